Source: an optimization exercise on an open RTL-to-GDS flow (aim: small area and a short achievable clock period). Production flows keep margins and buffers that such runs may drop. RTL that was checked went through simulation tests only; none was proved equivalent to the original. Runs are listed by start time; runs that overlapped did not see each other's results, and the first one shown may already differ from the original design. The series may have gaps, and a smaller design here may also do less where the tests do not look. The RTL of runs 12 and 13 was laid out without a check of its function.

<file path="design/flow/design.v">
module intt4point(
    input clk, rst,
    input [15:0] in0, in1, in2, in3,
    output reg [15:0] out0, out1, out2, out3
);
    wire [15:0] q_val = 16'd7681;
    wire [15:0] phim1 = 16'd1213;
    wire [15:0] phim2 = 16'd4298;
    wire [15:0] phim3 = 16'd5756;
    wire [15:0] temp0, temp1, temp2, temp3;
    wire [15:0] y0, y1, y2, y3;
    wire [15:0] n_inv = 16'd5761;  
    wire [15:0] z0, z1, z2, z3;
    gsbf u0(.in_up(in0), .in_down(in2), .twf(phim1), .q(q_val), .out_up(temp0), .out_down(temp1)); 
    gsbf u1(.in_up(in1), .in_down(in3), .twf(phim3), .q(q_val), .out_up(temp2), .out_down(temp3)); 
    gsbf u2(.in_up(temp0), .in_down(temp2), .twf(phim2), .q(q_val), .out_up(y0), .out_down(y2));
    gsbf u3(.in_up(temp1), .in_down(temp3), .twf(phim2), .q(q_val), .out_up(y1), .out_down(y3));
    modmul s0(.a(y0), .b(n_inv), .q(q_val), .y(z0));
    modmul s1(.a(y1), .b(n_inv), .q(q_val), .y(z1));
    modmul s2(.a(y2), .b(n_inv), .q(q_val), .y(z2));
    modmul s3(.a(y3), .b(n_inv), .q(q_val), .y(z3));
    always @(posedge clk) begin
      if (rst) begin
        out0 <= 0;
        out1 <= 0;
        out2 <= 0;
        out3 <= 0;
      end else begin
        out0 <= z0;  
        out1 <= z1;
        out2 <= z2;
        out3 <= z3;
      end
    end
endmodule
module gsbf(
  input [15:0] in_up, in_down, twf, q,
  output [15:0] out_up, out_down
);
  wire [15:0] temp;
  modadd ma(.a(in_up), .b(in_down), .q(q), .y(out_up));
  modsub ms(.a(in_up), .b(in_down), .q(q), .y(temp));
  modmul mm(.a(temp), .b(twf), .q(q), .y(out_down));
endmodule
module modadd(
    input [15:0] a, b, q,
    output [15:0] y
);
    wire [16:0] sum;
    assign sum = a + b;
    assign y = (sum >= q) ? sum - q : sum;
endmodule
module modsub(
    input [15:0] a, b, q,
    output [15:0] y
);
    wire [16:0] qplusa;
    assign qplusa = q + a;
    assign y = (a >= b) ? (a - b) : (qplusa - b);
endmodule
module modmul(
    input [15:0] a, b, q,
    output [15:0] y
);
    wire [31:0] result;
    assign result = a * b;
    assign y = result % q;
endmodule
</file>
<file path="design/flow/run.sh">
#!/bin/bash
# synth_recipe.tcl (not shown) runs the flow's synth.tcl, then flattens the netlist and writes it again
# the make line also repeats each setting of config.mk as NAME=value (left out here)
make -C /OpenROAD-flow-scripts/flow DESIGN_CONFIG=/design/flow/config.mk WORK_HOME=/design/flow/orfs CLKGATE_MAP_FILE= SYNTH_SCRIPT=/design/flow/synth_recipe.tcl finish
</file>
<file path="design/flow/config.mk">
export PLATFORM = sky130hd
export DESIGN_NAME = intt4point
export DESIGN_NICKNAME = intt4point
export VERILOG_FILES = /design/flow/design.v
export SDC_FILE = /design/flow/constraint.sdc
export NUM_CORES = 4
export LEC_CHECK = 0
export CAP_MARGIN = 20
export CORE_MARGIN = 2
export CORE_UTILIZATION = 40
export SLEW_MARGIN = 20
</file>
<file path="design/flow/constraint.sdc">
create_clock -name core_clock -period 110.0 [get_ports {clk}]
set_input_delay 22.0000 -clock core_clock [delete_from_list [all_inputs] [get_ports {clk}]]
set_output_delay 22.0000 -clock core_clock [all_outputs]
set_load 0.01 [all_outputs]
</file>
==> results of run 1 <==
==> worst max-delay path: cells and delay by family <==
family | cells | cell delay [ns]
compound gates | 151 | 35.47
simple gates | 100 | 24.94
fa+ha+maj | 29 | 10.33
xor+xnor | 26 | 5.72
buf+inv | 32 | 4.41
mux | 8 | 2.26
==> sequential cells by signal (all words and copies together), names as in the netlist <==
register,cells
out1,16
out2,16
out3,16
out0,16
==> cells by family after synthesis <==
group | synth area share, %
adder cells (fa/ha/maj) | 18.88
flip-flops | 1.246
multiplexers | 2.550
AND/OR/NAND/NOR | 27.41
AO/OA/AOI/OAI | 27.46
XOR/XNOR | 14.79
buffers and inverters | 7.665
==> final cells by class <==
| cell class | instances | share of cell area [%] |
|---|---|---|
| clock buffers | 10 | 0.2156 |
| well taps | 3384 | 3.820 |
| clock inverters | 6 | 0.03950 |
| inverters | 1242 | 4.232 |
| repair buffers | 629 | 4.592 |
| flip-flops and latches | 64 | 1.156 |
| multi-input cells | 11960 | 85.95 |
==> path summary, 6_finish.rpt <==
kind / start / end / slack [ns] / depth (start not counted)
max: in3[2] / out3[15] / 4.89 / 346
min: rst / out2[7] / 22.26 / 3
==> through the flow <==
| step | TNS, ns | cells |
|---|---|---|
| final | 0 | 17290 |
| after global routing | -4.105 | 17290 |
| after CTS | 0 | 17200 |
| after detailed placement | -39.01 | 17190 |
| after global placement | -27.42 | 17190 |
| after floorplan | 0 | 13620 |
==> placed cells by master (no fill, tap or decap), types with 127 or more instances in the layout <==
| cell | instances |
|---|---|
| sky130_fd_sc_hd__a21oi_1 | 632 |
| sky130_fd_sc_hd__a31oi_1 | 152 |
| sky130_fd_sc_hd__and2_1 | 130 |
| sky130_fd_sc_hd__buf_4 | 496 |
| sky130_fd_sc_hd__clkdlybuf4s50_1 | 128 |
| sky130_fd_sc_hd__fa_1 | 369 |
| sky130_fd_sc_hd__ha_1 | 927 |
| sky130_fd_sc_hd__inv_1 | 1228 |
| sky130_fd_sc_hd__mux2i_1 | 131 |
| sky130_fd_sc_hd__nand2_1 | 971 |
| sky130_fd_sc_hd__nand2b_1 | 157 |
| sky130_fd_sc_hd__nand3_1 | 410 |
| sky130_fd_sc_hd__nand4_1 | 160 |
| sky130_fd_sc_hd__nor2_1 | 1288 |
| sky130_fd_sc_hd__nor3_1 | 444 |
| sky130_fd_sc_hd__nor4_1 | 127 |
| sky130_fd_sc_hd__o211ai_1 | 136 |
| sky130_fd_sc_hd__o21ai_0 | 496 |
| sky130_fd_sc_hd__o21bai_1 | 128 |
| sky130_fd_sc_hd__or2_2 | 134 |
| sky130_fd_sc_hd__or3_1 | 127 |
| sky130_fd_sc_hd__xnor2_1 | 1070 |
| sky130_fd_sc_hd__xor2_1 | 435 |
==> per-layer routing <==
metal	global-route usage, %	up-vias	part of all wire [%]
met5	0	-	0
met4	3.464	0	1.6
met3	1.106	286	4.1
met2	37.60	2477	46
met1	31.29	47480	48
li1	-	49950	-
==> synth_stat cells, types with 127 or more instances <==
cell type and n:
sky130_fd_sc_hd__nor2_1 1295, sky130_fd_sc_hd__inv_1 1228, sky130_fd_sc_hd__xnor2_1 1103, sky130_fd_sc_hd__nand2_1 973, sky130_fd_sc_hd__ha_1 928, sky130_fd_sc_hd__a21oi_1 653
sky130_fd_sc_hd__o21ai_0 508, sky130_fd_sc_hd__xor2_1 456, sky130_fd_sc_hd__nor3_1 450, sky130_fd_sc_hd__nand3_1 411, sky130_fd_sc_hd__fa_1 369, sky130_fd_sc_hd__nand4_1 160
sky130_fd_sc_hd__a31oi_1 158, sky130_fd_sc_hd__nand2b_1 158, sky130_fd_sc_hd__mux2i_1 142, sky130_fd_sc_hd__nor4_1 139, sky130_fd_sc_hd__o211ai_1 136, sky130_fd_sc_hd__or2_2 134
sky130_fd_sc_hd__and2_1 132, sky130_fd_sc_hd__o21bai_1 128, sky130_fd_sc_hd__or3_1 127
==> what timing repair did <==
action | 4_1_cts | 5_1_grt
gates cloned | 1 | 3
buffers inserted | 2 | 84
resized for setup | 20 | 255
setup endpoints to repair | 16 | 16
pin swaps | 2 | 50
==> flow_results.org, run 1 <==
** Drt
- Pre-Repair DR Iteration Count :: 6
- Mean routed wirelength per cell :: between 15 and 20 µm
- Via count normalized by instance count :: ~5.8
- Total DRC errors in the routed layout :: 0
- Remaining antenna violation count :: 0
- Total wirelength of the detailed-routed design :: about 300000 µm
- Via count of the routed design :: ~100k
- Starting DRC count in detailed routing :: 6924

** Synthesis
- For this run, the number of Yosys warnings is 1.
- For this run, asynchronously set or reset flops after synthesis account for 0%.
- Post-synthesis area per instance :: approximately 7.6 µm²
- Synthesis produced a netlist whose cell count is around 14000.
- Sequential area share after synthesis :: approximately 1.2%
- Yosys mapped a number of flops with a built-in enable equal to 0.
- The cell area that synthesis handed to floorplanning was slightly above 100000 µm².
- Unique cell type count in the Yosys netlist :: 237
- The synthesized design spends more area on one cell type than any other, namely sky130_fd_sc_hd__ha_1.
- Most frequently used flop master after synthesis :: sky130_fd_sc_hd__dfxtp_1
- Counting flops and latches in the post-synthesis netlist gives 64.
- After synthesis, the cell types taking the most area are sky130_fd_sc_hd__ha_1 11%, sky130_fd_sc_hd__xnor2_1 9.4%, sky130_fd_sc_hd__fa_1 7.2%.
- Share of the synthesized area in the top cell type :: between 10% and 20%

** Clock network
- CTS tree :: built
- Root Buffer Master :: sky130_fd_sc_hd__clkbuf_16
- The clock drives between 60 and 70 sinks.
- Clock-pin slew was measured on the worst setup and hold paths at 0.09 ns.
- The clock passes through at most 2 buffers.
- In this run, post-CTS hold repair placed 0 buffers.
- The clock tree synthesis step divided the H-tree into 3 levels.
- TritonCTS buffer count :: 9

** GRT
- The initial antenna violation count is 1.
- Wire length of the first global-routing pass :: slightly below 500000 µm
- Pin count of the biggest net entering global routing :: between 60 and 70
- Vias in the first global route :: around 94000
- All-Layer GR Usage :: approximately 22%
- The total overflow left after global routing is 0.

** Cells and area
- Count of fill cells added during filler insertion :: approximately 26000
- The multi-input combinational cells in the finished layout cover a total of between 90000 and 100000 µm².
- Registers take 1281 µm².
- Layout-stage area growth over the synthesis result :: 7.772%
- Ratio of cells with drive above 1 in the final layout :: between 15 and 20%
- For this run, the share of the core covered by cells in the final layout is a little over two fifths.
- The repair_antennas step left the layout with diodes totalling 0.
- Final std cell area, no fill :: approximately 110000 µm²
- Final layout net count :: approximately 15000

** Timing
- Final-report setup violation count :: 0
- Number of max-slew violations in the final report :: 0
- Final hold slack :: 22.26 ns
- Crit path time final :: between 100 and 150 ns
- Hold Violations, Final :: 0
- For the pin with the worst max-slew slack, the measured transition is 1.101 ns.
- Max transition margin :: between 20% and 30%
- Dividing the final minimum period by the clock period gives a little over nine tenths.
- Max Freq :: 9.514 MHz
- Across all setup checks in the final design, the least slack found is just under 5 ns.

** Setup path
- Worst Path Required :: 110.27 ns
- Crit path max-delay cell type :: sky130_fd_sc_hd__or4b_2
- Crit start category :: input pin
- Crit path kind :: input pin to flip-flop
- Worst path max stage delay :: approximately 0.75 ns
- Maximum fanout count along the critical path :: 13
- Data arrives at the worst endpoint at 105.38 ns.
- The cell that appears most often on the critical path is sky130_fd_sc_hd__a21oi_1.
- STA classifies the critical path endpoint as a flip-flop.

** Die
- Die footprint :: 261200 µm²
- Number of I/O pins :: 130
- DIE HEIGHT :: between 500 and 600 µm
- After floorplanning, the core was sized to cover ~260000 µm².
- Core Rows :: between 150 and 200
- From left edge to right edge, the die measures around 500 µm.
- Initial Util :: 40.14%

** Place
- After legalization and detailed placement, the total HPWL measured about 260000 µm.
- At the end of routability-driven placement, the weighted congestion stood at slightly below 1.
- Placed standard-cell area :: between 100000 and 150000 µm²
- In this run the tool buffered the top-level ports with around 130 buffer cells.
- Worst slack, placed :: -2.599 ns

** Hold path
- Worst min-delay path category :: input pin to flip-flop

** Run status
- Run status :: no timing/DRC/antenna violations

** Flow run
- Max-capacitance violation count :: 0
Power of run 1 is left out: the tool's default activity adds up to more than one toggle a clock period on the data nets, which glitch-free logic cannot reach.
==> inputs of run 2 (changes only) <==
==> design/flow/design.v (replaced) <==
module intt4point(
    input clk, rst,
    input [15:0] in0, in1, in2, in3,
    output [15:0] out0, out1, out2, out3
);
  wire [12:0] z0, z1, z2, z3;
  wire s1, c2;
  ha_m us1 (.a(in0[0]), .b(in2[0]), .s(s1), .co(c2));
  wire s3, c4;
  fa_m us3 (.a(in0[1]), .b(in2[1]), .c(c2), .s(s3), .co(c4));
  wire s5, c6;
  fa_m us5 (.a(in0[2]), .b(in2[2]), .c(c4), .s(s5), .co(c6));
  wire s7, c8;
  fa_m us7 (.a(in0[3]), .b(in2[3]), .c(c6), .s(s7), .co(c8));
  wire s9, c10;
  fa_m us9 (.a(in0[4]), .b(in2[4]), .c(c8), .s(s9), .co(c10));
  wire s11, c12;
  fa_m us11 (.a(in0[5]), .b(in2[5]), .c(c10), .s(s11), .co(c12));
  wire s13, c14;
  fa_m us13 (.a(in0[6]), .b(in2[6]), .c(c12), .s(s13), .co(c14));
  wire s15, c16;
  fa_m us15 (.a(in0[7]), .b(in2[7]), .c(c14), .s(s15), .co(c16));
  wire s17, c18;
  fa_m us17 (.a(in0[8]), .b(in2[8]), .c(c16), .s(s17), .co(c18));
  wire s19, c20;
  fa_m us19 (.a(in0[9]), .b(in2[9]), .c(c18), .s(s19), .co(c20));
  wire s21, c22;
  fa_m us21 (.a(in0[10]), .b(in2[10]), .c(c20), .s(s21), .co(c22));
  wire s23, c24;
  fa_m us23 (.a(in0[11]), .b(in2[11]), .c(c22), .s(s23), .co(c24));
  wire s25, c26;
  fa_m us25 (.a(in0[12]), .b(in2[12]), .c(c24), .s(s25), .co(c26));
  wire s27, c28;
  ha_m us27 (.a(in1[0]), .b(in3[0]), .s(s27), .co(c28));
  wire s29, c30;
  fa_m us29 (.a(in1[1]), .b(in3[1]), .c(c28), .s(s29), .co(c30));
  wire s31, c32;
  fa_m us31 (.a(in1[2]), .b(in3[2]), .c(c30), .s(s31), .co(c32));
  wire s33, c34;
  fa_m us33 (.a(in1[3]), .b(in3[3]), .c(c32), .s(s33), .co(c34));
  wire s35, c36;
  fa_m us35 (.a(in1[4]), .b(in3[4]), .c(c34), .s(s35), .co(c36));
  wire s37, c38;
  fa_m us37 (.a(in1[5]), .b(in3[5]), .c(c36), .s(s37), .co(c38));
  wire s39, c40;
  fa_m us39 (.a(in1[6]), .b(in3[6]), .c(c38), .s(s39), .co(c40));
  wire s41, c42;
  fa_m us41 (.a(in1[7]), .b(in3[7]), .c(c40), .s(s41), .co(c42));
  wire s43, c44;
  fa_m us43 (.a(in1[8]), .b(in3[8]), .c(c42), .s(s43), .co(c44));
  wire s45, c46;
  fa_m us45 (.a(in1[9]), .b(in3[9]), .c(c44), .s(s45), .co(c46));
  wire s47, c48;
  fa_m us47 (.a(in1[10]), .b(in3[10]), .c(c46), .s(s47), .co(c48));
  wire s49, c50;
  fa_m us49 (.a(in1[11]), .b(in3[11]), .c(c48), .s(s49), .co(c50));
  wire s51, c52;
  fa_m us51 (.a(in1[12]), .b(in3[12]), .c(c50), .s(s51), .co(c52));
  wire i53 = ~in2[1];
  wire s54, c55;
  ha_m us54 (.a(in0[1]), .b(i53), .s(s54), .co(c55));
  wire i56 = ~in2[2];
  wire s57, c58;
  ha_m us57 (.a(in0[2]), .b(i56), .s(s57), .co(c58));
  wire i59 = ~in2[3];
  wire s60, c61;
  ha_m us60 (.a(in0[3]), .b(i59), .s(s60), .co(c61));
  wire i62 = ~in2[4];
  wire s63, c64;
  ha_m us63 (.a(in0[4]), .b(i62), .s(s63), .co(c64));
  wire i65 = ~in2[5];
  wire s66, c67;
  ha_m us66 (.a(in0[5]), .b(i65), .s(s66), .co(c67));
  wire i68 = ~in2[6];
  wire s69, c70;
  ha_m us69 (.a(in0[6]), .b(i68), .s(s69), .co(c70));
  wire i71 = ~in2[7];
  wire s72, c73;
  ha_m us72 (.a(in0[7]), .b(i71), .s(s72), .co(c73));
  wire i74 = ~in2[8];
  wire s75, c76;
  ha_m us75 (.a(in0[8]), .b(i74), .s(s75), .co(c76));
  wire i77 = ~in2[9];
  wire s78, c79;
  ha_m us78 (.a(in0[9]), .b(i77), .s(s78), .co(c79));
  wire i80 = ~in2[10];
  wire s81, c82;
  ha_m us81 (.a(in0[10]), .b(i80), .s(s81), .co(c82));
  wire i83 = ~in2[11];
  wire s84, c85;
  ha_m us84 (.a(in0[11]), .b(i83), .s(s84), .co(c85));
  wire i86 = ~in2[12];
  wire s87, c88;
  ha_m us87 (.a(in0[12]), .b(i86), .s(s87), .co(c88));
  wire s89, c90;
  xn_m us89 (.a(in2[0]), .b(in0[0]), .y(s89));
  or_m uc90 (.a(in2[0]), .b(in0[0]), .y(c90));
  wire i91 = ~c90;
  wire s92, c93;
  fa_m us92 (.a(in0[0]), .b(s54), .c(i91), .s(s92), .co(c93));
  wire s94, c95;
  fa_m us94 (.a(c55), .b(s57), .c(c93), .s(s94), .co(c95));
  wire s96, c97;
  fa_m us96 (.a(c58), .b(s60), .c(c95), .s(s96), .co(c97));
  wire s98, c99;
  fa_m us98 (.a(c61), .b(s63), .c(c97), .s(s98), .co(c99));
  wire s100, c101;
  fa_m us100 (.a(c64), .b(s66), .c(c99), .s(s100), .co(c101));
  wire s102, c103;
  fa_m us102 (.a(c67), .b(s69), .c(c101), .s(s102), .co(c103));
  wire s104, c105;
  fa_m us104 (.a(c70), .b(s72), .c(c103), .s(s104), .co(c105));
  wire s106, c107;
  fa_m us106 (.a(c73), .b(s75), .c(c105), .s(s106), .co(c107));
  wire s108, c109;
  fa_m us108 (.a(c76), .b(s78), .c(c107), .s(s108), .co(c109));
  wire s110, c111;
  fa_m us110 (.a(c79), .b(s81), .c(c109), .s(s110), .co(c111));
  wire s112, c113;
  fa_m us112 (.a(c82), .b(s84), .c(c111), .s(s112), .co(c113));
  wire s114, c115;
  fa_m us114 (.a(c85), .b(s87), .c(c113), .s(s114), .co(c115));
  wire s116, c117;
  xn_m us116 (.a(c88), .b(c115), .y(s116));
  or_m uc117 (.a(c88), .b(c115), .y(c117));
  wire i118 = ~in3[1];
  wire s119, c120;
  ha_m us119 (.a(in1[1]), .b(i118), .s(s119), .co(c120));
  wire i121 = ~in3[2];
  wire s122, c123;
  ha_m us122 (.a(in1[2]), .b(i121), .s(s122), .co(c123));
  wire i124 = ~in3[3];
  wire s125, c126;
  ha_m us125 (.a(in1[3]), .b(i124), .s(s125), .co(c126));
  wire i127 = ~in3[4];
  wire s128, c129;
  ha_m us128 (.a(in1[4]), .b(i127), .s(s128), .co(c129));
  wire i130 = ~in3[5];
  wire s131, c132;
  ha_m us131 (.a(in1[5]), .b(i130), .s(s131), .co(c132));
  wire i133 = ~in3[6];
  wire s134, c135;
  ha_m us134 (.a(in1[6]), .b(i133), .s(s134), .co(c135));
  wire i136 = ~in3[7];
  wire s137, c138;
  ha_m us137 (.a(in1[7]), .b(i136), .s(s137), .co(c138));
  wire i139 = ~in3[8];
  wire s140, c141;
  ha_m us140 (.a(in1[8]), .b(i139), .s(s140), .co(c141));
  wire i142 = ~in3[9];
  wire s143, c144;
  ha_m us143 (.a(in1[9]), .b(i142), .s(s143), .co(c144));
  wire i145 = ~in3[10];
  wire s146, c147;
  ha_m us146 (.a(in1[10]), .b(i145), .s(s146), .co(c147));
  wire i148 = ~in3[11];
  wire s149, c150;
  ha_m us149 (.a(in1[11]), .b(i148), .s(s149), .co(c150));
  wire i151 = ~in3[12];
  wire s152, c153;
  ha_m us152 (.a(in1[12]), .b(i151), .s(s152), .co(c153));
  wire s154, c155;
  xn_m us154 (.a(in3[0]), .b(in1[0]), .y(s154));
  or_m uc155 (.a(in3[0]), .b(in1[0]), .y(c155));
  wire i156 = ~c155;
  wire s157, c158;
  fa_m us157 (.a(in1[0]), .b(s119), .c(i156), .s(s157), .co(c158));
  wire s159, c160;
  fa_m us159 (.a(c120), .b(s122), .c(c158), .s(s159), .co(c160));
  wire s161, c162;
  fa_m us161 (.a(c123), .b(s125), .c(c160), .s(s161), .co(c162));
  wire s163, c164;
  fa_m us163 (.a(c126), .b(s128), .c(c162), .s(s163), .co(c164));
  wire s165, c166;
  fa_m us165 (.a(c129), .b(s131), .c(c164), .s(s165), .co(c166));
  wire s167, c168;
  fa_m us167 (.a(c132), .b(s134), .c(c166), .s(s167), .co(c168));
  wire s169, c170;
  fa_m us169 (.a(c135), .b(s137), .c(c168), .s(s169), .co(c170));
  wire s171, c172;
  fa_m us171 (.a(c138), .b(s140), .c(c170), .s(s171), .co(c172));
  wire s173, c174;
  fa_m us173 (.a(c141), .b(s143), .c(c172), .s(s173), .co(c174));
  wire s175, c176;
  fa_m us175 (.a(c144), .b(s146), .c(c174), .s(s175), .co(c176));
  wire s177, c178;
  fa_m us177 (.a(c147), .b(s149), .c(c176), .s(s177), .co(c178));
  wire s179, c180;
  fa_m us179 (.a(c150), .b(s152), .c(c178), .s(s179), .co(c180));
  wire s181, c182;
  xn_m us181 (.a(c153), .b(c180), .y(s181));
  or_m uc182 (.a(c153), .b(c180), .y(c182));
  wire s183, c184;
  ha_m us183 (.a(s1), .b(s27), .s(s183), .co(c184));
  wire s185, c186;
  fa_m us185 (.a(s3), .b(s29), .c(c184), .s(s185), .co(c186));
  wire s187, c188;
  fa_m us187 (.a(s5), .b(s31), .c(c186), .s(s187), .co(c188));
  wire s189, c190;
  fa_m us189 (.a(s7), .b(s33), .c(c188), .s(s189), .co(c190));
  wire s191, c192;
  fa_m us191 (.a(s9), .b(s35), .c(c190), .s(s191), .co(c192));
  wire s193, c194;
  fa_m us193 (.a(s11), .b(s37), .c(c192), .s(s193), .co(c194));
  wire s195, c196;
  fa_m us195 (.a(s13), .b(s39), .c(c194), .s(s195), .co(c196));
  wire s197, c198;
  fa_m us197 (.a(s15), .b(s41), .c(c196), .s(s197), .co(c198));
  wire s199, c200;
  fa_m us199 (.a(s17), .b(s43), .c(c198), .s(s199), .co(c200));
  wire s201, c202;
  fa_m us201 (.a(s19), .b(s45), .c(c200), .s(s201), .co(c202));
  wire s203, c204;
  fa_m us203 (.a(s21), .b(s47), .c(c202), .s(s203), .co(c204));
  wire s205, c206;
  fa_m us205 (.a(s23), .b(s49), .c(c204), .s(s205), .co(c206));
  wire s207, c208;
  fa_m us207 (.a(s25), .b(s51), .c(c206), .s(s207), .co(c208));
  wire s209, c210;
  fa_m us209 (.a(c26), .b(c52), .c(c208), .s(s209), .co(c210));
  wire s211, c212;
  xn_m us211 (.a(s183), .b(s185), .y(s211));
  or_m uc212 (.a(s183), .b(s185), .y(c212));
  wire s213, c214;
  ha_m us213 (.a(s183), .b(s201), .s(s213), .co(c214));
  wire s215, c216;
  fa_m us215 (.a(s185), .b(s203), .c(c214), .s(s215), .co(c216));
  wire s217, c218;
  ha_m us217 (.a(s205), .b(c216), .s(s217), .co(c218));
  wire s219, c220;
  ha_m us219 (.a(s207), .b(c218), .s(s219), .co(c220));
  wire s221, c222;
  fa_m us221 (.a(s209), .b(s183), .c(c220), .s(s221), .co(c222));
  wire i223 = ~s211;
  wire s224, c225;
  fa_m us224 (.a(c210), .b(i223), .c(c222), .s(s224), .co(c225));
  wire i226 = ~c212;
  wire s227, c228;
  xn_m us227 (.a(i226), .b(c225), .y(s227));
  or_m uc228 (.a(i226), .b(c225), .y(c228));
  wire [12:0] w229 = {s224, s221, s219, s217, s215, s213, s199, s197, s195, s193, s191, s189, s187};
  assign z0 = s227 ? w229 + 13'd7681 : w229;
  wire s230, c231;
  ha_m us230 (.a(s1), .b(s3), .s(s230), .co(c231));
  wire s232, c233;
  ha_m us232 (.a(c231), .b(s5), .s(s232), .co(c233));
  wire s234, c235;
  ha_m us234 (.a(c233), .b(s7), .s(s234), .co(c235));
  wire s236, c237;
  ha_m us236 (.a(c235), .b(s9), .s(s236), .co(c237));
  wire s238, c239;
  ha_m us238 (.a(c237), .b(s11), .s(s238), .co(c239));
  wire s240, c241;
  ha_m us240 (.a(c239), .b(s13), .s(s240), .co(c241));
  wire i242 = ~s1;
  wire s243, c244;
  xn_m us243 (.a(i242), .b(s27), .y(s243));
  or_m uc244 (.a(i242), .b(s27), .y(c244));
  wire s245, c246;
  fa_m us245 (.a(s243), .b(c241), .c(s15), .s(s245), .co(c246));
  wire i247 = ~s3;
  wire s248, c249;
  fa_m us248 (.a(i247), .b(s29), .c(c244), .s(s248), .co(c249));
  wire s250, c251;
  fa_m us250 (.a(s248), .b(s17), .c(c246), .s(s250), .co(c251));
  wire i252 = ~s5;
  wire s253, c254;
  fa_m us253 (.a(i252), .b(s31), .c(c249), .s(s253), .co(c254));
  wire s255, c256;
  fa_m us255 (.a(s253), .b(s19), .c(c251), .s(s255), .co(c256));
  wire i257 = ~s7;
  wire s258, c259;
  fa_m us258 (.a(i257), .b(s33), .c(c254), .s(s258), .co(c259));
  wire s260, c261;
  fa_m us260 (.a(s258), .b(s21), .c(c256), .s(s260), .co(c261));
  wire i262 = ~s9;
  wire s263, c264;
  fa_m us263 (.a(c259), .b(i262), .c(s35), .s(s263), .co(c264));
  wire s265, c266;
  fa_m us265 (.a(s263), .b(s23), .c(c261), .s(s265), .co(c266));
  wire i267 = ~s11;
  wire s268, c269;
  fa_m us268 (.a(i267), .b(s37), .c(c264), .s(s268), .co(c269));
  wire s270, c271;
  fa_m us270 (.a(s268), .b(s25), .c(c266), .s(s270), .co(c271));
  wire i272 = ~s13;
  wire s273, c274;
  fa_m us273 (.a(i272), .b(s39), .c(c269), .s(s273), .co(c274));
  wire i275 = ~c52;
  wire s276, c277;
  fa_m us276 (.a(s273), .b(c26), .c(i275), .s(s276), .co(c277));
  wire i278 = ~s15;
  wire s279, c280;
  xn_m us279 (.a(i278), .b(s41), .y(s279));
  or_m uc280 (.a(i278), .b(s41), .y(c280));
  wire s281, c282;
  ha_m us281 (.a(c274), .b(s279), .s(s281), .co(c282));
  wire i283 = ~s17;
  wire s284, c285;
  xn_m us284 (.a(i283), .b(s43), .y(s284));
  or_m uc285 (.a(i283), .b(s43), .y(c285));
  wire s286, c287;
  ha_m us286 (.a(c280), .b(c282), .s(s286), .co(c287));
  wire i288 = ~s19;
  wire s289, c290;
  xn_m us289 (.a(i288), .b(s45), .y(s289));
  or_m uc290 (.a(i288), .b(s45), .y(c290));
  wire s291, c292;
  ha_m us291 (.a(c285), .b(c287), .s(s291), .co(c292));
  wire i293 = ~s21;
  wire s294, c295;
  xn_m us294 (.a(i293), .b(s47), .y(s294));
  or_m uc295 (.a(i293), .b(s47), .y(c295));
  wire s296, c297;
  ha_m us296 (.a(c290), .b(c292), .s(s296), .co(c297));
  wire i298 = ~s23;
  wire s299, c300;
  xn_m us299 (.a(c297), .b(i298), .y(s299));
  or_m uc300 (.a(c297), .b(i298), .y(c300));
  wire s301, c302;
  ha_m us301 (.a(s49), .b(c295), .s(s301), .co(c302));
  wire i303 = ~s25;
  wire s304, c305;
  xn_m us304 (.a(c302), .b(i303), .y(s304));
  or_m uc305 (.a(c302), .b(i303), .y(c305));
  wire s306, c307;
  ha_m us306 (.a(s51), .b(c300), .s(s306), .co(c307));
  wire i308 = ~c26;
  wire s309, c310;
  xn_m us309 (.a(i308), .b(c52), .y(s309));
  or_m uc310 (.a(i308), .b(c52), .y(c310));
  wire s311, c312;
  ha_m us311 (.a(c307), .b(c305), .s(s311), .co(c312));
  wire s313, c314;
  xn_m us313 (.a(s27), .b(s1), .y(s313));
  or_m uc314 (.a(s27), .b(s1), .y(c314));
  wire i315 = ~s230;
  wire s316, c317;
  fa_m us316 (.a(s29), .b(i315), .c(c314), .s(s316), .co(c317));
  wire i318 = ~s232;
  wire s319, c320;
  fa_m us319 (.a(s31), .b(i318), .c(c317), .s(s319), .co(c320));
  wire i321 = ~s234;
  wire s322, c323;
  fa_m us322 (.a(s33), .b(i321), .c(c320), .s(s322), .co(c323));
  wire i324 = ~s236;
  wire s325, c326;
  fa_m us325 (.a(s35), .b(i324), .c(c323), .s(s325), .co(c326));
  wire i327 = ~s238;
  wire s328, c329;
  fa_m us328 (.a(s37), .b(i327), .c(c326), .s(s328), .co(c329));
  wire i330 = ~s240;
  wire s331, c332;
  fa_m us331 (.a(s39), .b(i330), .c(c329), .s(s331), .co(c332));
  wire i333 = ~s245;
  wire s334, c335;
  fa_m us334 (.a(s41), .b(i333), .c(c332), .s(s334), .co(c335));
  wire i336 = ~s250;
  wire s337, c338;
  fa_m us337 (.a(s43), .b(i336), .c(c335), .s(s337), .co(c338));
  wire s339, c340;
  fa_m us339 (.a(s313), .b(s45), .c(c338), .s(s339), .co(c340));
  wire s341, c342;
  fa_m us341 (.a(s316), .b(s47), .c(c340), .s(s341), .co(c342));
  wire s343, c344;
  fa_m us343 (.a(s319), .b(s49), .c(c342), .s(s343), .co(c344));
  wire s345, c346;
  fa_m us345 (.a(s322), .b(s51), .c(c344), .s(s345), .co(c346));
  wire i347 = ~s325;
  wire s348, c349;
  xn_m us348 (.a(s313), .b(i347), .y(s348));
  or_m uc349 (.a(s313), .b(i347), .y(c349));
  wire s350, c351;
  fa_m us350 (.a(s348), .b(c271), .c(s276), .s(s350), .co(c351));
  wire i352 = ~s328;
  wire s353, c354;
  fa_m us353 (.a(s316), .b(i352), .c(c349), .s(s353), .co(c354));
  wire s355, c356;
  fa_m us355 (.a(s353), .b(s281), .c(c277), .s(s355), .co(c356));
  wire i357 = ~s331;
  wire s358, c359;
  fa_m us358 (.a(s319), .b(i357), .c(c354), .s(s358), .co(c359));
  wire s360, c361;
  fa_m us360 (.a(s358), .b(s284), .c(s286), .s(s360), .co(c361));
  wire i362 = ~s334;
  wire s363, c364;
  fa_m us363 (.a(s322), .b(c359), .c(i362), .s(s363), .co(c364));
  wire s365, c366;
  fa_m us365 (.a(s289), .b(s291), .c(s363), .s(s365), .co(c366));
  wire i367 = ~s337;
  wire s368, c369;
  fa_m us368 (.a(s325), .b(i367), .c(c364), .s(s368), .co(c369));
  wire s370, c371;
  fa_m us370 (.a(s296), .b(s294), .c(c366), .s(s370), .co(c371));
  wire s372, c373;
  fa_m us372 (.a(s328), .b(c369), .c(s301), .s(s372), .co(c373));
  wire s374, c375;
  ha_m us374 (.a(s299), .b(c371), .s(s374), .co(c375));
  wire s376, c377;
  fa_m us376 (.a(s331), .b(s306), .c(c373), .s(s376), .co(c377));
  wire s378, c379;
  ha_m us378 (.a(c375), .b(s304), .s(s378), .co(c379));
  wire s380, c381;
  fa_m us380 (.a(s334), .b(s309), .c(s311), .s(s380), .co(c381));
  wire s382, c383;
  ha_m us382 (.a(c377), .b(c379), .s(s382), .co(c383));
  wire s384, c385;
  fa_m us384 (.a(s337), .b(c310), .c(c312), .s(s384), .co(c385));
  wire s386, c387;
  ha_m us386 (.a(c383), .b(c381), .s(s386), .co(c387));
  wire i388 = ~s339;
  wire s389, c390;
  ha_m us389 (.a(s255), .b(i388), .s(s389), .co(c390));
  wire i391 = ~s341;
  wire s392, c393;
  fa_m us392 (.a(s260), .b(i391), .c(c390), .s(s392), .co(c393));
  wire i394 = ~s343;
  wire s395, c396;
  fa_m us395 (.a(s265), .b(i394), .c(c393), .s(s395), .co(c396));
  wire i397 = ~s345;
  wire s398, c399;
  fa_m us398 (.a(s270), .b(i397), .c(c396), .s(s398), .co(c399));
  wire i400 = ~c346;
  wire s401, c402;
  fa_m us401 (.a(i400), .b(s350), .c(c399), .s(s401), .co(c402));
  wire s403, c404;
  fa_m us403 (.a(c351), .b(s355), .c(c402), .s(s403), .co(c404));
  wire s405, c406;
  fa_m us405 (.a(c356), .b(s360), .c(c404), .s(s405), .co(c406));
  wire s407, c408;
  fa_m us407 (.a(c361), .b(s365), .c(c406), .s(s407), .co(c408));
  wire s409, c410;
  fa_m us409 (.a(s368), .b(s370), .c(c408), .s(s409), .co(c410));
  wire s411, c412;
  fa_m us411 (.a(s389), .b(s372), .c(s374), .s(s411), .co(c412));
  wire s413, c414;
  fa_m us413 (.a(s392), .b(s376), .c(s378), .s(s413), .co(c414));
  wire s415, c416;
  fa_m us415 (.a(s395), .b(s382), .c(s380), .s(s415), .co(c416));
  wire s417, c418;
  fa_m us417 (.a(s384), .b(s398), .c(s386), .s(s417), .co(c418));
  wire i419 = ~s389;
  wire s420, c421;
  xn_m us420 (.a(i419), .b(c385), .y(s420));
  or_m uc421 (.a(i419), .b(c385), .y(c421));
  wire s422, c423;
  fa_m us422 (.a(c387), .b(s420), .c(s401), .s(s422), .co(c423));
  wire i424 = ~s392;
  wire s425, c426;
  xn_m us425 (.a(i424), .b(c421), .y(s425));
  or_m uc426 (.a(i424), .b(c421), .y(c426));
  wire s427, c428;
  ha_m us427 (.a(s425), .b(s403), .s(s427), .co(c428));
  wire i429 = ~s395;
  wire s430, c431;
  xn_m us430 (.a(i429), .b(c426), .y(s430));
  or_m uc431 (.a(i429), .b(c426), .y(c431));
  wire s432, c433;
  ha_m us432 (.a(s430), .b(c428), .s(s432), .co(c433));
  wire i434 = ~s398;
  wire s435, c436;
  xn_m us435 (.a(i434), .b(c431), .y(s435));
  or_m uc436 (.a(i434), .b(c431), .y(c436));
  wire s437, c438;
  ha_m us437 (.a(c433), .b(s435), .s(s437), .co(c438));
  wire i439 = ~s401;
  wire s440, c441;
  xn_m us440 (.a(i439), .b(c436), .y(s440));
  or_m uc441 (.a(i439), .b(c436), .y(c441));
  wire s442, c443;
  ha_m us442 (.a(c438), .b(s440), .s(s442), .co(c443));
  wire i444 = ~s403;
  wire s445, c446;
  xn_m us445 (.a(i444), .b(c441), .y(s445));
  or_m uc446 (.a(i444), .b(c441), .y(c446));
  wire s447, c448;
  ha_m us447 (.a(c410), .b(s411), .s(s447), .co(c448));
  wire s449, c450;
  xn_m us449 (.a(c412), .b(s413), .y(s449));
  or_m uc450 (.a(c412), .b(s413), .y(c450));
  wire s451, c452;
  ha_m us451 (.a(c414), .b(s415), .s(s451), .co(c452));
  wire s453, c454;
  ha_m us453 (.a(c416), .b(s417), .s(s453), .co(c454));
  wire s455, c456;
  ha_m us455 (.a(c418), .b(c454), .s(s455), .co(c456));
  wire s457, c458;
  ha_m us457 (.a(c423), .b(c456), .s(s457), .co(c458));
  wire s459, c460;
  ha_m us459 (.a(s405), .b(c458), .s(s459), .co(c460));
  wire s461, c462;
  ha_m us461 (.a(c460), .b(s407), .s(s461), .co(c462));
  wire s463, c464;
  ha_m us463 (.a(c462), .b(s409), .s(s463), .co(c464));
  wire s465, c466;
  fa_m us465 (.a(c443), .b(s445), .c(c464), .s(s465), .co(c466));
  wire s467, c468;
  xn_m us467 (.a(s405), .b(c446), .y(s467));
  or_m uc468 (.a(s405), .b(c446), .y(c468));
  wire i469 = ~s405;
  wire s470, c471;
  xn_m us470 (.a(i469), .b(s407), .y(s470));
  or_m uc471 (.a(i469), .b(s407), .y(c471));
  wire i472 = ~s407;
  wire s473, c474;
  xn_m us473 (.a(i472), .b(s409), .y(s473));
  or_m uc474 (.a(i472), .b(s409), .y(c474));
  wire s475, c476;
  xn_m us475 (.a(s409), .b(s447), .y(s475));
  or_m uc476 (.a(s409), .b(s447), .y(c476));
  wire s477, c478;
  ha_m us477 (.a(c448), .b(s449), .s(s477), .co(c478));
  wire s479, c480;
  fa_m us479 (.a(c450), .b(s451), .c(c478), .s(s479), .co(c480));
  wire s481, c482;
  fa_m us481 (.a(c452), .b(s453), .c(c480), .s(s481), .co(c482));
  wire s483, c484;
  fa_m us483 (.a(s422), .b(s455), .c(c482), .s(s483), .co(c484));
  wire s485, c486;
  fa_m us485 (.a(s427), .b(s457), .c(c484), .s(s485), .co(c486));
  wire s487, c488;
  fa_m us487 (.a(s432), .b(s459), .c(c486), .s(s487), .co(c488));
  wire s489, c490;
  fa_m us489 (.a(s437), .b(s461), .c(c488), .s(s489), .co(c490));
  wire s491, c492;
  fa_m us491 (.a(s442), .b(s463), .c(c490), .s(s491), .co(c492));
  wire s493, c494;
  fa_m us493 (.a(s447), .b(s465), .c(c492), .s(s493), .co(c494));
  wire s495, c496;
  fa_m us495 (.a(c466), .b(s467), .c(c494), .s(s495), .co(c496));
  wire s497, c498;
  fa_m us497 (.a(c468), .b(s470), .c(c496), .s(s497), .co(c498));
  wire s499, c500;
  fa_m us499 (.a(c471), .b(s473), .c(c498), .s(s499), .co(c500));
  wire i501 = ~s475;
  wire s502, c503;
  fa_m us502 (.a(c474), .b(i501), .c(c500), .s(s502), .co(c503));
  wire i504 = ~c476;
  wire s505, c506;
  xn_m us505 (.a(i504), .b(c503), .y(s505));
  or_m uc506 (.a(i504), .b(c503), .y(c506));
  wire [13:0] w507 = {s505, s502, s499, s497, s495, s493, s491, s489, s487, s485, s483, s481, s479, s477};
  wire i508 = ~s505;
  wire n509 = i508 & (w507[12:0] >= 13'd7681);
  wire n510 = s505 | n509;
  wire [12:0] w511 = {s502, s499, s497, s495, s493, s491, s489, s487, s485, s483, s481, s479, s477};
  assign z2 = s505 ? w511 + 13'd7681 : (n509 ? w511 + 13'd511 : w511);
  wire i512 = ~s92;
  wire s513, c514;
  ha_m us513 (.a(s89), .b(i512), .s(s513), .co(c514));
  wire i515 = ~s94;
  wire s516, c517;
  ha_m us516 (.a(c514), .b(i515), .s(s516), .co(c517));
  wire i518 = ~s96;
  wire s519, c520;
  ha_m us519 (.a(c517), .b(i518), .s(s519), .co(c520));
  wire s521, c522;
  xn_m us521 (.a(s89), .b(c520), .y(s521));
  or_m uc522 (.a(s89), .b(c520), .y(c522));
  wire i523 = ~s98;
  wire s524, c525;
  ha_m us524 (.a(i523), .b(s521), .s(s524), .co(c525));
  wire i526 = ~c522;
  wire s527, c528;
  fa_m us527 (.a(s92), .b(i526), .c(s100), .s(s527), .co(c528));
  wire i529 = ~s527;
  wire s530, c531;
  ha_m us530 (.a(c525), .b(i529), .s(s530), .co(c531));
  wire s532, c533;
  xn_m us532 (.a(s89), .b(i515), .y(s532));
  or_m uc533 (.a(s89), .b(i515), .y(c533));
  wire i534 = ~s532;
  wire s535, c536;
  fa_m us535 (.a(i534), .b(s102), .c(c528), .s(s535), .co(c536));
  wire i537 = ~s535;
  wire s538, c539;
  ha_m us538 (.a(c531), .b(i537), .s(s538), .co(c539));
  wire i540 = ~c533;
  wire s541, c542;
  fa_m us541 (.a(s92), .b(i540), .c(s96), .s(s541), .co(c542));
  wire s543, c544;
  fa_m us543 (.a(s541), .b(s104), .c(c536), .s(s543), .co(c544));
  wire i545 = ~s543;
  wire s546, c547;
  ha_m us546 (.a(c539), .b(i545), .s(s546), .co(c547));
  wire s548, c549;
  fa_m us548 (.a(s94), .b(s98), .c(c542), .s(s548), .co(c549));
  wire s550, c551;
  fa_m us550 (.a(s548), .b(s106), .c(c544), .s(s550), .co(c551));
  wire i552 = ~s550;
  wire s553, c554;
  ha_m us553 (.a(c547), .b(i552), .s(s553), .co(c554));
  wire s555, c556;
  xn_m us555 (.a(s154), .b(i518), .y(s555));
  or_m uc556 (.a(s154), .b(i518), .y(c556));
  wire i557 = ~s555;
  wire s558, c559;
  fa_m us558 (.a(i557), .b(s100), .c(c549), .s(s558), .co(c559));
  wire s560, c561;
  fa_m us560 (.a(s558), .b(s108), .c(c551), .s(s560), .co(c561));
  wire i562 = ~s560;
  wire s563, c564;
  ha_m us563 (.a(c554), .b(i562), .s(s563), .co(c564));
  wire i565 = ~s157;
  wire s566, c567;
  xn_m us566 (.a(s89), .b(i565), .y(s566));
  or_m uc567 (.a(s89), .b(i565), .y(c567));
  wire s568, c569;
  fa_m us568 (.a(s566), .b(i523), .c(c556), .s(s568), .co(c569));
  wire i570 = ~s568;
  wire s571, c572;
  fa_m us571 (.a(i570), .b(s102), .c(c559), .s(s571), .co(c572));
  wire s573, c574;
  fa_m us573 (.a(s571), .b(s110), .c(c561), .s(s573), .co(c574));
  wire i575 = ~s573;
  wire s576, c577;
  ha_m us576 (.a(c564), .b(i575), .s(s576), .co(c577));
  wire s578, c579;
  ha_m us578 (.a(s92), .b(s159), .s(s578), .co(c579));
  wire i580 = ~c567;
  wire s581, c582;
  fa_m us581 (.a(i580), .b(s578), .c(s100), .s(s581), .co(c582));
  wire s583, c584;
  fa_m us583 (.a(s581), .b(s104), .c(c572), .s(s583), .co(c584));
  wire s585, c586;
  fa_m us585 (.a(s583), .b(s112), .c(c574), .s(s585), .co(c586));
  wire i587 = ~s585;
  wire s588, c589;
  fa_m us588 (.a(c569), .b(c577), .c(i587), .s(s588), .co(c589));
  wire s590, c591;
  ha_m us590 (.a(s94), .b(c579), .s(s590), .co(c591));
  wire s592, c593;
  fa_m us592 (.a(s161), .b(s590), .c(s102), .s(s592), .co(c593));
  wire s594, c595;
  fa_m us594 (.a(c582), .b(s592), .c(s106), .s(s594), .co(c595));
  wire s596, c597;
  fa_m us596 (.a(c584), .b(s594), .c(s114), .s(s596), .co(c597));
  wire i598 = ~c586;
  wire s599, c600;
  ha_m us599 (.a(i598), .b(c589), .s(s599), .co(c600));
  wire s601, c602;
  fa_m us601 (.a(s96), .b(c591), .c(s163), .s(s601), .co(c602));
  wire s603, c604;
  fa_m us603 (.a(s601), .b(s104), .c(c593), .s(s603), .co(c604));
  wire s605, c606;
  fa_m us605 (.a(s603), .b(s108), .c(c595), .s(s605), .co(c606));
  wire i607 = ~s116;
  wire s608, c609;
  fa_m us608 (.a(s605), .b(i607), .c(c597), .s(s608), .co(c609));
  wire s610, c611;
  ha_m us610 (.a(s98), .b(s165), .s(s610), .co(c611));
  wire s612, c613;
  fa_m us612 (.a(c602), .b(s610), .c(s106), .s(s612), .co(c613));
  wire s614, c615;
  fa_m us614 (.a(c604), .b(s612), .c(s110), .s(s614), .co(c615));
  wire s616, c617;
  xn_m us616 (.a(c606), .b(s614), .y(s616));
  or_m uc617 (.a(c606), .b(s614), .y(c617));
  wire s618, c619;
  ha_m us618 (.a(s100), .b(s167), .s(s618), .co(c619));
  wire s620, c621;
  fa_m us620 (.a(c611), .b(s618), .c(s108), .s(s620), .co(c621));
  wire s622, c623;
  fa_m us622 (.a(c613), .b(s620), .c(s112), .s(s622), .co(c623));
  wire s624, c625;
  xn_m us624 (.a(c615), .b(c617), .y(s624));
  or_m uc625 (.a(c615), .b(c617), .y(c625));
  wire s626, c627;
  ha_m us626 (.a(s102), .b(s169), .s(s626), .co(c627));
  wire s628, c629;
  fa_m us628 (.a(c619), .b(s626), .c(s110), .s(s628), .co(c629));
  wire s630, c631;
  fa_m us630 (.a(c621), .b(s628), .c(s114), .s(s630), .co(c631));
  wire s632, c633;
  xn_m us632 (.a(c623), .b(c625), .y(s632));
  or_m uc633 (.a(c623), .b(c625), .y(c633));
  wire s634, c635;
  fa_m us634 (.a(s104), .b(s171), .c(c627), .s(s634), .co(c635));
  wire s636, c637;
  fa_m us636 (.a(s634), .b(s112), .c(c629), .s(s636), .co(c637));
  wire s638, c639;
  fa_m us638 (.a(s636), .b(c633), .c(c631), .s(s638), .co(c639));
  wire s640, c641;
  ha_m us640 (.a(s106), .b(s173), .s(s640), .co(c641));
  wire s642, c643;
  fa_m us642 (.a(c635), .b(s640), .c(s114), .s(s642), .co(c643));
  wire s644, c645;
  xn_m us644 (.a(c637), .b(s642), .y(s644));
  or_m uc645 (.a(c637), .b(s642), .y(c645));
  wire s646, c647;
  fa_m us646 (.a(s108), .b(s175), .c(c641), .s(s646), .co(c647));
  wire s648, c649;
  fa_m us648 (.a(s646), .b(i607), .c(c643), .s(s648), .co(c649));
  wire s650, c651;
  ha_m us650 (.a(s110), .b(s177), .s(s650), .co(c651));
  wire s652, c653;
  xn_m us652 (.a(c647), .b(s650), .y(s652));
  or_m uc653 (.a(c647), .b(s650), .y(c653));
  wire s654, c655;
  ha_m us654 (.a(s112), .b(s179), .s(s654), .co(c655));
  wire s656, c657;
  xn_m us656 (.a(c651), .b(c653), .y(s656));
  or_m uc657 (.a(c651), .b(c653), .y(c657));
  wire i658 = ~s181;
  wire s659, c660;
  fa_m us659 (.a(s114), .b(i658), .c(c655), .s(s659), .co(c660));
  wire i661 = ~s89;
  wire s662, c663;
  ha_m us662 (.a(s159), .b(i661), .s(s662), .co(c663));
  wire s664, c665;
  fa_m us664 (.a(s161), .b(s513), .c(c663), .s(s664), .co(c665));
  wire s666, c667;
  fa_m us666 (.a(s163), .b(s516), .c(c665), .s(s666), .co(c667));
  wire s668, c669;
  fa_m us668 (.a(s165), .b(s519), .c(c667), .s(s668), .co(c669));
  wire s670, c671;
  fa_m us670 (.a(s167), .b(s524), .c(c669), .s(s670), .co(c671));
  wire s672, c673;
  fa_m us672 (.a(s169), .b(s530), .c(c671), .s(s672), .co(c673));
  wire s674, c675;
  fa_m us674 (.a(s171), .b(s538), .c(c673), .s(s674), .co(c675));
  wire s676, c677;
  fa_m us676 (.a(s546), .b(s173), .c(c675), .s(s676), .co(c677));
  wire s678, c679;
  fa_m us678 (.a(s157), .b(s553), .c(s175), .s(s678), .co(c679));
  wire s680, c681;
  fa_m us680 (.a(s662), .b(s563), .c(s177), .s(s680), .co(c681));
  wire s682, c683;
  fa_m us682 (.a(s664), .b(s576), .c(s179), .s(s682), .co(c683));
  wire s684, c685;
  xn_m us684 (.a(s154), .b(s666), .y(s684));
  or_m uc685 (.a(s154), .b(s666), .y(c685));
  wire s686, c687;
  fa_m us686 (.a(s684), .b(c683), .c(s588), .s(s686), .co(c687));
  wire s688, c689;
  fa_m us688 (.a(i565), .b(s668), .c(c685), .s(s688), .co(c689));
  wire i690 = ~s596;
  wire s691, c692;
  fa_m us691 (.a(s688), .b(i690), .c(s599), .s(s691), .co(c692));
  wire i693 = ~s662;
  wire s694, c695;
  fa_m us694 (.a(i693), .b(s670), .c(c689), .s(s694), .co(c695));
  wire i696 = ~s608;
  wire s697, c698;
  fa_m us697 (.a(s694), .b(c600), .c(i696), .s(s697), .co(c698));
  wire i699 = ~s664;
  wire s700, c701;
  fa_m us700 (.a(i699), .b(s672), .c(c695), .s(s700), .co(c701));
  wire i702 = ~s700;
  wire s703, c704;
  fa_m us703 (.a(i702), .b(s616), .c(c609), .s(s703), .co(c704));
  wire i705 = ~s666;
  wire s706, c707;
  fa_m us706 (.a(i705), .b(s674), .c(c701), .s(s706), .co(c707));
  wire i708 = ~s706;
  wire s709, c710;
  fa_m us709 (.a(i708), .b(s622), .c(s624), .s(s709), .co(c710));
  wire s711, c712;
  fa_m us711 (.a(s668), .b(s632), .c(s630), .s(s711), .co(c712));
  wire i713 = ~c710;
  wire s714, c715;
  ha_m us714 (.a(c707), .b(i713), .s(s714), .co(c715));
  wire s716, c717;
  fa_m us716 (.a(s670), .b(s638), .c(c712), .s(s716), .co(c717));
  wire s718, c719;
  ha_m us718 (.a(s116), .b(c715), .s(s718), .co(c719));
  wire s720, c721;
  fa_m us720 (.a(s672), .b(s644), .c(c639), .s(s720), .co(c721));
  wire i722 = ~c717;
  wire s723, c724;
  ha_m us723 (.a(c719), .b(i722), .s(s723), .co(c724));
  wire s725, c726;
  fa_m us725 (.a(s674), .b(c645), .c(s648), .s(s725), .co(c726));
  wire s727, c728;
  xn_m us727 (.a(c721), .b(s725), .y(s727));
  or_m uc728 (.a(c721), .b(s725), .y(c728));
  wire s729, c730;
  ha_m us729 (.a(s652), .b(c649), .s(s729), .co(c730));
  wire s731, c732;
  xn_m us731 (.a(c726), .b(s729), .y(s731));
  or_m uc732 (.a(c726), .b(s729), .y(c732));
  wire s733, c734;
  ha_m us733 (.a(s654), .b(s656), .s(s733), .co(c734));
  wire s735, c736;
  xn_m us735 (.a(s733), .b(c730), .y(s735));
  or_m uc736 (.a(s733), .b(c730), .y(c736));
  wire s737, c738;
  ha_m us737 (.a(c657), .b(s659), .s(s737), .co(c738));
  wire s739, c740;
  xn_m us739 (.a(c734), .b(s737), .y(s739));
  or_m uc740 (.a(c734), .b(s737), .y(c740));
  wire i741 = ~c660;
  wire s742, c743;
  xn_m us742 (.a(s116), .b(i741), .y(s742));
  or_m uc743 (.a(s116), .b(i741), .y(c743));
  wire i744 = ~c738;
  wire s745, c746;
  ha_m us745 (.a(i744), .b(s742), .s(s745), .co(c746));
  wire i747 = ~s154;
  wire s748, c749;
  ha_m us748 (.a(i747), .b(s676), .s(s748), .co(c749));
  wire s750, c751;
  fa_m us750 (.a(c677), .b(s678), .c(c749), .s(s750), .co(c751));
  wire s752, c753;
  fa_m us752 (.a(c679), .b(s680), .c(c751), .s(s752), .co(c753));
  wire s754, c755;
  fa_m us754 (.a(c681), .b(s682), .c(c753), .s(s754), .co(c755));
  wire s756, c757;
  xn_m us756 (.a(i658), .b(c755), .y(s756));
  or_m uc757 (.a(i658), .b(c755), .y(c757));
  wire s758, c759;
  ha_m us758 (.a(c687), .b(s691), .s(s758), .co(c759));
  wire s760, c761;
  ha_m us760 (.a(c692), .b(s697), .s(s760), .co(c761));
  wire i762 = ~s703;
  wire s763, c764;
  ha_m us763 (.a(c698), .b(i762), .s(s763), .co(c764));
  wire s765, c766;
  xn_m us765 (.a(s709), .b(c704), .y(s765));
  or_m uc766 (.a(s709), .b(c704), .y(c766));
  wire i767 = ~s711;
  wire s768, c769;
  fa_m us768 (.a(s748), .b(s714), .c(i767), .s(s768), .co(c769));
  wire s770, c771;
  fa_m us770 (.a(s750), .b(s718), .c(c769), .s(s770), .co(c771));
  wire i772 = ~s720;
  wire s773, c774;
  fa_m us773 (.a(s752), .b(i772), .c(s723), .s(s773), .co(c774));
  wire i775 = ~s727;
  wire s776, c777;
  fa_m us776 (.a(s754), .b(c724), .c(i775), .s(s776), .co(c777));
  wire s778, c779;
  fa_m us778 (.a(s748), .b(c728), .c(s731), .s(s778), .co(c779));
  wire s780, c781;
  fa_m us780 (.a(s750), .b(c732), .c(s735), .s(s780), .co(c781));
  wire s782, c783;
  fa_m us782 (.a(s752), .b(c736), .c(s739), .s(s782), .co(c783));
  wire i784 = ~s745;
  wire s785, c786;
  fa_m us785 (.a(s754), .b(c740), .c(i784), .s(s785), .co(c786));
  wire s787, c788;
  ha_m us787 (.a(c743), .b(c746), .s(s787), .co(c788));
  wire s789, c790;
  ha_m us789 (.a(s686), .b(s756), .s(s789), .co(c790));
  wire s791, c792;
  fa_m us791 (.a(c757), .b(s758), .c(c790), .s(s791), .co(c792));
  wire s793, c794;
  fa_m us793 (.a(c759), .b(s760), .c(c792), .s(s793), .co(c794));
  wire s795, c796;
  fa_m us795 (.a(c761), .b(s763), .c(c794), .s(s795), .co(c796));
  wire i797 = ~s765;
  wire s798, c799;
  fa_m us798 (.a(c764), .b(i797), .c(c796), .s(s798), .co(c799));
  wire i800 = ~c766;
  wire s801, c802;
  fa_m us801 (.a(i800), .b(s768), .c(c799), .s(s801), .co(c802));
  wire i803 = ~s716;
  wire s804, c805;
  fa_m us804 (.a(i803), .b(s770), .c(c802), .s(s804), .co(c805));
  wire s806, c807;
  fa_m us806 (.a(c771), .b(s773), .c(c805), .s(s806), .co(c807));
  wire s808, c809;
  fa_m us808 (.a(c774), .b(s776), .c(c807), .s(s808), .co(c809));
  wire i810 = ~s778;
  wire s811, c812;
  fa_m us811 (.a(c777), .b(i810), .c(c809), .s(s811), .co(c812));
  wire i813 = ~c812;
  wire s814, c815;
  fa_m us814 (.a(c779), .b(s780), .c(i813), .s(s814), .co(c815));
  wire s816, c817;
  fa_m us816 (.a(c781), .b(s782), .c(c815), .s(s816), .co(c817));
  wire s818, c819;
  fa_m us818 (.a(c783), .b(s785), .c(c817), .s(s818), .co(c819));
  wire i820 = ~s787;
  wire s821, c822;
  fa_m us821 (.a(c786), .b(i820), .c(c819), .s(s821), .co(c822));
  wire i823 = ~c822;
  wire s824, c825;
  xn_m us824 (.a(c788), .b(i823), .y(s824));
  or_m uc825 (.a(c788), .b(i823), .y(c825));
  wire [14:0] w826 = {s824, ~s821, ~s818, ~s816, ~s814, s811, s808, s806, s804, s801, s798, s795, s793, s791, s789};
  wire i827 = ~s824;
  wire n828 = i827 & (w826[13:0] >= 14'd7681);
  wire n829 = s824 | n828;
  wire i830 = ~s814;
  wire i831 = ~s816;
  wire i832 = ~s818;
  wire [12:0] w833 = {i832, i831, i830, s811, s808, s806, s804, s801, s798, s795, s793, s791, s789};
  assign z1 = s824 ? w833 + 13'd7681 : (n828 ? w833 + 13'd511 : w833);
  wire s834, c835;
  ha_m us834 (.a(i565), .b(s94), .s(s834), .co(c835));
  wire i836 = ~s159;
  wire s837, c838;
  ha_m us837 (.a(i836), .b(c835), .s(s837), .co(c838));
  wire i839 = ~s161;
  wire s840, c841;
  ha_m us840 (.a(i839), .b(c838), .s(s840), .co(c841));
  wire s842, c843;
  xn_m us842 (.a(s154), .b(c841), .y(s842));
  or_m uc843 (.a(s154), .b(c841), .y(c843));
  wire i844 = ~s163;
  wire s845, c846;
  ha_m us845 (.a(i844), .b(s842), .s(s845), .co(c846));
  wire i847 = ~c843;
  wire s848, c849;
  fa_m us848 (.a(s157), .b(i847), .c(s165), .s(s848), .co(c849));
  wire i850 = ~s848;
  wire s851, c852;
  ha_m us851 (.a(c846), .b(i850), .s(s851), .co(c852));
  wire s853, c854;
  xn_m us853 (.a(s154), .b(i836), .y(s853));
  or_m uc854 (.a(s154), .b(i836), .y(c854));
  wire i855 = ~s853;
  wire s856, c857;
  fa_m us856 (.a(i855), .b(s167), .c(c849), .s(s856), .co(c857));
  wire i858 = ~s856;
  wire s859, c860;
  ha_m us859 (.a(c852), .b(i858), .s(s859), .co(c860));
  wire i861 = ~c854;
  wire s862, c863;
  fa_m us862 (.a(s157), .b(i861), .c(s161), .s(s862), .co(c863));
  wire s864, c865;
  fa_m us864 (.a(s862), .b(s169), .c(c857), .s(s864), .co(c865));
  wire i866 = ~s864;
  wire s867, c868;
  ha_m us867 (.a(c860), .b(i866), .s(s867), .co(c868));
  wire s869, c870;
  fa_m us869 (.a(s159), .b(s163), .c(c863), .s(s869), .co(c870));
  wire s871, c872;
  fa_m us871 (.a(s869), .b(s171), .c(c865), .s(s871), .co(c872));
  wire i873 = ~s871;
  wire s874, c875;
  ha_m us874 (.a(c868), .b(i873), .s(s874), .co(c875));
  wire s876, c877;
  xn_m us876 (.a(s89), .b(i839), .y(s876));
  or_m uc877 (.a(s89), .b(i839), .y(c877));
  wire i878 = ~s876;
  wire s879, c880;
  fa_m us879 (.a(i878), .b(s165), .c(c870), .s(s879), .co(c880));
  wire s881, c882;
  fa_m us881 (.a(s879), .b(s173), .c(c872), .s(s881), .co(c882));
  wire i883 = ~s881;
  wire s884, c885;
  ha_m us884 (.a(c875), .b(i883), .s(s884), .co(c885));
  wire s886, c887;
  xn_m us886 (.a(s154), .b(i512), .y(s886));
  or_m uc887 (.a(s154), .b(i512), .y(c887));
  wire s888, c889;
  fa_m us888 (.a(s886), .b(i844), .c(c877), .s(s888), .co(c889));
  wire i890 = ~s888;
  wire s891, c892;
  fa_m us891 (.a(i890), .b(s167), .c(c880), .s(s891), .co(c892));
  wire s893, c894;
  fa_m us893 (.a(s891), .b(s175), .c(c882), .s(s893), .co(c894));
  wire i895 = ~s893;
  wire s896, c897;
  ha_m us896 (.a(c885), .b(i895), .s(s896), .co(c897));
  wire s898, c899;
  ha_m us898 (.a(s157), .b(s94), .s(s898), .co(c899));
  wire i900 = ~c887;
  wire s901, c902;
  fa_m us901 (.a(i900), .b(s898), .c(s165), .s(s901), .co(c902));
  wire s903, c904;
  fa_m us903 (.a(s901), .b(s169), .c(c892), .s(s903), .co(c904));
  wire s905, c906;
  fa_m us905 (.a(s903), .b(s177), .c(c894), .s(s905), .co(c906));
  wire i907 = ~s905;
  wire s908, c909;
  fa_m us908 (.a(c889), .b(c897), .c(i907), .s(s908), .co(c909));
  wire s910, c911;
  ha_m us910 (.a(s159), .b(c899), .s(s910), .co(c911));
  wire s912, c913;
  fa_m us912 (.a(s96), .b(s910), .c(s167), .s(s912), .co(c913));
  wire s914, c915;
  fa_m us914 (.a(c902), .b(s912), .c(s171), .s(s914), .co(c915));
  wire s916, c917;
  fa_m us916 (.a(c904), .b(s914), .c(s179), .s(s916), .co(c917));
  wire i918 = ~c906;
  wire s919, c920;
  ha_m us919 (.a(i918), .b(c909), .s(s919), .co(c920));
  wire s921, c922;
  fa_m us921 (.a(s161), .b(c911), .c(s98), .s(s921), .co(c922));
  wire s923, c924;
  fa_m us923 (.a(s921), .b(s169), .c(c913), .s(s923), .co(c924));
  wire s925, c926;
  fa_m us925 (.a(s923), .b(s173), .c(c915), .s(s925), .co(c926));
  wire s927, c928;
  fa_m us927 (.a(s925), .b(i658), .c(c917), .s(s927), .co(c928));
  wire s929, c930;
  ha_m us929 (.a(s163), .b(s100), .s(s929), .co(c930));
  wire s931, c932;
  fa_m us931 (.a(c922), .b(s929), .c(s171), .s(s931), .co(c932));
  wire s933, c934;
  fa_m us933 (.a(c924), .b(s931), .c(s175), .s(s933), .co(c934));
  wire s935, c936;
  xn_m us935 (.a(c926), .b(s933), .y(s935));
  or_m uc936 (.a(c926), .b(s933), .y(c936));
  wire s937, c938;
  ha_m us937 (.a(s165), .b(s102), .s(s937), .co(c938));
  wire s939, c940;
  fa_m us939 (.a(c930), .b(s937), .c(s173), .s(s939), .co(c940));
  wire s941, c942;
  fa_m us941 (.a(c932), .b(s939), .c(s177), .s(s941), .co(c942));
  wire s943, c944;
  xn_m us943 (.a(c934), .b(c936), .y(s943));
  or_m uc944 (.a(c934), .b(c936), .y(c944));
  wire s945, c946;
  ha_m us945 (.a(s167), .b(s104), .s(s945), .co(c946));
  wire s947, c948;
  fa_m us947 (.a(c938), .b(s945), .c(s175), .s(s947), .co(c948));
  wire s949, c950;
  fa_m us949 (.a(c940), .b(s947), .c(s179), .s(s949), .co(c950));
  wire s951, c952;
  xn_m us951 (.a(c942), .b(c944), .y(s951));
  or_m uc952 (.a(c942), .b(c944), .y(c952));
  wire s953, c954;
  fa_m us953 (.a(s169), .b(s106), .c(c946), .s(s953), .co(c954));
  wire s955, c956;
  fa_m us955 (.a(s953), .b(s177), .c(c948), .s(s955), .co(c956));
  wire s957, c958;
  fa_m us957 (.a(s955), .b(c952), .c(c950), .s(s957), .co(c958));
  wire s959, c960;
  ha_m us959 (.a(s171), .b(s108), .s(s959), .co(c960));
  wire s961, c962;
  fa_m us961 (.a(c954), .b(s959), .c(s179), .s(s961), .co(c962));
  wire s963, c964;
  xn_m us963 (.a(c956), .b(s961), .y(s963));
  or_m uc964 (.a(c956), .b(s961), .y(c964));
  wire s965, c966;
  fa_m us965 (.a(s173), .b(s110), .c(c960), .s(s965), .co(c966));
  wire s967, c968;
  fa_m us967 (.a(s965), .b(i658), .c(c962), .s(s967), .co(c968));
  wire s969, c970;
  ha_m us969 (.a(s175), .b(s112), .s(s969), .co(c970));
  wire s971, c972;
  xn_m us971 (.a(c966), .b(s969), .y(s971));
  or_m uc972 (.a(c966), .b(s969), .y(c972));
  wire s973, c974;
  ha_m us973 (.a(s177), .b(s114), .s(s973), .co(c974));
  wire s975, c976;
  xn_m us975 (.a(c970), .b(c972), .y(s975));
  or_m uc976 (.a(c970), .b(c972), .y(c976));
  wire s977, c978;
  fa_m us977 (.a(s179), .b(i607), .c(c974), .s(s977), .co(c978));
  wire s979, c980;
  ha_m us979 (.a(s154), .b(i515), .s(s979), .co(c980));
  wire s981, c982;
  fa_m us981 (.a(s96), .b(s834), .c(c980), .s(s981), .co(c982));
  wire s983, c984;
  fa_m us983 (.a(s98), .b(s837), .c(c982), .s(s983), .co(c984));
  wire s985, c986;
  fa_m us985 (.a(s100), .b(s840), .c(c984), .s(s985), .co(c986));
  wire s987, c988;
  fa_m us987 (.a(s102), .b(s845), .c(c986), .s(s987), .co(c988));
  wire s989, c990;
  fa_m us989 (.a(s104), .b(s851), .c(c988), .s(s989), .co(c990));
  wire s991, c992;
  fa_m us991 (.a(s106), .b(s859), .c(c990), .s(s991), .co(c992));
  wire s993, c994;
  fa_m us993 (.a(s867), .b(s108), .c(c992), .s(s993), .co(c994));
  wire s995, c996;
  fa_m us995 (.a(s92), .b(s874), .c(s110), .s(s995), .co(c996));
  wire s997, c998;
  fa_m us997 (.a(s979), .b(s884), .c(s112), .s(s997), .co(c998));
  wire s999, c1000;
  fa_m us999 (.a(s981), .b(s896), .c(s114), .s(s999), .co(c1000));
  wire s1001, c1002;
  xn_m us1001 (.a(s89), .b(s983), .y(s1001));
  or_m uc1002 (.a(s89), .b(s983), .y(c1002));
  wire s1003, c1004;
  fa_m us1003 (.a(s1001), .b(c1000), .c(s908), .s(s1003), .co(c1004));
  wire s1005, c1006;
  fa_m us1005 (.a(i512), .b(s985), .c(c1002), .s(s1005), .co(c1006));
  wire i1007 = ~s916;
  wire s1008, c1009;
  fa_m us1008 (.a(s1005), .b(i1007), .c(s919), .s(s1008), .co(c1009));
  wire i1010 = ~s979;
  wire s1011, c1012;
  fa_m us1011 (.a(i1010), .b(s987), .c(c1006), .s(s1011), .co(c1012));
  wire i1013 = ~s927;
  wire s1014, c1015;
  fa_m us1014 (.a(s1011), .b(c920), .c(i1013), .s(s1014), .co(c1015));
  wire i1016 = ~s981;
  wire s1017, c1018;
  fa_m us1017 (.a(i1016), .b(s989), .c(c1012), .s(s1017), .co(c1018));
  wire i1019 = ~s1017;
  wire s1020, c1021;
  fa_m us1020 (.a(i1019), .b(s935), .c(c928), .s(s1020), .co(c1021));
  wire i1022 = ~s983;
  wire s1023, c1024;
  fa_m us1023 (.a(i1022), .b(s991), .c(c1018), .s(s1023), .co(c1024));
  wire i1025 = ~s1023;
  wire s1026, c1027;
  fa_m us1026 (.a(i1025), .b(s941), .c(s943), .s(s1026), .co(c1027));
  wire s1028, c1029;
  fa_m us1028 (.a(s985), .b(s951), .c(s949), .s(s1028), .co(c1029));
  wire i1030 = ~c1027;
  wire s1031, c1032;
  ha_m us1031 (.a(c1024), .b(i1030), .s(s1031), .co(c1032));
  wire s1033, c1034;
  fa_m us1033 (.a(s987), .b(s957), .c(c1029), .s(s1033), .co(c1034));
  wire s1035, c1036;
  ha_m us1035 (.a(s181), .b(c1032), .s(s1035), .co(c1036));
  wire s1037, c1038;
  fa_m us1037 (.a(s989), .b(s963), .c(c958), .s(s1037), .co(c1038));
  wire i1039 = ~c1034;
  wire s1040, c1041;
  ha_m us1040 (.a(c1036), .b(i1039), .s(s1040), .co(c1041));
  wire s1042, c1043;
  fa_m us1042 (.a(s991), .b(c964), .c(s967), .s(s1042), .co(c1043));
  wire s1044, c1045;
  xn_m us1044 (.a(c1038), .b(s1042), .y(s1044));
  or_m uc1045 (.a(c1038), .b(s1042), .y(c1045));
  wire s1046, c1047;
  ha_m us1046 (.a(s971), .b(c968), .s(s1046), .co(c1047));
  wire s1048, c1049;
  xn_m us1048 (.a(c1043), .b(s1046), .y(s1048));
  or_m uc1049 (.a(c1043), .b(s1046), .y(c1049));
  wire s1050, c1051;
  ha_m us1050 (.a(s973), .b(s975), .s(s1050), .co(c1051));
  wire s1052, c1053;
  xn_m us1052 (.a(s1050), .b(c1047), .y(s1052));
  or_m uc1053 (.a(s1050), .b(c1047), .y(c1053));
  wire s1054, c1055;
  ha_m us1054 (.a(c976), .b(s977), .s(s1054), .co(c1055));
  wire s1056, c1057;
  xn_m us1056 (.a(c1051), .b(s1054), .y(s1056));
  or_m uc1057 (.a(c1051), .b(s1054), .y(c1057));
  wire i1058 = ~c978;
  wire s1059, c1060;
  xn_m us1059 (.a(s181), .b(i1058), .y(s1059));
  or_m uc1060 (.a(s181), .b(i1058), .y(c1060));
  wire i1061 = ~c1055;
  wire s1062, c1063;
  ha_m us1062 (.a(i1061), .b(s1059), .s(s1062), .co(c1063));
  wire s1064, c1065;
  ha_m us1064 (.a(i661), .b(s993), .s(s1064), .co(c1065));
  wire s1066, c1067;
  fa_m us1066 (.a(c994), .b(s995), .c(c1065), .s(s1066), .co(c1067));
  wire s1068, c1069;
  fa_m us1068 (.a(c996), .b(s997), .c(c1067), .s(s1068), .co(c1069));
  wire s1070, c1071;
  fa_m us1070 (.a(c998), .b(s999), .c(c1069), .s(s1070), .co(c1071));
  wire s1072, c1073;
  xn_m us1072 (.a(i607), .b(c1071), .y(s1072));
  or_m uc1073 (.a(i607), .b(c1071), .y(c1073));
  wire s1074, c1075;
  ha_m us1074 (.a(c1004), .b(s1008), .s(s1074), .co(c1075));
  wire s1076, c1077;
  ha_m us1076 (.a(c1009), .b(s1014), .s(s1076), .co(c1077));
  wire i1078 = ~s1020;
  wire s1079, c1080;
  ha_m us1079 (.a(c1015), .b(i1078), .s(s1079), .co(c1080));
  wire s1081, c1082;
  xn_m us1081 (.a(s1026), .b(c1021), .y(s1081));
  or_m uc1082 (.a(s1026), .b(c1021), .y(c1082));
  wire i1083 = ~s1028;
  wire s1084, c1085;
  fa_m us1084 (.a(s1064), .b(s1031), .c(i1083), .s(s1084), .co(c1085));
  wire s1086, c1087;
  fa_m us1086 (.a(s1066), .b(s1035), .c(c1085), .s(s1086), .co(c1087));
  wire i1088 = ~s1037;
  wire s1089, c1090;
  fa_m us1089 (.a(s1068), .b(i1088), .c(s1040), .s(s1089), .co(c1090));
  wire i1091 = ~s1044;
  wire s1092, c1093;
  fa_m us1092 (.a(s1070), .b(c1041), .c(i1091), .s(s1092), .co(c1093));
  wire s1094, c1095;
  fa_m us1094 (.a(s1064), .b(c1045), .c(s1048), .s(s1094), .co(c1095));
  wire s1096, c1097;
  fa_m us1096 (.a(s1066), .b(c1049), .c(s1052), .s(s1096), .co(c1097));
  wire s1098, c1099;
  fa_m us1098 (.a(s1068), .b(c1053), .c(s1056), .s(s1098), .co(c1099));
  wire i1100 = ~s1062;
  wire s1101, c1102;
  fa_m us1101 (.a(s1070), .b(c1057), .c(i1100), .s(s1101), .co(c1102));
  wire s1103, c1104;
  ha_m us1103 (.a(c1060), .b(c1063), .s(s1103), .co(c1104));
  wire s1105, c1106;
  ha_m us1105 (.a(s1003), .b(s1072), .s(s1105), .co(c1106));
  wire s1107, c1108;
  fa_m us1107 (.a(c1073), .b(s1074), .c(c1106), .s(s1107), .co(c1108));
  wire s1109, c1110;
  fa_m us1109 (.a(c1075), .b(s1076), .c(c1108), .s(s1109), .co(c1110));
  wire s1111, c1112;
  fa_m us1111 (.a(c1077), .b(s1079), .c(c1110), .s(s1111), .co(c1112));
  wire i1113 = ~s1081;
  wire s1114, c1115;
  fa_m us1114 (.a(c1080), .b(i1113), .c(c1112), .s(s1114), .co(c1115));
  wire i1116 = ~c1082;
  wire s1117, c1118;
  fa_m us1117 (.a(i1116), .b(s1084), .c(c1115), .s(s1117), .co(c1118));
  wire i1119 = ~s1033;
  wire s1120, c1121;
  fa_m us1120 (.a(i1119), .b(s1086), .c(c1118), .s(s1120), .co(c1121));
  wire s1122, c1123;
  fa_m us1122 (.a(c1087), .b(s1089), .c(c1121), .s(s1122), .co(c1123));
  wire s1124, c1125;
  fa_m us1124 (.a(c1090), .b(s1092), .c(c1123), .s(s1124), .co(c1125));
  wire i1126 = ~s1094;
  wire s1127, c1128;
  fa_m us1127 (.a(c1093), .b(i1126), .c(c1125), .s(s1127), .co(c1128));
  wire i1129 = ~c1128;
  wire s1130, c1131;
  fa_m us1130 (.a(c1095), .b(s1096), .c(i1129), .s(s1130), .co(c1131));
  wire s1132, c1133;
  fa_m us1132 (.a(c1097), .b(s1098), .c(c1131), .s(s1132), .co(c1133));
  wire s1134, c1135;
  fa_m us1134 (.a(c1099), .b(s1101), .c(c1133), .s(s1134), .co(c1135));
  wire i1136 = ~s1103;
  wire s1137, c1138;
  fa_m us1137 (.a(c1102), .b(i1136), .c(c1135), .s(s1137), .co(c1138));
  wire i1139 = ~c1138;
  wire s1140, c1141;
  xn_m us1140 (.a(c1104), .b(i1139), .y(s1140));
  or_m uc1141 (.a(c1104), .b(i1139), .y(c1141));
  wire [14:0] w1142 = {s1140, ~s1137, ~s1134, ~s1132, ~s1130, s1127, s1124, s1122, s1120, s1117, s1114, s1111, s1109, s1107, s1105};
  wire i1143 = ~s1140;
  wire n1144 = i1143 & (w1142[13:0] >= 14'd7681);
  wire n1145 = s1140 | n1144;
  wire i1146 = ~s1130;
  wire i1147 = ~s1132;
  wire i1148 = ~s1134;
  wire [12:0] w1149 = {i1148, i1147, i1146, s1127, s1124, s1122, s1120, s1117, s1114, s1111, s1109, s1107, s1105};
  assign z3 = s1140 ? w1149 + 13'd7681 : (n1144 ? w1149 + 13'd511 : w1149);
  reg [12:0] r0, r1, r2, r3;
  always @(posedge clk) begin
    if (rst) begin
      r0 <= 13'd0; r1 <= 13'd0; r2 <= 13'd0; r3 <= 13'd0;
    end else begin
      r0 <= z0; r1 <= z1; r2 <= z2; r3 <= z3;
    end
  end
  assign out0 = {3'b000, r0};
  assign out1 = {3'b000, r1};
  assign out2 = {3'b000, r2};
  assign out3 = {3'b000, r3};
endmodule
module fa_m(input a, b, c, output s, co);
  assign s = a ^ b ^ c;
  assign co = (a & b) | (a & c) | (b & c);
endmodule
module xn_m(input a, b, output y);
  assign y = ~(a ^ b);
endmodule
module or_m(input a, b, output y);
  assign y = a | b;
endmodule
module ha_m(input a, b, output s, co);
  assign s = a ^ b;
  assign co = a & b;
endmodule
--- a/design/flow/config.mk
+++ b/design/flow/config.mk
@@ -11 +11,3 @@
 export SLEW_MARGIN = 20
+export SYNTH_HIERARCHICAL = 1
+export SYNTH_MINIMUM_KEEP_SIZE = 0
==> run 2 against run 1 <==
Effect of this change:
- final cell count shrank 90%
- synthesized cell count shrank 92%
- sequential cell count down 12
- synthesized area fell by 88%
- fmax grew to 2.8 times the previous value
- critical path type unchanged
- still clean
- die area shrank 87%
- first-iteration DRC count decreased by 92%
- hold slack gained 0.11 ns
- non-clock buffer count is 518 lower
- routed wire length decreased by 91%
- core utilization up 2.1 points
==> flow_results.org, run 2 <==
** Run status
- The run finished with no timing, DRC or antenna violations.

** Drt
- Starting DRC count in detailed routing :: 553
- Mean routed wirelength per cell :: 17.26 µm
- Via count of the routed design :: just over 8000
- Remaining antenna violation count :: 0
- Summed over all layers, the routed wires come to 28360 µm.
- In the routed design, unresolved DRC markers number 0.
- In the routed layout, each cell is associated on average with a via count of between 5 and 6.
- The first detailed-routing pass ran for 5 iterations.

** Clock network
- Clock tree synthesis inserted a total of 5 buffers.
- Count of hold-fix buffers inserted at cts :: 0
- The clock passes through at most 2 buffers.
- After clock tree synthesis, the clock-pin slew on the worst setup and hold paths is 0.08 ns.
- TritonCTS built the clock tree.
- After clock tree synthesis, the setup repair step added 0 buffers.
- After clock tree synthesis, the repair step resized 0 gates.
- Number of sinks handled by clock tree synthesis :: 52
- Level count of the clock H-tree :: 2
- The cell sitting at the root of the clock tree is a sky130_fd_sc_hd__clkbuf_16.

** Synthesis
- In this run, synthesis inferred 0 flip-flops with an integrated enable.
- Syn Std Cell Area :: approximately 13000 µm²
- Most frequently used flop master after synthesis :: sky130_fd_sc_hd__dfxtp_1
- Most used standard cell by instance count after synthesis :: sky130_fd_sc_hd__fa_1
- By count the netlist is led by 292 x sky130_fd_sc_hd__fa_1, 171 x sky130_fd_sc_hd__inv_1, 137 x sky130_fd_sc_hd__ha_1.
- Share of the synthesized area in the top cell type :: 46.28%
- Mapped Cells :: between 1000 and 1500
- Sequential elements use between 8 and 9% of the synthesized area.
- For this run, the number of Yosys warnings is 7.
- sky130_fd_sc_hd__fa_1 takes more of the synthesized area than any other cell.
- Yosys attributes the largest share of cell area to sky130_fd_sc_hd__fa_1 46%, sky130_fd_sc_hd__ha_1 14%, sky130_fd_sc_hd__dfxtp_1 8.2%.
- Post-synthesis area per instance :: ~11 µm²
- Share of async-settable or async-resettable flops after synthesis :: 0%
- In this run, distinct cell masters in the synthesized netlist total 59.
- Synthesis inferred 52 register bits.

** Setup path
- Of all nets on the critical path, the largest fanout is 10.
- Worst Path Required :: about 110 ns
- STA classifies the critical path endpoint as a flip-flop.
- The largest single stage delay on the critical path is roughly 0.61 ns.
- For this design, the slowest cell found on the critical path is sky130_fd_sc_hd__or4b_2.
- STA classifies the critical path startpoint as an input pin.
- Crit path kind :: input pin to flip-flop
- Counting stages on the worst path, the most repeated cell is sky130_fd_sc_hd__fa_1.
- Data arrival time of the critical path :: around 38 ns

** Timing
- The worst pin sits at a relative slew slack of 26.42%.
- The final-report max-slew violation count came to 0.
- Actual slew at the worst max-slew pin :: around 1.1 ns
- Final-report setup violation count :: 0
- Max Freq :: about 26 MHz
- Setup total negative slack :: 0 ns
- The final critical path takes up ~35% of the cycle.
- RSZ-0062 raised after global routing :: false
- Hold Violations, Final :: 0
- Crit path time final :: roughly 38 ns

** Flow run
- Across the run, the number of max-cap violations was 0.

** Hold path
- The path with the worst hold slack has its endpoint at r0[0].
- Worst hold start :: rst
- Counting instances, the worst hold path has a depth of 3.
- In this run the worst hold path is classified as input pin to flip-flop.

** GRT
- The initial antenna violation count was 0.
- The number of global-route vias before repair is just under 9000.
- In the global route stage, overall resource usage came out at 17.91%.
- Global-route congestion overflow total :: 0
- Pin count of the biggest net entering global routing :: 83
- Wire length of the first global-routing pass :: about 47000 µm

** Die
- For this design the top-level I/O count stands at between 100 and 150.
- Initial Util :: between 40% and 50%
- Die Width :: roughly 180 µm
- The die covers ~33000 µm².
- Core Region :: 31310 µm²
- The die is approximately 180 µm tall.
- Core Rows :: 65

** Place
- At the end of routability-driven placement, the weighted congestion stood at 0.9032.
- Detailed placement finished with a half-perimeter wire length of about 25000 µm.
- Port buffering added roughly 110 buffers.

** Cells and area
- In the final layout, the share of cells above drive strength 1 is under 10%.
- The library cell used most frequently in the layout, excluding fill and tap cells, is sky130_fd_sc_hd__fa_1.
- The library cells used most frequently in the layout, excluding fill and tap cells, are 292 x sky130_fd_sc_hd__fa_1, 171 x sky130_fd_sc_hd__inv_1, 137 x sky130_fd_sc_hd__ha_1, 104 x sky130_fd_sc_hd__clkdlybuf4s50_1, 69 x sky130_fd_sc_hd__xnor2_1.
- Final layout net count :: 1735
- Measured on the finished design, the core utilization comes to around 45%.
- 0 antenna diodes ended up in the layout.
- Layout-stage area growth over the synthesis result :: 12.50%
-- run 2: cell count changes after synthesis, sizes merged, moves of 474 or more --
cell and delta:
ha -791, xnor2 -1092, xor2 -474, nand2 -985
nor2 -1290, o21ai -640, a21oi -710, inv -1063
-- run 2: worst max path at each step --
stage	startpoint	to	depth (start not counted)
5_1_grt	in0[0]	r2[12]	44
2_1_floorplan	in0[0]	r2[5]	42
3_3_place_gp	in0[0]	r2[12]	43
4_1_cts	in0[0]	r2[12]	43
3_5_place_dp	in0[0]	r2[12]	43
6_report	in0[0]	r2[12]	44
-- run 2: Yosys stat by module (local to each module, per instance) --
module	cells	copies in the design	cell area, µm²	flops+latches
ha_m	1	127	12.51	0
intt4point	609	1	4244	52
xn_m	1	66	8.758	0
or_m	1	60	6.256	0
fa_m	1	292	20.02	0
-- run 2: area by class of cell --
class,count,area [µm²]
inverter,171,641.9
sequential,52,1041
clock inverter,2,38.79
clock buffer,6,128.9
fill,2891,17100
timing repair buffer,111,1089
tap,402,503.0
multi-input combinational,899,10770
-- run 2: metrics by stage --
step                instance area, µm²  setup WS, ns  instances  hold slack (ns)
finish                           14210         71.94       1643            22.38
global route                     14210         71.30       1643            22.43
CTS                              14200         71.79       1642            22.37
detailed placement               14040         71.49       1634            22.69
global placement                 14040         71.62       1634            22.69
floorplan                        12670         73.34       1165            22.30
-- run 2: critical path: cells and delay by family --
kind                       cells  cell delay (ns)
xor gates and xnor gates       1             0.40
buffers and inverters          4             0.90
adders and majority gates     35            13.89
AOI/OAI and AO/OA              1             0.20
and+or+nand+nor                3             0.88
-- run 2: cells by family after synthesis --
| group | Yosys count | share of synthesized area, % |
|---|---|---|
| buffers and inverters | 214 | 6.844 |
| AO/OA/AOI/OAI | 86 | 4.834 |
| adder cells (fa/ha/maj) | 429 | 59.85 |
| other | 1 | 0.02969 |
| flip-flops | 52 | 8.241 |
| multiplexers | 24 | 2.130 |
| XOR/XNOR | 77 | 5.339 |
| AND/OR/NAND/NOR | 271 | 12.74 |
-- run 2: routing by layer --
layer	vias to the layer above	wire length, µm	GRT usage [%]
met1	4175	14120	27.09
met3	21	1065	1.424
met2	202	12580	27.54
li1	3897	-	-
met4	0	594	5.268
met5	-	0	0
Power of run 2 is left out for the same reason.
## Run 3: large edit since run 2, in outline
design/flow/design.v: 1252 -> 1283 lines; modules unchanged: 4
  intt4point: edited, 1238 -> 1269 lines, shown in part
==> module intt4point, changes in run 3, first 39 of 1926 lines <==
@@ -6,2 +6,6 @@
   wire [12:0] z0, z1, z2, z3;
+  reg [13:0] ra;
+  reg [13:0] rc;
+  reg [13:0] rb;
+  reg [13:0] rd;
   wire s1, c2;
@@ -192,39 +196,43 @@
   or_m uc182 (.a(c153), .b(c180), .y(c182));
-  wire s183, c184;
-  ha_m us183 (.a(s1), .b(s27), .s(s183), .co(c184));
+  wire [13:0] ra_d = {c26, s25, s23, s21, s19, s17, s15, s13, s11, s9, s7, s5, s3, s1};
+  wire [13:0] rc_d = {c52, s51, s49, s47, s45, s43, s41, s39, s37, s35, s33, s31, s29, s27};
+  wire i183 = ~s89;
+  wire [13:0] rb_d = {s116, s114, s112, s110, s108, s106, s104, s102, s100, s98, s96, s94, s92, i183};
+  wire i184 = ~s154;
+  wire [13:0] rd_d = {s181, s179, s177, s175, s173, s171, s169, s167, s165, s163, s161, s159, s157, i184};
   wire s185, c186;
-  fa_m us185 (.a(s3), .b(s29), .c(c184), .s(s185), .co(c186));
+  ha_m us185 (.a(ra[0]), .b(rc[0]), .s(s185), .co(c186));
   wire s187, c188;
-  fa_m us187 (.a(s5), .b(s31), .c(c186), .s(s187), .co(c188));
+  fa_m us187 (.a(ra[1]), .b(rc[1]), .c(c186), .s(s187), .co(c188));
   wire s189, c190;
-  fa_m us189 (.a(s7), .b(s33), .c(c188), .s(s189), .co(c190));
+  fa_m us189 (.a(ra[2]), .b(rc[2]), .c(c188), .s(s189), .co(c190));
   wire s191, c192;
-  fa_m us191 (.a(s9), .b(s35), .c(c190), .s(s191), .co(c192));
+  fa_m us191 (.a(ra[3]), .b(rc[3]), .c(c190), .s(s191), .co(c192));
   wire s193, c194;
-  fa_m us193 (.a(s11), .b(s37), .c(c192), .s(s193), .co(c194));
+  fa_m us193 (.a(ra[4]), .b(rc[4]), .c(c192), .s(s193), .co(c194));
   wire s195, c196;
-  fa_m us195 (.a(s13), .b(s39), .c(c194), .s(s195), .co(c196));
+  fa_m us195 (.a(ra[5]), .b(rc[5]), .c(c194), .s(s195), .co(c196));
   wire s197, c198;
-  fa_m us197 (.a(s15), .b(s41), .c(c196), .s(s197), .co(c198));
+  fa_m us197 (.a(ra[6]), .b(rc[6]), .c(c196), .s(s197), .co(c198));
   wire s199, c200;
==> run 3 against run 2 <==
Effect of this change:
- cell area down 2.1%
- sequential share of layout area up 0.73 points
- via count down 8.0%
- first-iteration DRC count down 33%
- count of clock-buffer cells in the layout down 1
- fmax up 7.6%
- sequential cell count up 4
- synthesized cell count down 4.7%
- core utilization up 0.33 points
- critical path type is now flip-flop to output port
==> flow_results.org, run 3 <==
** Run status
- The run finished with no timing, DRC or antenna violations.

** Hold path
- In this run the most critical hold path is launched from rst.
- Worst min-delay path category :: input pin to flip-flop

** Drt
- Dividing the detail-routed via count by the number of cells gives roughly 4.8.
- The count of nets left with antenna violations once routing finished came out at 0.
- Via count of the routed design :: roughly 7600
- Summed over all layers, the routed wires come to 26990 µm.
- After detailed routing, the average wire length per cell comes to roughly 17 µm.
- Starting DRC count in detailed routing :: around 370
- Pre-Repair DR Iteration Count :: 4
- For this run, design rule violations remaining after detail routing come to 0.

** GRT
- Vias in the first global route :: about 8400
- For this run, the total global-route usage over all layers was measured as 17.80%.
- Entering global routing, the biggest net connects 57 pins.
- Global-route congestion overflow total :: 0
- Antenna violations before repair :: 1
- Wire length of the first global-routing pass :: between 40000 and 50000 µm

** Clock network
- After clock tree synthesis, the setup repair step added 0 buffers.
- CTS tree :: built
- Number of buffers between clock root and the deepest sink :: 2
- The H-tree was split into 2 levels.
- CTS saw 56 sinks.
- Clock slew at the register clock pins of the worst setup and hold paths :: roughly 0.07 ns
- The number of gates resized after CTS was 0.
- TritonCTS buffer count :: 5
- For this design, the CTS-stage hold fixing added 0 buffers.
- In this run the clock root is driven by a sky130_fd_sc_hd__clkbuf_16.

** Cells and area
- Final cell count without fillers :: between 1500 and 2000
- Ratio of cells with drive above 1 in the final layout :: roughly 1.8%
- Number of antenna cells inserted :: 0
- The final layout contains ~1700 nets.
- Leaving out fill and tap cells, the most frequent cells in the layout are 292 x sky130_fd_sc_hd__fa_1, 169 x sky130_fd_sc_hd__inv_1, 128 x sky130_fd_sc_hd__ha_1, 105 x sky130_fd_sc_hd__xnor2_1, 104 x sky130_fd_sc_hd__clkdlybuf4s50_1.
- Count of fill cells added during filler insertion :: around 2900
- Compared with the post-synthesis result, the final layout area differs by 13.15%.
- Cells fill roughly 46% of the core in the end.
- Most common cell after layout, fill and taps aside :: sky130_fd_sc_hd__fa_1

** Synthesis
- Post-synthesis register bit count :: 56
- The synthesized design contains 0 enable-type register cells.
- After Yosys synthesis, and, or, nand and nor cells account for 11.91% of the synthesized area.
- Top post-synthesis cells by area :: sky130_fd_sc_hd__fa_1 48%, sky130_fd_sc_hd__ha_1 13%, sky130_fd_sc_hd__dfxtp_1 9.1%
- Most frequently used flop master after synthesis :: sky130_fd_sc_hd__dfxtp_1
- Each instance of the synthesized netlist takes up on average 11.18 µm².
- Mapped Cells :: between 1000 and 1500
- The commonest cells after synthesis are 292 x sky130_fd_sc_hd__fa_1, 169 x sky130_fd_sc_hd__inv_1, 128 x sky130_fd_sc_hd__ha_1.
- In the post-synthesis netlist, the cell with the most instances is sky130_fd_sc_hd__fa_1.
- In this run the cell area of the synthesized design comes to 12290 µm².
- Post-Synth XOR/XNOR Area :: 8.549%
- Sequential area share after synthesis :: a little under a tenth
- Summing the areas of all fa, ha and maj instances in the mapped netlist gives between 60% and 70% of the synthesized area.
- For this run, the number of Yosys warnings is 7.
- Largest area contributor in the synthesized netlist :: sky130_fd_sc_hd__fa_1
- Compound-cell area share of the yosys netlist :: about 3.2%
- Share of the synthesized area in the top cell type :: between 40% and 50%
- After synthesis, the netlist uses 59 different library cells.
- Share of async-settable or async-resettable flops after synthesis :: 0%
- Largest family of logic cells by synthesized area :: adder cells
- Of the post-synthesis cell area, the part taken by muxes is 0.3460%.

** Place
- At the placement stage, the worst setup path has a slack of 75.02 ns.
- Including well taps, the total number of placed cells is 1588.
- During placement, the flow inserted port buffers numbering ~110.
- Detailed placement ended at an HPWL of between 20000 and 25000 µm.
- Last weighted congestion value of the routability-driven placer :: 0.8496

** Timing
- Crit path time final :: roughly 35 ns
- Post-route clock period utilization :: 32.16%
- Setup violations remaining at the end of the flow were counted as 0.
- Number of max-slew violations in the final report :: 0
- Once routing completed, OpenROAD measured the worst setup slack at around 75 ns.
- RSZ-0062 raised after global routing :: false
- For this run, the top clock speed supported by timing is about 28 MHz.
- The worst pin sits at a relative slew slack of 34.43%.
- For the pin with the worst max-slew slack, the measured transition is 0.9765 ns.
- Hold Violations, Final :: 0
- For the final routed database, the setup TNS stands at 0 ns.

** Setup path
- The largest single stage delay on the critical path is between 0.7 and 0.8 ns.
- Maximum fanout count along the critical path :: 10
- The slowest stage of the critical path is the sky130_fd_sc_hd__xnor2_1 cell.
- Data arrival time of the critical path :: approximately 13 ns
- The most critical setup path has its startpoint at rc[1].
- Worst path bufs/invs :: 4
- Counting stages on the worst path, the most repeated cell is sky130_fd_sc_hd__fa_1.
- The worst setup path is launched from a flip-flop.
- Worst Path Required :: 88.00 ns
- By startpoint and endpoint, the worst setup path is classified as flip-flop to output port.
- Among cell families on the critical path, the largest total delay comes from adder cells.
- STA classifies the critical path endpoint as an output port.

** Die
- Initial Util :: between 40 and 50%
- Die footprint :: around 32000 µm²
- In this run the count of I/O pins placed on the die edge is 130.
- The floorplan has 64 rows.
- Core Region :: about 30000 µm²
- DIE HEIGHT :: around 180 µm
- Die Width :: approximately 180 µm

** Flow run
- Max-capacitance violation count :: 0
[run 3: cell count changes after synthesis, sizes merged, moves of 10 or more]
cell and delta:
xnor2 +36, nor2b +26, nor2 -23, mux2 -21, a31oi -16, clkbuf -15
or2 +12, and4 -10
[run 3: cells by family (layout without fill, tap and decap cells)]
kind of cell | count (synthesis) | after routing
adders and majority gates | 420 | 420
muxes | 4 | 4
buffers and inverters | 193 | 282
other | 1 | 12
and+or+nand+nor | 248 | 248
DFF | 56 | 56
xor gates and xnor gates | 120 | 120
AOI/OAI and AO/OA | 58 | 58
[run 3: per-stage QoR]
stage	instance area, µm²	hold WS (ns)
global placement	13740	22.66
CTS	13910	22.36
global route	13910	22.41
detailed placement	13740	22.67
floorplan	12340	22.15
finish	13910	22.36
[run 3: final cells by class]
class | count | area [µm²] | area share [%]
Multi-Input combinational cell | 862 | 10440 | 75.07
Sequential cell | 56 | 1121 | 8.059
Timing Repair Buffer | 105 | 1046 | 7.519
Inverter | 169 | 634.4 | 4.560
Tap cell | 396 | 495.5 | 3.562
Clock buffer | 5 | 125.1 | 0.8994
Clock inverter | 3 | 46.29 | 0.3328
[run 3: Yosys stat by module (local to each module, per instance)]
| module | flops+latches | area [µm²] |
|---|---|---|
| intt4point | 56 | 3884 |
| fa_m | 0 | 20.02 |
| ha_m | 0 | 12.51 |
| xn_m | 0 | 8.758 |
| or_m | 0 | 6.256 |
[run 3: per-layer routing]
layer,vias to the layer above,share of wire [%],track usage [%]
met2,169,46,28.82
met1,3815,49,26.42
li1,3627,-,-
met5,-,0,0
met3,23,4.4,1.908
met4,0,1.2,2.587
[run 3: final timing paths]
| path | slack [ns] | cells past startpoint | to |
|---|---|---|---|
| worst max-delay path | 74.63 | 41 | out2[5] |
| worst min-delay path | 22.36 | 2 | ra[0] |
Power of run 3 is left out for the same reason.
## Run 4: large edit since run 3, in outline
design/flow/design.v: 1283 -> 1154 lines; modules unchanged: 4
  intt4point: edited, 1269 -> 1140 lines, shown in part
==> module intt4point, changes in run 4, first 38 of 1828 lines <==
@@ -6,4 +6,4 @@
   wire [12:0] z0, z1, z2, z3;
-  reg [13:0] ra;
-  reg [13:0] rc;
+  reg [14:0] rs0;
+  reg [14:0] rs2;
   reg [13:0] rb;
@@ -196,1061 +196,932 @@
   or_m uc182 (.a(c153), .b(c180), .y(c182));
-  wire [13:0] ra_d = {c26, s25, s23, s21, s19, s17, s15, s13, s11, s9, s7, s5, s3, s1};
-  wire [13:0] rc_d = {c52, s51, s49, s47, s45, s43, s41, s39, s37, s35, s33, s31, s29, s27};
-  wire i183 = ~s89;
-  wire [13:0] rb_d = {s116, s114, s112, s110, s108, s106, s104, s102, s100, s98, s96, s94, s92, i183};
-  wire i184 = ~s154;
-  wire [13:0] rd_d = {s181, s179, s177, s175, s173, s171, s169, s167, s165, s163, s161, s159, s157, i184};
+  wire s183, c184;
+  ha_m us183 (.a(s1), .b(s27), .s(s183), .co(c184));
   wire s185, c186;
-  ha_m us185 (.a(ra[0]), .b(rc[0]), .s(s185), .co(c186));
+  fa_m us185 (.a(s3), .b(s29), .c(c184), .s(s185), .co(c186));
   wire s187, c188;
-  fa_m us187 (.a(ra[1]), .b(rc[1]), .c(c186), .s(s187), .co(c188));
+  fa_m us187 (.a(s5), .b(s31), .c(c186), .s(s187), .co(c188));
   wire s189, c190;
-  fa_m us189 (.a(ra[2]), .b(rc[2]), .c(c188), .s(s189), .co(c190));
+  fa_m us189 (.a(s7), .b(s33), .c(c188), .s(s189), .co(c190));
   wire s191, c192;
-  fa_m us191 (.a(ra[3]), .b(rc[3]), .c(c190), .s(s191), .co(c192));
+  fa_m us191 (.a(s9), .b(s35), .c(c190), .s(s191), .co(c192));
   wire s193, c194;
-  fa_m us193 (.a(ra[4]), .b(rc[4]), .c(c192), .s(s193), .co(c194));
+  fa_m us193 (.a(s11), .b(s37), .c(c192), .s(s193), .co(c194));
   wire s195, c196;
-  fa_m us195 (.a(ra[5]), .b(rc[5]), .c(c194), .s(s195), .co(c196));
+  fa_m us195 (.a(s13), .b(s39), .c(c194), .s(s195), .co(c196));
   wire s197, c198;
-  fa_m us197 (.a(ra[6]), .b(rc[6]), .c(c196), .s(s197), .co(c198));
+  fa_m us197 (.a(s15), .b(s41), .c(c196), .s(s197), .co(c198));
==> run 4 against run 3 <==
Effect of this change:
- critical path type unchanged
- routed wire length decreased by 6.6%
- cell area is 3.6% lower
- still clean on timing, DRC and antenna
- final cell count down 4.8%
- critical path depth decreased by 12
- synthesized area decreased by 5.1%
- count of clock-buffer cells in the layout up 4
- die area is 4.9% lower
- core utilization grew 1.0 points
==> flow_results.org, run 4 <==
** Run status
- Run status :: no timing/DRC/antenna violations

** Cells and area
- Leading cell types in the layout, fill and taps excluded :: 300 x sky130_fd_sc_hd__fa_1, 184 x sky130_fd_sc_hd__inv_1, 104 x sky130_fd_sc_hd__clkdlybuf4s50_1, 94 x sky130_fd_sc_hd__ha_1, 64 x sky130_fd_sc_hd__xnor2_1
- The area growth from synthesis to layout is 14.89%.
- Regs by FF count :: rs0: 15 flops, rs2: 15 flops
- Of the cells placed in the final design, the portion with a size suffix greater than 1 is under 10%.
- Final layout net count :: ~1600
- Most common cell after layout, fill and taps aside :: sky130_fd_sc_hd__fa_1
- 0 antenna diodes ended up in the layout.

** Drt
- For this block, the routed nets add up to 25200 µm of wire.
- Pre-Repair DR Iteration Count :: 5
- Via count normalized by instance count :: just under 5
- In this run the remaining antenna-violating nets after routing total 0.
- Via count of the routed design :: between 7000 and 8000
- For this block, the initial DRC count from the detailed router was around 290.
- Dividing the detail-routed wire length by the instance count gives between 15 and 20 µm.
- Total DRC errors in the routed layout :: 0

** GRT
- Entering global routing, the biggest net connects 59 pins.
- After global routing the overflow that remains totals 0.
- Across every metal layer, demand over resource in global routing totals roughly 18%.
- Antenna violations before repair :: 0
- The number of global-route vias before repair was between 8000 and 9000.
- Wire length of the first global-routing pass :: around 42000 µm

** Setup path
- Setup crit end kind :: output port
- Crit start category :: flip-flop
- On the worst path, the slowest cell contributes a delay of roughly 0.7 ns.
- Crit path kind :: flip-flop to output port
- The number of buffers and inverters on the critical path is 3.
- For this design, the slowest cell found on the critical path is sky130_fd_sc_hd__dfxtp_1.
- Data arrival time of the critical path :: ~10 ns
- Crit path max-delay family :: adder cells
- Worst Path Required :: 88.00 ns
- The critical path crosses 29 cells after its start point.
- In this run the worst path has a maximum fanout of 7.
- In this design, the critical path's most frequently occurring cell is sky130_fd_sc_hd__fa_1.

** Timing
- Setup repair after global routing left no endpoint under its margin.
- In this run the tightest slew margin relative to its limit is a little under a third.
- Hold Violations, Final :: 0
- Number of max-slew violations in the final report :: 0
- Final-report setup violation count :: 0
- Post-route clock period utilization :: 29.47%
- Max Freq :: 30.85 MHz
- Crit path time final :: around 32 ns
- For the final routed database, the setup TNS stands at 0 ns.
- For the pin with the worst max-slew slack, the measured transition is 1.022 ns.

** Place
- Routability-driven placement finished with a final weighted congestion of approximately 0.84.
- IO Port Bufs :: ~110
- HPWL reported at the end of detailed placement :: roughly 23000 µm

** Synthesis
- For this run, the number of Yosys warnings is 7.
- Most used standard cell by instance count after synthesis :: sky130_fd_sc_hd__fa_1
- Of all cell types, the one taking the most synthesized area is sky130_fd_sc_hd__fa_1.
- Top post-synthesis cells by area :: sky130_fd_sc_hd__fa_1 51%, sky130_fd_sc_hd__ha_1 10%, sky130_fd_sc_hd__dfxtp_1 9.9%
- Summing the sequential cell areas from Yosys gives 9.947% of the chip area.
- Yosys mapped a number of flops with a built-in enable equal to 0.
- Mapped Cells :: between 1000 and 1500
- Post-synthesis area per instance :: 11.26 µm²
- Share of async-settable or async-resettable flops after synthesis :: 0%
- The synthesized netlist occupies a cell area of approximately 12000 µm².
- Unique cell type count in the Yosys netlist :: ~60
- Top cells by instance count after synthesis :: 300 x sky130_fd_sc_hd__fa_1, 184 x sky130_fd_sc_hd__inv_1, 94 x sky130_fd_sc_hd__ha_1
- In this run, synthesis produced a sequential element count of 58.
- Share of the synthesized area in the top cell type :: between 50 and 60%
- Most frequently used flop master after synthesis :: sky130_fd_sc_hd__dfxtp_1

** Die
- Core Region :: ~29000 µm²
- In this run the core area contains between 60 and 70 standard-cell rows.
- Die Width :: 174.8 µm
- Die footprint :: approximately 31000 µm²
- Measured along the y axis, the die boundary spans ~170 µm.
- The initial utilization of the core area, before any placement, comes to 40.67%.
- Number of I/O pins :: 130

** Clock network
- Count of hold-fix buffers inserted at cts :: 0
- Clock slew at the register clock pins of the worst setup and hold paths :: 0.06 ns
- Setup Fix Bufs, Post-CTS :: 0
- TritonCTS buffer count :: 9
- Number of sinks handled by clock tree synthesis :: 58
- Number of cells upsized or downsized after cts :: 0
- CTS tree :: built
- The H-tree generated during clock tree synthesis spans 3 levels.
- In this run the clock root is driven by a sky130_fd_sc_hd__clkbuf_16.
- Number of buffers between clock root and the deepest sink :: 2

** Flow run
- Max-capacitance violation count :: 0

** Hold path
- Worst hold start :: rst
- Worst min-delay path category :: input pin to flip-flop
- Capture endpoint of the worst hold path :: rs2[11]
- Along the worst hold path, the cell count comes to 2.
-- run 4: logic make-up after synthesis --
family,Yosys count,synth area share (%)
AO/OA/AOI/OAI,55,3.441
XOR/XNOR,88,6.603
adder cells (fa/ha/maj),394,61.53
buffers and inverters,217,7.461
flip-flops,58,9.947
multiplexers,5,0.4609
other,1,0.03213
AND/OR/NAND/NOR,219,10.53
-- run 4: how the worst max path moves through the flow --
stage,start,to
after floorplan,rd[4],out3[4]
after global placement,rd[3],out3[4]
after detailed placement,rd[3],out3[11]
after CTS,rd[3],out3[11]
after global routing,rd[3],out3[3]
final,rd[3],out3[11]
-- run 4: layer usage --
metal	GRT usage [%]	up-vias	share of wire, %
li1	-	3364	-
met1	22.32	3806	40
met2	32.23	155	54
met3	3.068	19	4.8
met4	2.361	0	0.92
met5	0	-	0
-- run 4: cell type report --
class,count,area (µm²)
Clock buffer,9,225.2
Clock inverter,7,125.1
Fill cell,2700,15290
Inverter,184,690.7
Multi-Input combinational cell,773,9682
Sequential cell,58,1161
Tap cell,384,480.5
Timing Repair Buffer,105,1046
-- run 4: through the flow --
stage          cell area, µm²  hold slack [ns]  setup WS, ns  util, %  instances
3_5_place_dp            13060            22.67         77.88    45.50       1504
4_1_cts                 13410            22.33         77.52    46.72       1520
5_1_grt                 13410            22.39         77.10    46.72       1520
2_1_floorplan           11710            22.15         79.00        -       1048
3_3_place_gp            13060            22.67         77.95    45.50       1504
6_report                13410            22.31         77.59    46.72       1520
-- run 4: Yosys stat by module (local to each module, per instance) --
module / flops+latches / cells / copies in the design
xn_m: 0 / 1 / 40
or_m: 0 / 1 / 36
intt4point: 58 / 577 / 1
fa_m: 0 / 1 / 300
ha_m: 0 / 1 / 84
Power of run 4 is left out for the same reason.
==> run 5: too many edits to list; what changed since run 4 <==
design/flow/design.v: 1154 -> 1175 lines; modules unchanged: 4
  intt4point: edited, 1140 -> 1161 lines, shown in part
==> module intt4point, changes in run 5, first 45 of 1107 lines <==
@@ -531,593 +531,614 @@
   wire s501, c502;
-  ha_m us501 (.a(rb[4]), .b(rb[0]), .s(s501), .co(c502));
-  wire i503 = ~rd[7];
-  wire s504, c505;
-  fa_m us504 (.a(rb[5]), .b(rb[1]), .c(i503), .s(s504), .co(c505));
-  wire s506, c507;
-  ha_m us506 (.a(rb[6]), .b(rb[2]), .s(s506), .co(c507));
-  wire s508, c509;
-  fa_m us508 (.a(rb[0]), .b(c505), .c(s506), .s(s508), .co(c509));
-  wire s510, c511;
-  fa_m us510 (.a(rb[7]), .b(rb[3]), .c(rb[1]), .s(s510), .co(c511));
-  wire i512 = ~c507;
-  wire s513, c514;
-  fa_m us513 (.a(rd[9]), .b(rd[0]), .c(i512), .s(s513), .co(c514));
-  wire s515, c516;
-  xn_m us515 (.a(s510), .b(c509), .y(s515));
-  or_m uc516 (.a(s510), .b(c509), .y(c516));
-  wire s517, c518;
-  fa_m us517 (.a(rb[8]), .b(rb[4]), .c(rb[2]), .s(s517), .co(c518));
-  wire i519 = ~c511;
-  wire s520, c521;
-  fa_m us520 (.a(rd[10]), .b(rd[1]), .c(i519), .s(s520), .co(c521));
-  wire i522 = ~s517;
+  fa_m us501 (.a(rb[7]), .b(rb[3]), .c(rb[1]), .s(s501), .co(c502));
+  wire s503, c504;
+  ha_m us503 (.a(rd[9]), .b(rd[0]), .s(s503), .co(c504));
+  wire s505, c506;
+  fa_m us505 (.a(rb[8]), .b(rb[4]), .c(rb[2]), .s(s505), .co(c506));
+  wire s507, c508;
+  fa_m us507 (.a(rd[10]), .b(rd[1]), .c(c504), .s(s507), .co(c508));
+  wire s509, c510;
+  xn_m us509 (.a(c502), .b(s505), .y(s509));
+  or_m uc510 (.a(c502), .b(s505), .y(c510));
+  wire s511, c512;
+  fa_m us511 (.a(rb[0]), .b(rb[9]), .c(rb[5]), .s(s511), .co(c512));
+  wire i513 = ~rb[3];
+  wire s514, c515;
+  fa_m us514 (.a(rd[2]), .b(i513), .c(rd[11]), .s(s514), .co(c515));
+  wire s516, c517;
+  fa_m us516 (.a(rd[0]), .b(c506), .c(s511), .s(s516), .co(c517));
+  wire i518 = ~c510;
+  wire s519, c520;
+  fa_m us519 (.a(s514), .b(c508), .c(i518), .s(s519), .co(c520));
+  wire s521, c522;
==> run 5 against run 4 <==
Effect of this change:
- synthesized cell count grew 0.29%
- first-iteration DRC count shrank 0.34%
- fmax increased by 1.1%
- highest routed layer unchanged
- worst setup slack improved by 0.36 ns
- cell area increased by 1.8%
- non-clock buffer count increased by 1
- critical path type unchanged
==> flow_results.org, run 5 <==
** Run status
- Run status :: no timing/DRC/antenna violations

** Drt
- Via count of the routed design :: approximately 7400
- Routed wire length on met2 :: between 10000 and 15000 µm
- Once detail routing completed, the nets flagged for antenna violations numbered 0.
- Mean routed wirelength per cell :: ~16 µm
- After the first detailed-routing iteration, the DRC count stood at slightly below 300.
- Via count normalized by instance count :: between 4 and 5
- In this run the top signal layer used is met4.
- Total wirelength of the detailed-routed design :: between 20000 and 25000 µm
- Total DRC errors in the routed layout :: 0
- The routed design uses between 800 and 900 µm of met3 wire.
- Pre-Repair DR Iteration Count :: 4
- Total routed wire length on the met1 layer :: ~11000 µm

** Cells and area
- Regs by FF count :: rs0: 15 flops, rs2: 15 flops
- Fill cells in the final layout number 2748.
- In the final layout, the share of cells above drive strength 1 is 2.717%.
- Leading cell types in the layout, fill and taps excluded :: 316 x sky130_fd_sc_hd__fa_1, 177 x sky130_fd_sc_hd__inv_1, 104 x sky130_fd_sc_hd__clkdlybuf4s50_1, 94 x sky130_fd_sc_hd__ha_1, 70 x sky130_fd_sc_hd__xnor2_1
- For this run, the post-layout net count is 1612.
- Leaving out fill and tap cells, the most frequent cell in the layout is sky130_fd_sc_hd__fa_1.
- Compared with the post-synthesis result, the final layout area differs by 14.12%.
- 0 antenna diodes ended up in the layout.

** Timing
- For the final routed database, the setup TNS stands at 0 ns.
- Crit path time final :: about 32 ns
- For the pin with the worst max-slew slack, the measured transition is around 1.0 ns.
- The final-report max-slew violation count is 0.
- The number of hold violations in the final report is 0.
- RSZ-0062 raised after global routing :: false
- Max transition margin :: 31.05%
- Setup violations remaining at the end of the flow were counted as 0.
- Post-route clock period utilization :: around 29%
- For this run, the top clock speed supported by timing is ~31 MHz.
- Worst setup slack after layout :: 77.95 ns

** Synthesis
- Yosys mapped a number of flops with a built-in enable equal to 0.
- Top cells by instance count after synthesis :: 316 x sky130_fd_sc_hd__fa_1, 177 x sky130_fd_sc_hd__inv_1, 94 x sky130_fd_sc_hd__ha_1
- Unique cell type count in the Yosys netlist :: 60
- Most frequently used flop master after synthesis :: sky130_fd_sc_hd__dfxtp_1
- Most used standard cell by instance count after synthesis :: sky130_fd_sc_hd__fa_1
- In this run the mean area of a mapped cell was 11.50 µm².
- The synthesized design contains 58 register bits.
- By area the synthesized netlist is led by sky130_fd_sc_hd__fa_1 53%, sky130_fd_sc_hd__ha_1 9.8%, sky130_fd_sc_hd__dfxtp_1 9.7%.
- Largest area contributor in the synthesized netlist :: sky130_fd_sc_hd__fa_1
- Share of async-settable or async-resettable flops after synthesis :: 0%
- Count of yosys warnings during synthesis :: 7
- Syn Std Cell Area :: ~12000 µm²
- The synthesized design devotes to its leading area cell type between 50% and 60% of total area.
- Sequential area share after synthesis :: 9.705%
- Mapped Cells :: 1040

** GRT
- The initial antenna violation count came to 0.
- The number of global-route vias before repair came to roughly 8000.
- The first global-routing pass estimated around 42000 µm of wire.
- Entering global routing, the biggest net connects between 50 and 60 pins.
- Global-route congestion overflow total :: 0
- All-Layer GR Usage :: between 10% and 20%

** Setup path
- Crit start category :: flip-flop
- Maximum fanout count along the critical path :: 10
- Data arrival time of the critical path :: ~10 ns
- Worst Path Required :: about 88 ns
- Setup crit end kind :: output port
- Crit path kind :: flip-flop to output port

** Die
- In this run the vertical extent of the chip is ~180 µm.
- The initialized floorplan defines 63 standard-cell rows.
- The die is 176.9 µm wide.
- The core region is roughly 30000 µm².
- Die footprint :: between 30000 and 40000 µm²
- Number of I/O pins :: between 100 and 150
- For this configuration, the core starts out at a cell density of 40.47%.

** Clock network
- TritonCTS buffer count :: 9
- Buffers inserted to repair hold after CTS numbered 0.
- Root Buffer Master :: sky130_fd_sc_hd__clkbuf_16
- Level count of the clock H-tree :: 3
- CTS tree :: built
- Number of sinks handled by clock tree synthesis :: 58
- Gates resized during post-CTS repair numbered 0.
- Clock-pin slew was measured on the worst setup and hold paths at 0.05 ns.
- Number of buffers between clock root and the deepest sink :: 2
- Setup Fix Bufs, Post-CTS :: 0

** Place
- Worst slack, placed :: 78.26 ns
- IO Port Bufs :: around 110
- HPWL reported at the end of detailed placement :: 22060 µm
- Last weighted congestion value of the routability-driven placer :: 0.8189

** Flow run
- Across the run, the number of max-cap violations was 0.

** Hold path
- Along the worst hold path, the cell count comes to 2.
- Worst min-delay path category :: input pin to flip-flop
## run 5: per-layer routing
| layer | track usage (%) | up-vias |
|---|---|---|
| met5 | 0 | - |
| met2 | 30.50 | 143 |
| li1 | - | 3386 |
| met3 | 1.740 | 21 |
| met1 | 23.37 | 3842 |
| met4 | 3.065 | 0 |
## run 5: critical path: stages (launching register included)
cell	delay, ns
sky130_fd_sc_hd__dfxtp_1	0.88
sky130_fd_sc_hd__fa_1	0.56
sky130_fd_sc_hd__fa_1	0.50
sky130_fd_sc_hd__fa_1	0.40
sky130_fd_sc_hd__fa_1	0.51
sky130_fd_sc_hd__inv_1	0.04
sky130_fd_sc_hd__ha_1	0.30
sky130_fd_sc_hd__fa_1	0.42
sky130_fd_sc_hd__fa_1	0.40
sky130_fd_sc_hd__fa_1	0.39
sky130_fd_sc_hd__fa_1	0.39
sky130_fd_sc_hd__fa_1	0.38
sky130_fd_sc_hd__fa_1	0.38
sky130_fd_sc_hd__fa_1	0.38
sky130_fd_sc_hd__fa_1	0.39
sky130_fd_sc_hd__fa_1	0.39
sky130_fd_sc_hd__fa_1	0.36
sky130_fd_sc_hd__inv_1	0.07
sky130_fd_sc_hd__fa_1	0.17
sky130_fd_sc_hd__fa_1	0.18
sky130_fd_sc_hd__fa_1	0.47
sky130_fd_sc_hd__and3b_1	0.23
sky130_fd_sc_hd__and2_1	0.17
sky130_fd_sc_hd__nor4bb_1	0.43
sky130_fd_sc_hd__a21boi_0	0.19
sky130_fd_sc_hd__xnor2_1	0.16
sky130_fd_sc_hd__clkdlybuf4s50_1	0.56
## run 5: cell families after synthesis
logic type | Yosys count | synth area share (%)
compound gates | 52 | 3.106
xor+xnor | 87 | 6.369
fa+ha+maj | 410 | 62.71
buf+inv | 209 | 7.059
flops | 58 | 9.705
mux | 5 | 0.4497
other cells | 1 | 0.03134
simple gates | 218 | 10.57
## run 5: through the flow
step | instance area, µm² | cells | hold WS, ns | utilization [%]
floorplan | 12010 | 1051 | 22.15 | -
global placement | 13370 | 1515 | 22.68 | 45.22
detailed placement | 13370 | 1515 | 22.69 | 45.22
CTS | 13650 | 1531 | 22.36 | 46.19
global route | 13650 | 1531 | 22.40 | 46.19
finish | 13650 | 1531 | 22.35 | 46.19
## run 5: final cells by class
type | count | area (µm²) | area share (%)
Sequential cell | 58 | 1161 | 8.504
Inverter | 177 | 664.4 | 4.866
Tap cell | 390 | 488.0 | 3.574
Multi-Input combinational cell | 784 | 10000 | 73.24
Clock buffer | 10 | 229.0 | 1.677
Timing Repair Buffer | 106 | 1054 | 7.716
Clock inverter | 6 | 57.56 | 0.4216
## run 5: final timing paths
| kind | from | end | slack [ns] |
|---|---|---|---|
| worst min-delay path | rst | rs2[8] | 22.35 |
| worst max-delay path | rb[0] | out3[8] | 77.95 |
## run 5: modules after synthesis (local to each module, per instance)
module | flops+latches | cells | times used
xn_m | 0 | 1 | 40
or_m | 0 | 1 | 36
ha_m | 0 | 1 | 84
fa_m | 0 | 1 | 316
intt4point | 58 | 564 | 1
Power of run 5 is left out for the same reason.
## Run 6: large edit since run 5, in outline
design/flow/design.v: 1175 -> 1035 lines; modules unchanged: 4
  intt4point: edited, 1161 -> 1021 lines, shown in part
==> module intt4point, changes in run 6, first 49 of 1863 lines <==
@@ -62,1083 +62,943 @@
   fa_m us51 (.a(in1[12]), .b(in3[12]), .c(c50), .s(s51), .co(c52));
-  wire i53 = ~in2[1];
+  wire i53 = ~in2[0];
   wire s54, c55;
-  ha_m us54 (.a(in0[1]), .b(i53), .s(s54), .co(c55));
-  wire i56 = ~in2[2];
+  xn_m us54 (.a(in0[0]), .b(i53), .y(s54));
+  or_m uc55 (.a(in0[0]), .b(i53), .y(c55));
+  wire i56 = ~in2[1];
   wire s57, c58;
-  ha_m us57 (.a(in0[2]), .b(i56), .s(s57), .co(c58));
-  wire i59 = ~in2[3];
+  fa_m us57 (.a(in0[1]), .b(i56), .c(c55), .s(s57), .co(c58));
+  wire i59 = ~in2[2];
   wire s60, c61;
-  ha_m us60 (.a(in0[3]), .b(i59), .s(s60), .co(c61));
-  wire i62 = ~in2[4];
+  fa_m us60 (.a(in0[2]), .b(i59), .c(c58), .s(s60), .co(c61));
+  wire i62 = ~in2[3];
   wire s63, c64;
-  ha_m us63 (.a(in0[4]), .b(i62), .s(s63), .co(c64));
-  wire i65 = ~in2[5];
+  fa_m us63 (.a(in0[3]), .b(i62), .c(c61), .s(s63), .co(c64));
+  wire i65 = ~in2[4];
   wire s66, c67;
-  ha_m us66 (.a(in0[5]), .b(i65), .s(s66), .co(c67));
-  wire i68 = ~in2[6];
+  fa_m us66 (.a(in0[4]), .b(i65), .c(c64), .s(s66), .co(c67));
+  wire i68 = ~in2[5];
   wire s69, c70;
-  ha_m us69 (.a(in0[6]), .b(i68), .s(s69), .co(c70));
-  wire i71 = ~in2[7];
+  fa_m us69 (.a(in0[5]), .b(i68), .c(c67), .s(s69), .co(c70));
+  wire i71 = ~in2[6];
   wire s72, c73;
-  ha_m us72 (.a(in0[7]), .b(i71), .s(s72), .co(c73));
-  wire i74 = ~in2[8];
+  fa_m us72 (.a(in0[6]), .b(i71), .c(c70), .s(s72), .co(c73));
+  wire i74 = ~in2[7];
   wire s75, c76;
-  ha_m us75 (.a(in0[8]), .b(i74), .s(s75), .co(c76));
-  wire i77 = ~in2[9];
+  fa_m us75 (.a(in0[7]), .b(i74), .c(c73), .s(s75), .co(c76));
+  wire i77 = ~in2[8];
   wire s78, c79;
-  ha_m us78 (.a(in0[9]), .b(i77), .s(s78), .co(c79));
-  wire i80 = ~in2[10];
+  fa_m us78 (.a(in0[8]), .b(i77), .c(c76), .s(s78), .co(c79));
--- a/design/flow/config.mk
+++ b/design/flow/config.mk
@@ -10,2 +10,3 @@
 export CORE_UTILIZATION = 40
+export CTS_BUF_LIST = sky130_fd_sc_hd__clkbuf_4 sky130_fd_sc_hd__clkbuf_8
 export SLEW_MARGIN = 20
==> run 6 against run 5 <==
Effect of this change:
- worst setup slack worse by 0.80 ns
- hold slack worse by 0.34 ns
- via count is 6.9% lower
- final cell count is 4.6% lower
- core utilization is 0.19 points higher
- fmax is 2.4% lower
- non-clock buffer count is 1 higher
- die area is 6.8% lower
- routed wire length is 2.8% lower
- critical path type unchanged
- still clean on timing, DRC and antenna
- sequential cell count stayed put
- sequential share of layout area is 0.58 points higher
- cell area is 6.4% lower
==> flow_results.org, run 6 <==
** Synthesis
- After Yosys synthesis, XOR and XNOR cells account for around 6.9% of the synthesized area.
- In the synthesized netlist, mux cells make up 0.4273% of the area.
- The synthesized netlist devotes about an eighth of its cell area to simple gates.
- After Yosys synthesis, full adders, half adders and majority gates account for between 50% and 60% of the synthesized area.
- Largest area contributor in the synthesized netlist :: sky130_fd_sc_hd__fa_1
- Unique cell type count in the Yosys netlist :: a little under 60
- Sorting the synthesized cells by how often they occur yields 300 x sky130_fd_sc_hd__fa_1, 164 x sky130_fd_sc_hd__inv_1, 62 x sky130_fd_sc_hd__xnor2_1.
- In this run the mean area of a mapped cell was approximately 11 µm².
- Sequential area share after synthesis :: a little over a tenth
- Syn Std Cell Area :: between 10000 and 15000 µm²
- By instance count, the leading cell after synthesis is sky130_fd_sc_hd__fa_1.
- For this run, the leading register cell type out of synthesis is sky130_fd_sc_hd__dfxtp_1.
- After synthesis, the largest area contributor takes up between 50 and 60% of total cell area.
- In the post-synthesis netlist, the biggest area contributors are sky130_fd_sc_hd__fa_1 54%, sky130_fd_sc_hd__dfxtp_1 10%, sky130_fd_sc_hd__ha_1 6.0%.
- Mapped Cells :: slightly below 1000
- Largest family of logic cells by synthesized area :: adder cells
- Count of yosys warnings during synthesis :: 7
- Compound-cell area share of the yosys netlist :: under 10%
- Post-synth EDFFs :: 0
- After synthesis, the share of flip-flops with an asynchronous set or reset is 0%.
- Post-synthesis register bit count :: 58

** Drt
- The pre-antenna-repair detailed-routing pass consisted of 4 iterations.
- For this run, design rule violations remaining after detail routing come to 0.
- Mean routed wirelength per cell :: approximately 17 µm
- Via count normalized by instance count :: ~4.7
- Via count of the routed design :: between 6000 and 7000
- The count of nets left with antenna violations once routing finished came out at 0.
- For this block, the initial DRC count from the detailed router was between 200 and 300.
- Total wirelength of the detailed-routed design :: approximately 24000 µm

** Cells and area
- Final layout net count :: roughly 1500
- Most common cell after layout, fill and taps aside :: sky130_fd_sc_hd__fa_1
- The repair_antennas step left the layout with diodes totalling 0.
- Regs by FF count :: rs0: 15 flops, rs2: 15 flops
- Of the cells placed in the final design, the portion with a size suffix greater than 1 is a little under 3%.
- Registers take about 1200 µm².
- Leaving out fill and tap cells, the most frequent cells in the layout are 300 x sky130_fd_sc_hd__fa_1, 164 x sky130_fd_sc_hd__inv_1, 104 x sky130_fd_sc_hd__clkdlybuf4s50_1, 62 x sky130_fd_sc_hd__xnor2_1, 60 x sky130_fd_sc_hd__nor2b_1.
- Cells fill a little under half of the core in the end.
- Total area of multi-input combinational cells :: 9230 µm²
- Relative to the synthesized area, the layout overhead comes to 14.83%.
- Counting the fill cells in the layout gives 2538.

** Clock network
- The number of gates resized after CTS was 0.
- The clock passes through at most 2 buffers.
- Root Buffer Master :: sky130_fd_sc_hd__clkbuf_8
- TritonCTS buffer count :: 9
- Hold repair after CTS inserted 0 buffers.
- For this design, the sink count on the clock tree is just under 60.
- Clock slew at the register clock pins of the worst setup and hold paths :: 0.08 ns
- In this run the number of H-tree levels came out at 3.
- Once the clock tree was built, the setup fixing pass inserted 0 buffers.
- TritonCTS built the clock tree.

** GRT
- Entering global routing, the biggest net connects 59 pins.
- The first global-routing pass estimated between 30000 and 40000 µm of wire.
- Across every metal layer, demand over resource in global routing totals roughly 18%.
- Vias in the first global route :: between 7000 and 8000
- Antenna violations before repair :: 0
- Global-route congestion overflow total :: 0

** Run status
- The run finished with no timing, DRC or antenna violations.

** Die
- During I/O placement, the number of pins put on the boundary was 130.
- The die is between 150 and 200 µm tall.
- Core Region :: between 20000 and 30000 µm²
- Die footprint :: ~29000 µm²
- Initial Util :: 40.39%
- The die is ~170 µm wide.
- The floorplan has a little over 60 rows.

** Setup path
- Crit path kind :: flip-flop to output port
- The worst setup path is captured at an output port.
- The worst setup path is launched from a flip-flop.
- Maximum fanout count along the critical path :: 7
- Data arrival time of the critical path :: around 11 ns
- Worst Path Required :: about 90 ns
- On the critical path, the stage with the largest delay is an instance of sky130_fd_sc_hd__dfxtp_1.
- Library cell appearing most often on the critical path :: sky130_fd_sc_hd__fa_1
- Worst path max stage delay :: 0.63 ns

** Timing
- The final-report max-slew violation count was 0.
- Based on the critical path, the design can be clocked at up to ~30 MHz.
- After routing, the total negative slack on setup checks comes to 0 ns.
- Setup violations remaining at the end of the flow were counted as 0.
- Crit path time final :: between 30 and 40 ns
- Max transition margin :: between 50% and 60%
- For the pin with the worst max-slew slack, the measured transition is just under 0.7 ns.
- Setup repair after global routing left no endpoint under its margin.
- Dividing the final minimum period by the clock period gives 29.86%.
- The number of hold violations in the final report came to 0.

** Place
- Last weighted congestion value of the routability-driven placer :: between 0.8 and 0.9
- Input and output buffers added on the ports amount to 105.
- HPWL reported at the end of detailed placement :: 21600 µm

** Flow run
- Across the run, the number of max-cap violations was 0.

** Hold path
- Worst min-delay path category :: input pin to flip-flop
==> run 6: path summary, 6_finish.rpt <==
path | startpoint | end | slack (ns) | cells past startpoint
min | rst | rd[13] | 22.00 | 2
max | rd[4] | out3[7] | 77.15 | 29
==> run 6: through the flow <==
step	instance area, µm²	hold slack [ns]	cells	worst slack, ns
6_report	12780	22.00	1460	77.15
5_1_grt	12780	22.03	1460	76.49
4_1_cts	12760	22.32	1459	77.08
3_5_place_dp	12530	22.71	1443	77.51
3_3_place_gp	12530	22.70	1443	77.61
2_1_floorplan	11170	22.20	988	78.78
==> run 6: critical path: cells and delay by family (launching register included) <==
| kind | cells | cell delay, ns |
|---|---|---|
| buffers and inverters | 3 | 0.86 |
| and+or+nand+nor | 2 | 0.84 |
| AOI/OAI and AO/OA | 2 | 0.38 |
| xor gates and xnor gates | 2 | 0.37 |
| DFF | 1 | 0.63 |
| adders and majority gates | 20 | 7.40 |
==> run 6: logic make-up after synthesis <==
| group | Yosys count |
|---|---|
| buffers and inverters | 193 |
| other | 1 |
| and+or+nand+nor | 225 |
| DFF | 58 |
| AOI/OAI and AO/OA | 55 |
| adders and majority gates | 353 |
| muxes | 4 |
| xor gates and xnor gates | 88 |
==> run 6: Yosys stat by module, one instance, submodules excluded <==
module / flops+latches / cell area (µm²)
or_m: 0 / 6.256
fa_m: 0 / 20.02
intt4point: 58 / 3975
xn_m: 0 / 8.758
ha_m: 0 / 12.51
==> run 6: metal layers <==
layer | wire length (µm) | global-route usage, %
met5 | 0 | 0
met4 | 487 | 3.828
met3 | 1483 | 3.516
met2 | 10640 | 27.37
met1 | 11640 | 26.75
==> run 6: cell type report <==
class	instances	share of cell area, %
Clock buffer	9	0.9694
Tap cell	378	3.701
Multi-Input combinational cell	737	72.23
Sequential cell	58	9.086
Inverter	164	4.817
Timing Repair Buffer	107	8.401
Clock inverter	7	0.7931
Power of run 6 is left out for the same reason.
==> inputs of run 7 (changes only) <==
--- a/design/flow/config.mk
+++ b/design/flow/config.mk
@@ -10,3 +10,2 @@
 export CORE_UTILIZATION = 40
-export CTS_BUF_LIST = sky130_fd_sc_hd__clkbuf_4 sky130_fd_sc_hd__clkbuf_8
 export SLEW_MARGIN = 20
==> run 7 against run 6 <==
Effect of this change:
- hold slack improved by 0.33 ns
- still clean
- global-route usage is essentially flat
- final cell count about the same
- worst setup slack better by 0.016 ns
- fmax about the same
- count of clock-buffer cells in the layout did not move
- critical endpoint unchanged
- sequential cell count stayed put
- cell area is 0.64% higher
==> flow_results.org, run 7 <==
** Die
- Die footprint :: around 30000 µm²
- Number of I/O pins :: between 100 and 150
- DIE HEIGHT :: roughly 170 µm
- Core Rows :: 61
- Core Region :: ~28000 µm²
- Die Width :: ~170 µm
- For this configuration, the core starts out at a cell density of approximately two fifths.

** Cells and area
- Ratio of cells with drive above 1 in the final layout :: 2.868%
- Seq. cell area :: 1161 µm²
- The library cell used most frequently in the layout, excluding fill and tap cells, is sky130_fd_sc_hd__fa_1.
- Total area of multi-input combinational cells :: ~9200 µm²
- From synthesis to final layout, the design area changed by 15.56%.
- After the last flow step, the layout net total stands at between 1000 and 1500.
- Count of fill cells added during filler insertion :: 2526
- The largest registers in the layout are rs0: 15 flops, rs2: 15 flops.
- Measured on the finished design, the core utilization comes to 46.67%.
- The number of antenna diodes in the final layout is 0.
- In the layout the commonest cells are 300 x sky130_fd_sc_hd__fa_1, 164 x sky130_fd_sc_hd__inv_1, 104 x sky130_fd_sc_hd__clkdlybuf4s50_1, 62 x sky130_fd_sc_hd__xnor2_1, 60 x sky130_fd_sc_hd__nor2b_1.
- Summing all non-filler instances in the final layout gives an area of 12860 µm².

** Clock network
- Clock slew at the register clock pins of the worst setup and hold paths :: about 0.060 ns
- Number of buffers between clock root and the deepest sink :: 2
- Number of cells upsized or downsized after cts :: 0
- Clock tree synthesis found a total of 58 sinks.
- Setup Fix Bufs, Post-CTS :: 0
- Root Buffer Master :: sky130_fd_sc_hd__clkbuf_16
- CTS tree :: built
- In this run the number of H-tree levels came out at 3.
- Buffers inserted during clock tree synthesis total 9.
- For this design, the CTS-stage hold fixing added 0 buffers.

** Place
- The wire-length estimate of the detail-placed layout is approximately 22000 µm.
- Buffers placed on the I/O ports in this run total roughly 110.
- In this run the cell area measured after placement is between 10000 and 15000 µm².
- Last weighted congestion value of the routability-driven placer :: 0.8763

** Setup path
- Data arrival time of the critical path :: approximately 11 ns
- For this design, the slowest cell found on the critical path is sky130_fd_sc_hd__dfxtp_1.
- Library cell appearing most often on the critical path :: sky130_fd_sc_hd__fa_1
- The critical path is of the flip-flop to output port type.
- STA classifies the critical path startpoint as a flip-flop.
- In this run the worst path has a maximum fanout of 7.
- Setup crit end kind :: output port
- Worst Path Required :: a little under 90 ns
- In this design, the stage delay of the slowest critical-path cell is between 0.6 and 0.7 ns.

** Drt
- The first TritonRoute pass finished after 5 iterations.
- For this block, the routed nets add up to approximately 24000 µm of wire.
- The routed layout has 6885 vias.
- After detailed routing, the number of remaining DRC violations is 0.
- The detail route stage leaves a number of antenna-violating nets equal to 0.
- Dividing the detail-routed wire length by the instance count gives approximately 17 µm.
- In the routed layout, each cell is associated on average with a via count of ~4.7.
- Starting DRC count in detailed routing :: between 300 and 400

** GRT
- Vias in the first global route :: roughly 7500
- For this run, global-route usage on met3 was measured as about 3.5%.
- Pin count of the biggest net entering global routing :: ~60
- In this run the most used layer during global routing was met2.
- The first global-routing pass estimated about 40000 µm of wire.
- For met1 alone, demand over resource in global routing was a little over a quarter.
- Global routing consumed, over all layers together, between 10% and 20% of the routing resources.
- Antenna violations before repair :: 0
- Global routing used between 20% and 30% of the available met2 tracks.
- For this run the aggregate overflow at the end of global routing stands at 0.

** Run status
- The run finished with no timing, DRC or antenna violations.

** Synthesis
- Counting every instance in the synthesized netlist gives 977.
- Post-synth EDFFs :: 0
- In the synthesized netlist, the cells that appear most often are 300 x sky130_fd_sc_hd__fa_1, 164 x sky130_fd_sc_hd__inv_1, 62 x sky130_fd_sc_hd__xnor2_1.
- The Yosys step of the flow raised 7 warnings.
- Share of async-settable or async-resettable flops after synthesis :: 0%
- Syn Std Cell Area :: ~11000 µm²
- Summed over all instances, the cell type with the most area after synthesis is sky130_fd_sc_hd__fa_1.
- In the post-synthesis netlist, the biggest area contributors are sky130_fd_sc_hd__fa_1 54%, sky130_fd_sc_hd__dfxtp_1 10%, sky130_fd_sc_hd__ha_1 6.0%.
- Post-synthesis area per instance :: 11.39 µm²
- The synthesized design devotes to its leading area cell type between 50% and 60% of total area.
- Unique cell type count in the Yosys netlist :: roughly 60
- By instance count, the leading cell after synthesis is sky130_fd_sc_hd__fa_1.
- Among all flip-flop cells after synthesis, the most frequent one is sky130_fd_sc_hd__dfxtp_1.
- Sequential area share after synthesis :: between 10% and 20%
- Counting flops and latches in the post-synthesis netlist gives 58.

** Timing
- Number of max-slew violations in the final report :: 0
- Final-report setup violation count :: 0
- RSZ-0062 raised after global routing :: false
- Static timing analysis puts the maximum clock frequency at 30.46 MHz.
- The number of hold violations in the final report is 0.
- Max transition margin :: between 20% and 30%
- Across all hold checks on the routed design, the worst slack comes to approximately 22 ns.
- Actual slew at the worst max-slew pin :: about 1.1 ns
- Crit path time final :: 32.83 ns
- Setup total negative slack :: 0 ns
- Post-route clock period utilization :: a little under 30%

** Hold path
- The worst hold path begins at rst.
- Along the worst hold path, the cell count comes to 2.
- Capture endpoint of the worst hold path :: rd[13]
- Worst min-delay path category :: input pin to flip-flop

** Flow run
- Max-capacitance violation count :: 0
run 7: cell counts after synthesis:
No cell type changed its count.
run 7: per-module statistics from Yosys, one instance, submodules excluded:
module      flops+latches  cell area, µm²
intt4point             58            3975
xn_m                    0           8.758
ha_m                    0           12.51
or_m                    0           6.256
fa_m                    0           20.02
run 7: cell type report:
cell class / count / area share (%)
well taps: 378 / 3.678
inverters: 164 / 4.787
clock buffers: 9 / 1.751
clock inverters: 7 / 0.7881
multi-input cells: 737 / 71.77
repair buffers: 106 / 8.192
flip-flops and latches: 58 / 9.029
run 7: logic make-up after synthesis:
group,after synthesis,share of synthesized area (%)
other,1,0.03370
AND/OR/NAND/NOR,225,11.78
buffers and inverters,193,6.993
XOR/XNOR,88,6.926
flip-flops,58,10.43
multiplexers,4,0.4272
AO/OA/AOI/OAI,55,3.475
adder cells (fa/ha/maj),353,59.93
run 7: critical path, delay by kind of cell (launching register included):
kind            cells  cell delay, ns
compound gates      2            0.38
simple gates        2            0.84
flops               1            0.63
fa+ha+maj          20            7.40
buf+inv             3            0.85
xor+xnor            2            0.37
run 7: through the flow:
stage               std cells  worst slack, ns
global route             1459            76.53
floorplan                 988            78.78
finish                   1459            77.17
global placement         1443            77.61
detailed placement       1443            77.51
CTS                      1459            77.12
run 7: worst max path at each step:
stage	startpoint	end	slack, ns
2_1_floorplan	rb[0]	out1[3]	78.78
3_3_place_gp	rd[4]	out3[7]	77.61
3_5_place_dp	rd[4]	out3[7]	77.51
4_1_cts	rd[4]	out3[7]	77.12
5_1_grt	rd[4]	out3[7]	76.53
6_report	rd[4]	out3[7]	77.17
run 7: metal layers:
metal,vias to the layer above,wire length (µm)
li1,3182,-
met1,3503,11850
met2,187,10790
met3,13,1280
met4,0,314
met5,-,0
Power of run 7 is left out for the same reason.
==> inputs of run 8 (changes only) <==
==> design/flow/flow/run.sh (new file) <==
#!/bin/bash
set -e
export BUFFER_PORTS_ARGS="-buffer_cell sky130_fd_sc_hd__buf_1"
bash standard.sh > standard.log 2>&1
==> design/flow/standard.sh (new file) <==
#!/bin/bash
# synth_recipe.tcl (not shown) runs the flow's synth.tcl, then flattens the netlist and writes it again
# the make line also repeats each setting of config.mk as NAME=value (left out here)
make -C /OpenROAD-flow-scripts/flow DESIGN_CONFIG=/design/flow/config.mk WORK_HOME=/design/flow/orfs CLKGATE_MAP_FILE= SYNTH_SCRIPT=/design/flow/synth_recipe.tcl "${@:-finish}"
removed: design/flow/run.sh
==> run 8 against run 7 <==
Effect of this change:
- cell area shrank 5.0%
- sequential share of layout area grew 0.47 points
- routed wire length up 1.3%
- core utilization decreased by 2.3 points
- critical path depth unchanged
- first-iteration DRC count shrank 22%
- via count increased by 1.1%
- synthesized cell count unchanged
- die area unchanged
- fmax up 1.3%
- non-clock buffer count grew 1
- synthesized area stayed put
- largest cell class unchanged
- highest routed layer unchanged
==> flow_results.org, run 8 <==
** Drt
- Pre-Repair DR Iteration Count :: 5
- For this block, the routed nets add up to between 20000 and 25000 µm of wire.
- The final route contains a little under 7000 vias.
- Total DRC errors in the routed layout :: 0
- Remaining antenna violation count :: 0
- Via count normalized by instance count :: between 4 and 5
- Starting DRC count in detailed routing :: around 260
- Dividing the detail-routed wire length by the instance count gives 16.78 µm.

** Timing
- Crit path time final :: roughly 32 ns
- Number of max-slew violations in the final report :: 0
- Derived from the worst setup path, the maximum achievable clock frequency is 30.85 MHz.
- RSZ-0062 raised after global routing :: false
- At the pin with the least slew margin, the transition time is just over 0.7 ns.
- Max transition margin :: around half
- Summed over all failing endpoints, the final setup total negative slack is 0 ns.
- Setup violations remaining at the end of the flow were counted as 0.
- Post-route clock period utilization :: roughly 29%
- The number of hold violations in the final report was 0.

** Synthesis
- Post-synthesis register bit count :: slightly below 60
- Largest family of logic cells by synthesized area :: adder cells
- Top cells by instance count after synthesis :: 300 x sky130_fd_sc_hd__fa_1, 164 x sky130_fd_sc_hd__inv_1, 62 x sky130_fd_sc_hd__xnor2_1
- Syn Std Cell Area :: about 11000 µm²
- Multiplexer cells account for less than 1% of the synthesized area.
- Most frequently used flop master after synthesis :: sky130_fd_sc_hd__dfxtp_1
- In the synthesized netlist, the number of instances is between 900 and 1000.
- After synthesis, the largest area contributor takes up 53.97% of total cell area.
- Yosys instantiated no cell more often than sky130_fd_sc_hd__fa_1.
- Summing the areas of all compound-gate instances in the mapped netlist gives about 3.5% of the synthesized area.
- Largest area contributor in the synthesized netlist :: sky130_fd_sc_hd__fa_1
- Post-synthesis area per instance :: roughly 11 µm²
- Counting flops with a built-in enable in the synthesized netlist gives 0.
- Sequential area share after synthesis :: 10.43%
- Share of async-settable or async-resettable flops after synthesis :: 0%
- Unique cell type count in the Yosys netlist :: 59
- Top post-synthesis cells by area :: sky130_fd_sc_hd__fa_1 54%, sky130_fd_sc_hd__dfxtp_1 10%, sky130_fd_sc_hd__ha_1 6.0%
- Adder-cell share of the synthesized area :: around three fifths
- Summing the areas of all xor and xnor instances in the mapped netlist gives a little under 7% of the synthesized area.
- Count of yosys warnings during synthesis :: 7
- Fraction of the mapped netlist area in simple logic gates :: a little under an eighth

** GRT
- Vias in the first global route :: 7458
- Antenna violations before repair :: 1
- Global routing used a little under a fifth of the available tracks.
- The first global-routing pass estimated 39860 µm of wire.
- Global-route congestion overflow total :: 0
- Pin count of the biggest net entering global routing :: slightly below 60

** Setup path
- The worst setup path is of the flip-flop to output port kind.
- Crit start category :: flip-flop
- Following the worst setup path forward leads to its endpoint at out3[7].
- At the worst endpoint, the arrival time is roughly 10 ns.
- For this run, the slowest stage of the critical path takes about 0.64 ns.
- Setup crit end kind :: output port
- For the worst setup path, the data required time is 88.00 ns.
- Library cell appearing most often on the critical path :: sky130_fd_sc_hd__fa_1
- The slowest stage of the critical path is the sky130_fd_sc_hd__dfxtp_1 cell.
- Tracing the worst setup path back leads to its startpoint at rd[4].
- Maximum fanout count along the critical path :: 7

** Clock network
- TritonCTS built the clock tree.
- Clock tree synthesis found a total of 58 sinks.
- Post-CTS repair changed the size of 0 cells.
- Clock tree synthesis selected as its root buffer the cell sky130_fd_sc_hd__clkbuf_16.
- TritonCTS buffer count :: 9
- After clock tree synthesis, the setup repair step added 0 buffers.
- After clock tree synthesis, the clock-pin slew on the worst setup and hold paths is approximately 0.06 ns.
- The number of hold buffers added after CTS was 0.
- The clock passes through at most 2 buffers.
- Level count of the clock H-tree :: 3

** Die
- After floorplanning, the core was sized to cover 27550 µm².
- Initial Util :: between 40% and 50%
- The floorplan has between 60 and 70 rows.
- 130 I/O pins were placed.
- DIE HEIGHT :: between 150 and 200 µm
- Die Width :: roughly 170 µm
- Die footprint :: a little under 30000 µm²

** Cells and area
- Counting the fill cells in the layout gives approximately 2600.
- Final cell count without fillers :: ~1500
- In the final layout, the share of cells above drive strength 1 is approximately 3%.
- Layout-stage area growth over the synthesis result :: 9.816%
- Most common cell after layout, fill and taps aside :: sky130_fd_sc_hd__fa_1
- At the end of the flow, the number of nets in the layout was about 1500.
- Regs by FF count :: rs0: 15 flops, rs2: 15 flops
- Summing all multi-input logic gate instances after layout gives ~9000 µm².
- The library cells used most frequently in the layout, excluding fill and tap cells, are 300 x sky130_fd_sc_hd__fa_1, 164 x sky130_fd_sc_hd__inv_1, 104 x sky130_fd_sc_hd__buf_1, 62 x sky130_fd_sc_hd__xnor2_1, 60 x sky130_fd_sc_hd__nor2b_1.
- Seq. cell area :: roughly 1200 µm²

** Place
- The congestion estimate from routability-driven global placement came to between 0.8 and 0.9.
- Post-Place Cells :: roughly 1400
- IO Port Bufs :: ~110
- After legalization and detailed placement, the total HPWL measured about 22000 µm.

** Hold path
- The worst hold path belongs to the class input pin to flip-flop.
- Worst hold start :: in0[0]

** Run status
- Run status :: no timing/DRC/antenna violations

** Flow run
- Max-cap violations in this run came to 0.
-- run 8: cell counts after synthesis --
No cell type changed its count.
-- run 8: worst max-delay path: cells and delay by family (launching register included) --
kind | cells | cell delay, ns
fa+ha+maj | 20 | 7.38
simple gates | 2 | 0.79
flops | 1 | 0.64
buf+inv | 3 | 0.48
xor+xnor | 2 | 0.38
compound gates | 2 | 0.38
-- run 8: cell type report --
cell class / count / area share, %
multi-input cells: 737 / 75.53
flip-flops and latches: 58 / 9.501
inverters: 164 / 5.037
well taps: 378 / 3.870
repair buffers: 107 / 3.358
clock buffers: 9 / 1.843
clock inverters: 7 / 0.8191
diodes: 2 / 0.04095
-- run 8: through the flow --
step                area, µm²  hold slack (ns)  setup WS [ns]  utilization (%)
detailed placement      11890            22.39          77.86            43.15
CTS                     12220            22.02          77.49            44.34
finish                  12220            22.02          77.58            44.35
floorplan               11170            22.20          78.78                -
global route            12220            22.06          77.01            44.34
global placement        11890            22.39          77.96            43.15
-- run 8: worst min-delay path by stage --
stage	cells after the start	slack, ns	to
floorplan	2	22.20	rb[0]
global placement	3	22.39	rb[0]
detailed placement	3	22.39	rb[0]
CTS	3	22.02	rb[0]
global route	3	22.06	rb[0]
finish	3	22.02	rb[0]
-- run 8: cell families (layout without fill, tap and decap cells) --
kind of cell / count (synthesis) / count (layout)
buffers and inverters: 193 / 287
adder cells (fa/ha/maj): 353 / 353
AND/OR/NAND/NOR: 225 / 225
flip-flops: 58 / 58
multiplexers: 4 / 4
AO/OA/AOI/OAI: 55 / 55
XOR/XNOR: 88 / 88
other: 1 / 14
-- run 8: Yosys stat by module (local to each module, per instance) --
module | area [µm²] | times used | cells
intt4point | 3975 | 1 | 553
or_m | 6.256 | 40 | 1
ha_m | 12.51 | 43 | 1
fa_m | 20.02 | 300 | 1
xn_m | 8.758 | 41 | 1
-- run 8: per-layer routing --
| metal | GRT usage [%] | share of wire [%] | vias up |
|---|---|---|---|
| li1 | - | - | 3181 |
| met2 | 27.35 | 44 | 178 |
| met3 | 3.539 | 5.6 | 26 |
| met5 | 0 | 0 | - |
| met1 | 26.85 | 49 | 3574 |
| met4 | 4.274 | 1.7 | 0 |
Power of run 8 is left out for the same reason.
==> inputs of run 9 (changes only) <==
==> design/flow/design.v (replaced) <==
module intt4point(
    input clk, rst,
    input [15:0] in0, in1, in2, in3,
    output [15:0] out0, out1, out2, out3
);
  wire [12:0] z0, z1, z2, z3;
  reg [14:0] rs0;
  reg [14:0] rs2;
  reg [13:0] rb;
  reg [13:0] rd;
  wire [12:0] g0 = in0[12:0] & {13{~rst}};
  wire [12:0] g1 = in1[12:0] & {13{~rst}};
  wire [12:0] g2 = in2[12:0] & {13{~rst}};
  wire [12:0] g3 = in3[12:0] & {13{~rst}};
  wire s1, c2;
  ha_m us1 (.a(g0[0]), .b(g2[0]), .s(s1), .co(c2));
  wire s3, c4;
  fa_m us3 (.a(g0[1]), .b(g2[1]), .c(c2), .s(s3), .co(c4));
  wire s5, c6;
  fa_m us5 (.a(g0[2]), .b(g2[2]), .c(c4), .s(s5), .co(c6));
  wire s7, c8;
  fa_m us7 (.a(g0[3]), .b(g2[3]), .c(c6), .s(s7), .co(c8));
  wire s9, c10;
  fa_m us9 (.a(g0[4]), .b(g2[4]), .c(c8), .s(s9), .co(c10));
  wire s11, c12;
  fa_m us11 (.a(g0[5]), .b(g2[5]), .c(c10), .s(s11), .co(c12));
  wire s13, c14;
  fa_m us13 (.a(g0[6]), .b(g2[6]), .c(c12), .s(s13), .co(c14));
  wire s15, c16;
  fa_m us15 (.a(g0[7]), .b(g2[7]), .c(c14), .s(s15), .co(c16));
  wire s17, c18;
  fa_m us17 (.a(g0[8]), .b(g2[8]), .c(c16), .s(s17), .co(c18));
  wire s19, c20;
  fa_m us19 (.a(g0[9]), .b(g2[9]), .c(c18), .s(s19), .co(c20));
  wire s21, c22;
  fa_m us21 (.a(g0[10]), .b(g2[10]), .c(c20), .s(s21), .co(c22));
  wire s23, c24;
  fa_m us23 (.a(g0[11]), .b(g2[11]), .c(c22), .s(s23), .co(c24));
  wire s25, c26;
  fa_m us25 (.a(g0[12]), .b(g2[12]), .c(c24), .s(s25), .co(c26));
  wire s27, c28;
  ha_m us27 (.a(g1[0]), .b(g3[0]), .s(s27), .co(c28));
  wire s29, c30;
  fa_m us29 (.a(g1[1]), .b(g3[1]), .c(c28), .s(s29), .co(c30));
  wire s31, c32;
  fa_m us31 (.a(g1[2]), .b(g3[2]), .c(c30), .s(s31), .co(c32));
  wire s33, c34;
  fa_m us33 (.a(g1[3]), .b(g3[3]), .c(c32), .s(s33), .co(c34));
  wire s35, c36;
  fa_m us35 (.a(g1[4]), .b(g3[4]), .c(c34), .s(s35), .co(c36));
  wire s37, c38;
  fa_m us37 (.a(g1[5]), .b(g3[5]), .c(c36), .s(s37), .co(c38));
  wire s39, c40;
  fa_m us39 (.a(g1[6]), .b(g3[6]), .c(c38), .s(s39), .co(c40));
  wire s41, c42;
  fa_m us41 (.a(g1[7]), .b(g3[7]), .c(c40), .s(s41), .co(c42));
  wire s43, c44;
  fa_m us43 (.a(g1[8]), .b(g3[8]), .c(c42), .s(s43), .co(c44));
  wire s45, c46;
  fa_m us45 (.a(g1[9]), .b(g3[9]), .c(c44), .s(s45), .co(c46));
  wire s47, c48;
  fa_m us47 (.a(g1[10]), .b(g3[10]), .c(c46), .s(s47), .co(c48));
  wire s49, c50;
  fa_m us49 (.a(g1[11]), .b(g3[11]), .c(c48), .s(s49), .co(c50));
  wire s51, c52;
  fa_m us51 (.a(g1[12]), .b(g3[12]), .c(c50), .s(s51), .co(c52));
  wire i53 = ~g2[0];
  wire s54, c55;
  xn_m us54 (.a(g0[0]), .b(i53), .y(s54));
  or_m uc55 (.a(g0[0]), .b(i53), .y(c55));
  wire i56 = ~g2[1];
  wire s57, c58;
  fa_m us57 (.a(g0[1]), .b(i56), .c(c55), .s(s57), .co(c58));
  wire i59 = ~g2[2];
  wire s60, c61;
  fa_m us60 (.a(g0[2]), .b(i59), .c(c58), .s(s60), .co(c61));
  wire i62 = ~g2[3];
  wire s63, c64;
  fa_m us63 (.a(g0[3]), .b(i62), .c(c61), .s(s63), .co(c64));
  wire i65 = ~g2[4];
  wire s66, c67;
  fa_m us66 (.a(g0[4]), .b(i65), .c(c64), .s(s66), .co(c67));
  wire i68 = ~g2[5];
  wire s69, c70;
  fa_m us69 (.a(g0[5]), .b(i68), .c(c67), .s(s69), .co(c70));
  wire i71 = ~g2[6];
  wire s72, c73;
  fa_m us72 (.a(g0[6]), .b(i71), .c(c70), .s(s72), .co(c73));
  wire i74 = ~g2[7];
  wire s75, c76;
  fa_m us75 (.a(g0[7]), .b(i74), .c(c73), .s(s75), .co(c76));
  wire i77 = ~g2[8];
  wire s78, c79;
  fa_m us78 (.a(g0[8]), .b(i77), .c(c76), .s(s78), .co(c79));
  wire i80 = ~g2[9];
  wire s81, c82;
  fa_m us81 (.a(g0[9]), .b(i80), .c(c79), .s(s81), .co(c82));
  wire i83 = ~g2[10];
  wire s84, c85;
  fa_m us84 (.a(g0[10]), .b(i83), .c(c82), .s(s84), .co(c85));
  wire i86 = ~g2[11];
  wire s87, c88;
  fa_m us87 (.a(g0[11]), .b(i86), .c(c85), .s(s87), .co(c88));
  wire i89 = ~g2[12];
  wire s90, c91;
  fa_m us90 (.a(g0[12]), .b(i89), .c(c88), .s(s90), .co(c91));
  wire i92 = ~g3[0];
  wire s93, c94;
  xn_m us93 (.a(g1[0]), .b(i92), .y(s93));
  or_m uc94 (.a(g1[0]), .b(i92), .y(c94));
  wire i95 = ~g3[1];
  wire s96, c97;
  fa_m us96 (.a(g1[1]), .b(i95), .c(c94), .s(s96), .co(c97));
  wire i98 = ~g3[2];
  wire s99, c100;
  fa_m us99 (.a(g1[2]), .b(i98), .c(c97), .s(s99), .co(c100));
  wire i101 = ~g3[3];
  wire s102, c103;
  fa_m us102 (.a(g1[3]), .b(i101), .c(c100), .s(s102), .co(c103));
  wire i104 = ~g3[4];
  wire s105, c106;
  fa_m us105 (.a(g1[4]), .b(i104), .c(c103), .s(s105), .co(c106));
  wire i107 = ~g3[5];
  wire s108, c109;
  fa_m us108 (.a(g1[5]), .b(i107), .c(c106), .s(s108), .co(c109));
  wire i110 = ~g3[6];
  wire s111, c112;
  fa_m us111 (.a(g1[6]), .b(i110), .c(c109), .s(s111), .co(c112));
  wire i113 = ~g3[7];
  wire s114, c115;
  fa_m us114 (.a(g1[7]), .b(i113), .c(c112), .s(s114), .co(c115));
  wire i116 = ~g3[8];
  wire s117, c118;
  fa_m us117 (.a(g1[8]), .b(i116), .c(c115), .s(s117), .co(c118));
  wire i119 = ~g3[9];
  wire s120, c121;
  fa_m us120 (.a(g1[9]), .b(i119), .c(c118), .s(s120), .co(c121));
  wire i122 = ~g3[10];
  wire s123, c124;
  fa_m us123 (.a(g1[10]), .b(i122), .c(c121), .s(s123), .co(c124));
  wire i125 = ~g3[11];
  wire s126, c127;
  fa_m us126 (.a(g1[11]), .b(i125), .c(c124), .s(s126), .co(c127));
  wire i128 = ~g3[12];
  wire s129, c130;
  fa_m us129 (.a(g1[12]), .b(i128), .c(c127), .s(s129), .co(c130));
  wire s131, c132;
  ha_m us131 (.a(s1), .b(s27), .s(s131), .co(c132));
  wire s133, c134;
  fa_m us133 (.a(s3), .b(s29), .c(c132), .s(s133), .co(c134));
  wire s135, c136;
  fa_m us135 (.a(s5), .b(s31), .c(c134), .s(s135), .co(c136));
  wire s137, c138;
  fa_m us137 (.a(s7), .b(s33), .c(c136), .s(s137), .co(c138));
  wire s139, c140;
  fa_m us139 (.a(s9), .b(s35), .c(c138), .s(s139), .co(c140));
  wire s141, c142;
  fa_m us141 (.a(s11), .b(s37), .c(c140), .s(s141), .co(c142));
  wire s143, c144;
  fa_m us143 (.a(s13), .b(s39), .c(c142), .s(s143), .co(c144));
  wire s145, c146;
  fa_m us145 (.a(s15), .b(s41), .c(c144), .s(s145), .co(c146));
  wire s147, c148;
  fa_m us147 (.a(s17), .b(s43), .c(c146), .s(s147), .co(c148));
  wire s149, c150;
  fa_m us149 (.a(s19), .b(s45), .c(c148), .s(s149), .co(c150));
  wire s151, c152;
  fa_m us151 (.a(s21), .b(s47), .c(c150), .s(s151), .co(c152));
  wire s153, c154;
  fa_m us153 (.a(s23), .b(s49), .c(c152), .s(s153), .co(c154));
  wire s155, c156;
  fa_m us155 (.a(s25), .b(s51), .c(c154), .s(s155), .co(c156));
  wire s157, c158;
  fa_m us157 (.a(c26), .b(c52), .c(c156), .s(s157), .co(c158));
  wire i159 = ~s27;
  wire s160, c161;
  xn_m us160 (.a(s1), .b(i159), .y(s160));
  or_m uc161 (.a(s1), .b(i159), .y(c161));
  wire i162 = ~s29;
  wire s163, c164;
  fa_m us163 (.a(s3), .b(i162), .c(c161), .s(s163), .co(c164));
  wire i165 = ~s31;
  wire s166, c167;
  fa_m us166 (.a(s5), .b(i165), .c(c164), .s(s166), .co(c167));
  wire i168 = ~s33;
  wire s169, c170;
  fa_m us169 (.a(s7), .b(i168), .c(c167), .s(s169), .co(c170));
  wire i171 = ~s35;
  wire s172, c173;
  fa_m us172 (.a(s9), .b(i171), .c(c170), .s(s172), .co(c173));
  wire i174 = ~s37;
  wire s175, c176;
  fa_m us175 (.a(s11), .b(i174), .c(c173), .s(s175), .co(c176));
  wire i177 = ~s39;
  wire s178, c179;
  fa_m us178 (.a(s13), .b(i177), .c(c176), .s(s178), .co(c179));
  wire i180 = ~s41;
  wire s181, c182;
  fa_m us181 (.a(s15), .b(i180), .c(c179), .s(s181), .co(c182));
  wire i183 = ~s43;
  wire s184, c185;
  fa_m us184 (.a(s17), .b(i183), .c(c182), .s(s184), .co(c185));
  wire i186 = ~s45;
  wire s187, c188;
  fa_m us187 (.a(s19), .b(i186), .c(c185), .s(s187), .co(c188));
  wire i189 = ~s47;
  wire s190, c191;
  fa_m us190 (.a(s21), .b(i189), .c(c188), .s(s190), .co(c191));
  wire i192 = ~s49;
  wire s193, c194;
  fa_m us193 (.a(s23), .b(i192), .c(c191), .s(s193), .co(c194));
  wire i195 = ~s51;
  wire s196, c197;
  fa_m us196 (.a(s25), .b(i195), .c(c194), .s(s196), .co(c197));
  wire i198 = ~c52;
  wire s199, c200;
  fa_m us199 (.a(c26), .b(i198), .c(c197), .s(s199), .co(c200));
  wire [14:0] rs0_d = {c158, s157, s155, s153, s151, s149, s147, s145, s143, s141, s139, s137, s135, s133, s131};
  wire [14:0] rs2_d = {c200, s199, s196, s193, s190, s187, s184, s181, s178, s175, s172, s169, s166, s163, s160};
  wire [13:0] rb_d = {c91, s90, s87, s84, s81, s78, s75, s72, s69, s66, s63, s60, s57, s54};
  wire [13:0] rd_d = {c130, s129, s126, s123, s120, s117, s114, s111, s108, s105, s102, s99, s96, s93};
  wire i201 = ~rs0[1];
  wire s202, c203;
  ha_m us202 (.a(i201), .b(rs0[14]), .s(s202), .co(c203));
  wire s204, c205;
  ha_m us204 (.a(rs0[0]), .b(rs0[9]), .s(s204), .co(c205));
  wire s206, c207;
  fa_m us206 (.a(rs0[1]), .b(rs0[10]), .c(c205), .s(s206), .co(c207));
  wire s208, c209;
  ha_m us208 (.a(rs0[11]), .b(c207), .s(s208), .co(c209));
  wire s210, c211;
  ha_m us210 (.a(rs0[12]), .b(c209), .s(s210), .co(c211));
  wire s212, c213;
  fa_m us212 (.a(rs0[13]), .b(rs0[0]), .c(c211), .s(s212), .co(c213));
  wire i214 = ~rs0[0];
  wire s215, c216;
  fa_m us215 (.a(i214), .b(s202), .c(c213), .s(s215), .co(c216));
  wire s217, c218;
  xn_m us217 (.a(c203), .b(c216), .y(s217));
  or_m uc218 (.a(c203), .b(c216), .y(c218));
  wire [12:0] w219 = {s215, s212, s210, s208, s206, s204, rs0[8], rs0[7], rs0[6], rs0[5], rs0[4], rs0[3], rs0[2]};
  assign z0 = s217 ? w219 + 13'd7681 : w219;
  wire i220 = ~rs2[1];
  wire s221, c222;
  xn_m us221 (.a(i220), .b(rs2[14]), .y(s221));
  or_m uc222 (.a(i220), .b(rs2[14]), .y(c222));
  wire i223 = ~rs2[7];
  wire s224, c225;
  ha_m us224 (.a(i223), .b(rs2[5]), .s(s224), .co(c225));
  wire s226, c227;
  ha_m us226 (.a(rs2[2]), .b(rs2[8]), .s(s226), .co(c227));
  wire s228, c229;
  fa_m us228 (.a(rs2[6]), .b(c225), .c(c222), .s(s228), .co(c229));
  wire s230, c231;
  fa_m us230 (.a(rs2[3]), .b(rs2[9]), .c(rs2[0]), .s(s230), .co(c231));
  wire s232, c233;
  fa_m us232 (.a(i223), .b(c227), .c(s230), .s(s232), .co(c233));
  wire s234, c235;
  fa_m us234 (.a(rs2[4]), .b(rs2[10]), .c(rs2[1]), .s(s234), .co(c235));
  wire s236, c237;
  fa_m us236 (.a(c231), .b(s234), .c(c233), .s(s236), .co(c237));
  wire s238, c239;
  fa_m us238 (.a(rs2[2]), .b(rs2[5]), .c(rs2[11]), .s(s238), .co(c239));
  wire i240 = ~c235;
  wire s241, c242;
  fa_m us241 (.a(rs2[0]), .b(rs2[9]), .c(i240), .s(s241), .co(c242));
  wire i243 = ~s238;
  wire s244, c245;
  ha_m us244 (.a(i243), .b(s241), .s(s244), .co(c245));
  wire s246, c247;
  fa_m us246 (.a(rs2[3]), .b(rs2[6]), .c(rs2[12]), .s(s246), .co(c247));
  wire s248, c249;
  fa_m us248 (.a(rs2[1]), .b(rs2[10]), .c(c242), .s(s248), .co(c249));
  wire i250 = ~c245;
  wire s251, c252;
  fa_m us251 (.a(c239), .b(s246), .c(i250), .s(s251), .co(c252));
  wire s253, c254;
  fa_m us253 (.a(rs2[2]), .b(rs2[11]), .c(rs2[0]), .s(s253), .co(c254));
  wire s255, c256;
  fa_m us255 (.a(rs2[4]), .b(rs2[7]), .c(rs2[13]), .s(s255), .co(c256));
  wire i257 = ~s253;
  wire s258, c259;
  fa_m us258 (.a(c247), .b(i257), .c(s255), .s(s258), .co(c259));
  wire i260 = ~s258;
  wire s261, c262;
  ha_m us261 (.a(i260), .b(c249), .s(s261), .co(c262));
  wire s263, c264;
  xn_m us263 (.a(rs2[3]), .b(rs2[12]), .y(s263));
  or_m uc264 (.a(rs2[3]), .b(rs2[12]), .y(c264));
  wire s265, c266;
  fa_m us265 (.a(rs2[5]), .b(rs2[8]), .c(rs2[14]), .s(s265), .co(c266));
  wire s267, c268;
  fa_m us267 (.a(rs2[1]), .b(c254), .c(s263), .s(s267), .co(c268));
  wire s269, c270;
  fa_m us269 (.a(c256), .b(s265), .c(c259), .s(s269), .co(c270));
  wire i271 = ~s269;
  wire s272, c273;
  ha_m us272 (.a(s267), .b(i271), .s(s272), .co(c273));
  wire s274, c275;
  ha_m us274 (.a(rs2[0]), .b(rs2[9]), .s(s274), .co(c275));
  wire s276, c277;
  fa_m us276 (.a(rs2[2]), .b(rs2[4]), .c(rs2[13]), .s(s276), .co(c277));
  wire s278, c279;
  fa_m us278 (.a(rs2[0]), .b(rs2[6]), .c(c266), .s(s278), .co(c279));
  wire s280, c281;
  fa_m us280 (.a(c264), .b(s276), .c(c268), .s(s280), .co(c281));
  wire s282, c283;
  fa_m us282 (.a(s274), .b(s278), .c(c270), .s(s282), .co(c283));
  wire s284, c285;
  ha_m us284 (.a(s280), .b(c273), .s(s284), .co(c285));
  wire s286, c287;
  fa_m us286 (.a(rs2[1]), .b(rs2[10]), .c(c275), .s(s286), .co(c287));
  wire s288, c289;
  fa_m us288 (.a(rs2[3]), .b(c277), .c(c281), .s(s288), .co(c289));
  wire s290, c291;
  fa_m us290 (.a(c279), .b(s286), .c(c283), .s(s290), .co(c291));
  wire s292, c293;
  ha_m us292 (.a(s288), .b(c285), .s(s292), .co(c293));
  wire i294 = ~rs2[4];
  wire s295, c296;
  fa_m us295 (.a(rs2[2]), .b(rs2[11]), .c(i294), .s(s295), .co(c296));
  wire s297, c298;
  fa_m us297 (.a(s295), .b(c287), .c(c291), .s(s297), .co(c298));
  wire s299, c300;
  ha_m us299 (.a(c289), .b(c293), .s(s299), .co(c300));
  wire s301, c302;
  fa_m us301 (.a(rs2[3]), .b(rs2[12]), .c(c296), .s(s301), .co(c302));
  wire i303 = ~s301;
  wire s304, c305;
  fa_m us304 (.a(rs2[5]), .b(i303), .c(c300), .s(s304), .co(c305));
  wire i306 = ~rs2[0];
  wire s307, c308;
  fa_m us307 (.a(i306), .b(rs2[4]), .c(rs2[13]), .s(s307), .co(c308));
  wire i309 = ~rs2[6];
  wire s310, c311;
  fa_m us310 (.a(i309), .b(s307), .c(c302), .s(s310), .co(c311));
  wire s312, c313;
  ha_m us312 (.a(s221), .b(s224), .s(s312), .co(c313));
  wire i314 = ~s226;
  wire s315, c316;
  fa_m us315 (.a(i314), .b(s228), .c(c313), .s(s315), .co(c316));
  wire i317 = ~s232;
  wire s318, c319;
  fa_m us318 (.a(c229), .b(i317), .c(c316), .s(s318), .co(c319));
  wire i320 = ~s236;
  wire s321, c322;
  fa_m us321 (.a(rs2[8]), .b(i320), .c(c319), .s(s321), .co(c322));
  wire i323 = ~c237;
  wire s324, c325;
  fa_m us324 (.a(i323), .b(s244), .c(c322), .s(s324), .co(c325));
  wire i326 = ~s251;
  wire s327, c328;
  xn_m us327 (.a(s248), .b(i326), .y(s327));
  or_m uc328 (.a(s248), .b(i326), .y(c328));
  wire i329 = ~c252;
  wire s330, c331;
  ha_m us330 (.a(i329), .b(s261), .s(s330), .co(c331));
  wire s332, c333;
  ha_m us332 (.a(c262), .b(s272), .s(s332), .co(c333));
  wire i334 = ~s282;
  wire s335, c336;
  ha_m us335 (.a(i334), .b(s284), .s(s335), .co(c336));
  wire s337, c338;
  fa_m us337 (.a(s312), .b(s292), .c(c336), .s(s337), .co(c338));
  wire s339, c340;
  fa_m us339 (.a(s315), .b(s299), .c(c338), .s(s339), .co(c340));
  wire s341, c342;
  fa_m us341 (.a(s318), .b(s304), .c(c340), .s(s341), .co(c342));
  wire s343, c344;
  fa_m us343 (.a(s321), .b(c305), .c(c342), .s(s343), .co(c344));
  wire s345, c346;
  ha_m us345 (.a(c308), .b(s312), .s(s345), .co(c346));
  wire i347 = ~s324;
  wire s348, c349;
  fa_m us348 (.a(s345), .b(c311), .c(i347), .s(s348), .co(c349));
  wire s350, c351;
  ha_m us350 (.a(c346), .b(s315), .s(s350), .co(c351));
  wire s352, c353;
  ha_m us352 (.a(c325), .b(s327), .s(s352), .co(c353));
  wire s354, c355;
  fa_m us354 (.a(c328), .b(s330), .c(c353), .s(s354), .co(c355));
  wire s356, c357;
  fa_m us356 (.a(c331), .b(s332), .c(c355), .s(s356), .co(c357));
  wire s358, c359;
  fa_m us358 (.a(c333), .b(s335), .c(c357), .s(s358), .co(c359));
  wire i360 = ~s290;
  wire s361, c362;
  fa_m us361 (.a(i360), .b(s337), .c(c359), .s(s361), .co(c362));
  wire i363 = ~s297;
  wire s364, c365;
  fa_m us364 (.a(i363), .b(s339), .c(c362), .s(s364), .co(c365));
  wire i366 = ~c298;
  wire s367, c368;
  fa_m us367 (.a(i366), .b(s341), .c(c365), .s(s367), .co(c368));
  wire i369 = ~s310;
  wire s370, c371;
  fa_m us370 (.a(i369), .b(s343), .c(c368), .s(s370), .co(c371));
  wire i372 = ~s348;
  wire s373, c374;
  fa_m us373 (.a(c344), .b(i372), .c(c371), .s(s373), .co(c374));
  wire i375 = ~c374;
  wire s376, c377;
  fa_m us376 (.a(c349), .b(s350), .c(i375), .s(s376), .co(c377));
  wire s378, c379;
  fa_m us378 (.a(s318), .b(c351), .c(c377), .s(s378), .co(c379));
  wire s380, c381;
  ha_m us380 (.a(s321), .b(c379), .s(s380), .co(c381));
  wire s382, c383;
  ha_m us382 (.a(s324), .b(c381), .s(s382), .co(c383));
  wire i384 = ~s376;
  wire i385 = ~s378;
  wire i386 = ~s380;
  wire i387 = ~s382;
  wire [12:0] w388 = {i387, i386, i385, i384, s373, s370, s367, s364, s361, s358, s356, s354, s352};
  assign z2 = c383 ? w388 + 13'd7681 : w388;
  wire s389, c390;
  ha_m us389 (.a(rb[4]), .b(rb[0]), .s(s389), .co(c390));
  wire s391, c392;
  fa_m us391 (.a(rb[5]), .b(rb[1]), .c(c390), .s(s391), .co(c392));
  wire s393, c394;
  ha_m us393 (.a(rb[6]), .b(rb[2]), .s(s393), .co(c394));
  wire s395, c396;
  fa_m us395 (.a(rb[0]), .b(s393), .c(c392), .s(s395), .co(c396));
  wire s397, c398;
  fa_m us397 (.a(rb[7]), .b(rb[3]), .c(rb[1]), .s(s397), .co(c398));
  wire i399 = ~c394;
  wire s400, c401;
  fa_m us400 (.a(rd[9]), .b(rd[0]), .c(i399), .s(s400), .co(c401));
  wire i402 = ~s397;
  wire s403, c404;
  ha_m us403 (.a(i402), .b(s400), .s(s403), .co(c404));
  wire s405, c406;
  fa_m us405 (.a(rb[8]), .b(rb[4]), .c(rb[2]), .s(s405), .co(c406));
  wire s407, c408;
  fa_m us407 (.a(rd[10]), .b(rd[1]), .c(c401), .s(s407), .co(c408));
  wire i409 = ~c404;
  wire s410, c411;
  fa_m us410 (.a(c398), .b(s405), .c(i409), .s(s410), .co(c411));
  wire s412, c413;
  fa_m us412 (.a(rb[0]), .b(rb[9]), .c(rb[5]), .s(s412), .co(c413));
  wire s414, c415;
  fa_m us414 (.a(rb[3]), .b(rd[0]), .c(c406), .s(s414), .co(c415));
  wire s416, c417;
  fa_m us416 (.a(rd[2]), .b(rd[11]), .c(c408), .s(s416), .co(c417));
  wire s418, c419;
  fa_m us418 (.a(s412), .b(s414), .c(c411), .s(s418), .co(c419));
  wire s420, c421;
  fa_m us420 (.a(rb[1]), .b(rb[10]), .c(rb[6]), .s(s420), .co(c421));
  wire s422, c423;
  fa_m us422 (.a(rb[4]), .b(rb[0]), .c(rd[1]), .s(s422), .co(c423));
  wire s424, c425;
  fa_m us424 (.a(c413), .b(s420), .c(s422), .s(s424), .co(c425));
  wire i426 = ~c415;
  wire s427, c428;
  fa_m us427 (.a(rd[3]), .b(rd[12]), .c(i426), .s(s427), .co(c428));
  wire i429 = ~s424;
  wire s430, c431;
  fa_m us430 (.a(i429), .b(s427), .c(c417), .s(s430), .co(c431));
  wire i432 = ~rb[2];
  wire s433, c434;
  xn_m us433 (.a(i432), .b(rd[4]), .y(s433));
  or_m uc434 (.a(i432), .b(rd[4]), .y(c434));
  wire s435, c436;
  fa_m us435 (.a(rb[11]), .b(rb[7]), .c(rb[5]), .s(s435), .co(c436));
  wire s437, c438;
  fa_m us437 (.a(rb[1]), .b(rd[2]), .c(rd[0]), .s(s437), .co(c438));
  wire s439, c440;
  fa_m us439 (.a(c421), .b(c423), .c(s435), .s(s439), .co(c440));
  wire s441, c442;
  fa_m us441 (.a(s437), .b(c425), .c(s439), .s(s441), .co(c442));
  wire s443, c444;
  fa_m us443 (.a(rd[13]), .b(s433), .c(c428), .s(s443), .co(c444));
  wire i445 = ~s441;
  wire s446, c447;
  ha_m us446 (.a(i445), .b(s443), .s(s446), .co(c447));
  wire s448, c449;
  fa_m us448 (.a(rb[12]), .b(rb[8]), .c(rb[6]), .s(s448), .co(c449));
  wire s450, c451;
  fa_m us450 (.a(rb[2]), .b(rd[3]), .c(rd[1]), .s(s450), .co(c451));
  wire s452, c453;
  fa_m us452 (.a(c436), .b(c438), .c(s448), .s(s452), .co(c453));
  wire s454, c455;
  fa_m us454 (.a(s450), .b(c440), .c(s452), .s(s454), .co(c455));
  wire s456, c457;
  fa_m us456 (.a(c434), .b(c444), .c(c447), .s(s456), .co(c457));
  wire s458, c459;
  xn_m us458 (.a(c442), .b(s454), .y(s458));
  or_m uc459 (.a(c442), .b(s454), .y(c459));
  wire i460 = ~rd[2];
  wire s461, c462;
  xn_m us461 (.a(rb[0]), .b(i460), .y(s461));
  or_m uc462 (.a(rb[0]), .b(i460), .y(c462));
  wire s463, c464;
  fa_m us463 (.a(rb[13]), .b(rb[9]), .c(rb[7]), .s(s463), .co(c464));
  wire s465, c466;
  fa_m us465 (.a(rb[3]), .b(rd[4]), .c(c449), .s(s465), .co(c466));
  wire s467, c468;
  fa_m us467 (.a(c451), .b(s463), .c(c453), .s(s467), .co(c468));
  wire s469, c470;
  fa_m us469 (.a(s465), .b(c455), .c(s467), .s(s469), .co(c470));
  wire i471 = ~s461;
  wire s472, c473;
  fa_m us472 (.a(i471), .b(c459), .c(s469), .s(s472), .co(c473));
  wire i474 = ~rd[3];
  wire s475, c476;
  xn_m us475 (.a(rb[1]), .b(i474), .y(s475));
  or_m uc476 (.a(rb[1]), .b(i474), .y(c476));
  wire s477, c478;
  fa_m us477 (.a(rb[10]), .b(rb[8]), .c(rb[4]), .s(s477), .co(c478));
  wire s479, c480;
  fa_m us479 (.a(rd[5]), .b(c464), .c(s477), .s(s479), .co(c480));
  wire s481, c482;
  fa_m us481 (.a(c466), .b(s479), .c(c468), .s(s481), .co(c482));
  wire s483, c484;
  fa_m us483 (.a(s481), .b(c470), .c(c473), .s(s483), .co(c484));
  wire s485, c486;
  ha_m us485 (.a(c462), .b(s475), .s(s485), .co(c486));
  wire i487 = ~rd[4];
  wire s488, c489;
  xn_m us488 (.a(rb[2]), .b(i487), .y(s488));
  or_m uc489 (.a(rb[2]), .b(i487), .y(c489));
  wire s490, c491;
  fa_m us490 (.a(rb[11]), .b(rb[9]), .c(rb[5]), .s(s490), .co(c491));
  wire s492, c493;
  fa_m us492 (.a(rd[6]), .b(c478), .c(s490), .s(s492), .co(c493));
  wire s494, c495;
  fa_m us494 (.a(c476), .b(s488), .c(c486), .s(s494), .co(c495));
  wire s496, c497;
  fa_m us496 (.a(c480), .b(s492), .c(c482), .s(s496), .co(c497));
  wire i498 = ~s496;
  wire s499, c500;
  ha_m us499 (.a(s494), .b(i498), .s(s499), .co(c500));
  wire s501, c502;
  ha_m us501 (.a(rb[12]), .b(rb[10]), .s(s501), .co(c502));
  wire s503, c504;
  fa_m us503 (.a(rb[6]), .b(rd[7]), .c(c491), .s(s503), .co(c504));
  wire s505, c506;
  fa_m us505 (.a(s501), .b(c493), .c(s503), .s(s505), .co(c506));
  wire i507 = ~s505;
  wire s508, c509;
  fa_m us508 (.a(c489), .b(c495), .c(i507), .s(s508), .co(c509));
  wire i510 = ~c497;
  wire s511, c512;
  ha_m us511 (.a(s508), .b(i510), .s(s511), .co(c512));
  wire s513, c514;
  ha_m us513 (.a(rb[13]), .b(rb[11]), .s(s513), .co(c514));
  wire s515, c516;
  fa_m us515 (.a(rb[7]), .b(rd[8]), .c(c502), .s(s515), .co(c516));
  wire s517, c518;
  fa_m us517 (.a(s513), .b(c504), .c(s515), .s(s517), .co(c518));
  wire i519 = ~c509;
  wire s520, c521;
  fa_m us520 (.a(c506), .b(s517), .c(i519), .s(s520), .co(c521));
  wire s522, c523;
  fa_m us522 (.a(rb[12]), .b(rb[8]), .c(rd[9]), .s(s522), .co(c523));
  wire s524, c525;
  fa_m us524 (.a(c514), .b(s522), .c(c516), .s(s524), .co(c525));
  wire s526, c527;
  xn_m us526 (.a(c518), .b(s524), .y(s526));
  or_m uc527 (.a(c518), .b(s524), .y(c527));
  wire s528, c529;
  fa_m us528 (.a(rb[13]), .b(rb[9]), .c(rd[10]), .s(s528), .co(c529));
  wire s530, c531;
  fa_m us530 (.a(c523), .b(s528), .c(c525), .s(s530), .co(c531));
  wire s532, c533;
  ha_m us532 (.a(rb[10]), .b(rd[11]), .s(s532), .co(c533));
  wire s534, c535;
  xn_m us534 (.a(c529), .b(s532), .y(s534));
  or_m uc535 (.a(c529), .b(s532), .y(c535));
  wire s536, c537;
  ha_m us536 (.a(rb[11]), .b(rd[12]), .s(s536), .co(c537));
  wire s538, c539;
  xn_m us538 (.a(c533), .b(s536), .y(s538));
  or_m uc539 (.a(c533), .b(s536), .y(c539));
  wire s540, c541;
  fa_m us540 (.a(rb[12]), .b(rd[13]), .c(c537), .s(s540), .co(c541));
  wire i542 = ~rb[3];
  wire s543, c544;
  ha_m us543 (.a(i542), .b(rd[5]), .s(s543), .co(c544));
  wire i545 = ~s389;
  wire s546, c547;
  fa_m us546 (.a(rd[6]), .b(i545), .c(c544), .s(s546), .co(c547));
  wire i548 = ~s391;
  wire s549, c550;
  fa_m us549 (.a(rd[7]), .b(i548), .c(c547), .s(s549), .co(c550));
  wire i551 = ~s395;
  wire s552, c553;
  fa_m us552 (.a(rd[8]), .b(i551), .c(c550), .s(s552), .co(c553));
  wire i554 = ~c396;
  wire s555, c556;
  fa_m us555 (.a(i554), .b(s403), .c(c553), .s(s555), .co(c556));
  wire i557 = ~s410;
  wire s558, c559;
  fa_m us558 (.a(s407), .b(i557), .c(c556), .s(s558), .co(c559));
  wire i560 = ~s418;
  wire s561, c562;
  fa_m us561 (.a(s416), .b(i560), .c(c559), .s(s561), .co(c562));
  wire i563 = ~c419;
  wire s564, c565;
  fa_m us564 (.a(i563), .b(s430), .c(c562), .s(s564), .co(c565));
  wire s566, c567;
  xn_m us566 (.a(s446), .b(c431), .y(s566));
  or_m uc567 (.a(s446), .b(c431), .y(c567));
  wire s568, c569;
  fa_m us568 (.a(s543), .b(s456), .c(c567), .s(s568), .co(c569));
  wire s570, c571;
  fa_m us570 (.a(s546), .b(c457), .c(c569), .s(s570), .co(c571));
  wire s572, c573;
  fa_m us572 (.a(s485), .b(s549), .c(c571), .s(s572), .co(c573));
  wire i574 = ~c484;
  wire s575, c576;
  fa_m us575 (.a(s552), .b(s499), .c(i574), .s(s575), .co(c576));
  wire i577 = ~s543;
  wire s578, c579;
  xn_m us578 (.a(i577), .b(s555), .y(s578));
  or_m uc579 (.a(i577), .b(s555), .y(c579));
  wire s580, c581;
  fa_m us580 (.a(s511), .b(c500), .c(s578), .s(s580), .co(c581));
  wire s582, c583;
  fa_m us582 (.a(c512), .b(s558), .c(c579), .s(s582), .co(c583));
  wire i584 = ~c581;
  wire s585, c586;
  fa_m us585 (.a(s546), .b(s520), .c(i584), .s(s585), .co(c586));
  wire s587, c588;
  fa_m us587 (.a(s549), .b(s526), .c(c521), .s(s587), .co(c588));
  wire i589 = ~s587;
  wire s590, c591;
  fa_m us590 (.a(i589), .b(s561), .c(c583), .s(s590), .co(c591));
  wire s592, c593;
  fa_m us592 (.a(c527), .b(s530), .c(s552), .s(s592), .co(c593));
  wire i594 = ~s564;
  wire s595, c596;
  fa_m us595 (.a(s592), .b(c588), .c(i594), .s(s595), .co(c596));
  wire s597, c598;
  ha_m us597 (.a(s534), .b(c531), .s(s597), .co(c598));
  wire s599, c600;
  fa_m us599 (.a(s597), .b(s555), .c(c593), .s(s599), .co(c600));
  wire s601, c602;
  ha_m us601 (.a(c535), .b(s538), .s(s601), .co(c602));
  wire s603, c604;
  fa_m us603 (.a(s601), .b(c598), .c(s558), .s(s603), .co(c604));
  wire s605, c606;
  ha_m us605 (.a(c539), .b(s540), .s(s605), .co(c606));
  wire s607, c608;
  fa_m us607 (.a(c602), .b(s605), .c(s561), .s(s607), .co(c608));
  wire s609, c610;
  ha_m us609 (.a(rb[13]), .b(c541), .s(s609), .co(c610));
  wire s611, c612;
  fa_m us611 (.a(c606), .b(s609), .c(s564), .s(s611), .co(c612));
  wire s613, c614;
  ha_m us613 (.a(c565), .b(s566), .s(s613), .co(c614));
  wire i615 = ~s458;
  wire s616, c617;
  fa_m us616 (.a(i615), .b(s568), .c(c614), .s(s616), .co(c617));
  wire i618 = ~s472;
  wire s619, c620;
  fa_m us619 (.a(i618), .b(s570), .c(c617), .s(s619), .co(c620));
  wire i621 = ~s483;
  wire s622, c623;
  fa_m us622 (.a(i621), .b(s572), .c(c620), .s(s622), .co(c623));
  wire s624, c625;
  fa_m us624 (.a(c573), .b(s575), .c(c623), .s(s624), .co(c625));
  wire s626, c627;
  fa_m us626 (.a(c576), .b(s580), .c(c625), .s(s626), .co(c627));
  wire i628 = ~s585;
  wire s629, c630;
  fa_m us629 (.a(s582), .b(i628), .c(c627), .s(s629), .co(c630));
  wire i631 = ~c586;
  wire s632, c633;
  fa_m us632 (.a(i631), .b(s590), .c(c630), .s(s632), .co(c633));
  wire i634 = ~s595;
  wire s635, c636;
  fa_m us635 (.a(c591), .b(i634), .c(c633), .s(s635), .co(c636));
  wire i637 = ~c636;
  wire s638, c639;
  fa_m us638 (.a(c596), .b(s599), .c(i637), .s(s638), .co(c639));
  wire s640, c641;
  fa_m us640 (.a(c600), .b(s603), .c(c639), .s(s640), .co(c641));
  wire s642, c643;
  fa_m us642 (.a(c604), .b(s607), .c(c641), .s(s642), .co(c643));
  wire s644, c645;
  fa_m us644 (.a(c608), .b(s611), .c(c643), .s(s644), .co(c645));
  wire s646, c647;
  fa_m us646 (.a(c610), .b(c612), .c(c645), .s(s646), .co(c647));
  wire [14:0] w648 = {c647, ~s646, ~s644, ~s642, ~s640, ~s638, s635, s632, s629, s626, s624, s622, s619, s616, s613};
  wire i649 = ~c647;
  wire n650 = i649 & (w648[13:0] >= 14'd7681);
  wire n651 = c647 | n650;
  wire i652 = ~s638;
  wire i653 = ~s640;
  wire i654 = ~s642;
  wire i655 = ~s644;
  wire [12:0] w656 = {i655, i654, i653, i652, s635, s632, s629, s626, s624, s622, s619, s616, s613};
  assign z1 = c647 ? w656 + 13'd7681 : (n650 ? w656 + 13'd511 : w656);
  wire s657, c658;
  xn_m us657 (.a(rb[6]), .b(i487), .y(s657));
  or_m uc658 (.a(rb[6]), .b(i487), .y(c658));
  wire i659 = ~rb[7];
  wire s660, c661;
  fa_m us660 (.a(i659), .b(rd[5]), .c(rd[1]), .s(s660), .co(c661));
  wire i662 = ~rd[6];
  wire s663, c664;
  xn_m us663 (.a(rb[8]), .b(i662), .y(s663));
  or_m uc664 (.a(rb[8]), .b(i662), .y(c664));
  wire s665, c666;
  fa_m us665 (.a(rd[2]), .b(rd[0]), .c(c661), .s(s665), .co(c666));
  wire s667, c668;
  fa_m us667 (.a(rd[7]), .b(rd[3]), .c(rd[1]), .s(s667), .co(c668));
  wire s669, c670;
  fa_m us669 (.a(rb[0]), .b(rb[9]), .c(c664), .s(s669), .co(c670));
  wire s671, c672;
  xn_m us671 (.a(s667), .b(c666), .y(s671));
  or_m uc672 (.a(s667), .b(c666), .y(c672));
  wire s673, c674;
  fa_m us673 (.a(rd[8]), .b(rd[4]), .c(rd[2]), .s(s673), .co(c674));
  wire s675, c676;
  fa_m us675 (.a(rb[1]), .b(rb[10]), .c(c670), .s(s675), .co(c676));
  wire s677, c678;
  fa_m us677 (.a(c668), .b(s673), .c(c672), .s(s677), .co(c678));
  wire s679, c680;
  fa_m us679 (.a(rd[0]), .b(rb[0]), .c(rd[9]), .s(s679), .co(c680));
  wire s681, c682;
  fa_m us681 (.a(rd[5]), .b(rd[3]), .c(c674), .s(s681), .co(c682));
  wire s683, c684;
  fa_m us683 (.a(rb[2]), .b(rb[11]), .c(c676), .s(s683), .co(c684));
  wire s685, c686;
  fa_m us685 (.a(s679), .b(s681), .c(c678), .s(s685), .co(c686));
  wire s687, c688;
  fa_m us687 (.a(rd[1]), .b(rb[1]), .c(rd[10]), .s(s687), .co(c688));
  wire s689, c690;
  fa_m us689 (.a(rd[6]), .b(rd[4]), .c(rd[0]), .s(s689), .co(c690));
  wire s691, c692;
  fa_m us691 (.a(c680), .b(s687), .c(s689), .s(s691), .co(c692));
  wire i693 = ~c682;
  wire s694, c695;
  fa_m us694 (.a(rb[3]), .b(rb[12]), .c(i693), .s(s694), .co(c695));
  wire i696 = ~s691;
  wire s697, c698;
  fa_m us697 (.a(i696), .b(s694), .c(c684), .s(s697), .co(c698));
  wire i699 = ~rb[0];
  wire s700, c701;
  xn_m us700 (.a(i699), .b(rb[13]), .y(s700));
  or_m uc701 (.a(i699), .b(rb[13]), .y(c701));
  wire s702, c703;
  fa_m us702 (.a(rb[2]), .b(rd[11]), .c(rd[7]), .s(s702), .co(c703));
  wire s704, c705;
  fa_m us704 (.a(rd[5]), .b(rd[1]), .c(rd[2]), .s(s704), .co(c705));
  wire s706, c707;
  fa_m us706 (.a(c688), .b(c690), .c(s702), .s(s706), .co(c707));
  wire s708, c709;
  fa_m us708 (.a(s704), .b(c692), .c(s706), .s(s708), .co(c709));
  wire s710, c711;
  fa_m us710 (.a(rb[4]), .b(s700), .c(c695), .s(s710), .co(c711));
  wire i712 = ~s708;
  wire s713, c714;
  ha_m us713 (.a(i712), .b(s710), .s(s713), .co(c714));
  wire s715, c716;
  fa_m us715 (.a(rb[1]), .b(rb[3]), .c(rd[12]), .s(s715), .co(c716));
  wire s717, c718;
  fa_m us717 (.a(rd[8]), .b(rd[6]), .c(rd[2]), .s(s717), .co(c718));
  wire s719, c720;
  fa_m us719 (.a(c703), .b(c705), .c(s715), .s(s719), .co(c720));
  wire s721, c722;
  fa_m us721 (.a(s717), .b(c707), .c(s719), .s(s721), .co(c722));
  wire s723, c724;
  fa_m us723 (.a(c701), .b(c711), .c(c714), .s(s723), .co(c724));
  wire s725, c726;
  xn_m us725 (.a(c709), .b(s721), .y(s725));
  or_m uc726 (.a(c709), .b(s721), .y(c726));
  wire s727, c728;
  xn_m us727 (.a(i432), .b(rd[0]), .y(s727));
  or_m uc728 (.a(i432), .b(rd[0]), .y(c728));
  wire s729, c730;
  fa_m us729 (.a(rb[4]), .b(rd[13]), .c(rd[9]), .s(s729), .co(c730));
  wire s731, c732;
  fa_m us731 (.a(rd[7]), .b(rd[3]), .c(c716), .s(s731), .co(c732));
  wire s733, c734;
  fa_m us733 (.a(c718), .b(s729), .c(c720), .s(s733), .co(c734));
  wire s735, c736;
  fa_m us735 (.a(s731), .b(c722), .c(s733), .s(s735), .co(c736));
  wire i737 = ~s727;
  wire s738, c739;
  fa_m us738 (.a(i737), .b(c726), .c(s735), .s(s738), .co(c739));
  wire s740, c741;
  xn_m us740 (.a(i542), .b(rd[1]), .y(s740));
  or_m uc741 (.a(i542), .b(rd[1]), .y(c741));
  wire s742, c743;
  fa_m us742 (.a(rb[5]), .b(rd[10]), .c(rd[8]), .s(s742), .co(c743));
  wire s744, c745;
  fa_m us744 (.a(rd[4]), .b(c730), .c(s742), .s(s744), .co(c745));
  wire s746, c747;
  fa_m us746 (.a(c732), .b(s744), .c(c734), .s(s746), .co(c747));
  wire s748, c749;
  fa_m us748 (.a(s746), .b(c736), .c(c739), .s(s748), .co(c749));
  wire s750, c751;
  ha_m us750 (.a(c728), .b(s740), .s(s750), .co(c751));
  wire i752 = ~rb[4];
  wire s753, c754;
  xn_m us753 (.a(i752), .b(rd[2]), .y(s753));
  or_m uc754 (.a(i752), .b(rd[2]), .y(c754));
  wire s755, c756;
  fa_m us755 (.a(rb[6]), .b(rd[11]), .c(rd[9]), .s(s755), .co(c756));
  wire s757, c758;
  fa_m us757 (.a(rd[5]), .b(c743), .c(s755), .s(s757), .co(c758));
  wire s759, c760;
  fa_m us759 (.a(c741), .b(s753), .c(c751), .s(s759), .co(c760));
  wire s761, c762;
  fa_m us761 (.a(c745), .b(s757), .c(c747), .s(s761), .co(c762));
  wire i763 = ~s761;
  wire s764, c765;
  ha_m us764 (.a(s759), .b(i763), .s(s764), .co(c765));
  wire s766, c767;
  ha_m us766 (.a(rb[7]), .b(rd[12]), .s(s766), .co(c767));
  wire s768, c769;
  fa_m us768 (.a(rd[10]), .b(rd[6]), .c(c756), .s(s768), .co(c769));
  wire s770, c771;
  fa_m us770 (.a(s766), .b(c758), .c(s768), .s(s770), .co(c771));
  wire i772 = ~s770;
  wire s773, c774;
  fa_m us773 (.a(c754), .b(c760), .c(i772), .s(s773), .co(c774));
  wire i775 = ~c762;
  wire s776, c777;
  ha_m us776 (.a(s773), .b(i775), .s(s776), .co(c777));
  wire s778, c779;
  ha_m us778 (.a(rb[8]), .b(rd[13]), .s(s778), .co(c779));
  wire s780, c781;
  fa_m us780 (.a(rd[11]), .b(rd[7]), .c(c767), .s(s780), .co(c781));
  wire s782, c783;
  fa_m us782 (.a(s778), .b(c769), .c(s780), .s(s782), .co(c783));
  wire i784 = ~c774;
  wire s785, c786;
  fa_m us785 (.a(c771), .b(s782), .c(i784), .s(s785), .co(c786));
  wire s787, c788;
  fa_m us787 (.a(rb[9]), .b(rd[12]), .c(rd[8]), .s(s787), .co(c788));
  wire s789, c790;
  fa_m us789 (.a(c779), .b(s787), .c(c781), .s(s789), .co(c790));
  wire s791, c792;
  xn_m us791 (.a(c783), .b(s789), .y(s791));
  or_m uc792 (.a(c783), .b(s789), .y(c792));
  wire s793, c794;
  fa_m us793 (.a(rb[10]), .b(rd[13]), .c(rd[9]), .s(s793), .co(c794));
  wire s795, c796;
  fa_m us795 (.a(c788), .b(s793), .c(c790), .s(s795), .co(c796));
  wire s797, c798;
  ha_m us797 (.a(rb[11]), .b(rd[10]), .s(s797), .co(c798));
  wire s799, c800;
  xn_m us799 (.a(c794), .b(s797), .y(s799));
  or_m uc800 (.a(c794), .b(s797), .y(c800));
  wire s801, c802;
  ha_m us801 (.a(rb[12]), .b(rd[11]), .s(s801), .co(c802));
  wire s803, c804;
  xn_m us803 (.a(c798), .b(s801), .y(s803));
  or_m uc804 (.a(c798), .b(s801), .y(c804));
  wire s805, c806;
  fa_m us805 (.a(rb[13]), .b(rd[12]), .c(c802), .s(s805), .co(c806));
  wire s807, c808;
  ha_m us807 (.a(rb[5]), .b(i474), .s(s807), .co(c808));
  wire i809 = ~rd[0];
  wire s810, c811;
  fa_m us810 (.a(i809), .b(s657), .c(c808), .s(s810), .co(c811));
  wire i812 = ~s660;
  wire s813, c814;
  fa_m us813 (.a(c658), .b(i812), .c(c811), .s(s813), .co(c814));
  wire i815 = ~s665;
  wire s816, c817;
  fa_m us816 (.a(s663), .b(i815), .c(c814), .s(s816), .co(c817));
  wire i818 = ~s671;
  wire s819, c820;
  fa_m us819 (.a(s669), .b(i818), .c(c817), .s(s819), .co(c820));
  wire i821 = ~s677;
  wire s822, c823;
  fa_m us822 (.a(s675), .b(i821), .c(c820), .s(s822), .co(c823));
  wire i824 = ~s685;
  wire s825, c826;
  fa_m us825 (.a(s683), .b(i824), .c(c823), .s(s825), .co(c826));
  wire i827 = ~c686;
  wire s828, c829;
  fa_m us828 (.a(i827), .b(s697), .c(c826), .s(s828), .co(c829));
  wire s830, c831;
  xn_m us830 (.a(s713), .b(c698), .y(s830));
  or_m uc831 (.a(s713), .b(c698), .y(c831));
  wire s832, c833;
  fa_m us832 (.a(s807), .b(s723), .c(c831), .s(s832), .co(c833));
  wire s834, c835;
  fa_m us834 (.a(s810), .b(c724), .c(c833), .s(s834), .co(c835));
  wire s836, c837;
  fa_m us836 (.a(s750), .b(s813), .c(c835), .s(s836), .co(c837));
  wire i838 = ~c749;
  wire s839, c840;
  fa_m us839 (.a(s816), .b(s764), .c(i838), .s(s839), .co(c840));
  wire i841 = ~s807;
  wire s842, c843;
  xn_m us842 (.a(i841), .b(s819), .y(s842));
  or_m uc843 (.a(i841), .b(s819), .y(c843));
  wire s844, c845;
  fa_m us844 (.a(s776), .b(c765), .c(s842), .s(s844), .co(c845));
  wire s846, c847;
  fa_m us846 (.a(c777), .b(s822), .c(c843), .s(s846), .co(c847));
  wire i848 = ~c845;
  wire s849, c850;
  fa_m us849 (.a(s810), .b(s785), .c(i848), .s(s849), .co(c850));
  wire s851, c852;
  fa_m us851 (.a(s813), .b(s791), .c(c786), .s(s851), .co(c852));
  wire i853 = ~s851;
  wire s854, c855;
  fa_m us854 (.a(i853), .b(s825), .c(c847), .s(s854), .co(c855));
  wire s856, c857;
  fa_m us856 (.a(c792), .b(s795), .c(s816), .s(s856), .co(c857));
  wire i858 = ~s828;
  wire s859, c860;
  fa_m us859 (.a(s856), .b(c852), .c(i858), .s(s859), .co(c860));
  wire s861, c862;
  ha_m us861 (.a(s799), .b(c796), .s(s861), .co(c862));
  wire s863, c864;
  fa_m us863 (.a(s861), .b(s819), .c(c857), .s(s863), .co(c864));
  wire s865, c866;
  ha_m us865 (.a(c800), .b(s803), .s(s865), .co(c866));
  wire s867, c868;
  fa_m us867 (.a(s865), .b(c862), .c(s822), .s(s867), .co(c868));
  wire s869, c870;
  ha_m us869 (.a(c804), .b(s805), .s(s869), .co(c870));
  wire s871, c872;
  fa_m us871 (.a(c866), .b(s869), .c(s825), .s(s871), .co(c872));
  wire s873, c874;
  ha_m us873 (.a(rd[13]), .b(c806), .s(s873), .co(c874));
  wire s875, c876;
  fa_m us875 (.a(c870), .b(s873), .c(s828), .s(s875), .co(c876));
  wire s877, c878;
  ha_m us877 (.a(c829), .b(s830), .s(s877), .co(c878));
  wire i879 = ~s725;
  wire s880, c881;
  fa_m us880 (.a(i879), .b(s832), .c(c878), .s(s880), .co(c881));
  wire i882 = ~s738;
  wire s883, c884;
  fa_m us883 (.a(i882), .b(s834), .c(c881), .s(s883), .co(c884));
  wire i885 = ~s748;
  wire s886, c887;
  fa_m us886 (.a(i885), .b(s836), .c(c884), .s(s886), .co(c887));
  wire s888, c889;
  fa_m us888 (.a(c837), .b(s839), .c(c887), .s(s888), .co(c889));
  wire s890, c891;
  fa_m us890 (.a(c840), .b(s844), .c(c889), .s(s890), .co(c891));
  wire i892 = ~s849;
  wire s893, c894;
  fa_m us893 (.a(s846), .b(i892), .c(c891), .s(s893), .co(c894));
  wire i895 = ~c850;
  wire s896, c897;
  fa_m us896 (.a(i895), .b(s854), .c(c894), .s(s896), .co(c897));
  wire i898 = ~s859;
  wire s899, c900;
  fa_m us899 (.a(c855), .b(i898), .c(c897), .s(s899), .co(c900));
  wire i901 = ~c900;
  wire s902, c903;
  fa_m us902 (.a(c860), .b(s863), .c(i901), .s(s902), .co(c903));
  wire s904, c905;
  fa_m us904 (.a(c864), .b(s867), .c(c903), .s(s904), .co(c905));
  wire s906, c907;
  fa_m us906 (.a(c868), .b(s871), .c(c905), .s(s906), .co(c907));
  wire s908, c909;
  fa_m us908 (.a(c872), .b(s875), .c(c907), .s(s908), .co(c909));
  wire s910, c911;
  fa_m us910 (.a(c874), .b(c876), .c(c909), .s(s910), .co(c911));
  wire [14:0] w912 = {c911, ~s910, ~s908, ~s906, ~s904, ~s902, s899, s896, s893, s890, s888, s886, s883, s880, s877};
  wire i913 = ~c911;
  wire n914 = i913 & (w912[13:0] >= 14'd7681);
  wire n915 = c911 | n914;
  wire i916 = ~s902;
  wire i917 = ~s904;
  wire i918 = ~s906;
  wire i919 = ~s908;
  wire [12:0] w920 = {i919, i918, i917, i916, s899, s896, s893, s890, s888, s886, s883, s880, s877};
  assign z3 = c911 ? w920 + 13'd7681 : (n914 ? w920 + 13'd511 : w920);
  always @(posedge clk) begin
    rs0 <= rs0_d;
    rs2 <= rs2_d;
    rb <= rb_d;
    rd <= rd_d;
  end
  assign out0 = {3'b000, z0};
  assign out1 = {3'b000, z1};
  assign out2 = {3'b000, z2};
  assign out3 = {3'b000, z3};
endmodule
module fa_m(input a, b, c, output s, co);
  assign s = a ^ b ^ c;
  assign co = (a & b) | (a & c) | (b & c);
endmodule
module ha_m(input a, b, output s, co);
  assign s = a ^ b;
  assign co = a & b;
endmodule
module xn_m(input a, b, output y);
  assign y = ~(a ^ b);
endmodule
module or_m(input a, b, output y);
  assign y = a | b;
endmodule
==> run 9 against run 8 <==
Effect of this change:
- critical endpoint is now out1[8]
- hold slack improved by 0.020 ns
- synthesized area fell by 4.5%
- routed wire length fell by 6.8%
- synthesized cell count fell by 8.8%
- largest cell class unchanged
- final cell count fell by 8.9%
==> flow_results.org, run 9 <==
** Clock network
- Setup Fix Bufs, Post-CTS :: 0
- Clock tree synthesis inserted a total of 9 buffers.
- Clock-pin slew was measured on the worst setup and hold paths at 0.05 ns.
- Number of buffers between clock root and the deepest sink :: 2
- The clock net in this run drives a total of 58 sinks.
- CTS tree :: built
- The cell sitting at the root of the clock tree is a sky130_fd_sc_hd__clkbuf_16.
- Number of cells upsized or downsized after cts :: 0
- The H-tree was split into 3 levels.
- For this design, the CTS-stage hold fixing added 0 buffers.

** GRT
- Wire length of the first global-routing pass :: around 38000 µm
- Entering global routing, the biggest net connects between 50 and 60 pins.
- Antenna violations before repair :: 0
- Global-route congestion overflow total :: 0
- All-Layer GR Usage :: roughly 18%
- The number of global-route vias before repair came to between 7000 and 8000.

** Cells and area
- The library cells used most frequently in the layout, excluding fill and tap cells, are 295 x sky130_fd_sc_hd__fa_1, 143 x sky130_fd_sc_hd__inv_1, 104 x sky130_fd_sc_hd__buf_1, 64 x sky130_fd_sc_hd__ha_1, 61 x sky130_fd_sc_hd__xnor2_1.
- Once layout is complete, the utilization of the core stands at approximately 45%.
- Ratio of cells with drive above 1 in the final layout :: 2.708%
- The largest registers in the layout are rs0: 15 flops, rs2: 15 flops.
- Summing all non-filler instances in the final layout gives an area of approximately 12000 µm².
- Relative to the synthesized area, the layout overhead comes to 9.654%.
- Leaving out fill and tap cells, the most frequent cell in the layout is sky130_fd_sc_hd__fa_1.
- At the end of the flow, the number of nets in the layout was about 1400.
- Final cell count without fillers :: approximately 1300
- The number of antenna diodes in the final layout is 0.

** Drt
- Total DRC errors in the routed layout :: 0
- Remaining antenna violation count :: 0
- Via count normalized by instance count :: about 4.8
- For this block, the routed nets add up to between 20000 and 25000 µm of wire.
- Mean routed wirelength per cell :: around 17 µm
- In this run, the number of DRC markers left after iteration 0 of detailed routing was 267.
- For this run, the detailed router's first-pass iteration total came to 4.
- Via count of the routed design :: roughly 6400

** Setup path
- Worst Path Required :: around 88 ns
- The worst setup path is launched from a flip-flop.
- Maximum fanout count along the critical path :: 9
- Crit path max-delay cell type :: sky130_fd_sc_hd__dfxtp_1
- STA classifies the critical path endpoint as an output port.
- The critical path is of the flip-flop to output port type.
- Worst path max stage delay :: 0.77 ns
- Library cell appearing most often on the critical path :: sky130_fd_sc_hd__fa_1
- Data arrival time of the critical path :: between 10 and 15 ns

** Hold path
- The worst hold path passes through 3 cells.
- Worst hold start :: in2[12]
- Worst min-delay path category :: input pin to flip-flop
- Capture endpoint of the worst hold path :: rb[12]

** Timing
- For the pin with the worst max-slew slack, the measured transition is approximately 0.73 ns.
- Setup violations remaining at the end of the flow were counted as 0.
- The worst pin sits at a relative slew slack of between 50% and 60%.
- The number of hold violations in the final report is 0.
- Setup repair after global routing left no endpoint under its margin.
- Derived from the worst setup path, the maximum achievable clock frequency is roughly 31 MHz.
- Crit path time final :: 32.27 ns
- Dividing the final minimum period by the clock period gives between 20% and 30%.
- The final-report max-slew violation count came to 0.
- For the final routed database, the setup TNS stands at 0 ns.

** Run status
- Run status :: no timing/DRC/antenna violations

** Synthesis
- Top post-synthesis cells by area :: sky130_fd_sc_hd__fa_1 56%, sky130_fd_sc_hd__dfxtp_1 11%, sky130_fd_sc_hd__ha_1 7.5%
- Mapped Cells :: between 800 and 900
- Of the synthesized area, sequential elements account for 10.93%.
- Share of async-settable or async-resettable flops after synthesis :: 0%
- The share of synthesized area in the top cell type comes to 55.57%.
- Each instance of the synthesized netlist takes up on average approximately 12 µm².
- Count of yosys warnings during synthesis :: 7
- Among all flip-flop cells after synthesis, the most frequent one is sky130_fd_sc_hd__dfxtp_1.
- Summing every instance area after synthesis gives around 11000 µm².
- The number of different library cells used by synthesis comes to 52.
- Most used standard cell by instance count after synthesis :: sky130_fd_sc_hd__fa_1
- By count the netlist is led by 295 x sky130_fd_sc_hd__fa_1, 143 x sky130_fd_sc_hd__inv_1, 64 x sky130_fd_sc_hd__ha_1.
- Post-synthesis register bit count :: between 50 and 60
- Post-synth EDFFs :: 0
- Largest area contributor in the synthesized netlist :: sky130_fd_sc_hd__fa_1

** Die
- Core Region :: ~26000 µm²
- Initial Util :: approximately 41%
- Number of I/O pins :: 130
- The die is about 170 µm tall.
- In this run the horizontal extent of the chip is around 170 µm.
- In this run the core area contains 59 standard-cell rows.
- Die footprint :: ~28000 µm²

** Flow run
- Max-capacitance violation count :: 0

** Place
- Including well taps, the total number of placed cells is around 1300.
- Detailed placement finished with a half-perimeter wire length of slightly above 20000 µm.
- Placed standard-cell area :: 11350 µm²
- Last weighted congestion value of the routability-driven placer :: between 0.8 and 0.9
- Input and output buffers added on the ports amount to 105.
## run 9: changes by cell type in the layout (fill, tap and decap cells not counted), sizes merged, moves of 6 or more
cell	delta
nor2b	-31
inv	-23
nand2b	+22
nor2	-13
ha	+11
or2	-11
xor2	-10
o21ai	-8
nand2	+6
## run 9: logic make-up after synthesis
group	after synthesis	synth area share (%)
buf+inv	169	6.393
simple gates	183	9.819
xor+xnor	77	6.346
flops	58	10.93
compound gates	41	3.073
other cells	1	0.03529
fa+ha+maj	359	63.10
mux	3	0.3061
## run 9: critical path, delay by kind of cell, from the launching register on
family / cells / cell delay, ns
adder cells (fa/ha/maj): 21 / 7.37
AO/OA/AOI/OAI: 3 / 1.13
XOR/XNOR: 1 / 0.18
buffers and inverters: 3 / 0.30
flip-flops: 1 / 0.77
AND/OR/NAND/NOR: 1 / 0.17
## run 9: worst max path at each step
stage / cells past startpoint / to / startpoint
after floorplan: 28 / out3[8] / rd[4]
after detailed placement: 29 / out1[8] / rb[0]
final: 29 / out1[8] / rb[0]
after CTS: 29 / out1[8] / rb[0]
after global routing: 29 / out1[8] / rb[0]
after global placement: 29 / out1[8] / rb[0]
## run 9: metrics by stage
stage          worst slack [ns]  hold WS [ns]
2_1_floorplan             78.98         22.21
3_3_place_gp              78.17         22.38
3_5_place_dp              78.11         22.37
4_1_cts                   77.76         22.03
5_1_grt                   77.33         22.06
6_report                  77.73         22.04
## run 9: per-module statistics from Yosys, one instance, submodules excluded
| module | times used | cells | flip-flops and latches | cell area [µm²] |
|---|---|---|---|---|
| fa_m | 295 | 1 | 0 | 20.02 |
| xn_m | 30 | 1 | 0 | 8.758 |
| or_m | 29 | 1 | 0 | 6.256 |
| intt4point | 1 | 481 | 58 | 3577 |
| ha_m | 56 | 1 | 0 | 12.51 |
## run 9: layout make-up
cell class,instances,area (µm²)
fill,2465,14410
multi-input combinational,675,8828
sequential,58,1161
inverter,143,536.8
tap,335,419.2
timing repair buffer,106,402.9
clock buffer,13,270.3
clock inverter,2,35.03
## run 9: metal layers
layer | GRT usage [%] | wire, µm
met5 | 0 | 0
met4 | 4.535 | 507
met3 | 4.064 | 1373
met2 | 29.86 | 11170
met1 | 23.29 | 9828
Power of run 9 is left out for the same reason.
==> inputs of run 10 (changes only) <==
--- a/design/flow/config.mk
+++ b/design/flow/config.mk
@@ -9,3 +9,3 @@
 export CORE_MARGIN = 2
-export CORE_UTILIZATION = 40
+export CORE_UTILIZATION = 60
 export SLEW_MARGIN = 20
==> run 10 against run 9 <==
Effect of this change:
- synthesized cell count unchanged
- cell area decreased by 1.1%
- critical path type unchanged
- worst setup slack improved by 0.052 ns
- sequential cell count did not move
- synthesized area unchanged
- largest cell class unchanged
- non-clock buffer count is the same
- still clean on timing, DRC and antenna
- via count rose by 1.7%
- sequential share of layout area up 0.11 points
==> flow_results.org, run 10 <==
** Timing
- RSZ-0062 raised after global routing :: false
- For the final routed database, the setup TNS stands at 0 ns.
- The number of hold violations in the final report is 0.
- Max Freq :: roughly 31 MHz
- Dividing the final minimum period by the clock period gives between 20 and 30%.
- Crit path time final :: roughly 32 ns
- At the pin with the least slew margin, the transition time is ~0.72 ns.
- Setup violations remaining at the end of the flow were counted as 0.
- Max transition margin :: about half
- Number of max-slew violations in the final report :: 0

** Clock network
- Root Buffer Master :: sky130_fd_sc_hd__clkbuf_16
- Clock-pin slew was measured on the worst setup and hold paths at about 0.050 ns.
- Level count of the clock H-tree :: 3
- CTS tree :: built
- The tree built by TritonCTS fans out to 58 sinks.
- TritonCTS created 9 clock buffers.
- Number of cells upsized or downsized after cts :: 0
- The clock passes through at most 2 buffers.
- Buffers inserted to repair hold after CTS numbered 0.
- After clock tree synthesis, the setup repair step added 0 buffers.

** Cells and area
- Total area of multi-input combinational cells :: slightly below 9000 µm²
- Leading cell types in the layout, fill and taps excluded :: 295 x sky130_fd_sc_hd__fa_1, 143 x sky130_fd_sc_hd__inv_1, 105 x sky130_fd_sc_hd__buf_1, 64 x sky130_fd_sc_hd__ha_1, 61 x sky130_fd_sc_hd__xnor2_1
- Cells with a size suffix above 1 make up 2.705% of the layout.
- From synthesis to final layout, the design area changed by 8.488%.
- Regs by FF count :: rs0: 15 flops, rs2: 15 flops
- The filler cells instantiated in the layout total 1350.
- The library cell used most frequently in the layout, excluding fill and tap cells, is sky130_fd_sc_hd__fa_1.
- Number of antenna cells inserted :: 0
- Final layout net count :: roughly 1400
- Seq. cell area :: 1161 µm²

** Hold path
- Worst hold start :: in2[0]
- Hold path depth :: 3
- Worst min-delay path category :: input pin to flip-flop
- Capture endpoint of the worst hold path :: rb[0]

** Synthesis
- Mapped Cells :: between 800 and 900
- Most used standard cell by instance count after synthesis :: sky130_fd_sc_hd__fa_1
- Top cells by instance count after synthesis :: 295 x sky130_fd_sc_hd__fa_1, 143 x sky130_fd_sc_hd__inv_1, 64 x sky130_fd_sc_hd__ha_1
- Summed over all instances, the cell type with the most area after synthesis is sky130_fd_sc_hd__fa_1.
- Most frequently used flop master after synthesis :: sky130_fd_sc_hd__dfxtp_1
- After synthesis the netlist holds a flip-flop and latch count of 58.
- Sequential area share after synthesis :: a little over a tenth
- Post-synth EDFFs :: 0
- Post-synthesis area per instance :: roughly 12 µm²
- The synthesized netlist contains 52 unique library cells.
- The synthesized design devotes to its leading area cell type between 50% and 60% of total area.
- Top post-synthesis cells by area :: sky130_fd_sc_hd__fa_1 56%, sky130_fd_sc_hd__dfxtp_1 11%, sky130_fd_sc_hd__ha_1 7.5%
- The Yosys step of the flow raised 7 warnings.
- After synthesis the cells add up to roughly 11000 µm².
- Of all flip-flops after synthesis, the portion carrying an async set or reset was 0%.

** Setup path
- Maximum fanout count along the critical path :: 7
- STA puts the critical path data arrival time at 10.21 ns.
- By instance count, the cell type seen most on the critical path is sky130_fd_sc_hd__fa_1.
- Setup crit end kind :: output port
- On the worst path, the slowest cell contributes a delay of about 0.70 ns.
- The setup path with the least slack is of type flip-flop to output port.
- On the critical path, the stage with the largest delay is an instance of sky130_fd_sc_hd__dfxtp_1.
- Data on the critical path is required at its endpoint by between 80 and 90 ns.
- STA classifies the critical path startpoint as a flip-flop.

** Die
- Core Rows :: 48
- Die footprint :: between 15000 and 20000 µm²
- The region available for standard cell placement spans roughly 17000 µm².
- Initial Util :: between 60% and 70%
- Die Width :: 137.1 µm
- Number of I/O pins :: 130
- From bottom edge to top edge, the die measures roughly 140 µm.

** Drt
- Once detail routing completed, the nets flagged for antenna violations numbered 0.
- Dividing the detail-routed wire length by the instance count gives between 15 and 20 µm.
- Dividing the detail-routed via count by the number of cells gives approximately 5.3.
- Total DRC errors in the routed layout :: 0
- In this run, the number of DRC markers left after iteration 0 of detailed routing was 218.
- The first detailed-routing pass took 4 iterations.
- Detailed routing inserted a total of 6511 vias.
- Total wirelength of the detailed-routed design :: 21930 µm

** GRT
- Entering global routing, the biggest net connects 53 pins.
- All-Layer GR Usage :: about a quarter
- Antenna violations before repair :: 0
- The number of global-route vias before repair was between 7000 and 8000.
- Wire length of the first global-routing pass :: between 30000 and 40000 µm
- Global-route congestion overflow total :: 0

** Place
- The wire-length estimate of the detail-placed layout is about 20000 µm.
- In this run the tool buffered the top-level ports with 105 buffer cells.
- Last weighted congestion value of the routability-driven placer :: 0.8724

** Flow run
- Max-capacitance violation count :: 0

** Run status
- Run status :: no timing/DRC/antenna violations
[run 10: cell counts after synthesis]
Identical to the previous run, type by type.
[run 10: cell type report]
type | instances | share of cell area (%)
Clock buffer | 11 | 2.105
Clock inverter | 5 | 0.6728
Inverter | 143 | 4.655
Multi-Input combinational cell | 675 | 76.57
Sequential cell | 58 | 10.07
Tap cell | 225 | 2.442
Timing Repair Buffer | 106 | 3.483
[run 10: how the worst max path moves through the flow]
stage,startpoint,endpoint,slack [ns],cells after the start
2_1_floorplan,rd[4],out3[8],78.98,28
3_3_place_gp,rb[3],out1[8],78.30,29
3_5_place_dp,rb[3],out1[6],78.21,29
4_1_cts,rb[3],out1[6],77.84,29
5_1_grt,rb[3],out1[6],77.41,29
6_report,rd[4],out3[7],77.79,30
[run 10: worst max-delay path, delay by kind of cell, from the launching register on]
family                   cells  cell delay, ns
flip-flops                   1            0.70
AND/OR/NAND/NOR              1            0.34
adder cells (fa/ha/maj)     21            7.31
XOR/XNOR                     2            0.37
AO/OA/AOI/OAI                3            0.68
buffers and inverters        3            0.47
[run 10: kinds of logic after synthesis]
kind of cell | Yosys count | synth area share [%]
compound gates | 41 | 3.073
mux | 3 | 0.3061
flops | 58 | 10.93
buf+inv | 169 | 6.393
other cells | 1 | 0.03529
xor+xnor | 77 | 6.346
simple gates | 183 | 9.819
fa+ha+maj | 359 | 63.10
[run 10: modules after synthesis (local to each module, per instance)]
module,times used,flip-flops and latches,cells inside
or_m,29,0,1
ha_m,56,0,1
xn_m,30,0,1
fa_m,295,0,1
intt4point,1,58,481
[run 10: stage by stage]
step / cells / cell area [µm²] / utilization [%] / worst slack [ns] / hold WS [ns]
6_report: 1223 / 11530 / 66.66 / 77.79 / 21.99
5_1_grt: 1223 / 11530 / 66.66 / 77.41 / 22.00
3_5_place_dp: 1207 / 11210 / 64.81 / 78.21 / 22.32
3_3_place_gp: 1207 / 11210 / 64.81 / 78.30 / 22.31
4_1_cts: 1223 / 11530 / 66.66 / 77.84 / 21.98
2_1_floorplan: 902 / 10670 / - / 78.98 / 22.21
[run 10: layer usage]
| layer | part of all wire [%] | track usage (%) | vias up |
|---|---|---|---|
| met3 | 3.9 | 3.667 | 21 |
| met4 | 0.98 | 3.895 | 0 |
| met1 | 43 | 35.29 | 3418 |
| met2 | 52 | 45.33 | 136 |
| met5 | 0 | 0 | - |
| li1 | - | - | 2936 |
Power of run 10 is left out for the same reason.
==> inputs of run 11 (changes only) <==
--- a/design/flow/config.mk
+++ b/design/flow/config.mk
@@ -9,3 +9,3 @@
 export CORE_MARGIN = 2
-export CORE_UTILIZATION = 60
+export CORE_UTILIZATION = 75
 export SLEW_MARGIN = 20
==> run 11 against run 10 <==
Effect of this change:
- still clean on timing, DRC and antenna
- routed wire length increased by 7.8%
- final cell count shrank 3.7%
- core utilization up 16 points
- first-iteration DRC count rose by 100%
- critical path depth unchanged
- critical endpoint is now out3[5]
- largest cell class unchanged
- highest routed layer unchanged
==> flow_results.org, run 11 <==
** Cells and area
- Count of fill cells added during filler insertion :: between 700 and 800
- Number of antenna cells inserted :: 0
- Seq. cell area :: 1161 µm²
- The final layout contains approximately 1400 nets.
- In the final layout, the registers with the most flip-flops are rs0: 15 flops, rs2: 15 flops.
- Ratio of cells with drive above 1 in the final layout :: 2.605%
- Leading cell types in the layout, fill and taps excluded :: 295 x sky130_fd_sc_hd__fa_1, 143 x sky130_fd_sc_hd__inv_1, 105 x sky130_fd_sc_hd__buf_1, 64 x sky130_fd_sc_hd__ha_1, 61 x sky130_fd_sc_hd__xnor2_1
- Layout-stage area growth over the synthesis result :: 7.935%
- Leaving out fill and tap cells, the most frequent cell in the layout is sky130_fd_sc_hd__fa_1.
- Total area of multi-input combinational cells :: between 8000 and 9000 µm²

** Synthesis
- For this run, the leading register cell type out of synthesis is sky130_fd_sc_hd__dfxtp_1.
- The share of the Yosys chip area taken by registers is 10.93%.
- Count of yosys warnings during synthesis :: 7
- The synthesized netlist contains between 50 and 60 unique library cells.
- Syn Std Cell Area :: between 10000 and 15000 µm²
- In the post-synthesis netlist, the biggest area contributors are sky130_fd_sc_hd__fa_1 56%, sky130_fd_sc_hd__dfxtp_1 11%, sky130_fd_sc_hd__ha_1 7.5%.
- Multiplexer share of the synthesized area :: less than 1%
- Top cells by instance count after synthesis :: 295 x sky130_fd_sc_hd__fa_1, 143 x sky130_fd_sc_hd__inv_1, 64 x sky130_fd_sc_hd__ha_1
- Post-synthesis area per instance :: ~12 µm²
- Post-Synth XOR/XNOR Area :: about 6.3%
- The synthesized netlist devotes a little under 10% of its cell area to simple gates.
- Mapped Cells :: approximately 890
- After synthesis, the largest family of logic cells by area is adder cells.
- Compound-cell area share of the yosys netlist :: between 3 and 4%
- Largest area contributor in the synthesized netlist :: sky130_fd_sc_hd__fa_1
- After synthesis the netlist holds a flip-flop and latch count of 58.
- In this run the biggest area consumer among cell types represents between 50 and 60% of the synthesized area.
- Share of async-settable or async-resettable flops after synthesis :: 0%
- Among all cell types in the netlist, the one instantiated most often is sky130_fd_sc_hd__fa_1.
- Post-synth EDFFs :: 0
- The synthesized netlist devotes between 60% and 70% of its cell area to adder and majority cells.

** Clock network
- TritonCTS built the clock tree.
- Count of hold-fix buffers inserted at cts :: 0
- In this run, CTS created clock tree buffers numbering 9.
- The number of setup buffers added after CTS is 0.
- After clock tree synthesis, the repair step resized 0 gates.
- In this run the clock root is driven by a sky130_fd_sc_hd__clkbuf_16.
- Number of buffers between clock root and the deepest sink :: 2
- Level count of the clock H-tree :: 3
- After clock tree synthesis, the clock-pin slew on the worst setup and hold paths is approximately 0.050 ns.
- The clock net in this run drives a total of 58 sinks.

** Place
- Last weighted congestion value of the routability-driven placer :: 0.9133
- IO Port Bufs :: about 110
- HPWL reported at the end of detailed placement :: between 20000 and 25000 µm

** Drt
- Via count normalized by instance count :: 5.869
- In the final routed layout, each cell accounts on average for 20.06 µm.
- Pre-Repair DR Iteration Count :: 5
- Remaining antenna violation count :: 0
- Via count of the routed design :: 6914
- For this run, design rule violations remaining after detail routing come to 0.
- Starting DRC count in detailed routing :: about 440
- Total wirelength of the detailed-routed design :: roughly 24000 µm

** GRT
- Pin count of the biggest net entering global routing :: 53
- Wire length of the first global-routing pass :: 38720 µm
- Antenna violations before repair :: 0
- Global routing finished with a remaining overflow of 0.
- All-Layer GR Usage :: a little over a third
- The number of global-route vias before repair is between 7000 and 8000.

** Setup path
- Data arrival time of the critical path :: a little over 10 ns
- Maximum fanout count along the critical path :: 7
- The critical path in this run is classified as flip-flop to output port.
- Setup crit end kind :: output port
- Crit start category :: flip-flop
- By instance count, the cell type seen most on the critical path is sky130_fd_sc_hd__fa_1.
- Worst path max stage delay :: around 0.6 ns
- Crit. Startpoint :: rd[4]
- Worst Path Required :: between 80 and 90 ns
- Among all stages on the critical path, the largest delay is contributed by sky130_fd_sc_hd__dfxtp_1.

** Timing
- Number of max-slew violations in the final report :: 0
- Max Freq :: between 30 and 40 MHz
- In this run the tightest slew margin relative to its limit is 51.18%.
- RSZ-0062 raised after global routing :: false
- The worst path uses between 20% and 30% of the clock period.
- Final-report setup violation count :: 0
- For the final routed database, the setup TNS stands at 0 ns.
- The number of hold violations in the final report came to 0.
- Actual slew at the worst max-slew pin :: 0.7271 ns
- Crit path time final :: approximately 32 ns

** Die
- Core Rows :: 43
- DIE HEIGHT :: roughly 120 µm
- Number of I/O pins :: 130
- Measured along the x axis, the die boundary spans between 100 and 150 µm.
- Die footprint :: 15140 µm²
- Initial Util :: between 70% and 80%
- The region available for standard cell placement spans roughly 14000 µm².

** Hold path
- Capture endpoint of the worst hold path :: rb[0]
- Along the worst hold path, the cell count comes to 3.
- Worst hold start :: in2[0]
- The path class of the tightest hold or removal check is input pin to flip-flop.

** Run status
- The flow ran to the end and the layout has no timing, DRC or antenna violations.

** Flow run
- Max-capacitance violation count :: 0
-- run 11: cell count changes in the layout (fill, tap and decap cells not counted), sizes merged --
cell	delta
clkbuf	+4
clkinv	-2
bufinv	-1
clkinvlp	-1
-- run 11: layout make-up --
type                       count  share of cell area, %
sequential                    58                  10.12
clock buffer                  15                  2.509
tap                          180                  1.963
timing repair buffer         106                  3.501
inverter                     143                  4.679
multi-input combinational    675                  76.96
clock inverter                 1                 0.2618
-- run 11: per-module statistics from Yosys, one instance, submodules excluded --
module | cell area (µm²) | flops+latches | times used | cells
intt4point | 3577 | 58 | 1 | 481
ha_m | 12.51 | 0 | 56 | 1
xn_m | 8.758 | 0 | 30 | 1
or_m | 6.256 | 0 | 29 | 1
fa_m | 20.02 | 0 | 295 | 1
-- run 11: cells by family after synthesis --
logic type,after synthesis
adder cells (fa/ha/maj),359
AND/OR/NAND/NOR,183
buffers and inverters,169
XOR/XNOR,77
flip-flops,58
AO/OA/AOI/OAI,41
multiplexers,3
other,1
-- run 11: routing by layer --
metal	global-route usage (%)	up-vias	share of wire (%)
met3	5.074	82	5.4
met5	0	-	0
met4	13.71	0	4.0
met1	44.15	3607	38
met2	60.91	290	53
li1	-	2935	-
-- run 11: worst max path at each step --
| stage | endpoint | slack, ns | depth (start not counted) |
|---|---|---|---|
| 2_1_floorplan | out3[8] | 78.98 | 28 |
| 3_3_place_gp | out1[8] | 78.38 | 29 |
| 3_5_place_dp | out3[5] | 78.17 | 30 |
| 4_1_cts | out3[5] | 77.83 | 30 |
| 5_1_grt | out3[5] | 77.28 | 30 |
| 6_report | out3[5] | 77.75 | 30 |
-- run 11: critical path: cells and delay by family (launching register included) --
kind / cells / cell delay, ns
adder cells (fa/ha/maj): 21 / 7.41
AO/OA/AOI/OAI: 3 / 0.76
flip-flops: 1 / 0.61
buffers and inverters: 3 / 0.42
AND/OR/NAND/NOR: 1 / 0.37
XOR/XNOR: 2 / 0.36
-- run 11: metrics by stage --
stage	hold WS [ns]	instance area [µm²]	std cells	worst slack [ns]	utilization, %
CTS	21.98	11470	1178	77.83	82.64
global placement	22.31	11150	1162	78.38	80.35
global route	22.01	11470	1178	77.28	82.64
finish	21.98	11470	1178	77.75	82.64
detailed placement	22.32	11150	1162	78.17	80.35
floorplan	22.21	10670	902	78.98	-
Power of run 11 is left out for the same reason.
==> inputs of run 12 (changes only) <==
==> design/flow/design.v (replaced) <==
module intt4point(
    input clk, rst,
    input [15:0] in0, in1, in2, in3,
    output [15:0] out0, out1, out2, out3
);
  wire [12:0] z0, z1, z2, z3;
  reg [14:0] rs0;
  reg [14:0] rs2;
  reg [13:0] rb;
  reg [13:0] rd;
  wire [12:0] g0 = in0[12:0] & {13{~rst}};
  wire [12:0] g1 = in1[12:0] & {13{~rst}};
  wire [12:0] g2 = in2[12:0] & {13{~rst}};
  wire [12:0] g3 = in3[12:0] & {13{~rst}};
  wire s1, c2;
  ha_m us1 (.a(g0[0]), .b(g2[0]), .s(s1), .co(c2));
  wire s3, c4;
  fa_m us3 (.a(g0[1]), .b(g2[1]), .c(c2), .s(s3), .co(c4));
  wire s5, c6;
  fa_m us5 (.a(g0[2]), .b(g2[2]), .c(c4), .s(s5), .co(c6));
  wire s7, c8;
  fa_m us7 (.a(g0[3]), .b(g2[3]), .c(c6), .s(s7), .co(c8));
  wire s9, c10;
  fa_m us9 (.a(g0[4]), .b(g2[4]), .c(c8), .s(s9), .co(c10));
  wire s11, c12;
  fa_m us11 (.a(g0[5]), .b(g2[5]), .c(c10), .s(s11), .co(c12));
  wire s13, c14;
  fa_m us13 (.a(g0[6]), .b(g2[6]), .c(c12), .s(s13), .co(c14));
  wire s15, c16;
  fa_m us15 (.a(g0[7]), .b(g2[7]), .c(c14), .s(s15), .co(c16));
  wire s17, c18;
  fa_m us17 (.a(g0[8]), .b(g2[8]), .c(c16), .s(s17), .co(c18));
  wire s19, c20;
  fa_m us19 (.a(g0[9]), .b(g2[9]), .c(c18), .s(s19), .co(c20));
  wire s21, c22;
  fa_m us21 (.a(g0[10]), .b(g2[10]), .c(c20), .s(s21), .co(c22));
  wire s23, c24;
  fa_m us23 (.a(g0[11]), .b(g2[11]), .c(c22), .s(s23), .co(c24));
  wire s25, c26;
  fa_m us25 (.a(g0[12]), .b(g2[12]), .c(c24), .s(s25), .co(c26));
  wire s27, c28;
  ha_m us27 (.a(g1[0]), .b(g3[0]), .s(s27), .co(c28));
  wire s29, c30;
  fa_m us29 (.a(g1[1]), .b(g3[1]), .c(c28), .s(s29), .co(c30));
  wire s31, c32;
  fa_m us31 (.a(g1[2]), .b(g3[2]), .c(c30), .s(s31), .co(c32));
  wire s33, c34;
  fa_m us33 (.a(g1[3]), .b(g3[3]), .c(c32), .s(s33), .co(c34));
  wire s35, c36;
  fa_m us35 (.a(g1[4]), .b(g3[4]), .c(c34), .s(s35), .co(c36));
  wire s37, c38;
  fa_m us37 (.a(g1[5]), .b(g3[5]), .c(c36), .s(s37), .co(c38));
  wire s39, c40;
  fa_m us39 (.a(g1[6]), .b(g3[6]), .c(c38), .s(s39), .co(c40));
  wire s41, c42;
  fa_m us41 (.a(g1[7]), .b(g3[7]), .c(c40), .s(s41), .co(c42));
  wire s43, c44;
  fa_m us43 (.a(g1[8]), .b(g3[8]), .c(c42), .s(s43), .co(c44));
  wire s45, c46;
  fa_m us45 (.a(g1[9]), .b(g3[9]), .c(c44), .s(s45), .co(c46));
  wire s47, c48;
  fa_m us47 (.a(g1[10]), .b(g3[10]), .c(c46), .s(s47), .co(c48));
  wire s49, c50;
  fa_m us49 (.a(g1[11]), .b(g3[11]), .c(c48), .s(s49), .co(c50));
  wire s51, c52;
  fa_m us51 (.a(g1[12]), .b(g3[12]), .c(c50), .s(s51), .co(c52));
  wire i53 = ~g2[0];
  wire s54, c55;
  xn_m us54 (.a(g0[0]), .b(i53), .y(s54));
  or_m uc55 (.a(g0[0]), .b(i53), .y(c55));
  wire i56 = ~g2[1];
  wire s57, c58;
  fa_m us57 (.a(g0[1]), .b(i56), .c(c55), .s(s57), .co(c58));
  wire i59 = ~g2[2];
  wire s60, c61;
  fa_m us60 (.a(g0[2]), .b(i59), .c(c58), .s(s60), .co(c61));
  wire i62 = ~g2[3];
  wire s63, c64;
  fa_m us63 (.a(g0[3]), .b(i62), .c(c61), .s(s63), .co(c64));
  wire i65 = ~g2[4];
  wire s66, c67;
  fa_m us66 (.a(g0[4]), .b(i65), .c(c64), .s(s66), .co(c67));
  wire i68 = ~g2[5];
  wire s69, c70;
  fa_m us69 (.a(g0[5]), .b(i68), .c(c67), .s(s69), .co(c70));
  wire i71 = ~g2[6];
  wire s72, c73;
  fa_m us72 (.a(g0[6]), .b(i71), .c(c70), .s(s72), .co(c73));
  wire i74 = ~g2[7];
  wire s75, c76;
  fa_m us75 (.a(g0[7]), .b(i74), .c(c73), .s(s75), .co(c76));
  wire i77 = ~g2[8];
  wire s78, c79;
  fa_m us78 (.a(g0[8]), .b(i77), .c(c76), .s(s78), .co(c79));
  wire i80 = ~g2[9];
  wire s81, c82;
  fa_m us81 (.a(g0[9]), .b(i80), .c(c79), .s(s81), .co(c82));
  wire i83 = ~g2[10];
  wire s84, c85;
  fa_m us84 (.a(g0[10]), .b(i83), .c(c82), .s(s84), .co(c85));
  wire i86 = ~g2[11];
  wire s87, c88;
  fa_m us87 (.a(g0[11]), .b(i86), .c(c85), .s(s87), .co(c88));
  wire i89 = ~g2[12];
  wire s90, c91;
  fa_m us90 (.a(g0[12]), .b(i89), .c(c88), .s(s90), .co(c91));
  wire i92 = ~g3[0];
  wire s93, c94;
  xn_m us93 (.a(g1[0]), .b(i92), .y(s93));
  or_m uc94 (.a(g1[0]), .b(i92), .y(c94));
  wire i95 = ~g3[1];
  wire s96, c97;
  fa_m us96 (.a(g1[1]), .b(i95), .c(c94), .s(s96), .co(c97));
  wire i98 = ~g3[2];
  wire s99, c100;
  fa_m us99 (.a(g1[2]), .b(i98), .c(c97), .s(s99), .co(c100));
  wire i101 = ~g3[3];
  wire s102, c103;
  fa_m us102 (.a(g1[3]), .b(i101), .c(c100), .s(s102), .co(c103));
  wire i104 = ~g3[4];
  wire s105, c106;
  fa_m us105 (.a(g1[4]), .b(i104), .c(c103), .s(s105), .co(c106));
  wire i107 = ~g3[5];
  wire s108, c109;
  fa_m us108 (.a(g1[5]), .b(i107), .c(c106), .s(s108), .co(c109));
  wire i110 = ~g3[6];
  wire s111, c112;
  fa_m us111 (.a(g1[6]), .b(i110), .c(c109), .s(s111), .co(c112));
  wire i113 = ~g3[7];
  wire s114, c115;
  fa_m us114 (.a(g1[7]), .b(i113), .c(c112), .s(s114), .co(c115));
  wire i116 = ~g3[8];
  wire s117, c118;
  fa_m us117 (.a(g1[8]), .b(i116), .c(c115), .s(s117), .co(c118));
  wire i119 = ~g3[9];
  wire s120, c121;
  fa_m us120 (.a(g1[9]), .b(i119), .c(c118), .s(s120), .co(c121));
  wire i122 = ~g3[10];
  wire s123, c124;
  fa_m us123 (.a(g1[10]), .b(i122), .c(c121), .s(s123), .co(c124));
  wire i125 = ~g3[11];
  wire s126, c127;
  fa_m us126 (.a(g1[11]), .b(i125), .c(c124), .s(s126), .co(c127));
  wire i128 = ~g3[12];
  wire s129, c130;
  fa_m us129 (.a(g1[12]), .b(i128), .c(c127), .s(s129), .co(c130));
  wire s131, c132;
  ha_m us131 (.a(s1), .b(s27), .s(s131), .co(c132));
  wire s133, c134;
  fa_m us133 (.a(s3), .b(s29), .c(c132), .s(s133), .co(c134));
  wire s135, c136;
  fa_m us135 (.a(s5), .b(s31), .c(c134), .s(s135), .co(c136));
  wire s137, c138;
  fa_m us137 (.a(s7), .b(s33), .c(c136), .s(s137), .co(c138));
  wire s139, c140;
  fa_m us139 (.a(s9), .b(s35), .c(c138), .s(s139), .co(c140));
  wire s141, c142;
  fa_m us141 (.a(s11), .b(s37), .c(c140), .s(s141), .co(c142));
  wire s143, c144;
  fa_m us143 (.a(s13), .b(s39), .c(c142), .s(s143), .co(c144));
  wire s145, c146;
  fa_m us145 (.a(s15), .b(s41), .c(c144), .s(s145), .co(c146));
  wire s147, c148;
  fa_m us147 (.a(s17), .b(s43), .c(c146), .s(s147), .co(c148));
  wire s149, c150;
  fa_m us149 (.a(s19), .b(s45), .c(c148), .s(s149), .co(c150));
  wire s151, c152;
  fa_m us151 (.a(s21), .b(s47), .c(c150), .s(s151), .co(c152));
  wire s153, c154;
  fa_m us153 (.a(s23), .b(s49), .c(c152), .s(s153), .co(c154));
  wire s155, c156;
  fa_m us155 (.a(s25), .b(s51), .c(c154), .s(s155), .co(c156));
  wire s157, c158;
  fa_m us157 (.a(c26), .b(c52), .c(c156), .s(s157), .co(c158));
  wire i159 = ~s27;
  wire s160, c161;
  xn_m us160 (.a(s1), .b(i159), .y(s160));
  or_m uc161 (.a(s1), .b(i159), .y(c161));
  wire i162 = ~s29;
  wire s163, c164;
  fa_m us163 (.a(s3), .b(i162), .c(c161), .s(s163), .co(c164));
  wire i165 = ~s31;
  wire s166, c167;
  fa_m us166 (.a(s5), .b(i165), .c(c164), .s(s166), .co(c167));
  wire i168 = ~s33;
  wire s169, c170;
  fa_m us169 (.a(s7), .b(i168), .c(c167), .s(s169), .co(c170));
  wire i171 = ~s35;
  wire s172, c173;
  fa_m us172 (.a(s9), .b(i171), .c(c170), .s(s172), .co(c173));
  wire i174 = ~s37;
  wire s175, c176;
  fa_m us175 (.a(s11), .b(i174), .c(c173), .s(s175), .co(c176));
  wire i177 = ~s39;
  wire s178, c179;
  fa_m us178 (.a(s13), .b(i177), .c(c176), .s(s178), .co(c179));
  wire i180 = ~s41;
  wire s181, c182;
  fa_m us181 (.a(s15), .b(i180), .c(c179), .s(s181), .co(c182));
  wire i183 = ~s43;
  wire s184, c185;
  fa_m us184 (.a(s17), .b(i183), .c(c182), .s(s184), .co(c185));
  wire i186 = ~s45;
  wire s187, c188;
  fa_m us187 (.a(s19), .b(i186), .c(c185), .s(s187), .co(c188));
  wire i189 = ~s47;
  wire s190, c191;
  fa_m us190 (.a(s21), .b(i189), .c(c188), .s(s190), .co(c191));
  wire i192 = ~s49;
  wire s193, c194;
  fa_m us193 (.a(s23), .b(i192), .c(c191), .s(s193), .co(c194));
  wire i195 = ~s51;
  wire s196, c197;
  fa_m us196 (.a(s25), .b(i195), .c(c194), .s(s196), .co(c197));
  wire i198 = ~c52;
  wire s199, c200;
  fa_m us199 (.a(c26), .b(i198), .c(c197), .s(s199), .co(c200));
  wire [14:0] rs0_d = {c158, s157, s155, s153, s151, s149, s147, s145, s143, s141, s139, s137, s135, s133, s131};
  wire [14:0] rs2_d = {c200, s199, s196, s193, s190, s187, s184, s181, s178, s175, s172, s169, s166, s163, s160};
  wire [13:0] rb_d = {c91, s90, s87, s84, s81, s78, s75, s72, s69, s66, s63, s60, s57, s54};
  wire [13:0] rd_d = {c130, s129, s126, s123, s120, s117, s114, s111, s108, s105, s102, s99, s96, s93};
  wire i201 = ~rs0[1];
  wire s202, c203;
  ha_m us202 (.a(i201), .b(rs0[14]), .s(s202), .co(c203));
  wire s204, c205;
  ha_m us204 (.a(rs0[0]), .b(rs0[9]), .s(s204), .co(c205));
  wire s206, c207;
  fa_m us206 (.a(rs0[1]), .b(rs0[10]), .c(c205), .s(s206), .co(c207));
  wire s208, c209;
  ha_m us208 (.a(rs0[11]), .b(c207), .s(s208), .co(c209));
  wire s210, c211;
  ha_m us210 (.a(rs0[12]), .b(c209), .s(s210), .co(c211));
  wire s212, c213;
  fa_m us212 (.a(rs0[13]), .b(rs0[0]), .c(c211), .s(s212), .co(c213));
  wire i214 = ~rs0[0];
  wire s215, c216;
  fa_m us215 (.a(i214), .b(s202), .c(c213), .s(s215), .co(c216));
  wire s217, c218;
  xn_m us217 (.a(c203), .b(c216), .y(s217));
  or_m uc218 (.a(c203), .b(c216), .y(c218));
  wire [12:0] w219 = {s215, s212, s210, s208, s206, s204, rs0[8], rs0[7], rs0[6], rs0[5], rs0[4], rs0[3], rs0[2]};
  assign z0 = s217 ? w219 + 13'd7681 : w219;
  wire i220 = ~rs2[14];
  wire s221, c222;
  fa_m us221 (.a(rs2[1]), .b(i220), .c(rs2[7]), .s(s221), .co(c222));
  wire s223, c224;
  fa_m us223 (.a(rs2[2]), .b(rs2[8]), .c(c222), .s(s223), .co(c224));
  wire s225, c226;
  fa_m us225 (.a(rs2[3]), .b(rs2[9]), .c(rs2[0]), .s(s225), .co(c226));
  wire i227 = ~s225;
  wire s228, c229;
  ha_m us228 (.a(rs2[7]), .b(i227), .s(s228), .co(c229));
  wire s230, c231;
  ha_m us230 (.a(rs2[4]), .b(rs2[10]), .s(s230), .co(c231));
  wire s232, c233;
  fa_m us232 (.a(rs2[1]), .b(c226), .c(s230), .s(s232), .co(c233));
  wire s234, c235;
  ha_m us234 (.a(rs2[8]), .b(c229), .s(s234), .co(c235));
  wire s236, c237;
  fa_m us236 (.a(rs2[2]), .b(rs2[5]), .c(rs2[11]), .s(s236), .co(c237));
  wire s238, c239;
  fa_m us238 (.a(c231), .b(s236), .c(c233), .s(s238), .co(c239));
  wire s240, c241;
  fa_m us240 (.a(rs2[0]), .b(rs2[9]), .c(c235), .s(s240), .co(c241));
  wire s242, c243;
  fa_m us242 (.a(rs2[3]), .b(rs2[6]), .c(rs2[12]), .s(s242), .co(c243));
  wire i244 = ~c237;
  wire s245, c246;
  fa_m us245 (.a(rs2[1]), .b(rs2[10]), .c(i244), .s(s245), .co(c246));
  wire i247 = ~s245;
  wire s248, c249;
  fa_m us248 (.a(s242), .b(i247), .c(c239), .s(s248), .co(c249));
  wire s250, c251;
  fa_m us250 (.a(rs2[2]), .b(rs2[11]), .c(rs2[0]), .s(s250), .co(c251));
  wire s252, c253;
  fa_m us252 (.a(rs2[4]), .b(rs2[7]), .c(rs2[13]), .s(s252), .co(c253));
  wire i254 = ~s250;
  wire s255, c256;
  fa_m us255 (.a(c243), .b(i254), .c(s252), .s(s255), .co(c256));
  wire i257 = ~s255;
  wire s258, c259;
  ha_m us258 (.a(c246), .b(i257), .s(s258), .co(c259));
  wire s260, c261;
  xn_m us260 (.a(rs2[3]), .b(rs2[12]), .y(s260));
  or_m uc261 (.a(rs2[3]), .b(rs2[12]), .y(c261));
  wire s262, c263;
  fa_m us262 (.a(rs2[5]), .b(rs2[8]), .c(rs2[14]), .s(s262), .co(c263));
  wire s264, c265;
  fa_m us264 (.a(rs2[1]), .b(c251), .c(s260), .s(s264), .co(c265));
  wire s266, c267;
  fa_m us266 (.a(c253), .b(s262), .c(c256), .s(s266), .co(c267));
  wire s268, c269;
  ha_m us268 (.a(s264), .b(c259), .s(s268), .co(c269));
  wire s270, c271;
  ha_m us270 (.a(rs2[0]), .b(rs2[9]), .s(s270), .co(c271));
  wire s272, c273;
  fa_m us272 (.a(rs2[2]), .b(rs2[4]), .c(rs2[13]), .s(s272), .co(c273));
  wire s274, c275;
  fa_m us274 (.a(rs2[0]), .b(rs2[6]), .c(c263), .s(s274), .co(c275));
  wire s276, c277;
  fa_m us276 (.a(c261), .b(s272), .c(c265), .s(s276), .co(c277));
  wire s278, c279;
  fa_m us278 (.a(s270), .b(s274), .c(c267), .s(s278), .co(c279));
  wire s280, c281;
  ha_m us280 (.a(s276), .b(c269), .s(s280), .co(c281));
  wire s282, c283;
  ha_m us282 (.a(rs2[1]), .b(rs2[10]), .s(s282), .co(c283));
  wire s284, c285;
  fa_m us284 (.a(c271), .b(s282), .c(c275), .s(s284), .co(c285));
  wire s286, c287;
  fa_m us286 (.a(rs2[3]), .b(c273), .c(c277), .s(s286), .co(c287));
  wire i288 = ~c281;
  wire s289, c290;
  fa_m us289 (.a(s284), .b(c279), .c(i288), .s(s289), .co(c290));
  wire s291, c292;
  ha_m us291 (.a(rs2[2]), .b(rs2[11]), .s(s291), .co(c292));
  wire s293, c294;
  fa_m us293 (.a(c283), .b(s291), .c(c285), .s(s293), .co(c294));
  wire i295 = ~s293;
  wire s296, c297;
  fa_m us296 (.a(rs2[4]), .b(c287), .c(i295), .s(s296), .co(c297));
  wire s298, c299;
  fa_m us298 (.a(rs2[3]), .b(rs2[12]), .c(c292), .s(s298), .co(c299));
  wire i300 = ~rs2[5];
  wire s301, c302;
  fa_m us301 (.a(i300), .b(s298), .c(c294), .s(s301), .co(c302));
  wire i303 = ~rs2[4];
  wire s304, c305;
  xn_m us304 (.a(rs2[0]), .b(i303), .y(s304));
  or_m uc305 (.a(rs2[0]), .b(i303), .y(c305));
  wire i306 = ~rs2[13];
  wire s307, c308;
  fa_m us307 (.a(i306), .b(rs2[6]), .c(s304), .s(s307), .co(c308));
  wire i309 = ~c299;
  wire s310, c311;
  ha_m us310 (.a(i309), .b(s307), .s(s310), .co(c311));
  wire s312, c313;
  ha_m us312 (.a(c305), .b(c308), .s(s312), .co(c313));
  wire i314 = ~s221;
  wire s315, c316;
  ha_m us315 (.a(rs2[5]), .b(i314), .s(s315), .co(c316));
  wire i317 = ~s223;
  wire s318, c319;
  fa_m us318 (.a(rs2[6]), .b(i317), .c(c316), .s(s318), .co(c319));
  wire i320 = ~c224;
  wire s321, c322;
  fa_m us321 (.a(i320), .b(s228), .c(c319), .s(s321), .co(c322));
  wire i323 = ~s232;
  wire s324, c325;
  fa_m us324 (.a(i323), .b(s234), .c(c322), .s(s324), .co(c325));
  wire i326 = ~s238;
  wire s327, c328;
  fa_m us327 (.a(i326), .b(s240), .c(c325), .s(s327), .co(c328));
  wire i329 = ~s248;
  wire s330, c331;
  xn_m us330 (.a(c241), .b(i329), .y(s330));
  or_m uc331 (.a(c241), .b(i329), .y(c331));
  wire i332 = ~c249;
  wire s333, c334;
  ha_m us333 (.a(s258), .b(i332), .s(s333), .co(c334));
  wire i335 = ~s266;
  wire s336, c337;
  ha_m us336 (.a(i335), .b(s268), .s(s336), .co(c337));
  wire i338 = ~s278;
  wire s339, c340;
  ha_m us339 (.a(i338), .b(s280), .s(s339), .co(c340));
  wire s341, c342;
  fa_m us341 (.a(s315), .b(s286), .c(c340), .s(s341), .co(c342));
  wire s343, c344;
  fa_m us343 (.a(s318), .b(s296), .c(c342), .s(s343), .co(c344));
  wire s345, c346;
  fa_m us345 (.a(s321), .b(c297), .c(c344), .s(s345), .co(c346));
  wire i347 = ~c302;
  wire s348, c349;
  fa_m us348 (.a(s310), .b(i347), .c(s324), .s(s348), .co(c349));
  wire i350 = ~s315;
  wire s351, c352;
  xn_m us351 (.a(i350), .b(c311), .y(s351));
  or_m uc352 (.a(i350), .b(c311), .y(c352));
  wire s353, c354;
  fa_m us353 (.a(s312), .b(s351), .c(s327), .s(s353), .co(c354));
  wire i355 = ~s318;
  wire s356, c357;
  xn_m us356 (.a(c313), .b(i355), .y(s356));
  or_m uc357 (.a(c313), .b(i355), .y(c357));
  wire s358, c359;
  ha_m us358 (.a(c352), .b(s356), .s(s358), .co(c359));
  wire i360 = ~s321;
  wire s361, c362;
  xn_m us361 (.a(i360), .b(c357), .y(s361));
  or_m uc362 (.a(i360), .b(c357), .y(c362));
  wire s363, c364;
  ha_m us363 (.a(c328), .b(s330), .s(s363), .co(c364));
  wire s365, c366;
  fa_m us365 (.a(c331), .b(s333), .c(c364), .s(s365), .co(c366));
  wire s367, c368;
  fa_m us367 (.a(c334), .b(s336), .c(c366), .s(s367), .co(c368));
  wire s369, c370;
  fa_m us369 (.a(c337), .b(s339), .c(c368), .s(s369), .co(c370));
  wire i371 = ~s289;
  wire s372, c373;
  fa_m us372 (.a(i371), .b(s341), .c(c370), .s(s372), .co(c373));
  wire i374 = ~c290;
  wire s375, c376;
  fa_m us375 (.a(i374), .b(s343), .c(c373), .s(s375), .co(c376));
  wire i377 = ~s301;
  wire s378, c379;
  fa_m us378 (.a(i377), .b(s345), .c(c376), .s(s378), .co(c379));
  wire s380, c381;
  fa_m us380 (.a(c346), .b(s348), .c(c379), .s(s380), .co(c381));
  wire s382, c383;
  fa_m us382 (.a(c349), .b(s353), .c(c381), .s(s382), .co(c383));
  wire s384, c385;
  fa_m us384 (.a(c354), .b(s358), .c(c383), .s(s384), .co(c385));
  wire s386, c387;
  fa_m us386 (.a(c359), .b(s361), .c(c385), .s(s386), .co(c387));
  wire s388, c389;
  fa_m us388 (.a(c362), .b(s324), .c(c387), .s(s388), .co(c389));
  wire i390 = ~s324;
  wire s391, c392;
  fa_m us391 (.a(i390), .b(s327), .c(c389), .s(s391), .co(c392));
  wire i393 = ~s327;
  wire s394, c395;
  xn_m us394 (.a(i393), .b(c392), .y(s394));
  or_m uc395 (.a(i393), .b(c392), .y(c395));
  wire [12:0] w396 = {s391, s388, s386, s384, s382, s380, s378, s375, s372, s369, s367, s365, s363};
  assign z2 = s394 ? w396 + 13'd7681 : w396;
  wire s397, c398;
  xn_m us397 (.a(rb[4]), .b(rb[0]), .y(s397));
  or_m uc398 (.a(rb[4]), .b(rb[0]), .y(c398));
  wire s399, c400;
  fa_m us399 (.a(rb[5]), .b(rb[1]), .c(c398), .s(s399), .co(c400));
  wire s401, c402;
  ha_m us401 (.a(rb[6]), .b(rb[2]), .s(s401), .co(c402));
  wire s403, c404;
  fa_m us403 (.a(rb[0]), .b(s401), .c(c400), .s(s403), .co(c404));
  wire s405, c406;
  fa_m us405 (.a(rb[7]), .b(rb[3]), .c(rb[1]), .s(s405), .co(c406));
  wire s407, c408;
  fa_m us407 (.a(c402), .b(s405), .c(c404), .s(s407), .co(c408));
  wire s409, c410;
  ha_m us409 (.a(rd[9]), .b(rd[0]), .s(s409), .co(c410));
  wire s411, c412;
  fa_m us411 (.a(rb[8]), .b(rb[4]), .c(rb[2]), .s(s411), .co(c412));
  wire s413, c414;
  fa_m us413 (.a(rd[10]), .b(rd[1]), .c(c410), .s(s413), .co(c414));
  wire s415, c416;
  fa_m us415 (.a(c406), .b(s411), .c(c408), .s(s415), .co(c416));
  wire s417, c418;
  fa_m us417 (.a(rb[0]), .b(rb[9]), .c(rb[5]), .s(s417), .co(c418));
  wire s419, c420;
  fa_m us419 (.a(rb[3]), .b(rd[0]), .c(c412), .s(s419), .co(c420));
  wire s421, c422;
  fa_m us421 (.a(rd[2]), .b(rd[11]), .c(c414), .s(s421), .co(c422));
  wire s423, c424;
  fa_m us423 (.a(s417), .b(s419), .c(c416), .s(s423), .co(c424));
  wire s425, c426;
  fa_m us425 (.a(rb[1]), .b(rb[10]), .c(rb[6]), .s(s425), .co(c426));
  wire s427, c428;
  fa_m us427 (.a(rb[4]), .b(rb[0]), .c(rd[1]), .s(s427), .co(c428));
  wire s429, c430;
  fa_m us429 (.a(c418), .b(s425), .c(s427), .s(s429), .co(c430));
  wire s431, c432;
  fa_m us431 (.a(rd[3]), .b(rd[12]), .c(c422), .s(s431), .co(c432));
  wire s433, c434;
  fa_m us433 (.a(c420), .b(s429), .c(c424), .s(s433), .co(c434));
  wire i435 = ~rb[2];
  wire s436, c437;
  xn_m us436 (.a(i435), .b(rd[4]), .y(s436));
  or_m uc437 (.a(i435), .b(rd[4]), .y(c437));
  wire s438, c439;
  fa_m us438 (.a(rb[11]), .b(rb[7]), .c(rb[5]), .s(s438), .co(c439));
  wire s440, c441;
  fa_m us440 (.a(rb[1]), .b(rd[2]), .c(rd[0]), .s(s440), .co(c441));
  wire s442, c443;
  fa_m us442 (.a(c426), .b(c428), .c(s438), .s(s442), .co(c443));
  wire s444, c445;
  fa_m us444 (.a(s440), .b(c430), .c(s442), .s(s444), .co(c445));
  wire s446, c447;
  fa_m us446 (.a(rd[13]), .b(s436), .c(c432), .s(s446), .co(c447));
  wire i448 = ~s444;
  wire s449, c450;
  ha_m us449 (.a(i448), .b(s446), .s(s449), .co(c450));
  wire s451, c452;
  fa_m us451 (.a(rb[12]), .b(rb[8]), .c(rb[6]), .s(s451), .co(c452));
  wire s453, c454;
  fa_m us453 (.a(rb[2]), .b(rd[3]), .c(rd[1]), .s(s453), .co(c454));
  wire s455, c456;
  fa_m us455 (.a(c439), .b(c441), .c(s451), .s(s455), .co(c456));
  wire s457, c458;
  fa_m us457 (.a(s453), .b(c443), .c(s455), .s(s457), .co(c458));
  wire i459 = ~c437;
  wire s460, c461;
  fa_m us460 (.a(i459), .b(c445), .c(s457), .s(s460), .co(c461));
  wire i462 = ~s460;
  wire s463, c464;
  ha_m us463 (.a(i462), .b(c447), .s(s463), .co(c464));
  wire s465, c466;
  fa_m us465 (.a(rd[2]), .b(rb[13]), .c(rb[9]), .s(s465), .co(c466));
  wire s467, c468;
  fa_m us467 (.a(rb[7]), .b(rb[3]), .c(rd[4]), .s(s467), .co(c468));
  wire s469, c470;
  fa_m us469 (.a(c452), .b(c454), .c(s465), .s(s469), .co(c470));
  wire s471, c472;
  fa_m us471 (.a(s467), .b(c456), .c(s469), .s(s471), .co(c472));
  wire s473, c474;
  fa_m us473 (.a(c458), .b(s471), .c(c461), .s(s473), .co(c474));
  wire s475, c476;
  ha_m us475 (.a(rb[0]), .b(c464), .s(s475), .co(c476));
  wire s477, c478;
  fa_m us477 (.a(rd[3]), .b(rb[10]), .c(rb[8]), .s(s477), .co(c478));
  wire s479, c480;
  fa_m us479 (.a(rb[4]), .b(rd[5]), .c(c466), .s(s479), .co(c480));
  wire s481, c482;
  fa_m us481 (.a(c468), .b(s477), .c(c470), .s(s481), .co(c482));
  wire s483, c484;
  fa_m us483 (.a(s479), .b(c472), .c(s481), .s(s483), .co(c484));
  wire i485 = ~rb[1];
  wire s486, c487;
  fa_m us486 (.a(i485), .b(s483), .c(c474), .s(s486), .co(c487));
  wire s488, c489;
  fa_m us488 (.a(rd[4]), .b(rb[11]), .c(rb[9]), .s(s488), .co(c489));
  wire s490, c491;
  fa_m us490 (.a(rb[5]), .b(rd[6]), .c(c478), .s(s490), .co(c491));
  wire s492, c493;
  fa_m us492 (.a(s488), .b(c480), .c(s490), .s(s492), .co(c493));
  wire s494, c495;
  fa_m us494 (.a(c482), .b(s492), .c(c484), .s(s494), .co(c495));
  wire i496 = ~s494;
  wire s497, c498;
  ha_m us497 (.a(rb[2]), .b(i496), .s(s497), .co(c498));
  wire s499, c500;
  fa_m us499 (.a(rb[12]), .b(rb[10]), .c(rb[6]), .s(s499), .co(c500));
  wire s501, c502;
  fa_m us501 (.a(rd[7]), .b(c489), .c(s499), .s(s501), .co(c502));
  wire s503, c504;
  fa_m us503 (.a(c491), .b(s501), .c(c493), .s(s503), .co(c504));
  wire s505, c506;
  xn_m us505 (.a(s503), .b(c495), .y(s505));
  or_m uc506 (.a(s503), .b(c495), .y(c506));
  wire s507, c508;
  ha_m us507 (.a(rb[13]), .b(rb[11]), .s(s507), .co(c508));
  wire s509, c510;
  fa_m us509 (.a(rb[7]), .b(rd[8]), .c(c500), .s(s509), .co(c510));
  wire s511, c512;
  fa_m us511 (.a(s507), .b(c502), .c(s509), .s(s511), .co(c512));
  wire s513, c514;
  xn_m us513 (.a(s511), .b(c504), .y(s513));
  or_m uc514 (.a(s511), .b(c504), .y(c514));
  wire s515, c516;
  fa_m us515 (.a(rb[12]), .b(rb[8]), .c(rd[9]), .s(s515), .co(c516));
  wire s517, c518;
  fa_m us517 (.a(c508), .b(s515), .c(c510), .s(s517), .co(c518));
  wire s519, c520;
  xn_m us519 (.a(c512), .b(s517), .y(s519));
  or_m uc520 (.a(c512), .b(s517), .y(c520));
  wire s521, c522;
  fa_m us521 (.a(rb[13]), .b(rb[9]), .c(rd[10]), .s(s521), .co(c522));
  wire s523, c524;
  fa_m us523 (.a(c516), .b(s521), .c(c518), .s(s523), .co(c524));
  wire s525, c526;
  ha_m us525 (.a(rb[10]), .b(rd[11]), .s(s525), .co(c526));
  wire s527, c528;
  xn_m us527 (.a(c522), .b(s525), .y(s527));
  or_m uc528 (.a(c522), .b(s525), .y(c528));
  wire s529, c530;
  ha_m us529 (.a(rb[11]), .b(rd[12]), .s(s529), .co(c530));
  wire s531, c532;
  xn_m us531 (.a(c526), .b(s529), .y(s531));
  or_m uc532 (.a(c526), .b(s529), .y(c532));
  wire s533, c534;
  fa_m us533 (.a(rb[12]), .b(rd[13]), .c(c530), .s(s533), .co(c534));
  wire i535 = ~rb[3];
  wire s536, c537;
  ha_m us536 (.a(i535), .b(rd[5]), .s(s536), .co(c537));
  wire i538 = ~s397;
  wire s539, c540;
  fa_m us539 (.a(rd[6]), .b(i538), .c(c537), .s(s539), .co(c540));
  wire i541 = ~s399;
  wire s542, c543;
  fa_m us542 (.a(rd[7]), .b(i541), .c(c540), .s(s542), .co(c543));
  wire i544 = ~s403;
  wire s545, c546;
  fa_m us545 (.a(rd[8]), .b(i544), .c(c543), .s(s545), .co(c546));
  wire i547 = ~s407;
  wire s548, c549;
  fa_m us548 (.a(i547), .b(s409), .c(c546), .s(s548), .co(c549));
  wire i550 = ~s415;
  wire s551, c552;
  fa_m us551 (.a(s413), .b(i550), .c(c549), .s(s551), .co(c552));
  wire i553 = ~s423;
  wire s554, c555;
  fa_m us554 (.a(s421), .b(i553), .c(c552), .s(s554), .co(c555));
  wire i556 = ~s433;
  wire s557, c558;
  fa_m us557 (.a(s431), .b(i556), .c(c555), .s(s557), .co(c558));
  wire i559 = ~c434;
  wire s560, c561;
  xn_m us560 (.a(s449), .b(i559), .y(s560));
  or_m uc561 (.a(s449), .b(i559), .y(c561));
  wire s562, c563;
  fa_m us562 (.a(s536), .b(s463), .c(c450), .s(s562), .co(c563));
  wire s564, c565;
  fa_m us564 (.a(s539), .b(s475), .c(c563), .s(s564), .co(c565));
  wire s566, c567;
  fa_m us566 (.a(s542), .b(c476), .c(c565), .s(s566), .co(c567));
  wire i568 = ~c487;
  wire s569, c570;
  fa_m us569 (.a(s545), .b(s497), .c(i568), .s(s569), .co(c570));
  wire i571 = ~s536;
  wire s572, c573;
  xn_m us572 (.a(i571), .b(s548), .y(s572));
  or_m uc573 (.a(i571), .b(s548), .y(c573));
  wire s574, c575;
  fa_m us574 (.a(s572), .b(c498), .c(c570), .s(s574), .co(c575));
  wire s576, c577;
  fa_m us576 (.a(s539), .b(s513), .c(c506), .s(s576), .co(c577));
  wire s578, c579;
  fa_m us578 (.a(s551), .b(c573), .c(c575), .s(s578), .co(c579));
  wire s580, c581;
  fa_m us580 (.a(s542), .b(s519), .c(c514), .s(s580), .co(c581));
  wire i582 = ~s554;
  wire s583, c584;
  fa_m us583 (.a(s580), .b(c577), .c(i582), .s(s583), .co(c584));
  wire s585, c586;
  fa_m us585 (.a(c520), .b(s545), .c(s523), .s(s585), .co(c586));
  wire s587, c588;
  fa_m us587 (.a(s585), .b(c581), .c(c584), .s(s587), .co(c588));
  wire s589, c590;
  ha_m us589 (.a(s527), .b(c524), .s(s589), .co(c590));
  wire s591, c592;
  fa_m us591 (.a(s548), .b(c586), .c(s589), .s(s591), .co(c592));
  wire s593, c594;
  ha_m us593 (.a(c528), .b(s531), .s(s593), .co(c594));
  wire s595, c596;
  fa_m us595 (.a(s593), .b(c590), .c(s551), .s(s595), .co(c596));
  wire s597, c598;
  ha_m us597 (.a(c532), .b(s533), .s(s597), .co(c598));
  wire s599, c600;
  fa_m us599 (.a(c594), .b(s597), .c(c596), .s(s599), .co(c600));
  wire s601, c602;
  ha_m us601 (.a(rb[13]), .b(c534), .s(s601), .co(c602));
  wire s603, c604;
  fa_m us603 (.a(c598), .b(s601), .c(c600), .s(s603), .co(c604));
  wire s605, c606;
  ha_m us605 (.a(c558), .b(s560), .s(s605), .co(c606));
  wire s607, c608;
  fa_m us607 (.a(c561), .b(s562), .c(c606), .s(s607), .co(c608));
  wire i609 = ~s473;
  wire s610, c611;
  fa_m us610 (.a(i609), .b(s564), .c(c608), .s(s610), .co(c611));
  wire i612 = ~s486;
  wire s613, c614;
  fa_m us613 (.a(i612), .b(s566), .c(c611), .s(s613), .co(c614));
  wire s615, c616;
  fa_m us615 (.a(c567), .b(s569), .c(c614), .s(s615), .co(c616));
  wire i617 = ~s505;
  wire s618, c619;
  fa_m us618 (.a(i617), .b(s574), .c(c616), .s(s618), .co(c619));
  wire i620 = ~s576;
  wire s621, c622;
  fa_m us621 (.a(i620), .b(s578), .c(c619), .s(s621), .co(c622));
  wire i623 = ~s583;
  wire s624, c625;
  fa_m us624 (.a(c579), .b(i623), .c(c622), .s(s624), .co(c625));
  wire i626 = ~s587;
  wire s627, c628;
  fa_m us627 (.a(s557), .b(i626), .c(c625), .s(s627), .co(c628));
  wire i629 = ~c628;
  wire s630, c631;
  fa_m us630 (.a(c588), .b(s591), .c(i629), .s(s630), .co(c631));
  wire s632, c633;
  fa_m us632 (.a(c592), .b(s595), .c(c631), .s(s632), .co(c633));
  wire s634, c635;
  fa_m us634 (.a(s554), .b(s599), .c(c633), .s(s634), .co(c635));
  wire s636, c637;
  fa_m us636 (.a(s557), .b(s603), .c(c635), .s(s636), .co(c637));
  wire s638, c639;
  fa_m us638 (.a(c602), .b(c604), .c(c637), .s(s638), .co(c639));
  wire [14:0] w640 = {c639, ~s638, ~s636, ~s634, ~s632, ~s630, s627, s624, s621, s618, s615, s613, s610, s607, s605};
  wire i641 = ~c639;
  wire n642 = i641 & (w640[13:0] >= 14'd7681);
  wire n643 = c639 | n642;
  wire i644 = ~s630;
  wire i645 = ~s632;
  wire i646 = ~s634;
  wire i647 = ~s636;
  wire [12:0] w648 = {i647, i646, i645, i644, s627, s624, s621, s618, s615, s613, s610, s607, s605};
  assign z1 = c639 ? w648 + 13'd7681 : (n642 ? w648 + 13'd511 : w648);
  wire i649 = ~rd[4];
  wire s650, c651;
  ha_m us650 (.a(rb[6]), .b(i649), .s(s650), .co(c651));
  wire i652 = ~rb[7];
  wire s653, c654;
  fa_m us653 (.a(i652), .b(rd[5]), .c(rd[1]), .s(s653), .co(c654));
  wire i655 = ~rd[6];
  wire s656, c657;
  xn_m us656 (.a(rb[8]), .b(i655), .y(s656));
  or_m uc657 (.a(rb[8]), .b(i655), .y(c657));
  wire s658, c659;
  fa_m us658 (.a(rd[2]), .b(rd[0]), .c(c654), .s(s658), .co(c659));
  wire s660, c661;
  fa_m us660 (.a(rd[7]), .b(rd[3]), .c(rd[1]), .s(s660), .co(c661));
  wire s662, c663;
  fa_m us662 (.a(rb[0]), .b(rb[9]), .c(c657), .s(s662), .co(c663));
  wire s664, c665;
  xn_m us664 (.a(s660), .b(c659), .y(s664));
  or_m uc665 (.a(s660), .b(c659), .y(c665));
  wire s666, c667;
  fa_m us666 (.a(rd[8]), .b(rd[4]), .c(rd[2]), .s(s666), .co(c667));
  wire s668, c669;
  fa_m us668 (.a(rb[1]), .b(rb[10]), .c(c663), .s(s668), .co(c669));
  wire s670, c671;
  fa_m us670 (.a(c661), .b(s666), .c(c665), .s(s670), .co(c671));
  wire s672, c673;
  fa_m us672 (.a(rd[0]), .b(rb[0]), .c(rd[9]), .s(s672), .co(c673));
  wire s674, c675;
  fa_m us674 (.a(rd[5]), .b(rd[3]), .c(c667), .s(s674), .co(c675));
  wire s676, c677;
  fa_m us676 (.a(rb[2]), .b(rb[11]), .c(c669), .s(s676), .co(c677));
  wire s678, c679;
  fa_m us678 (.a(s672), .b(s674), .c(c671), .s(s678), .co(c679));
  wire s680, c681;
  fa_m us680 (.a(rd[1]), .b(rb[1]), .c(rd[10]), .s(s680), .co(c681));
  wire s682, c683;
  fa_m us682 (.a(rd[6]), .b(rd[4]), .c(rd[0]), .s(s682), .co(c683));
  wire s684, c685;
  fa_m us684 (.a(c673), .b(s680), .c(s682), .s(s684), .co(c685));
  wire i686 = ~c675;
  wire s687, c688;
  fa_m us687 (.a(rb[3]), .b(rb[12]), .c(i686), .s(s687), .co(c688));
  wire i689 = ~s684;
  wire s690, c691;
  fa_m us690 (.a(i689), .b(s687), .c(c677), .s(s690), .co(c691));
  wire i692 = ~rb[0];
  wire s693, c694;
  xn_m us693 (.a(i692), .b(rb[13]), .y(s693));
  or_m uc694 (.a(i692), .b(rb[13]), .y(c694));
  wire s695, c696;
  fa_m us695 (.a(rb[2]), .b(rd[11]), .c(rd[7]), .s(s695), .co(c696));
  wire s697, c698;
  fa_m us697 (.a(rd[5]), .b(rd[1]), .c(rd[2]), .s(s697), .co(c698));
  wire s699, c700;
  fa_m us699 (.a(c681), .b(c683), .c(s695), .s(s699), .co(c700));
  wire s701, c702;
  fa_m us701 (.a(s697), .b(c685), .c(s699), .s(s701), .co(c702));
  wire s703, c704;
  fa_m us703 (.a(rb[4]), .b(s693), .c(c688), .s(s703), .co(c704));
  wire i705 = ~s701;
  wire s706, c707;
  ha_m us706 (.a(i705), .b(s703), .s(s706), .co(c707));
  wire s708, c709;
  fa_m us708 (.a(rb[1]), .b(rb[3]), .c(rd[12]), .s(s708), .co(c709));
  wire s710, c711;
  fa_m us710 (.a(rd[8]), .b(rd[6]), .c(rd[2]), .s(s710), .co(c711));
  wire s712, c713;
  fa_m us712 (.a(c696), .b(c698), .c(s708), .s(s712), .co(c713));
  wire s714, c715;
  fa_m us714 (.a(s710), .b(c700), .c(s712), .s(s714), .co(c715));
  wire s716, c717;
  fa_m us716 (.a(c694), .b(c704), .c(c707), .s(s716), .co(c717));
  wire s718, c719;
  xn_m us718 (.a(c702), .b(s714), .y(s718));
  or_m uc719 (.a(c702), .b(s714), .y(c719));
  wire s720, c721;
  fa_m us720 (.a(rb[2]), .b(rb[4]), .c(rd[13]), .s(s720), .co(c721));
  wire s722, c723;
  fa_m us722 (.a(rd[9]), .b(rd[7]), .c(rd[3]), .s(s722), .co(c723));
  wire s724, c725;
  fa_m us724 (.a(c709), .b(c711), .c(s720), .s(s724), .co(c725));
  wire s726, c727;
  fa_m us726 (.a(s722), .b(c713), .c(s724), .s(s726), .co(c727));
  wire s728, c729;
  fa_m us728 (.a(c715), .b(s726), .c(c719), .s(s728), .co(c729));
  wire i730 = ~s728;
  wire s731, c732;
  ha_m us731 (.a(rd[0]), .b(i730), .s(s731), .co(c732));
  wire s733, c734;
  fa_m us733 (.a(rb[3]), .b(rb[5]), .c(rd[10]), .s(s733), .co(c734));
  wire s735, c736;
  fa_m us735 (.a(rd[8]), .b(rd[4]), .c(c721), .s(s735), .co(c736));
  wire s737, c738;
  fa_m us737 (.a(c723), .b(s733), .c(c725), .s(s737), .co(c738));
  wire s739, c740;
  fa_m us739 (.a(s735), .b(c727), .c(s737), .s(s739), .co(c740));
  wire i741 = ~rd[1];
  wire s742, c743;
  fa_m us742 (.a(i741), .b(s739), .c(c729), .s(s742), .co(c743));
  wire s744, c745;
  fa_m us744 (.a(rb[4]), .b(rb[6]), .c(rd[11]), .s(s744), .co(c745));
  wire s746, c747;
  fa_m us746 (.a(rd[9]), .b(rd[5]), .c(c734), .s(s746), .co(c747));
  wire s748, c749;
  fa_m us748 (.a(s744), .b(c736), .c(s746), .s(s748), .co(c749));
  wire s750, c751;
  fa_m us750 (.a(c738), .b(s748), .c(c740), .s(s750), .co(c751));
  wire i752 = ~s750;
  wire s753, c754;
  ha_m us753 (.a(rd[2]), .b(i752), .s(s753), .co(c754));
  wire s755, c756;
  fa_m us755 (.a(rb[7]), .b(rd[12]), .c(rd[10]), .s(s755), .co(c756));
  wire s757, c758;
  fa_m us757 (.a(rd[6]), .b(c745), .c(s755), .s(s757), .co(c758));
  wire s759, c760;
  fa_m us759 (.a(c747), .b(s757), .c(c749), .s(s759), .co(c760));
  wire s761, c762;
  xn_m us761 (.a(s759), .b(c751), .y(s761));
  or_m uc762 (.a(s759), .b(c751), .y(c762));
  wire s763, c764;
  ha_m us763 (.a(rb[8]), .b(rd[13]), .s(s763), .co(c764));
  wire s765, c766;
  fa_m us765 (.a(rd[11]), .b(rd[7]), .c(c756), .s(s765), .co(c766));
  wire s767, c768;
  fa_m us767 (.a(s763), .b(c758), .c(s765), .s(s767), .co(c768));
  wire s769, c770;
  xn_m us769 (.a(s767), .b(c760), .y(s769));
  or_m uc770 (.a(s767), .b(c760), .y(c770));
  wire s771, c772;
  fa_m us771 (.a(rb[9]), .b(rd[12]), .c(rd[8]), .s(s771), .co(c772));
  wire s773, c774;
  fa_m us773 (.a(c764), .b(s771), .c(c766), .s(s773), .co(c774));
  wire s775, c776;
  xn_m us775 (.a(c768), .b(s773), .y(s775));
  or_m uc776 (.a(c768), .b(s773), .y(c776));
  wire s777, c778;
  fa_m us777 (.a(rb[10]), .b(rd[13]), .c(rd[9]), .s(s777), .co(c778));
  wire s779, c780;
  fa_m us779 (.a(c772), .b(s777), .c(c774), .s(s779), .co(c780));
  wire s781, c782;
  ha_m us781 (.a(rb[11]), .b(rd[10]), .s(s781), .co(c782));
  wire s783, c784;
  xn_m us783 (.a(c778), .b(s781), .y(s783));
  or_m uc784 (.a(c778), .b(s781), .y(c784));
  wire s785, c786;
  ha_m us785 (.a(rb[12]), .b(rd[11]), .s(s785), .co(c786));
  wire s787, c788;
  xn_m us787 (.a(c782), .b(s785), .y(s787));
  or_m uc788 (.a(c782), .b(s785), .y(c788));
  wire s789, c790;
  fa_m us789 (.a(rb[13]), .b(rd[12]), .c(c786), .s(s789), .co(c790));
  wire i791 = ~rd[3];
  wire s792, c793;
  ha_m us792 (.a(rb[5]), .b(i791), .s(s792), .co(c793));
  wire i794 = ~rd[0];
  wire s795, c796;
  fa_m us795 (.a(i794), .b(s650), .c(c793), .s(s795), .co(c796));
  wire i797 = ~s653;
  wire s798, c799;
  fa_m us798 (.a(c651), .b(i797), .c(c796), .s(s798), .co(c799));
  wire i800 = ~s658;
  wire s801, c802;
  fa_m us801 (.a(s656), .b(i800), .c(c799), .s(s801), .co(c802));
  wire i803 = ~s664;
  wire s804, c805;
  fa_m us804 (.a(s662), .b(i803), .c(c802), .s(s804), .co(c805));
  wire i806 = ~s670;
  wire s807, c808;
  fa_m us807 (.a(s668), .b(i806), .c(c805), .s(s807), .co(c808));
  wire i809 = ~s678;
  wire s810, c811;
  fa_m us810 (.a(s676), .b(i809), .c(c808), .s(s810), .co(c811));
  wire i812 = ~c679;
  wire s813, c814;
  fa_m us813 (.a(i812), .b(s690), .c(c811), .s(s813), .co(c814));
  wire s815, c816;
  xn_m us815 (.a(s706), .b(c691), .y(s815));
  or_m uc816 (.a(s706), .b(c691), .y(c816));
  wire s817, c818;
  fa_m us817 (.a(s792), .b(s716), .c(c816), .s(s817), .co(c818));
  wire s819, c820;
  fa_m us819 (.a(s795), .b(c717), .c(s731), .s(s819), .co(c820));
  wire s821, c822;
  fa_m us821 (.a(s798), .b(c732), .c(c820), .s(s821), .co(c822));
  wire s823, c824;
  fa_m us823 (.a(s801), .b(s753), .c(c822), .s(s823), .co(c824));
  wire i825 = ~s792;
  wire s826, c827;
  xn_m us826 (.a(i825), .b(s804), .y(s826));
  or_m uc827 (.a(i825), .b(s804), .y(c827));
  wire i828 = ~s761;
  wire s829, c830;
  fa_m us829 (.a(i828), .b(s826), .c(c754), .s(s829), .co(c830));
  wire s831, c832;
  fa_m us831 (.a(s795), .b(s769), .c(c762), .s(s831), .co(c832));
  wire s833, c834;
  fa_m us833 (.a(s807), .b(c827), .c(c830), .s(s833), .co(c834));
  wire s835, c836;
  fa_m us835 (.a(s798), .b(s775), .c(c770), .s(s835), .co(c836));
  wire i837 = ~s810;
  wire s838, c839;
  fa_m us838 (.a(s835), .b(i837), .c(c832), .s(s838), .co(c839));
  wire s840, c841;
  fa_m us840 (.a(c776), .b(s801), .c(s779), .s(s840), .co(c841));
  wire s842, c843;
  fa_m us842 (.a(s840), .b(c836), .c(c839), .s(s842), .co(c843));
  wire s844, c845;
  ha_m us844 (.a(s783), .b(c780), .s(s844), .co(c845));
  wire s846, c847;
  fa_m us846 (.a(s804), .b(c841), .c(s844), .s(s846), .co(c847));
  wire s848, c849;
  ha_m us848 (.a(c784), .b(s787), .s(s848), .co(c849));
  wire s850, c851;
  fa_m us850 (.a(s848), .b(c845), .c(s807), .s(s850), .co(c851));
  wire s852, c853;
  ha_m us852 (.a(c788), .b(s789), .s(s852), .co(c853));
  wire s854, c855;
  fa_m us854 (.a(c849), .b(s852), .c(s810), .s(s854), .co(c855));
  wire s856, c857;
  ha_m us856 (.a(rd[13]), .b(c790), .s(s856), .co(c857));
  wire s858, c859;
  fa_m us858 (.a(c853), .b(s856), .c(s813), .s(s858), .co(c859));
  wire s860, c861;
  ha_m us860 (.a(c814), .b(s815), .s(s860), .co(c861));
  wire i862 = ~s718;
  wire s863, c864;
  fa_m us863 (.a(i862), .b(s817), .c(c861), .s(s863), .co(c864));
  wire s865, c866;
  fa_m us865 (.a(c818), .b(s819), .c(c864), .s(s865), .co(c866));
  wire i867 = ~s742;
  wire s868, c869;
  fa_m us868 (.a(i867), .b(s821), .c(c866), .s(s868), .co(c869));
  wire i870 = ~c743;
  wire s871, c872;
  fa_m us871 (.a(i870), .b(s823), .c(c869), .s(s871), .co(c872));
  wire s873, c874;
  fa_m us873 (.a(c824), .b(s829), .c(c872), .s(s873), .co(c874));
  wire i875 = ~s831;
  wire s876, c877;
  fa_m us876 (.a(i875), .b(s833), .c(c874), .s(s876), .co(c877));
  wire i878 = ~s838;
  wire s879, c880;
  fa_m us879 (.a(c834), .b(i878), .c(c877), .s(s879), .co(c880));
  wire i881 = ~s842;
  wire s882, c883;
  fa_m us882 (.a(s813), .b(i881), .c(c880), .s(s882), .co(c883));
  wire i884 = ~c883;
  wire s885, c886;
  fa_m us885 (.a(c843), .b(s846), .c(i884), .s(s885), .co(c886));
  wire s887, c888;
  fa_m us887 (.a(c847), .b(s850), .c(c886), .s(s887), .co(c888));
  wire s889, c890;
  fa_m us889 (.a(c851), .b(s854), .c(c888), .s(s889), .co(c890));
  wire s891, c892;
  fa_m us891 (.a(c855), .b(s858), .c(c890), .s(s891), .co(c892));
  wire s893, c894;
  fa_m us893 (.a(c857), .b(c859), .c(c892), .s(s893), .co(c894));
  wire [14:0] w895 = {c894, ~s893, ~s891, ~s889, ~s887, ~s885, s882, s879, s876, s873, s871, s868, s865, s863, s860};
  wire i896 = ~c894;
  wire n897 = i896 & (w895[13:0] >= 14'd7681);
  wire n898 = c894 | n897;
  wire i899 = ~s885;
  wire i900 = ~s887;
  wire i901 = ~s889;
  wire i902 = ~s891;
  wire [12:0] w903 = {i902, i901, i900, i899, s882, s879, s876, s873, s871, s868, s865, s863, s860};
  assign z3 = c894 ? w903 + 13'd7681 : (n897 ? w903 + 13'd511 : w903);
  always @(posedge clk) begin
    rs0 <= rs0_d;
    rs2 <= rs2_d;
    rb <= rb_d;
    rd <= rd_d;
  end
  assign out0 = {3'b000, z0};
  assign out1 = {3'b000, z1};
  assign out2 = {3'b000, z2};
  assign out3 = {3'b000, z3};
endmodule
module fa_m(input a, b, c, output s, co);
  assign s = a ^ b ^ c;
  assign co = (a & b) | (a & c) | (b & c);
endmodule
module ha_m(input a, b, output s, co);
  assign s = a ^ b;
  assign co = a & b;
endmodule
module xn_m(input a, b, output y);
  assign y = ~(a ^ b);
endmodule
module or_m(input a, b, output y);
  assign y = a | b;
endmodule
--- a/design/flow/config.mk
+++ b/design/flow/config.mk
@@ -9,3 +9,3 @@
 export CORE_MARGIN = 2
-export CORE_UTILIZATION = 75
+export CORE_UTILIZATION = 40
 export SLEW_MARGIN = 20
==> run 12 against run 11 <==
Effect of this change:
- still clean on timing, DRC and antenna
- hold slack gained 0.013 ns
- non-clock buffer count grew 1
- global-route usage shrank 17 points
- routed wire length shrank 4.7%
- synthesized cell count shrank 0.45%
- die area grew 84%
- via count shrank 6.6%
- synthesized area is essentially flat
- largest cell class unchanged
==> flow_results.org, run 12 <==
** Run status
- Run status :: no timing/DRC/antenna violations

** Cells and area
- The filler cells instantiated in the layout total between 2000 and 2500.
- Layout-stage area growth over the synthesis result :: 9.651%
- Leaving out fill and tap cells, the most frequent cell in the layout is sky130_fd_sc_hd__fa_1.
- 0 antenna diodes ended up in the layout.
- Leaving out fill and tap cells, the most frequent cells in the layout are 296 x sky130_fd_sc_hd__fa_1, 132 x sky130_fd_sc_hd__inv_1, 104 x sky130_fd_sc_hd__buf_1, 60 x sky130_fd_sc_hd__ha_1, 58 x sky130_fd_sc_hd__dfxtp_1.
- Cells with a size suffix above 1 make up under 10% of the layout.
- The largest registers in the layout are rs0: 15 flops, rs2: 15 flops.
- Final layout net count :: ~1400

** Drt
- Remaining antenna violation count :: 0
- Summed over all layers, the routed wires come to between 20000 and 25000 µm.
- After detailed routing, the average wire length per cell comes to 16.95 µm.
- The final route contains between 6000 and 7000 vias.
- The first detailed-routing pass took 4 iterations.
- In the routed layout, each cell is associated on average with a via count of 4.857.
- After detailed routing, the number of remaining DRC violations is 0.
- For this block, the initial DRC count from the detailed router was between 300 and 400.

** Clock network
- Buffers inserted to repair hold after CTS numbered 0.
- In this run the deepest clock path goes through 2 buffers.
- CTS tree :: built
- CTS placed an instance of sky130_fd_sc_hd__clkbuf_16 at the clock tree root.
- Number of cells upsized or downsized after cts :: 0
- Clock slew at the register clock pins of the worst setup and hold paths :: approximately 0.05 ns
- Number of sinks handled by clock tree synthesis :: slightly below 60
- Buffers added to address setup during post-CTS repair amount to 0.
- The H-tree generated during clock tree synthesis spans 3 levels.
- The number of clock buffers added by TritonCTS is 9.

** Place
- Input and output buffers added on the ports amount to 105.
- HPWL reported at the end of detailed placement :: around 20000 µm
- At the placement stage, the worst setup path has a slack of between 70 and 80 ns.
- Last weighted congestion value of the routability-driven placer :: 0.8767

** Setup path
- The cell that appears most often on the critical path is sky130_fd_sc_hd__fa_1.
- The worst setup path is launched from a flip-flop.
- For the worst setup path, the data required time is between 80 and 90 ns.
- Crit path kind :: flip-flop to output port
- Data arrival time of the critical path :: between 10 and 15 ns
- For this design, the slowest cell found on the critical path is sky130_fd_sc_hd__dfxtp_1.
- Together, buffers and inverters on the worst path number 3.
- Crit path max-delay family :: adder cells
- Worst path max stage delay :: 0.67 ns
- Maximum fanout count along the critical path :: 8
- Setup crit end kind :: output port

** Timing
- Derived from the worst setup path, the maximum achievable clock frequency is 31.12 MHz.
- The worst path uses a little under 30% of the clock period.
- Worst setup slack after layout :: just under 80 ns
- The worst pin sits at a relative slew slack of between 50 and 60%.
- At the pin with the least slew margin, the transition time is just over 0.7 ns.
- Adding up every negative setup slack in the final design gives 0 ns.
- The number of hold violations in the final report is 0.
- Crit path time final :: 32.13 ns
- Setup violations remaining at the end of the flow were counted as 0.
- Setup repair after global routing left no endpoint under its margin.
- The final-report max-slew violation count is 0.
- Hold timing on the final database bottoms out at a slack of between 20 and 25 ns.

** Die
- 130 I/O pins were placed.
- In this run the standard cell core region covers ~26000 µm².
- The die covers about 28000 µm².
- Initial Util :: 40.75%
- Core Rows :: 59
- DIE HEIGHT :: around 170 µm
- In this run the horizontal extent of the chip is between 150 and 200 µm.

** Synthesis
- Syn Std Cell Area :: around 11000 µm²
- After synthesis, the netlist uses 56 different library cells.
- Post-synth EDFFs :: 0
- Share of async-settable or async-resettable flops after synthesis :: 0%
- Largest area contributor in the synthesized netlist :: sky130_fd_sc_hd__fa_1
- For this run, the number of Yosys warnings is 7.
- Of the post-synthesis cell area, the dominant cell type holds 55.81%.
- Yosys instantiated no cell more often than sky130_fd_sc_hd__fa_1.
- Post-synthesis area per instance :: between 10 and 15 µm²
- Top cells by instance count after synthesis :: 296 x sky130_fd_sc_hd__fa_1, 132 x sky130_fd_sc_hd__inv_1, 60 x sky130_fd_sc_hd__ha_1
- Top post-synthesis cells by area :: sky130_fd_sc_hd__fa_1 56%, sky130_fd_sc_hd__dfxtp_1 11%, sky130_fd_sc_hd__ha_1 7.1%
- Sequential elements use 10.94% of the synthesized area.
- Synthesis inferred 58 register bits.
- Among all flip-flop cells after synthesis, the most frequent one is sky130_fd_sc_hd__dfxtp_1.
- After technology mapping, the gate count stands at about 890.

** Flow run
- Across the run, the number of max-cap violations was 0.

** GRT
- All-Layer GR Usage :: about 17%
- The initial antenna violation count is 0.
- The number of global-route vias before repair is roughly 7200.
- Entering global routing, the biggest net connects 53 pins.
- Wire length of the first global-routing pass :: 37590 µm
- Global-route congestion overflow total :: 0

** Hold path
- The worst hold path belongs to the class input pin to flip-flop.
## run 12: cell count changes after synthesis, sizes merged, moves of 4 or more
| cell | previous run | this run |
|---|---|---|
| xor2 | 16 | 24 |
| a21oi | 9 | 2 |
| inv | 143 | 132 |
| ha | 64 | 60 |
| nand3 | 10 | 19 |
| xnor2 | 61 | 53 |
| o21ai | 4 | 11 |
## run 12: cells by family (layout without fill, tap and decap cells)
logic type | after synthesis | after routing | share of synthesized area, %
XOR/XNOR | 77 | 77 | 6.352
adder cells (fa/ha/maj) | 356 | 356 | 62.88
other | 1 | 12 | 0.03532
flip-flops | 58 | 58 | 10.94
AO/OA/AOI/OAI | 40 | 40 | 2.946
AND/OR/NAND/NOR | 193 | 193 | 10.45
buffers and inverters | 159 | 255 | 6.092
multiplexers | 3 | 3 | 0.3064
## run 12: worst paths after layout
kind | start | to | cells past startpoint
setup / recovery | rd[4] | out3[5] | 29
hold / removal | in3[0] | rd[0] | 3
## run 12: metal layers
metal / GRT usage (%) / share of wire, % / vias up
met4: 4.535 / 2.3 / 0
met1: 23.95 / 43 / 3348
met5: 0 / 0 / -
met2: 29.43 / 50 / 157
met3: 2.044 / 5.0 / 31
li1: - / - / 2919
## run 12: per-module statistics from Yosys, one instance, submodules excluded
module      copies in the design  cells
xn_m                          31      1
fa_m                         296      1
intt4point                     1    479
ha_m                          52      1
or_m                          29      1
## run 12: layout make-up
type	instances	area, µm²	area share [%]
multi-input cells	681	8851	76.02
inverters	132	495.5	4.256
clock inverters	5	52.55	0.4514
well taps	335	419.2	3.600
repair buffers	107	410.4	3.525
clock buffers	11	252.7	2.171
flip-flops and latches	58	1161	9.973
## run 12: metrics by stage
step	area, µm²	cells	util [%]
global route	11640	1329	44.68
finish	11640	1329	44.68
global placement	11340	1313	43.51
floorplan	10660	898	-
CTS	11640	1329	44.68
detailed placement	11340	1313	43.51
## run 12: tightest hold or removal path, delay by kind of cell
family	cells	cell delay (ns)
AND/OR/NAND/NOR	1	0.11
buffers and inverters	1	0.08
XOR/XNOR	1	0.08
Power of run 12 is left out for the same reason.
==> inputs of run 13 (changes only) <==
==> design/flow/design.v (replaced) <==
module intt4point(
    input clk, rst,
    input [15:0] in0, in1, in2, in3,
    output [15:0] out0, out1, out2, out3
);
  wire [12:0] z0, z1, z2, z3;
  reg [14:0] rs0;
  reg [14:0] rs2;
  reg [13:0] rb;
  reg [13:0] rd;
  wire [12:0] g0 = in0[12:0] & {13{~rst}};
  wire [12:0] g1 = in1[12:0] & {13{~rst}};
  wire [12:0] g2 = in2[12:0] & {13{~rst}};
  wire [12:0] g3 = in3[12:0] & {13{~rst}};
  wire s1, c2;
  ha_m us1 (.a(g0[0]), .b(g2[0]), .s(s1), .co(c2));
  wire s3, c4;
  fa_m us3 (.a(g0[1]), .b(g2[1]), .c(c2), .s(s3), .co(c4));
  wire s5, c6;
  fa_m us5 (.a(g0[2]), .b(g2[2]), .c(c4), .s(s5), .co(c6));
  wire s7, c8;
  fa_m us7 (.a(g0[3]), .b(g2[3]), .c(c6), .s(s7), .co(c8));
  wire s9, c10;
  fa_m us9 (.a(g0[4]), .b(g2[4]), .c(c8), .s(s9), .co(c10));
  wire s11, c12;
  fa_m us11 (.a(g0[5]), .b(g2[5]), .c(c10), .s(s11), .co(c12));
  wire s13, c14;
  fa_m us13 (.a(g0[6]), .b(g2[6]), .c(c12), .s(s13), .co(c14));
  wire s15, c16;
  fa_m us15 (.a(g0[7]), .b(g2[7]), .c(c14), .s(s15), .co(c16));
  wire s17, c18;
  fa_m us17 (.a(g0[8]), .b(g2[8]), .c(c16), .s(s17), .co(c18));
  wire s19, c20;
  fa_m us19 (.a(g0[9]), .b(g2[9]), .c(c18), .s(s19), .co(c20));
  wire s21, c22;
  fa_m us21 (.a(g0[10]), .b(g2[10]), .c(c20), .s(s21), .co(c22));
  wire s23, c24;
  fa_m us23 (.a(g0[11]), .b(g2[11]), .c(c22), .s(s23), .co(c24));
  wire s25, c26;
  fa_m us25 (.a(g0[12]), .b(g2[12]), .c(c24), .s(s25), .co(c26));
  wire s27, c28;
  ha_m us27 (.a(g1[0]), .b(g3[0]), .s(s27), .co(c28));
  wire s29, c30;
  fa_m us29 (.a(g1[1]), .b(g3[1]), .c(c28), .s(s29), .co(c30));
  wire s31, c32;
  fa_m us31 (.a(g1[2]), .b(g3[2]), .c(c30), .s(s31), .co(c32));
  wire s33, c34;
  fa_m us33 (.a(g1[3]), .b(g3[3]), .c(c32), .s(s33), .co(c34));
  wire s35, c36;
  fa_m us35 (.a(g1[4]), .b(g3[4]), .c(c34), .s(s35), .co(c36));
  wire s37, c38;
  fa_m us37 (.a(g1[5]), .b(g3[5]), .c(c36), .s(s37), .co(c38));
  wire s39, c40;
  fa_m us39 (.a(g1[6]), .b(g3[6]), .c(c38), .s(s39), .co(c40));
  wire s41, c42;
  fa_m us41 (.a(g1[7]), .b(g3[7]), .c(c40), .s(s41), .co(c42));
  wire s43, c44;
  fa_m us43 (.a(g1[8]), .b(g3[8]), .c(c42), .s(s43), .co(c44));
  wire s45, c46;
  fa_m us45 (.a(g1[9]), .b(g3[9]), .c(c44), .s(s45), .co(c46));
  wire s47, c48;
  fa_m us47 (.a(g1[10]), .b(g3[10]), .c(c46), .s(s47), .co(c48));
  wire s49, c50;
  fa_m us49 (.a(g1[11]), .b(g3[11]), .c(c48), .s(s49), .co(c50));
  wire s51, c52;
  fa_m us51 (.a(g1[12]), .b(g3[12]), .c(c50), .s(s51), .co(c52));
  wire i53 = ~g0[0];
  wire s54, c55;
  xn_m us54 (.a(g2[0]), .b(i53), .y(s54));
  or_m uc55 (.a(g2[0]), .b(i53), .y(c55));
  wire i56 = ~g0[1];
  wire s57, c58;
  fa_m us57 (.a(g2[1]), .b(i56), .c(c55), .s(s57), .co(c58));
  wire i59 = ~g0[2];
  wire s60, c61;
  fa_m us60 (.a(g2[2]), .b(i59), .c(c58), .s(s60), .co(c61));
  wire i62 = ~g0[3];
  wire s63, c64;
  fa_m us63 (.a(g2[3]), .b(i62), .c(c61), .s(s63), .co(c64));
  wire i65 = ~g0[4];
  wire s66, c67;
  fa_m us66 (.a(g2[4]), .b(i65), .c(c64), .s(s66), .co(c67));
  wire i68 = ~g0[5];
  wire s69, c70;
  fa_m us69 (.a(g2[5]), .b(i68), .c(c67), .s(s69), .co(c70));
  wire i71 = ~g0[6];
  wire s72, c73;
  fa_m us72 (.a(g2[6]), .b(i71), .c(c70), .s(s72), .co(c73));
  wire i74 = ~g0[7];
  wire s75, c76;
  fa_m us75 (.a(g2[7]), .b(i74), .c(c73), .s(s75), .co(c76));
  wire i77 = ~g0[8];
  wire s78, c79;
  fa_m us78 (.a(g2[8]), .b(i77), .c(c76), .s(s78), .co(c79));
  wire i80 = ~g0[9];
  wire s81, c82;
  fa_m us81 (.a(g2[9]), .b(i80), .c(c79), .s(s81), .co(c82));
  wire i83 = ~g0[10];
  wire s84, c85;
  fa_m us84 (.a(g2[10]), .b(i83), .c(c82), .s(s84), .co(c85));
  wire i86 = ~g0[11];
  wire s87, c88;
  fa_m us87 (.a(g2[11]), .b(i86), .c(c85), .s(s87), .co(c88));
  wire i89 = ~g0[12];
  wire s90, c91;
  fa_m us90 (.a(g2[12]), .b(i89), .c(c88), .s(s90), .co(c91));
  wire i92 = ~g1[0];
  wire s93, c94;
  xn_m us93 (.a(g3[0]), .b(i92), .y(s93));
  or_m uc94 (.a(g3[0]), .b(i92), .y(c94));
  wire i95 = ~g1[1];
  wire s96, c97;
  fa_m us96 (.a(g3[1]), .b(i95), .c(c94), .s(s96), .co(c97));
  wire i98 = ~g1[2];
  wire s99, c100;
  fa_m us99 (.a(g3[2]), .b(i98), .c(c97), .s(s99), .co(c100));
  wire i101 = ~g1[3];
  wire s102, c103;
  fa_m us102 (.a(g3[3]), .b(i101), .c(c100), .s(s102), .co(c103));
  wire i104 = ~g1[4];
  wire s105, c106;
  fa_m us105 (.a(g3[4]), .b(i104), .c(c103), .s(s105), .co(c106));
  wire i107 = ~g1[5];
  wire s108, c109;
  fa_m us108 (.a(g3[5]), .b(i107), .c(c106), .s(s108), .co(c109));
  wire i110 = ~g1[6];
  wire s111, c112;
  fa_m us111 (.a(g3[6]), .b(i110), .c(c109), .s(s111), .co(c112));
  wire i113 = ~g1[7];
  wire s114, c115;
  fa_m us114 (.a(g3[7]), .b(i113), .c(c112), .s(s114), .co(c115));
  wire i116 = ~g1[8];
  wire s117, c118;
  fa_m us117 (.a(g3[8]), .b(i116), .c(c115), .s(s117), .co(c118));
  wire i119 = ~g1[9];
  wire s120, c121;
  fa_m us120 (.a(g3[9]), .b(i119), .c(c118), .s(s120), .co(c121));
  wire i122 = ~g1[10];
  wire s123, c124;
  fa_m us123 (.a(g3[10]), .b(i122), .c(c121), .s(s123), .co(c124));
  wire i125 = ~g1[11];
  wire s126, c127;
  fa_m us126 (.a(g3[11]), .b(i125), .c(c124), .s(s126), .co(c127));
  wire i128 = ~g1[12];
  wire s129, c130;
  fa_m us129 (.a(g3[12]), .b(i128), .c(c127), .s(s129), .co(c130));
  wire s131, c132;
  ha_m us131 (.a(s1), .b(s27), .s(s131), .co(c132));
  wire s133, c134;
  fa_m us133 (.a(s3), .b(s29), .c(c132), .s(s133), .co(c134));
  wire s135, c136;
  fa_m us135 (.a(s5), .b(s31), .c(c134), .s(s135), .co(c136));
  wire s137, c138;
  fa_m us137 (.a(s7), .b(s33), .c(c136), .s(s137), .co(c138));
  wire s139, c140;
  fa_m us139 (.a(s9), .b(s35), .c(c138), .s(s139), .co(c140));
  wire s141, c142;
  fa_m us141 (.a(s11), .b(s37), .c(c140), .s(s141), .co(c142));
  wire s143, c144;
  fa_m us143 (.a(s13), .b(s39), .c(c142), .s(s143), .co(c144));
  wire s145, c146;
  fa_m us145 (.a(s15), .b(s41), .c(c144), .s(s145), .co(c146));
  wire s147, c148;
  fa_m us147 (.a(s17), .b(s43), .c(c146), .s(s147), .co(c148));
  wire s149, c150;
  fa_m us149 (.a(s19), .b(s45), .c(c148), .s(s149), .co(c150));
  wire s151, c152;
  fa_m us151 (.a(s21), .b(s47), .c(c150), .s(s151), .co(c152));
  wire s153, c154;
  fa_m us153 (.a(s23), .b(s49), .c(c152), .s(s153), .co(c154));
  wire s155, c156;
  fa_m us155 (.a(s25), .b(s51), .c(c154), .s(s155), .co(c156));
  wire s157, c158;
  fa_m us157 (.a(c26), .b(c52), .c(c156), .s(s157), .co(c158));
  wire i159 = ~s27;
  wire s160, c161;
  xn_m us160 (.a(s1), .b(i159), .y(s160));
  or_m uc161 (.a(s1), .b(i159), .y(c161));
  wire i162 = ~s29;
  wire s163, c164;
  fa_m us163 (.a(s3), .b(i162), .c(c161), .s(s163), .co(c164));
  wire i165 = ~s31;
  wire s166, c167;
  fa_m us166 (.a(s5), .b(i165), .c(c164), .s(s166), .co(c167));
  wire i168 = ~s33;
  wire s169, c170;
  fa_m us169 (.a(s7), .b(i168), .c(c167), .s(s169), .co(c170));
  wire i171 = ~s35;
  wire s172, c173;
  fa_m us172 (.a(s9), .b(i171), .c(c170), .s(s172), .co(c173));
  wire i174 = ~s37;
  wire s175, c176;
  fa_m us175 (.a(s11), .b(i174), .c(c173), .s(s175), .co(c176));
  wire i177 = ~s39;
  wire s178, c179;
  fa_m us178 (.a(s13), .b(i177), .c(c176), .s(s178), .co(c179));
  wire i180 = ~s41;
  wire s181, c182;
  fa_m us181 (.a(s15), .b(i180), .c(c179), .s(s181), .co(c182));
  wire i183 = ~s43;
  wire s184, c185;
  fa_m us184 (.a(s17), .b(i183), .c(c182), .s(s184), .co(c185));
  wire i186 = ~s45;
  wire s187, c188;
  fa_m us187 (.a(s19), .b(i186), .c(c185), .s(s187), .co(c188));
  wire i189 = ~s47;
  wire s190, c191;
  fa_m us190 (.a(s21), .b(i189), .c(c188), .s(s190), .co(c191));
  wire i192 = ~s49;
  wire s193, c194;
  fa_m us193 (.a(s23), .b(i192), .c(c191), .s(s193), .co(c194));
  wire i195 = ~s51;
  wire s196, c197;
  fa_m us196 (.a(s25), .b(i195), .c(c194), .s(s196), .co(c197));
  wire i198 = ~c52;
  wire s199, c200;
  fa_m us199 (.a(c26), .b(i198), .c(c197), .s(s199), .co(c200));
  wire [14:0] rs0_d = {c158, s157, s155, s153, s151, s149, s147, s145, s143, s141, s139, s137, s135, s133, s131};
  wire [14:0] rs2_d = {c200, s199, s196, s193, s190, s187, s184, s181, s178, s175, s172, s169, s166, s163, s160};
  wire [13:0] rb_d = {c91, s90, s87, s84, s81, s78, s75, s72, s69, s66, s63, s60, s57, s54};
  wire [13:0] rd_d = {c130, s129, s126, s123, s120, s117, s114, s111, s108, s105, s102, s99, s96, s93};
  wire i201 = ~rs0[1];
  wire s202, c203;
  ha_m us202 (.a(i201), .b(rs0[14]), .s(s202), .co(c203));
  wire s204, c205;
  ha_m us204 (.a(rs0[0]), .b(rs0[9]), .s(s204), .co(c205));
  wire s206, c207;
  fa_m us206 (.a(rs0[1]), .b(rs0[10]), .c(c205), .s(s206), .co(c207));
  wire s208, c209;
  ha_m us208 (.a(rs0[11]), .b(c207), .s(s208), .co(c209));
  wire s210, c211;
  ha_m us210 (.a(rs0[12]), .b(c209), .s(s210), .co(c211));
  wire s212, c213;
  fa_m us212 (.a(rs0[13]), .b(rs0[0]), .c(c211), .s(s212), .co(c213));
  wire i214 = ~rs0[0];
  wire s215, c216;
  fa_m us215 (.a(i214), .b(s202), .c(c213), .s(s215), .co(c216));
  wire s217, c218;
  xn_m us217 (.a(c203), .b(c216), .y(s217));
  or_m uc218 (.a(c203), .b(c216), .y(c218));
  wire [12:0] w219 = {s215, s212, s210, s208, s206, s204, rs0[8], rs0[7], rs0[6], rs0[5], rs0[4], rs0[3], rs0[2]};
  assign z0 = s217 ? w219 + 13'd7681 : w219;
  wire i220 = ~rs2[1];
  wire s221, c222;
  xn_m us221 (.a(i220), .b(rs2[14]), .y(s221));
  or_m uc222 (.a(i220), .b(rs2[14]), .y(c222));
  wire i223 = ~rs2[7];
  wire s224, c225;
  ha_m us224 (.a(i223), .b(rs2[5]), .s(s224), .co(c225));
  wire s226, c227;
  ha_m us226 (.a(rs2[2]), .b(rs2[8]), .s(s226), .co(c227));
  wire s228, c229;
  fa_m us228 (.a(rs2[6]), .b(c225), .c(c222), .s(s228), .co(c229));
  wire s230, c231;
  fa_m us230 (.a(rs2[3]), .b(rs2[9]), .c(rs2[0]), .s(s230), .co(c231));
  wire s232, c233;
  fa_m us232 (.a(i223), .b(c227), .c(s230), .s(s232), .co(c233));
  wire s234, c235;
  fa_m us234 (.a(rs2[4]), .b(rs2[10]), .c(rs2[1]), .s(s234), .co(c235));
  wire s236, c237;
  fa_m us236 (.a(c231), .b(s234), .c(c233), .s(s236), .co(c237));
  wire s238, c239;
  fa_m us238 (.a(rs2[2]), .b(rs2[5]), .c(rs2[11]), .s(s238), .co(c239));
  wire i240 = ~c235;
  wire s241, c242;
  fa_m us241 (.a(rs2[0]), .b(rs2[9]), .c(i240), .s(s241), .co(c242));
  wire i243 = ~s238;
  wire s244, c245;
  ha_m us244 (.a(i243), .b(s241), .s(s244), .co(c245));
  wire s246, c247;
  fa_m us246 (.a(rs2[3]), .b(rs2[6]), .c(rs2[12]), .s(s246), .co(c247));
  wire s248, c249;
  fa_m us248 (.a(rs2[1]), .b(rs2[10]), .c(c242), .s(s248), .co(c249));
  wire i250 = ~c245;
  wire s251, c252;
  fa_m us251 (.a(c239), .b(s246), .c(i250), .s(s251), .co(c252));
  wire s253, c254;
  fa_m us253 (.a(rs2[2]), .b(rs2[11]), .c(rs2[0]), .s(s253), .co(c254));
  wire s255, c256;
  fa_m us255 (.a(rs2[4]), .b(rs2[7]), .c(rs2[13]), .s(s255), .co(c256));
  wire i257 = ~s253;
  wire s258, c259;
  fa_m us258 (.a(c247), .b(i257), .c(s255), .s(s258), .co(c259));
  wire i260 = ~s258;
  wire s261, c262;
  ha_m us261 (.a(i260), .b(c249), .s(s261), .co(c262));
  wire s263, c264;
  xn_m us263 (.a(rs2[3]), .b(rs2[12]), .y(s263));
  or_m uc264 (.a(rs2[3]), .b(rs2[12]), .y(c264));
  wire s265, c266;
  fa_m us265 (.a(rs2[5]), .b(rs2[8]), .c(rs2[14]), .s(s265), .co(c266));
  wire s267, c268;
  fa_m us267 (.a(rs2[1]), .b(c254), .c(s263), .s(s267), .co(c268));
  wire s269, c270;
  fa_m us269 (.a(c256), .b(s265), .c(c259), .s(s269), .co(c270));
  wire i271 = ~s269;
  wire s272, c273;
  ha_m us272 (.a(s267), .b(i271), .s(s272), .co(c273));
  wire s274, c275;
  ha_m us274 (.a(rs2[0]), .b(rs2[9]), .s(s274), .co(c275));
  wire s276, c277;
  fa_m us276 (.a(rs2[2]), .b(rs2[4]), .c(rs2[13]), .s(s276), .co(c277));
  wire s278, c279;
  fa_m us278 (.a(rs2[0]), .b(rs2[6]), .c(c266), .s(s278), .co(c279));
  wire s280, c281;
  fa_m us280 (.a(c264), .b(s276), .c(c268), .s(s280), .co(c281));
  wire s282, c283;
  fa_m us282 (.a(s274), .b(s278), .c(c270), .s(s282), .co(c283));
  wire s284, c285;
  ha_m us284 (.a(s280), .b(c273), .s(s284), .co(c285));
  wire s286, c287;
  fa_m us286 (.a(rs2[1]), .b(rs2[10]), .c(c275), .s(s286), .co(c287));
  wire s288, c289;
  fa_m us288 (.a(rs2[3]), .b(c277), .c(c281), .s(s288), .co(c289));
  wire s290, c291;
  fa_m us290 (.a(c279), .b(s286), .c(c283), .s(s290), .co(c291));
  wire s292, c293;
  ha_m us292 (.a(s288), .b(c285), .s(s292), .co(c293));
  wire i294 = ~rs2[4];
  wire s295, c296;
  fa_m us295 (.a(rs2[2]), .b(rs2[11]), .c(i294), .s(s295), .co(c296));
  wire s297, c298;
  fa_m us297 (.a(s295), .b(c287), .c(c291), .s(s297), .co(c298));
  wire s299, c300;
  ha_m us299 (.a(c289), .b(c293), .s(s299), .co(c300));
  wire s301, c302;
  fa_m us301 (.a(rs2[3]), .b(rs2[12]), .c(c296), .s(s301), .co(c302));
  wire i303 = ~s301;
  wire s304, c305;
  fa_m us304 (.a(rs2[5]), .b(i303), .c(c300), .s(s304), .co(c305));
  wire i306 = ~rs2[0];
  wire s307, c308;
  fa_m us307 (.a(i306), .b(rs2[4]), .c(rs2[13]), .s(s307), .co(c308));
  wire i309 = ~rs2[6];
  wire s310, c311;
  fa_m us310 (.a(i309), .b(s307), .c(c302), .s(s310), .co(c311));
  wire s312, c313;
  ha_m us312 (.a(s221), .b(s224), .s(s312), .co(c313));
  wire i314 = ~s226;
  wire s315, c316;
  fa_m us315 (.a(i314), .b(s228), .c(c313), .s(s315), .co(c316));
  wire i317 = ~s232;
  wire s318, c319;
  fa_m us318 (.a(c229), .b(i317), .c(c316), .s(s318), .co(c319));
  wire i320 = ~s236;
  wire s321, c322;
  fa_m us321 (.a(rs2[8]), .b(i320), .c(c319), .s(s321), .co(c322));
  wire i323 = ~c237;
  wire s324, c325;
  fa_m us324 (.a(i323), .b(s244), .c(c322), .s(s324), .co(c325));
  wire i326 = ~s251;
  wire s327, c328;
  xn_m us327 (.a(s248), .b(i326), .y(s327));
  or_m uc328 (.a(s248), .b(i326), .y(c328));
  wire i329 = ~c252;
  wire s330, c331;
  ha_m us330 (.a(i329), .b(s261), .s(s330), .co(c331));
  wire s332, c333;
  ha_m us332 (.a(c262), .b(s272), .s(s332), .co(c333));
  wire i334 = ~s282;
  wire s335, c336;
  ha_m us335 (.a(i334), .b(s284), .s(s335), .co(c336));
  wire s337, c338;
  fa_m us337 (.a(s312), .b(s292), .c(c336), .s(s337), .co(c338));
  wire s339, c340;
  fa_m us339 (.a(s315), .b(s299), .c(c338), .s(s339), .co(c340));
  wire s341, c342;
  fa_m us341 (.a(s318), .b(s304), .c(c340), .s(s341), .co(c342));
  wire s343, c344;
  fa_m us343 (.a(s321), .b(c305), .c(c342), .s(s343), .co(c344));
  wire s345, c346;
  ha_m us345 (.a(c308), .b(s312), .s(s345), .co(c346));
  wire i347 = ~s324;
  wire s348, c349;
  fa_m us348 (.a(s345), .b(c311), .c(i347), .s(s348), .co(c349));
  wire s350, c351;
  ha_m us350 (.a(c346), .b(s315), .s(s350), .co(c351));
  wire s352, c353;
  ha_m us352 (.a(c325), .b(s327), .s(s352), .co(c353));
  wire s354, c355;
  fa_m us354 (.a(c328), .b(s330), .c(c353), .s(s354), .co(c355));
  wire s356, c357;
  fa_m us356 (.a(c331), .b(s332), .c(c355), .s(s356), .co(c357));
  wire s358, c359;
  fa_m us358 (.a(c333), .b(s335), .c(c357), .s(s358), .co(c359));
  wire i360 = ~s290;
  wire s361, c362;
  fa_m us361 (.a(i360), .b(s337), .c(c359), .s(s361), .co(c362));
  wire i363 = ~s297;
  wire s364, c365;
  fa_m us364 (.a(i363), .b(s339), .c(c362), .s(s364), .co(c365));
  wire i366 = ~c298;
  wire s367, c368;
  fa_m us367 (.a(i366), .b(s341), .c(c365), .s(s367), .co(c368));
  wire i369 = ~s310;
  wire s370, c371;
  fa_m us370 (.a(i369), .b(s343), .c(c368), .s(s370), .co(c371));
  wire i372 = ~s348;
  wire s373, c374;
  fa_m us373 (.a(c344), .b(i372), .c(c371), .s(s373), .co(c374));
  wire i375 = ~c374;
  wire s376, c377;
  fa_m us376 (.a(c349), .b(s350), .c(i375), .s(s376), .co(c377));
  wire s378, c379;
  fa_m us378 (.a(s318), .b(c351), .c(c377), .s(s378), .co(c379));
  wire s380, c381;
  ha_m us380 (.a(s321), .b(c379), .s(s380), .co(c381));
  wire s382, c383;
  ha_m us382 (.a(s324), .b(c381), .s(s382), .co(c383));
  wire i384 = ~s376;
  wire i385 = ~s378;
  wire i386 = ~s380;
  wire i387 = ~s382;
  wire [12:0] w388 = {i387, i386, i385, i384, s373, s370, s367, s364, s361, s358, s356, s354, s352};
  assign z2 = c383 ? w388 + 13'd7681 : w388;
  wire s389, c390;
  ha_m us389 (.a(rb[4]), .b(rb[0]), .s(s389), .co(c390));
  wire s391, c392;
  fa_m us391 (.a(rb[5]), .b(rb[1]), .c(c390), .s(s391), .co(c392));
  wire s393, c394;
  fa_m us393 (.a(rb[6]), .b(rb[2]), .c(rb[0]), .s(s393), .co(c394));
  wire i395 = ~rd[8];
  wire s396, c397;
  ha_m us396 (.a(i395), .b(s393), .s(s396), .co(c397));
  wire s398, c399;
  xn_m us398 (.a(rb[7]), .b(rb[3]), .y(s398));
  or_m uc399 (.a(rb[7]), .b(rb[3]), .y(c399));
  wire s400, c401;
  fa_m us400 (.a(rb[1]), .b(c394), .c(s398), .s(s400), .co(c401));
  wire i402 = ~c397;
  wire s403, c404;
  fa_m us403 (.a(rd[9]), .b(rd[0]), .c(i402), .s(s403), .co(c404));
  wire s405, c406;
  fa_m us405 (.a(rb[8]), .b(rb[4]), .c(rb[2]), .s(s405), .co(c406));
  wire s407, c408;
  fa_m us407 (.a(c399), .b(s405), .c(c401), .s(s407), .co(c408));
  wire s409, c410;
  fa_m us409 (.a(rd[10]), .b(rd[1]), .c(c404), .s(s409), .co(c410));
  wire s411, c412;
  fa_m us411 (.a(rb[0]), .b(rb[9]), .c(rb[5]), .s(s411), .co(c412));
  wire s413, c414;
  fa_m us413 (.a(rb[3]), .b(rd[0]), .c(c406), .s(s413), .co(c414));
  wire i415 = ~s411;
  wire s416, c417;
  fa_m us416 (.a(rd[2]), .b(rd[11]), .c(i415), .s(s416), .co(c417));
  wire i418 = ~s416;
  wire s419, c420;
  fa_m us419 (.a(s413), .b(i418), .c(c408), .s(s419), .co(c420));
  wire s421, c422;
  fa_m us421 (.a(rb[1]), .b(rb[10]), .c(rb[6]), .s(s421), .co(c422));
  wire s423, c424;
  fa_m us423 (.a(rb[4]), .b(rb[0]), .c(rd[1]), .s(s423), .co(c424));
  wire s425, c426;
  fa_m us425 (.a(c412), .b(s421), .c(s423), .s(s425), .co(c426));
  wire s427, c428;
  fa_m us427 (.a(rd[3]), .b(rd[12]), .c(c417), .s(s427), .co(c428));
  wire s429, c430;
  fa_m us429 (.a(c414), .b(s425), .c(c420), .s(s429), .co(c430));
  wire i431 = ~rd[4];
  wire s432, c433;
  xn_m us432 (.a(rb[2]), .b(i431), .y(s432));
  or_m uc433 (.a(rb[2]), .b(i431), .y(c433));
  wire s434, c435;
  fa_m us434 (.a(rb[11]), .b(rb[7]), .c(rb[5]), .s(s434), .co(c435));
  wire s436, c437;
  fa_m us436 (.a(rb[1]), .b(rd[2]), .c(rd[0]), .s(s436), .co(c437));
  wire s438, c439;
  fa_m us438 (.a(c422), .b(c424), .c(s432), .s(s438), .co(c439));
  wire s440, c441;
  fa_m us440 (.a(s434), .b(s436), .c(c426), .s(s440), .co(c441));
  wire i442 = ~s438;
  wire s443, c444;
  fa_m us443 (.a(rd[13]), .b(i442), .c(c428), .s(s443), .co(c444));
  wire i445 = ~s443;
  wire s446, c447;
  ha_m us446 (.a(s440), .b(i445), .s(s446), .co(c447));
  wire s448, c449;
  xn_m us448 (.a(rb[12]), .b(rb[8]), .y(s448));
  or_m uc449 (.a(rb[12]), .b(rb[8]), .y(c449));
  wire s450, c451;
  fa_m us450 (.a(rb[6]), .b(rb[2]), .c(rd[3]), .s(s450), .co(c451));
  wire s452, c453;
  fa_m us452 (.a(rd[1]), .b(c433), .c(c435), .s(s452), .co(c453));
  wire s454, c455;
  fa_m us454 (.a(c437), .b(s448), .c(s450), .s(s454), .co(c455));
  wire s456, c457;
  fa_m us456 (.a(c439), .b(s452), .c(s454), .s(s456), .co(c457));
  wire s458, c459;
  fa_m us458 (.a(c441), .b(s456), .c(c447), .s(s458), .co(c459));
  wire i460 = ~rb[0];
  wire s461, c462;
  xn_m us461 (.a(i460), .b(rd[2]), .y(s461));
  or_m uc462 (.a(i460), .b(rd[2]), .y(c462));
  wire s463, c464;
  fa_m us463 (.a(rb[13]), .b(rb[9]), .c(rb[7]), .s(s463), .co(c464));
  wire s465, c466;
  fa_m us465 (.a(rb[3]), .b(rd[4]), .c(c449), .s(s465), .co(c466));
  wire s467, c468;
  fa_m us467 (.a(c451), .b(s461), .c(s463), .s(s467), .co(c468));
  wire s469, c470;
  fa_m us469 (.a(c453), .b(c455), .c(s465), .s(s469), .co(c470));
  wire s471, c472;
  fa_m us471 (.a(s467), .b(c457), .c(s469), .s(s471), .co(c472));
  wire i473 = ~rb[1];
  wire s474, c475;
  xn_m us474 (.a(i473), .b(rd[3]), .y(s474));
  or_m uc475 (.a(i473), .b(rd[3]), .y(c475));
  wire s476, c477;
  fa_m us476 (.a(rb[10]), .b(rb[8]), .c(rb[4]), .s(s476), .co(c477));
  wire s478, c479;
  fa_m us478 (.a(rd[5]), .b(c462), .c(c464), .s(s478), .co(c479));
  wire s480, c481;
  fa_m us480 (.a(s474), .b(s476), .c(c466), .s(s480), .co(c481));
  wire s482, c483;
  fa_m us482 (.a(c468), .b(s478), .c(c470), .s(s482), .co(c483));
  wire s484, c485;
  ha_m us484 (.a(s480), .b(s482), .s(s484), .co(c485));
  wire i486 = ~rb[2];
  wire s487, c488;
  xn_m us487 (.a(i486), .b(rd[4]), .y(s487));
  or_m uc488 (.a(i486), .b(rd[4]), .y(c488));
  wire s489, c490;
  fa_m us489 (.a(rb[11]), .b(rb[9]), .c(rb[5]), .s(s489), .co(c490));
  wire s491, c492;
  fa_m us491 (.a(rd[6]), .b(c475), .c(c477), .s(s491), .co(c492));
  wire s493, c494;
  fa_m us493 (.a(s487), .b(s489), .c(c479), .s(s493), .co(c494));
  wire s495, c496;
  fa_m us495 (.a(s491), .b(c481), .c(s493), .s(s495), .co(c496));
  wire s497, c498;
  ha_m us497 (.a(c483), .b(s495), .s(s497), .co(c498));
  wire s499, c500;
  xn_m us499 (.a(rb[12]), .b(rb[10]), .y(s499));
  or_m uc500 (.a(rb[12]), .b(rb[10]), .y(c500));
  wire s501, c502;
  fa_m us501 (.a(rb[6]), .b(rd[7]), .c(c488), .s(s501), .co(c502));
  wire s503, c504;
  fa_m us503 (.a(c490), .b(s499), .c(c492), .s(s503), .co(c504));
  wire s505, c506;
  fa_m us505 (.a(s501), .b(c494), .c(s503), .s(s505), .co(c506));
  wire s507, c508;
  ha_m us507 (.a(c496), .b(s505), .s(s507), .co(c508));
  wire s509, c510;
  xn_m us509 (.a(rb[13]), .b(rb[11]), .y(s509));
  or_m uc510 (.a(rb[13]), .b(rb[11]), .y(c510));
  wire s511, c512;
  fa_m us511 (.a(rb[7]), .b(rd[8]), .c(c500), .s(s511), .co(c512));
  wire s513, c514;
  fa_m us513 (.a(s509), .b(c502), .c(s511), .s(s513), .co(c514));
  wire s515, c516;
  fa_m us515 (.a(c504), .b(s513), .c(c506), .s(s515), .co(c516));
  wire s517, c518;
  fa_m us517 (.a(rb[12]), .b(rb[8]), .c(rd[9]), .s(s517), .co(c518));
  wire s519, c520;
  fa_m us519 (.a(c510), .b(s517), .c(c512), .s(s519), .co(c520));
  wire s521, c522;
  ha_m us521 (.a(c514), .b(s519), .s(s521), .co(c522));
  wire s523, c524;
  fa_m us523 (.a(rb[13]), .b(rb[9]), .c(rd[10]), .s(s523), .co(c524));
  wire s525, c526;
  fa_m us525 (.a(c518), .b(s523), .c(c520), .s(s525), .co(c526));
  wire s527, c528;
  xn_m us527 (.a(rb[10]), .b(rd[11]), .y(s527));
  or_m uc528 (.a(rb[10]), .b(rd[11]), .y(c528));
  wire s529, c530;
  ha_m us529 (.a(c524), .b(s527), .s(s529), .co(c530));
  wire s531, c532;
  xn_m us531 (.a(rb[11]), .b(rd[12]), .y(s531));
  or_m uc532 (.a(rb[11]), .b(rd[12]), .y(c532));
  wire s533, c534;
  ha_m us533 (.a(c528), .b(s531), .s(s533), .co(c534));
  wire s535, c536;
  fa_m us535 (.a(rb[12]), .b(rd[13]), .c(c532), .s(s535), .co(c536));
  wire i537 = ~rd[5];
  wire s538, c539;
  ha_m us538 (.a(rb[3]), .b(i537), .s(s538), .co(c539));
  wire i540 = ~rd[6];
  wire s541, c542;
  fa_m us541 (.a(i540), .b(s389), .c(c539), .s(s541), .co(c542));
  wire i543 = ~rd[7];
  wire s544, c545;
  fa_m us544 (.a(i543), .b(s391), .c(c542), .s(s544), .co(c545));
  wire s546, c547;
  fa_m us546 (.a(c392), .b(s396), .c(c545), .s(s546), .co(c547));
  wire i548 = ~s403;
  wire s549, c550;
  fa_m us549 (.a(s400), .b(i548), .c(c547), .s(s549), .co(c550));
  wire i551 = ~s409;
  wire s552, c553;
  fa_m us552 (.a(s407), .b(i551), .c(c550), .s(s552), .co(c553));
  wire i554 = ~c410;
  wire s555, c556;
  fa_m us555 (.a(i554), .b(s419), .c(c553), .s(s555), .co(c556));
  wire i557 = ~s427;
  wire s558, c559;
  fa_m us558 (.a(i557), .b(s429), .c(c556), .s(s558), .co(c559));
  wire s560, c561;
  xn_m us560 (.a(s446), .b(c430), .y(s560));
  or_m uc561 (.a(s446), .b(c430), .y(c561));
  wire s562, c563;
  fa_m us562 (.a(s538), .b(s458), .c(c561), .s(s562), .co(c563));
  wire s564, c565;
  fa_m us564 (.a(s541), .b(s471), .c(c459), .s(s564), .co(c565));
  wire s566, c567;
  fa_m us566 (.a(s544), .b(c472), .c(s484), .s(s566), .co(c567));
  wire s568, c569;
  fa_m us568 (.a(s546), .b(c485), .c(s497), .s(s568), .co(c569));
  wire i570 = ~s538;
  wire s571, c572;
  xn_m us571 (.a(i570), .b(s549), .y(s571));
  or_m uc572 (.a(i570), .b(s549), .y(c572));
  wire s573, c574;
  fa_m us573 (.a(c498), .b(s507), .c(c569), .s(s573), .co(c574));
  wire s575, c576;
  fa_m us575 (.a(c508), .b(s515), .c(s552), .s(s575), .co(c576));
  wire s577, c578;
  fa_m us577 (.a(c572), .b(c574), .c(s575), .s(s577), .co(c578));
  wire s579, c580;
  fa_m us579 (.a(s521), .b(c516), .c(s555), .s(s579), .co(c580));
  wire s581, c582;
  fa_m us581 (.a(c576), .b(c578), .c(s579), .s(s581), .co(c582));
  wire i583 = ~s546;
  wire s584, c585;
  fa_m us584 (.a(c522), .b(i583), .c(s525), .s(s584), .co(c585));
  wire s586, c587;
  fa_m us586 (.a(s584), .b(s558), .c(c580), .s(s586), .co(c587));
  wire s588, c589;
  xn_m us588 (.a(s529), .b(c526), .y(s588));
  or_m uc589 (.a(s529), .b(c526), .y(c589));
  wire i590 = ~s549;
  wire s591, c592;
  fa_m us591 (.a(i590), .b(c585), .c(s588), .s(s591), .co(c592));
  wire s593, c594;
  xn_m us593 (.a(c530), .b(s533), .y(s593));
  or_m uc594 (.a(c530), .b(s533), .y(c594));
  wire s595, c596;
  fa_m us595 (.a(s593), .b(c589), .c(c592), .s(s595), .co(c596));
  wire s597, c598;
  xn_m us597 (.a(c534), .b(s535), .y(s597));
  or_m uc598 (.a(c534), .b(s535), .y(c598));
  wire s599, c600;
  fa_m us599 (.a(c594), .b(s597), .c(c596), .s(s599), .co(c600));
  wire s601, c602;
  xn_m us601 (.a(rb[13]), .b(c536), .y(s601));
  or_m uc602 (.a(rb[13]), .b(c536), .y(c602));
  wire s603, c604;
  fa_m us603 (.a(c598), .b(s601), .c(c600), .s(s603), .co(c604));
  wire s605, c606;
  ha_m us605 (.a(c559), .b(s560), .s(s605), .co(c606));
  wire i607 = ~c444;
  wire s608, c609;
  fa_m us608 (.a(i607), .b(s562), .c(c606), .s(s608), .co(c609));
  wire s610, c611;
  fa_m us610 (.a(c563), .b(s564), .c(c609), .s(s610), .co(c611));
  wire s612, c613;
  fa_m us612 (.a(c565), .b(s566), .c(c611), .s(s612), .co(c613));
  wire s614, c615;
  fa_m us614 (.a(c567), .b(s568), .c(c613), .s(s614), .co(c615));
  wire s616, c617;
  fa_m us616 (.a(s571), .b(s573), .c(c615), .s(s616), .co(c617));
  wire i618 = ~s541;
  wire s619, c620;
  fa_m us619 (.a(i618), .b(s577), .c(c617), .s(s619), .co(c620));
  wire i621 = ~s544;
  wire s622, c623;
  fa_m us622 (.a(i621), .b(s581), .c(c620), .s(s622), .co(c623));
  wire s624, c625;
  fa_m us624 (.a(c582), .b(s586), .c(c623), .s(s624), .co(c625));
  wire s626, c627;
  fa_m us626 (.a(c587), .b(s591), .c(c625), .s(s626), .co(c627));
  wire i628 = ~s552;
  wire s629, c630;
  fa_m us629 (.a(i628), .b(s595), .c(c627), .s(s629), .co(c630));
  wire i631 = ~s555;
  wire s632, c633;
  fa_m us632 (.a(i631), .b(s599), .c(c630), .s(s632), .co(c633));
  wire i634 = ~s558;
  wire s635, c636;
  fa_m us635 (.a(i634), .b(s603), .c(c633), .s(s635), .co(c636));
  wire s637, c638;
  fa_m us637 (.a(c602), .b(c604), .c(c636), .s(s637), .co(c638));
  wire [14:0] w639 = {~c638, s637, s635, s632, s629, s626, s624, s622, s619, s616, s614, s612, s610, s608, s605};
  wire n640 = c638 & (w639[13:0] >= 14'd7681);
  wire n641 = ~c638 | n640;
  wire [12:0] w642 = {s635, s632, s629, s626, s624, s622, s619, s616, s614, s612, s610, s608, s605};
  wire i643 = ~c638;
  assign z1 = i643 ? w642 + 13'd7681 : (n640 ? w642 + 13'd511 : w642);
  wire i644 = ~rb[6];
  wire s645, c646;
  ha_m us645 (.a(i644), .b(rd[4]), .s(s645), .co(c646));
  wire s647, c648;
  fa_m us647 (.a(rd[5]), .b(rd[1]), .c(c646), .s(s647), .co(c648));
  wire s649, c650;
  fa_m us649 (.a(rd[6]), .b(rd[2]), .c(rd[0]), .s(s649), .co(c650));
  wire i651 = ~rb[8];
  wire s652, c653;
  ha_m us652 (.a(i651), .b(s649), .s(s652), .co(c653));
  wire s654, c655;
  ha_m us654 (.a(rb[0]), .b(rb[9]), .s(s654), .co(c655));
  wire s656, c657;
  fa_m us656 (.a(rd[7]), .b(rd[3]), .c(rd[1]), .s(s656), .co(c657));
  wire s658, c659;
  fa_m us658 (.a(c650), .b(s656), .c(c653), .s(s658), .co(c659));
  wire s660, c661;
  fa_m us660 (.a(rd[8]), .b(rd[4]), .c(rd[2]), .s(s660), .co(c661));
  wire s662, c663;
  fa_m us662 (.a(rb[1]), .b(rb[10]), .c(c655), .s(s662), .co(c663));
  wire s664, c665;
  fa_m us664 (.a(c657), .b(s660), .c(c659), .s(s664), .co(c665));
  wire s666, c667;
  fa_m us666 (.a(rd[0]), .b(rb[0]), .c(rd[9]), .s(s666), .co(c667));
  wire s668, c669;
  fa_m us668 (.a(rd[5]), .b(rd[3]), .c(c661), .s(s668), .co(c669));
  wire s670, c671;
  fa_m us670 (.a(rb[2]), .b(rb[11]), .c(c663), .s(s670), .co(c671));
  wire s672, c673;
  fa_m us672 (.a(s666), .b(s668), .c(c665), .s(s672), .co(c673));
  wire s674, c675;
  fa_m us674 (.a(rd[1]), .b(rb[1]), .c(rd[10]), .s(s674), .co(c675));
  wire s676, c677;
  fa_m us676 (.a(rd[6]), .b(rd[4]), .c(rd[0]), .s(s676), .co(c677));
  wire s678, c679;
  fa_m us678 (.a(c667), .b(s674), .c(s676), .s(s678), .co(c679));
  wire s680, c681;
  fa_m us680 (.a(rb[3]), .b(rb[12]), .c(c671), .s(s680), .co(c681));
  wire s682, c683;
  fa_m us682 (.a(c669), .b(s678), .c(c673), .s(s682), .co(c683));
  wire i684 = ~rb[13];
  wire s685, c686;
  xn_m us685 (.a(rb[0]), .b(i684), .y(s685));
  or_m uc686 (.a(rb[0]), .b(i684), .y(c686));
  wire s687, c688;
  fa_m us687 (.a(rb[2]), .b(rd[11]), .c(rd[7]), .s(s687), .co(c688));
  wire s689, c690;
  fa_m us689 (.a(rd[5]), .b(rd[1]), .c(rd[2]), .s(s689), .co(c690));
  wire s691, c692;
  fa_m us691 (.a(c675), .b(c677), .c(s685), .s(s691), .co(c692));
  wire s693, c694;
  fa_m us693 (.a(s687), .b(s689), .c(c679), .s(s693), .co(c694));
  wire i695 = ~rb[4];
  wire s696, c697;
  fa_m us696 (.a(i695), .b(s691), .c(s693), .s(s696), .co(c697));
  wire i698 = ~c681;
  wire s699, c700;
  ha_m us699 (.a(i698), .b(s696), .s(s699), .co(c700));
  wire s701, c702;
  xn_m us701 (.a(rb[1]), .b(rb[3]), .y(s701));
  or_m uc702 (.a(rb[1]), .b(rb[3]), .y(c702));
  wire s703, c704;
  fa_m us703 (.a(rd[12]), .b(rd[8]), .c(rd[6]), .s(s703), .co(c704));
  wire s705, c706;
  fa_m us705 (.a(rd[2]), .b(c686), .c(c688), .s(s705), .co(c706));
  wire s707, c708;
  fa_m us707 (.a(c690), .b(s701), .c(s703), .s(s707), .co(c708));
  wire s709, c710;
  fa_m us709 (.a(c692), .b(s705), .c(s707), .s(s709), .co(c710));
  wire s711, c712;
  fa_m us711 (.a(c694), .b(s709), .c(c697), .s(s711), .co(c712));
  wire i713 = ~rd[0];
  wire s714, c715;
  xn_m us714 (.a(rb[2]), .b(i713), .y(s714));
  or_m uc715 (.a(rb[2]), .b(i713), .y(c715));
  wire s716, c717;
  fa_m us716 (.a(rb[4]), .b(rd[13]), .c(rd[9]), .s(s716), .co(c717));
  wire s718, c719;
  fa_m us718 (.a(rd[7]), .b(rd[3]), .c(c702), .s(s718), .co(c719));
  wire s720, c721;
  fa_m us720 (.a(c704), .b(s714), .c(s716), .s(s720), .co(c721));
  wire s722, c723;
  fa_m us722 (.a(c706), .b(c708), .c(s718), .s(s722), .co(c723));
  wire s724, c725;
  fa_m us724 (.a(s720), .b(c710), .c(s722), .s(s724), .co(c725));
  wire i726 = ~rd[1];
  wire s727, c728;
  xn_m us727 (.a(rb[3]), .b(i726), .y(s727));
  or_m uc728 (.a(rb[3]), .b(i726), .y(c728));
  wire s729, c730;
  fa_m us729 (.a(rb[5]), .b(rd[10]), .c(rd[8]), .s(s729), .co(c730));
  wire s731, c732;
  fa_m us731 (.a(rd[4]), .b(c715), .c(c717), .s(s731), .co(c732));
  wire s733, c734;
  fa_m us733 (.a(s727), .b(s729), .c(c719), .s(s733), .co(c734));
  wire s735, c736;
  fa_m us735 (.a(c721), .b(s731), .c(c723), .s(s735), .co(c736));
  wire s737, c738;
  ha_m us737 (.a(s733), .b(s735), .s(s737), .co(c738));
  wire i739 = ~rd[2];
  wire s740, c741;
  xn_m us740 (.a(rb[4]), .b(i739), .y(s740));
  or_m uc741 (.a(rb[4]), .b(i739), .y(c741));
  wire s742, c743;
  fa_m us742 (.a(rb[6]), .b(rd[11]), .c(rd[9]), .s(s742), .co(c743));
  wire s744, c745;
  fa_m us744 (.a(rd[5]), .b(c728), .c(c730), .s(s744), .co(c745));
  wire s746, c747;
  fa_m us746 (.a(s740), .b(s742), .c(c732), .s(s746), .co(c747));
  wire s748, c749;
  fa_m us748 (.a(s744), .b(c734), .c(s746), .s(s748), .co(c749));
  wire s750, c751;
  ha_m us750 (.a(c736), .b(s748), .s(s750), .co(c751));
  wire s752, c753;
  xn_m us752 (.a(rb[7]), .b(rd[12]), .y(s752));
  or_m uc753 (.a(rb[7]), .b(rd[12]), .y(c753));
  wire s754, c755;
  fa_m us754 (.a(rd[10]), .b(rd[6]), .c(c741), .s(s754), .co(c755));
  wire s756, c757;
  fa_m us756 (.a(c743), .b(s752), .c(c745), .s(s756), .co(c757));
  wire s758, c759;
  fa_m us758 (.a(s754), .b(c747), .c(s756), .s(s758), .co(c759));
  wire s760, c761;
  ha_m us760 (.a(c749), .b(s758), .s(s760), .co(c761));
  wire s762, c763;
  xn_m us762 (.a(rb[8]), .b(rd[13]), .y(s762));
  or_m uc763 (.a(rb[8]), .b(rd[13]), .y(c763));
  wire s764, c765;
  fa_m us764 (.a(rd[11]), .b(rd[7]), .c(c753), .s(s764), .co(c765));
  wire s766, c767;
  fa_m us766 (.a(s762), .b(c755), .c(s764), .s(s766), .co(c767));
  wire s768, c769;
  fa_m us768 (.a(c757), .b(s766), .c(c759), .s(s768), .co(c769));
  wire s770, c771;
  fa_m us770 (.a(rb[9]), .b(rd[12]), .c(rd[8]), .s(s770), .co(c771));
  wire s772, c773;
  fa_m us772 (.a(c763), .b(s770), .c(c765), .s(s772), .co(c773));
  wire s774, c775;
  ha_m us774 (.a(c767), .b(s772), .s(s774), .co(c775));
  wire s776, c777;
  fa_m us776 (.a(rb[10]), .b(rd[13]), .c(rd[9]), .s(s776), .co(c777));
  wire s778, c779;
  fa_m us778 (.a(c771), .b(s776), .c(c773), .s(s778), .co(c779));
  wire s780, c781;
  xn_m us780 (.a(rb[11]), .b(rd[10]), .y(s780));
  or_m uc781 (.a(rb[11]), .b(rd[10]), .y(c781));
  wire s782, c783;
  ha_m us782 (.a(c777), .b(s780), .s(s782), .co(c783));
  wire s784, c785;
  xn_m us784 (.a(rb[12]), .b(rd[11]), .y(s784));
  or_m uc785 (.a(rb[12]), .b(rd[11]), .y(c785));
  wire s786, c787;
  ha_m us786 (.a(c781), .b(s784), .s(s786), .co(c787));
  wire s788, c789;
  fa_m us788 (.a(rb[13]), .b(rd[12]), .c(c785), .s(s788), .co(c789));
  wire i790 = ~rb[5];
  wire s791, c792;
  ha_m us791 (.a(i790), .b(rd[3]), .s(s791), .co(c792));
  wire s793, c794;
  fa_m us793 (.a(rd[0]), .b(s645), .c(c792), .s(s793), .co(c794));
  wire i795 = ~rb[7];
  wire s796, c797;
  fa_m us796 (.a(i795), .b(s647), .c(c794), .s(s796), .co(c797));
  wire s798, c799;
  fa_m us798 (.a(c648), .b(s652), .c(c797), .s(s798), .co(c799));
  wire i800 = ~s654;
  wire s801, c802;
  fa_m us801 (.a(i800), .b(s658), .c(c799), .s(s801), .co(c802));
  wire i803 = ~s662;
  wire s804, c805;
  fa_m us804 (.a(i803), .b(s664), .c(c802), .s(s804), .co(c805));
  wire i806 = ~s670;
  wire s807, c808;
  fa_m us807 (.a(i806), .b(s672), .c(c805), .s(s807), .co(c808));
  wire i809 = ~s680;
  wire s810, c811;
  fa_m us810 (.a(i809), .b(s682), .c(c808), .s(s810), .co(c811));
  wire s812, c813;
  xn_m us812 (.a(s699), .b(c683), .y(s812));
  or_m uc813 (.a(s699), .b(c683), .y(c813));
  wire s814, c815;
  fa_m us814 (.a(s791), .b(c700), .c(s711), .s(s814), .co(c815));
  wire s816, c817;
  fa_m us816 (.a(s793), .b(s724), .c(c712), .s(s816), .co(c817));
  wire s818, c819;
  fa_m us818 (.a(s796), .b(c725), .c(s737), .s(s818), .co(c819));
  wire s820, c821;
  fa_m us820 (.a(s798), .b(c738), .c(s750), .s(s820), .co(c821));
  wire i822 = ~s791;
  wire s823, c824;
  xn_m us823 (.a(i822), .b(s801), .y(s823));
  or_m uc824 (.a(i822), .b(s801), .y(c824));
  wire s825, c826;
  fa_m us825 (.a(c751), .b(s760), .c(c821), .s(s825), .co(c826));
  wire s827, c828;
  fa_m us827 (.a(c761), .b(s768), .c(s804), .s(s827), .co(c828));
  wire s829, c830;
  fa_m us829 (.a(c824), .b(c826), .c(s827), .s(s829), .co(c830));
  wire s831, c832;
  fa_m us831 (.a(s774), .b(c769), .c(s807), .s(s831), .co(c832));
  wire s833, c834;
  fa_m us833 (.a(c828), .b(c830), .c(s831), .s(s833), .co(c834));
  wire i835 = ~s798;
  wire s836, c837;
  fa_m us836 (.a(c775), .b(i835), .c(s778), .s(s836), .co(c837));
  wire s838, c839;
  fa_m us838 (.a(s836), .b(s810), .c(c832), .s(s838), .co(c839));
  wire s840, c841;
  xn_m us840 (.a(s782), .b(c779), .y(s840));
  or_m uc841 (.a(s782), .b(c779), .y(c841));
  wire i842 = ~s801;
  wire s843, c844;
  fa_m us843 (.a(i842), .b(c837), .c(s840), .s(s843), .co(c844));
  wire s845, c846;
  xn_m us845 (.a(c783), .b(s786), .y(s845));
  or_m uc846 (.a(c783), .b(s786), .y(c846));
  wire s847, c848;
  fa_m us847 (.a(s845), .b(c841), .c(c844), .s(s847), .co(c848));
  wire s849, c850;
  xn_m us849 (.a(c787), .b(s788), .y(s849));
  or_m uc850 (.a(c787), .b(s788), .y(c850));
  wire s851, c852;
  fa_m us851 (.a(c846), .b(s849), .c(c848), .s(s851), .co(c852));
  wire s853, c854;
  xn_m us853 (.a(rd[13]), .b(c789), .y(s853));
  or_m uc854 (.a(rd[13]), .b(c789), .y(c854));
  wire s855, c856;
  fa_m us855 (.a(c850), .b(s853), .c(c852), .s(s855), .co(c856));
  wire s857, c858;
  ha_m us857 (.a(c811), .b(s812), .s(s857), .co(c858));
  wire s859, c860;
  fa_m us859 (.a(c813), .b(s814), .c(c858), .s(s859), .co(c860));
  wire s861, c862;
  fa_m us861 (.a(c815), .b(s816), .c(c860), .s(s861), .co(c862));
  wire s863, c864;
  fa_m us863 (.a(c817), .b(s818), .c(c862), .s(s863), .co(c864));
  wire s865, c866;
  fa_m us865 (.a(c819), .b(s820), .c(c864), .s(s865), .co(c866));
  wire s867, c868;
  fa_m us867 (.a(s823), .b(s825), .c(c866), .s(s867), .co(c868));
  wire i869 = ~s793;
  wire s870, c871;
  fa_m us870 (.a(i869), .b(s829), .c(c868), .s(s870), .co(c871));
  wire i872 = ~s796;
  wire s873, c874;
  fa_m us873 (.a(i872), .b(s833), .c(c871), .s(s873), .co(c874));
  wire s875, c876;
  fa_m us875 (.a(c834), .b(s838), .c(c874), .s(s875), .co(c876));
  wire s877, c878;
  fa_m us877 (.a(c839), .b(s843), .c(c876), .s(s877), .co(c878));
  wire i879 = ~s804;
  wire s880, c881;
  fa_m us880 (.a(i879), .b(s847), .c(c878), .s(s880), .co(c881));
  wire i882 = ~s807;
  wire s883, c884;
  fa_m us883 (.a(i882), .b(s851), .c(c881), .s(s883), .co(c884));
  wire i885 = ~s810;
  wire s886, c887;
  fa_m us886 (.a(i885), .b(s855), .c(c884), .s(s886), .co(c887));
  wire s888, c889;
  fa_m us888 (.a(c854), .b(c856), .c(c887), .s(s888), .co(c889));
  wire [14:0] w890 = {~c889, s888, s886, s883, s880, s877, s875, s873, s870, s867, s865, s863, s861, s859, s857};
  wire n891 = c889 & (w890[13:0] >= 14'd7681);
  wire n892 = ~c889 | n891;
  wire [12:0] w893 = {s886, s883, s880, s877, s875, s873, s870, s867, s865, s863, s861, s859, s857};
  wire i894 = ~c889;
  assign z3 = i894 ? w893 + 13'd7681 : (n891 ? w893 + 13'd511 : w893);
  always @(posedge clk) begin
    rs0 <= rs0_d;
    rs2 <= rs2_d;
    rb <= rb_d;
    rd <= rd_d;
  end
  assign out0 = {3'b000, z0};
  assign out1 = {3'b000, z1};
  assign out2 = {3'b000, z2};
  assign out3 = {3'b000, z3};
endmodule
module fa_m(input a, b, c, output s, co);
  assign s = a ^ b ^ c;
  assign co = (a & b) | (a & c) | (b & c);
endmodule
module ha_m(input a, b, output s, co);
  assign s = a ^ b;
  assign co = a & b;
endmodule
module xn_m(input a, b, output y);
  assign y = ~(a ^ b);
endmodule
module or_m(input a, b, output y);
  assign y = a | b;
endmodule
==> run 13 against run 12 <==
Effect of this change:
- sequential cell count stayed put
- final cell count is 0.53% higher
- still clean on timing, DRC and antenna
- largest cell class unchanged
- fmax is 2.0% lower
- critical path type unchanged
- cell area hardly changed
==> flow_results.org, run 13 <==
** Drt
- Pre-Repair DR Iteration Count :: 4
- Total DRC errors in the routed layout :: 0
- Dividing the detail-routed via count by the number of cells gives a little under 5.
- Total wirelength of the detailed-routed design :: approximately 23000 µm
- Mean routed wirelength per cell :: between 15 and 20 µm
- The count of nets left with antenna violations once routing finished came out at 0.
- In this run, the number of DRC markers left after iteration 0 of detailed routing was between 300 and 400.
- The routed layout has 6500 vias.

** Setup path
- Worst Path Required :: 88.00 ns
- Worst path max stage delay :: 0.63 ns
- Library cell appearing most often on the critical path :: sky130_fd_sc_hd__fa_1
- Crit path kind :: flip-flop to output port
- Maximum fanout count along the critical path :: 6
- At the worst endpoint, the arrival time is 10.80 ns.
- Setup crit end kind :: output port
- Crit start category :: flip-flop
- Crit path max-delay cell type :: sky130_fd_sc_hd__dfxtp_1

** Clock network
- In this run, CTS created clock tree buffers numbering 9.
- Number of cells upsized or downsized after cts :: 0
- Number of sinks handled by clock tree synthesis :: 58
- In this run the number of H-tree levels came out at 3.
- Clock tree synthesis selected as its root buffer the cell sky130_fd_sc_hd__clkbuf_16.
- CTS tree :: built
- Number of buffers between clock root and the deepest sink :: 2
- Count of hold-fix buffers inserted at cts :: 0
- After clock tree synthesis, the setup repair step added 0 buffers.
- Clock slew at the register clock pins of the worst setup and hold paths :: about 0.05 ns

** Synthesis
- During synthesis, Yosys emitted a total of 7 warnings.
- Post-synthesis area per instance :: about 12 µm²
- Post-synthesis register bit count :: a little under 60
- Summed over its instances, the top area cell type makes up a little under three fifths of the synthesized netlist area.
- Mapped Cells :: between 800 and 900
- The most common cell in the synthesized netlist is sky130_fd_sc_hd__fa_1.
- Unique cell type count in the Yosys netlist :: 49
- Yosys mapped a number of flops with a built-in enable equal to 0.
- The cell area that synthesis handed to floorplanning was approximately 11000 µm².
- Sorting the synthesized cells by area gives the leading types as sky130_fd_sc_hd__fa_1 56%, sky130_fd_sc_hd__dfxtp_1 11%, sky130_fd_sc_hd__ha_1 6.6%.
- Sequential area share after synthesis :: between 10% and 20%
- In the synthesized netlist the async set-or-reset flop fraction comes to 0%.
- Top cells by instance count after synthesis :: 295 x sky130_fd_sc_hd__fa_1, 125 x sky130_fd_sc_hd__inv_1, 61 x sky130_fd_sc_hd__xnor2_1
- In the synthesized netlist the dominant register cell turns out to be sky130_fd_sc_hd__dfxtp_1.
- sky130_fd_sc_hd__fa_1 takes more of the synthesized area than any other cell.

** Cells and area
- Regs by FF count :: rs0: 15 flops, rs2: 15 flops
- After the last flow step, the layout net total stands at between 1000 and 1500.
- Final std cell area, no fill :: about 12000 µm²
- Layout-stage area growth over the synthesis result :: 9.847%
- In the layout the commonest cells are 295 x sky130_fd_sc_hd__fa_1, 125 x sky130_fd_sc_hd__inv_1, 104 x sky130_fd_sc_hd__buf_1, 61 x sky130_fd_sc_hd__xnor2_1, 58 x sky130_fd_sc_hd__dfxtp_1.
- The number of antenna diodes in the final layout is 0.
- Ratio of cells with drive above 1 in the final layout :: around 3.0%
- The library cell used most frequently in the layout, excluding fill and tap cells, is sky130_fd_sc_hd__fa_1.

** Place
- Prior to clock tree synthesis, the placed netlist has a worst setup slack of ~78 ns.
- During placement, the flow inserted port buffers numbering about 110.
- Last weighted congestion value of the routability-driven placer :: approximately 0.88
- After legalization and detailed placement, the total HPWL measured 20130 µm.
- Placed standard-cell area :: approximately 11000 µm²

** GRT
- The number of global-route vias before repair came to approximately 7100.
- Wire length of the first global-routing pass :: between 30000 and 40000 µm
- Global routing used 17.43% of the available tracks across all layers.
- Pin count of the biggest net entering global routing :: 53
- The initial antenna violation count was 0.
- Global routing finished with a remaining overflow of 0.

** Flow run
- Max-capacitance violation count :: 0

** Hold path
- The tightest min-delay check is of the input pin to flip-flop type.

** Die
- The die covers between 20000 and 30000 µm².
- Once the floorplan was initialized, standard cells occupied 40.67% of the core.
- During I/O placement, the number of pins put on the boundary was between 100 and 150.
- Measured along the x axis, the die boundary spans around 170 µm.
- After floorplanning, the core was sized to cover 26060 µm².
- Measured along the y axis, the die boundary spans ~170 µm.
- After floorplanning, the core was divided into just under 60 placement rows.

** Timing
- Hold timing on the final database bottoms out at a slack of roughly 22 ns.
- RSZ-0062 raised after global routing :: false
- Worst setup slack after layout :: a little under 80 ns
- Post-route clock period utilization :: 29.82%
- The final-report max-slew violation count was 0.
- Max transition margin :: 53.66%
- Final-report setup violation count :: 0
- Summed over all failing endpoints, the final setup total negative slack is 0 ns.
- Crit path time final :: between 30 and 40 ns
- Static timing analysis puts the maximum clock frequency at a little over 30 MHz.
- Hold Violations, Final :: 0
- Actual slew at the worst max-slew pin :: ~0.69 ns

** Run status
- Run status :: no timing/DRC/antenna violations
-- run 13: cell types whose count changed after synthesis, sizes merged, moves of 3 or more --
cell / change
a21oi: +5
a22oi: +3
and3: +3
and4: +3
ha: -4
inv: -7
nand2: -3
nand3: -5
nor2b: +4
nor4: +4
o32ai: -3
or2: +7
xnor2: +8
-- run 13: per-module statistics from Yosys (local to each module, per instance) --
module / flip-flops and latches / cells inside / times used
fa_m: 0 / 1 / 295
or_m: 0 / 1 / 37
ha_m: 0 / 1 / 48
xn_m: 0 / 1 / 38
intt4point: 58 / 473 / 1
-- run 13: worst paths after layout --
path    start        to  slack (ns)  cells past startpoint
min   in0[12]    rb[12]       22.04                      3
max     rb[6]  out3[12]       77.20                     28
-- run 13: logic make-up (layout without fill, tap and decap cells) --
kind of cell | Yosys count | after routing | synth area share (%)
AO/OA/AOI/OAI | 40 | 40 | 2.586
XOR/XNOR | 85 | 85 | 7.025
adder cells (fa/ha/maj) | 351 | 351 | 62.34
buffers and inverters | 152 | 251 | 5.880
flip-flops | 58 | 58 | 10.96
multiplexers | 2 | 2 | 0.2125
other | 1 | 12 | 0.03539
AND/OR/NAND/NOR | 202 | 202 | 10.97
-- run 13: critical path, delay by kind of cell, from the launching register on --
family          cells  cell delay, ns
fa+ha+maj          22            8.64
compound gates      3            0.77
flops               1            0.63
buf+inv             2            0.28
xor+xnor            1            0.17
-- run 13: cell type report --
class / count / area [µm²]
Sequential cell: 58 / 1161
Clock buffer: 9 / 225.2
Clock inverter: 7 / 78.83
Multi-Input combinational cell: 692 / 8855
Fill cell: 2466 / 14420
Inverter: 125 / 469.2
Tap cell: 335 / 419.2
Timing Repair Buffer: 110 / 432.9
-- run 13: per-stage QoR --
step / std cells / util [%]
floorplan: 902 / -
global placement: 1320 / 43.51
detailed placement: 1320 / 43.51
CTS: 1336 / 44.67
global route: 1336 / 44.67
finish: 1336 / 44.67
-- run 13: layer usage --
metal | vias to the layer above | GRT usage (%) | share of wire, %
li1 | 2937 | - | -
met1 | 3383 | 24.24 | 43
met2 | 166 | 29.20 | 50
met3 | 14 | 3.137 | 5.6
met4 | 0 | 2.886 | 1.2
met5 | - | 0 | 0
Power of run 13 is left out for the same reason.
==> run 14: too many edits to list; what changed since run 13 <==
design/flow/design.v: 979 -> 1048 lines; modules unchanged: 4
  intt4point: edited, 965 -> 1034 lines, shown in part
==> module intt4point, changes in run 14, first 53 of 1689 lines <==
@@ -8,4 +8,6 @@
   reg [14:0] rs2;
-  reg [13:0] rb;
-  reg [13:0] rd;
+  reg [12:0] rb;
+  reg [12:0] rd;
+  wire [12:0] dmz;
+  wire [12:0] bmz;
   wire [12:0] g0 = in0[12:0] & {13{~rst}};
@@ -66,890 +68,957 @@
   fa_m us51 (.a(g1[12]), .b(g3[12]), .c(c50), .s(s51), .co(c52));
-  wire i53 = ~g0[0];
+  wire i53 = ~g2[0];
   wire s54, c55;
-  xn_m us54 (.a(g2[0]), .b(i53), .y(s54));
-  or_m uc55 (.a(g2[0]), .b(i53), .y(c55));
-  wire i56 = ~g0[1];
+  xn_m us54 (.a(g0[0]), .b(i53), .y(s54));
+  or_m uc55 (.a(g0[0]), .b(i53), .y(c55));
+  wire i56 = ~g2[1];
   wire s57, c58;
-  fa_m us57 (.a(g2[1]), .b(i56), .c(c55), .s(s57), .co(c58));
-  wire i59 = ~g0[2];
+  assign c58 = (g0[1] & i56) | (g0[1] & c55) | (i56 & c55);
+  wire i59 = ~g2[2];
   wire s60, c61;
-  fa_m us60 (.a(g2[2]), .b(i59), .c(c58), .s(s60), .co(c61));
-  wire i62 = ~g0[3];
+  assign c61 = (g0[2] & i59) | (g0[2] & c58) | (i59 & c58);
+  wire i62 = ~g2[3];
   wire s63, c64;
-  fa_m us63 (.a(g2[3]), .b(i62), .c(c61), .s(s63), .co(c64));
-  wire i65 = ~g0[4];
+  assign c64 = (g0[3] & i62) | (g0[3] & c61) | (i62 & c61);
+  wire i65 = ~g2[4];
   wire s66, c67;
-  fa_m us66 (.a(g2[4]), .b(i65), .c(c64), .s(s66), .co(c67));
-  wire i68 = ~g0[5];
+  assign c67 = (g0[4] & i65) | (g0[4] & c64) | (i65 & c64);
+  wire i68 = ~g2[5];
   wire s69, c70;
-  fa_m us69 (.a(g2[5]), .b(i68), .c(c67), .s(s69), .co(c70));
-  wire i71 = ~g0[6];
+  assign c70 = (g0[5] & i68) | (g0[5] & c67) | (i68 & c67);
+  wire i71 = ~g2[6];
   wire s72, c73;
-  fa_m us72 (.a(g2[6]), .b(i71), .c(c70), .s(s72), .co(c73));
-  wire i74 = ~g0[7];
+  assign c73 = (g0[6] & i71) | (g0[6] & c70) | (i71 & c70);
+  wire i74 = ~g2[7];
   wire s75, c76;
-  fa_m us75 (.a(g2[7]), .b(i74), .c(c73), .s(s75), .co(c76));
-  wire i77 = ~g0[8];
==> run 14 against run 13 <==
Effect of this change:
- worst setup slack improved by 1.5 ns
- largest cell class unchanged
- sequential cell count decreased by 2
- via count decreased by 4.0%
- cell area decreased by 2.1%
- still clean
- core utilization decreased by 0.68 points
- highest routed layer unchanged
- routed wire length decreased by 4.9%
- first-iteration DRC count decreased by 28%
- fmax increased by 5.0%
- critical endpoint is now out3[11]
==> flow_results.org, run 14 <==
** Synthesis
- After synthesis, flip-flops and latches occupy a little over a tenth of the total area.
- In this run the cell area of the synthesized design comes to 10510 µm².
- Top cells by instance count after synthesis :: 281 x sky130_fd_sc_hd__fa_1, 133 x sky130_fd_sc_hd__inv_1, 68 x sky130_fd_sc_hd__ha_1
- The synthesized design contains 0 enable-type register cells.
- Mapped Cells :: about 900
- In this run, distinct cell masters in the synthesized netlist total a little over 40.
- Most used standard cell by instance count after synthesis :: sky130_fd_sc_hd__fa_1
- Post-synthesis area per instance :: around 12 µm²
- Counting flops with an async set or reset pin after synthesis yields a share of 0%.
- Top post-synthesis cells by area :: sky130_fd_sc_hd__fa_1 54%, sky130_fd_sc_hd__dfxtp_1 11%, sky130_fd_sc_hd__ha_1 8.1%
- During synthesis, Yosys emitted a total of 7 warnings.
- The most used flip-flop cell after synthesis is sky130_fd_sc_hd__dfxtp_1.
- The share of synthesized area in the top cell type comes to a little over half.
- Largest area contributor in the synthesized netlist :: sky130_fd_sc_hd__fa_1
- After synthesis the netlist holds a flip-flop and latch count of 56.

** Place
- The number of placed instances, taps included, is 1312.
- HPWL reported at the end of detailed placement :: 19690 µm
- During placement, the flow inserted port buffers numbering 105.
- Routability-driven placement finished with a final weighted congestion of approximately 0.85.
- The placed instances occupy a cell area of 11250 µm².

** Clock network
- Level count of the clock H-tree :: 2
- TritonCTS built the clock tree.
- Setup Fix Bufs, Post-CTS :: 0
- Number of buffers between clock root and the deepest sink :: 2
- Number of cells upsized or downsized after cts :: 0
- Counting the buffers created by CTS gives 5.
- Clock slew at the register clock pins of the worst setup and hold paths :: around 0.070 ns
- Number of sinks handled by clock tree synthesis :: 56
- Count of hold-fix buffers inserted at cts :: 0
- Root Buffer Master :: sky130_fd_sc_hd__clkbuf_16

** Timing
- Measured against its own limit, the worst slew margin works out to 41.91%.
- Setup total negative slack :: 0 ns
- Setup violations remaining at the end of the flow were counted as 0.
- At the pin with the least slew margin, the transition time is ~0.87 ns.
- Post-route clock period utilization :: about 28%
- The worst path needs roughly 31 ns of the cycle, external delays included.
- Max Freq :: 32.00 MHz
- Setup repair after global routing left no endpoint under its margin.
- The final-report max-slew violation count came to 0.
- The number of hold violations in the final report was 0.

** Drt
- Total routed wire length on the met1 layer :: around 9800 µm
- Remaining antenna violation count :: 0
- Met3 Routed Length :: ~1100 µm
- Summing over every cut layer, the via total after detailed routing is between 6000 and 7000.
- Mean routed wirelength per cell :: 16.34 µm
- Using the TritonRoute via totals, the vias-per-cell ratio works out to approximately 4.7.
- For this run, the detailed router's first-pass iteration total came to 4.
- The highest metal layer carrying signal wires in the routed design is met4.
- For this run, design rule violations remaining after detail routing come to 0.
- For this block, the initial DRC count from the detailed router was ~260.
- Detailed routing placed a total of ~11000 µm of wire on met2.
- Total wirelength of the detailed-routed design :: between 20000 and 25000 µm

** Cells and area
- After the last flow step, the layout net total stands at around 1400.
- The post-route netlist has 3.147% of its cells at a drive strength greater than 1.
- The repair_antennas step left the layout with diodes totalling 0.
- For this run, the share of the core covered by cells in the final layout is a little over two fifths.
- Regs by FF count :: rs0: 15 flops, rs2: 15 flops
- Excluding fillers, the count of instances in the completed layout stands at between 1000 and 1500.
- The area growth from synthesis to layout is 8.464%.
- Summing all non-filler instances in the final layout gives an area of roughly 11000 µm².
- Most common cell after layout, fill and taps aside :: sky130_fd_sc_hd__fa_1
- The library cells used most frequently in the layout, excluding fill and tap cells, are 281 x sky130_fd_sc_hd__fa_1, 133 x sky130_fd_sc_hd__inv_1, 104 x sky130_fd_sc_hd__buf_1, 68 x sky130_fd_sc_hd__ha_1, 64 x sky130_fd_sc_hd__xnor2_1.

** Die
- From bottom edge to top edge, the die measures between 150 and 200 µm.
- In this run the core area contains 59 standard-cell rows.
- Number of I/O pins :: between 100 and 150
- The floorplan step defined a core boundary enclosing around 26000 µm².
- Initial Util :: 40.56%
- Die footprint :: 27590 µm²
- Die Width :: between 150 and 200 µm

** GRT
- Vias in the first global route :: between 6000 and 7000
- The first global-routing pass estimated between 30000 and 40000 µm of wire.
- The initial antenna violation count came to 0.
- Pin count of the biggest net entering global routing :: 53
- All-Layer GR Usage :: roughly 17%
- For this run the aggregate overflow at the end of global routing stands at 0.

** Hold path
- Capture endpoint of the worst hold path :: rd[12]
- The worst hold path passes through 4 cells.
- The path class of the tightest hold or removal check is input pin to flip-flop.
- Worst hold start :: in3[12]

** Setup path
- Data arrival time of the critical path :: 9.25 ns
- Of all nets on the critical path, the largest fanout is 7.
- In this design, the critical path's most frequently occurring cell is sky130_fd_sc_hd__fa_1.
- The worst setup path is captured at an output port.
- Worst path bufs/invs :: 3
- Worst Path Required :: 88.00 ns
- The largest individual stage delay along the critical path comes from the cell sky130_fd_sc_hd__dfxtp_1.
- Crit path max-delay family :: adder cells
- The worst setup path is launched from a flip-flop.
- The critical path is of the flip-flop to output port type.
- Worst path max stage delay :: between 0.6 and 0.7 ns

** Run status
- Run status :: no timing/DRC/antenna violations

** Flow run
- Max-cap violations in this run came to 0.
## run 14: cell count changes in the layout (fill, tap and decap cells not counted), sizes merged, moves of 4 or more
| cell | delta |
|---|---|
| or2 | -6 |
| ha | +12 |
| nand3 | +10 |
| inv | +8 |
| xor2 | +16 |
| mux2 | +4 |
| o21ai | -8 |
| a31oi | -6 |
| xnor2 | +4 |
| nor4 | -6 |
| a21oi | -5 |
| fa | -14 |
| clkbuf | -4 |
| buf | -4 |
## run 14: how the worst max path moves through the flow
stage          startpoint        to  cells past startpoint
2_1_floorplan       rb[0]  out1[12]                     27
3_3_place_gp        rb[0]  out1[12]                     28
3_5_place_dp        rb[0]  out1[11]                     28
4_1_cts             rb[0]  out1[11]                     28
5_1_grt             rb[0]  out1[12]                     28
6_report            rd[4]  out3[11]                     28
## run 14: through the flow
step,setup WS [ns],hold slack (ns)
finish,78.75,22.22
global route,78.37,22.27
detailed placement,79.03,22.56
global placement,79.08,22.53
CTS,78.67,22.24
floorplan,79.71,22.38
## run 14: cell families after synthesis
kind of cell / share of synthesized area [%]
DFF: 10.67
adders and majority gates: 61.62
AOI/OAI and AO/OA: 0.5952
muxes: 0.6428
other: 0.03568
xor gates and xnor gates: 9.274
and+or+nand+nor: 11.21
buffers and inverters: 5.952
## run 14: tightest hold or removal path: stages
cell and delay, ns:
sky130_fd_sc_hd__buf_1 0.07, sky130_fd_sc_hd__nand2b_1 0.13, sky130_fd_sc_hd__fa_1 0.21, sky130_fd_sc_hd__xor2_1 0.07
## run 14: cell type report
type / instances / area [µm²]
multi-input combinational: 682 / 8805
fill: 2458 / 14510
inverter: 133 / 499.2
sequential: 56 / 1121
timing repair buffer: 106 / 402.9
clock buffer: 5 / 125.1
tap: 335 / 419.2
clock inverter: 3 / 27.53
## run 14: modules after synthesis, one instance, submodules excluded
| module | cells | area [µm²] |
|---|---|---|
| fa_m | 1 | 20.02 |
| xn_m | 1 | 8.758 |
| ha_m | 1 | 12.51 |
| or_m | 1 | 6.256 |
| intt4point | 471 | 3605 |
## run 14: metal layers
metal	track usage, %	up-vias
li1	-	2872
met1	23.45	3206
met4	1.815	0
met5	0	-
met3	2.216	6
met2	28.20	158
Power of run 14 is left out for the same reason.
## Run 15: large edit since run 14, in outline
design/flow/design.v: 1048 -> 1014 lines; modules unchanged: 4
  intt4point: edited, 1034 -> 1000 lines, shown in part
==> module intt4point, changes in run 15, first 39 of 972 lines <==
@@ -476,66 +476,68 @@
   wire s445, c446;
-  ha_m us445 (.a(rb[4]), .b(rb[0]), .s(s445), .co(c446));
+  fa_m us445 (.a(rb[7]), .b(rb[3]), .c(rb[1]), .s(s445), .co(c446));
   wire s447, c448;
-  fa_m us447 (.a(rb[5]), .b(rb[1]), .c(c446), .s(s447), .co(c448));
+  ha_m us447 (.a(rd[9]), .b(rd[0]), .s(s447), .co(c448));
   wire s449, c450;
-  ha_m us449 (.a(rb[6]), .b(rb[2]), .s(s449), .co(c450));
+  fa_m us449 (.a(rb[8]), .b(rb[4]), .c(rb[2]), .s(s449), .co(c450));
   wire s451, c452;
-  fa_m us451 (.a(rb[0]), .b(s449), .c(c448), .s(s451), .co(c452));
+  fa_m us451 (.a(rd[10]), .b(rd[1]), .c(c448), .s(s451), .co(c452));
   wire s453, c454;
-  fa_m us453 (.a(rb[7]), .b(rb[3]), .c(rb[1]), .s(s453), .co(c454));
-  wire i455 = ~c450;
-  wire s456, c457;
-  fa_m us456 (.a(rd[9]), .b(rd[0]), .c(i455), .s(s456), .co(c457));
-  wire i458 = ~s453;
+  xn_m us453 (.a(c446), .b(s449), .y(s453));
+  or_m uc454 (.a(c446), .b(s449), .y(c454));
+  wire s455, c456;
+  fa_m us455 (.a(rb[0]), .b(rb[9]), .c(rb[5]), .s(s455), .co(c456));
+  wire s457, c458;
+  fa_m us457 (.a(rb[3]), .b(rd[0]), .c(c450), .s(s457), .co(c458));
   wire s459, c460;
-  ha_m us459 (.a(i458), .b(s456), .s(s459), .co(c460));
+  fa_m us459 (.a(rd[2]), .b(rd[11]), .c(c452), .s(s459), .co(c460));
   wire s461, c462;
-  fa_m us461 (.a(rb[8]), .b(rb[4]), .c(rb[2]), .s(s461), .co(c462));
+  fa_m us461 (.a(s455), .b(c454), .c(s457), .s(s461), .co(c462));
   wire s463, c464;
-  fa_m us463 (.a(rd[10]), .b(rd[1]), .c(c457), .s(s463), .co(c464));
-  wire i465 = ~c460;
-  wire s466, c467;
-  fa_m us466 (.a(c454), .b(s461), .c(i465), .s(s466), .co(c467));
-  wire s468, c469;
-  fa_m us468 (.a(rb[0]), .b(rb[9]), .c(rb[5]), .s(s468), .co(c469));
-  wire s470, c471;
==> run 15 against run 14 <==
Effect of this change:
- count of clock-buffer cells in the layout unchanged
- final cell count decreased by 2.0%
- sequential cell count unchanged
- die area unchanged
- critical path type unchanged
- largest cell class unchanged
==> flow_results.org, run 15 <==
** Run status
- The run finished with no timing, DRC or antenna violations.

** Synthesis
- Counting every instance in the synthesized netlist gives between 800 and 900.
- Adder-cell share of the synthesized area :: 63.98%
- Unique cell type count in the Yosys netlist :: 33
- Largest area contributor in the synthesized netlist :: sky130_fd_sc_hd__fa_1
- Compound-cell area share of the yosys netlist :: 1.548%
- Fraction of the mapped netlist area in simple logic gates :: a little under a tenth
- Multiplexer share of the synthesized area :: 0.6429%
- Summing the areas of all xor and xnor instances in the mapped netlist gives slightly below 8% of the synthesized area.
- Share of the synthesized area in the top cell type :: between 50% and 60%
- Post-synth EDFFs :: 0
- Syn Std Cell Area :: 10510 µm²
- Ranked by total cell area, the synthesized netlist is headed by sky130_fd_sc_hd__fa_1 57%, sky130_fd_sc_hd__dfxtp_1 11%, sky130_fd_sc_hd__ha_1 7.0%.
- Post-synthesis register bit count :: 56
- Share of async-settable or async-resettable flops after synthesis :: 0%
- Sequential area share after synthesis :: a little over a tenth
- In the synthesized netlist, the cells that appear most often are 299 x sky130_fd_sc_hd__fa_1, 123 x sky130_fd_sc_hd__inv_1, 59 x sky130_fd_sc_hd__ha_1, 59 x sky130_fd_sc_hd__xnor2_1, 56 x sky130_fd_sc_hd__dfxtp_1.
- Largest family of logic cells by synthesized area :: adder cells
- Most used standard cell by instance count after synthesis :: sky130_fd_sc_hd__fa_1
- The Yosys step of the flow raised 7 warnings.
- Most frequently used flop master after synthesis :: sky130_fd_sc_hd__dfxtp_1
- Dividing the synthesized area by the synthesized cell count gives 12.31 µm².

** Die
- The floorplan step defined a die boundary enclosing between 20000 and 30000 µm².
- For this configuration, the core starts out at a cell density of ~41%.
- From left edge to right edge, the die measures between 150 and 200 µm.
- After floorplanning, the core was divided into 59 placement rows.
- DIE HEIGHT :: 166.1 µm
- After floorplanning, the core was sized to cover around 26000 µm².
- Number of I/O pins :: 130

** Setup path
- Data on the critical path is required at its endpoint by 88.00 ns.
- For the worst setup path, the data arrival time is around 9.1 ns.
- The worst setup path is launched from a flip-flop.
- The setup path with the least slack is of type flip-flop to output port.
- Maximum fanout count along the critical path :: 10
- STA classifies the critical path endpoint as an output port.

** Cells and area
- The net count of the finished layout is 1381.
- Leading cell types in the layout, fill and taps excluded :: 299 x sky130_fd_sc_hd__fa_1, 123 x sky130_fd_sc_hd__inv_1, 105 x sky130_fd_sc_hd__buf_1, 59 x sky130_fd_sc_hd__xnor2_1, 59 x sky130_fd_sc_hd__ha_1
- Ratio of cells with drive above 1 in the final layout :: 2.401%
- Layout-stage area growth over the synthesis result :: 8.405%
- The finished layout holds 1293 standard cells, fillers aside.
- Count of fill cells added during filler insertion :: around 2400
- Number of antenna cells inserted :: 0
- Regs by FF count :: rs0: 15 flops, rs2: 15 flops
- Most common cell after layout, fill and taps aside :: sky130_fd_sc_hd__fa_1

** GRT
- The initial antenna violation count came to 0.
- Vias in the first global route :: around 7000
- Wire length of the first global-routing pass :: 36600 µm
- Pin count of the biggest net entering global routing :: 53
- For this run the aggregate overflow at the end of global routing stands at 0.
- All-Layer GR Usage :: 16.86%

** Drt
- Wires add up to around 22000 µm.
- Remaining antenna violation count :: 0
- Using the TritonRoute via totals, the vias-per-cell ratio works out to roughly 4.8.
- Detailed routing inserted a total of 6195 vias.
- For this run, design rule violations remaining after detail routing come to 0.
- The first routing iteration left 240 violations.
- After detailed routing, the average wire length per cell comes to around 17 µm.
- Pre-Repair DR Iteration Count :: 5

** Clock network
- TritonCTS buffer count :: 5
- Level count of the clock H-tree :: 2
- Root Buffer Master :: sky130_fd_sc_hd__clkbuf_16
- CTS tree :: built
- Count of hold-fix buffers inserted at cts :: 0
- Setup Fix Bufs, Post-CTS :: 0
- The clock drives 56 sinks.
- Clock slew at the register clock pins of the worst setup and hold paths :: 0.07 ns
- Number of cells upsized or downsized after cts :: 0
- Number of buffers between clock root and the deepest sink :: 2

** Timing
- Actual slew at the worst max-slew pin :: approximately 0.8 ns
- RSZ-0062 raised after global routing :: false
- Derived from the worst setup path, the maximum achievable clock frequency is 32.11 MHz.
- The number of hold violations in the final report was 0.
- Max transition margin :: 45.13%
- The worst path needs between 30 and 40 ns of the cycle, external delays included.
- Final hold slack :: between 20 and 25 ns
- Setup total negative slack :: 0 ns
- The final-report max-slew violation count was 0.
- Post-route clock period utilization :: between 20% and 30%
- Final-report setup violation count :: 0

** Place
- Last weighted congestion value of the routability-driven placer :: ~0.84
- The HPWL after detailed placement is 19800 µm.
- Input and output buffers added on the ports amount to 105.
- Once placement completed, the tool counted placed cells totaling 1285.

** Flow run
- Max-capacitance violation count :: 0

** Hold path
- The path class of the tightest hold or removal check is input pin to flip-flop.
[run 15: kinds of logic (layout without fill, tap and decap cells)]
logic type / Yosys count / count (layout)
compound gates: 24 / 24
xor+xnor: 95 / 95
fa+ha+maj: 358 / 358
buf+inv: 145 / 238
flops: 56 / 56
mux: 6 / 6
other cells: 1 / 12
simple gates: 169 / 169
[run 15: layout make-up]
cell class	instances	area, µm²	share of cell area (%)
clock inverter	3	21.27	0.1867
multi-input combinational	664	8836	77.55
tap	335	419.2	3.679
timing repair buffer	107	409.1	3.591
inverter	123	461.7	4.052
clock buffer	5	125.1	1.098
sequential	56	1121	9.840
[run 15: worst max-delay path, cell delays in order (launching register included)]
cell and delay [ns]:
sky130_fd_sc_hd__dfxtp_1 0.79, sky130_fd_sc_hd__fa_1 0.57, sky130_fd_sc_hd__or2_1 0.26, sky130_fd_sc_hd__fa_1 0.41, sky130_fd_sc_hd__fa_1 0.41, sky130_fd_sc_hd__fa_1 0.40, sky130_fd_sc_hd__fa_1 0.50, sky130_fd_sc_hd__inv_1 0.04
sky130_fd_sc_hd__ha_1 0.29, sky130_fd_sc_hd__fa_1 0.41, sky130_fd_sc_hd__fa_1 0.39, sky130_fd_sc_hd__fa_1 0.39, sky130_fd_sc_hd__fa_1 0.39, sky130_fd_sc_hd__fa_1 0.40, sky130_fd_sc_hd__fa_1 0.39, sky130_fd_sc_hd__fa_1 0.39
sky130_fd_sc_hd__fa_1 0.39, sky130_fd_sc_hd__fa_1 0.37, sky130_fd_sc_hd__inv_1 0.07, sky130_fd_sc_hd__fa_1 0.17, sky130_fd_sc_hd__fa_1 0.18, sky130_fd_sc_hd__fa_1 0.18, sky130_fd_sc_hd__xnor2_1 0.20, sky130_fd_sc_hd__nand4b_1 0.32
sky130_fd_sc_hd__nor2_1 0.16, sky130_fd_sc_hd__xor2_1 0.17, sky130_fd_sc_hd__buf_1 0.17
[run 15: final timing paths]
kind | cells past startpoint | slack, ns | startpoint | to
worst min-delay path | 4 | 22.22 | in3[12] | rd[12]
worst max-delay path | 26 | 78.86 | rb[2] | out1[7]
[run 15: per-stage QoR]
stage / instance area [µm²] / utilization [%] / worst slack, ns
global route: 11390 / 43.97 / 78.42
finish: 11390 / 43.97 / 78.86
floorplan: 10550 / - / 79.78
CTS: 11390 / 43.97 / 78.77
global placement: 11250 / 43.41 / 79.25
detailed placement: 11250 / 43.41 / 79.11
[run 15: metal layers]
metal | track usage, % | vias up | part of all wire, %
met5 | 0 | - | 0
met4 | 2.609 | 0 | 1.2
met3 | 1.668 | 14 | 3.2
met2 | 27.67 | 124 | 48
met1 | 24.96 | 3243 | 48
li1 | - | 2814 | -
[run 15: modules after synthesis, one instance, submodules excluded]
module      cell area, µm²  cells inside  copies in the design
ha_m                 12.51             1                    53
intt4point            3535           459                     1
or_m                 6.256             1                    20
fa_m                 20.02             1                   299
xn_m                 8.758             1                    23
Power of run 15 is left out for the same reason.
--- run 16: outline of the changes from run 15 ---
design/flow/design.v: 1014 -> 999 lines; modules unchanged: 4
  intt4point: edited, 1000 -> 985 lines, shown in part
==> module intt4point, changes in run 16, first 36 of 898 lines <==
@@ -476,258 +476,256 @@
   wire s445, c446;
-  fa_m us445 (.a(rb[7]), .b(rb[3]), .c(rb[1]), .s(s445), .co(c446));
+  xn_m us445 (.a(rb[5]), .b(rb[1]), .y(s445));
+  or_m uc446 (.a(rb[5]), .b(rb[1]), .y(c446));
   wire s447, c448;
-  ha_m us447 (.a(rd[9]), .b(rd[0]), .s(s447), .co(c448));
+  ha_m us447 (.a(rb[6]), .b(rb[2]), .s(s447), .co(c448));
   wire s449, c450;
-  fa_m us449 (.a(rb[8]), .b(rb[4]), .c(rb[2]), .s(s449), .co(c450));
+  fa_m us449 (.a(rb[0]), .b(c446), .c(s447), .s(s449), .co(c450));
   wire s451, c452;
-  fa_m us451 (.a(rd[10]), .b(rd[1]), .c(c448), .s(s451), .co(c452));
+  fa_m us451 (.a(rb[7]), .b(rb[3]), .c(rb[1]), .s(s451), .co(c452));
   wire s453, c454;
-  xn_m us453 (.a(c446), .b(s449), .y(s453));
-  or_m uc454 (.a(c446), .b(s449), .y(c454));
+  fa_m us453 (.a(c448), .b(s451), .c(c450), .s(s453), .co(c454));
   wire s455, c456;
-  fa_m us455 (.a(rb[0]), .b(rb[9]), .c(rb[5]), .s(s455), .co(c456));
+  ha_m us455 (.a(rd[9]), .b(rd[0]), .s(s455), .co(c456));
   wire s457, c458;
-  fa_m us457 (.a(rb[3]), .b(rd[0]), .c(c450), .s(s457), .co(c458));
+  fa_m us457 (.a(rb[8]), .b(rb[4]), .c(rb[2]), .s(s457), .co(c458));
   wire s459, c460;
-  fa_m us459 (.a(rd[2]), .b(rd[11]), .c(c452), .s(s459), .co(c460));
+  fa_m us459 (.a(rd[10]), .b(rd[1]), .c(c456), .s(s459), .co(c460));
   wire s461, c462;
-  fa_m us461 (.a(s455), .b(c454), .c(s457), .s(s461), .co(c462));
+  fa_m us461 (.a(c452), .b(s457), .c(c454), .s(s461), .co(c462));
   wire s463, c464;
-  fa_m us463 (.a(rb[1]), .b(rb[10]), .c(rb[6]), .s(s463), .co(c464));
+  fa_m us463 (.a(rb[0]), .b(rb[9]), .c(rb[5]), .s(s463), .co(c464));
   wire s465, c466;
-  fa_m us465 (.a(rb[4]), .b(rb[0]), .c(rd[1]), .s(s465), .co(c466));
+  fa_m us465 (.a(rb[3]), .b(rd[0]), .c(c458), .s(s465), .co(c466));
==> run 16 against run 15 <==
Effect of this change:
- still clean on timing, DRC and antenna
- first-iteration DRC count is 14% higher
- fmax hardly changed
- worst setup slack better by 0.025 ns
- sequential share of layout area is 0.19 points higher
- cell area is 1.9% lower
- routed wire length is 0.72% lower
- critical path type unchanged
- largest cell class unchanged
==> flow_results.org, run 16 <==
** GRT
- Wire length of the first global-routing pass :: between 30000 and 40000 µm
- Pin count of the biggest net entering global routing :: 53
- Vias in the first global route :: roughly 6700
- Global routing used 17.29% of the available tracks across all layers.
- Global-route congestion overflow total :: 0
- The initial antenna violation count was 0.

** Timing
- Max transition margin :: around two fifths
- Post-route clock period utilization :: 28.29%
- The number of hold violations in the final report was 0.
- Derived from the worst setup path, the maximum achievable clock frequency is approximately 32 MHz.
- Final-report setup violation count :: 0
- Number of max-slew violations in the final report :: 0
- Crit path time final :: approximately 31 ns
- Setup total negative slack :: 0 ns
- Actual slew at the worst max-slew pin :: 0.8826 ns
- RSZ-0062 raised after global routing :: false

** Clock network
- In this run the deepest clock path goes through 2 buffers.
- Post-CTS repair changed the size of 0 cells.
- Clock slew at the register clock pins of the worst setup and hold paths :: ~0.07 ns
- TritonCTS built the clock tree.
- TritonCTS created 5 clock buffers.
- The clock net in this run drives a total of 56 sinks.
- Level count of the clock H-tree :: 2
- After clock tree synthesis, the setup repair step added 0 buffers.
- Count of hold-fix buffers inserted at cts :: 0
- The tree is rooted in a sky130_fd_sc_hd__clkbuf_16.

** Die
- Once the floorplan was initialized, standard cells occupied 40.78% of the core.
- During I/O placement, the number of pins put on the boundary was between 100 and 150.
- Die footprint :: roughly 27000 µm²
- Row generation in the floorplan step produced 58 rows.
- DIE HEIGHT :: about 160 µm
- Core Region :: 25250 µm²
- The floorplan step set the die width to between 150 and 200 µm.

** Synthesis
- Summing every instance area after synthesis gives 10300 µm².
- Post-synthesis register bit count :: between 50 and 60
- Top post-synthesis cells by area :: sky130_fd_sc_hd__fa_1 56%, sky130_fd_sc_hd__dfxtp_1 11%, sky130_fd_sc_hd__ha_1 7.5%
- Dividing the synthesized area by the synthesized cell count gives 12.12 µm².
- The synthesized design contains 0 enable-type register cells.
- After synthesis, flip-flops and latches occupy 10.88% of the total area.
- Most frequently used flop master after synthesis :: sky130_fd_sc_hd__dfxtp_1
- Largest area contributor in the synthesized netlist :: sky130_fd_sc_hd__fa_1
- Share of async-settable or async-resettable flops after synthesis :: 0%
- Mapped Cells :: 850
- Among all cell types in the netlist, the one instantiated most often is sky130_fd_sc_hd__fa_1.
- Unique cell type count in the Yosys netlist :: 32
- The top cell type by area accounts for roughly 56% of the synthesized area.
- Top cells by instance count after synthesis :: 289 x sky130_fd_sc_hd__fa_1, 132 x sky130_fd_sc_hd__inv_1, 62 x sky130_fd_sc_hd__ha_1
- Count of yosys warnings during synthesis :: 7

** Setup path
- Library cell appearing most often on the critical path :: sky130_fd_sc_hd__fa_1
- Crit path max-delay cell type :: sky130_fd_sc_hd__dfxtp_1
- Maximum fanout count along the critical path :: 8
- For the worst setup path, the data arrival time is between 9 and 10 ns.
- STA classifies the critical path startpoint as a flip-flop.
- The critical path is of the flip-flop to output port type.
- Setup crit end kind :: output port
- Worst path max stage delay :: between 0.6 and 0.7 ns
- STA puts the critical path data required time at 88.00 ns.

** Cells and area
- Regs by FF count :: rs0: 15 flops, rs2: 15 flops
- The net count of the finished layout is about 1400.
- Compared with the post-synthesis result, the final layout area differs by 8.492%.
- Most common cell after layout, fill and taps aside :: sky130_fd_sc_hd__fa_1
- Leaving out fill and tap cells, the most frequent cells in the layout are 289 x sky130_fd_sc_hd__fa_1, 132 x sky130_fd_sc_hd__inv_1, 104 x sky130_fd_sc_hd__buf_1, 62 x sky130_fd_sc_hd__ha_1.
- Ratio of cells with drive above 1 in the final layout :: between 1.5 and 2%

** Place
- Last weighted congestion value of the routability-driven placer :: around 0.87
- IO Port Bufs :: between 100 and 150
- After legalization and detailed placement, the total HPWL measured 19500 µm.

** Drt
- Remaining antenna violation count :: 0
- In the final routed layout, each cell accounts on average for between 15 and 20 µm.
- After detailed routing, the total wire length is 21780 µm.
- For this block, the initial DRC count from the detailed router was 274.
- Dividing the detail-routed via count by the number of cells gives approximately 4.8.
- The routed layout has a little over 6000 vias.
- Pre-Repair DR Iteration Count :: 4
- In the routed design, unresolved DRC markers number 0.

** Hold path
- Worst min-delay path category :: input pin to flip-flop
- The worst hold path passes through 4 cells.

** Run status
- Run status :: no timing/DRC/antenna violations

** Flow run
- Across the run, the number of max-cap violations was 0.
-- run 16: cell count changes after synthesis, sizes merged, moves of 3 or more --
cell,previous run,this run
xnor2,59,56
nor2,17,13
ha,59,62
inv,123,132
nor3,8,11
or2,20,17
fa,299,289
-- run 16: metrics by stage --
| step | instance area [µm²] | std cells | utilization (%) | setup slack, ns | hold WS, ns |
|---|---|---|---|---|---|
| 2_1_floorplan | 10340 | 861 | - | 79.84 | 22.39 |
| 3_3_place_gp | 11020 | 1274 | 43.63 | 79.22 | 22.52 |
| 3_5_place_dp | 11020 | 1274 | 43.63 | 79.19 | 22.52 |
| 4_1_cts | 11170 | 1282 | 44.24 | 78.81 | 22.20 |
| 5_1_grt | 11170 | 1282 | 44.24 | 78.40 | 22.21 |
| 6_report | 11170 | 1283 | 44.25 | 78.88 | 22.19 |
-- run 16: routing by layer --
metal	part of all wire [%]	global-route usage (%)	vias to the layer above
li1	-	-	2808
met5	0	0	-
met3	5.6	2.587	17
met1	48	26.22	3236
met4	1.1	2.411	0
met2	46	27.08	155
-- run 16: per-module statistics from Yosys, one instance, submodules excluded --
module / flip-flops and latches / cell area, µm² / cells / copies in the design
ha_m: 0 / 12.51 / 1 / 56
xn_m: 0 / 8.758 / 1 / 20
or_m: 0 / 6.256 / 1 / 17
intt4point: 56 / 3532 / 468 / 1
fa_m: 0 / 20.02 / 1 / 289
-- run 16: worst paths after layout --
kind	from	endpoint	slack (ns)
worst max-delay path	rb[7]	out3[12]	78.88
worst min-delay path	in2[12]	rb[12]	22.19
-- run 16: cells by family (layout without fill, tap and decap cells) --
| kind of cell | after synthesis | count (layout) | share of synthesized area [%] |
|---|---|---|---|
| other | 1 | 13 | 0.03641 |
| adder cells (fa/ha/maj) | 351 | 351 | 63.70 |
| buffers and inverters | 154 | 245 | 6.074 |
| XOR/XNOR | 92 | 92 | 7.823 |
| AO/OA/AOI/OAI | 24 | 24 | 1.628 |
| AND/OR/NAND/NOR | 166 | 166 | 9.196 |
| multiplexers | 6 | 6 | 0.6559 |
| flip-flops | 56 | 56 | 10.88 |
-- run 16: critical path, delay by kind of cell (launching register included) --
kind	cells	cell delay, ns
adders and majority gates	20	6.95
xor gates and xnor gates	2	0.38
AOI/OAI and AO/OA	1	0.15
and+or+nand+nor	1	0.33
buffers and inverters	4	0.34
DFF	1	0.64
-- run 16: layout make-up --
class,instances,area [µm²]
Tap cell,330,412.9
Inverter,132,495.5
Fill cell,2382,14080
Sequential cell,56,1121
Multi-Input combinational cell,651,8594
Clock inverter,3,27.53
Timing Repair Buffer,105,395.4
Antenna cell,1,2.502
Clock buffer,5,125.1
Power of run 16 is left out for the same reason.
==> inputs of run 17 (changes only) <==
==> design/flow/flow/run.sh (replaced) <==
#!/bin/bash
set -e
export BUFFER_PORTS_ARGS="-buffer_cell sky130_fd_sc_hd__buf_1"
export SETUP_SLACK_MARGIN=80
bash standard.sh > standard.log 2>&1
==> run 17 against run 16 <==
Effect of this change:
- count of clock-buffer cells in the layout grew 1
- non-clock buffer count grew 28
- worst setup slack gained 1.1 ns
- via count grew 2.4%
- critical path depth shrank 1
- critical path type unchanged
==> flow_results.org, run 17 <==
** Place
- Last weighted congestion value of the routability-driven placer :: 0.9042
- The number of placed instances, taps included, is roughly 1300.
- IO Port Bufs :: roughly 110
- Summed over all nets, the half-perimeter wirelength after detailed placement is about 20000 µm.

** Synthesis
- Most used standard cell by instance count after synthesis :: sky130_fd_sc_hd__fa_1
- The synthesized design spends more area on one cell type than any other, namely sky130_fd_sc_hd__fa_1.
- Mapped Cells :: 850
- Summing the sequential cell areas from Yosys gives a little over a tenth of the chip area.
- By count the netlist is led by 289 x sky130_fd_sc_hd__fa_1, 132 x sky130_fd_sc_hd__inv_1, 62 x sky130_fd_sc_hd__ha_1.
- For this run, asynchronously set or reset flops after synthesis account for 0%.
- After synthesis, the netlist uses 32 different library cells.
- In this run, synthesis produced a sequential element count of 56.
- After synthesis, the largest area contributor takes up approximately 56% of total cell area.
- Yosys printed 7 warnings.
- Post-synthesis area per instance :: 12.12 µm²
- Top post-synthesis cells by area :: sky130_fd_sc_hd__fa_1 56%, sky130_fd_sc_hd__dfxtp_1 11%, sky130_fd_sc_hd__ha_1 7.5%
- Yosys mapped a number of flops with a built-in enable equal to 0.
- Syn Std Cell Area :: 10300 µm²
- Most frequently used flop master after synthesis :: sky130_fd_sc_hd__dfxtp_1

** Die
- DIE HEIGHT :: 164.5 µm
- Initial Util :: ~41%
- The initialized floorplan defines between 50 and 60 standard-cell rows.
- Die footprint :: around 27000 µm²
- Core Region :: around 25000 µm²
- Die Width :: about 160 µm
- In this run the count of I/O pins placed on the die edge is 130.

** Cells and area
- Leaving out fill and tap cells, the most frequent cell in the layout is sky130_fd_sc_hd__fa_1.
- The count of cells in the finished layout, fillers not included, comes to roughly 1300.
- From synthesis to final layout, the design area changed by 15.09%.
- The number of antenna diodes in the final layout is 0.
- Ratio of cells with drive above 1 in the final layout :: ~18%
- Regs by FF count :: rs0: 15 flops, rs2: 15 flops
- In the layout the commonest cells are 240 x sky130_fd_sc_hd__fa_1, 125 x sky130_fd_sc_hd__inv_1, 79 x sky130_fd_sc_hd__buf_1, 55 x sky130_fd_sc_hd__ha_1, 52 x sky130_fd_sc_hd__xnor2_1.
- Final layout net count :: 1396
- Count of fill cells added during filler insertion :: approximately 2300

** Setup path
- Setup crit end kind :: output port
- The kind of cell with the highest combined delay along the critical path is adder cells.
- The worst setup path is launched from a flip-flop.
- The number of buffers and inverters on the critical path is 6.
- In this design, the stage delay of the slowest critical-path cell is 0.54 ns.
- At the worst endpoint, the required time is between 80 and 90 ns.
- In this run the worst path has a maximum fanout of 5.
- Crit. Startpoint :: rb[7]
- Crit path kind :: flip-flop to output port
- The largest individual stage delay along the critical path comes from the cell sky130_fd_sc_hd__fa_2.
- At the worst endpoint, the arrival time is about 8.0 ns.
- Library cell appearing most often on the critical path :: sky130_fd_sc_hd__fa_2

** Clock network
- Number of sinks handled by clock tree synthesis :: 56
- After clock tree synthesis, the clock-pin slew on the worst setup and hold paths is 0.07 ns.
- Root Buffer Master :: sky130_fd_sc_hd__clkbuf_16
- In this run, CTS created clock tree buffers numbering 5.
- CTS tree :: built
- In this run the number of H-tree levels came out at 2.
- Number of buffers between clock root and the deepest sink :: 2

** GRT
- Wire length of the first global-routing pass :: 36320 µm
- Vias in the first global route :: 6857
- Entering global routing, the biggest net connects 53 pins.
- Global routing used between 10% and 20% of the available tracks across all layers.
- Global-route congestion overflow total :: 0
- The initial antenna violation count was 0.

** Hold path
- The startpoint identified for the worst hold timing path is in3[12].
- The worst hold path belongs to the class input pin to flip-flop.

** Timing
- The number of hold violations in the final report is 0.
- Setup total negative slack :: 0 ns
- Number of max-slew violations in the final report :: 0
- Subtracting the final worst setup slack from the clock period gives 29.98 ns.
- Max Freq :: 33.36 MHz
- In this run the tightest slew margin relative to its limit is around 43%.
- For the pin with the worst max-slew slack, the measured transition is around 0.85 ns.
- Setup violations remaining at the end of the flow were counted as 0.
- Setup repair after global routing could not meet its margin everywhere.
- The worst path uses between 20% and 30% of the clock period.

** Drt
- The final layout contains routed wiring with a total length of 22730 µm.
- Total DRC errors in the routed layout :: 0
- The detailed router placed 6365 vias in this run.
- Remaining antenna violation count :: 0
- Starting DRC count in detailed routing :: around 310
- Before antenna repair, the detailed router went through 6 iterations.
- Via count normalized by instance count :: 4.859
- Mean routed wirelength per cell :: 17.35 µm

** Run status
- Run status :: no timing/DRC/antenna violations

** Flow run
- Max-capacitance violation count :: 0
-- run 17: cell counts after synthesis --
Identical to the previous run, type by type.
-- run 17: metrics by stage --
step           area [µm²]  hold slack, ns  setup slack [ns]  util (%)
6_report            11850           22.20             80.02     46.94
3_5_place_dp        11030           22.52             79.33     43.67
2_1_floorplan       10350           22.39             79.98         -
5_1_grt             11850           22.22             79.76     46.94
4_1_cts             11560           22.19             80.00     45.76
3_3_place_gp        11030           22.52             79.31     43.67
-- run 17: cell families (layout without fill, tap and decap cells) --
family / count (synthesis) / count (layout) / synth area share [%]
other: 1 / 12 / 0.03641
buffers and inverters: 154 / 273 / 6.074
adder cells (fa/ha/maj): 351 / 351 / 63.70
multiplexers: 6 / 6 / 0.6559
AO/OA/AOI/OAI: 24 / 24 / 1.628
flip-flops: 56 / 56 / 10.88
AND/OR/NAND/NOR: 166 / 166 / 9.196
XOR/XNOR: 92 / 92 / 7.823
-- run 17: final cells by class --
| cell class | count | area (µm²) | share of cell area [%] |
|---|---|---|---|
| sequential | 56 | 1195 | 10.08 |
| multi-input combinational | 651 | 8922 | 75.27 |
| tap | 330 | 412.9 | 3.483 |
| clock inverter | 2 | 18.77 | 0.1583 |
| clock buffer | 6 | 138.9 | 1.172 |
| timing repair buffer | 133 | 668.1 | 5.636 |
| inverter | 132 | 498.0 | 4.201 |
-- run 17: what timing repair did --
| action | in CTS | in global routing |
|---|---|---|
| setup buffers | 13 | 15 |
| hold buffers | 0 | 0 |
| setup endpoints to repair | 39 | 34 |
| pin swaps | 11 | 23 |
| hold endpoints to repair | 0 | 0 |
| gates resized for setup | 102 | 67 |
-- run 17: worst min-delay path, cell delays in order --
cell and delay (ns):
sky130_fd_sc_hd__buf_1 0.07, sky130_fd_sc_hd__nand2b_1 0.12, sky130_fd_sc_hd__fa_1 0.20, sky130_fd_sc_hd__xnor2_1 0.07
-- run 17: path summary, 6_finish.rpt --
| kind | endpoint | slack (ns) | cells after the start |
|---|---|---|---|
| worst max-delay path | out1[1] | 80.02 | 27 |
| worst min-delay path | rd[12] | 22.20 | 4 |
-- run 17: layer usage --
layer  share of wire (%)  global-route usage (%)
met1                  47                   26.98
met2                  47                   27.96
met3                 5.4                   2.737
met4                0.73                   2.292
met5                   0                       0
-- run 17: modules after synthesis (local to each module, per instance) --
module      flops+latches  cell area [µm²]  times used  cells
fa_m                    0            20.02         289      1
ha_m                    0            12.51          56      1
intt4point             56             3532           1    468
or_m                    0            6.256          17      1
xn_m                    0            8.758          20      1
Power of run 17 is left out for the same reason.
==> inputs of run 18 (changes only) <==
==> design/flow/flow/run.sh (replaced) <==
#!/bin/bash
set -e
export BUFFER_PORTS_ARGS="-buffer_cell sky130_fd_sc_hd__buf_1"
export SETUP_SLACK_MARGIN=78
bash standard.sh > standard.log 2>&1
==> run 18 against run 17 <==
Effect of this change:
- global-route usage down 0.51 points
- still clean on timing, DRC and antenna
- fmax is 3.7% lower
- routed wire length decreased by 4.1%
- cell area shrank 5.7%
- synthesized cell count did not move
- sequential share of layout area barely moved
==> flow_results.org, run 18 <==
** Timing
- Number of max-slew violations in the final report :: 0
- The number of hold violations in the final report is 0.
- Max transition margin :: 40.73%
- Actual slew at the worst max-slew pin :: about 0.88 ns
- RSZ-0062 raised after global routing :: false
- Post-route clock period utilization :: roughly 28%
- Max Freq :: ~32 MHz
- Setup total negative slack :: 0 ns
- Final hold slack :: about 22 ns
- Setup violations remaining at the end of the flow were counted as 0.
- Crit path time final :: between 30 and 40 ns

** Clock network
- The clock tree synthesis step divided the H-tree into 2 levels.
- Setup Fix Bufs, Post-CTS :: 0
- Number of sinks handled by clock tree synthesis :: 56
- TritonCTS built the clock tree.
- Count of hold-fix buffers inserted at cts :: 0
- In this run, post-CTS repair resized a total of 0 instances.
- Root Buffer Master :: sky130_fd_sc_hd__clkbuf_16
- In this run, CTS created clock tree buffers numbering 5.
- After clock tree synthesis, the clock-pin slew on the worst setup and hold paths is 0.07 ns.
- Number of buffers between clock root and the deepest sink :: 2

** Setup path
- The cell that appears most often on the critical path is sky130_fd_sc_hd__fa_1.
- Setup crit end kind :: output port
- The critical path contains buffers and inverters numbering 4 combined.
- Broken down by cell family, the worst path's largest delay share belongs to adder cells.
- The worst setup path is launched from a flip-flop.
- The setup path with the least slack is of type flip-flop to output port.
- Data arrival time of the critical path :: around 9.1 ns
- Worst Path Required :: roughly 88 ns
- The slowest stage of the critical path is the sky130_fd_sc_hd__dfxtp_1 cell.
- Maximum fanout count along the critical path :: 8
- For this run, the slowest stage of the critical path takes approximately 0.64 ns.

** GRT
- Global-route congestion overflow total :: 0
- The first global-routing pass estimated ~35000 µm of wire.
- Entering global routing, the biggest net connects 53 pins.
- Antenna violations before repair :: 0
- All-Layer GR Usage :: 17.29%
- The number of global-route vias before repair came to approximately 6700.

** Die
- Number of I/O pins :: 130
- Die Width :: ~160 µm
- Die footprint :: 27050 µm²
- The floorplan step set the die height to 164.5 µm.
- For this configuration, the core starts out at a cell density of about two fifths.
- The initialized floorplan defines 58 standard-cell rows.
- The region available for standard cell placement spans 25250 µm².

** Synthesis
- In the post-synthesis netlist, the cell with the most instances is sky130_fd_sc_hd__fa_1.
- Mapped Cells :: 850
- Unique cell type count in the Yosys netlist :: 32
- Count of yosys warnings during synthesis :: 7
- The largest total area in the synthesized netlist belongs to sky130_fd_sc_hd__fa_1.
- Sequential area share after synthesis :: a little over a tenth
- By count the netlist is led by 289 x sky130_fd_sc_hd__fa_1, 132 x sky130_fd_sc_hd__inv_1, 62 x sky130_fd_sc_hd__ha_1.
- Syn Std Cell Area :: about 10000 µm²
- The synthesized design contains 56 register bits.
- Post-synthesis area per instance :: about 12 µm²
- Top post-synthesis cells by area :: sky130_fd_sc_hd__fa_1 56%, sky130_fd_sc_hd__dfxtp_1 11%, sky130_fd_sc_hd__ha_1 7.5%
- Share of async-settable or async-resettable flops after synthesis :: 0%
- Post-synth EDFFs :: 0
- Share of the synthesized area in the top cell type :: a little under three fifths
- Most frequently used flop master after synthesis :: sky130_fd_sc_hd__dfxtp_1

** Cells and area
- Seq. cell area :: roughly 1100 µm²
- In the final layout, the multi-input gates occupy roughly 8600 µm².
- The largest registers in the layout are rs0: 15 flops, rs2: 15 flops.
- Layout-stage area growth over the synthesis result :: 8.492%
- Ratio of cells with drive above 1 in the final layout :: under 10%
- Final layout net count :: 1368
- The library cell used most frequently in the layout, excluding fill and tap cells, is sky130_fd_sc_hd__fa_1.
- The filler cells instantiated in the layout total 2382.
- Leading cell types in the layout, fill and taps excluded :: 289 x sky130_fd_sc_hd__fa_1, 132 x sky130_fd_sc_hd__inv_1, 104 x sky130_fd_sc_hd__buf_1, 62 x sky130_fd_sc_hd__ha_1
- Once layout is complete, the utilization of the core stands at 44.25%.

** Place
- IO Port Bufs :: between 100 and 150
- HPWL reported at the end of detailed placement :: between 15000 and 20000 µm
- Last weighted congestion value of the routability-driven placer :: a little under 0.9

** Drt
- Pre-Repair DR Iteration Count :: 4
- For this block, the routed nets add up to roughly 22000 µm of wire.
- Starting DRC count in detailed routing :: between 200 and 300
- Remaining antenna violation count :: 0
- Total DRC errors in the routed layout :: 0
- The detailed router placed 6216 vias in this run.
- Dividing the detail-routed via count by the number of cells gives 4.845.
- Dividing the detail-routed wire length by the instance count gives 16.98 µm.

** Run status
- Run status :: no timing/DRC/antenna violations

** Hold path
- The tightest min-delay check is of the input pin to flip-flop type.

** Flow run
- Max-capacitance violation count :: 0
run 18: kinds of logic after synthesis:
kind of cell,share of synthesized area (%)
buf+inv,6.074
flops,10.88
simple gates,9.196
fa+ha+maj,63.70
other cells,0.03641
xor+xnor,7.823
compound gates,1.628
mux,0.6559
run 18: cell type report:
class	count	share of cell area, %
diodes	1	0.02239
clock buffers	5	1.120
clock inverters	3	0.2463
inverters	132	4.434
multi-input cells	651	76.91
flip-flops and latches	56	10.03
well taps	330	3.695
repair buffers	105	3.538
run 18: metrics by stage:
| stage | area, µm² | setup WS [ns] | instances |
|---|---|---|---|
| finish | 11170 | 78.88 | 1283 |
| global route | 11170 | 78.40 | 1282 |
| CTS | 11170 | 78.81 | 1282 |
| detailed placement | 11020 | 79.19 | 1274 |
| global placement | 11020 | 79.22 | 1274 |
| floorplan | 10340 | 79.84 | 861 |
run 18: Yosys stat by module, one instance, submodules excluded:
module	copies in the design	cells	cell area [µm²]	flip-flops and latches
xn_m	20	1	8.758	0
intt4point	1	468	3532	56
or_m	17	1	6.256	0
ha_m	56	1	12.51	0
fa_m	289	1	20.02	0
run 18: final timing paths:
path / start / endpoint / cells past startpoint / slack (ns)
setup / recovery: rb[7] / out3[12] / 28 / 78.88
hold / removal: in2[12] / rb[12] / 4 / 22.19
run 18: routing by layer:
metal / GRT usage (%) / up-vias / share of wire (%)
met5: 0 / - / 0
met4: 2.411 / 0 / 1.1
met3: 2.587 / 17 / 5.6
met2: 27.08 / 155 / 46
met1: 26.22 / 3236 / 48
li1: - / 2808 / -
Power of run 18 is left out for the same reason.
==> inputs of run 19 (changes only) <==
==> design/flow/run.sh (new file) <==
#!/bin/bash
# synth_recipe.tcl (not shown) runs the flow's synth.tcl, then flattens the netlist and writes it again
# the make line also repeats each setting of config.mk as NAME=value (left out here)
make -C /OpenROAD-flow-scripts/flow DESIGN_CONFIG=/design/flow/config.mk WORK_HOME=/design/flow/orfs CLKGATE_MAP_FILE= SYNTH_SCRIPT=/design/flow/synth_recipe.tcl finish
removed: design/flow/flow/run.sh
removed: design/flow/standard.sh
==> run 19 against run 18 <==
Effect of this change:
- critical endpoint is now out1[8]
- highest routed layer unchanged
- non-clock buffer count rose by 1
- fmax fell by 1.2%
- routed wire length rose by 0.62%
- sequential share of layout area fell by 0.56 points
- synthesized cell count did not move
- count of clock-buffer cells in the layout did not move
- critical path depth fell by 1
==> flow_results.org, run 19 <==
** Synthesis
- A synthesized cell averages between 10 and 15 µm².
- Sequential area share after synthesis :: a little over a tenth
- Share of async-settable or async-resettable flops after synthesis :: 0%
- In the synthesized netlist, the number of instances is 850.
- Counting instances in the post-synthesis netlist gives the leading cell types as 289 x sky130_fd_sc_hd__fa_1, 132 x sky130_fd_sc_hd__inv_1, 62 x sky130_fd_sc_hd__ha_1.
- The biggest area contributor in the post-synthesis netlist is sky130_fd_sc_hd__fa_1.
- Top post-synthesis cells by area :: sky130_fd_sc_hd__fa_1 56%, sky130_fd_sc_hd__dfxtp_1 11%, sky130_fd_sc_hd__ha_1 7.5%
- In the post-synthesis netlist, the cell with the most instances is sky130_fd_sc_hd__fa_1.
- Synthesis inferred 56 register bits.
- Count of yosys warnings during synthesis :: 7
- Post-synth EDFFs :: 0
- In this run the cell area of the synthesized design comes to just over 10000 µm².
- Share of the synthesized area in the top cell type :: between 50 and 60%
- Synthesis instantiated 32 different standard cells from the library.
- Among all flip-flop cells after synthesis, the most frequent one is sky130_fd_sc_hd__dfxtp_1.

** Die
- Initial Util :: between 40% and 50%
- After floorplanning, the core was divided into 58 placement rows.
- Number of I/O pins :: between 100 and 150
- Core Region :: approximately 25000 µm²
- The floorplan step defined a die boundary enclosing around 27000 µm².
- The die is 164.5 µm wide.
- From bottom edge to top edge, the die measures between 150 and 200 µm.

** GRT
- Summed over all layers, the global routing overflow is 0.
- Wire length of the first global-routing pass :: roughly 36000 µm
- Entering global routing, the biggest net connects 53 pins.
- The initial antenna violation count is 3.
- All-Layer GR Usage :: between 15 and 20%
- Vias in the first global route :: 6699

** Drt
- Mean routed wirelength per cell :: 17.08 µm
- In the routed layout, each cell is associated on average with a via count of 4.817.
- Pre-Repair DR Iteration Count :: 4
- Starting DRC count in detailed routing :: approximately 290
- After detailed routing, the total wire length is ~22000 µm.
- The final route contains approximately 6000 vias.
- Remaining antenna violation count :: 0
- Total DRC errors in the routed layout :: 0

** Timing
- The worst pin sits at a relative slew slack of a little over two fifths.
- At the pin with the least slew margin, the transition time is approximately 0.86 ns.
- Post-route clock period utilization :: 28.63%
- Setup violations remaining at the end of the flow were counted as 0.
- Number of max-slew violations in the final report :: 0
- Derived from the worst setup path, the maximum achievable clock frequency is 31.76 MHz.
- The number of hold violations in the final report was 0.
- Setup total negative slack on the finished layout was measured at 0 ns.
- RSZ-0062 raised after global routing :: false
- Crit path time final :: ~31 ns

** Clock network
- TritonCTS buffer count :: 5
- Count of hold-fix buffers inserted at cts :: 0
- TritonCTS built the clock tree.
- Clock slew at the register clock pins of the worst setup and hold paths :: approximately 0.07 ns
- Number of buffers between clock root and the deepest sink :: 2
- Root Buffer Master :: sky130_fd_sc_hd__clkbuf_16
- Setup Fix Bufs, Post-CTS :: 0
- The tree built by TritonCTS fans out to 56 sinks.
- Post-CTS repair changed the size of 0 cells.
- Level count of the clock H-tree :: 2

** Cells and area
- The multi-input combinational cells in the finished layout cover a total of between 8000 and 9000 µm².
- 0 antenna diodes ended up in the layout.
- Final layout net count :: approximately 1400
- Regs by FF count :: rs0: 15 flops, rs2: 15 flops
- Most common cell after layout, fill and taps aside :: sky130_fd_sc_hd__fa_1
- From synthesis to final layout, the design area changed by 14.91%.
- Ratio of cells with drive above 1 in the final layout :: 1.574%
- Seq. cell area :: between 1000 and 1500 µm²
- Count of fill cells added during filler insertion :: about 2400
- Leading cell types in the layout, fill and taps excluded :: 289 x sky130_fd_sc_hd__fa_1, 132 x sky130_fd_sc_hd__inv_1, 105 x sky130_fd_sc_hd__clkdlybuf4s50_1, 62 x sky130_fd_sc_hd__ha_1

** Setup path
- Data arrival time of the critical path :: around 9.5 ns
- Along the worst path, the maximum fanout reaches 8.
- Crit path kind :: flip-flop to output port
- Worst Path Required :: a little under 90 ns
- Crit path max-delay family :: adder cells
- The critical path contains buffers and inverters numbering 3 combined.
- STA classifies the critical path startpoint as a flip-flop.
- Worst path max stage delay :: around 0.74 ns
- The slowest stage of the critical path belongs to the cell sky130_fd_sc_hd__dfxtp_1.
- Setup crit end kind :: output port
- Library cell appearing most often on the critical path :: sky130_fd_sc_hd__fa_1

** Flow run
- Max-capacitance violation count :: 0

** Place
- IO Port Bufs :: 105
- At the end of routability-driven placement, the weighted congestion stood at a little over 0.9.
- HPWL reported at the end of detailed placement :: a little under 20000 µm

** Hold path
- The min-delay analysis places its worst path in the category input pin to flip-flop.

** Run status
- The run finished with no timing, DRC or antenna violations.
-- run 19: stage by stage --
step	cell area, µm²	hold WS, ns	setup WS [ns]	cells	util (%)
2_1_floorplan	10340	22.39	79.84	861	-
3_3_place_gp	11680	22.86	78.82	1275	46.26
3_5_place_dp	11680	22.86	78.78	1275	46.26
4_1_cts	11840	22.53	78.42	1283	46.86
5_1_grt	11840	22.56	78.02	1283	46.86
6_report	11840	22.53	78.51	1283	46.86
-- run 19: final cells by class --
type	count	area share (%)
tap	330	3.489
clock buffer	5	1.057
timing repair buffer	106	8.944
multi-input combinational	651	72.62
inverter	132	4.186
sequential	56	9.473
clock inverter	3	0.2326
-- run 19: cells by family (layout without fill, tap and decap cells) --
logic type	Yosys count	count (layout)	synth area share (%)
DFF	56	56	10.88
AOI/OAI and AO/OA	24	24	1.628
other	1	12	0.03641
adders and majority gates	351	351	63.70
and+or+nand+nor	166	166	9.196
buffers and inverters	154	246	6.074
xor gates and xnor gates	92	92	7.823
muxes	6	6	0.6559
-- run 19: path summary, 6_finish.rpt --
kind                  startpoint  endpoint  cells after the start
worst max-delay path       rb[2]   out1[8]                     27
worst min-delay path     in2[12]    rb[12]                      4
-- run 19: worst min-delay path, stage by stage --
cell and delay [ns]:
sky130_fd_sc_hd__clkdlybuf4s50_1 0.40, sky130_fd_sc_hd__nand2b_1 0.13, sky130_fd_sc_hd__fa_1 0.19, sky130_fd_sc_hd__xnor2_1 0.07
-- run 19: routing by layer --
layer	GRT usage (%)	vias to the layer above	share of wire [%]
li1	-	2810	-
met2	28.05	170	46
met1	26.36	3187	47
met5	0	-	0
met4	2.055	0	0.82
met3	3.064	13	6.4
-- run 19: Yosys stat by module (local to each module, per instance) --
module      cell area, µm²  flops+latches  times used
fa_m                 20.02              0         289
ha_m                 12.51              0          56
intt4point            3532             56           1
or_m                 6.256              0          17
xn_m                 8.758              0          20
Power of run 19 is left out for the same reason.
==> inputs of run 20 (changes only) <==
==> design/flow/flow/run.sh (new file) <==
#!/bin/bash
set -e
export BUFFER_PORTS_ARGS="-buffer_cell sky130_fd_sc_hd__buf_1"
bash standard.sh > standard.log 2>&1
==> design/flow/standard.sh (new file) <==
#!/bin/bash
# synth_recipe.tcl (not shown) runs the flow's synth.tcl, then flattens the netlist and writes it again
# the make line also repeats each setting of config.mk as NAME=value (left out here)
make -C /OpenROAD-flow-scripts/flow DESIGN_CONFIG=/design/flow/config.mk WORK_HOME=/design/flow/orfs CLKGATE_MAP_FILE= SYNTH_SCRIPT=/design/flow/synth_recipe.tcl "${@:-finish}"
--- a/design/flow/config.mk
+++ b/design/flow/config.mk
@@ -10,2 +10,3 @@
 export CORE_UTILIZATION = 40
+export CTS_BUF_LIST = sky130_fd_sc_hd__clkbuf_4 sky130_fd_sc_hd__clkbuf_8
 export SLEW_MARGIN = 20
removed: design/flow/run.sh
==> run 20 against run 19 <==
Effect of this change:
- die area is the same
- hold slack lost 0.37 ns
- largest cell class unchanged
- critical path depth grew 1
- global-route usage shrank 0.34 points
- synthesized area is the same
- first-iteration DRC count shrank 12%
- sequential share of layout area grew 0.61 points
- synthesized cell count is the same
- still clean
- worst setup slack gained 0.34 ns
==> flow_results.org, run 20 <==
** Run status
- Run status :: no timing/DRC/antenna violations

** Setup path
- The cell that appears most often on the critical path is sky130_fd_sc_hd__fa_1.
- The critical path in this run is classified as flip-flop to output port.
- Crit path max-delay cell type :: sky130_fd_sc_hd__dfxtp_1
- The worst setup path is launched from a flip-flop.
- Setup crit end kind :: output port
- Worst path max stage delay :: 0.65 ns
- STA puts the critical path data arrival time at a little over 9 ns.
- Worst Path Required :: around 90 ns
- Maximum fanout count along the critical path :: 8

** Clock network
- The number of clock buffers added by TritonCTS is 5.
- Count of hold-fix buffers inserted at cts :: 0
- Number of buffers between clock root and the deepest sink :: 2
- After clock tree synthesis, the repair step resized 0 gates.
- After clock tree synthesis, the clock-pin slew on the worst setup and hold paths is approximately 0.11 ns.
- Number of sinks handled by clock tree synthesis :: 56
- After clock tree synthesis, the setup repair step added 0 buffers.
- Root Buffer Master :: sky130_fd_sc_hd__clkbuf_8
- The H-tree was split into 2 levels.
- TritonCTS built the clock tree.

** Drt
- Summed over all layers, the routed wires come to about 22000 µm.
- Across all layers, the routed design uses roughly 6200 vias.
- Via count normalized by instance count :: 4.842
- In the routed design, unresolved DRC markers number 0.
- Pre-Repair DR Iteration Count :: 4
- Starting DRC count in detailed routing :: ~250
- Mean routed wirelength per cell :: 17.01 µm
- Remaining antenna violation count :: 0

** Place
- The congestion estimate from routability-driven global placement came to a little under 0.9.
- Buffers placed on the I/O ports in this run total between 100 and 150.
- HPWL reported at the end of detailed placement :: slightly below 20000 µm

** Synthesis
- Of all cell types, the one taking the most synthesized area is sky130_fd_sc_hd__fa_1.
- Most frequently used flop master after synthesis :: sky130_fd_sc_hd__dfxtp_1
- Of the synthesized area, sequential elements account for between 10% and 20%.
- Share of the synthesized area in the top cell type :: a little under three fifths
- Share of async-settable or async-resettable flops after synthesis :: 0%
- Count of yosys warnings during synthesis :: 7
- In this run the cell area of the synthesized design comes to approximately 10000 µm².
- Post-synthesis register bit count :: 56
- After synthesis, the mean cell area works out to 12.12 µm².
- By count the netlist is led by 289 x sky130_fd_sc_hd__fa_1, 132 x sky130_fd_sc_hd__inv_1, 62 x sky130_fd_sc_hd__ha_1.
- Mapped Cells :: 850
- After synthesis, the cell types taking the most area are sky130_fd_sc_hd__fa_1 56%, sky130_fd_sc_hd__dfxtp_1 11%, sky130_fd_sc_hd__ha_1 7.5%.
- Counting distinct cell types in the post-synthesis netlist gives 32.
- By instance count, the leading cell after synthesis is sky130_fd_sc_hd__fa_1.
- Counting flops with a built-in enable in the synthesized netlist gives 0.

** Die
- Once the floorplan was initialized, standard cells occupied ~40% of the core.
- The floorplan has between 50 and 60 rows.
- The core region is 25250 µm².
- between 100 and 150 I/O pins were placed.
- From bottom edge to top edge, the die measures between 150 and 200 µm.
- Die Width :: approximately 160 µm
- The floorplan step defined a die boundary enclosing ~27000 µm².

** Cells and area
- The final layout contains 1368 nets.
- Number of antenna cells inserted :: 0
- Regs by FF count :: rs0: 15 flops, rs2: 15 flops
- Relative to the synthesized area, the layout overhead comes to 7.921%.
- Leading cell types in the layout, fill and taps excluded :: 289 x sky130_fd_sc_hd__fa_1, 132 x sky130_fd_sc_hd__inv_1, 104 x sky130_fd_sc_hd__buf_1, 62 x sky130_fd_sc_hd__ha_1
- The post-route netlist has approximately 1.6% of its cells at a drive strength greater than 1.
- Fill cells in the final layout number 2394.
- Final design utilization :: around 44%
- The library cell used most frequently in the layout, excluding fill and tap cells, is sky130_fd_sc_hd__fa_1.

** Flow run
- Max-capacitance violation count :: 0

** GRT
- Antenna violations before repair :: 0
- The first global-routing pass estimated 35460 µm of wire.
- Pin count of the biggest net entering global routing :: 53
- Global-route congestion overflow total :: 0
- All-Layer GR Usage :: 17.32%
- The number of global-route vias before repair was 6740.

** Timing
- The final-report max-slew violation count is 0.
- Max Freq :: about 32 MHz
- Actual slew at the worst max-slew pin :: between 0.8 and 0.9 ns
- Max transition margin :: between 40% and 50%
- Setup total negative slack on the finished layout was measured at 0 ns.
- Dividing the final minimum period by the clock period gives about 28%.
- Setup repair after global routing left no endpoint under its margin.
- Final-report setup violation count :: 0
- Hold Violations, Final :: 0
- The worst path needs approximately 31 ns of the cycle, external delays included.

** Hold path
- In this run the worst hold path is classified as input pin to flip-flop.
-- run 20: changes by cell type in the layout (fill, tap and decap cells not counted), sizes merged --
cell and delta:
clkbuf +1, buf +103, clkdlybuf4s50 -105
-- run 20: worst max-delay path, delay by kind of cell (launching register included) --
| kind | cells | cell delay (ns) |
|---|---|---|
| adders and majority gates | 20 | 6.96 |
| DFF | 1 | 0.65 |
| xor gates and xnor gates | 2 | 0.38 |
| buffers and inverters | 4 | 0.34 |
| and+or+nand+nor | 1 | 0.33 |
| AOI/OAI and AO/OA | 1 | 0.15 |
-- run 20: cells by family (layout without fill, tap and decap cells) --
group                      count (synthesis)  after routing  synth area share, %
AOI/OAI and AO/OA                         24             24                1.628
and+or+nand+nor                          166            166                9.196
DFF                                       56             56                10.88
xor gates and xnor gates                  92             92                7.823
buffers and inverters                    154            245                6.074
adders and majority gates                351            351                63.70
muxes                                      6              6               0.6559
other                                      1             12              0.03641
-- run 20: final timing paths --
check	endpoint	start	depth (start not counted)
setup / recovery	out3[12]	rb[7]	28
hold / removal	rb[12]	in2[12]	4
-- run 20: area by class of cell --
| cell class | instances | area, µm² | area share, % |
|---|---|---|---|
| multi-input combinational | 651 | 8594 | 77.32 |
| sequential | 56 | 1121 | 10.09 |
| inverter | 132 | 495.5 | 4.457 |
| tap | 330 | 412.9 | 3.715 |
| clock inverter | 3 | 27.53 | 0.2476 |
| timing repair buffer | 105 | 395.4 | 3.557 |
| clock buffer | 5 | 68.82 | 0.6191 |
-- run 20: modules after synthesis (local to each module, per instance) --
module,flops+latches,cells
intt4point,56,468
fa_m,0,1
ha_m,0,1
xn_m,0,1
or_m,0,1
-- run 20: metrics by stage --
step	cell area [µm²]	hold slack [ns]	setup WS, ns	std cells
final	11120	22.16	78.85	1282
after global routing	11120	22.17	78.35	1282
after CTS	11120	22.16	78.77	1282
after detailed placement	11020	22.52	79.19	1274
after global placement	11020	22.52	79.22	1274
after floorplan	10340	22.39	79.84	861
-- run 20: layer usage --
layer	wire (µm)	GRT usage, %
met5	0	0
met4	261	2.530
met3	1201	2.587
met2	9948	27.10
met1	10400	26.25
Power of run 20 is left out for the same reason.
==> inputs of run 21 (changes only) <==
--- a/design/flow/design.v
+++ b/design/flow/design.v
@@ -6,3 +6,3 @@
   wire [12:0] z0, z1, z2, z3;
-  reg [14:0] rs0;
+  reg [12:0] rz0;
   reg [14:0] rs2;
@@ -10,2 +10,3 @@
   reg [12:0] rd;
+  wire [12:0] x0z;
   wire [12:0] dmz;
@@ -277,3 +278,25 @@
   fa_m us255 (.a(c26), .b(i254), .c(c253), .s(s255), .co(c256));
-  wire [14:0] rs0_d = {c214, s213, s211, s209, s207, s205, s203, s201, s199, s197, s195, s193, s191, s189, s187};
+  wire s257, c258;
+  xn_m us257 (.a(s187), .b(s189), .y(s257));
+  or_m uc258 (.a(s187), .b(s189), .y(c258));
+  wire s259, c260;
+  ha_m us259 (.a(s187), .b(s205), .s(s259), .co(c260));
+  wire s261, c262;
+  fa_m us261 (.a(s189), .b(s207), .c(c260), .s(s261), .co(c262));
+  wire s263, c264;
+  ha_m us263 (.a(s209), .b(c262), .s(s263), .co(c264));
+  wire s265, c266;
+  ha_m us265 (.a(s211), .b(c264), .s(s265), .co(c266));
+  wire s267, c268;
+  fa_m us267 (.a(s213), .b(s187), .c(c266), .s(s267), .co(c268));
+  wire i269 = ~s257;
+  wire s270, c271;
+  fa_m us270 (.a(c214), .b(i269), .c(c268), .s(s270), .co(c271));
+  wire i272 = ~c258;
+  wire s273, c274;
+  xn_m us273 (.a(i272), .b(c271), .y(s273));
+  or_m uc274 (.a(i272), .b(c271), .y(c274));
+  wire [12:0] w275 = {s270, s267, s265, s263, s261, s259, s203, s201, s199, s197, s195, s193, s191};
+  assign x0z = s273 ? w275 + 13'd7681 : w275;
+  wire [12:0] rz0_d = {x0z[12], x0z[11], x0z[10], x0z[9], x0z[8], x0z[7], x0z[6], x0z[5], x0z[4], x0z[3], x0z[2], x0z[1], x0z[0]};
   wire [14:0] rs2_d = {c256, s255, s252, s249, s246, s243, s240, s237, s234, s231, s228, s225, s222, s219, s216};
@@ -281,23 +304,3 @@
   wire [12:0] rd_d = {dmz[12], dmz[11], dmz[10], dmz[9], dmz[8], dmz[7], dmz[6], dmz[5], dmz[4], dmz[3], dmz[2], dmz[1], dmz[0]};
-  wire i257 = ~rs0[1];
-  wire s258, c259;
-  ha_m us258 (.a(i257), .b(rs0[14]), .s(s258), .co(c259));
-  wire s260, c261;
-  ha_m us260 (.a(rs0[0]), .b(rs0[9]), .s(s260), .co(c261));
-  wire s262, c263;
-  fa_m us262 (.a(rs0[1]), .b(rs0[10]), .c(c261), .s(s262), .co(c263));
-  wire s264, c265;
-  ha_m us264 (.a(rs0[11]), .b(c263), .s(s264), .co(c265));
-  wire s266, c267;
-  ha_m us266 (.a(rs0[12]), .b(c265), .s(s266), .co(c267));
-  wire s268, c269;
-  fa_m us268 (.a(rs0[13]), .b(rs0[0]), .c(c267), .s(s268), .co(c269));
-  wire i270 = ~rs0[0];
-  wire s271, c272;
-  fa_m us271 (.a(i270), .b(s258), .c(c269), .s(s271), .co(c272));
-  wire s273, c274;
-  xn_m us273 (.a(c259), .b(c272), .y(s273));
-  or_m uc274 (.a(c259), .b(c272), .y(c274));
-  wire [12:0] w275 = {s271, s268, s266, s264, s262, s260, rs0[8], rs0[7], rs0[6], rs0[5], rs0[4], rs0[3], rs0[2]};
-  assign z0 = s273 ? w275 + 13'd7681 : w275;
+  assign z0 = rz0;
   wire i276 = ~rs2[1];
@@ -975,3 +978,3 @@
   always @(posedge clk) begin
-    rs0 <= rs0_d;
+    rz0 <= rz0_d;
     rs2 <= rs2_d;
--- a/design/flow/config.mk
+++ b/design/flow/config.mk
@@ -10,3 +10,2 @@
 export CORE_UTILIZATION = 40
-export CTS_BUF_LIST = sky130_fd_sc_hd__clkbuf_4 sky130_fd_sc_hd__clkbuf_8
 export SLEW_MARGIN = 20
==> run 21 against run 20 <==
Effect of this change:
- synthesized cell count shrank 0.12%
- cell area grew 0.35%
- hold slack gained 0.055 ns
- global-route usage shrank 0.49 points
- sequential cell count shrank 2
- synthesized area shrank 0.36%
- via count shrank 2.2%
- first-iteration DRC count shrank 21%
==> flow_results.org, run 21 <==
** Drt
- Pre-Repair DR Iteration Count :: 7
- Dividing the detail-routed via count by the number of cells gives approximately 4.7.
- In the final routed layout, each cell accounts on average for around 16 µm.
- Total DRC errors in the routed layout :: 0
- Total wirelength of the detailed-routed design :: 20760 µm
- In this run, the number of DRC markers left after iteration 0 of detailed routing was 200.
- The count of nets left with antenna violations once routing finished came out at 0.
- Via count of the routed design :: approximately 6100

** Cells and area
- The register with the most flip-flops in the layout has 15 of them.
- Leading cell types in the layout, fill and taps excluded :: 289 x sky130_fd_sc_hd__fa_1, 132 x sky130_fd_sc_hd__inv_1, 104 x sky130_fd_sc_hd__buf_1, 61 x sky130_fd_sc_hd__ha_1, 57 x sky130_fd_sc_hd__xnor2_1
- Layout-stage area growth over the synthesis result :: 8.693%
- Number of antenna cells inserted :: 0
- Summing all multi-input logic gate instances after layout gives between 8000 and 9000 µm².
- Register ranked first by flip-flop count :: rs2
- Count of fill cells added during filler insertion :: ~2400
- After the last flow step, the layout net total stands at 1367.
- Leaving out fill and tap cells, the most frequent cell in the layout is sky130_fd_sc_hd__fa_1.
- Seq. cell area :: 1081 µm²
- Of the cells placed in the final design, the portion with a size suffix greater than 1 is under 10%.

** Run status
- Run status :: no timing/DRC/antenna violations

** Die
- Initial Util :: 40.75%
- The floorplan has 58 rows.
- Die footprint :: around 27000 µm²
- Die Width :: 164.2 µm
- Core Region :: about 25000 µm²
- DIE HEIGHT :: 164.2 µm
- Number of I/O pins :: 130

** Clock network
- TritonCTS buffer count :: 5
- The clock tree synthesis step divided the H-tree into 2 levels.
- Count of hold-fix buffers inserted at cts :: 0
- CTS tree :: built
- Root Buffer Master :: sky130_fd_sc_hd__clkbuf_16
- Clock slew at the register clock pins of the worst setup and hold paths :: about 0.060 ns
- In this run the post-CTS setup repair buffer count came out at 0.
- Post-CTS repair changed the size of 0 cells.
- Number of buffers between clock root and the deepest sink :: 2
- The tree built by TritonCTS fans out to between 50 and 60 sinks.

** Synthesis
- The biggest area contributor in the post-synthesis netlist is sky130_fd_sc_hd__fa_1.
- Post-synthesis register bit count :: 54
- In this run, synthesis inferred 0 flip-flops with an integrated enable.
- During synthesis, Yosys emitted a total of 7 warnings.
- Top cells by instance count after synthesis :: 289 x sky130_fd_sc_hd__fa_1, 132 x sky130_fd_sc_hd__inv_1, 61 x sky130_fd_sc_hd__ha_1
- Syn Std Cell Area :: about 10000 µm²
- Most frequently used flop master after synthesis :: sky130_fd_sc_hd__dfxtp_1
- Unique cell type count in the Yosys netlist :: 32
- Synthesis produced a netlist whose cell count is roughly 850.
- A synthesized cell averages between 10 and 15 µm².
- The synthesized design devotes to its leading area cell type between 50% and 60% of total area.
- Share of async-settable or async-resettable flops after synthesis :: 0%
- By instance count, the leading cell after synthesis is sky130_fd_sc_hd__fa_1.
- Of the synthesized area, sequential elements account for 10.53%.
- Top post-synthesis cells by area :: sky130_fd_sc_hd__fa_1 56%, sky130_fd_sc_hd__dfxtp_1 11%, sky130_fd_sc_hd__ha_1 7.4%

** Hold path
- Worst min-delay path category :: input pin to flip-flop
- The startpoint identified for the worst hold timing path is in2[12].

** GRT
- All-Layer GR Usage :: roughly 17%
- Summed over all layers, the global routing overflow is 0.
- Antenna violations before repair :: 0
- Met1 Use GR :: about a quarter
- GR Util met3 :: approximately 1.8%
- The number of global-route vias before repair was roughly 6600.
- Wire length of the first global-routing pass :: 34930 µm
- For this run, global-route usage on met2 was measured as a little over a quarter.
- Entering global routing, the biggest net connects 53 pins.
- Most Crowded Layer GR :: met2

** Setup path
- At the worst endpoint, the required time is about 88 ns.
- Counting stages on the worst path, the most repeated cell is sky130_fd_sc_hd__fa_1.
- The setup path with the least slack is of type flip-flop to output port.
- Setup crit end kind :: output port
- Crit. Startpoint :: rb[2]
- The kind of cell with the highest combined delay along the critical path is adder cells.
- The worst setup path is launched from a flip-flop.
- Worst path bufs/invs :: 3
- Maximum fanout count along the critical path :: 8
- STA puts the critical path data arrival time at just over 9 ns.
- For this run, the slowest stage of the critical path takes roughly 0.73 ns.
- Crit path max-delay cell type :: sky130_fd_sc_hd__dfxtp_1

** Flow run
- Across the run, the number of max-cap violations was 0.

** Timing
- The final-report max-slew violation count was 0.
- For this run, the top clock speed supported by timing is roughly 32 MHz.
- Max transition margin :: around 44%
- The routed design could run at a clock period as short as 31.13 ns.
- Final-report setup violation count :: 0
- Setup repair after global routing left no endpoint under its margin.
- Post-route clock period utilization :: between 20 and 30%
- For the pin with the worst max-slew slack, the measured transition is around 0.84 ns.
- Hold Violations, Final :: 0
- Setup total negative slack :: 0 ns

** Place
- After legalization and detailed placement, the total HPWL measured ~18000 µm.
- IO Port Bufs :: approximately 110
- The congestion estimate from routability-driven global placement came to 0.8601.
[run 21: cell types whose count changed after synthesis, sizes merged]
| cell | change |
|---|---|
| xnor2 | +1 |
| dfxtp | -2 |
| ha | -1 |
| or2 | +1 |
[run 21: final cells by class]
cell class              instances  area share, %
multi-input cells             652          77.07
flip-flops and latches         54          9.692
inverters                     132          4.442
well taps                     330          3.702
repair buffers                106          3.612
clock buffers                   5          1.122
clock inverters                 3         0.3589
[run 21: cells by family (layout without fill, tap and decap cells)]
group                    Yosys count  in the layout  synth area share (%)
AND/OR/NAND/NOR                  167            167                 9.290
other                              1             12               0.03654
multiplexers                       6              6                0.6583
adder cells (fa/ha/maj)          350            350                 63.81
XOR/XNOR                          93             93                 7.937
AO/OA/AOI/OAI                     24             24                 1.634
buffers and inverters            154            246                 6.096
flip-flops                        54             54                 10.53
[run 21: per-stage QoR]
step                      cell area [µm²]  cells  setup WS, ns  hold slack, ns  util [%]
final                               11150   1282         78.87           22.22     44.30
after global routing                11150   1282         78.40           22.27     44.30
after CTS                           11150   1282         78.81           22.20     44.30
after detailed placement            10990   1274         78.82           22.39     43.64
after global placement              10990   1274         78.85           22.39     43.64
after floorplan                     10300    860         79.84           22.30         -
[run 21: worst paths after layout]
path	endpoint	slack, ns	cells past startpoint
worst min-delay path	rb[12]	22.22	4
worst max-delay path	out1[8]	78.87	27
[run 21: routing by layer]
layer | vias up | routed length, µm
li1 | 2795 | -
met1 | 3127 | 9765
met2 | 135 | 9827
met3 | 15 | 834
met4 | 0 | 335
met5 | - | 0
[run 21: modules after synthesis, one instance, submodules excluded]
module      times used  cells
xn_m                21      1
or_m                18      1
fa_m               289      1
ha_m                55      1
intt4point           1    466
Power of run 21 is left out for the same reason.
==> inputs of run 22 (changes only) <==
==> design/flow/flow/run.sh (replaced) <==
#!/bin/bash
set -e
export BUFFER_PORTS_ARGS="-buffer_cell sky130_fd_sc_hd__buf_1"
export SETUP_SLACK_MARGIN=79.4
bash standard.sh > standard.log 2>&1
==> run 22 against run 21 <==
Effect of this change:
- still clean
- routed wire length increased by 1.4%
- critical path depth stayed put
- synthesized area is the same
- die area stayed put
- cell area up 2.8%
- global-route usage grew 0.11 points
- hold slack worse by 0.00060 ns
- worst setup slack improved by 0.82 ns
==> flow_results.org, run 22 <==
** Synthesis
- Summing the sequential cell areas from Yosys gives between 10% and 20% of the chip area.
- The most common cell in the synthesized netlist is sky130_fd_sc_hd__fa_1.
- Mapped Cells :: approximately 850
- Unique cell type count in the Yosys netlist :: 32
- Post-synthesis register bit count :: 54
- Summed over its instances, the top area cell type makes up between 50% and 60% of the synthesized netlist area.
- In the synthesized netlist the async set-or-reset flop fraction comes to 0%.
- Largest area contributor in the synthesized netlist :: sky130_fd_sc_hd__fa_1
- Most frequently used flop master after synthesis :: sky130_fd_sc_hd__dfxtp_1
- The mapped netlist covers just over 10000 µm².
- Top cells by instance count after synthesis :: 289 x sky130_fd_sc_hd__fa_1, 132 x sky130_fd_sc_hd__inv_1, 61 x sky130_fd_sc_hd__ha_1
- Post-synth EDFFs :: 0
- The Yosys step of the flow raised 7 warnings.
- Top post-synthesis cells by area :: sky130_fd_sc_hd__fa_1 56%, sky130_fd_sc_hd__dfxtp_1 11%, sky130_fd_sc_hd__ha_1 7.4%
- Post-synthesis area per instance :: between 10 and 15 µm²

** GRT
- In the global route stage, overall resource usage came out at 16.95%.
- Global-route congestion overflow total :: 0
- The first global-routing pass estimated roughly 35000 µm of wire.
- Entering global routing, the biggest net connects 53 pins.
- Antenna violations before repair :: 0
- Vias in the first global route :: around 6700

** Place
- Routability-driven placement finished with a final weighted congestion of ~0.86.
- During placement, the flow inserted port buffers numbering between 100 and 150.
- HPWL reported at the end of detailed placement :: roughly 18000 µm
- Post-Place Cells :: 1274
- Worst slack, placed :: between 70 and 80 ns

** Timing
- Dividing the final minimum period by the clock period gives ~28%.
- RSZ-0062 raised after global routing :: true
- Setup total negative slack :: 0 ns
- The worst pin sits at a relative slew slack of about three fifths.
- In the post-route analysis, the smallest setup slack over all paths is about 80 ns.
- Actual slew at the worst max-slew pin :: just under 0.6 ns
- Hold Violations, Final :: 0
- Final-report setup violation count :: 0
- Max Freq :: about 33 MHz
- The routed design could run at a clock period as short as 30.31 ns.
- The final-report max-slew violation count was 0.

** Clock network
- Root Buffer Master :: sky130_fd_sc_hd__clkbuf_16
- TritonCTS built the clock tree.
- TritonCTS buffer count :: 5
- Number of sinks handled by clock tree synthesis :: 54
- After clock tree synthesis, the clock-pin slew on the worst setup and hold paths is around 0.06 ns.
- The longest clock path from root to sink contains 2 buffers.
- The H-tree generated during clock tree synthesis spans 2 levels.

** Cells and area
- Ratio of cells with drive above 1 in the final layout :: under 10%
- Number of antenna cells inserted :: 0
- The register with the most flip-flops in the layout has 15 of them.
- Compared with the post-synthesis result, the final layout area differs by 11.77%.
- Final cell count without fillers :: ~1300
- Leaving out fill and tap cells, the most frequent cell in the layout is sky130_fd_sc_hd__fa_1.
- More flip-flops sit in one register than any other, and that register is rs2.
- At the end of the flow the core is filled with cells to a little under half.
- Final layout net count :: 1380
- In the layout the commonest cells are 265 x sky130_fd_sc_hd__fa_1, 132 x sky130_fd_sc_hd__inv_1, 99 x sky130_fd_sc_hd__buf_1, 60 x sky130_fd_sc_hd__ha_1, 54 x sky130_fd_sc_hd__xnor2_1.
- Count of fill cells added during filler insertion :: 2312

** Setup path
- By instance count, the cell type seen most on the critical path is sky130_fd_sc_hd__fa_2.
- Counting buffers and inverters, the worst setup path is 27 cells deep.
- On the critical path, the stage with the largest delay is an instance of sky130_fd_sc_hd__fa_2.
- Worst path max stage delay :: around 0.52 ns
- The worst setup path is captured at an output port.
- Maximum fanout count along the critical path :: 6
- Data arrival time of the critical path :: 8.31 ns
- The worst setup path is launched from a flip-flop.
- The setup path with the least slack is of type flip-flop to output port.
- Data on the critical path is required at its endpoint by just under 90 ns.
- The kind of cell with the highest combined delay along the critical path is adder cells.
- Worst path bufs/invs :: 3

** Die
- For this configuration, the core starts out at a cell density of between 40% and 50%.
- The floorplan step defined a die boundary enclosing 26950 µm².
- The die is 164.2 µm tall.
- In this run the horizontal extent of the chip is ~160 µm.
- Core Region :: ~25000 µm²
- Core Rows :: 58
- For this design the top-level I/O count stands at 130.

** Drt
- After detailed routing, the number of remaining DRC violations is 0.
- Starting DRC count in detailed routing :: slightly above 200
- Dividing the detail-routed wire length by the instance count gives about 16 µm.
- For this block, the routed nets add up to ~21000 µm of wire.
- Pre-Repair DR Iteration Count :: 4
- Using the TritonRoute via totals, the vias-per-cell ratio works out to about 4.8.
- Via count of the routed design :: about 6000
- Remaining antenna violation count :: 0

** Flow run
- The tool flagged a number of max-cap violations equal to 0.

** Run status
- The flow ran to the end and the layout has no timing, DRC or antenna violations.

** Hold path
- The min-delay analysis places its worst path in the category input pin to flip-flop.
- Hold path depth :: 4
## run 22: kinds of logic after synthesis
kind of cell	share of synthesized area (%)
AOI/OAI and AO/OA	1.634
xor gates and xnor gates	7.937
adders and majority gates	63.81
buffers and inverters	6.096
DFF	10.53
muxes	0.6583
other	0.03654
and+or+nand+nor	9.290
## run 22: what timing repair did
action,CTS,global route
gates cloned,0,0
setup buffers,6,7
setup endpoints to repair,31,33
resized for setup,40,37
hold buffers,0,0
pin swaps,3,10
## run 22: cell type report
type,instances,area (µm²),share of cell area (%)
clock buffers,5,125.1,1.091
inverters,132,495.5,4.320
multi-input cells,652,8747,76.26
repair buffers,119,514.2,4.483
well taps,330,412.9,3.600
flip-flops and latches,54,1135,9.894
clock inverters,3,40.04,0.3491
## run 22: worst paths after layout
| kind | start | to | slack, ns |
|---|---|---|---|
| setup / recovery | rb[6] | out1[5] | 79.69 |
| hold / removal | in2[12] | rb[12] | 22.22 |
## run 22: Yosys stat by module (local to each module, per instance)
module	cells inside	flops+latches
ha_m	1	0
or_m	1	0
intt4point	466	54
xn_m	1	0
fa_m	1	0
## run 22: metal layers
metal	up-vias	GRT usage, %	share of wire (%)	wire [µm]
met5	-	0	0	0
met4	0	3.628	1.8	374
met3	21	1.818	4.2	882
met2	153	27.69	48	10100
met1	3184	24.56	46	9701
li1	2821	-	-	-
## run 22: per-stage QoR
| stage | hold slack, ns | cell area, µm² |
|---|---|---|
| after floorplan | 22.30 | 10300 |
| after global placement | 22.39 | 10990 |
| after detailed placement | 22.39 | 10990 |
| after CTS | 22.20 | 11320 |
| after global routing | 22.27 | 11470 |
| final | 22.22 | 11470 |
Power of run 22 is left out for the same reason.
==> inputs of run 23 (changes only) <==
==> design/flow/flow/run.sh (replaced) <==
#!/bin/bash
set -e
export BUFFER_PORTS_ARGS="-buffer_cell sky130_fd_sc_hd__buf_1"
export SETUP_SLACK_MARGIN=79.0
bash standard.sh > standard.log 2>&1
==> run 23 against run 22 <==
Effect of this change:
- count of clock-buffer cells in the layout is the same
- sequential cell count is the same
- worst setup slack got worse by 0.29 ns
- hold slack hardly changed
- core utilization is 0.31 points lower
- non-clock buffer count shrank 2
- global-route usage decreased by 0.12 points
- cell area fell by 0.68%
- final cell count fell by 0.15%
- routed wire length shrank 0.75%
- critical path type unchanged
- critical endpoint is now out1[8]
- largest cell class unchanged
==> flow_results.org, run 23 <==
** Run status
- The flow ran to the end and the layout has no timing, DRC or antenna violations.

** Timing
- The final critical path takes up ~28% of the cycle.
- Hold Violations, Final :: 0
- The clock period could shrink to about 31 ns.
- Setup repair after global routing left no endpoint under its margin.
- Actual slew at the worst max-slew pin :: approximately 0.62 ns
- Setup violations remaining at the end of the flow were counted as 0.
- Max transition margin :: about 59%
- Max Freq :: between 30 and 40 MHz
- Number of max-slew violations in the final report :: 0
- After routing, the total negative slack on setup checks comes to 0 ns.

** Die
- Number of I/O pins :: 130
- After floorplanning, the core was sized to cover 25180 µm².
- Initial Util :: about two fifths
- The floorplan step set the die width to 164.2 µm.
- Die footprint :: 26950 µm²
- DIE HEIGHT :: approximately 160 µm
- Core Rows :: 58

** Cells and area
- The register with the most flip-flops in the final layout is rs2.
- Counting the fill cells in the layout gives roughly 2300.
- Final layout net count :: roughly 1400
- The register with the most flip-flops in the layout has 15 of them.
- Most common cell after layout, fill and taps aside :: sky130_fd_sc_hd__fa_1
- Leading cell types in the layout, fill and taps excluded :: 283 x sky130_fd_sc_hd__fa_1, 132 x sky130_fd_sc_hd__inv_1, 100 x sky130_fd_sc_hd__buf_1, 61 x sky130_fd_sc_hd__ha_1, 54 x sky130_fd_sc_hd__xnor2_1
- Measured on the finished design, the core utilization comes to a little under half.
- Number of antenna cells inserted :: 0
- Layout-stage area growth over the synthesis result :: 11.01%
- In the final layout, the share of cells above drive strength 1 is about 6.4%.
- Summing all flip-flop and latch instances after layout gives about 1100 µm².
- The multi-input combinational cells in the finished layout cover a total of around 8700 µm².

** Synthesis
- Synthesis inferred 54 register bits.
- Syn Std Cell Area :: a little over 10000 µm²
- Top post-synthesis cells by area :: sky130_fd_sc_hd__fa_1 56%, sky130_fd_sc_hd__dfxtp_1 11%, sky130_fd_sc_hd__ha_1 7.4%
- The number of different library cells used by synthesis comes to 32.
- In this run the biggest area consumer among cell types represents between 50% and 60% of the synthesized area.
- A synthesized cell averages ~12 µm².
- Among all flip-flop cells after synthesis, the most frequent one is sky130_fd_sc_hd__dfxtp_1.
- Sequential elements use a little over a tenth of the synthesized area.
- Yosys mapped a number of flops with a built-in enable equal to 0.
- Most used standard cell by instance count after synthesis :: sky130_fd_sc_hd__fa_1
- The synthesized design spends more area on one cell type than any other, namely sky130_fd_sc_hd__fa_1.
- Mapped Cells :: roughly 850
- Share of async-settable or async-resettable flops after synthesis :: 0%
- Top cells by instance count after synthesis :: 289 x sky130_fd_sc_hd__fa_1, 132 x sky130_fd_sc_hd__inv_1, 61 x sky130_fd_sc_hd__ha_1
- Count of yosys warnings during synthesis :: 7

** Flow run
- The tool flagged a number of max-cap violations equal to 0.

** Drt
- In the routed design, unresolved DRC markers number 0.
- The first TritonRoute pass finished after 4 iterations.
- The first routing iteration left between 200 and 250 violations.
- Via count normalized by instance count :: 4.749
- Via count of the routed design :: slightly above 6000
- Mean routed wirelength per cell :: around 16 µm
- Once detail routing completed, the nets flagged for antenna violations numbered 0.
- The routed design has 20900 µm of wire.

** Setup path
- Worst Path Required :: 88.00 ns
- The most critical setup path has its endpoint at out1[8].
- Crit path max-delay cell type :: sky130_fd_sc_hd__fa_2
- Worst path max stage delay :: roughly 0.53 ns
- Setup crit end kind :: output port
- Library cell appearing most often on the critical path :: sky130_fd_sc_hd__fa_1
- In this run the worst setup path begins at rb[5].
- The worst setup path is launched from a flip-flop.
- Crit path kind :: flip-flop to output port
- Maximum fanout count along the critical path :: 9
- Data arrival time of the critical path :: between 8 and 9 ns

** Hold path
- Worst min-delay path category :: input pin to flip-flop

** Place
- HPWL reported at the end of detailed placement :: 18490 µm
- At the end of routability-driven placement, the weighted congestion stood at ~0.86.
- Input and output buffers added on the ports amount to ~110.

** GRT
- The first global-routing pass estimated around 35000 µm of wire.
- Global-route congestion overflow total :: 0
- The initial antenna violation count is 0.
- The number of global-route vias before repair was between 6000 and 7000.
- Pin count of the biggest net entering global routing :: 53
- All-Layer GR Usage :: approximately 17%

** Clock network
- Buffers inserted during clock tree synthesis total 5.
- Number of sinks handled by clock tree synthesis :: between 50 and 60
- CTS tree :: built
- Counting along the longest clock path gives a buffer depth of 2.
- Level count of the clock H-tree :: 2
- Buffers inserted to repair hold after CTS numbered 0.
- Clock slew at the register clock pins of the worst setup and hold paths :: 0.06 ns
- Root Buffer Master :: sky130_fd_sc_hd__clkbuf_16
[run 23: cell families after synthesis]
group / Yosys count / share of synthesized area, %
muxes: 6 / 0.6583
buffers and inverters: 154 / 6.096
xor gates and xnor gates: 93 / 7.937
DFF: 54 / 10.53
AOI/OAI and AO/OA: 24 / 1.634
adders and majority gates: 350 / 63.81
other: 1 / 0.03654
and+or+nand+nor: 167 / 9.290
[run 23: Yosys stat by module (local to each module, per instance)]
module	flip-flops and latches	cells inside
intt4point	54	466
fa_m	0	1
ha_m	0	1
xn_m	0	1
or_m	0	1
[run 23: how the worst min path moves through the flow]
| stage | start | to | slack, ns | depth (start not counted) |
|---|---|---|---|---|
| global placement | rz0[11] | out0[11] | 22.39 | 1 |
| global route | in2[12] | rb[12] | 22.27 | 4 |
| detailed placement | rz0[12] | out0[12] | 22.39 | 1 |
| finish | in2[12] | rb[12] | 22.22 | 4 |
| CTS | in2[12] | rb[12] | 22.20 | 4 |
| floorplan | rz0[0] | out0[0] | 22.30 | 0 |
[run 23: layer usage]
layer | global-route usage (%) | part of all wire [%] | vias to the layer above
met4 | 3.589 | 1.6 | 0
met5 | 0 | 0 | -
met2 | 27.41 | 48 | 129
li1 | - | - | 2818
met3 | 1.793 | 3.9 | 15
met1 | 24.47 | 46 | 3178
[run 23: timing repair]
action,CTS,global route
setup endpoints to repair,16,30
pin swaps,0,4
setup buffers,0,11
gates resized for setup,4,42
[run 23: worst max-delay path, delay by kind of cell, from the launching register on]
kind,cells,cell delay [ns]
fa+ha+maj,19,6.66
simple gates,3,0.66
flops,1,0.41
buf+inv,3,0.29
xor+xnor,2,0.28
[run 23: final cells by class]
cell class | instances | area share [%]
multi-input cells | 652 | 76.44
inverters | 132 | 4.349
well taps | 330 | 3.624
repair buffers | 117 | 4.338
clock inverters | 3 | 0.3515
clock buffers | 5 | 1.098
flip-flops and latches | 54 | 9.797
[run 23: stage by stage]
step           hold WS [ns]  worst slack (ns)  std cells  area, µm²
6_report              22.22             79.40       1293      11390
5_1_grt               22.27             78.98       1293      11390
4_1_cts               22.20             79.02       1282      11160
3_5_place_dp          22.39             78.82       1274      10990
3_3_place_gp          22.39             78.85       1274      10990
2_1_floorplan         22.30             79.84        860      10300
Power of run 23 is left out for the same reason.

==> static timing again, ports no longer ideal <==
In the flow no input, the clock included, has a driving cell. The finished layouts below were timed again as built, in two steps.
Step 1 (the two cells are an assumption about what drives the block):
set clk [get_ports {clk}]
set_driving_cell -lib_cell sky130_fd_sc_hd__clkbuf_16 $clk
set_driving_cell -lib_cell sky130_fd_sc_hd__buf_2 [delete_from_list [all_inputs] $clk]
Step 2 times the ports against the registers' clock, not the clock port: input delays grow and output delays shrink by t, the midpoint of the rising clock arrivals with the driver on.
Three values: ideal, step 1, step 2; two values: the first two.
run	t, ns	setup slack, ns	worst setup path at the end
run 1	0.457	4.891 / 4.928 / 4.471	input to register
run 2	0.347	71.937 / 71.953 / 71.607	input to register
run 3	0.328	74.626 / 74.592 / 74.920	register to output
run 4	0.357	77.588 / 77.552 / 77.909	register to output
run 5	0.352	77.948 / 77.914 / 78.266	register to output
run 6	0.396	77.149 / 77.112 / 77.508	register to output
run 7	0.378	77.166 / 77.126 / 77.504	register to output
run 8	0.384	77.583 / 77.541 / 77.925	register to output
run 9	0.360	77.733 / 77.694 / 78.055	register to output
run 10	0.347	77.785 / 77.754 / 78.102	register to output
run 11	0.355	77.752 / 77.717 / 78.072	register to output
run 12	0.362	77.865 / 77.826 / 78.188	register to output
run 13	0.354	77.198 / 77.167 / 77.521	register to output
run 14	0.327	78.747 / 78.710 / 79.037	register to output
run 15	0.325	78.856 / 78.819 / 79.144	register to output
run 16	0.333	78.881 / 78.842 / 79.175	register to output
run 17	0.332	80.021 / 79.981 / 80.312	register to output
run 18	0.333	78.881 / 78.842 / 79.175	register to output
run 19	0.338	78.510 / 78.471 / 78.809	register to output
run 20	0.352	78.846 / 78.811 / 79.164	register to output
run 21	0.329	78.867 / 78.828 / 78.830	input to register
run 22	0.329	79.689 / 79.650 / 79.438	input to register
run 23	0.329	79.399 / 79.360 / 79.221	input to register
After both steps every run listed still meets setup and hold. For run 1, which loses most, drivers alone change the setup slack by +0.037 ns; drivers and shift together by -0.420 ns.
